Source: an optimization exercise on an open RTL-to-GDS flow (aim: small area). Production flows keep margins and buffers that such runs may drop. At most, simulation tests tie the RTL to the original design; equivalence was not proved. Runs are listed by start time; runs that overlapped did not see each other's results, and the first one shown may already differ from the original design. Some runs may be left out. An edit can pass the tests and still lose a function that they never use. Function not checked in runs 6 and 12: the RTL went through the layout flow alone. No activity file was given, so power comes from the tool's default toggle rates.

[flow/config.mk]
export PLATFORM = sky130hd
export DESIGN_NAME = efpga_macc_pipe_regi
export DESIGN_NICKNAME = efpga_macc_pipe_regi
export VERILOG_FILES = /design/flow/design.v
export SDC_FILE = /design/flow/constraint.sdc
export NUM_CORES = 4
export LEC_CHECK = 0
export CAP_MARGIN = 20
export CORE_MARGIN = 2
export CORE_UTILIZATION = 40
export SLEW_MARGIN = 20
[flow/constraint.sdc]
create_clock -name core_clock -period 6.5 [get_ports {clk}]
set_input_delay 1.3000 -clock core_clock [delete_from_list [all_inputs] [get_ports {clk}]]
set_output_delay 1.3000 -clock core_clock [all_outputs]
set_load 0.01 [all_outputs]
[flow/design.v]
(* extract_order=0 *)
module efpga_macc_pipe_regi
  # (
     parameter INPUT_WIDTH = 18,
     parameter OUTPUT_WIDTH = 40
     )
   (
    input 			    clk,
    input 			    resetn,
    input [(INPUT_WIDTH-1):0] 	    a,
    input [(INPUT_WIDTH-1):0] 	    b,
    output reg [(OUTPUT_WIDTH-1):0] y
    );
   reg [(2*INPUT_WIDTH-1):0] 	    product;
   reg [(INPUT_WIDTH-1):0] 	    a_reg;
   reg [(INPUT_WIDTH-1):0] 	    b_reg;
   always @(posedge clk or negedge resetn) begin
      if (~resetn) begin
	 a_reg <= 'h0;
	 b_reg <= 'h0;
      end
      else begin
	 a_reg <= a;
	 b_reg <= b;
      end
   end  
   always @(posedge clk or negedge resetn) begin
      if (~resetn) begin
	 product <= 'h0;
      end
      else begin
	 product <= a_reg * b_reg;
      end
   end
   always @(posedge clk or negedge resetn) begin
      if (~resetn) begin
	 y <= 'h0;
      end
      else begin
	 /*verilator lint_off WIDTH*/
	 y <= y + product;
	 /*verilator lint_on WIDTH*/
      end
   end
endmodule  
[flow/run.sh]
#!/bin/bash
# synth_recipe.tcl (not shown) runs the flow's synth.tcl, then flattens the netlist and writes it again
# the make line also repeats each setting of config.mk as NAME=value (left out here)
make -C /OpenROAD-flow-scripts/flow DESIGN_CONFIG=/design/flow/config.mk WORK_HOME=/design/flow/orfs CLKGATE_MAP_FILE= SYNTH_SCRIPT=/design/flow/synth_recipe.tcl finish
==> results of run 1 <==
-- final cells by class --
class                   instances  area (um^2)
clock inverters                 4         36.3
flip-flops and latches        112         2810
clock buffers                  12          267
well taps                     511          639
multi-input cells            1105        11000
inverters                     329         1230
repair buffers                112         1030
fillers                      3688        20600
-- repair_timing --
| item | 4_1_cts | 5_1_grt |
|---|---|---|
| hold buffers | 0 | 0 |
| gates resized for setup | 0 | 9 |
| setup buffers | 0 | 0 |
| endpoints found under the setup margin | 0 | 5 |
-- per-layer routing --
| metal | wire length (um) | track usage (%) | vias up |
|---|---|---|---|
| met5 | 0 | 0 | - |
| li1 | - | - | 5031 |
| met1 | 14800 | 24.1 | 5557 |
| met3 | 1580 | 2.73 | 29 |
| met4 | 647 | 4.61 | 0 |
| met2 | 18500 | 34.4 | 249 |
-- placed cells by master, fill, tap and decap left out, types with 3 or more instances in the layout --
| master | instances |
|---|---|
| a211o_1 | 3 |
| a21o_1 | 40 |
| a21oi_1 | 62 |
| a21oi_2 | 6 |
| a311oi_1 | 3 |
| a31oi_1 | 6 |
| and2_1 | 145 |
| and3_1 | 6 |
| and4_1 | 3 |
| buf_4 | 36 |
| clkbuf_16 | 9 |
| clkbuf_8 | 3 |
| clkdlybuf4s50_1 | 76 |
| dfrtp_1 | 103 |
| dfrtp_2 | 9 |
| fa_1 | 257 |
| ha_1 | 146 |
| inv_1 | 329 |
| nand2_1 | 213 |
| nand2b_1 | 9 |
| nand3_1 | 9 |
| nand4_1 | 12 |
| nor2_1 | 30 |
| nor2b_1 | 5 |
| nor3_1 | 5 |
| o211ai_1 | 3 |
| o21a_1 | 4 |
| o21ai_0 | 16 |
| o21ai_1 | 3 |
| o21ai_2 | 3 |
| o21bai_1 | 13 |
| o221ai_1 | 3 |
| o31ai_1 | 3 |
| xnor2_1 | 46 |
| xor2_1 | 21 |
-- worst min-delay path by stage --
stage | from | endpoint | slack (ns) | cells after the start
2_1_floorplan | product[0] | y[0] | 0.44 | 1
6_report | product[0] | y[0] | 0.47 | 1
3_5_place_dp | product[0] | y[0] | 0.46 | 1
3_3_place_gp | product[0] | y[0] | 0.45 | 1
4_1_cts | y[39] | y[39] | 0.47 | 1
5_1_grt | y[39] | y[39] | 0.49 | 1
-- logic make-up (layout without fill, tap and decap cells) --
logic type                 count (synthesis)  after routing  share of synthesized area [%]
and+or+nand+nor                          449            449                           14.5
adders and majority gates                403            403                           45.6
buffers and inverters                    382            457                           9.39
AOI/OAI and AO/OA                        186            186                           8.31
DFF                                      112            112                           18.3
xor gates and xnor gates                  67             67                           3.84
-- synthesized netlist by cell type (9+ instances only) --
master,instances
inv_1,329
xor2_1,21
nor2_1,30
nand4_1,12
a21o_1,40
nand2_1,213
ha_1,146
a21oi_1,62
nand2b_1,9
and2_1,145
o21ai_0,16
fa_1,257
dfrtp_1,112
xnor2_1,46
clkbuf_1,53
o21bai_1,13
nand3_1,9
-- metrics by stage --
| stage | worst slack [ns] | area (um^2) |
|---|---|---|
| after global placement | 0.266 | 16700 |
| after floorplan | 0.561 | 15300 |
| after detailed placement | 0.181 | 16700 |
| after global routing | 0.00201 | 17100 |
| final | 0.225 | 17100 |
| after CTS | 0.152 | 17000 |
==> metrics.md, run 1 <==
| Metric | Value |
|---|---|
| Area contributors post-synth | `fa_1, dfrtp_1, ha_1` |
| # rows | `71` |
| R2R Path Start | `a_reg[7]` |
| CTS tree | `yes` |
| Clock slew at reported path FFs | `0.08 ns` |
| Die Span Y | `199 um` |
| Post-synth EDFFs | `0` |
| Diodes inserted | `0` |
| Post-DP HPWL | `29.5 mm` |
| CTS H-tree depth | `3` |
| CP peak stage delay | `0.66 ns` |
| Largest Register | `y` |
| Finished Layout Cells | `2185` |
| Type of destination of the critical path | `flop` |
| Min Tclk post-route | `6.27 ns` |
| Share of the synthesized area in the top cell type | `33.7%` |
| Antenna-violating nets left | `0` |
| Post-Syn Area | `15300 um^2` |
| Flop2flop setup slack | `0.23 ns` |
| Initial antenna violation count | `0` |
| Area Overhead vs Synth | `11.7%` |
| Setup crit start kind | `flop` |
| Setup TNS | `0 ns` |
| Via density | `4.97` |
| Endpoints failing setup | `0` |
| PortBufs | `77` |
| Max Clock Freq | `159 MHz` |
| Mapped Avg Cell Area | `9.55 um^2` |
| Global-route wire length before repair | `58.3 mm` |
| CP bufs+invs | `4` |
| Unique masters post-synth | `56` |
| FFs w/ async S/R, synth | `100%` |
| Sequential share of the synthesized area | `18.3%` |
| Worst clock skew | `0.00930 ns` |
| Avg WL per Cell | `16.3 um` |
| Max_cap viols | `0` |
| Critical Path Stages | `21` |
| Post-synth net total | `2040` |
| Top Registers | `y (40), product (36)` |
| Nets@finish | `2110` |
| Largest net degree at the start of global routing | `67` |
| Placed Cells | `2169` |
| Worst Tran Pin Value | `0.877 ns` |
| Via count | `10900` |
| Final design utilization | `45.3%` |
| Critical Path Start | `a_reg[7]` |
| Total core area | `37700 um^2` |
| Crit path DAT | `6.58 ns` |
| Die ar. | `39800 um^2` |
| IO Count | `78` |
| HP Class | `flop to flop` |
| DRT iter0 DRCs | `508` |
| Most used DFF post-synth | `dfrtp_1` |
| Status | `timing/DRC/antenna clean` |
| Clk root buf | `clkbuf_16` |
| Horiz. Die Dim | `199 um` |
| Total global-route track usage | `19.1%` |
| Yosys synthesis warning count | `1` |
| Later-pin clock latency in the skew report | `0.38 ns` |
| Yosys top cell by area | `fa_1` |
| TritonCTS buffer count | `9` |
| First-pass iteration count of the detailed router | `5` |
| Starting Density | `40.6%` |
| CP Cell Sequence | `buf_4 -> nand2_1 -> fa_1 -> inv_1 -> fa_1 -> fa_1 -> fa_1 -> fa_1 -> inv_1 -> fa_1 -> inv_1 -> ha_1 -> a21o_1 -> a211o_1 -> a31oi_1 -> nor2_1 -> and4_1 -> o31a_1 -> a311o_1 -> a21oi_2 -> xnor2_1` |
| Period Utilization, post-route | `96.5%` |
| Max_slew headroom | `41.5%` |
| Top cell by count, worst path | `fa_1` |
| Reg2reg end | `product[32]` |
| Number of global-route vias before repair | `11500` |
| Layout cell share with drive strength beyond 1 | `5.08%` |
| GPL Wtd Cong | `0.885` |
| Critical Path RT | `6.80 ns` |
| Reg2Reg Depth | `21` |
| # DRC | `0` |
| Worst hold margin | `0.474 ns` |
| Gate Count Post-Synth | `1599` |
| Max reg flops | `40` |
| Seq cells post-synth | `112` |
| Crit path to | `product[32]` |
| RSZ-0062 raised after global routing | `no` |
| Clock buffer depth | `2` |
| Worst path top cell family by delay | `adder cells` |
| Grt ovf | `0` |
| CTS sink count | `112` |
| Max Slew Vio Count | `0` |
| Final hold violation count | `0` |
| Cell at the slowest stage of the critical path | `dfrtp_1` |
| Final wirelength | `35.6 mm` |
| Kind of critical path | `flop to flop` |
| Worst-path maximum fanout | `9` |
Power of run 1 is not shown: the default activity estimate is doubtful for this run.
==> inputs of run 2 (changes only) <==
==> flow/design.v (replaced) <==
module efpga_macc_pipe_regi
  # (
     parameter INPUT_WIDTH = 18,
     parameter OUTPUT_WIDTH = 40
     )
   (
    input             clk,
    input             resetn,
    input [17:0]      a,
    input [17:0]      b,
    output reg [39:0] y
    );
   reg [17:0] a_r;       
   reg [19:1] t_r;       
   reg [26:0] sel_r;     
   reg [35:0] p_r;       
   wire t_s1, t_c1;
   macc_ha t_ha1 (.a(a[1]), .b(a[0]), .s(t_s1), .co(t_c1));
   wire t_s2, t_c2;
   macc_fa t_fa2 (.a(a[2]), .b(a[1]), .c(t_c1), .s(t_s2), .co(t_c2));
   wire t_s3, t_c3;
   macc_fa t_fa3 (.a(a[3]), .b(a[2]), .c(t_c2), .s(t_s3), .co(t_c3));
   wire t_s4, t_c4;
   macc_fa t_fa4 (.a(a[4]), .b(a[3]), .c(t_c3), .s(t_s4), .co(t_c4));
   wire t_s5, t_c5;
   macc_fa t_fa5 (.a(a[5]), .b(a[4]), .c(t_c4), .s(t_s5), .co(t_c5));
   wire t_s6, t_c6;
   macc_fa t_fa6 (.a(a[6]), .b(a[5]), .c(t_c5), .s(t_s6), .co(t_c6));
   wire t_s7, t_c7;
   macc_fa t_fa7 (.a(a[7]), .b(a[6]), .c(t_c6), .s(t_s7), .co(t_c7));
   wire t_s8, t_c8;
   macc_fa t_fa8 (.a(a[8]), .b(a[7]), .c(t_c7), .s(t_s8), .co(t_c8));
   wire t_s9, t_c9;
   macc_fa t_fa9 (.a(a[9]), .b(a[8]), .c(t_c8), .s(t_s9), .co(t_c9));
   wire t_s10, t_c10;
   macc_ha t_ha10 (.a(a[10]), .b(a[9]), .s(t_s10), .co(t_c10));
   wire t_s11, t_c11;
   macc_fa t_fa11 (.a(a[11]), .b(a[10]), .c(t_c10), .s(t_s11), .co(t_c11));
   wire t_s12, t_c12;
   macc_fa t_fa12 (.a(a[12]), .b(a[11]), .c(t_c11), .s(t_s12), .co(t_c12));
   wire t_s13, t_c13;
   macc_fa t_fa13 (.a(a[13]), .b(a[12]), .c(t_c12), .s(t_s13), .co(t_c13));
   wire t_s14, t_c14;
   macc_fa t_fa14 (.a(a[14]), .b(a[13]), .c(t_c13), .s(t_s14), .co(t_c14));
   wire t_s15, t_c15;
   macc_fa t_fa15 (.a(a[15]), .b(a[14]), .c(t_c14), .s(t_s15), .co(t_c15));
   wire t_s16, t_c16;
   macc_fa t_fa16 (.a(a[16]), .b(a[15]), .c(t_c15), .s(t_s16), .co(t_c16));
   wire t_s17, t_c17;
   macc_fa t_fa17 (.a(a[17]), .b(a[16]), .c(t_c16), .s(t_s17), .co(t_c17));
   wire t_r18 = t_s10 ^ t_c9;
   wire t_r19 = t_s11 ^ (t_c9 & t_s10);
   wire t_p20 = t_s10 & t_s11;
   wire t_r21 = t_s12 ^ (t_c9 & t_p20);
   wire t_p22 = t_p20 & t_s12;
   wire t_r23 = t_s13 ^ (t_c9 & t_p22);
   wire t_p24 = t_p22 & t_s13;
   wire t_r25 = t_s14 ^ (t_c9 & t_p24);
   wire t_p26 = t_p24 & t_s14;
   wire t_r27 = t_s15 ^ (t_c9 & t_p26);
   wire t_p28 = t_p26 & t_s15;
   wire t_r29 = t_s16 ^ (t_c9 & t_p28);
   wire t_p30 = t_p28 & t_s16;
   wire t_r31 = t_s17 ^ (t_c9 & t_p30);
   wire t_p32 = t_p30 & t_s17;
   wire t_k33 = t_c17 | (t_p32 & t_c9);
   wire t_r34 = a[17] ^ t_k33;
   wire t_r35 = 1'b0 ^ (t_k33 & a[17]);
   wire [19:1] t_in = {t_r35, t_r34, t_r31, t_r29, t_r27, t_r25, t_r23, t_r21, t_r19, t_r18, t_s9, t_s8, t_s7, t_s6, t_s5, t_s4, t_s3, t_s2, t_s1};
   wire [26:0] sel_in;
   genvar g;
   generate for (g = 0; g < 9; g = g + 1) begin : dsel
      assign sel_in[3*g]   =  b[2*g] & ~b[2*g+1];
      assign sel_in[3*g+1] = ~b[2*g] &  b[2*g+1];
      assign sel_in[3*g+2] =  b[2*g] &  b[2*g+1];
   end endgenerate
   wire m_q1 = ~((sel_r[0] | sel_r[2]) & a_r[0]);
   wire m_q2;
   wire m_w2;
   macc_ao22 m_ao2 (.s1(sel_r[0]), .s2(sel_r[1]), .x1(a_r[1]), .x2(a_r[0]), .w(m_w2));
   macc_pp m_pp2 (.s3(sel_r[2]), .x3(t_r[1]), .w(m_w2), .n(m_q2));
   wire m_q3;
   wire m_w3;
   macc_ao22 m_ao3 (.s1(sel_r[0]), .s2(sel_r[1]), .x1(a_r[2]), .x2(a_r[1]), .w(m_w3));
   macc_pp m_pp3 (.s3(sel_r[2]), .x3(t_r[2]), .w(m_w3), .n(m_q3));
   wire m_q4;
   wire m_w4;
   macc_ao22 m_ao4 (.s1(sel_r[0]), .s2(sel_r[1]), .x1(a_r[3]), .x2(a_r[2]), .w(m_w4));
   macc_pp m_pp4 (.s3(sel_r[2]), .x3(t_r[3]), .w(m_w4), .n(m_q4));
   wire m_q5;
   wire m_w5;
   macc_ao22 m_ao5 (.s1(sel_r[0]), .s2(sel_r[1]), .x1(a_r[4]), .x2(a_r[3]), .w(m_w5));
   macc_pp m_pp5 (.s3(sel_r[2]), .x3(t_r[4]), .w(m_w5), .n(m_q5));
   wire m_q6;
   wire m_w6;
   macc_ao22 m_ao6 (.s1(sel_r[0]), .s2(sel_r[1]), .x1(a_r[5]), .x2(a_r[4]), .w(m_w6));
   macc_pp m_pp6 (.s3(sel_r[2]), .x3(t_r[5]), .w(m_w6), .n(m_q6));
   wire m_q7;
   wire m_w7;
   macc_ao22 m_ao7 (.s1(sel_r[0]), .s2(sel_r[1]), .x1(a_r[6]), .x2(a_r[5]), .w(m_w7));
   macc_pp m_pp7 (.s3(sel_r[2]), .x3(t_r[6]), .w(m_w7), .n(m_q7));
   wire m_q8;
   wire m_w8;
   macc_ao22 m_ao8 (.s1(sel_r[0]), .s2(sel_r[1]), .x1(a_r[7]), .x2(a_r[6]), .w(m_w8));
   macc_pp m_pp8 (.s3(sel_r[2]), .x3(t_r[7]), .w(m_w8), .n(m_q8));
   wire m_q9;
   wire m_w9;
   macc_ao22 m_ao9 (.s1(sel_r[0]), .s2(sel_r[1]), .x1(a_r[8]), .x2(a_r[7]), .w(m_w9));
   macc_pp m_pp9 (.s3(sel_r[2]), .x3(t_r[8]), .w(m_w9), .n(m_q9));
   wire m_q10;
   wire m_w10;
   macc_ao22 m_ao10 (.s1(sel_r[0]), .s2(sel_r[1]), .x1(a_r[9]), .x2(a_r[8]), .w(m_w10));
   macc_pp m_pp10 (.s3(sel_r[2]), .x3(t_r[9]), .w(m_w10), .n(m_q10));
   wire m_q11;
   wire m_w11;
   macc_ao22 m_ao11 (.s1(sel_r[0]), .s2(sel_r[1]), .x1(a_r[10]), .x2(a_r[9]), .w(m_w11));
   macc_pp m_pp11 (.s3(sel_r[2]), .x3(t_r[10]), .w(m_w11), .n(m_q11));
   wire m_q12;
   wire m_w12;
   macc_ao22 m_ao12 (.s1(sel_r[0]), .s2(sel_r[1]), .x1(a_r[11]), .x2(a_r[10]), .w(m_w12));
   macc_pp m_pp12 (.s3(sel_r[2]), .x3(t_r[11]), .w(m_w12), .n(m_q12));
   wire m_q13;
   wire m_w13;
   macc_ao22 m_ao13 (.s1(sel_r[0]), .s2(sel_r[1]), .x1(a_r[12]), .x2(a_r[11]), .w(m_w13));
   macc_pp m_pp13 (.s3(sel_r[2]), .x3(t_r[12]), .w(m_w13), .n(m_q13));
   wire m_q14;
   wire m_w14;
   macc_ao22 m_ao14 (.s1(sel_r[0]), .s2(sel_r[1]), .x1(a_r[13]), .x2(a_r[12]), .w(m_w14));
   macc_pp m_pp14 (.s3(sel_r[2]), .x3(t_r[13]), .w(m_w14), .n(m_q14));
   wire m_q15;
   wire m_w15;
   macc_ao22 m_ao15 (.s1(sel_r[0]), .s2(sel_r[1]), .x1(a_r[14]), .x2(a_r[13]), .w(m_w15));
   macc_pp m_pp15 (.s3(sel_r[2]), .x3(t_r[14]), .w(m_w15), .n(m_q15));
   wire m_q16;
   wire m_w16;
   macc_ao22 m_ao16 (.s1(sel_r[0]), .s2(sel_r[1]), .x1(a_r[15]), .x2(a_r[14]), .w(m_w16));
   macc_pp m_pp16 (.s3(sel_r[2]), .x3(t_r[15]), .w(m_w16), .n(m_q16));
   wire m_q17;
   wire m_w17;
   macc_ao22 m_ao17 (.s1(sel_r[0]), .s2(sel_r[1]), .x1(a_r[16]), .x2(a_r[15]), .w(m_w17));
   macc_pp m_pp17 (.s3(sel_r[2]), .x3(t_r[16]), .w(m_w17), .n(m_q17));
   wire m_q18;
   wire m_w18;
   macc_ao22 m_ao18 (.s1(sel_r[0]), .s2(sel_r[1]), .x1(a_r[17]), .x2(a_r[16]), .w(m_w18));
   macc_pp m_pp18 (.s3(sel_r[2]), .x3(t_r[17]), .w(m_w18), .n(m_q18));
   wire m_q19 = ~((sel_r[1] & a_r[17]) | (sel_r[2] & t_r[18]));
   wire m_q20 = ~((sel_r[1] & 1'b0) | (sel_r[2] & t_r[19]));
   wire m_q21 = ~((sel_r[3] | sel_r[5]) & a_r[0]);
   wire m_q22;
   wire m_w22;
   macc_ao22 m_ao22 (.s1(sel_r[3]), .s2(sel_r[4]), .x1(a_r[1]), .x2(a_r[0]), .w(m_w22));
   macc_pp m_pp22 (.s3(sel_r[5]), .x3(t_r[1]), .w(m_w22), .n(m_q22));
   wire m_q23;
   wire m_w23;
   macc_ao22 m_ao23 (.s1(sel_r[3]), .s2(sel_r[4]), .x1(a_r[2]), .x2(a_r[1]), .w(m_w23));
   macc_pp m_pp23 (.s3(sel_r[5]), .x3(t_r[2]), .w(m_w23), .n(m_q23));
   wire m_q24;
   wire m_w24;
   macc_ao22 m_ao24 (.s1(sel_r[3]), .s2(sel_r[4]), .x1(a_r[3]), .x2(a_r[2]), .w(m_w24));
   macc_pp m_pp24 (.s3(sel_r[5]), .x3(t_r[3]), .w(m_w24), .n(m_q24));
   wire m_q25;
   wire m_w25;
   macc_ao22 m_ao25 (.s1(sel_r[3]), .s2(sel_r[4]), .x1(a_r[4]), .x2(a_r[3]), .w(m_w25));
   macc_pp m_pp25 (.s3(sel_r[5]), .x3(t_r[4]), .w(m_w25), .n(m_q25));
   wire m_q26;
   wire m_w26;
   macc_ao22 m_ao26 (.s1(sel_r[3]), .s2(sel_r[4]), .x1(a_r[5]), .x2(a_r[4]), .w(m_w26));
   macc_pp m_pp26 (.s3(sel_r[5]), .x3(t_r[5]), .w(m_w26), .n(m_q26));
   wire m_q27;
   wire m_w27;
   macc_ao22 m_ao27 (.s1(sel_r[3]), .s2(sel_r[4]), .x1(a_r[6]), .x2(a_r[5]), .w(m_w27));
   macc_pp m_pp27 (.s3(sel_r[5]), .x3(t_r[6]), .w(m_w27), .n(m_q27));
   wire m_q28;
   wire m_w28;
   macc_ao22 m_ao28 (.s1(sel_r[3]), .s2(sel_r[4]), .x1(a_r[7]), .x2(a_r[6]), .w(m_w28));
   macc_pp m_pp28 (.s3(sel_r[5]), .x3(t_r[7]), .w(m_w28), .n(m_q28));
   wire m_q29;
   wire m_w29;
   macc_ao22 m_ao29 (.s1(sel_r[3]), .s2(sel_r[4]), .x1(a_r[8]), .x2(a_r[7]), .w(m_w29));
   macc_pp m_pp29 (.s3(sel_r[5]), .x3(t_r[8]), .w(m_w29), .n(m_q29));
   wire m_q30;
   wire m_w30;
   macc_ao22 m_ao30 (.s1(sel_r[3]), .s2(sel_r[4]), .x1(a_r[9]), .x2(a_r[8]), .w(m_w30));
   macc_pp m_pp30 (.s3(sel_r[5]), .x3(t_r[9]), .w(m_w30), .n(m_q30));
   wire m_q31;
   wire m_w31;
   macc_ao22 m_ao31 (.s1(sel_r[3]), .s2(sel_r[4]), .x1(a_r[10]), .x2(a_r[9]), .w(m_w31));
   macc_pp m_pp31 (.s3(sel_r[5]), .x3(t_r[10]), .w(m_w31), .n(m_q31));
   wire m_q32;
   wire m_w32;
   macc_ao22 m_ao32 (.s1(sel_r[3]), .s2(sel_r[4]), .x1(a_r[11]), .x2(a_r[10]), .w(m_w32));
   macc_pp m_pp32 (.s3(sel_r[5]), .x3(t_r[11]), .w(m_w32), .n(m_q32));
   wire m_q33;
   wire m_w33;
   macc_ao22 m_ao33 (.s1(sel_r[3]), .s2(sel_r[4]), .x1(a_r[12]), .x2(a_r[11]), .w(m_w33));
   macc_pp m_pp33 (.s3(sel_r[5]), .x3(t_r[12]), .w(m_w33), .n(m_q33));
   wire m_q34;
   wire m_w34;
   macc_ao22 m_ao34 (.s1(sel_r[3]), .s2(sel_r[4]), .x1(a_r[13]), .x2(a_r[12]), .w(m_w34));
   macc_pp m_pp34 (.s3(sel_r[5]), .x3(t_r[13]), .w(m_w34), .n(m_q34));
   wire m_q35;
   wire m_w35;
   macc_ao22 m_ao35 (.s1(sel_r[3]), .s2(sel_r[4]), .x1(a_r[14]), .x2(a_r[13]), .w(m_w35));
   macc_pp m_pp35 (.s3(sel_r[5]), .x3(t_r[14]), .w(m_w35), .n(m_q35));
   wire m_q36;
   wire m_w36;
   macc_ao22 m_ao36 (.s1(sel_r[3]), .s2(sel_r[4]), .x1(a_r[15]), .x2(a_r[14]), .w(m_w36));
   macc_pp m_pp36 (.s3(sel_r[5]), .x3(t_r[15]), .w(m_w36), .n(m_q36));
   wire m_q37;
   wire m_w37;
   macc_ao22 m_ao37 (.s1(sel_r[3]), .s2(sel_r[4]), .x1(a_r[16]), .x2(a_r[15]), .w(m_w37));
   macc_pp m_pp37 (.s3(sel_r[5]), .x3(t_r[16]), .w(m_w37), .n(m_q37));
   wire m_q38;
   wire m_w38;
   macc_ao22 m_ao38 (.s1(sel_r[3]), .s2(sel_r[4]), .x1(a_r[17]), .x2(a_r[16]), .w(m_w38));
   macc_pp m_pp38 (.s3(sel_r[5]), .x3(t_r[17]), .w(m_w38), .n(m_q38));
   wire m_q39 = ~((sel_r[4] & a_r[17]) | (sel_r[5] & t_r[18]));
   wire m_q40 = ~((sel_r[4] & 1'b0) | (sel_r[5] & t_r[19]));
   wire m_q41 = ~((sel_r[6] | sel_r[8]) & a_r[0]);
   wire m_q42;
   wire m_w42;
   macc_ao22 m_ao42 (.s1(sel_r[6]), .s2(sel_r[7]), .x1(a_r[1]), .x2(a_r[0]), .w(m_w42));
   macc_pp m_pp42 (.s3(sel_r[8]), .x3(t_r[1]), .w(m_w42), .n(m_q42));
   wire m_q43;
   wire m_w43;
   macc_ao22 m_ao43 (.s1(sel_r[6]), .s2(sel_r[7]), .x1(a_r[2]), .x2(a_r[1]), .w(m_w43));
   macc_pp m_pp43 (.s3(sel_r[8]), .x3(t_r[2]), .w(m_w43), .n(m_q43));
   wire m_q44;
   wire m_w44;
   macc_ao22 m_ao44 (.s1(sel_r[6]), .s2(sel_r[7]), .x1(a_r[3]), .x2(a_r[2]), .w(m_w44));
   macc_pp m_pp44 (.s3(sel_r[8]), .x3(t_r[3]), .w(m_w44), .n(m_q44));
   wire m_q45;
   wire m_w45;
   macc_ao22 m_ao45 (.s1(sel_r[6]), .s2(sel_r[7]), .x1(a_r[4]), .x2(a_r[3]), .w(m_w45));
   macc_pp m_pp45 (.s3(sel_r[8]), .x3(t_r[4]), .w(m_w45), .n(m_q45));
   wire m_q46;
   wire m_w46;
   macc_ao22 m_ao46 (.s1(sel_r[6]), .s2(sel_r[7]), .x1(a_r[5]), .x2(a_r[4]), .w(m_w46));
   macc_pp m_pp46 (.s3(sel_r[8]), .x3(t_r[5]), .w(m_w46), .n(m_q46));
   wire m_q47;
   wire m_w47;
   macc_ao22 m_ao47 (.s1(sel_r[6]), .s2(sel_r[7]), .x1(a_r[6]), .x2(a_r[5]), .w(m_w47));
   macc_pp m_pp47 (.s3(sel_r[8]), .x3(t_r[6]), .w(m_w47), .n(m_q47));
   wire m_q48;
   wire m_w48;
   macc_ao22 m_ao48 (.s1(sel_r[6]), .s2(sel_r[7]), .x1(a_r[7]), .x2(a_r[6]), .w(m_w48));
   macc_pp m_pp48 (.s3(sel_r[8]), .x3(t_r[7]), .w(m_w48), .n(m_q48));
   wire m_q49;
   wire m_w49;
   macc_ao22 m_ao49 (.s1(sel_r[6]), .s2(sel_r[7]), .x1(a_r[8]), .x2(a_r[7]), .w(m_w49));
   macc_pp m_pp49 (.s3(sel_r[8]), .x3(t_r[8]), .w(m_w49), .n(m_q49));
   wire m_q50;
   wire m_w50;
   macc_ao22 m_ao50 (.s1(sel_r[6]), .s2(sel_r[7]), .x1(a_r[9]), .x2(a_r[8]), .w(m_w50));
   macc_pp m_pp50 (.s3(sel_r[8]), .x3(t_r[9]), .w(m_w50), .n(m_q50));
   wire m_q51;
   wire m_w51;
   macc_ao22 m_ao51 (.s1(sel_r[6]), .s2(sel_r[7]), .x1(a_r[10]), .x2(a_r[9]), .w(m_w51));
   macc_pp m_pp51 (.s3(sel_r[8]), .x3(t_r[10]), .w(m_w51), .n(m_q51));
   wire m_q52;
   wire m_w52;
   macc_ao22 m_ao52 (.s1(sel_r[6]), .s2(sel_r[7]), .x1(a_r[11]), .x2(a_r[10]), .w(m_w52));
   macc_pp m_pp52 (.s3(sel_r[8]), .x3(t_r[11]), .w(m_w52), .n(m_q52));
   wire m_q53;
   wire m_w53;
   macc_ao22 m_ao53 (.s1(sel_r[6]), .s2(sel_r[7]), .x1(a_r[12]), .x2(a_r[11]), .w(m_w53));
   macc_pp m_pp53 (.s3(sel_r[8]), .x3(t_r[12]), .w(m_w53), .n(m_q53));
   wire m_q54;
   wire m_w54;
   macc_ao22 m_ao54 (.s1(sel_r[6]), .s2(sel_r[7]), .x1(a_r[13]), .x2(a_r[12]), .w(m_w54));
   macc_pp m_pp54 (.s3(sel_r[8]), .x3(t_r[13]), .w(m_w54), .n(m_q54));
   wire m_q55;
   wire m_w55;
   macc_ao22 m_ao55 (.s1(sel_r[6]), .s2(sel_r[7]), .x1(a_r[14]), .x2(a_r[13]), .w(m_w55));
   macc_pp m_pp55 (.s3(sel_r[8]), .x3(t_r[14]), .w(m_w55), .n(m_q55));
   wire m_q56;
   wire m_w56;
   macc_ao22 m_ao56 (.s1(sel_r[6]), .s2(sel_r[7]), .x1(a_r[15]), .x2(a_r[14]), .w(m_w56));
   macc_pp m_pp56 (.s3(sel_r[8]), .x3(t_r[15]), .w(m_w56), .n(m_q56));
   wire m_q57;
   wire m_w57;
   macc_ao22 m_ao57 (.s1(sel_r[6]), .s2(sel_r[7]), .x1(a_r[16]), .x2(a_r[15]), .w(m_w57));
   macc_pp m_pp57 (.s3(sel_r[8]), .x3(t_r[16]), .w(m_w57), .n(m_q57));
   wire m_q58;
   wire m_w58;
   macc_ao22 m_ao58 (.s1(sel_r[6]), .s2(sel_r[7]), .x1(a_r[17]), .x2(a_r[16]), .w(m_w58));
   macc_pp m_pp58 (.s3(sel_r[8]), .x3(t_r[17]), .w(m_w58), .n(m_q58));
   wire m_q59 = ~((sel_r[7] & a_r[17]) | (sel_r[8] & t_r[18]));
   wire m_q60 = ~((sel_r[7] & 1'b0) | (sel_r[8] & t_r[19]));
   wire m_q61 = ~((sel_r[9] | sel_r[11]) & a_r[0]);
   wire m_q62;
   wire m_w62;
   macc_ao22 m_ao62 (.s1(sel_r[9]), .s2(sel_r[10]), .x1(a_r[1]), .x2(a_r[0]), .w(m_w62));
   macc_pp m_pp62 (.s3(sel_r[11]), .x3(t_r[1]), .w(m_w62), .n(m_q62));
   wire m_q63;
   wire m_w63;
   macc_ao22 m_ao63 (.s1(sel_r[9]), .s2(sel_r[10]), .x1(a_r[2]), .x2(a_r[1]), .w(m_w63));
   macc_pp m_pp63 (.s3(sel_r[11]), .x3(t_r[2]), .w(m_w63), .n(m_q63));
   wire m_q64;
   wire m_w64;
   macc_ao22 m_ao64 (.s1(sel_r[9]), .s2(sel_r[10]), .x1(a_r[3]), .x2(a_r[2]), .w(m_w64));
   macc_pp m_pp64 (.s3(sel_r[11]), .x3(t_r[3]), .w(m_w64), .n(m_q64));
   wire m_q65;
   wire m_w65;
   macc_ao22 m_ao65 (.s1(sel_r[9]), .s2(sel_r[10]), .x1(a_r[4]), .x2(a_r[3]), .w(m_w65));
   macc_pp m_pp65 (.s3(sel_r[11]), .x3(t_r[4]), .w(m_w65), .n(m_q65));
   wire m_q66;
   wire m_w66;
   macc_ao22 m_ao66 (.s1(sel_r[9]), .s2(sel_r[10]), .x1(a_r[5]), .x2(a_r[4]), .w(m_w66));
   macc_pp m_pp66 (.s3(sel_r[11]), .x3(t_r[5]), .w(m_w66), .n(m_q66));
   wire m_q67;
   wire m_w67;
   macc_ao22 m_ao67 (.s1(sel_r[9]), .s2(sel_r[10]), .x1(a_r[6]), .x2(a_r[5]), .w(m_w67));
   macc_pp m_pp67 (.s3(sel_r[11]), .x3(t_r[6]), .w(m_w67), .n(m_q67));
   wire m_q68;
   wire m_w68;
   macc_ao22 m_ao68 (.s1(sel_r[9]), .s2(sel_r[10]), .x1(a_r[7]), .x2(a_r[6]), .w(m_w68));
   macc_pp m_pp68 (.s3(sel_r[11]), .x3(t_r[7]), .w(m_w68), .n(m_q68));
   wire m_q69;
   wire m_w69;
   macc_ao22 m_ao69 (.s1(sel_r[9]), .s2(sel_r[10]), .x1(a_r[8]), .x2(a_r[7]), .w(m_w69));
   macc_pp m_pp69 (.s3(sel_r[11]), .x3(t_r[8]), .w(m_w69), .n(m_q69));
   wire m_q70;
   wire m_w70;
   macc_ao22 m_ao70 (.s1(sel_r[9]), .s2(sel_r[10]), .x1(a_r[9]), .x2(a_r[8]), .w(m_w70));
   macc_pp m_pp70 (.s3(sel_r[11]), .x3(t_r[9]), .w(m_w70), .n(m_q70));
   wire m_q71;
   wire m_w71;
   macc_ao22 m_ao71 (.s1(sel_r[9]), .s2(sel_r[10]), .x1(a_r[10]), .x2(a_r[9]), .w(m_w71));
   macc_pp m_pp71 (.s3(sel_r[11]), .x3(t_r[10]), .w(m_w71), .n(m_q71));
   wire m_q72;
   wire m_w72;
   macc_ao22 m_ao72 (.s1(sel_r[9]), .s2(sel_r[10]), .x1(a_r[11]), .x2(a_r[10]), .w(m_w72));
   macc_pp m_pp72 (.s3(sel_r[11]), .x3(t_r[11]), .w(m_w72), .n(m_q72));
   wire m_q73;
   wire m_w73;
   macc_ao22 m_ao73 (.s1(sel_r[9]), .s2(sel_r[10]), .x1(a_r[12]), .x2(a_r[11]), .w(m_w73));
   macc_pp m_pp73 (.s3(sel_r[11]), .x3(t_r[12]), .w(m_w73), .n(m_q73));
   wire m_q74;
   wire m_w74;
   macc_ao22 m_ao74 (.s1(sel_r[9]), .s2(sel_r[10]), .x1(a_r[13]), .x2(a_r[12]), .w(m_w74));
   macc_pp m_pp74 (.s3(sel_r[11]), .x3(t_r[13]), .w(m_w74), .n(m_q74));
   wire m_q75;
   wire m_w75;
   macc_ao22 m_ao75 (.s1(sel_r[9]), .s2(sel_r[10]), .x1(a_r[14]), .x2(a_r[13]), .w(m_w75));
   macc_pp m_pp75 (.s3(sel_r[11]), .x3(t_r[14]), .w(m_w75), .n(m_q75));
   wire m_q76;
   wire m_w76;
   macc_ao22 m_ao76 (.s1(sel_r[9]), .s2(sel_r[10]), .x1(a_r[15]), .x2(a_r[14]), .w(m_w76));
   macc_pp m_pp76 (.s3(sel_r[11]), .x3(t_r[15]), .w(m_w76), .n(m_q76));
   wire m_q77;
   wire m_w77;
   macc_ao22 m_ao77 (.s1(sel_r[9]), .s2(sel_r[10]), .x1(a_r[16]), .x2(a_r[15]), .w(m_w77));
   macc_pp m_pp77 (.s3(sel_r[11]), .x3(t_r[16]), .w(m_w77), .n(m_q77));
   wire m_q78;
   wire m_w78;
   macc_ao22 m_ao78 (.s1(sel_r[9]), .s2(sel_r[10]), .x1(a_r[17]), .x2(a_r[16]), .w(m_w78));
   macc_pp m_pp78 (.s3(sel_r[11]), .x3(t_r[17]), .w(m_w78), .n(m_q78));
   wire m_q79 = ~((sel_r[10] & a_r[17]) | (sel_r[11] & t_r[18]));
   wire m_q80 = ~((sel_r[10] & 1'b0) | (sel_r[11] & t_r[19]));
   wire m_q81 = ~((sel_r[12] | sel_r[14]) & a_r[0]);
   wire m_q82;
   wire m_w82;
   macc_ao22 m_ao82 (.s1(sel_r[12]), .s2(sel_r[13]), .x1(a_r[1]), .x2(a_r[0]), .w(m_w82));
   macc_pp m_pp82 (.s3(sel_r[14]), .x3(t_r[1]), .w(m_w82), .n(m_q82));
   wire m_q83;
   wire m_w83;
   macc_ao22 m_ao83 (.s1(sel_r[12]), .s2(sel_r[13]), .x1(a_r[2]), .x2(a_r[1]), .w(m_w83));
   macc_pp m_pp83 (.s3(sel_r[14]), .x3(t_r[2]), .w(m_w83), .n(m_q83));
   wire m_q84;
   wire m_w84;
   macc_ao22 m_ao84 (.s1(sel_r[12]), .s2(sel_r[13]), .x1(a_r[3]), .x2(a_r[2]), .w(m_w84));
   macc_pp m_pp84 (.s3(sel_r[14]), .x3(t_r[3]), .w(m_w84), .n(m_q84));
   wire m_q85;
   wire m_w85;
   macc_ao22 m_ao85 (.s1(sel_r[12]), .s2(sel_r[13]), .x1(a_r[4]), .x2(a_r[3]), .w(m_w85));
   macc_pp m_pp85 (.s3(sel_r[14]), .x3(t_r[4]), .w(m_w85), .n(m_q85));
   wire m_q86;
   wire m_w86;
   macc_ao22 m_ao86 (.s1(sel_r[12]), .s2(sel_r[13]), .x1(a_r[5]), .x2(a_r[4]), .w(m_w86));
   macc_pp m_pp86 (.s3(sel_r[14]), .x3(t_r[5]), .w(m_w86), .n(m_q86));
   wire m_q87;
   wire m_w87;
   macc_ao22 m_ao87 (.s1(sel_r[12]), .s2(sel_r[13]), .x1(a_r[6]), .x2(a_r[5]), .w(m_w87));
   macc_pp m_pp87 (.s3(sel_r[14]), .x3(t_r[6]), .w(m_w87), .n(m_q87));
   wire m_q88;
   wire m_w88;
   macc_ao22 m_ao88 (.s1(sel_r[12]), .s2(sel_r[13]), .x1(a_r[7]), .x2(a_r[6]), .w(m_w88));
   macc_pp m_pp88 (.s3(sel_r[14]), .x3(t_r[7]), .w(m_w88), .n(m_q88));
   wire m_q89;
   wire m_w89;
   macc_ao22 m_ao89 (.s1(sel_r[12]), .s2(sel_r[13]), .x1(a_r[8]), .x2(a_r[7]), .w(m_w89));
   macc_pp m_pp89 (.s3(sel_r[14]), .x3(t_r[8]), .w(m_w89), .n(m_q89));
   wire m_q90;
   wire m_w90;
   macc_ao22 m_ao90 (.s1(sel_r[12]), .s2(sel_r[13]), .x1(a_r[9]), .x2(a_r[8]), .w(m_w90));
   macc_pp m_pp90 (.s3(sel_r[14]), .x3(t_r[9]), .w(m_w90), .n(m_q90));
   wire m_q91;
   wire m_w91;
   macc_ao22 m_ao91 (.s1(sel_r[12]), .s2(sel_r[13]), .x1(a_r[10]), .x2(a_r[9]), .w(m_w91));
   macc_pp m_pp91 (.s3(sel_r[14]), .x3(t_r[10]), .w(m_w91), .n(m_q91));
   wire m_q92;
   wire m_w92;
   macc_ao22 m_ao92 (.s1(sel_r[12]), .s2(sel_r[13]), .x1(a_r[11]), .x2(a_r[10]), .w(m_w92));
   macc_pp m_pp92 (.s3(sel_r[14]), .x3(t_r[11]), .w(m_w92), .n(m_q92));
   wire m_q93;
   wire m_w93;
   macc_ao22 m_ao93 (.s1(sel_r[12]), .s2(sel_r[13]), .x1(a_r[12]), .x2(a_r[11]), .w(m_w93));
   macc_pp m_pp93 (.s3(sel_r[14]), .x3(t_r[12]), .w(m_w93), .n(m_q93));
   wire m_q94;
   wire m_w94;
   macc_ao22 m_ao94 (.s1(sel_r[12]), .s2(sel_r[13]), .x1(a_r[13]), .x2(a_r[12]), .w(m_w94));
   macc_pp m_pp94 (.s3(sel_r[14]), .x3(t_r[13]), .w(m_w94), .n(m_q94));
   wire m_q95;
   wire m_w95;
   macc_ao22 m_ao95 (.s1(sel_r[12]), .s2(sel_r[13]), .x1(a_r[14]), .x2(a_r[13]), .w(m_w95));
   macc_pp m_pp95 (.s3(sel_r[14]), .x3(t_r[14]), .w(m_w95), .n(m_q95));
   wire m_q96;
   wire m_w96;
   macc_ao22 m_ao96 (.s1(sel_r[12]), .s2(sel_r[13]), .x1(a_r[15]), .x2(a_r[14]), .w(m_w96));
   macc_pp m_pp96 (.s3(sel_r[14]), .x3(t_r[15]), .w(m_w96), .n(m_q96));
   wire m_q97;
   wire m_w97;
   macc_ao22 m_ao97 (.s1(sel_r[12]), .s2(sel_r[13]), .x1(a_r[16]), .x2(a_r[15]), .w(m_w97));
   macc_pp m_pp97 (.s3(sel_r[14]), .x3(t_r[16]), .w(m_w97), .n(m_q97));
   wire m_q98;
   wire m_w98;
   macc_ao22 m_ao98 (.s1(sel_r[12]), .s2(sel_r[13]), .x1(a_r[17]), .x2(a_r[16]), .w(m_w98));
   macc_pp m_pp98 (.s3(sel_r[14]), .x3(t_r[17]), .w(m_w98), .n(m_q98));
   wire m_q99 = ~((sel_r[13] & a_r[17]) | (sel_r[14] & t_r[18]));
   wire m_q100 = ~((sel_r[13] & 1'b0) | (sel_r[14] & t_r[19]));
   wire m_q101 = ~((sel_r[15] | sel_r[17]) & a_r[0]);
   wire m_q102;
   wire m_w102;
   macc_ao22 m_ao102 (.s1(sel_r[15]), .s2(sel_r[16]), .x1(a_r[1]), .x2(a_r[0]), .w(m_w102));
   macc_pp m_pp102 (.s3(sel_r[17]), .x3(t_r[1]), .w(m_w102), .n(m_q102));
   wire m_q103;
   wire m_w103;
   macc_ao22 m_ao103 (.s1(sel_r[15]), .s2(sel_r[16]), .x1(a_r[2]), .x2(a_r[1]), .w(m_w103));
   macc_pp m_pp103 (.s3(sel_r[17]), .x3(t_r[2]), .w(m_w103), .n(m_q103));
   wire m_q104;
   wire m_w104;
   macc_ao22 m_ao104 (.s1(sel_r[15]), .s2(sel_r[16]), .x1(a_r[3]), .x2(a_r[2]), .w(m_w104));
   macc_pp m_pp104 (.s3(sel_r[17]), .x3(t_r[3]), .w(m_w104), .n(m_q104));
   wire m_q105;
   wire m_w105;
   macc_ao22 m_ao105 (.s1(sel_r[15]), .s2(sel_r[16]), .x1(a_r[4]), .x2(a_r[3]), .w(m_w105));
   macc_pp m_pp105 (.s3(sel_r[17]), .x3(t_r[4]), .w(m_w105), .n(m_q105));
   wire m_q106;
   wire m_w106;
   macc_ao22 m_ao106 (.s1(sel_r[15]), .s2(sel_r[16]), .x1(a_r[5]), .x2(a_r[4]), .w(m_w106));
   macc_pp m_pp106 (.s3(sel_r[17]), .x3(t_r[5]), .w(m_w106), .n(m_q106));
   wire m_q107;
   wire m_w107;
   macc_ao22 m_ao107 (.s1(sel_r[15]), .s2(sel_r[16]), .x1(a_r[6]), .x2(a_r[5]), .w(m_w107));
   macc_pp m_pp107 (.s3(sel_r[17]), .x3(t_r[6]), .w(m_w107), .n(m_q107));
   wire m_q108;
   wire m_w108;
   macc_ao22 m_ao108 (.s1(sel_r[15]), .s2(sel_r[16]), .x1(a_r[7]), .x2(a_r[6]), .w(m_w108));
   macc_pp m_pp108 (.s3(sel_r[17]), .x3(t_r[7]), .w(m_w108), .n(m_q108));
   wire m_q109;
   wire m_w109;
   macc_ao22 m_ao109 (.s1(sel_r[15]), .s2(sel_r[16]), .x1(a_r[8]), .x2(a_r[7]), .w(m_w109));
   macc_pp m_pp109 (.s3(sel_r[17]), .x3(t_r[8]), .w(m_w109), .n(m_q109));
   wire m_q110;
   wire m_w110;
   macc_ao22 m_ao110 (.s1(sel_r[15]), .s2(sel_r[16]), .x1(a_r[9]), .x2(a_r[8]), .w(m_w110));
   macc_pp m_pp110 (.s3(sel_r[17]), .x3(t_r[9]), .w(m_w110), .n(m_q110));
   wire m_q111;
   wire m_w111;
   macc_ao22 m_ao111 (.s1(sel_r[15]), .s2(sel_r[16]), .x1(a_r[10]), .x2(a_r[9]), .w(m_w111));
   macc_pp m_pp111 (.s3(sel_r[17]), .x3(t_r[10]), .w(m_w111), .n(m_q111));
   wire m_q112;
   wire m_w112;
   macc_ao22 m_ao112 (.s1(sel_r[15]), .s2(sel_r[16]), .x1(a_r[11]), .x2(a_r[10]), .w(m_w112));
   macc_pp m_pp112 (.s3(sel_r[17]), .x3(t_r[11]), .w(m_w112), .n(m_q112));
   wire m_q113;
   wire m_w113;
   macc_ao22 m_ao113 (.s1(sel_r[15]), .s2(sel_r[16]), .x1(a_r[12]), .x2(a_r[11]), .w(m_w113));
   macc_pp m_pp113 (.s3(sel_r[17]), .x3(t_r[12]), .w(m_w113), .n(m_q113));
   wire m_q114;
   wire m_w114;
   macc_ao22 m_ao114 (.s1(sel_r[15]), .s2(sel_r[16]), .x1(a_r[13]), .x2(a_r[12]), .w(m_w114));
   macc_pp m_pp114 (.s3(sel_r[17]), .x3(t_r[13]), .w(m_w114), .n(m_q114));
   wire m_q115;
   wire m_w115;
   macc_ao22 m_ao115 (.s1(sel_r[15]), .s2(sel_r[16]), .x1(a_r[14]), .x2(a_r[13]), .w(m_w115));
   macc_pp m_pp115 (.s3(sel_r[17]), .x3(t_r[14]), .w(m_w115), .n(m_q115));
   wire m_q116;
   wire m_w116;
   macc_ao22 m_ao116 (.s1(sel_r[15]), .s2(sel_r[16]), .x1(a_r[15]), .x2(a_r[14]), .w(m_w116));
   macc_pp m_pp116 (.s3(sel_r[17]), .x3(t_r[15]), .w(m_w116), .n(m_q116));
   wire m_q117;
   wire m_w117;
   macc_ao22 m_ao117 (.s1(sel_r[15]), .s2(sel_r[16]), .x1(a_r[16]), .x2(a_r[15]), .w(m_w117));
   macc_pp m_pp117 (.s3(sel_r[17]), .x3(t_r[16]), .w(m_w117), .n(m_q117));
   wire m_q118;
   wire m_w118;
   macc_ao22 m_ao118 (.s1(sel_r[15]), .s2(sel_r[16]), .x1(a_r[17]), .x2(a_r[16]), .w(m_w118));
   macc_pp m_pp118 (.s3(sel_r[17]), .x3(t_r[17]), .w(m_w118), .n(m_q118));
   wire m_q119 = ~((sel_r[16] & a_r[17]) | (sel_r[17] & t_r[18]));
   wire m_q120 = ~((sel_r[16] & 1'b0) | (sel_r[17] & t_r[19]));
   wire m_q121 = ~((sel_r[18] | sel_r[20]) & a_r[0]);
   wire m_q122;
   wire m_w122;
   macc_ao22 m_ao122 (.s1(sel_r[18]), .s2(sel_r[19]), .x1(a_r[1]), .x2(a_r[0]), .w(m_w122));
   macc_pp m_pp122 (.s3(sel_r[20]), .x3(t_r[1]), .w(m_w122), .n(m_q122));
   wire m_q123;
   wire m_w123;
   macc_ao22 m_ao123 (.s1(sel_r[18]), .s2(sel_r[19]), .x1(a_r[2]), .x2(a_r[1]), .w(m_w123));
   macc_pp m_pp123 (.s3(sel_r[20]), .x3(t_r[2]), .w(m_w123), .n(m_q123));
   wire m_q124;
   wire m_w124;
   macc_ao22 m_ao124 (.s1(sel_r[18]), .s2(sel_r[19]), .x1(a_r[3]), .x2(a_r[2]), .w(m_w124));
   macc_pp m_pp124 (.s3(sel_r[20]), .x3(t_r[3]), .w(m_w124), .n(m_q124));
   wire m_q125;
   wire m_w125;
   macc_ao22 m_ao125 (.s1(sel_r[18]), .s2(sel_r[19]), .x1(a_r[4]), .x2(a_r[3]), .w(m_w125));
   macc_pp m_pp125 (.s3(sel_r[20]), .x3(t_r[4]), .w(m_w125), .n(m_q125));
   wire m_q126;
   wire m_w126;
   macc_ao22 m_ao126 (.s1(sel_r[18]), .s2(sel_r[19]), .x1(a_r[5]), .x2(a_r[4]), .w(m_w126));
   macc_pp m_pp126 (.s3(sel_r[20]), .x3(t_r[5]), .w(m_w126), .n(m_q126));
   wire m_q127;
   wire m_w127;
   macc_ao22 m_ao127 (.s1(sel_r[18]), .s2(sel_r[19]), .x1(a_r[6]), .x2(a_r[5]), .w(m_w127));
   macc_pp m_pp127 (.s3(sel_r[20]), .x3(t_r[6]), .w(m_w127), .n(m_q127));
   wire m_q128;
   wire m_w128;
   macc_ao22 m_ao128 (.s1(sel_r[18]), .s2(sel_r[19]), .x1(a_r[7]), .x2(a_r[6]), .w(m_w128));
   macc_pp m_pp128 (.s3(sel_r[20]), .x3(t_r[7]), .w(m_w128), .n(m_q128));
   wire m_q129;
   wire m_w129;
   macc_ao22 m_ao129 (.s1(sel_r[18]), .s2(sel_r[19]), .x1(a_r[8]), .x2(a_r[7]), .w(m_w129));
   macc_pp m_pp129 (.s3(sel_r[20]), .x3(t_r[8]), .w(m_w129), .n(m_q129));
   wire m_q130;
   wire m_w130;
   macc_ao22 m_ao130 (.s1(sel_r[18]), .s2(sel_r[19]), .x1(a_r[9]), .x2(a_r[8]), .w(m_w130));
   macc_pp m_pp130 (.s3(sel_r[20]), .x3(t_r[9]), .w(m_w130), .n(m_q130));
   wire m_q131;
   wire m_w131;
   macc_ao22 m_ao131 (.s1(sel_r[18]), .s2(sel_r[19]), .x1(a_r[10]), .x2(a_r[9]), .w(m_w131));
   macc_pp m_pp131 (.s3(sel_r[20]), .x3(t_r[10]), .w(m_w131), .n(m_q131));
   wire m_q132;
   wire m_w132;
   macc_ao22 m_ao132 (.s1(sel_r[18]), .s2(sel_r[19]), .x1(a_r[11]), .x2(a_r[10]), .w(m_w132));
   macc_pp m_pp132 (.s3(sel_r[20]), .x3(t_r[11]), .w(m_w132), .n(m_q132));
   wire m_q133;
   wire m_w133;
   macc_ao22 m_ao133 (.s1(sel_r[18]), .s2(sel_r[19]), .x1(a_r[12]), .x2(a_r[11]), .w(m_w133));
   macc_pp m_pp133 (.s3(sel_r[20]), .x3(t_r[12]), .w(m_w133), .n(m_q133));
   wire m_q134;
   wire m_w134;
   macc_ao22 m_ao134 (.s1(sel_r[18]), .s2(sel_r[19]), .x1(a_r[13]), .x2(a_r[12]), .w(m_w134));
   macc_pp m_pp134 (.s3(sel_r[20]), .x3(t_r[13]), .w(m_w134), .n(m_q134));
   wire m_q135;
   wire m_w135;
   macc_ao22 m_ao135 (.s1(sel_r[18]), .s2(sel_r[19]), .x1(a_r[14]), .x2(a_r[13]), .w(m_w135));
   macc_pp m_pp135 (.s3(sel_r[20]), .x3(t_r[14]), .w(m_w135), .n(m_q135));
   wire m_q136;
   wire m_w136;
   macc_ao22 m_ao136 (.s1(sel_r[18]), .s2(sel_r[19]), .x1(a_r[15]), .x2(a_r[14]), .w(m_w136));
   macc_pp m_pp136 (.s3(sel_r[20]), .x3(t_r[15]), .w(m_w136), .n(m_q136));
   wire m_q137;
   wire m_w137;
   macc_ao22 m_ao137 (.s1(sel_r[18]), .s2(sel_r[19]), .x1(a_r[16]), .x2(a_r[15]), .w(m_w137));
   macc_pp m_pp137 (.s3(sel_r[20]), .x3(t_r[16]), .w(m_w137), .n(m_q137));
   wire m_q138;
   wire m_w138;
   macc_ao22 m_ao138 (.s1(sel_r[18]), .s2(sel_r[19]), .x1(a_r[17]), .x2(a_r[16]), .w(m_w138));
   macc_pp m_pp138 (.s3(sel_r[20]), .x3(t_r[17]), .w(m_w138), .n(m_q138));
   wire m_q139 = ~((sel_r[19] & a_r[17]) | (sel_r[20] & t_r[18]));
   wire m_q140 = ~((sel_r[19] & 1'b0) | (sel_r[20] & t_r[19]));
   wire m_q141 = ~((sel_r[21] | sel_r[23]) & a_r[0]);
   wire m_q142;
   wire m_w142;
   macc_ao22 m_ao142 (.s1(sel_r[21]), .s2(sel_r[22]), .x1(a_r[1]), .x2(a_r[0]), .w(m_w142));
   macc_pp m_pp142 (.s3(sel_r[23]), .x3(t_r[1]), .w(m_w142), .n(m_q142));
   wire m_q143;
   wire m_w143;
   macc_ao22 m_ao143 (.s1(sel_r[21]), .s2(sel_r[22]), .x1(a_r[2]), .x2(a_r[1]), .w(m_w143));
   macc_pp m_pp143 (.s3(sel_r[23]), .x3(t_r[2]), .w(m_w143), .n(m_q143));
   wire m_q144;
   wire m_w144;
   macc_ao22 m_ao144 (.s1(sel_r[21]), .s2(sel_r[22]), .x1(a_r[3]), .x2(a_r[2]), .w(m_w144));
   macc_pp m_pp144 (.s3(sel_r[23]), .x3(t_r[3]), .w(m_w144), .n(m_q144));
   wire m_q145;
   wire m_w145;
   macc_ao22 m_ao145 (.s1(sel_r[21]), .s2(sel_r[22]), .x1(a_r[4]), .x2(a_r[3]), .w(m_w145));
   macc_pp m_pp145 (.s3(sel_r[23]), .x3(t_r[4]), .w(m_w145), .n(m_q145));
   wire m_q146;
   wire m_w146;
   macc_ao22 m_ao146 (.s1(sel_r[21]), .s2(sel_r[22]), .x1(a_r[5]), .x2(a_r[4]), .w(m_w146));
   macc_pp m_pp146 (.s3(sel_r[23]), .x3(t_r[5]), .w(m_w146), .n(m_q146));
   wire m_q147;
   wire m_w147;
   macc_ao22 m_ao147 (.s1(sel_r[21]), .s2(sel_r[22]), .x1(a_r[6]), .x2(a_r[5]), .w(m_w147));
   macc_pp m_pp147 (.s3(sel_r[23]), .x3(t_r[6]), .w(m_w147), .n(m_q147));
   wire m_q148;
   wire m_w148;
   macc_ao22 m_ao148 (.s1(sel_r[21]), .s2(sel_r[22]), .x1(a_r[7]), .x2(a_r[6]), .w(m_w148));
   macc_pp m_pp148 (.s3(sel_r[23]), .x3(t_r[7]), .w(m_w148), .n(m_q148));
   wire m_q149;
   wire m_w149;
   macc_ao22 m_ao149 (.s1(sel_r[21]), .s2(sel_r[22]), .x1(a_r[8]), .x2(a_r[7]), .w(m_w149));
   macc_pp m_pp149 (.s3(sel_r[23]), .x3(t_r[8]), .w(m_w149), .n(m_q149));
   wire m_q150;
   wire m_w150;
   macc_ao22 m_ao150 (.s1(sel_r[21]), .s2(sel_r[22]), .x1(a_r[9]), .x2(a_r[8]), .w(m_w150));
   macc_pp m_pp150 (.s3(sel_r[23]), .x3(t_r[9]), .w(m_w150), .n(m_q150));
   wire m_q151;
   wire m_w151;
   macc_ao22 m_ao151 (.s1(sel_r[21]), .s2(sel_r[22]), .x1(a_r[10]), .x2(a_r[9]), .w(m_w151));
   macc_pp m_pp151 (.s3(sel_r[23]), .x3(t_r[10]), .w(m_w151), .n(m_q151));
   wire m_q152;
   wire m_w152;
   macc_ao22 m_ao152 (.s1(sel_r[21]), .s2(sel_r[22]), .x1(a_r[11]), .x2(a_r[10]), .w(m_w152));
   macc_pp m_pp152 (.s3(sel_r[23]), .x3(t_r[11]), .w(m_w152), .n(m_q152));
   wire m_q153;
   wire m_w153;
   macc_ao22 m_ao153 (.s1(sel_r[21]), .s2(sel_r[22]), .x1(a_r[12]), .x2(a_r[11]), .w(m_w153));
   macc_pp m_pp153 (.s3(sel_r[23]), .x3(t_r[12]), .w(m_w153), .n(m_q153));
   wire m_q154;
   wire m_w154;
   macc_ao22 m_ao154 (.s1(sel_r[21]), .s2(sel_r[22]), .x1(a_r[13]), .x2(a_r[12]), .w(m_w154));
   macc_pp m_pp154 (.s3(sel_r[23]), .x3(t_r[13]), .w(m_w154), .n(m_q154));
   wire m_q155;
   wire m_w155;
   macc_ao22 m_ao155 (.s1(sel_r[21]), .s2(sel_r[22]), .x1(a_r[14]), .x2(a_r[13]), .w(m_w155));
   macc_pp m_pp155 (.s3(sel_r[23]), .x3(t_r[14]), .w(m_w155), .n(m_q155));
   wire m_q156;
   wire m_w156;
   macc_ao22 m_ao156 (.s1(sel_r[21]), .s2(sel_r[22]), .x1(a_r[15]), .x2(a_r[14]), .w(m_w156));
   macc_pp m_pp156 (.s3(sel_r[23]), .x3(t_r[15]), .w(m_w156), .n(m_q156));
   wire m_q157;
   wire m_w157;
   macc_ao22 m_ao157 (.s1(sel_r[21]), .s2(sel_r[22]), .x1(a_r[16]), .x2(a_r[15]), .w(m_w157));
   macc_pp m_pp157 (.s3(sel_r[23]), .x3(t_r[16]), .w(m_w157), .n(m_q157));
   wire m_q158;
   wire m_w158;
   macc_ao22 m_ao158 (.s1(sel_r[21]), .s2(sel_r[22]), .x1(a_r[17]), .x2(a_r[16]), .w(m_w158));
   macc_pp m_pp158 (.s3(sel_r[23]), .x3(t_r[17]), .w(m_w158), .n(m_q158));
   wire m_q159 = ~((sel_r[22] & a_r[17]) | (sel_r[23] & t_r[18]));
   wire m_q160 = ~((sel_r[22] & 1'b0) | (sel_r[23] & t_r[19]));
   wire m_q161 = ~((sel_r[24] | sel_r[26]) & a_r[0]);
   wire m_q162;
   wire m_w162;
   macc_ao22 m_ao162 (.s1(sel_r[24]), .s2(sel_r[25]), .x1(a_r[1]), .x2(a_r[0]), .w(m_w162));
   macc_pp m_pp162 (.s3(sel_r[26]), .x3(t_r[1]), .w(m_w162), .n(m_q162));
   wire m_q163;
   wire m_w163;
   macc_ao22 m_ao163 (.s1(sel_r[24]), .s2(sel_r[25]), .x1(a_r[2]), .x2(a_r[1]), .w(m_w163));
   macc_pp m_pp163 (.s3(sel_r[26]), .x3(t_r[2]), .w(m_w163), .n(m_q163));
   wire m_q164;
   wire m_w164;
   macc_ao22 m_ao164 (.s1(sel_r[24]), .s2(sel_r[25]), .x1(a_r[3]), .x2(a_r[2]), .w(m_w164));
   macc_pp m_pp164 (.s3(sel_r[26]), .x3(t_r[3]), .w(m_w164), .n(m_q164));
   wire m_q165;
   wire m_w165;
   macc_ao22 m_ao165 (.s1(sel_r[24]), .s2(sel_r[25]), .x1(a_r[4]), .x2(a_r[3]), .w(m_w165));
   macc_pp m_pp165 (.s3(sel_r[26]), .x3(t_r[4]), .w(m_w165), .n(m_q165));
   wire m_q166;
   wire m_w166;
   macc_ao22 m_ao166 (.s1(sel_r[24]), .s2(sel_r[25]), .x1(a_r[5]), .x2(a_r[4]), .w(m_w166));
   macc_pp m_pp166 (.s3(sel_r[26]), .x3(t_r[5]), .w(m_w166), .n(m_q166));
   wire m_q167;
   wire m_w167;
   macc_ao22 m_ao167 (.s1(sel_r[24]), .s2(sel_r[25]), .x1(a_r[6]), .x2(a_r[5]), .w(m_w167));
   macc_pp m_pp167 (.s3(sel_r[26]), .x3(t_r[6]), .w(m_w167), .n(m_q167));
   wire m_q168;
   wire m_w168;
   macc_ao22 m_ao168 (.s1(sel_r[24]), .s2(sel_r[25]), .x1(a_r[7]), .x2(a_r[6]), .w(m_w168));
   macc_pp m_pp168 (.s3(sel_r[26]), .x3(t_r[7]), .w(m_w168), .n(m_q168));
   wire m_q169;
   wire m_w169;
   macc_ao22 m_ao169 (.s1(sel_r[24]), .s2(sel_r[25]), .x1(a_r[8]), .x2(a_r[7]), .w(m_w169));
   macc_pp m_pp169 (.s3(sel_r[26]), .x3(t_r[8]), .w(m_w169), .n(m_q169));
   wire m_q170;
   wire m_w170;
   macc_ao22 m_ao170 (.s1(sel_r[24]), .s2(sel_r[25]), .x1(a_r[9]), .x2(a_r[8]), .w(m_w170));
   macc_pp m_pp170 (.s3(sel_r[26]), .x3(t_r[9]), .w(m_w170), .n(m_q170));
   wire m_q171;
   wire m_w171;
   macc_ao22 m_ao171 (.s1(sel_r[24]), .s2(sel_r[25]), .x1(a_r[10]), .x2(a_r[9]), .w(m_w171));
   macc_pp m_pp171 (.s3(sel_r[26]), .x3(t_r[10]), .w(m_w171), .n(m_q171));
   wire m_q172;
   wire m_w172;
   macc_ao22 m_ao172 (.s1(sel_r[24]), .s2(sel_r[25]), .x1(a_r[11]), .x2(a_r[10]), .w(m_w172));
   macc_pp m_pp172 (.s3(sel_r[26]), .x3(t_r[11]), .w(m_w172), .n(m_q172));
   wire m_q173;
   wire m_w173;
   macc_ao22 m_ao173 (.s1(sel_r[24]), .s2(sel_r[25]), .x1(a_r[12]), .x2(a_r[11]), .w(m_w173));
   macc_pp m_pp173 (.s3(sel_r[26]), .x3(t_r[12]), .w(m_w173), .n(m_q173));
   wire m_q174;
   wire m_w174;
   macc_ao22 m_ao174 (.s1(sel_r[24]), .s2(sel_r[25]), .x1(a_r[13]), .x2(a_r[12]), .w(m_w174));
   macc_pp m_pp174 (.s3(sel_r[26]), .x3(t_r[13]), .w(m_w174), .n(m_q174));
   wire m_q175;
   wire m_w175;
   macc_ao22 m_ao175 (.s1(sel_r[24]), .s2(sel_r[25]), .x1(a_r[14]), .x2(a_r[13]), .w(m_w175));
   macc_pp m_pp175 (.s3(sel_r[26]), .x3(t_r[14]), .w(m_w175), .n(m_q175));
   wire m_q176;
   wire m_w176;
   macc_ao22 m_ao176 (.s1(sel_r[24]), .s2(sel_r[25]), .x1(a_r[15]), .x2(a_r[14]), .w(m_w176));
   macc_pp m_pp176 (.s3(sel_r[26]), .x3(t_r[15]), .w(m_w176), .n(m_q176));
   wire m_q177;
   wire m_w177;
   macc_ao22 m_ao177 (.s1(sel_r[24]), .s2(sel_r[25]), .x1(a_r[16]), .x2(a_r[15]), .w(m_w177));
   macc_pp m_pp177 (.s3(sel_r[26]), .x3(t_r[16]), .w(m_w177), .n(m_q177));
   wire m_q178;
   wire m_w178;
   macc_ao22 m_ao178 (.s1(sel_r[24]), .s2(sel_r[25]), .x1(a_r[17]), .x2(a_r[16]), .w(m_w178));
   macc_pp m_pp178 (.s3(sel_r[26]), .x3(t_r[17]), .w(m_w178), .n(m_q178));
   wire m_q179 = ~((sel_r[25] & a_r[17]) | (sel_r[26] & t_r[18]));
   wire m_q180 = ~((sel_r[25] & 1'b0) | (sel_r[26] & t_r[19]));
   wire m_s181 = ~m_q17;
   wire m_s182, m_c182;
   macc_ha m_ha182 (.a(m_q18), .b(m_q36), .s(m_s182), .co(m_c182));
   wire m_s183, m_c183;
   macc_ha m_ha183 (.a(m_q19), .b(m_q37), .s(m_s183), .co(m_c183));
   wire m_s184, m_c184;
   macc_ha m_ha184 (.a(m_q20), .b(m_q38), .s(m_s184), .co(m_c184));
   wire m_s185 = ~m_q39;
   wire m_s186 = ~m_q40;
   wire m_s187 = ~m_q11;
   wire m_s188, m_c188;
   macc_ha m_ha188 (.a(m_q12), .b(m_q30), .s(m_s188), .co(m_c188));
   wire m_s189 = m_q13 ~^ m_q31;
   wire m_c190 = m_q13 | m_q31;
   wire m_s191, m_c191;
   macc_ha m_ha191 (.a(m_q49), .b(m_q67), .s(m_s191), .co(m_c191));
   wire m_s192, m_c192;
   macc_fa m_fa192 (.a(m_q14), .b(m_q32), .c(m_q50), .s(m_s192), .co(m_c192));
   wire m_s193, m_c193;
   macc_ha m_ha193 (.a(m_q68), .b(m_q86), .s(m_s193), .co(m_c193));
   wire m_s194 = m_q15 ~^ m_q33;
   wire m_c195 = m_q15 | m_q33;
   wire m_s196, m_c196;
   macc_fa m_fa196 (.a(m_q51), .b(m_q69), .c(m_q87), .s(m_s196), .co(m_c196));
   wire m_s197, m_c197;
   macc_ha m_ha197 (.a(m_q105), .b(m_q123), .s(m_s197), .co(m_c197));
   wire m_s198, m_c198;
   macc_fa m_fa198 (.a(m_q16), .b(m_q34), .c(m_q52), .s(m_s198), .co(m_c198));
   wire m_s199, m_c199;
   macc_fa m_fa199 (.a(m_q70), .b(m_q88), .c(m_q106), .s(m_s199), .co(m_c199));
   wire m_s200, m_c200;
   macc_ha m_ha200 (.a(m_q124), .b(m_q142), .s(m_s200), .co(m_c200));
   wire m_s201, m_c201;
   macc_fa m_fa201 (.a(m_q35), .b(m_q53), .c(m_q71), .s(m_s201), .co(m_c201));
   wire m_s202, m_c202;
   macc_fa m_fa202 (.a(m_q89), .b(m_q107), .c(m_q125), .s(m_s202), .co(m_c202));
   wire m_s203, m_c203;
   macc_fa m_fa203 (.a(m_q143), .b(m_q161), .c(m_s181), .s(m_s203), .co(m_c203));
   wire m_s204, m_c204;
   macc_fa m_fa204 (.a(m_q54), .b(m_q72), .c(m_q90), .s(m_s204), .co(m_c204));
   wire m_s205, m_c205;
   macc_fa m_fa205 (.a(m_q108), .b(m_q126), .c(m_q144), .s(m_s205), .co(m_c205));
   wire m_s206, m_c206;
   macc_fa m_fa206 (.a(m_q162), .b(m_q17), .c(m_s182), .s(m_s206), .co(m_c206));
   wire m_s207, m_c207;
   macc_fa m_fa207 (.a(m_q55), .b(m_q73), .c(m_q91), .s(m_s207), .co(m_c207));
   wire m_s208, m_c208;
   macc_fa m_fa208 (.a(m_q109), .b(m_q127), .c(m_q145), .s(m_s208), .co(m_c208));
   wire m_s209, m_c209;
   macc_fa m_fa209 (.a(m_q163), .b(m_s183), .c(m_c182), .s(m_s209), .co(m_c209));
   wire m_s210, m_c210;
   macc_fa m_fa210 (.a(m_q56), .b(m_q74), .c(m_q92), .s(m_s210), .co(m_c210));
   wire m_s211, m_c211;
   macc_fa m_fa211 (.a(m_q110), .b(m_q128), .c(m_q146), .s(m_s211), .co(m_c211));
   wire m_s212, m_c212;
   macc_fa m_fa212 (.a(m_q164), .b(m_s184), .c(m_c183), .s(m_s212), .co(m_c212));
   wire m_s213, m_c213;
   macc_fa m_fa213 (.a(m_q57), .b(m_q75), .c(m_q93), .s(m_s213), .co(m_c213));
   wire m_s214, m_c214;
   macc_fa m_fa214 (.a(m_q111), .b(m_q129), .c(m_q147), .s(m_s214), .co(m_c214));
   wire m_s215, m_c215;
   macc_fa m_fa215 (.a(m_q165), .b(m_s185), .c(m_c184), .s(m_s215), .co(m_c215));
   wire m_s216, m_c216;
   macc_fa m_fa216 (.a(m_q58), .b(m_q76), .c(m_q94), .s(m_s216), .co(m_c216));
   wire m_s217, m_c217;
   macc_fa m_fa217 (.a(m_q112), .b(m_q130), .c(m_q148), .s(m_s217), .co(m_c217));
   wire m_s218, m_c218;
   macc_fa m_fa218 (.a(m_q166), .b(m_q39), .c(m_s186), .s(m_s218), .co(m_c218));
   wire m_s219, m_c219;
   macc_fa m_fa219 (.a(m_q59), .b(m_q77), .c(m_q95), .s(m_s219), .co(m_c219));
   wire m_s220, m_c220;
   macc_fa m_fa220 (.a(m_q113), .b(m_q131), .c(m_q149), .s(m_s220), .co(m_c220));
   wire m_s221, m_c221;
   macc_ha m_ha221 (.a(m_q167), .b(m_q40), .s(m_s221), .co(m_c221));
   wire m_s222 = m_q60 ~^ m_q78;
   wire m_c223 = m_q60 | m_q78;
   wire m_s224, m_c224;
   macc_fa m_fa224 (.a(m_q96), .b(m_q114), .c(m_q132), .s(m_s224), .co(m_c224));
   wire m_s225, m_c225;
   macc_ha m_ha225 (.a(m_q150), .b(m_q168), .s(m_s225), .co(m_c225));
   wire m_s226, m_c226;
   macc_fa m_fa226 (.a(m_q79), .b(m_q97), .c(m_q115), .s(m_s226), .co(m_c226));
   wire m_s227, m_c227;
   macc_ha m_ha227 (.a(m_q133), .b(m_q151), .s(m_s227), .co(m_c227));
   wire m_s228 = m_q80 ~^ m_q98;
   wire m_c229 = m_q80 | m_q98;
   wire m_s230, m_c230;
   macc_ha m_ha230 (.a(m_q116), .b(m_q134), .s(m_s230), .co(m_c230));
   wire m_s231, m_c231;
   macc_ha m_ha231 (.a(m_q99), .b(m_q117), .s(m_s231), .co(m_c231));
   wire m_s232 = ~m_q100;
   wire m_s233 = ~m_q7;
   wire m_s234, m_c234;
   macc_ha m_ha234 (.a(m_q8), .b(m_q26), .s(m_s234), .co(m_c234));
   wire m_s235 = m_q9 ~^ m_q27;
   wire m_c236 = m_q9 | m_q27;
   wire m_s237, m_c237;
   macc_ha m_ha237 (.a(m_q45), .b(m_q63), .s(m_s237), .co(m_c237));
   wire m_s238, m_c238;
   macc_fa m_fa238 (.a(m_q10), .b(m_q28), .c(m_q46), .s(m_s238), .co(m_c238));
   wire m_s239, m_c239;
   macc_ha m_ha239 (.a(m_q64), .b(m_q82), .s(m_s239), .co(m_c239));
   wire m_s240, m_c240;
   macc_fa m_fa240 (.a(m_q29), .b(m_q47), .c(m_q65), .s(m_s240), .co(m_c240));
   wire m_s241, m_c241;
   macc_fa m_fa241 (.a(m_q83), .b(m_q101), .c(m_s187), .s(m_s241), .co(m_c241));
   wire m_s242, m_c242;
   macc_fa m_fa242 (.a(m_q48), .b(m_q66), .c(m_q84), .s(m_s242), .co(m_c242));
   wire m_s243, m_c243;
   macc_fa m_fa243 (.a(m_q102), .b(m_q11), .c(m_s188), .s(m_s243), .co(m_c243));
   wire m_s244, m_c244;
   macc_fa m_fa244 (.a(m_q85), .b(m_q103), .c(m_q121), .s(m_s244), .co(m_c244));
   wire m_s245, m_c245;
   macc_fa m_fa245 (.a(m_s189), .b(m_s191), .c(m_c188), .s(m_s245), .co(m_c245));
   wire m_s246, m_c246;
   macc_fa m_fa246 (.a(m_q104), .b(m_q122), .c(m_c190), .s(m_s246), .co(m_c246));
   wire m_s247, m_c247;
   macc_fa m_fa247 (.a(m_s193), .b(m_c191), .c(m_s192), .s(m_s247), .co(m_c247));
   wire m_s248, m_c248;
   macc_fa m_fa248 (.a(m_q141), .b(m_s194), .c(m_s197), .s(m_s248), .co(m_c248));
   wire m_s249, m_c249;
   macc_fa m_fa249 (.a(m_c193), .b(m_s196), .c(m_c192), .s(m_s249), .co(m_c249));
   wire m_s250, m_c250;
   macc_fa m_fa250 (.a(m_c195), .b(m_s200), .c(m_c197), .s(m_s250), .co(m_c250));
   wire m_s251, m_c251;
   macc_fa m_fa251 (.a(m_s198), .b(m_s199), .c(m_c196), .s(m_s251), .co(m_c251));
   wire m_s252, m_c252;
   macc_fa m_fa252 (.a(m_c200), .b(m_s201), .c(m_s202), .s(m_s252), .co(m_c252));
   wire m_s253, m_c253;
   macc_fa m_fa253 (.a(m_c198), .b(m_c199), .c(m_s203), .s(m_s253), .co(m_c253));
   wire m_s254, m_c254;
   macc_fa m_fa254 (.a(m_s204), .b(m_s205), .c(m_c201), .s(m_s254), .co(m_c254));
   wire m_s255, m_c255;
   macc_fa m_fa255 (.a(m_c202), .b(m_c203), .c(m_s206), .s(m_s255), .co(m_c255));
   wire m_s256, m_c256;
   macc_fa m_fa256 (.a(m_s207), .b(m_s208), .c(m_c204), .s(m_s256), .co(m_c256));
   wire m_s257, m_c257;
   macc_fa m_fa257 (.a(m_c205), .b(m_s209), .c(m_c206), .s(m_s257), .co(m_c257));
   wire m_s258, m_c258;
   macc_fa m_fa258 (.a(m_s210), .b(m_s211), .c(m_c207), .s(m_s258), .co(m_c258));
   wire m_s259, m_c259;
   macc_fa m_fa259 (.a(m_c208), .b(m_s212), .c(m_c209), .s(m_s259), .co(m_c259));
   wire m_s260, m_c260;
   macc_fa m_fa260 (.a(m_s213), .b(m_s214), .c(m_c210), .s(m_s260), .co(m_c260));
   wire m_s261, m_c261;
   macc_fa m_fa261 (.a(m_c211), .b(m_s215), .c(m_c212), .s(m_s261), .co(m_c261));
   wire m_s262, m_c262;
   macc_fa m_fa262 (.a(m_s216), .b(m_s217), .c(m_c213), .s(m_s262), .co(m_c262));
   wire m_s263, m_c263;
   macc_fa m_fa263 (.a(m_c214), .b(m_s218), .c(m_c215), .s(m_s263), .co(m_c263));
   wire m_s264, m_c264;
   macc_fa m_fa264 (.a(m_s221), .b(m_s219), .c(m_s220), .s(m_s264), .co(m_c264));
   wire m_s265, m_c265;
   macc_fa m_fa265 (.a(m_c216), .b(m_c217), .c(m_c218), .s(m_s265), .co(m_c265));
   wire m_s266, m_c266;
   macc_fa m_fa266 (.a(m_s222), .b(m_s225), .c(m_c221), .s(m_s266), .co(m_c266));
   wire m_s267, m_c267;
   macc_fa m_fa267 (.a(m_s224), .b(m_c219), .c(m_c220), .s(m_s267), .co(m_c267));
   wire m_s268, m_c268;
   macc_fa m_fa268 (.a(m_q169), .b(m_c223), .c(m_s227), .s(m_s268), .co(m_c268));
   wire m_s269, m_c269;
   macc_fa m_fa269 (.a(m_c225), .b(m_s226), .c(m_c224), .s(m_s269), .co(m_c269));
   wire m_s270, m_c270;
   macc_fa m_fa270 (.a(m_q152), .b(m_q170), .c(m_s228), .s(m_s270), .co(m_c270));
   wire m_s271, m_c271;
   macc_fa m_fa271 (.a(m_s230), .b(m_c227), .c(m_c226), .s(m_s271), .co(m_c271));
   wire m_s272, m_c272;
   macc_fa m_fa272 (.a(m_q135), .b(m_q153), .c(m_q171), .s(m_s272), .co(m_c272));
   wire m_s273, m_c273;
   macc_fa m_fa273 (.a(m_c229), .b(m_s231), .c(m_c230), .s(m_s273), .co(m_c273));
   wire m_s274, m_c274;
   macc_fa m_fa274 (.a(m_q118), .b(m_q136), .c(m_q154), .s(m_s274), .co(m_c274));
   wire m_s275, m_c275;
   macc_fa m_fa275 (.a(m_q172), .b(m_s232), .c(m_c231), .s(m_s275), .co(m_c275));
   wire m_s276, m_c276;
   macc_fa m_fa276 (.a(m_q119), .b(m_q137), .c(m_q155), .s(m_s276), .co(m_c276));
   wire m_s277, m_c277;
   macc_ha m_ha277 (.a(m_q173), .b(m_q100), .s(m_s277), .co(m_c277));
   wire m_s278 = m_q120 ~^ m_q138;
   wire m_c279 = m_q120 | m_q138;
   wire m_s280, m_c280;
   macc_ha m_ha280 (.a(m_q156), .b(m_q174), .s(m_s280), .co(m_c280));
   wire m_s281, m_c281;
   macc_ha m_ha281 (.a(m_q139), .b(m_q157), .s(m_s281), .co(m_c281));
   wire m_s282 = ~m_q140;
   wire m_s283 = ~m_q5;
   wire m_s284, m_c284;
   macc_ha m_ha284 (.a(m_q6), .b(m_q24), .s(m_s284), .co(m_c284));
   wire m_s285, m_c285;
   macc_fa m_fa285 (.a(m_q25), .b(m_q43), .c(m_q61), .s(m_s285), .co(m_c285));
   wire m_s286, m_c286;
   macc_fa m_fa286 (.a(m_q44), .b(m_q62), .c(m_q7), .s(m_s286), .co(m_c286));
   wire m_s287, m_c287;
   macc_fa m_fa287 (.a(m_q81), .b(m_s235), .c(m_s237), .s(m_s287), .co(m_c287));
   wire m_s288, m_c288;
   macc_fa m_fa288 (.a(m_c236), .b(m_s239), .c(m_c237), .s(m_s288), .co(m_c288));
   wire m_s289, m_c289;
   macc_fa m_fa289 (.a(m_c239), .b(m_s240), .c(m_c238), .s(m_s289), .co(m_c289));
   wire m_s290, m_c290;
   macc_fa m_fa290 (.a(m_s242), .b(m_c240), .c(m_c241), .s(m_s290), .co(m_c290));
   wire m_s291, m_c291;
   macc_fa m_fa291 (.a(m_s244), .b(m_c242), .c(m_s245), .s(m_s291), .co(m_c291));
   wire m_s292, m_c292;
   macc_fa m_fa292 (.a(m_c244), .b(m_s246), .c(m_c245), .s(m_s292), .co(m_c292));
   wire m_s293, m_c293;
   macc_fa m_fa293 (.a(m_c246), .b(m_s248), .c(m_s249), .s(m_s293), .co(m_c293));
   wire m_s294, m_c294;
   macc_fa m_fa294 (.a(m_s250), .b(m_c248), .c(m_s251), .s(m_s294), .co(m_c294));
   wire m_s295, m_c295;
   macc_fa m_fa295 (.a(m_c250), .b(m_s252), .c(m_c251), .s(m_s295), .co(m_c295));
   wire m_s296, m_c296;
   macc_fa m_fa296 (.a(m_s254), .b(m_c252), .c(m_c253), .s(m_s296), .co(m_c296));
   wire m_s297, m_c297;
   macc_fa m_fa297 (.a(m_s256), .b(m_c254), .c(m_s257), .s(m_s297), .co(m_c297));
   wire m_s298, m_c298;
   macc_fa m_fa298 (.a(m_s258), .b(m_c256), .c(m_s259), .s(m_s298), .co(m_c298));
   wire m_s299, m_c299;
   macc_fa m_fa299 (.a(m_s260), .b(m_c258), .c(m_s261), .s(m_s299), .co(m_c299));
   wire m_s300, m_c300;
   macc_fa m_fa300 (.a(m_s262), .b(m_c260), .c(m_s263), .s(m_s300), .co(m_c300));
   wire m_s301, m_c301;
   macc_fa m_fa301 (.a(m_s264), .b(m_c262), .c(m_s265), .s(m_s301), .co(m_c301));
   wire m_s302, m_c302;
   macc_fa m_fa302 (.a(m_s266), .b(m_s267), .c(m_c264), .s(m_s302), .co(m_c302));
   wire m_s303, m_c303;
   macc_fa m_fa303 (.a(m_s268), .b(m_c266), .c(m_s269), .s(m_s303), .co(m_c303));
   wire m_s304, m_c304;
   macc_fa m_fa304 (.a(m_s270), .b(m_c268), .c(m_s271), .s(m_s304), .co(m_c304));
   wire m_s305, m_c305;
   macc_fa m_fa305 (.a(m_s272), .b(m_c270), .c(m_s273), .s(m_s305), .co(m_c305));
   wire m_s306, m_c306;
   macc_fa m_fa306 (.a(m_s274), .b(m_c272), .c(m_s275), .s(m_s306), .co(m_c306));
   wire m_s307, m_c307;
   macc_fa m_fa307 (.a(m_s277), .b(m_s276), .c(m_c274), .s(m_s307), .co(m_c307));
   wire m_s308, m_c308;
   macc_fa m_fa308 (.a(m_s278), .b(m_s280), .c(m_c277), .s(m_s308), .co(m_c308));
   wire m_s309, m_c309;
   macc_fa m_fa309 (.a(m_q175), .b(m_c279), .c(m_s281), .s(m_s309), .co(m_c309));
   wire m_s310, m_c310;
   macc_fa m_fa310 (.a(m_q158), .b(m_q176), .c(m_s282), .s(m_s310), .co(m_c310));
   wire m_s311, m_c311;
   macc_ha m_ha311 (.a(m_q159), .b(m_q177), .s(m_s311), .co(m_c311));
   wire m_s312 = ~m_q160;
   wire m_s313 = ~m_q3;
   wire m_s314, m_c314;
   macc_ha m_ha314 (.a(m_q4), .b(m_q22), .s(m_s314), .co(m_c314));
   wire m_s315, m_c315;
   macc_fa m_fa315 (.a(m_q23), .b(m_q41), .c(m_s283), .s(m_s315), .co(m_c315));
   wire m_s316, m_c316;
   macc_fa m_fa316 (.a(m_q42), .b(m_q5), .c(m_s284), .s(m_s316), .co(m_c316));
   wire m_s317, m_c317;
   macc_fa m_fa317 (.a(m_s233), .b(m_c284), .c(m_s285), .s(m_s317), .co(m_c317));
   wire m_s318, m_c318;
   macc_fa m_fa318 (.a(m_s234), .b(m_s286), .c(m_c285), .s(m_s318), .co(m_c318));
   wire m_s319, m_c319;
   macc_fa m_fa319 (.a(m_c234), .b(m_c286), .c(m_s287), .s(m_s319), .co(m_c319));
   wire m_s320, m_c320;
   macc_fa m_fa320 (.a(m_s238), .b(m_s288), .c(m_c287), .s(m_s320), .co(m_c320));
   wire m_s321, m_c321;
   macc_fa m_fa321 (.a(m_s241), .b(m_c288), .c(m_s289), .s(m_s321), .co(m_c321));
   wire m_s322, m_c322;
   macc_fa m_fa322 (.a(m_s243), .b(m_c289), .c(m_s290), .s(m_s322), .co(m_c322));
   wire m_s323, m_c323;
   macc_fa m_fa323 (.a(m_c243), .b(m_c290), .c(m_s291), .s(m_s323), .co(m_c323));
   wire m_s324, m_c324;
   macc_fa m_fa324 (.a(m_s247), .b(m_s292), .c(m_c291), .s(m_s324), .co(m_c324));
   wire m_s325, m_c325;
   macc_fa m_fa325 (.a(m_c247), .b(m_c292), .c(m_s293), .s(m_s325), .co(m_c325));
   wire m_s326, m_c326;
   macc_fa m_fa326 (.a(m_c249), .b(m_s294), .c(m_c293), .s(m_s326), .co(m_c326));
   wire m_s327, m_c327;
   macc_fa m_fa327 (.a(m_s253), .b(m_s295), .c(m_c294), .s(m_s327), .co(m_c327));
   wire m_s328, m_c328;
   macc_fa m_fa328 (.a(m_s255), .b(m_c295), .c(m_s296), .s(m_s328), .co(m_c328));
   wire m_s329, m_c329;
   macc_fa m_fa329 (.a(m_c255), .b(m_c296), .c(m_s297), .s(m_s329), .co(m_c329));
   wire m_s330, m_c330;
   macc_fa m_fa330 (.a(m_c257), .b(m_s298), .c(m_c297), .s(m_s330), .co(m_c330));
   wire m_s331, m_c331;
   macc_fa m_fa331 (.a(m_c259), .b(m_s299), .c(m_c298), .s(m_s331), .co(m_c331));
   wire m_s332, m_c332;
   macc_fa m_fa332 (.a(m_c261), .b(m_s300), .c(m_c299), .s(m_s332), .co(m_c332));
   wire m_s333, m_c333;
   macc_fa m_fa333 (.a(m_c263), .b(m_s301), .c(m_c300), .s(m_s333), .co(m_c333));
   wire m_s334, m_c334;
   macc_fa m_fa334 (.a(m_c265), .b(m_s302), .c(m_c301), .s(m_s334), .co(m_c334));
   wire m_s335, m_c335;
   macc_fa m_fa335 (.a(m_c267), .b(m_s303), .c(m_c302), .s(m_s335), .co(m_c335));
   wire m_s336, m_c336;
   macc_fa m_fa336 (.a(m_c269), .b(m_s304), .c(m_c303), .s(m_s336), .co(m_c336));
   wire m_s337, m_c337;
   macc_fa m_fa337 (.a(m_c271), .b(m_s305), .c(m_c304), .s(m_s337), .co(m_c337));
   wire m_s338, m_c338;
   macc_fa m_fa338 (.a(m_c273), .b(m_s306), .c(m_c305), .s(m_s338), .co(m_c338));
   wire m_s339, m_c339;
   macc_fa m_fa339 (.a(m_c275), .b(m_s307), .c(m_c306), .s(m_s339), .co(m_c339));
   wire m_s340, m_c340;
   macc_fa m_fa340 (.a(m_c276), .b(m_s308), .c(m_c307), .s(m_s340), .co(m_c340));
   wire m_s341, m_c341;
   macc_fa m_fa341 (.a(m_c280), .b(m_s309), .c(m_c308), .s(m_s341), .co(m_c341));
   wire m_s342, m_c342;
   macc_fa m_fa342 (.a(m_c281), .b(m_s310), .c(m_c309), .s(m_s342), .co(m_c342));
   wire m_s343, m_c343;
   macc_fa m_fa343 (.a(m_q140), .b(m_s311), .c(m_c310), .s(m_s343), .co(m_c343));
   wire m_s344, m_c344;
   macc_fa m_fa344 (.a(m_q178), .b(m_s312), .c(m_c311), .s(m_s344), .co(m_c344));
   wire m_s345, m_c345;
   macc_ha m_ha345 (.a(m_q179), .b(m_q160), .s(m_s345), .co(m_c345));
   wire m_s346 = ~m_q180;
   wire m_s347, m_c347;
   macc_ha m_ha347 (.a(m_q21), .b(m_s313), .s(m_s347), .co(m_c347));
   wire m_s348, m_c348;
   macc_fa m_fa348 (.a(m_s314), .b(m_q3), .c(m_c347), .s(m_s348), .co(m_c348));
   wire m_s349, m_c349;
   macc_fa m_fa349 (.a(m_s315), .b(m_c314), .c(m_c348), .s(m_s349), .co(m_c349));
   wire m_s350, m_c350;
   macc_fa m_fa350 (.a(m_s316), .b(m_c315), .c(m_c349), .s(m_s350), .co(m_c350));
   wire m_s351, m_c351;
   macc_fa m_fa351 (.a(m_s317), .b(m_c316), .c(m_c350), .s(m_s351), .co(m_c351));
   wire m_s352, m_c352;
   macc_fa m_fa352 (.a(m_s318), .b(m_c317), .c(m_c351), .s(m_s352), .co(m_c352));
   wire m_s353, m_c353;
   macc_fa m_fa353 (.a(m_s319), .b(m_c318), .c(m_c352), .s(m_s353), .co(m_c353));
   wire m_s354, m_c354;
   macc_fa m_fa354 (.a(m_s320), .b(m_c319), .c(m_c353), .s(m_s354), .co(m_c354));
   wire m_i355 = ~m_q1;
   wire m_i356 = ~m_q2;
   wire m_i357 = ~m_s347;
   wire m_i358 = ~m_s348;
   wire m_i359 = ~m_s349;
   wire m_i360 = ~m_s350;
   wire m_i361 = ~m_s351;
   wire m_i362 = ~m_s352;
   wire m_i363 = ~m_s353;
   wire m_i364 = ~m_s354;
   wire m_s365, m_c365;
   macc_ha m_ha365 (.a(m_s321), .b(m_c320), .s(m_s365), .co(m_c365));
   wire m_s366, m_c366;
   macc_fa m_fa366 (.a(m_s322), .b(m_c321), .c(m_c365), .s(m_s366), .co(m_c366));
   wire m_s367, m_c367;
   macc_fa m_fa367 (.a(m_s323), .b(m_c322), .c(m_c366), .s(m_s367), .co(m_c367));
   wire m_s368, m_c368;
   macc_fa m_fa368 (.a(m_s324), .b(m_c323), .c(m_c367), .s(m_s368), .co(m_c368));
   wire m_r369 = m_s365 ~^ m_c354;
   wire m_r370 = m_s366 ~^ (m_c354 & m_s365);
   wire m_p371 = m_s365 & m_s366;
   wire m_r372 = m_s367 ~^ (m_c354 & m_p371);
   wire m_p373 = m_p371 & m_s367;
   wire m_r374 = m_s368 ~^ (m_c354 & m_p373);
   wire m_p375 = m_p373 & m_s368;
   wire m_k376 = m_c368 | (m_p375 & m_c354);
   wire m_s377, m_c377;
   macc_ha m_ha377 (.a(m_s325), .b(m_c324), .s(m_s377), .co(m_c377));
   wire m_s378, m_c378;
   macc_fa m_fa378 (.a(m_s326), .b(m_c325), .c(m_c377), .s(m_s378), .co(m_c378));
   wire m_s379, m_c379;
   macc_fa m_fa379 (.a(m_s327), .b(m_c326), .c(m_c378), .s(m_s379), .co(m_c379));
   wire m_s380, m_c380;
   macc_fa m_fa380 (.a(m_s328), .b(m_c327), .c(m_c379), .s(m_s380), .co(m_c380));
   wire m_r381 = m_s377 ~^ m_k376;
   wire m_r382 = m_s378 ~^ (m_k376 & m_s377);
   wire m_p383 = m_s377 & m_s378;
   wire m_r384 = m_s379 ~^ (m_k376 & m_p383);
   wire m_p385 = m_p383 & m_s379;
   wire m_r386 = m_s380 ~^ (m_k376 & m_p385);
   wire m_p387 = m_p385 & m_s380;
   wire m_k388 = m_c380 | (m_p387 & m_k376);
   wire m_s389, m_c389;
   macc_ha m_ha389 (.a(m_s329), .b(m_c328), .s(m_s389), .co(m_c389));
   wire m_s390, m_c390;
   macc_fa m_fa390 (.a(m_s330), .b(m_c329), .c(m_c389), .s(m_s390), .co(m_c390));
   wire m_s391, m_c391;
   macc_fa m_fa391 (.a(m_s331), .b(m_c330), .c(m_c390), .s(m_s391), .co(m_c391));
   wire m_s392, m_c392;
   macc_fa m_fa392 (.a(m_s332), .b(m_c331), .c(m_c391), .s(m_s392), .co(m_c392));
   wire m_r393 = m_s389 ~^ m_k388;
   wire m_r394 = m_s390 ~^ (m_k388 & m_s389);
   wire m_p395 = m_s389 & m_s390;
   wire m_r396 = m_s391 ~^ (m_k388 & m_p395);
   wire m_p397 = m_p395 & m_s391;
   wire m_r398 = m_s392 ~^ (m_k388 & m_p397);
   wire m_p399 = m_p397 & m_s392;
   wire m_k400 = m_c392 | (m_p399 & m_k388);
   wire m_s401, m_c401;
   macc_ha m_ha401 (.a(m_s333), .b(m_c332), .s(m_s401), .co(m_c401));
   wire m_s402, m_c402;
   macc_fa m_fa402 (.a(m_s334), .b(m_c333), .c(m_c401), .s(m_s402), .co(m_c402));
   wire m_s403, m_c403;
   macc_fa m_fa403 (.a(m_s335), .b(m_c334), .c(m_c402), .s(m_s403), .co(m_c403));
   wire m_s404, m_c404;
   macc_fa m_fa404 (.a(m_s336), .b(m_c335), .c(m_c403), .s(m_s404), .co(m_c404));
   wire m_r405 = m_s401 ~^ m_k400;
   wire m_r406 = m_s402 ~^ (m_k400 & m_s401);
   wire m_p407 = m_s401 & m_s402;
   wire m_r408 = m_s403 ~^ (m_k400 & m_p407);
   wire m_p409 = m_p407 & m_s403;
   wire m_r410 = m_s404 ~^ (m_k400 & m_p409);
   wire m_p411 = m_p409 & m_s404;
   wire m_k412 = m_c404 | (m_p411 & m_k400);
   wire m_s413, m_c413;
   macc_ha m_ha413 (.a(m_s337), .b(m_c336), .s(m_s413), .co(m_c413));
   wire m_s414, m_c414;
   macc_fa m_fa414 (.a(m_s338), .b(m_c337), .c(m_c413), .s(m_s414), .co(m_c414));
   wire m_s415, m_c415;
   macc_fa m_fa415 (.a(m_s339), .b(m_c338), .c(m_c414), .s(m_s415), .co(m_c415));
   wire m_s416, m_c416;
   macc_fa m_fa416 (.a(m_s340), .b(m_c339), .c(m_c415), .s(m_s416), .co(m_c416));
   wire m_s417, m_c417;
   macc_fa m_fa417 (.a(m_s341), .b(m_c340), .c(m_c416), .s(m_s417), .co(m_c417));
   wire m_r418 = m_s413 ~^ m_k412;
   wire m_r419 = m_s414 ~^ (m_k412 & m_s413);
   wire m_p420 = m_s413 & m_s414;
   wire m_r421 = m_s415 ~^ (m_k412 & m_p420);
   wire m_p422 = m_p420 & m_s415;
   wire m_r423 = m_s416 ~^ (m_k412 & m_p422);
   wire m_p424 = m_p422 & m_s416;
   wire m_r425 = m_s417 ~^ (m_k412 & m_p424);
   wire m_p426 = m_p424 & m_s417;
   wire m_k427 = m_c417 | (m_p426 & m_k412);
   wire m_s428, m_c428;
   macc_ha m_ha428 (.a(m_s342), .b(m_c341), .s(m_s428), .co(m_c428));
   wire m_s429, m_c429;
   macc_fa m_fa429 (.a(m_s343), .b(m_c342), .c(m_c428), .s(m_s429), .co(m_c429));
   wire m_s430, m_c430;
   macc_fa m_fa430 (.a(m_s344), .b(m_c343), .c(m_c429), .s(m_s430), .co(m_c430));
   wire m_s431, m_c431;
   macc_fa m_fa431 (.a(m_s345), .b(m_c344), .c(m_c430), .s(m_s431), .co(m_c431));
   wire m_r432 = m_s428 ~^ m_k427;
   wire m_r433 = m_s429 ~^ (m_k427 & m_s428);
   wire m_p434 = m_s428 & m_s429;
   wire m_r435 = m_s430 ~^ (m_k427 & m_p434);
   wire m_p436 = m_p434 & m_s430;
   wire m_r437 = m_s431 ~^ (m_k427 & m_p436);
   wire m_p438 = m_p436 & m_s431;
   wire m_k439 = m_c431 | (m_p438 & m_k427);
   wire m_s440, m_c440;
   macc_ha m_ha440 (.a(m_s346), .b(m_c345), .s(m_s440), .co(m_c440));
   wire m_r441 = m_s440 ~^ m_k439;
   wire [35:0] p_in = {m_r441, m_r437, m_r435, m_r433, m_r432, m_r425, m_r423, m_r421, m_r419, m_r418, m_r410, m_r408, m_r406, m_r405, m_r398, m_r396, m_r394, m_r393, m_r386, m_r384, m_r382, m_r381, m_r374, m_r372, m_r370, m_r369, m_i364, m_i363, m_i362, m_i361, m_i360, m_i359, m_i358, m_i357, m_i356, m_i355};
   wire y_s1, y_c1;
   macc_ha y_ha1 (.a(y[0]), .b(p_r[0]), .s(y_s1), .co(y_c1));
   wire y_s2, y_c2;
   macc_fa y_fa2 (.a(y[1]), .b(p_r[1]), .c(y_c1), .s(y_s2), .co(y_c2));
   wire y_s3, y_c3;
   macc_fa y_fa3 (.a(y[2]), .b(p_r[2]), .c(y_c2), .s(y_s3), .co(y_c3));
   wire y_s4, y_c4;
   macc_fa y_fa4 (.a(y[3]), .b(p_r[3]), .c(y_c3), .s(y_s4), .co(y_c4));
   wire y_s5, y_c5;
   macc_fa y_fa5 (.a(y[4]), .b(p_r[4]), .c(y_c4), .s(y_s5), .co(y_c5));
   wire y_s6, y_c6;
   macc_fa y_fa6 (.a(y[5]), .b(p_r[5]), .c(y_c5), .s(y_s6), .co(y_c6));
   wire y_s7, y_c7;
   macc_fa y_fa7 (.a(y[6]), .b(p_r[6]), .c(y_c6), .s(y_s7), .co(y_c7));
   wire y_s8, y_c8;
   macc_fa y_fa8 (.a(y[7]), .b(p_r[7]), .c(y_c7), .s(y_s8), .co(y_c8));
   wire y_s9, y_c9;
   macc_fa y_fa9 (.a(y[8]), .b(p_r[8]), .c(y_c8), .s(y_s9), .co(y_c9));
   wire y_s10, y_c10;
   macc_fa y_fa10 (.a(y[9]), .b(p_r[9]), .c(y_c9), .s(y_s10), .co(y_c10));
   wire y_s11, y_c11;
   macc_ha y_ha11 (.a(y[10]), .b(p_r[10]), .s(y_s11), .co(y_c11));
   wire y_s12, y_c12;
   macc_fa y_fa12 (.a(y[11]), .b(p_r[11]), .c(y_c11), .s(y_s12), .co(y_c12));
   wire y_s13, y_c13;
   macc_fa y_fa13 (.a(y[12]), .b(p_r[12]), .c(y_c12), .s(y_s13), .co(y_c13));
   wire y_s14, y_c14;
   macc_fa y_fa14 (.a(y[13]), .b(p_r[13]), .c(y_c13), .s(y_s14), .co(y_c14));
   wire y_s15, y_c15;
   macc_fa y_fa15 (.a(y[14]), .b(p_r[14]), .c(y_c14), .s(y_s15), .co(y_c15));
   wire y_s16, y_c16;
   macc_fa y_fa16 (.a(y[15]), .b(p_r[15]), .c(y_c15), .s(y_s16), .co(y_c16));
   wire y_s17, y_c17;
   macc_fa y_fa17 (.a(y[16]), .b(p_r[16]), .c(y_c16), .s(y_s17), .co(y_c17));
   wire y_s18, y_c18;
   macc_fa y_fa18 (.a(y[17]), .b(p_r[17]), .c(y_c17), .s(y_s18), .co(y_c18));
   wire y_s19, y_c19;
   macc_fa y_fa19 (.a(y[18]), .b(p_r[18]), .c(y_c18), .s(y_s19), .co(y_c19));
   wire y_r20 = y_s11 ^ y_c10;
   wire y_r21 = y_s12 ^ (y_c10 & y_s11);
   wire y_p22 = y_s11 & y_s12;
   wire y_r23 = y_s13 ^ (y_c10 & y_p22);
   wire y_p24 = y_p22 & y_s13;
   wire y_r25 = y_s14 ^ (y_c10 & y_p24);
   wire y_p26 = y_p24 & y_s14;
   wire y_r27 = y_s15 ^ (y_c10 & y_p26);
   wire y_p28 = y_p26 & y_s15;
   wire y_r29 = y_s16 ^ (y_c10 & y_p28);
   wire y_p30 = y_p28 & y_s16;
   wire y_r31 = y_s17 ^ (y_c10 & y_p30);
   wire y_p32 = y_p30 & y_s17;
   wire y_r33 = y_s18 ^ (y_c10 & y_p32);
   wire y_p34 = y_p32 & y_s18;
   wire y_r35 = y_s19 ^ (y_c10 & y_p34);
   wire y_p36 = y_p34 & y_s19;
   wire y_k37 = y_c19 | (y_p36 & y_c10);
   wire y_s38, y_c38;
   macc_ha y_ha38 (.a(y[19]), .b(p_r[19]), .s(y_s38), .co(y_c38));
   wire y_s39, y_c39;
   macc_fa y_fa39 (.a(y[20]), .b(p_r[20]), .c(y_c38), .s(y_s39), .co(y_c39));
   wire y_s40, y_c40;
   macc_fa y_fa40 (.a(y[21]), .b(p_r[21]), .c(y_c39), .s(y_s40), .co(y_c40));
   wire y_s41, y_c41;
   macc_fa y_fa41 (.a(y[22]), .b(p_r[22]), .c(y_c40), .s(y_s41), .co(y_c41));
   wire y_s42, y_c42;
   macc_fa y_fa42 (.a(y[23]), .b(p_r[23]), .c(y_c41), .s(y_s42), .co(y_c42));
   wire y_s43, y_c43;
   macc_fa y_fa43 (.a(y[24]), .b(p_r[24]), .c(y_c42), .s(y_s43), .co(y_c43));
   wire y_s44, y_c44;
   macc_fa y_fa44 (.a(y[25]), .b(p_r[25]), .c(y_c43), .s(y_s44), .co(y_c44));
   wire y_s45, y_c45;
   macc_fa y_fa45 (.a(y[26]), .b(p_r[26]), .c(y_c44), .s(y_s45), .co(y_c45));
   wire y_s46, y_c46;
   macc_fa y_fa46 (.a(y[27]), .b(p_r[27]), .c(y_c45), .s(y_s46), .co(y_c46));
   wire y_s47, y_c47;
   macc_fa y_fa47 (.a(y[28]), .b(p_r[28]), .c(y_c46), .s(y_s47), .co(y_c47));
   wire y_r48 = y_s38 ^ y_k37;
   wire y_r49 = y_s39 ^ (y_k37 & y_s38);
   wire y_p50 = y_s38 & y_s39;
   wire y_r51 = y_s40 ^ (y_k37 & y_p50);
   wire y_p52 = y_p50 & y_s40;
   wire y_r53 = y_s41 ^ (y_k37 & y_p52);
   wire y_p54 = y_p52 & y_s41;
   wire y_r55 = y_s42 ^ (y_k37 & y_p54);
   wire y_p56 = y_p54 & y_s42;
   wire y_r57 = y_s43 ^ (y_k37 & y_p56);
   wire y_p58 = y_p56 & y_s43;
   wire y_r59 = y_s44 ^ (y_k37 & y_p58);
   wire y_p60 = y_p58 & y_s44;
   wire y_r61 = y_s45 ^ (y_k37 & y_p60);
   wire y_p62 = y_p60 & y_s45;
   wire y_r63 = y_s46 ^ (y_k37 & y_p62);
   wire y_p64 = y_p62 & y_s46;
   wire y_r65 = y_s47 ^ (y_k37 & y_p64);
   wire y_p66 = y_p64 & y_s47;
   wire y_k67 = y_c47 | (y_p66 & y_k37);
   wire y_s68, y_c68;
   macc_ha y_ha68 (.a(y[29]), .b(p_r[29]), .s(y_s68), .co(y_c68));
   wire y_s69, y_c69;
   macc_fa y_fa69 (.a(y[30]), .b(p_r[30]), .c(y_c68), .s(y_s69), .co(y_c69));
   wire y_s70, y_c70;
   macc_fa y_fa70 (.a(y[31]), .b(p_r[31]), .c(y_c69), .s(y_s70), .co(y_c70));
   wire y_s71, y_c71;
   macc_fa y_fa71 (.a(y[32]), .b(p_r[32]), .c(y_c70), .s(y_s71), .co(y_c71));
   wire y_s72, y_c72;
   macc_fa y_fa72 (.a(y[33]), .b(p_r[33]), .c(y_c71), .s(y_s72), .co(y_c72));
   wire y_s73, y_c73;
   macc_fa y_fa73 (.a(y[34]), .b(p_r[34]), .c(y_c72), .s(y_s73), .co(y_c73));
   wire y_r74 = y_s68 ^ y_k67;
   wire y_r75 = y_s69 ^ (y_k67 & y_s68);
   wire y_p76 = y_s68 & y_s69;
   wire y_r77 = y_s70 ^ (y_k67 & y_p76);
   wire y_p78 = y_p76 & y_s70;
   wire y_r79 = y_s71 ^ (y_k67 & y_p78);
   wire y_p80 = y_p78 & y_s71;
   wire y_r81 = y_s72 ^ (y_k67 & y_p80);
   wire y_p82 = y_p80 & y_s72;
   wire y_r83 = y_s73 ^ (y_k67 & y_p82);
   wire y_p84 = y_p82 & y_s73;
   wire y_k85 = y_c73 | (y_p84 & y_k67);
   wire y_s86, y_c86;
   macc_ha y_ha86 (.a(y[35]), .b(p_r[35]), .s(y_s86), .co(y_c86));
   wire y_r87 = y_s86 ^ y_k85;
   wire y_k88 = y_c86 | (y_s86 & y_k85);
   wire y_r89 = y[36] ^ y_k88;
   wire y_r90 = y[37] ^ (y_k88 & y[36]);
   wire y_p91 = y[36] & y[37];
   wire y_r92 = y[38] ^ (y_k88 & y_p91);
   wire y_p93 = y_p91 & y[38];
   wire y_r94 = y[39] ^ (y_k88 & y_p93);
   wire [39:0] y_in = {y_r94, y_r92, y_r90, y_r89, y_r87, y_r83, y_r81, y_r79, y_r77, y_r75, y_r74, y_r65, y_r63, y_r61, y_r59, y_r57, y_r55, y_r53, y_r51, y_r49, y_r48, y_r35, y_r33, y_r31, y_r29, y_r27, y_r25, y_r23, y_r21, y_r20, y_s10, y_s9, y_s8, y_s7, y_s6, y_s5, y_s4, y_s3, y_s2, y_s1};
   always @(posedge clk) begin
      a_r <= a;
      t_r <= t_in;
   end
   always @(posedge clk or negedge resetn) begin
      if (~resetn) begin
         sel_r <= 27'h0;
         p_r <= 36'h0;
         y   <= 40'h0;
      end
      else begin
         sel_r <= sel_in;
         p_r <= p_in;
         y   <= y_in;
      end
   end
endmodule
module macc_fa (input a, input b, input c, output s, output co);
   assign s  = a ^ b ^ c;
   assign co = (a & b) | (a & c) | (b & c);
endmodule
module macc_ha (input a, input b, output s, output co);
   assign s  = a ^ b;
   assign co = a & b;
endmodule
module macc_ao22 (input s1, input s2, input x1, input x2, output w);
   assign w = (s1 & x1) | (s2 & x2);
endmodule
module macc_pp (input s3, input x3, input w, output n);
   assign n = ~((s3 & x3) | w);
endmodule
==> flow/flow/run.sh (new file) <==
#!/bin/bash
# Layout flow: the standard flow (standard.sh) with its synthesis unchanged,
# and these changes to how the layout is made:
#  - after synthesis, combinational cells that synthesis sized up are swapped
#    for the smallest cell of the same function (flow/downsize.tcl); the
#    flow's own timing repair sizes up again what needs it;
#  - the buffers that global placement puts on every input and output port
#    are sky130_fd_sc_hd__buf_1;
#  - clock tree synthesis inserts no dummy loads (CTS_EXTRA below).
# Each tool's output goes to a log of its own in this folder; ORFS also keeps
# each step's log under orfs/logs.
set -euo pipefail
cd "$(dirname "$0")/.."
CTS_EXTRA="${CTS_EXTRA:-}"
cat >> config.mk <<EOF
export BUFFER_PORTS_ARGS = -buffer_cell sky130_fd_sc_hd__buf_1
export CTS_ARGS = -sink_clustering_enable -repair_clock_nets -dont_use_dummy_load $CTS_EXTRA
EOF
bash standard.sh synth > synth.log 2>&1
DOWNSIZE_ODB=orfs/results/$FLOW_PLATFORM/efpga_macc_pipe_regi/base/1_synth.odb \
LIB=$FLOW_HOME/platforms/$FLOW_PLATFORM/lib/sky130_fd_sc_hd__tt_025C_1v80.lib \
  openroad -no_init -exit flow/downsize.tcl > downsize.log 2>&1
bash standard.sh > layout.log 2>&1
==> flow/flow/downsize.tcl (new file) <==
# Swap every combinational cell that synthesis sized up for the smallest cell
# of the same function (same name up to the drive-strength suffix). Registers
# are left alone. Timing repair later in the flow sizes up what needs it.
set odb $::env(DOWNSIZE_ODB)
read_liberty $::env(LIB)
read_db $odb
set block [ord::get_db_block]
set n 0
foreach inst [$block getInsts] {
  set m [[$inst getMaster] getName]
  if {![regexp {^(sky130_fd_sc_hd__([a-z0-9]+))_([0-9]+)$} $m -> base fn drive]} { continue }
  if {[regexp {^(df|sdf|edf|dl|sdl|clk|buf|conb|tap|fill|decap|lpflow|diode|probe|mux4|inv)} $fn]} { continue }
  if {$drive <= 1} { continue }
  foreach cand [list ${base}_1 ${base}_0] {
    set cm [[ord::get_db] findMaster $cand]
    if {$cm ne "NULL"} {
      $inst swapMaster $cm
      incr n
      break
    }
  }
}
puts "downsize: swapped $n instances"
write_db $odb
==> flow/standard.sh (new file) <==
#!/bin/bash
# synth_recipe.tcl (not shown) runs the flow's synth.tcl, then flattens the netlist and writes it again
# the make line also repeats each setting of config.mk as NAME=value (left out here)
make -C /OpenROAD-flow-scripts/flow DESIGN_CONFIG=/design/flow/config.mk WORK_HOME=/design/flow/orfs CLKGATE_MAP_FILE= SYNTH_SCRIPT=/design/flow/synth_recipe.tcl "${@:-finish}"
--- a/flow/config.mk
+++ b/flow/config.mk
@@ -11 +11,4 @@
 export SLEW_MARGIN = 20
+export SYNTH_HIERARCHICAL = 1
+export BUFFER_PORTS_ARGS = -buffer_cell sky130_fd_sc_hd__buf_1
+export CTS_ARGS = -sink_clustering_enable -repair_clock_nets -dont_use_dummy_load 
removed: flow/run.sh
==> run 2 against run 1 <==
  * Still clean
  * Worst setup slack gained 0.055 ns
  * Hold slack lost 0.0088 ns
  * Critical path depth is the same
  * Final cell count shrank 33%
  * Synthesized cell count shrank 42%
  * Register-to-register slack gained 0.06 ns
  * Critical path type unchanged
  * Critical endpoint is now y[37]
==> metrics.md, run 2 <==
| Metric | Value |
|---|---|
| FILL cells | `2602 (-29%)` |
| GPL Wtd Cong | `0.957 (+8.1%)` |
| Max Clock Freq | `161 MHz (+0.88%)` |
| Via density | `5.69 (+15%)` |
| Max reg flops | `40 (unchanged)` |
| Post-DP HPWL | `23.3 mm (-21%)` |
| Worst Tran Pin Value | `0.773 ns (-0.105 ns)` |
| Period Utilization, post-route | `95.7% (-0.85 points)` |
| # rows | `61 (-14%)` |
| Min Tclk post-route | `6.22 ns (-0.0550 ns)` |
| Commonest non-fill, non-tap cell in the layout | `fa_1` |
| Status | `timing/DRC/antenna clean` |
| Largest Register | `y` |
| Setup crit start kind | `flop` |
| Area Overhead vs Synth | `14.9%` |
| Worst-path maximum fanout | `6 (-3)` |
| Max_cap viols | `0 (unchanged)` |
| Max_slew headroom | `48.5% (+7.0 points)` |
| Kind of critical path | `flop to flop` |
| DRT iter0 DRCs | `844 (+66%)` |
| Grt ovf | `0 (unchanged)` |
| Setup TNS | `0 ns (unchanged)` |
| Worst clock skew | `0.0325 ns (+0.0232 ns)` |
| Largest net degree at the start of global routing | `63 (-6.0%)` |
| PortBufs | `77 (unchanged)` |
| Nets@finish | `1381 (-35%)` |
| Gate Count Post-Synth | `933 (-42%)` |
| RSZ-0062 raised after global routing | `no` |
| Dpl cell area | `12700 um^2 (-24%)` |
| CTS sink count | `140 (+25%)` |
| Die ar. | `29900 um^2 (-25%)` |
| Type of destination of the critical path | `flop` |
| Die Span Y | `173 um (-13%)` |
| CTS tree | `yes` |
| Clock slew at reported path FFs | `0.06 ns (-0.02 ns)` |
| Horiz. Die Dim | `173 um (-13%)` |
| Via count | `8371 (-23%)` |
| Final wirelength | `29.8 mm (-16%)` |
| Crit path DAT | `6.53 ns (-0.05 ns)` |
| CTS Hold Bufs | `0 (unchanged)` |
| Global-route wire length before repair | `47.6 mm (-18%)` |
| Starting Density | `40.8% (+0.28 points)` |
| Antenna-violating nets left | `0 (unchanged)` |
| # DRC | `0 (unchanged)` |
| Resized cells post-CTS | `0 (unchanged)` |
| Initial antenna violation count | `0 (unchanged)` |
| Diodes inserted | `0 (unchanged)` |
| CTS H-tree depth | `4 (+1)` |
| # Post-CTS Setup Buffers | `0 (unchanged)` |
| First-pass iteration count of the detailed router | `7 (+2)` |
| Total global-route track usage | `20.4% (+1.3 points)` |
| Avg WL per Cell | `20.3 um (+24%)` |
| TritonCTS buffer count | `17 (+8)` |
| IO Count | `78 (unchanged)` |
| Later-pin clock latency in the skew report | `0.43 ns (+0.05 ns)` |
| Register Area | `3320 um^2 (+18%)` |
| Number of global-route vias before repair | `8490 (-26%)` |
| Layout cell share with drive strength beyond 1 | `8.24% (+3.2 points)` |
| Mapped Avg Cell Area | `12.2 um^2 (+28%)` |
| Most frequent cells in the layout | `fa_1, a21oi_1, a22o_1, dfrtp_1, buf_1` |
| Footprint of the multi-input gates | `7880 um^2 (-29%)` |
| Clk root buf | `clkbuf_16` |
| Max Slew Vio Count | `0 (unchanged)` |
| Post-Syn Area | `11400 um^2 (-25%)` |
| HP Class | `flop to flop` |
| Top Registers | `y (40), p_r (36), sel_r (27)` |
| Total core area | `27900 um^2 (-26%)` |
| Yosys synthesis warning count | `7 (+6)` |
| Critical Path RT | `6.81 ns (about the same)` |
| Final hold violation count | `0 (unchanged)` |
| Post-route cell area | `13100 um^2 (-23%)` |
| Post-synth net total | `1220 (-40%)` |
| Endpoints failing setup | `0 (unchanged)` |
| Clock buffer depth | `2 (unchanged)` |
-- run 2: critical path, cell delays in order, from the launching register on --
cell     delay [ns]
dfrtp_1        0.38
ha_1           0.21
fa_1           0.39
fa_1           0.40
fa_1           0.39
fa_1           0.40
fa_1           0.39
fa_1           0.39
fa_1           0.39
fa_1           0.40
fa_2           0.38
and4_2         0.29
a41oi_2        0.20
buf_4          0.16
o41ai_1        0.14
nand4_1        0.15
nor2_1         0.08
a21o_1         0.18
ha_1           0.17
or2_1          0.26
ha_1           0.20
xor2_1         0.15
-- run 2: layer usage --
metal	track usage (%)	wire, um
met5	0	0
met4	6.14	645
met1	29.0	12600
met3	3.34	2350
met2	32.2	14100
-- run 2: final cells by class --
| cell class | count | area share (%) |
|---|---|---|
| flip-flops and latches | 140 | 25.3 |
| inverters | 52 | 1.49 |
| multi-input cells | 737 | 60.1 |
| clock buffers | 17 | 3.25 |
| repair buffers | 146 | 6.19 |
| well taps | 378 | 3.61 |
-- run 2: final timing paths --
path                            startpoint         to  slack (ns)  cells past startpoint
worst min register to register      p_r[0]       y[0]        0.47                      1
worst min-delay path                p_r[0]       y[0]        0.47                      1
worst max-delay path                  y[0]      y[37]        0.28                     21
worst max register to register        y[0]      y[37]        0.28                     21
min in group asynchronous           resetn   sel_r[2]        0.93                      1
max in group asynchronous           resetn  sel_r[11]        4.37                      2
-- run 2: through the flow --
stage / hold WS (ns) / worst slack [ns] / instances / util [%]
floorplan: 0.443 / 0.473 / 933 / -
global placement: 0.457 / 0.217 / 1453 / 45.3
detailed placement: 0.455 / 0.149 / 1453 / 45.3
CTS: 0.469 / 0.125 / 1470 / 46.9
global route: 0.472 / 0.00784 / 1470 / 46.9
finish: 0.465 / 0.280 / 1470 / 46.9
Power of run 2 is not shown: the default activity estimate is doubtful for this run.
==> inputs of run 3 (changes only) <==
--- a/flow/flow/run.sh
+++ b/flow/flow/run.sh
@@ -13,3 +13,3 @@
 cd "$(dirname "$0")/.."
-CTS_EXTRA="${CTS_EXTRA:-}"
+CTS_EXTRA="-buf_list sky130_fd_sc_hd__clkbuf_8"
 cat >> config.mk <<EOF
--- a/flow/config.mk
+++ b/flow/config.mk
@@ -7,8 +7,9 @@
 export LEC_CHECK = 0
-export CAP_MARGIN = 20
+export CAP_MARGIN = 0
 export CORE_MARGIN = 2
 export CORE_UTILIZATION = 40
-export SLEW_MARGIN = 20
+export GPL_TIMING_DRIVEN = 0
+export SLEW_MARGIN = 0
 export SYNTH_HIERARCHICAL = 1
 export BUFFER_PORTS_ARGS = -buffer_cell sky130_fd_sc_hd__buf_1
-export CTS_ARGS = -sink_clustering_enable -repair_clock_nets -dont_use_dummy_load 
+export CTS_ARGS = -sink_clustering_enable -repair_clock_nets -dont_use_dummy_load -buf_list sky130_fd_sc_hd__clkbuf_8
==> run 3 against run 2 <==
  * Final cell count fell by 4.1%
  * Die area did not move
  * Global-route usage rose by 0.31 points
  * Final area fell by 4.4%
  * Register-to-register slack got worse by 0.02 ns
  * Area after synthesis did not move
  * Critical path depth fell by 4
  * Clock skew rose by 0.011 ns
  * Via count fell by 2.8%
  * Synthesized cell count did not move
  * Critical path type unchanged
==> metrics.md, run 3 <==
| Metric | Value |
|---|---|
| Status | `timing/DRC/antenna clean` |
| Worst-path maximum fanout | `18 (+12)` |
| Die ar. | `29900 um^2 (unchanged)` |
| Total global-route track usage | `20.7% (+0.31 points)` |
| Starting Density | `40.8% (unchanged)` |
| TritonCTS buffer count | `17 (unchanged)` |
| Grt ovf | `0 (unchanged)` |
| Worst slack, placed | `-0.283 ns (-0.431 ns)` |
| Gate Count Post-Synth | `933 (unchanged)` |
| Nets@finish | `1320 (-4.4%)` |
| Period Utilization, post-route | `96.0% (+0.34 points)` |
| Via count | `8137 (-2.8%)` |
| Mapped Avg Cell Area | `12.2 um^2 (unchanged)` |
| Setup crit start kind | `flop` |
| Max_cap viols | `0 (unchanged)` |
| Max reg flops | `40 (unchanged)` |
| Final hold violation count | `0 (unchanged)` |
| Setup TNS | `0 ns (unchanged)` |
| Type of destination of the critical path | `flop` |
| # DRC | `0 (unchanged)` |
| Post-DP HPWL | `21.2 mm (-9.0%)` |
| Via density | `5.78 (+1.4%)` |
| Antenna-violating nets left | `0 (unchanged)` |
| Max Clock Freq | `160 MHz (-0.36%)` |
| PortBufs | `77 (unchanged)` |
| Crit path DAT | `6.58 ns (+0.05 ns)` |
| Clk root buf | `clkbuf_8` |
| Number of global-route vias before repair | `8477 (-0.15%)` |
| Post-synth net total | `1220 (unchanged)` |
| First-pass iteration count of the detailed router | `5 (-2)` |
| Die Span Y | `173 um (unchanged)` |
| Worst clock skew | `0.0435 ns (+0.0110 ns)` |
| Min Tclk post-route | `6.24 ns (+0.0224 ns)` |
| Layout cell share with drive strength beyond 1 | `3.88% (-4.4 points)` |
| Commonest non-fill, non-tap cell in the layout | `fa_1` |
| Global-route wire length before repair | `48.4 mm (+1.6%)` |
| Yosys synthesis warning count | `7 (unchanged)` |
| Dpl cell area | `12200 um^2 (-3.6%)` |
| GPL Wtd Cong | `0.888 (-7.3%)` |
| CTS H-tree depth | `4 (unchanged)` |
| Most frequent cells in the layout | `fa_1, a22o_1, a21oi_1, dfrtp_1, buf_1` |
| CTS Hold Bufs | `0 (unchanged)` |
| Clock buffer depth | `2 (unchanged)` |
| Max_slew headroom | `32.9% (-16 points)` |
| Worst Tran Pin Value | `1.01 ns (+0.235 ns)` |
| Largest net degree at the start of global routing | `42 (-33%)` |
| CTS sink count | `140 (unchanged)` |
| Finished Layout Cells | `1409 (-4.1%)` |
| Final wirelength | `29.7 mm (-0.27%)` |
| Diodes inserted | `0 (unchanged)` |
| Post-Syn Area | `11400 um^2 (unchanged)` |
| Avg WL per Cell | `21.1 um (+4.0%)` |
| Total core area | `27900 um^2 (unchanged)` |
| HP Class | `flop to flop` |
| Initial antenna violation count | `0 (unchanged)` |
| Area Overhead vs Synth | `9.87%` |
| Clock slew at reported path FFs | `0.07 ns (about the same)` |
| RSZ-0062 raised after global routing | `no` |
| Top Registers | `y (40), p_r (36), sel_r (27)` |
| Later-pin clock latency in the skew report | `0.47 ns (+0.04 ns)` |
| # rows | `61 (unchanged)` |
| Placed Cells | `1390 (-4.3%)` |
| Max Slew Vio Count | `0 (unchanged)` |
| Critical Path RT | `6.84 ns (+0.03 ns)` |
| Post-route cell area | `12500 um^2 (-4.4%)` |
| Horiz. Die Dim | `173 um (unchanged)` |
| DRT iter0 DRCs | `585 (-31%)` |
| IO Count | `78 (unchanged)` |
| Largest Register | `y` |
| Endpoints failing setup | `0 (unchanged)` |
| Kind of critical path | `flop to flop` |
| PnR worst setup slack | `0.258 ns (-0.0224 ns)` |
| CTS tree | `yes` |
run 3: per-layer routing:
metal | part of all wire, % | GRT usage [%]
met4 | 3.4 | 8.55
met5 | 0 | 0
met3 | 7.1 | 3.96
met1 | 43 | 28.8
met2 | 47 | 31.9
run 3: area by class of cell:
cell class	instances	area (um^2)
fillers	2672	15400
multi-input cells	737	7930
flip-flops and latches	140	3330
well taps	378	473
repair buffers	81	345
clock buffers	17	234
inverters	52	195
plain buffers	4	23.8
run 3: path summary, 6_finish.rpt:
path	end	slack, ns	startpoint	cells after the start
min reg2reg	y[0]	0.47	p_r[0]	1
max	p_r[32]	0.26	sel_r[9]	17
min in group asynchronous	y[16]	0.96	resetn	1
min	y[0]	0.47	p_r[0]	1
max in group asynchronous	sel_r[12]	4.81	resetn	2
max reg2reg	p_r[32]	0.26	sel_r[9]	17
run 3: what timing repair did:
item                                    in CTS  in global routing
pin swaps                                    0                  2
resized for setup                            3                 19
buffers inserted                             0                  2
hold endpoints to repair                     0                  0
endpoints found under the setup margin       9                  9
run 3: per-stage QoR:
step	utilization (%)	hold slack, ns
after floorplan	-	0.443
after global routing	44.9	0.499
after detailed placement	43.7	0.456
after CTS	44.6	0.470
final	44.9	0.467
after global placement	43.6	0.452
run 3: critical path, cell delays in order (launching register included):
cell and delay, ns:
dfrtp_1 0.84, a22o_1 0.25, a21oi_1 0.06, fa_1 0.57, fa_1 0.45, fa_1 0.51
fa_1 0.42, ha_1 0.22, fa_1 0.38, fa_1 0.39, fa_1 0.49, nand4_1 0.20
o21ai_1 0.18, o21ai_0 0.46, a21oi_2 0.16, or2_1 0.24, ha_1 0.19, xnor2_1 0.12
Power of run 3 is not shown: the default activity estimate is doubtful for this run.
==> inputs of run 4 (changes only) <==
--- a/flow/config.mk
+++ b/flow/config.mk
@@ -10,3 +10,2 @@
 export CORE_UTILIZATION = 40
-export GPL_TIMING_DRIVEN = 0
 export SLEW_MARGIN = 0
==> run 4 against run 3 <==
  * Sequential share of layout area down 0.89 points
  * Worst setup slack better by 0.089 ns
  * Non-clock buffer count grew 61
  * Largest cell class unchanged
==> metrics.md, run 4 <==
| Metric | Value |
|---|---|
| Grt ovf | `0 (unchanged)` |
| Worst clock skew | `0.0484 ns (+0.00488 ns)` |
| Nets@finish | `1381 (+4.6%)` |
| Setup TNS | `0 ns (unchanged)` |
| DRT iter0 DRCs | `808 (+38%)` |
| Top Registers | `y (40), p_r (36), sel_r (27)` |
| Dpl cell area | `12700 um^2 (+3.8%)` |
| Top layer in use | `met4` |
| IO Count | `78 (unchanged)` |
| Worst Tran Pin Value | `0.779 ns (-0.228 ns)` |
| CTS sink count | `140 (unchanged)` |
| Footprint of the multi-input gates | `7880 um^2 (-0.58%)` |
| PnR worst setup slack | `0.347 ns (+0.0887 ns)` |
| Via count | `8375 (+2.9%)` |
| CTS Hold Bufs | `0 (unchanged)` |
| WHS Path Cells | `1 (unchanged)` |
| Setup crit start kind | `flop` |
| Max reg flops | `40 (unchanged)` |
| CTS H-tree depth | `4 (unchanged)` |
| Antenna-violating nets left | `0 (unchanged)` |
| FILL cells | `2635 (-1.4%)` |
| Status | `timing/DRC/antenna clean` |
| Avg WL per Cell | `20.2 um (-3.9%)` |
| # Post-CTS Setup Buffers | `0 (unchanged)` |
| HP Class | `flop to flop` |
| Diodes inserted | `0 (unchanged)` |
| Metal-1 WL | `12.7 mm (about the same)` |
| Largest Register | `y` |
| GPL Wtd Cong | `0.957 (+7.8%)` |
| Endpoints failing setup | `0 (unchanged)` |
| Cell at the slowest stage of the critical path | `fa_1` |
| Via density | `5.70 (-1.3%)` |
| CTS tree | `yes` |
| Gate Count Post-Synth | `933 (unchanged)` |
| CP peak stage delay | `0.40 ns (-0.44 ns)` |
| Post-DP HPWL | `23.3 mm (+9.9%)` |
| Post-synth net total | `1220 (unchanged)` |
| Resized cells post-CTS | `0 (-3)` |
| Die ar. | `29900 um^2 (unchanged)` |
| Max_cap viols | `0 (unchanged)` |
| Clock buffer depth | `2 (unchanged)` |
| Post-route cell area | `12900 um^2 (+3.0%)` |
| Area Overhead vs Synth | `13.2%` |
| Mapped Avg Cell Area | `12.2 um^2 (unchanged)` |
| Global-route wire length before repair | `47.5 mm (-1.9%)` |
| Clock slew at reported path FFs | `0.09 ns (+0.02 ns)` |
| Layout cell share with drive strength beyond 1 | `8.24% (+4.4 points)` |
| Register Area | `3320 um^2 (-0.41%)` |
| Max Clock Freq | `163 MHz (+1.4%)` |
| Initial antenna violation count | `0 (unchanged)` |
| Later-pin clock latency in the skew report | `0.47 ns (about the same)` |
| Starting Density | `40.8% (unchanged)` |
| Post-Syn Area | `11400 um^2 (unchanged)` |
| Number of global-route vias before repair | `8457 (-0.24%)` |
| Kind of critical path | `flop to flop` |
| Most frequent cells in the layout | `fa_1, a21oi_1, a22o_1, dfrtp_1, buf_1` |
| Final wirelength | `29.8 mm (+0.23%)` |
| TritonCTS buffer count | `17 (unchanged)` |
| CP Cell Sequence | `ha_1 -> fa_1 -> fa_1 -> fa_1 -> fa_1 -> fa_1 -> fa_1 -> fa_1 -> fa_1 -> fa_2 -> and4_4 -> a41oi_2 -> buf_4 -> o41ai_1 -> nand4_1 -> nor2_1 -> a21o_1 -> ha_1 -> or2_1 -> ha_1 -> xor2_1` |
| Max_slew headroom | `48.1% (+15 points)` |
| Clk root buf | `clkbuf_8` |
| Total core area | `27900 um^2 (unchanged)` |
| Horiz. Die Dim | `173 um (unchanged)` |
| Top cell by count, worst path | `fa_1` |
| Worst-path maximum fanout | `6 (-12)` |
| # DRC | `0 (unchanged)` |
| Die Span Y | `173 um (unchanged)` |
| First-pass iteration count of the detailed router | `9 (+4)` |
| Worst slack, placed | `0.149 ns (+0.431 ns)` |
| Type of destination of the critical path | `flop` |
| Reg2Reg Depth | `21 (+4)` |
| Min Tclk post-route | `6.15 ns (-0.0887 ns)` |
| Crit path DAT | `6.49 ns (-0.09 ns)` |
| PortBufs | `77 (unchanged)` |
| Commonest non-fill, non-tap cell in the layout | `fa_1` |
| DR WL met2 | `14.0 mm (+0.99%)` |
| Max Slew Vio Count | `0 (unchanged)` |
| RSZ-0062 raised after global routing | `no` |
| Total global-route track usage | `20.3% (-0.41 points)` |
| Met3 routed WL | `2.32 mm (+9.4%)` |
| # rows | `61 (unchanged)` |
| Largest net degree at the start of global routing | `63 (+50%)` |
| Critical Path RT | `6.84 ns (about the same)` |
| Final hold violation count | `0 (unchanged)` |
| Yosys synthesis warning count | `7 (unchanged)` |
| Period Utilization, post-route | `94.7% (-1.4 points)` |
-- run 4: cell count changes in the layout (fill, tap and decap cells not counted), sizes merged --
cell    before  now
clkbuf      20   18
buf         82  145
-- run 4: area by class of cell --
| class | instances | share of cell area, % |
|---|---|---|
| inverter | 52 | 1.51 |
| timing repair buffer | 146 | 6.28 |
| tap | 378 | 3.66 |
| multi-input combinational | 737 | 61.0 |
| sequential | 140 | 25.7 |
| clock buffer | 17 | 1.81 |
-- run 4: final timing paths --
path | start | to | slack, ns
min | p_r[0] | y[0] | 0.47
max | y[0] | y[37] | 0.35
max reg2reg | y[0] | y[37] | 0.35
max in group asynchronous | resetn | sel_r[11] | 4.40
min reg2reg | p_r[0] | y[0] | 0.47
min in group asynchronous | resetn | sel_r[2] | 0.89
-- run 4: per-layer routing --
| metal | GRT usage [%] | up-vias |
|---|---|---|
| met5 | 0 | - |
| met4 | 5.61 | 0 |
| met3 | 3.36 | 64 |
| met2 | 32.2 | 398 |
| met1 | 28.9 | 4210 |
| li1 | - | 3703 |
-- run 4: worst max-delay path, delay by kind of cell, from the launching register on --
kind	cells	cell delay, ns
adders and majority gates	12	4.11
and+or+nand+nor	4	0.72
AOI/OAI and AO/OA	3	0.50
DFF	1	0.39
buffers and inverters	1	0.16
xor gates and xnor gates	1	0.15
-- run 4: per-stage QoR --
step                util [%]  hold WS, ns  cells
detailed placement      45.3        0.455   1453
floorplan                  -        0.443    933
finish                  46.2        0.474   1470
global route            46.2        0.479   1470
CTS                     46.2        0.476   1470
global placement        45.3        0.457   1453
Power of run 4 is not shown: the default activity estimate is doubtful for this run.
==> run 5: too many edits to list; what changed since run 4 <==
flow/design.v: 1316 -> 1109 lines; modules unchanged: 2
  efpga_macc_pipe_regi: edited, 1302 -> 1095 lines, shown in part
  macc_aoi22: new, 3 lines
  macc_pp: edited, 3 -> 3 lines
  removed: macc_ao22
==> module efpga_macc_pipe_regi, changes in run 5, first 45 of 1933 lines <==
@@ -13,4 +13,6 @@
    reg [17:0] a_r;       
-   reg [19:1] t_r;       
-   reg [26:0] sel_r;     
+   reg [19:1] nt_r;      
+   reg [8:0]  s1_r;      
+   reg [8:0]  s2_r;      
+   reg [8:0]  ns3_r;     
    reg [35:0] p_r;       
@@ -34,1122 +36,909 @@
    macc_fa t_fa9 (.a(a[9]), .b(a[8]), .c(t_c8), .s(t_s9), .co(t_c9));
-   wire t_s10, t_c10;
-   macc_ha t_ha10 (.a(a[10]), .b(a[9]), .s(t_s10), .co(t_c10));
-   wire t_s11, t_c11;
-   macc_fa t_fa11 (.a(a[11]), .b(a[10]), .c(t_c10), .s(t_s11), .co(t_c11));
-   wire t_s12, t_c12;
-   macc_fa t_fa12 (.a(a[12]), .b(a[11]), .c(t_c11), .s(t_s12), .co(t_c12));
-   wire t_s13, t_c13;
-   macc_fa t_fa13 (.a(a[13]), .b(a[12]), .c(t_c12), .s(t_s13), .co(t_c13));
-   wire t_s14, t_c14;
-   macc_fa t_fa14 (.a(a[14]), .b(a[13]), .c(t_c13), .s(t_s14), .co(t_c14));
-   wire t_s15, t_c15;
-   macc_fa t_fa15 (.a(a[15]), .b(a[14]), .c(t_c14), .s(t_s15), .co(t_c15));
-   wire t_s16, t_c16;
-   macc_fa t_fa16 (.a(a[16]), .b(a[15]), .c(t_c15), .s(t_s16), .co(t_c16));
-   wire t_s17, t_c17;
-   macc_fa t_fa17 (.a(a[17]), .b(a[16]), .c(t_c16), .s(t_s17), .co(t_c17));
-   wire t_r18 = t_s10 ^ t_c9;
-   wire t_r19 = t_s11 ^ (t_c9 & t_s10);
-   wire t_p20 = t_s10 & t_s11;
-   wire t_r21 = t_s12 ^ (t_c9 & t_p20);
-   wire t_p22 = t_p20 & t_s12;
-   wire t_r23 = t_s13 ^ (t_c9 & t_p22);
-   wire t_p24 = t_p22 & t_s13;
-   wire t_r25 = t_s14 ^ (t_c9 & t_p24);
-   wire t_p26 = t_p24 & t_s14;
-   wire t_r27 = t_s15 ^ (t_c9 & t_p26);
-   wire t_p28 = t_p26 & t_s15;
-   wire t_r29 = t_s16 ^ (t_c9 & t_p28);
-   wire t_p30 = t_p28 & t_s16;
-   wire t_r31 = t_s17 ^ (t_c9 & t_p30);
-   wire t_p32 = t_p30 & t_s17;
-   wire t_k33 = t_c17 | (t_p32 & t_c9);
-   wire t_r34 = a[17] ^ t_k33;
-   wire t_r35 = 1'b0 ^ (t_k33 & a[17]);
==> module macc_aoi22 as of run 5 <==
module macc_aoi22 (input s1, input x1, input s2, input x2, output nw);
   assign nw = ~((s1 & x1) | (s2 & x2));
endmodule
==> module macc_pp as of run 5 <==
module macc_pp (input ns3, input nx3, input nw, output p);
   assign p = ~((ns3 | nx3) & nw);
endmodule
--- a/flow/config.mk
+++ b/flow/config.mk
@@ -10,2 +10,3 @@
 export CORE_UTILIZATION = 40
+export GPL_TIMING_DRIVEN = 0
 export SLEW_MARGIN = 0
==> run 5 against run 4 <==
  * Still clean on timing, DRC and antenna
  * Sequential share of layout area increased by 2.5 points
  * Flip-flop and latch count is the same
  * Final area down 7.6%
  * Die area shrank 4.6%
  * Via count down 3.7%
  * Maximum frequency is 0.37% lower
  * Core utilization down 1.7 points
  * Clock skew is 0.010 ns lower
  * Final cell count decreased by 8.1%
  * Area after synthesis shrank 4.7%
  * First-iteration DRC count increased by 17%
==> metrics.md, run 5 <==
| Metric | Value |
|---|---|
| Status | `timing/DRC/antenna clean` |
| DR WL met2 | `13.4 mm (-4.2%)` |
| Worst Tran Pin Value | `0.744 ns (-0.0350 ns)` |
| Final wirelength | `27.7 mm (-7.0%)` |
| FILL cells | `2532 (-3.9%)` |
| Mapped Avg Cell Area | `11.9 um^2 (-2.7%)` |
| Horiz. Die Dim | `169 um (-2.3%)` |
| Kind of critical path | `flop to flop` |
| GPL Wtd Cong | `0.887 (-7.3%)` |
| Via count | `8063 (-3.7%)` |
| Grt ovf | `0 (unchanged)` |
| Metal-1 WL | `11.5 mm (-10%)` |
| Starting Density | `40.6% (-0.28 points)` |
| Clock slew at reported path FFs | `0.07 ns (-0.02 ns)` |
| Setup crit start kind | `flop` |
| Most frequent cells in the layout | `fa_1, o21ai_1, a22oi_1, dfrtp_1, buf_1` |
| Critical Path RT | `6.83 ns (about the same)` |
| Via density | `5.97 (+4.8%)` |
| Top Registers | `y (40), p_r (36), nt_r (19)` |
| # DRC | `0 (unchanged)` |
| Final hold violation count | `0 (unchanged)` |
| CTS sink count | `140 (unchanged)` |
| Layout cell share with drive strength beyond 1 | `6.24% (-2.0 points)` |
| First-pass iteration count of the detailed router | `6 (-3)` |
| IO Count | `78 (unchanged)` |
| Top cell by count, worst path | `fa_1` |
| CP Cell Sequence | `o21ai_1 -> fa_1 -> fa_1 -> fa_1 -> fa_1 -> ha_1 -> fa_1 -> fa_1 -> fa_1 -> fa_1 -> nand2_1 -> nor2_1 -> a221oi_2 -> o31ai_1 -> ha_1 -> xor2_1` |
| CTS Hold Bufs | `0 (unchanged)` |
| Worst-path maximum fanout | `20 (+14)` |
| Min Tclk post-route | `6.18 ns (+0.0231 ns)` |
| Met3 routed WL | `1.71 mm (-26%)` |
| Max_cap viols | `0 (unchanged)` |
| Worst path top cell family by delay | `adder cells` |
| Type of destination of the critical path | `flop` |
| Endpoints failing setup | `0 (unchanged)` |
| Cell at the slowest stage of the critical path | `dfstp_2` |
| RSZ-0062 raised after global routing | `no` |
| Dpl cell area | `11600 um^2 (-8.2%)` |
| Yosys synthesis warning count | `7 (unchanged)` |
| CP bufs+invs | `0 (-1)` |
| TritonCTS buffer count | `17 (unchanged)` |
| DRT iter0 DRCs | `946 (+17%)` |
| Later-pin clock latency in the skew report | `0.46 ns (about the same)` |
| Max reg flops | `40 (unchanged)` |
| Worst clock skew | `0.0381 ns (-0.0104 ns)` |
| Die Span Y | `169 um (-2.3%)` |
| PortBufs | `77 (unchanged)` |
| Worst hold margin | `0.470 ns (-0.00352 ns)` |
| CTS tree | `yes` |
| Number of global-route vias before repair | `8339 (-1.4%)` |
| Max Slew Vio Count | `0 (unchanged)` |
| Largest Register | `y` |
| Post-synth net total | `1177 (-3.5%)` |
| Post-DP HPWL | `20.5 mm (-12%)` |
| Commonest non-fill, non-tap cell in the layout | `fa_1` |
| Crit path DAT | `6.50 ns (about the same)` |
| HP Class | `flop to flop` |
| Post-Syn Area | `10900 um^2 (-4.7%)` |
| Max Clock Freq | `162 MHz (-0.37%)` |
| Max_slew headroom | `50.3% (+2.3 points)` |
| Total core area | `26800 um^2 (-4.1%)` |
| CP peak stage delay | `0.85 ns (+0.45 ns)` |
| Diodes inserted | `0 (unchanged)` |
| Largest net degree at the start of global routing | `40 (-37%)` |
| Initial antenna violation count | `0 (unchanged)` |
| Total global-route track usage | `20.2% (-0.11 points)` |
| Top layer in use | `met4` |
| CTS H-tree depth | `4 (unchanged)` |
| Clock buffer depth | `2 (unchanged)` |
| Global-route wire length before repair | `45.2 mm (-4.8%)` |
| Die ar. | `28500 um^2 (-4.6%)` |
| Period Utilization, post-route | `95.0% (+0.36 points)` |
| Post-route cell area | `11900 um^2 (-7.6%)` |
| Clk root buf | `clkbuf_8` |
| # rows | `60 (-1.6%)` |
| Nets@finish | `1275 (-7.7%)` |
| Footprint of the multi-input gates | `7440 um^2 (-5.7%)` |
| Antenna-violating nets left | `0 (unchanged)` |
| Register Area | `3370 um^2 (+1.4%)` |
| Gate Count Post-Synth | `914 (-2.0%)` |
| Avg WL per Cell | `20.5 um (+1.2%)` |
| Area Overhead vs Synth | `9.83%` |
-- run 5: cell type report --
| cell class | instances | share of cell area [%] |
|---|---|---|
| multi-input combinational | 738 | 62.3 |
| sequential | 140 | 28.2 |
| tap | 341 | 3.57 |
| timing repair buffer | 79 | 2.77 |
| clock buffer | 17 | 1.96 |
| inverter | 31 | 0.975 |
| buffer | 5 | 0.231 |
-- run 5: worst paths after layout --
| check | startpoint | end | slack, ns | cells after the start |
|---|---|---|---|---|
| max | ns3_r[6] | p_r[33] | 0.32 | 16 |
| min | p_r[0] | y[0] | 0.47 | 1 |
| max reg2reg | ns3_r[6] | p_r[33] | 0.32 | 16 |
| min reg2reg | p_r[0] | y[0] | 0.47 | 1 |
| max in group asynchronous | resetn | ns3_r[3] | 4.89 | 2 |
| min in group asynchronous | resetn | y[5] | 0.90 | 1 |
-- run 5: worst reg2reg max path, cell delays in order, from the launching register on --
cell      delay (ns)
dfstp_2         0.85
o21ai_1         0.17
fa_1            0.52
fa_1            0.61
fa_1            0.45
fa_1            0.47
ha_1            0.22
fa_1            0.38
fa_1            0.39
fa_1            0.38
fa_1            0.51
nand2_1         0.14
nor2_1          0.06
a221oi_2        0.41
o31ai_1         0.14
ha_1            0.21
xor2_1          0.16
-- run 5: repair_timing --
action / 4_1_cts / 5_1_grt
gates resized for setup: 2 / 34
setup buffers: 0 / 0
setup endpoints to repair: 5 / 10
pin swaps: 0 / 2
-- run 5: layer usage --
layer,up-vias,GRT usage (%)
li1,3538,-
met1,4092,27.6
met2,353,32.2
met3,80,2.95
met4,0,8.81
met5,-,0
-- run 5: stage by stage --
stage / setup TNS, ns / utilization [%] / worst slack [ns] / instances
3_3_place_gp: -33.51 / 43.2 / -0.374 / 1332
4_1_cts: 0 / 44.3 / 0.0149 / 1351
2_1_floorplan: 0 / - / 0.371 / 914
6_report: 0 / 44.5 / 0.323 / 1351
3_5_place_dp: -0.502 / 43.4 / -0.221 / 1334
5_1_grt: 0 / 44.5 / 0.0576 / 1351
Power of run 5 is not shown: the default activity estimate is doubtful for this run.
==> run 6: too many edits to list; what changed since run 5 <==
flow/design.v: 1109 -> 1129 lines; modules unchanged: 4
  efpga_macc_pipe_regi: edited, 1095 -> 1115 lines, shown in part
==> module efpga_macc_pipe_regi, changes in run 6, first 36 of 1541 lines <==
@@ -14,5 +14,3 @@
    reg [19:1] nt_r;      
-   reg [8:0]  s1_r;      
-   reg [8:0]  s2_r;      
-   reg [8:0]  ns3_r;     
+   reg [17:0] b_r;       
    reg [35:0] p_r;       
@@ -80,865 +78,891 @@
    wire [19:1] nt_in = {t_r44, t_r43, t_r40, t_r38, t_r36, t_r34, t_r32, t_r30, t_r28, t_r27, t_i18, t_i17, t_i16, t_i15, t_i14, t_i13, t_i12, t_i11, t_i10};
-   wire [8:0] s1_in, s2_in, ns3_in;
-   genvar g;
-   generate for (g = 0; g < 9; g = g + 1) begin : digit
-      assign s1_in[g]  =   b[2*g] & ~b[2*g+1];
-      assign s2_in[g]  =  ~b[2*g] &  b[2*g+1];
-      assign ns3_in[g] = ~(b[2*g] &  b[2*g+1]);
-   end endgenerate
-   wire m_q1 = (s1_r[0] | ~ns3_r[0]) & a_r[0];
-   wire m_q2, m_w2;
-   macc_aoi22 m_ao2 (.s1(s1_r[0]), .x1(a_r[1]), .s2(s2_r[0]), .x2(a_r[0]), .nw(m_w2));
-   macc_pp m_pp2 (.ns3(ns3_r[0]), .nx3(nt_r[1]), .nw(m_w2), .p(m_q2));
-   wire m_q3, m_w3;
-   macc_aoi22 m_ao3 (.s1(s1_r[0]), .x1(a_r[2]), .s2(s2_r[0]), .x2(a_r[1]), .nw(m_w3));
-   macc_pp m_pp3 (.ns3(ns3_r[0]), .nx3(nt_r[2]), .nw(m_w3), .p(m_q3));
-   wire m_q4, m_w4;
-   macc_aoi22 m_ao4 (.s1(s1_r[0]), .x1(a_r[3]), .s2(s2_r[0]), .x2(a_r[2]), .nw(m_w4));
-   macc_pp m_pp4 (.ns3(ns3_r[0]), .nx3(nt_r[3]), .nw(m_w4), .p(m_q4));
+   wire m_sa1 = b_r[0] & ~b_r[1];
+   wire m_sb2 = ~b_r[0] & b_r[1];
+   wire m_sc3 = ~(b_r[0] & b_r[1]);
+   wire m_q4 = (m_sa1 | ~m_sc3) & a_r[0];
    wire m_q5, m_w5;
-   macc_aoi22 m_ao5 (.s1(s1_r[0]), .x1(a_r[4]), .s2(s2_r[0]), .x2(a_r[3]), .nw(m_w5));
-   macc_pp m_pp5 (.ns3(ns3_r[0]), .nx3(nt_r[4]), .nw(m_w5), .p(m_q5));
+   macc_aoi22 m_ao5 (.s1(m_sa1), .x1(a_r[1]), .s2(m_sb2), .x2(a_r[0]), .nw(m_w5));
+   macc_pp m_pp5 (.ns3(m_sc3), .nx3(nt_r[1]), .nw(m_w5), .p(m_q5));
    wire m_q6, m_w6;
==> run 6 against run 5 <==
  * Hold slack improved by 0.0011 ns
  * Highest routed layer unchanged
  * Routed wire length increased by 3.3%
  * Clock-buffer cell count did not move
  * Non-clock buffer count up 50
  * Flip-flop and latch count is 9 lower
  * Worst setup slack worse by 0.16 ns
  * Via count is 1.0% higher
  * Die area fell by 2.7%
  * Maximum frequency shrank 2.5%
  * First-iteration DRC count increased by 11%
  * Global-route usage is 0.53 points higher
==> metrics.md, run 6 <==
| Metric | Value |
|---|---|
| Max Slew Vio Count | `0 (unchanged)` |
| Mapped Avg Cell Area | `12.0 um^2 (+0.70%)` |
| Worst slack, placed | `-0.838 ns (-0.617 ns)` |
| CP Cell Sequence | `ha_1 -> fa_2 -> fa_2 -> fa_2 -> fa_2 -> fa_1 -> fa_1 -> fa_1 -> fa_1 -> fa_2 -> and4_1 -> clkbuf_2 -> a41o_4 -> a31o_1 -> and4_2 -> a41o_1 -> ha_1 -> or2_1 -> ha_1 -> xor2_1` |
| Post-DP HPWL | `20.5 mm (+0.12%)` |
| Worst clock skew | `0.0501 ns (+0.0121 ns)` |
| Total global-route track usage | `20.7% (+0.53 points)` |
| Critical Path RT | `6.84 ns (about the same)` |
| Antenna-violating nets left | `0 (unchanged)` |
| Global-route wire length before repair | `45.1 mm (-0.12%)` |
| Largest net degree at the start of global routing | `41 (+2.5%)` |
| Nets@finish | `1299 (+1.9%)` |
| Reg2reg end | `y[37]` |
| CTS sink count | `131 (-6.4%)` |
| DRT iter0 DRCs | `1047 (+11%)` |
| Avg WL per Cell | `21.0 um (+2.3%)` |
| Top cell by count, worst path | `fa_2` |
| Post-route cell area | `12200 um^2 (+2.1%)` |
| IO Count | `78 (unchanged)` |
| R2R Path Start | `y[0]` |
| # rows | `59 (-1.7%)` |
| Post-Syn Area | `10600 um^2 (-2.7%)` |
| Max reg flops | `40 (unchanged)` |
| Finished Layout Cells | `1364 (+0.96%)` |
| Dpl cell area | `11300 um^2 (-2.6%)` |
| Worst hold margin | `0.471 ns (+0.00109 ns)` |
| Worst-path maximum fanout | `6 (-70%)` |
| Maximum vdd drop | `0.000330 V` |
| PnR worst setup slack | `0.167 ns (-0.157 ns)` |
| Setup crit start kind | `flop` |
| CP bufs+invs | `1 (+1)` |
| Cell at the slowest stage of the critical path | `fa_1` |
| GPL Wtd Cong | `0.939 (+5.8%)` |
| CTS tree | `yes` |
| Period Utilization, post-route | `97.4% (+2.4 points)` |
| # DRC | `0 (unchanged)` |
| CP peak stage delay | `0.40 ns (-0.45 ns)` |
| Status | `timing/DRC/antenna clean` |
| Diodes inserted | `0 (unchanged)` |
| Layout cell share with drive strength beyond 1 | `11.5% (+5.2 points)` |
| Horiz. Die Dim | `167 um (-1.3%)` |
| Max_slew headroom | `46.0% (-4.4 points)` |
| Worst Tran Pin Value | `0.806 ns (+0.0619 ns)` |
| Endpoints failing setup | `0 (unchanged)` |
| Clock slew at reported path FFs | `0.07 ns (about the same)` |
| Max_cap viols | `0 (unchanged)` |
| Worst path top cell family by delay | `adder cells` |
| Most frequent cells in the layout | `fa_1, o21ai_1, a22oi_1, dfrtp_1, buf_1` |
| Max Clock Freq | `158 MHz (-2.5%)` |
| Flop2flop setup slack | `0.17 ns (-0.16 ns)` |
| Commonest non-fill, non-tap cell in the layout | `fa_1` |
| HP Class | `flop to flop` |
| Later-pin clock latency in the skew report | `0.46 ns (about the same)` |
| Kind of critical path | `flop to flop` |
| Crit path to | `y[37]` |
| CTS Hold Bufs | `0 (unchanged)` |
| Min Tclk post-route | `6.33 ns (+0.157 ns)` |
| Die ar. | `27700 um^2 (-2.7%)` |
| TritonCTS buffer count | `17 (unchanged)` |
| Leak pwr | `5.09 nW` |
| Placed Cells | `1297 (-2.8%)` |
| Die Span Y | `167 um (-1.3%)` |
| Critical Path Start | `y[0]` |
| Crit path DAT | `6.67 ns (+0.17 ns)` |
| Starting Density | `40.7% (+0.14 points)` |
| Grt ovf | `0 (unchanged)` |
| Initial antenna violation count | `0 (unchanged)` |
| Via density | `5.97 (about the same)` |
| Post-synth net total | `1151 (-2.2%)` |
| Yosys synthesis warning count | `7 (unchanged)` |
| Power Dens Cells | `547 nW/um^2` |
| Number of global-route vias before repair | `8121 (-2.6%)` |
| Type of destination of the critical path | `flop` |
| Critical Path Stages | `20 (+4)` |
| FILL cells | `2436 (-3.8%)` |
| PortBufs | `77 (unchanged)` |
| Total power | `0.00667 W` |
| CTS H-tree depth | `4 (unchanged)` |
| First-pass iteration count of the detailed router | `8 (+2)` |
| Gate Count Post-Synth | `883 (-3.4%)` |
| Clock buffer depth | `2 (unchanged)` |
| Clk root buf | `clkbuf_8` |
| Reg2Reg Depth | `20 (+4)` |
| Final hold violation count | `0 (unchanged)` |
| Top Registers | `y (40), p_r (36), nt_r (19)` |
| RSZ-0062 raised after global routing | `no` |
| Via count | `8147 (+1.0%)` |
| Total core area | `26000 um^2 (-3.0%)` |
| Largest Register | `y` |
| Area Overhead vs Synth | `15.3%` |
| Final wirelength | `28.6 mm (+3.3%)` |
[run 6: area by class of cell]
| type | count | area, um^2 | area share, % |
|---|---|---|---|
| Buffer | 5 | 22.5 | 0.185 |
| Sequential cell | 131 | 3100 | 25.5 |
| Inverter | 17 | 63.8 | 0.523 |
| Clock buffer | 17 | 234 | 1.92 |
| Multi-Input combinational cell | 730 | 7600 | 62.4 |
| Timing Repair Buffer | 129 | 743 | 6.10 |
| Tap cell | 335 | 419 | 3.44 |
[run 6: what timing repair did]
action / 4_1_cts / 5_1_grt
gates resized for setup: 45 / 24
buffers inserted: 5 / 45
cloned: 0 / 0
endpoints found under the setup margin: 16 / 6
pin swaps: 0 / 1
[run 6: worst min path at each step]
stage,from,end,cells after the start
3_5_place_dp,p_r[0],y[0],1
5_1_grt,p_r[0],y[0],1
4_1_cts,p_r[0],y[0],1
3_3_place_gp,p_r[0],y[0],1
6_report,p_r[0],y[0],1
2_1_floorplan,p_r[0],y[0],1
[run 6: worst reg2reg max path, stage by stage (launching register included)]
cell and delay, ns:
dfrtp_1 0.38, ha_1 0.23, fa_2 0.36, fa_2 0.36, fa_2 0.37, fa_2 0.36
fa_1 0.39, fa_1 0.40, fa_1 0.39, fa_1 0.40, fa_2 0.38, and4_1 0.21
clkbuf_2 0.16, a41o_4 0.31, a31o_1 0.22, and4_2 0.28, a41o_1 0.25, ha_1 0.17
or2_1 0.26, ha_1 0.20, xor2_1 0.15
[run 6: routing by layer]
| layer | up-vias | global-route usage, % | share of wire (%) |
|---|---|---|---|
| li1 | 3554 | - | - |
| met5 | - | 0 | 0 |
| met1 | 4123 | 28.2 | 42 |
| met3 | 68 | 4.49 | 7.6 |
| met4 | 0 | 8.06 | 3.0 |
| met2 | 402 | 32.4 | 48 |
[run 6: through the flow]
stage                     util, %  TNS [ns]
final                        46.9         0
after global routing         46.9         0
after CTS                    45.2  -0.00335
after detailed placement     43.6     -4.89
after global placement       43.4     -5.48
after floorplan                 -         0
[run 6: report_power, final]
part	internal [W]	switching [W]	leakage, nW
logic	0.00219	0.00244	3.56
registers	0.00121	0.000307	1.41
clock network	0.000230	0.000288	0.122
total	0.00363	0.00304	5.09
==> inputs of run 7 (changes only) <==
==> flow/design.v: back to that of run 5 <==
--- a/flow/flow/run.sh
+++ b/flow/flow/run.sh
@@ -13,3 +13,3 @@
 cd "$(dirname "$0")/.."
-CTS_EXTRA="-buf_list sky130_fd_sc_hd__clkbuf_8"
+CTS_EXTRA="-buf_list sky130_fd_sc_hd__clkbuf_8 -sink_clustering_size 30 -sink_clustering_max_diameter 100"
 cat >> config.mk <<EOF
--- a/flow/config.mk
+++ b/flow/config.mk
@@ -14,2 +14,2 @@
 export BUFFER_PORTS_ARGS = -buffer_cell sky130_fd_sc_hd__buf_1
-export CTS_ARGS = -sink_clustering_enable -repair_clock_nets -dont_use_dummy_load -buf_list sky130_fd_sc_hd__clkbuf_8
+export CTS_ARGS = -sink_clustering_enable -repair_clock_nets -dont_use_dummy_load -buf_list sky130_fd_sc_hd__clkbuf_8 -sink_clustering_size 30 -sink_clustering_max_diameter 100
==> run 7 against run 6 <==
  * Critical path depth shrank 4
  * Clock skew is 0.012 ns lower
  * First-iteration DRC count is 9.6% lower
  * Largest cell class unchanged
  * Synthesized cell count rose by 3.5%
==> metrics.md, run 7 <==
| Metric | Value |
|---|---|
| First-pass iteration count of the detailed router | `6 (-2)` |
| CP peak stage delay | `0.85 ns (+0.45 ns)` |
| Gate Count Post-Synth | `914 (+3.5%)` |
| Global-route wire length before repair | `45.2 mm (+0.12%)` |
| Status | `timing/DRC/antenna clean` |
| Layout cell share with drive strength beyond 1 | `6.24% (-5.2 points)` |
| Worst hold margin | `0.470 ns (-0.00109 ns)` |
| Post-DP HPWL | `20.5 mm (-0.12%)` |
| HP Class | `flop to flop` |
| TritonCTS buffer count | `17 (unchanged)` |
| Yosys synthesis warning count | `7 (unchanged)` |
| CTS H-tree depth | `4 (unchanged)` |
| Critical Path RT | `6.83 ns (about the same)` |
| Worst Tran Pin Value | `0.744 ns (-0.0619 ns)` |
| Min Tclk post-route | `6.18 ns (-0.157 ns)` |
| Flop2flop setup slack | `0.32 ns (+0.16 ns)` |
| Commonest non-fill, non-tap cell in the layout | `fa_1` |
| Mapped Avg Cell Area | `11.9 um^2 (-0.69%)` |
| Nets@finish | `1275 (-1.8%)` |
| Post-Syn Area | `10900 um^2 (+2.8%)` |
| Antenna-violating nets left | `0 (unchanged)` |
| CP Cell Sequence | `o21ai_1 -> fa_1 -> fa_1 -> fa_1 -> fa_1 -> ha_1 -> fa_1 -> fa_1 -> fa_1 -> fa_1 -> nand2_1 -> nor2_1 -> a221oi_2 -> o31ai_1 -> ha_1 -> xor2_1` |
| Worst-path maximum fanout | `20 (+14)` |
| CTS sink count | `140 (+6.9%)` |
| Max Clock Freq | `162 MHz (+2.5%)` |
| Endpoints failing setup | `0 (unchanged)` |
| Initial antenna violation count | `0 (unchanged)` |
| # DRC | `0 (unchanged)` |
| Total global-route track usage | `20.2% (-0.53 points)` |
| Final design utilization | `44.5% (-2.4 points)` |
| Max reg flops | `40 (unchanged)` |
| Via density | `5.97 (about the same)` |
| Most frequent cells in the layout | `fa_1, o21ai_1, a22oi_1, dfrtp_1, buf_1` |
| Number of global-route vias before repair | `8339 (+2.7%)` |
| Later-pin clock latency in the skew report | `0.46 ns (about the same)` |
| Period Utilization, post-route | `95.0% (-2.4 points)` |
| PortBufs | `77 (unchanged)` |
| Horiz. Die Dim | `169 um (+1.4%)` |
| Total core area | `26800 um^2 (+3.1%)` |
| Max Slew Vio Count | `0 (unchanged)` |
| Setup crit start kind | `flop` |
| Die Span Y | `169 um (+1.4%)` |
| # Post-CTS Setup Buffers | `0 (-5)` |
| Top cell by count, worst path | `fa_1` |
| Avg WL per Cell | `20.5 um (-2.3%)` |
| DRT iter0 DRCs | `946 (-9.6%)` |
| Die ar. | `28500 um^2 (+2.7%)` |
| Clk root buf | `clkbuf_8` |
| Setup TNS | `0 ns (unchanged)` |
| Cell at the slowest stage of the critical path | `dfstp_2` |
| Clock buffer depth | `2 (unchanged)` |
| Crit path DAT | `6.50 ns (-0.17 ns)` |
| Final hold violation count | `0 (unchanged)` |
| FILL cells | `2532 (+3.9%)` |
| Via count | `8063 (-1.0%)` |
| Diodes inserted | `0 (unchanged)` |
| Footprint of the multi-input gates | `7440 um^2 (-2.2%)` |
| RSZ-0062 raised after global routing | `no` |
| Largest net degree at the start of global routing | `40 (-2.4%)` |
| Top Registers | `y (40), p_r (36), nt_r (19)` |
| Max_cap viols | `0 (unchanged)` |
| Final wirelength | `27.7 mm (-3.2%)` |
| Area Overhead vs Synth | `9.83%` |
| Grt ovf | `0 (unchanged)` |
| IO Count | `78 (unchanged)` |
| Largest Register | `y` |
| Type of destination of the critical path | `flop` |
| Kind of critical path | `flop to flop` |
| # rows | `60 (+1.7%)` |
| Clock slew at reported path FFs | `0.07 ns (about the same)` |
| CTS Hold Bufs | `0 (unchanged)` |
| Register Area | `3370 um^2 (+8.4%)` |
| Starting Density | `40.6% (-0.14 points)` |
| GPL Wtd Cong | `0.887 (-5.5%)` |
| Worst clock skew | `0.0381 ns (-0.0121 ns)` |
| Max_slew headroom | `50.3% (+4.4 points)` |
| CTS tree | `yes` |
| Post-synth net total | `1177 (+2.3%)` |
==> run 7: cell types whose count changed in the layout (fill, tap and decap cells not counted), moves of 9 or more <==
cell / before / now
buf_4: 47 / 2
nor2b_4: 18 / 0
nor2b_1: 1 / 18
inv_1: 17 / 31
and2_1: 12 / 1
ha_1: 52 / 42
nand2_1: 25 / 35
a21boi_0: 0 / 9
o211a_1: 9 / 0
o21ai_0: 1 / 10
==> run 7: what timing repair did <==
action / 4_1_cts / 5_1_grt
gates cloned: 0 / 0
pin swaps: 0 / 2
resized for setup: 2 / 34
setup endpoints to repair: 5 / 10
==> run 7: layer usage <==
| metal | part of all wire, % | GRT usage [%] | up-vias |
|---|---|---|---|
| met5 | 0 | 0 | - |
| met4 | 4.0 | 8.81 | 0 |
| met3 | 6.2 | 2.95 | 80 |
| met2 | 48 | 32.2 | 353 |
| met1 | 41 | 27.6 | 4092 |
| li1 | - | - | 3538 |
==> run 7: cell type report <==
type	instances	share of cell area, %
Multi-Input combinational cell	738	62.3
Buffer	5	0.231
Inverter	31	0.975
Timing Repair Buffer	79	2.77
Tap cell	341	3.57
Sequential cell	140	28.2
Clock buffer	17	1.96
==> run 7: final timing paths <==
path	to	cells after the start	startpoint
setup / recovery	p_r[33]	16	ns3_r[6]
hold / removal	y[0]	1	p_r[0]
setup reg to reg	p_r[33]	16	ns3_r[6]
hold reg to reg	y[0]	1	p_r[0]
max in group asynchronous	ns3_r[3]	2	resetn
min in group asynchronous	y[5]	1	resetn
==> run 7: metrics by stage <==
step	cell area (um^2)	cells	setup WS [ns]
after floorplan	10900	914	0.371
after global placement	11600	1332	-0.374
after detailed placement	11600	1334	-0.221
after CTS	11900	1351	0.0149
after global routing	11900	1351	0.0576
final	11900	1351	0.323
==> run 7: worst max-delay path: cells and delay by family (launching register included) <==
| family | cells | cell delay [ns] |
|---|---|---|
| AND/OR/NAND/NOR | 2 | 0.20 |
| flip-flops | 1 | 0.85 |
| AO/OA/AOI/OAI | 3 | 0.71 |
| XOR/XNOR | 1 | 0.16 |
| adder cells (fa/ha/maj) | 10 | 4.13 |
Power of run 7 is not shown: the default activity estimate is doubtful for this run.
==> inputs of run 8 (changes only) <==
--- a/flow/flow/run.sh
+++ b/flow/flow/run.sh
@@ -13,3 +13,3 @@
 cd "$(dirname "$0")/.."
-CTS_EXTRA="-buf_list sky130_fd_sc_hd__clkbuf_8 -sink_clustering_size 30 -sink_clustering_max_diameter 100"
+CTS_EXTRA="-buf_list {sky130_fd_sc_hd__clkbuf_4 sky130_fd_sc_hd__clkbuf_8}"
 cat >> config.mk <<EOF
--- a/flow/config.mk
+++ b/flow/config.mk
@@ -14,2 +14,2 @@
 export BUFFER_PORTS_ARGS = -buffer_cell sky130_fd_sc_hd__buf_1
-export CTS_ARGS = -sink_clustering_enable -repair_clock_nets -dont_use_dummy_load -buf_list sky130_fd_sc_hd__clkbuf_8 -sink_clustering_size 30 -sink_clustering_max_diameter 100
+export CTS_ARGS = -sink_clustering_enable -repair_clock_nets -dont_use_dummy_load -buf_list {sky130_fd_sc_hd__clkbuf_4 sky130_fd_sc_hd__clkbuf_8}
==> run 8 against run 7 <==
  * Still clean
  * First-iteration DRC count stayed put
  * Core utilization unchanged
  * Flip-flop and latch count stayed put
  * Die area is the same
  * Final area is the same
  * Largest cell class unchanged
==> metrics.md, run 8 <==
| Metric | Value |
|---|---|
| Status | `timing/DRC/antenna clean` |
| Die ar. | `28500 um^2 (unchanged)` |
| Max Clock Freq | `162 MHz (unchanged)` |
| Starting Density | `40.6% (unchanged)` |
| Final hold violation count | `0 (unchanged)` |
| Via count | `8063 (unchanged)` |
| Largest Register | `y` |
| Yosys synthesis warning count | `7 (unchanged)` |
| Clock buffer depth | `2 (unchanged)` |
| Max_cap viols | `0 (unchanged)` |
| TritonCTS buffer count | `17 (unchanged)` |
| First-pass iteration count of the detailed router | `6 (unchanged)` |
| Max reg flops | `40 (unchanged)` |
| Avg WL per Cell | `20.5 um (unchanged)` |
| Nets@finish | `1275 (unchanged)` |
| Horiz. Die Dim | `169 um (unchanged)` |
| CTS tree | `yes` |
| Max Slew Vio Count | `0 (unchanged)` |
| Most frequent cells in the layout | `fa_1, o21ai_1, a22oi_1, dfrtp_1, buf_1` |
| Worst Tran Pin Value | `0.744 ns (unchanged)` |
| Worst-path maximum fanout | `20 (unchanged)` |
| Final wirelength | `27.7 mm (unchanged)` |
| CTS Hold Bufs | `0 (unchanged)` |
| DRT iter0 DRCs | `946 (unchanged)` |
| Die Span Y | `169 um (unchanged)` |
| Number of global-route vias before repair | `8339 (unchanged)` |
| Mapped Avg Cell Area | `11.9 um^2 (unchanged)` |
| # rows | `60 (unchanged)` |
| CTS sink count | `140 (unchanged)` |
| Post-Syn Area | `10900 um^2 (unchanged)` |
| Total global-route track usage | `20.2% (unchanged)` |
| Diodes inserted | `0 (unchanged)` |
| Grt ovf | `0 (unchanged)` |
| Layout cell share with drive strength beyond 1 | `6.24% (unchanged)` |
| Grt peak-use layer | `met2` |
| Worst hold margin | `0.470 ns (unchanged)` |
| Commonest non-fill, non-tap cell in the layout | `fa_1` |
| Met2 usage | `32.2% (unchanged)` |
| Largest net degree at the start of global routing | `40 (unchanged)` |
| Type of destination of the critical path | `flop` |
| Antenna-violating nets left | `0 (unchanged)` |
| HP Class | `flop to flop` |
| Final design utilization | `44.5% (unchanged)` |
| Setup crit start kind | `flop` |
| Post-DP HPWL | `20.5 mm (unchanged)` |
| Clock slew at reported path FFs | `0.07 ns (about the same)` |
| FILL cells | `2532 (unchanged)` |
| Top Registers | `y (40), p_r (36), nt_r (19)` |
| PortBufs | `77 (unchanged)` |
| Later-pin clock latency in the skew report | `0.46 ns (about the same)` |
| Area Overhead vs Synth | `9.83% (unchanged)` |
| GPL Wtd Cong | `0.887 (unchanged)` |
| Worst clock skew | `0.0381 ns (unchanged)` |
| Total core area | `26800 um^2 (unchanged)` |
| Period Utilization, post-route | `95.0% (unchanged)` |
| Endpoints failing setup | `0 (unchanged)` |
| Critical Path RT | `6.83 ns (about the same)` |
| Global-route wire length before repair | `45.2 mm (unchanged)` |
| # DRC | `0 (unchanged)` |
| Clk root buf | `clkbuf_8` |
| Gate Count Post-Synth | `914 (unchanged)` |
| Kind of critical path | `flop to flop` |
| CTS H-tree depth | `4 (unchanged)` |
| Via density | `5.97 (unchanged)` |
| Initial antenna violation count | `0 (unchanged)` |
| IO Count | `78 (unchanged)` |
| Met3 usage | `2.95% (unchanged)` |
| Min Tclk post-route | `6.18 ns (unchanged)` |
| Max_slew headroom | `50.3% (unchanged)` |
| Met1 Use GR | `27.6% (unchanged)` |
| Crit path DAT | `6.50 ns (about the same)` |
| Post-synth net total | `1177 (unchanged)` |
| RSZ-0062 raised after global routing | `no` |
run 8: worst paths after layout:
check / startpoint / end / slack (ns) / cells after the start
setup reg to reg: ns3_r[6] / p_r[33] / 0.32 / 16
hold / removal: p_r[0] / y[0] / 0.47 / 1
setup / recovery: ns3_r[6] / p_r[33] / 0.32 / 16
min in group asynchronous: resetn / y[5] / 0.90 / 1
hold reg to reg: p_r[0] / y[0] / 0.47 / 1
max in group asynchronous: resetn / ns3_r[3] / 4.89 / 2
run 8: layout make-up:
cell class / count / area, um^2 / area share, %
clock buffer: 17 / 234 / 1.96
multi-input combinational: 738 / 7440 / 62.3
timing repair buffer: 79 / 330 / 2.77
sequential: 140 / 3370 / 28.2
inverter: 31 / 116 / 0.975
buffer: 5 / 27.5 / 0.231
tap: 341 / 427 / 3.57
run 8: repair_timing:
| action | in CTS | in global routing |
|---|---|---|
| gates resized for setup | 2 | 34 |
| pin swaps | 0 | 2 |
| gates cloned | 0 | 0 |
| setup endpoints to repair | 5 | 10 |
| buffers inserted | 0 | 0 |
run 8: metrics by stage:
| stage | TNS [ns] | area [um^2] | worst slack (ns) | instances |
|---|---|---|---|---|
| floorplan | 0 | 10900 | 0.371 | 914 |
| global placement | -33.51 | 11600 | -0.374 | 1332 |
| detailed placement | -0.502 | 11600 | -0.221 | 1334 |
| CTS | 0 | 11900 | 0.0149 | 1351 |
| global route | 0 | 11900 | 0.0576 | 1351 |
| finish | 0 | 11900 | 0.323 | 1351 |
run 8: layer usage:
metal  vias to the layer above  share of wire, %
met3                        80               6.2
li1                       3538                 -
met2                       353                48
met5                         -                 0
met1                      4092                41
met4                         0               4.0
run 8: worst max-delay path, cell delays in order, from the launching register on:
cell and delay, ns:
dfstp_2 0.85, o21ai_1 0.16, fa_1 0.52, fa_1 0.60, fa_1 0.45, fa_1 0.47
ha_1 0.22, fa_1 0.38, fa_1 0.39, fa_1 0.38, fa_1 0.51, nand2_1 0.14
nor2_1 0.06, a221oi_2 0.41, o31ai_1 0.14, ha_1 0.21, xor2_1 0.16
Power of run 8 is not shown: the default activity estimate is doubtful for this run.
==> inputs of run 9 (changes only) <==
--- a/flow/flow/run.sh
+++ b/flow/flow/run.sh
@@ -13,3 +13,3 @@
 cd "$(dirname "$0")/.."
-CTS_EXTRA="-buf_list {sky130_fd_sc_hd__clkbuf_4 sky130_fd_sc_hd__clkbuf_8}"
+CTS_EXTRA="-buf_list sky130_fd_sc_hd__clkbuf_8 -distance_between_buffers 200 -branching_point_buffers_distance 200"
 cat >> config.mk <<EOF
--- a/flow/config.mk
+++ b/flow/config.mk
@@ -14,2 +14,2 @@
 export BUFFER_PORTS_ARGS = -buffer_cell sky130_fd_sc_hd__buf_1
-export CTS_ARGS = -sink_clustering_enable -repair_clock_nets -dont_use_dummy_load -buf_list {sky130_fd_sc_hd__clkbuf_4 sky130_fd_sc_hd__clkbuf_8}
+export CTS_ARGS = -sink_clustering_enable -repair_clock_nets -dont_use_dummy_load -buf_list sky130_fd_sc_hd__clkbuf_8 -distance_between_buffers 200 -branching_point_buffers_distance 200
==> run 9 against run 8 <==
  * Clock skew increased by 0.00091 ns
  * Highest routed layer unchanged
  * Synthesized cell count unchanged
  * Clock-buffer cell count unchanged
  * Core utilization about the same
  * Worst setup slack got worse by 0.015 ns
==> metrics.md, run 9 <==
| Metric | Value |
|---|---|
| Min Tclk post-route | `6.19 ns (+0.0148 ns)` |
| Layout cell share with drive strength beyond 1 | `5.84% (-0.40 points)` |
| Later-pin clock latency in the skew report | `0.47 ns (about the same)` |
| DRT iter0 DRCs | `866 (-8.5%)` |
| # DRC | `0 (unchanged)` |
| Initial antenna violation count | `0 (unchanged)` |
| Number of global-route vias before repair | `8366 (+0.32%)` |
| Worst hold margin | `0.470 ns (-0.000528 ns)` |
| Setup crit start kind | `flop` |
| TritonCTS buffer count | `17 (unchanged)` |
| Period Utilization, post-route | `95.3% (+0.23 points)` |
| Nets@finish | `1275 (unchanged)` |
| First-pass iteration count of the detailed router | `7 (+1)` |
| Die Span Y | `169 um (unchanged)` |
| Clk root buf | `clkbuf_8` |
| Worst-path maximum fanout | `20 (unchanged)` |
| Yosys synthesis warning count | `7 (unchanged)` |
| Max Slew Vio Count | `0 (unchanged)` |
| Most frequent cells in the layout | `fa_1, o21ai_1, a22oi_1, dfrtp_1, buf_1` |
| CTS tree | `yes` |
| # rows | `60 (unchanged)` |
| Post-DP HPWL | `20.5 mm (unchanged)` |
| Final wirelength | `27.5 mm (-0.50%)` |
| Worst Tran Pin Value | `0.734 ns (-0.00973 ns)` |
| Grt ovf | `0 (unchanged)` |
| Diodes inserted | `0 (unchanged)` |
| Critical Path RT | `6.88 ns (+0.05 ns)` |
| Largest net degree at the start of global routing | `40 (unchanged)` |
| Max_slew headroom | `51.0% (+0.65 points)` |
| Die ar. | `28500 um^2 (unchanged)` |
| Max Clock Freq | `162 MHz (-0.24%)` |
| Status | `timing/DRC/antenna clean` |
| Global-route wire length before repair | `44.9 mm (-0.75%)` |
| CTS sink count | `140 (unchanged)` |
| Largest Register | `y` |
| Endpoints failing setup | `0 (unchanged)` |
| Clock slew at reported path FFs | `0.07 ns (about the same)` |
| Antenna-violating nets left | `0 (unchanged)` |
| Via density | `6.00 (+0.53%)` |
| Avg WL per Cell | `20.4 um (-0.50%)` |
| Final hold violation count | `0 (unchanged)` |
| Max_cap viols | `0 (unchanged)` |
| Post-synth net total | `1177 (unchanged)` |
| Type of destination of the critical path | `flop` |
| RSZ-0062 raised after global routing | `no` |
| Worst clock skew | `0.0390 ns (+0.000907 ns)` |
| IO Count | `78 (unchanged)` |
| Crit path DAT | `6.58 ns (+0.08 ns)` |
| Area Overhead vs Synth | `9.74% (about the same)` |
| Via count | `8106 (+0.53%)` |
| Total core area | `26800 um^2 (unchanged)` |
| CTS H-tree depth | `4 (unchanged)` |
| Gate Count Post-Synth | `914 (unchanged)` |
| Horiz. Die Dim | `169 um (unchanged)` |
| Starting Density | `40.6% (unchanged)` |
| Kind of critical path | `flop to flop` |
| Commonest non-fill, non-tap cell in the layout | `fa_1` |
| CTS Hold Bufs | `0 (unchanged)` |
| Max reg flops | `40 (unchanged)` |
| GPL Wtd Cong | `0.887 (unchanged)` |
| Mapped Avg Cell Area | `11.9 um^2 (unchanged)` |
| Total global-route track usage | `20.2% (about the same)` |
| HP Class | `flop to flop` |
| Top Registers | `y (40), p_r (36), nt_r (19)` |
| Clock buffer depth | `2 (unchanged)` |
| Post-Syn Area | `10900 um^2 (unchanged)` |
| PortBufs | `77 (unchanged)` |
==> run 9: path summary, 6_finish.rpt <==
path	startpoint	end	slack, ns	cells past startpoint
worst min register to register	p_r[0]	y[0]	0.47	1
max in group asynchronous	resetn	ns3_r[3]	4.90	2
min in group asynchronous	resetn	y[5]	0.88	1
worst max register to register	ns3_r[6]	p_r[33]	0.31	16
worst max-delay path	ns3_r[6]	p_r[33]	0.31	16
worst min-delay path	p_r[0]	y[0]	0.47	1
==> run 9: final cells by class <==
class,instances,area [um^2]
inverters,31,116
multi-input cells,738,7430
plain buffers,5,27.5
clock buffers,17,234
fillers,2518,14900
flip-flops and latches,140,3360
repair buffers,79,330
well taps,341,427
==> run 9: metrics by stage <==
step | cells | instance area [um^2] | worst slack (ns) | util, % | setup TNS, ns
5_1_grt | 1351 | 11900 | 0.00965 | 44.5 | 0
6_report | 1351 | 11900 | 0.309 | 44.5 | 0
3_3_place_gp | 1332 | 11600 | -0.374 | 43.2 | -33.51
3_5_place_dp | 1334 | 11600 | -0.221 | 43.4 | -0.502
4_1_cts | 1351 | 11900 | 0.0173 | 44.3 | 0
2_1_floorplan | 914 | 10900 | 0.371 | - | 0
==> run 9: what timing repair did <==
item,4_1_cts,5_1_grt
setup buffers,0,0
pin swaps,0,2
resized for setup,2,30
setup endpoints to repair,5,9
==> run 9: critical path, cell delays in order, from the launching register on <==
cell and delay (ns):
dfstp_2 0.86, o21ai_1 0.15, fa_1 0.52, fa_1 0.62, fa_1 0.45, fa_1 0.47
ha_1 0.22, fa_1 0.38, fa_1 0.39, fa_1 0.38, fa_1 0.57, nand2_1 0.09
nor4_1 0.23, a221oi_2 0.15, o31ai_1 0.28, ha_1 0.20, xor2_1 0.15
==> run 9: per-layer routing <==
layer | vias to the layer above | routed length (um) | GRT usage, %
li1 | 3533 | - | -
met1 | 4117 | 11300 | 27.3
met2 | 374 | 13300 | 31.6
met3 | 82 | 1730 | 3.65
met4 | 0 | 1110 | 9.48
met5 | - | 0 | 0
Power of run 9 is not shown: the default activity estimate is doubtful for this run.
==> inputs of run 10 (changes only) <==
--- a/flow/flow/run.sh
+++ b/flow/flow/run.sh
@@ -13,3 +13,3 @@
 cd "$(dirname "$0")/.."
-CTS_EXTRA="-buf_list sky130_fd_sc_hd__clkbuf_8 -distance_between_buffers 200 -branching_point_buffers_distance 200"
+CTS_EXTRA="-buf_list sky130_fd_sc_hd__clkbuf_16 -sink_clustering_size 40 -sink_clustering_max_diameter 300 -sink_clustering_levels 1"
 cat >> config.mk <<EOF
--- a/flow/config.mk
+++ b/flow/config.mk
@@ -14,2 +14,2 @@
 export BUFFER_PORTS_ARGS = -buffer_cell sky130_fd_sc_hd__buf_1
-export CTS_ARGS = -sink_clustering_enable -repair_clock_nets -dont_use_dummy_load -buf_list sky130_fd_sc_hd__clkbuf_8 -distance_between_buffers 200 -branching_point_buffers_distance 200
+export CTS_ARGS = -sink_clustering_enable -repair_clock_nets -dont_use_dummy_load -buf_list sky130_fd_sc_hd__clkbuf_16 -sink_clustering_size 40 -sink_clustering_max_diameter 300 -sink_clustering_levels 1
==> run 10 against run 9 <==
  * Still clean on timing, DRC and antenna
  * Worst setup slack improved by 0.021 ns
  * Core utilization grew 0.78 points
  * Sequential share of layout area fell by 0.39 points
  * Final area grew 1.8%
  * Clock-buffer cell count did not move
  * Clock skew is 0.0058 ns lower
  * Area after synthesis stayed put
  * Highest routed layer unchanged
==> metrics.md, run 10 <==
| Metric | Value |
|---|---|
| CTS Hold Bufs | `0 (unchanged)` |
| Horiz. Die Dim | `169 um (unchanged)` |
| Most frequent cells in the layout | `fa_1, o21ai_1, a22oi_1, dfrtp_1, buf_1` |
| Top layer in use | `met4` |
| Post-synth net total | `1177 (unchanged)` |
| Critical Path RT | `6.81 ns (-0.07 ns)` |
| Yosys synthesis warning count | `7 (unchanged)` |
| Initial antenna violation count | `0 (unchanged)` |
| PortBufs | `77 (unchanged)` |
| # DRC | `0 (unchanged)` |
| Gate Count Post-Synth | `914 (unchanged)` |
| Global-route wire length before repair | `45.0 mm (+0.39%)` |
| HP Class | `flop to flop` |
| Status | `timing/DRC/antenna clean` |
| Die ar. | `28500 um^2 (unchanged)` |
| Worst path top cell family by delay | `adder cells` |
| Max_cap viols | `0 (unchanged)` |
| CTS H-tree depth | `4 (unchanged)` |
| Endpoints failing setup | `0 (unchanged)` |
| Type of destination of the critical path | `flop` |
| CP peak stage delay | `0.40 ns (-0.46 ns)` |
| DRT iter0 DRCs | `906 (+4.6%)` |
| Final wirelength | `27.5 mm (-0.19%)` |
| RSZ-0062 raised after global routing | `no` |
| Max reg flops | `40 (unchanged)` |
| Largest net degree at the start of global routing | `40 (unchanged)` |
| Avg WL per Cell | `20.3 um (-0.19%)` |
| Metal-1 WL | `11.2 mm (-1.3%)` |
| # Post-CTS Setup Buffers | `0 (unchanged)` |
| Total core area | `26800 um^2 (unchanged)` |
| Max_slew headroom | `50.8% (-0.20 points)` |
| Clk root buf | `clkbuf_16` |
| Clock slew at reported path FFs | `0.06 ns (about the same)` |
| Commonest non-fill, non-tap cell in the layout | `fa_1` |
| Post-Syn Area | `10900 um^2 (unchanged)` |
| Starting Density | `40.6% (unchanged)` |
| Dpl cell area | `11600 um^2 (unchanged)` |
| Period Utilization, post-route | `94.9% (-0.32 points)` |
| Via count | `8054 (-0.64%)` |
| Diodes inserted | `0 (unchanged)` |
| Final hold violation count | `0 (unchanged)` |
| FILL cells | `2499 (-0.75%)` |
| CTS sink count | `140 (unchanged)` |
| # rows | `60 (unchanged)` |
| DR WL met2 | `13.2 mm (-1.3%)` |
| Area Overhead vs Synth | `11.7%` |
| Worst Tran Pin Value | `0.737 ns (+0.00302 ns)` |
| Met3 routed WL | `1.98 mm (+15%)` |
| First-pass iteration count of the detailed router | `7 (unchanged)` |
| CTS tree | `yes` |
| Min Tclk post-route | `6.17 ns (-0.0208 ns)` |
| Antenna-violating nets left | `0 (unchanged)` |
| Largest Register | `y` |
| Later-pin clock latency in the skew report | `0.43 ns (-0.04 ns)` |
| Setup crit start kind | `flop` |
| TritonCTS buffer count | `17 (unchanged)` |
| CP Cell Sequence | `ha_1 -> fa_1 -> fa_2 -> fa_1 -> fa_2 -> fa_1 -> fa_1 -> fa_2 -> fa_1 -> fa_2 -> and4_1 -> buf_4 -> and3_1 -> a211oi_4 -> nor3b_2 -> a21o_1 -> ha_1 -> or2_1 -> ha_1 -> xor2_1` |
| Worst hold margin | `0.466 ns (-0.00367 ns)` |
| Worst clock skew | `0.0331 ns (-0.00583 ns)` |
| Post-DP HPWL | `20.5 mm (unchanged)` |
| GPL Wtd Cong | `0.887 (unchanged)` |
| Cell at the slowest stage of the critical path | `fa_1` |
| Clock buffer depth | `2 (unchanged)` |
| Grt ovf | `0 (unchanged)` |
| Worst-path maximum fanout | `6 (-70%)` |
| Top Registers | `y (40), p_r (36), nt_r (19)` |
| Top cell by count, worst path | `fa_1` |
| Via density | `5.96 (-0.64%)` |
| Layout cell share with drive strength beyond 1 | `6.24% (+0.40 points)` |
| Max Clock Freq | `162 MHz (+0.34%)` |
| Nets@finish | `1275 (unchanged)` |
| Max Slew Vio Count | `0 (unchanged)` |
| Post-route cell area | `12100 um^2 (+1.8%)` |
| IO Count | `78 (unchanged)` |
| Number of global-route vias before repair | `8351 (-0.18%)` |
| Kind of critical path | `flop to flop` |
| Die Span Y | `169 um (unchanged)` |
| Total global-route track usage | `20.2% (about the same)` |
| Mapped Avg Cell Area | `11.9 um^2 (unchanged)` |
| CP bufs+invs | `1 (+1)` |
| Crit path DAT | `6.48 ns (-0.10 ns)` |
run 10: cell count changes in the layout (fill, tap and decap cells not counted):
cell,before,now
dfrtp_2,9,12
dfstp_4,2,4
dfrtp_1,85,82
clkbuf_8,17,0
nor4_1,3,2
clkbuf_16,0,17
nor4_2,0,1
dfstp_2,7,5
run 10: layout make-up:
type | instances | area (um^2) | area share [%]
Clock buffer | 17 | 425 | 3.51
Inverter | 31 | 116 | 0.959
Buffer | 5 | 27.5 | 0.227
Sequential cell | 140 | 3370 | 27.8
Timing Repair Buffer | 79 | 330 | 2.72
Multi-Input combinational cell | 738 | 7440 | 61.3
Tap cell | 341 | 427 | 3.52
run 10: worst reg2reg max path, cell delays in order (launching register included):
cell and delay [ns]:
dfrtp_1 0.37, ha_1 0.21, fa_1 0.40, fa_2 0.37
fa_1 0.40, fa_2 0.36, fa_1 0.38, fa_1 0.40
fa_2 0.36, fa_1 0.39, fa_2 0.38, and4_1 0.21
buf_4 0.16, and3_1 0.21, a211oi_4 0.38, nor3b_2 0.11
a21o_1 0.20, ha_1 0.16, or2_1 0.26, ha_1 0.20
xor2_1 0.15
run 10: path summary, 6_finish.rpt:
| path | end | slack (ns) | startpoint | cells past startpoint |
|---|---|---|---|---|
| max | y[37] | 0.33 | y[0] | 20 |
| max reg2reg | y[37] | 0.33 | y[0] | 20 |
| min in group asynchronous | y[5] | 0.93 | resetn | 1 |
| min | y[0] | 0.47 | p_r[0] | 1 |
| max in group asynchronous | ns3_r[3] | 4.87 | resetn | 2 |
| min reg2reg | y[0] | 0.47 | p_r[0] | 1 |
run 10: layer usage:
metal	vias to the layer above	global-route usage (%)
met4	0	9.52
met1	4056	27.2
met5	-	0
met3	79	3.48
li1	3537	-
met2	382	31.9
run 10: through the flow:
| step | utilization [%] | std cells | setup slack (ns) | TNS (ns) |
|---|---|---|---|---|
| CTS | 45.0 | 1351 | 0.0102 | 0 |
| floorplan | - | 914 | 0.371 | 0 |
| finish | 45.3 | 1351 | 0.330 | 0 |
| global placement | 43.2 | 1332 | -0.374 | -33.51 |
| global route | 45.3 | 1351 | 0.0528 | 0 |
| detailed placement | 43.4 | 1334 | -0.221 | -0.502 |
run 10: repair_timing:
item	CTS	global route
pin swaps	0	2
resized for setup	2	36
setup endpoints to repair	5	10
Power of run 10 is not shown: the default activity estimate is doubtful for this run.
==> inputs of run 11 (changes only) <==
--- a/flow/design.v
+++ b/flow/design.v
@@ -34,48 +34,51 @@
    macc_fa t_fa8 (.a(a[8]), .b(a[7]), .c(t_c7), .s(t_s8), .co(t_c8));
-   wire t_s9, t_c9;
-   macc_fa t_fa9 (.a(a[9]), .b(a[8]), .c(t_c8), .s(t_s9), .co(t_c9));
-   wire t_i10 = ~t_s1;
-   wire t_i11 = ~t_s2;
-   wire t_i12 = ~t_s3;
-   wire t_i13 = ~t_s4;
-   wire t_i14 = ~t_s5;
-   wire t_i15 = ~t_s6;
-   wire t_i16 = ~t_s7;
-   wire t_i17 = ~t_s8;
-   wire t_i18 = ~t_s9;
+   wire t_i9 = ~t_s1;
+   wire t_i10 = ~t_s2;
+   wire t_i11 = ~t_s3;
+   wire t_i12 = ~t_s4;
+   wire t_i13 = ~t_s5;
+   wire t_i14 = ~t_s6;
+   wire t_i15 = ~t_s7;
+   wire t_i16 = ~t_s8;
+   wire t_s17, t_c17;
+   macc_ha t_ha17 (.a(a[9]), .b(a[8]), .s(t_s17), .co(t_c17));
+   wire t_s18, t_c18;
+   macc_fa t_fa18 (.a(a[10]), .b(a[9]), .c(t_c17), .s(t_s18), .co(t_c18));
    wire t_s19, t_c19;
-   macc_ha t_ha19 (.a(a[10]), .b(a[9]), .s(t_s19), .co(t_c19));
+   macc_fa t_fa19 (.a(a[11]), .b(a[10]), .c(t_c18), .s(t_s19), .co(t_c19));
    wire t_s20, t_c20;
-   macc_fa t_fa20 (.a(a[11]), .b(a[10]), .c(t_c19), .s(t_s20), .co(t_c20));
+   macc_fa t_fa20 (.a(a[12]), .b(a[11]), .c(t_c19), .s(t_s20), .co(t_c20));
    wire t_s21, t_c21;
-   macc_fa t_fa21 (.a(a[12]), .b(a[11]), .c(t_c20), .s(t_s21), .co(t_c21));
+   macc_fa t_fa21 (.a(a[13]), .b(a[12]), .c(t_c20), .s(t_s21), .co(t_c21));
    wire t_s22, t_c22;
-   macc_fa t_fa22 (.a(a[13]), .b(a[12]), .c(t_c21), .s(t_s22), .co(t_c22));
-   wire t_s23, t_c23;
-   macc_fa t_fa23 (.a(a[14]), .b(a[13]), .c(t_c22), .s(t_s23), .co(t_c23));
-   wire t_s24, t_c24;
-   macc_fa t_fa24 (.a(a[15]), .b(a[14]), .c(t_c23), .s(t_s24), .co(t_c24));
-   wire t_s25, t_c25;
-   macc_fa t_fa25 (.a(a[16]), .b(a[15]), .c(t_c24), .s(t_s25), .co(t_c25));
-   wire t_s26, t_c26;
-   macc_fa t_fa26 (.a(a[17]), .b(a[16]), .c(t_c25), .s(t_s26), .co(t_c26));
-   wire t_r27 = t_s19 ~^ t_c9;
-   wire t_r28 = t_s20 ~^ (t_c9 & t_s19);
-   wire t_p29 = t_s19 & t_s20;
-   wire t_r30 = t_s21 ~^ (t_c9 & t_p29);
+   macc_fa t_fa22 (.a(a[14]), .b(a[13]), .c(t_c21), .s(t_s22), .co(t_c22));
+   wire t_r23 = t_s17 ~^ t_c8;
+   wire t_r24 = t_s18 ~^ (t_c8 & t_s17);
+   wire t_p25 = t_s17 & t_s18;
+   wire t_r26 = t_s19 ~^ (t_c8 & t_p25);
+   wire t_p27 = t_p25 & t_s19;
+   wire t_r28 = t_s20 ~^ (t_c8 & t_p27);
+   wire t_p29 = t_p27 & t_s20;
+   wire t_r30 = t_s21 ~^ (t_c8 & t_p29);
    wire t_p31 = t_p29 & t_s21;
-   wire t_r32 = t_s22 ~^ (t_c9 & t_p31);
+   wire t_r32 = t_s22 ~^ (t_c8 & t_p31);
    wire t_p33 = t_p31 & t_s22;
-   wire t_r34 = t_s23 ~^ (t_c9 & t_p33);
-   wire t_p35 = t_p33 & t_s23;
-   wire t_r36 = t_s24 ~^ (t_c9 & t_p35);
-   wire t_p37 = t_p35 & t_s24;
-   wire t_r38 = t_s25 ~^ (t_c9 & t_p37);
-   wire t_p39 = t_p37 & t_s25;
-   wire t_r40 = t_s26 ~^ (t_c9 & t_p39);
-   wire t_p41 = t_p39 & t_s26;
-   wire t_k42 = t_c26 | (t_p41 & t_c9);
-   wire t_r43 = a[17] ~^ t_k42;
-   wire t_r44 = 1'b0 ~^ (t_k42 & a[17]);
-   wire [19:1] nt_in = {t_r44, t_r43, t_r40, t_r38, t_r36, t_r34, t_r32, t_r30, t_r28, t_r27, t_i18, t_i17, t_i16, t_i15, t_i14, t_i13, t_i12, t_i11, t_i10};
+   wire t_k34 = t_c22 | (t_p33 & t_c8);
+   wire t_s35, t_c35;
+   macc_ha t_ha35 (.a(a[15]), .b(a[14]), .s(t_s35), .co(t_c35));
+   wire t_r36 = t_s35 ~^ t_k34;
+   wire t_k37 = t_c35 | (t_s35 & t_k34);
+   wire t_s38, t_c38;
+   macc_ha t_ha38 (.a(a[16]), .b(a[15]), .s(t_s38), .co(t_c38));
+   wire t_r39 = t_s38 ~^ t_k37;
+   wire t_k40 = t_c38 | (t_s38 & t_k37);
+   wire t_s41, t_c41;
+   macc_ha t_ha41 (.a(a[17]), .b(a[16]), .s(t_s41), .co(t_c41));
+   wire t_r42 = t_s41 ~^ t_k40;
+   wire t_k43 = t_c41 | (t_s41 & t_k40);
+   wire t_s44, t_c44;
+   macc_ha t_ha44 (.a(a[17]), .b(t_k43), .s(t_s44), .co(t_c44));
+   wire t_i45 = ~t_s44;
+   wire t_i46 = ~t_c44;
+   wire [19:1] nt_in = {t_i46, t_i45, t_r42, t_r39, t_r36, t_r32, t_r30, t_r28, t_r26, t_r24, t_r23, t_i16, t_i15, t_i14, t_i13, t_i12, t_i11, t_i10, t_i9};
    wire [8:0] s1_in, s2_in, ns3_in;
@@ -574,253 +577,253 @@
    wire m_s181, m_c181;
-   macc_ha m_ha181 (.a(m_q13), .b(m_q31), .s(m_s181), .co(m_c181));
+   macc_fa m_fa181 (.a(m_q5), .b(m_q23), .c(m_q41), .s(m_s181), .co(m_c181));
    wire m_s182, m_c182;
-   macc_fa m_fa182 (.a(m_q14), .b(m_q32), .c(m_q50), .s(m_s182), .co(m_c182));
+   macc_fa m_fa182 (.a(m_q6), .b(m_q24), .c(m_q42), .s(m_s182), .co(m_c182));
    wire m_s183, m_c183;
-   macc_fa m_fa183 (.a(m_q15), .b(m_q33), .c(m_q51), .s(m_s183), .co(m_c183));
+   macc_fa m_fa183 (.a(m_q7), .b(m_q25), .c(m_q43), .s(m_s183), .co(m_c183));
    wire m_s184, m_c184;
-   macc_ha m_ha184 (.a(m_q69), .b(m_q87), .s(m_s184), .co(m_c184));
+   macc_fa m_fa184 (.a(m_q8), .b(m_q26), .c(m_q44), .s(m_s184), .co(m_c184));
    wire m_s185, m_c185;
-   macc_fa m_fa185 (.a(m_q16), .b(m_q34), .c(m_q52), .s(m_s185), .co(m_c185));
+   macc_fa m_fa185 (.a(m_q9), .b(m_q27), .c(m_q45), .s(m_s185), .co(m_c185));
    wire m_s186, m_c186;
-   macc_fa m_fa186 (.a(m_q70), .b(m_q88), .c(m_q106), .s(m_s186), .co(m_c186));
+   macc_fa m_fa186 (.a(m_q10), .b(m_q28), .c(m_q46), .s(m_s186), .co(m_c186));
    wire m_s187, m_c187;
-   macc_fa m_fa187 (.a(m_q17), .b(m_q35), .c(m_q53), .s(m_s187), .co(m_c187));
+   macc_fa m_fa187 (.a(m_q11), .b(m_q29), .c(m_q47), .s(m_s187), .co(m_c187));
    wire m_s188, m_c188;
-   macc_fa m_fa188 (.a(m_q71), .b(m_q89), .c(m_q107), .s(m_s188), .co(m_c188));
+   macc_fa m_fa188 (.a(m_q65), .b(m_q83), .c(m_q101), .s(m_s188), .co(m_c188));
    wire m_s189, m_c189;
-   macc_ha m_ha189 (.a(m_q125), .b(m_q143), .s(m_s189), .co(m_c189));
+   macc_fa m_fa189 (.a(m_q12), .b(m_q30), .c(m_q48), .s(m_s189), .co(m_c189));
    wire m_s190, m_c190;
-   macc_fa m_fa190 (.a(m_q18), .b(m_q36), .c(m_q54), .s(m_s190), .co(m_c190));
+   macc_fa m_fa190 (.a(m_q66), .b(m_q84), .c(m_q102), .s(m_s190), .co(m_c190));
    wire m_s191, m_c191;
-   macc_fa m_fa191 (.a(m_q72), .b(m_q90), .c(m_q108), .s(m_s191), .co(m_c191));
+   macc_fa m_fa191 (.a(m_q13), .b(m_q31), .c(m_q49), .s(m_s191), .co(m_c191));
    wire m_s192, m_c192;
-   macc_fa m_fa192 (.a(m_q126), .b(m_q144), .c(m_q162), .s(m_s192), .co(m_c192));
+   macc_fa m_fa192 (.a(m_q67), .b(m_q85), .c(m_q103), .s(m_s192), .co(m_c192));
    wire m_s193, m_c193;
-   macc_fa m_fa193 (.a(m_q19), .b(m_q37), .c(m_q55), .s(m_s193), .co(m_c193));
+   macc_fa m_fa193 (.a(m_q14), .b(m_q32), .c(m_q50), .s(m_s193), .co(m_c193));
    wire m_s194, m_c194;
-   macc_fa m_fa194 (.a(m_q73), .b(m_q91), .c(m_q109), .s(m_s194), .co(m_c194));
+   macc_fa m_fa194 (.a(m_q68), .b(m_q86), .c(m_q104), .s(m_s194), .co(m_c194));
    wire m_s195, m_c195;
-   macc_fa m_fa195 (.a(m_q127), .b(m_q145), .c(m_q163), .s(m_s195), .co(m_c195));
+   macc_fa m_fa195 (.a(m_q15), .b(m_q33), .c(m_q51), .s(m_s195), .co(m_c195));
    wire m_s196, m_c196;
-   macc_fa m_fa196 (.a(m_q20), .b(m_q38), .c(m_q56), .s(m_s196), .co(m_c196));
+   macc_fa m_fa196 (.a(m_q69), .b(m_q87), .c(m_q105), .s(m_s196), .co(m_c196));
    wire m_s197, m_c197;
-   macc_fa m_fa197 (.a(m_q74), .b(m_q92), .c(m_q110), .s(m_s197), .co(m_c197));
+   macc_fa m_fa197 (.a(m_q16), .b(m_q34), .c(m_q52), .s(m_s197), .co(m_c197));
    wire m_s198, m_c198;
-   macc_fa m_fa198 (.a(m_q128), .b(m_q146), .c(m_q164), .s(m_s198), .co(m_c198));
+   macc_fa m_fa198 (.a(m_q70), .b(m_q88), .c(m_q106), .s(m_s198), .co(m_c198));
    wire m_s199, m_c199;
-   macc_fa m_fa199 (.a(m_q39), .b(m_q57), .c(m_q75), .s(m_s199), .co(m_c199));
+   macc_fa m_fa199 (.a(m_q17), .b(m_q35), .c(m_q53), .s(m_s199), .co(m_c199));
    wire m_s200, m_c200;
-   macc_fa m_fa200 (.a(m_q93), .b(m_q111), .c(m_q129), .s(m_s200), .co(m_c200));
+   macc_fa m_fa200 (.a(m_q71), .b(m_q89), .c(m_q107), .s(m_s200), .co(m_c200));
    wire m_s201, m_c201;
-   macc_ha m_ha201 (.a(m_q147), .b(m_q165), .s(m_s201), .co(m_c201));
+   macc_fa m_fa201 (.a(m_q125), .b(m_q143), .c(m_q161), .s(m_s201), .co(m_c201));
    wire m_s202, m_c202;
-   macc_fa m_fa202 (.a(m_q40), .b(m_q58), .c(m_q76), .s(m_s202), .co(m_c202));
+   macc_fa m_fa202 (.a(m_q18), .b(m_q36), .c(m_q54), .s(m_s202), .co(m_c202));
    wire m_s203, m_c203;
-   macc_fa m_fa203 (.a(m_q94), .b(m_q112), .c(m_q130), .s(m_s203), .co(m_c203));
+   macc_fa m_fa203 (.a(m_q72), .b(m_q90), .c(m_q108), .s(m_s203), .co(m_c203));
    wire m_s204, m_c204;
-   macc_ha m_ha204 (.a(m_q148), .b(m_q166), .s(m_s204), .co(m_c204));
+   macc_fa m_fa204 (.a(m_q126), .b(m_q144), .c(m_q162), .s(m_s204), .co(m_c204));
    wire m_s205, m_c205;
-   macc_fa m_fa205 (.a(m_q59), .b(m_q77), .c(m_q95), .s(m_s205), .co(m_c205));
+   macc_fa m_fa205 (.a(m_q19), .b(m_q37), .c(m_q55), .s(m_s205), .co(m_c205));
    wire m_s206, m_c206;
-   macc_fa m_fa206 (.a(m_q113), .b(m_q131), .c(m_q149), .s(m_s206), .co(m_c206));
+   macc_fa m_fa206 (.a(m_q73), .b(m_q91), .c(m_q109), .s(m_s206), .co(m_c206));
    wire m_s207, m_c207;
-   macc_fa m_fa207 (.a(m_q60), .b(m_q78), .c(m_q96), .s(m_s207), .co(m_c207));
+   macc_fa m_fa207 (.a(m_q127), .b(m_q145), .c(m_q163), .s(m_s207), .co(m_c207));
    wire m_s208, m_c208;
-   macc_ha m_ha208 (.a(m_q114), .b(m_q132), .s(m_s208), .co(m_c208));
+   macc_fa m_fa208 (.a(m_q20), .b(m_q38), .c(m_q56), .s(m_s208), .co(m_c208));
    wire m_s209, m_c209;
-   macc_fa m_fa209 (.a(m_q79), .b(m_q97), .c(m_q115), .s(m_s209), .co(m_c209));
+   macc_fa m_fa209 (.a(m_q74), .b(m_q92), .c(m_q110), .s(m_s209), .co(m_c209));
    wire m_s210, m_c210;
-   macc_ha m_ha210 (.a(m_q80), .b(m_q98), .s(m_s210), .co(m_c210));
+   macc_fa m_fa210 (.a(m_q128), .b(m_q146), .c(m_q164), .s(m_s210), .co(m_c210));
    wire m_s211, m_c211;
-   macc_ha m_ha211 (.a(m_q9), .b(m_q27), .s(m_s211), .co(m_c211));
+   macc_fa m_fa211 (.a(m_q39), .b(m_q57), .c(m_q75), .s(m_s211), .co(m_c211));
    wire m_s212, m_c212;
-   macc_fa m_fa212 (.a(m_q10), .b(m_q28), .c(m_q46), .s(m_s212), .co(m_c212));
+   macc_fa m_fa212 (.a(m_q93), .b(m_q111), .c(m_q129), .s(m_s212), .co(m_c212));
    wire m_s213, m_c213;
-   macc_fa m_fa213 (.a(m_q11), .b(m_q29), .c(m_q47), .s(m_s213), .co(m_c213));
+   macc_fa m_fa213 (.a(m_q40), .b(m_q58), .c(m_q76), .s(m_s213), .co(m_c213));
    wire m_s214, m_c214;
-   macc_ha m_ha214 (.a(m_q65), .b(m_q83), .s(m_s214), .co(m_c214));
+   macc_fa m_fa214 (.a(m_q94), .b(m_q112), .c(m_q130), .s(m_s214), .co(m_c214));
    wire m_s215, m_c215;
-   macc_fa m_fa215 (.a(m_q12), .b(m_q30), .c(m_q48), .s(m_s215), .co(m_c215));
+   macc_fa m_fa215 (.a(m_q59), .b(m_q77), .c(m_q95), .s(m_s215), .co(m_c215));
    wire m_s216, m_c216;
-   macc_fa m_fa216 (.a(m_q66), .b(m_q84), .c(m_q102), .s(m_s216), .co(m_c216));
+   macc_fa m_fa216 (.a(m_q113), .b(m_q131), .c(m_q149), .s(m_s216), .co(m_c216));
    wire m_s217, m_c217;
-   macc_fa m_fa217 (.a(m_q49), .b(m_q67), .c(m_q85), .s(m_s217), .co(m_c217));
+   macc_fa m_fa217 (.a(m_q60), .b(m_q78), .c(m_q96), .s(m_s217), .co(m_c217));
    wire m_s218, m_c218;
-   macc_fa m_fa218 (.a(m_q103), .b(m_q121), .c(m_s181), .s(m_s218), .co(m_c218));
+   macc_fa m_fa218 (.a(m_q114), .b(m_q132), .c(m_q150), .s(m_s218), .co(m_c218));
    wire m_s219, m_c219;
-   macc_fa m_fa219 (.a(m_q68), .b(m_q86), .c(m_q104), .s(m_s219), .co(m_c219));
+   macc_fa m_fa219 (.a(m_q79), .b(m_q97), .c(m_q115), .s(m_s219), .co(m_c219));
    wire m_s220, m_c220;
-   macc_fa m_fa220 (.a(m_q122), .b(m_c181), .c(m_s182), .s(m_s220), .co(m_c220));
+   macc_fa m_fa220 (.a(m_q133), .b(m_q151), .c(m_q169), .s(m_s220), .co(m_c220));
    wire m_s221, m_c221;
-   macc_fa m_fa221 (.a(m_q105), .b(m_q123), .c(m_q141), .s(m_s221), .co(m_c221));
+   macc_fa m_fa221 (.a(m_q80), .b(m_q98), .c(m_q116), .s(m_s221), .co(m_c221));
    wire m_s222, m_c222;
-   macc_fa m_fa222 (.a(m_s184), .b(m_s183), .c(m_c182), .s(m_s222), .co(m_c222));
+   macc_fa m_fa222 (.a(m_q134), .b(m_q152), .c(m_q170), .s(m_s222), .co(m_c222));
    wire m_s223, m_c223;
-   macc_fa m_fa223 (.a(m_q124), .b(m_q142), .c(m_c184), .s(m_s223), .co(m_c223));
+   macc_fa m_fa223 (.a(m_q99), .b(m_q117), .c(m_q135), .s(m_s223), .co(m_c223));
    wire m_s224, m_c224;
-   macc_fa m_fa224 (.a(m_s185), .b(m_s186), .c(m_c183), .s(m_s224), .co(m_c224));
+   macc_fa m_fa224 (.a(m_q100), .b(m_q118), .c(m_q136), .s(m_s224), .co(m_c224));
    wire m_s225, m_c225;
-   macc_fa m_fa225 (.a(m_q161), .b(m_s189), .c(m_s187), .s(m_s225), .co(m_c225));
+   macc_fa m_fa225 (.a(m_q119), .b(m_q137), .c(m_q155), .s(m_s225), .co(m_c225));
    wire m_s226, m_c226;
-   macc_fa m_fa226 (.a(m_s188), .b(m_c185), .c(m_c186), .s(m_s226), .co(m_c226));
+   macc_fa m_fa226 (.a(m_q120), .b(m_q138), .c(m_q156), .s(m_s226), .co(m_c226));
    wire m_s227, m_c227;
-   macc_fa m_fa227 (.a(m_c189), .b(m_s190), .c(m_s191), .s(m_s227), .co(m_c227));
+   macc_fa m_fa227 (.a(m_q139), .b(m_q157), .c(m_q175), .s(m_s227), .co(m_c227));
    wire m_s228, m_c228;
-   macc_fa m_fa228 (.a(m_s192), .b(m_c187), .c(m_c188), .s(m_s228), .co(m_c228));
+   macc_fa m_fa228 (.a(m_q140), .b(m_q158), .c(m_q176), .s(m_s228), .co(m_c228));
    wire m_s229, m_c229;
-   macc_fa m_fa229 (.a(m_s193), .b(m_s194), .c(m_s195), .s(m_s229), .co(m_c229));
+   macc_fa m_fa229 (.a(m_q61), .b(m_c182), .c(m_s183), .s(m_s229), .co(m_c229));
    wire m_s230, m_c230;
-   macc_fa m_fa230 (.a(m_c190), .b(m_c191), .c(m_c192), .s(m_s230), .co(m_c230));
+   macc_fa m_fa230 (.a(m_q62), .b(m_c183), .c(m_s184), .s(m_s230), .co(m_c230));
    wire m_s231, m_c231;
-   macc_fa m_fa231 (.a(m_s196), .b(m_s197), .c(m_s198), .s(m_s231), .co(m_c231));
+   macc_fa m_fa231 (.a(m_q63), .b(m_q81), .c(m_c184), .s(m_s231), .co(m_c231));
    wire m_s232, m_c232;
-   macc_fa m_fa232 (.a(m_c193), .b(m_c194), .c(m_c195), .s(m_s232), .co(m_c232));
+   macc_fa m_fa232 (.a(m_q64), .b(m_q82), .c(m_c185), .s(m_s232), .co(m_c232));
    wire m_s233, m_c233;
-   macc_fa m_fa233 (.a(m_s201), .b(m_s199), .c(m_s200), .s(m_s233), .co(m_c233));
+   macc_fa m_fa233 (.a(m_c186), .b(m_s187), .c(m_s188), .s(m_s233), .co(m_c233));
    wire m_s234, m_c234;
-   macc_fa m_fa234 (.a(m_c196), .b(m_c197), .c(m_c198), .s(m_s234), .co(m_c234));
+   macc_fa m_fa234 (.a(m_c187), .b(m_c188), .c(m_s189), .s(m_s234), .co(m_c234));
    wire m_s235, m_c235;
-   macc_fa m_fa235 (.a(m_s204), .b(m_c201), .c(m_s202), .s(m_s235), .co(m_c235));
+   macc_fa m_fa235 (.a(m_q121), .b(m_c189), .c(m_c190), .s(m_s235), .co(m_c235));
    wire m_s236, m_c236;
-   macc_fa m_fa236 (.a(m_s203), .b(m_c199), .c(m_c200), .s(m_s236), .co(m_c236));
+   macc_fa m_fa236 (.a(m_q122), .b(m_c191), .c(m_c192), .s(m_s236), .co(m_c236));
    wire m_s237, m_c237;
-   macc_fa m_fa237 (.a(m_q167), .b(m_c204), .c(m_s205), .s(m_s237), .co(m_c237));
+   macc_fa m_fa237 (.a(m_q123), .b(m_q141), .c(m_c193), .s(m_s237), .co(m_c237));
    wire m_s238, m_c238;
-   macc_fa m_fa238 (.a(m_s206), .b(m_c202), .c(m_c203), .s(m_s238), .co(m_c238));
+   macc_fa m_fa238 (.a(m_c194), .b(m_s195), .c(m_s196), .s(m_s238), .co(m_c238));
    wire m_s239, m_c239;
-   macc_fa m_fa239 (.a(m_q150), .b(m_q168), .c(m_s208), .s(m_s239), .co(m_c239));
+   macc_fa m_fa239 (.a(m_q124), .b(m_q142), .c(m_c195), .s(m_s239), .co(m_c239));
    wire m_s240, m_c240;
-   macc_fa m_fa240 (.a(m_s207), .b(m_c205), .c(m_c206), .s(m_s240), .co(m_c240));
+   macc_fa m_fa240 (.a(m_c196), .b(m_s197), .c(m_s198), .s(m_s240), .co(m_c240));
    wire m_s241, m_c241;
-   macc_fa m_fa241 (.a(m_q133), .b(m_q151), .c(m_q169), .s(m_s241), .co(m_c241));
+   macc_fa m_fa241 (.a(m_c197), .b(m_c198), .c(m_s199), .s(m_s241), .co(m_c241));
    wire m_s242, m_c242;
-   macc_fa m_fa242 (.a(m_c208), .b(m_s209), .c(m_c207), .s(m_s242), .co(m_c242));
+   macc_fa m_fa242 (.a(m_c199), .b(m_c200), .c(m_c201), .s(m_s242), .co(m_c242));
    wire m_s243, m_c243;
-   macc_fa m_fa243 (.a(m_q116), .b(m_q134), .c(m_q152), .s(m_s243), .co(m_c243));
+   macc_fa m_fa243 (.a(m_s202), .b(m_s203), .c(m_s204), .s(m_s243), .co(m_c243));
    wire m_s244, m_c244;
-   macc_fa m_fa244 (.a(m_q170), .b(m_s210), .c(m_c209), .s(m_s244), .co(m_c244));
+   macc_fa m_fa244 (.a(m_c202), .b(m_c203), .c(m_c204), .s(m_s244), .co(m_c244));
    wire m_s245, m_c245;
-   macc_fa m_fa245 (.a(m_q99), .b(m_q117), .c(m_q135), .s(m_s245), .co(m_c245));
+   macc_fa m_fa245 (.a(m_s205), .b(m_s206), .c(m_s207), .s(m_s245), .co(m_c245));
    wire m_s246, m_c246;
-   macc_fa m_fa246 (.a(m_q153), .b(m_q171), .c(m_c210), .s(m_s246), .co(m_c246));
+   macc_fa m_fa246 (.a(m_c205), .b(m_c206), .c(m_c207), .s(m_s246), .co(m_c246));
    wire m_s247, m_c247;
-   macc_fa m_fa247 (.a(m_q100), .b(m_q118), .c(m_q136), .s(m_s247), .co(m_c247));
+   macc_fa m_fa247 (.a(m_s208), .b(m_s209), .c(m_s210), .s(m_s247), .co(m_c247));
    wire m_s248, m_c248;
-   macc_ha m_ha248 (.a(m_q154), .b(m_q172), .s(m_s248), .co(m_c248));
+   macc_fa m_fa248 (.a(m_q147), .b(m_q165), .c(m_c208), .s(m_s248), .co(m_c248));
    wire m_s249, m_c249;
-   macc_fa m_fa249 (.a(m_q119), .b(m_q137), .c(m_q155), .s(m_s249), .co(m_c249));
+   macc_fa m_fa249 (.a(m_c209), .b(m_c210), .c(m_s211), .s(m_s249), .co(m_c249));
    wire m_s250, m_c250;
-   macc_ha m_ha250 (.a(m_q120), .b(m_q138), .s(m_s250), .co(m_c250));
+   macc_fa m_fa250 (.a(m_q148), .b(m_q166), .c(m_c211), .s(m_s250), .co(m_c250));
    wire m_s251, m_c251;
-   macc_ha m_ha251 (.a(m_q7), .b(m_q25), .s(m_s251), .co(m_c251));
+   macc_fa m_fa251 (.a(m_c212), .b(m_s213), .c(m_s214), .s(m_s251), .co(m_c251));
    wire m_s252, m_c252;
-   macc_fa m_fa252 (.a(m_q8), .b(m_q26), .c(m_q44), .s(m_s252), .co(m_c252));
+   macc_fa m_fa252 (.a(m_q167), .b(m_c213), .c(m_c214), .s(m_s252), .co(m_c252));
    wire m_s253, m_c253;
-   macc_fa m_fa253 (.a(m_q45), .b(m_q63), .c(m_q81), .s(m_s253), .co(m_c253));
+   macc_fa m_fa253 (.a(m_q168), .b(m_c215), .c(m_c216), .s(m_s253), .co(m_c253));
    wire m_s254, m_c254;
-   macc_fa m_fa254 (.a(m_q64), .b(m_q82), .c(m_c211), .s(m_s254), .co(m_c254));
+   macc_fa m_fa254 (.a(m_c217), .b(m_c218), .c(m_s219), .s(m_s254), .co(m_c254));
    wire m_s255, m_c255;
-   macc_fa m_fa255 (.a(m_q101), .b(m_s214), .c(m_s213), .s(m_s255), .co(m_c255));
+   macc_fa m_fa255 (.a(m_c219), .b(m_c220), .c(m_s221), .s(m_s255), .co(m_c255));
    wire m_s256, m_c256;
-   macc_fa m_fa256 (.a(m_c214), .b(m_s215), .c(m_s216), .s(m_s256), .co(m_c256));
+   macc_fa m_fa256 (.a(m_q153), .b(m_q171), .c(m_c221), .s(m_s256), .co(m_c256));
    wire m_s257, m_c257;
-   macc_fa m_fa257 (.a(m_s217), .b(m_c215), .c(m_c216), .s(m_s257), .co(m_c257));
+   macc_fa m_fa257 (.a(m_q154), .b(m_q172), .c(m_c223), .s(m_s257), .co(m_c257));
    wire m_s258, m_c258;
-   macc_fa m_fa258 (.a(m_s219), .b(m_c217), .c(m_c218), .s(m_s258), .co(m_c258));
+   macc_fa m_fa258 (.a(m_q173), .b(m_c224), .c(m_s225), .s(m_s258), .co(m_c258));
    wire m_s259, m_c259;
-   macc_fa m_fa259 (.a(m_s221), .b(m_c219), .c(m_s222), .s(m_s259), .co(m_c259));
+   macc_fa m_fa259 (.a(m_q174), .b(m_c225), .c(m_s226), .s(m_s259), .co(m_c259));
    wire m_s260, m_c260;
-   macc_fa m_fa260 (.a(m_c221), .b(m_s223), .c(m_s224), .s(m_s260), .co(m_c260));
+   macc_fa m_fa260 (.a(m_q159), .b(m_q177), .c(m_c228), .s(m_s260), .co(m_c260));
    wire m_s261, m_c261;
-   macc_fa m_fa261 (.a(m_c223), .b(m_s225), .c(m_s226), .s(m_s261), .co(m_c261));
+   macc_fa m_fa261 (.a(m_s185), .b(m_c230), .c(m_s231), .s(m_s261), .co(m_c261));
    wire m_s262, m_c262;
-   macc_fa m_fa262 (.a(m_s227), .b(m_s228), .c(m_c225), .s(m_s262), .co(m_c262));
+   macc_fa m_fa262 (.a(m_s186), .b(m_c231), .c(m_s232), .s(m_s262), .co(m_c262));
    wire m_s263, m_c263;
-   macc_fa m_fa263 (.a(m_s229), .b(m_s230), .c(m_c227), .s(m_s263), .co(m_c263));
+   macc_fa m_fa263 (.a(m_s190), .b(m_c233), .c(m_s234), .s(m_s263), .co(m_c263));
    wire m_s264, m_c264;
-   macc_fa m_fa264 (.a(m_s231), .b(m_s232), .c(m_c229), .s(m_s264), .co(m_c264));
+   macc_fa m_fa264 (.a(m_s191), .b(m_s192), .c(m_c234), .s(m_s264), .co(m_c264));
    wire m_s265, m_c265;
-   macc_fa m_fa265 (.a(m_s233), .b(m_s234), .c(m_c231), .s(m_s265), .co(m_c265));
+   macc_fa m_fa265 (.a(m_s193), .b(m_s194), .c(m_c235), .s(m_s265), .co(m_c265));
    wire m_s266, m_c266;
-   macc_fa m_fa266 (.a(m_s235), .b(m_s236), .c(m_c233), .s(m_s266), .co(m_c266));
+   macc_fa m_fa266 (.a(m_c236), .b(m_s237), .c(m_s238), .s(m_s266), .co(m_c266));
    wire m_s267, m_c267;
-   macc_fa m_fa267 (.a(m_s237), .b(m_s238), .c(m_c235), .s(m_s267), .co(m_c267));
+   macc_fa m_fa267 (.a(m_c237), .b(m_c238), .c(m_s239), .s(m_s267), .co(m_c267));
    wire m_s268, m_c268;
-   macc_fa m_fa268 (.a(m_s239), .b(m_s240), .c(m_c237), .s(m_s268), .co(m_c268));
+   macc_fa m_fa268 (.a(m_s200), .b(m_s201), .c(m_c239), .s(m_s268), .co(m_c268));
    wire m_s269, m_c269;
-   macc_fa m_fa269 (.a(m_s241), .b(m_c239), .c(m_s242), .s(m_s269), .co(m_c269));
+   macc_fa m_fa269 (.a(m_c241), .b(m_s242), .c(m_s243), .s(m_s269), .co(m_c269));
    wire m_s270, m_c270;
-   macc_fa m_fa270 (.a(m_s243), .b(m_c241), .c(m_s244), .s(m_s270), .co(m_c270));
+   macc_fa m_fa270 (.a(m_c242), .b(m_c243), .c(m_s244), .s(m_s270), .co(m_c270));
    wire m_s271, m_c271;
-   macc_fa m_fa271 (.a(m_s245), .b(m_c243), .c(m_s246), .s(m_s271), .co(m_c271));
+   macc_fa m_fa271 (.a(m_c244), .b(m_c245), .c(m_s246), .s(m_s271), .co(m_c271));
    wire m_s272, m_c272;
-   macc_fa m_fa272 (.a(m_s248), .b(m_s247), .c(m_c245), .s(m_s272), .co(m_c272));
+   macc_fa m_fa272 (.a(m_s212), .b(m_c246), .c(m_c247), .s(m_s272), .co(m_c272));
    wire m_s273, m_c273;
-   macc_fa m_fa273 (.a(m_q173), .b(m_c248), .c(m_s249), .s(m_s273), .co(m_c273));
+   macc_fa m_fa273 (.a(m_c248), .b(m_c249), .c(m_s250), .s(m_s273), .co(m_c273));
    wire m_s274, m_c274;
-   macc_fa m_fa274 (.a(m_q156), .b(m_q174), .c(m_s250), .s(m_s274), .co(m_c274));
+   macc_fa m_fa274 (.a(m_s215), .b(m_s216), .c(m_c250), .s(m_s274), .co(m_c274));
    wire m_s275, m_c275;
-   macc_fa m_fa275 (.a(m_q139), .b(m_q157), .c(m_q175), .s(m_s275), .co(m_c275));
+   macc_fa m_fa275 (.a(m_s217), .b(m_s218), .c(m_c252), .s(m_s275), .co(m_c275));
    wire m_s276, m_c276;
-   macc_ha m_ha276 (.a(m_q140), .b(m_q158), .s(m_s276), .co(m_c276));
+   macc_fa m_fa276 (.a(m_s220), .b(m_c253), .c(m_s254), .s(m_s276), .co(m_c276));
    wire m_s277, m_c277;
-   macc_ha m_ha277 (.a(m_q5), .b(m_q23), .s(m_s277), .co(m_c277));
+   macc_fa m_fa277 (.a(m_s222), .b(m_c254), .c(m_s255), .s(m_s277), .co(m_c277));
    wire m_s278, m_c278;
-   macc_fa m_fa278 (.a(m_q6), .b(m_q24), .c(m_q42), .s(m_s278), .co(m_c278));
+   macc_fa m_fa278 (.a(m_c222), .b(m_s223), .c(m_c255), .s(m_s278), .co(m_c278));
    wire m_s279, m_c279;
-   macc_fa m_fa279 (.a(m_q43), .b(m_q61), .c(m_s251), .s(m_s279), .co(m_c279));
+   macc_fa m_fa279 (.a(m_s224), .b(m_c256), .c(m_s257), .s(m_s279), .co(m_c279));
    wire m_s280, m_c280;
-   macc_fa m_fa280 (.a(m_q62), .b(m_c251), .c(m_s252), .s(m_s280), .co(m_c280));
+   macc_fa m_fa280 (.a(m_c226), .b(m_s227), .c(m_c259), .s(m_s280), .co(m_c280));
    wire m_s281, m_c281;
-   macc_fa m_fa281 (.a(m_s211), .b(m_s253), .c(m_c252), .s(m_s281), .co(m_c281));
+   macc_fa m_fa281 (.a(m_q160), .b(m_q178), .c(m_c260), .s(m_s281), .co(m_c281));
    wire m_s282, m_c282;
-   macc_fa m_fa282 (.a(m_s212), .b(m_c253), .c(m_s254), .s(m_s282), .co(m_c282));
+   macc_fa m_fa282 (.a(m_c232), .b(m_s233), .c(m_c262), .s(m_s282), .co(m_c282));
    wire m_s283, m_c283;
-   macc_fa m_fa283 (.a(m_c212), .b(m_c254), .c(m_s255), .s(m_s283), .co(m_c283));
+   macc_fa m_fa283 (.a(m_s235), .b(m_c263), .c(m_s264), .s(m_s283), .co(m_c283));
    wire m_s284, m_c284;
-   macc_fa m_fa284 (.a(m_c213), .b(m_s256), .c(m_c255), .s(m_s284), .co(m_c284));
+   macc_fa m_fa284 (.a(m_s236), .b(m_c264), .c(m_s265), .s(m_s284), .co(m_c284));
    wire m_s285, m_c285;
-   macc_fa m_fa285 (.a(m_s218), .b(m_s257), .c(m_c256), .s(m_s285), .co(m_c285));
+   macc_fa m_fa285 (.a(m_s240), .b(m_c266), .c(m_s267), .s(m_s285), .co(m_c285));
    wire m_s286, m_c286;
-   macc_fa m_fa286 (.a(m_s220), .b(m_c257), .c(m_s258), .s(m_s286), .co(m_c286));
+   macc_fa m_fa286 (.a(m_c240), .b(m_s241), .c(m_c267), .s(m_s286), .co(m_c286));
    wire m_s287, m_c287;
-   macc_fa m_fa287 (.a(m_c220), .b(m_c258), .c(m_s259), .s(m_s287), .co(m_c287));
+   macc_fa m_fa287 (.a(m_s245), .b(m_c269), .c(m_s270), .s(m_s287), .co(m_c287));
    wire m_s288, m_c288;
-   macc_fa m_fa288 (.a(m_c222), .b(m_s260), .c(m_c259), .s(m_s288), .co(m_c288));
+   macc_fa m_fa288 (.a(m_s247), .b(m_c270), .c(m_s271), .s(m_s288), .co(m_c288));
    wire m_s289, m_c289;
-   macc_fa m_fa289 (.a(m_c224), .b(m_s261), .c(m_c260), .s(m_s289), .co(m_c289));
+   macc_fa m_fa289 (.a(m_s248), .b(m_s249), .c(m_c271), .s(m_s289), .co(m_c289));
    wire m_s290, m_c290;
-   macc_fa m_fa290 (.a(m_c226), .b(m_s262), .c(m_c261), .s(m_s290), .co(m_c290));
+   macc_fa m_fa290 (.a(m_s251), .b(m_c272), .c(m_s273), .s(m_s290), .co(m_c290));
    wire m_s291, m_c291;
-   macc_fa m_fa291 (.a(m_c228), .b(m_s263), .c(m_c262), .s(m_s291), .co(m_c291));
+   macc_fa m_fa291 (.a(m_c251), .b(m_s252), .c(m_c273), .s(m_s291), .co(m_c291));
    wire m_s292, m_c292;
-   macc_fa m_fa292 (.a(m_c230), .b(m_s264), .c(m_c263), .s(m_s292), .co(m_c292));
+   macc_fa m_fa292 (.a(m_s253), .b(m_c274), .c(m_s275), .s(m_s292), .co(m_c292));
    wire m_s293, m_c293;
-   macc_fa m_fa293 (.a(m_c232), .b(m_s265), .c(m_c264), .s(m_s293), .co(m_c293));
+   macc_fa m_fa293 (.a(m_s256), .b(m_c277), .c(m_s278), .s(m_s293), .co(m_c293));
    wire m_s294, m_c294;
-   macc_fa m_fa294 (.a(m_c234), .b(m_s266), .c(m_c265), .s(m_s294), .co(m_c294));
+   macc_fa m_fa294 (.a(m_c257), .b(m_s258), .c(m_c279), .s(m_s294), .co(m_c294));
    wire m_s295, m_c295;
-   macc_fa m_fa295 (.a(m_c236), .b(m_s267), .c(m_c266), .s(m_s295), .co(m_c295));
+   macc_fa m_fa295 (.a(m_c227), .b(m_s228), .c(m_c280), .s(m_s295), .co(m_c295));
    wire m_s296, m_c296;
-   macc_fa m_fa296 (.a(m_c238), .b(m_s268), .c(m_c267), .s(m_s296), .co(m_c296));
+   macc_fa m_fa296 (.a(m_c265), .b(m_s266), .c(m_c284), .s(m_s296), .co(m_c296));
    wire m_s297, m_c297;
-   macc_fa m_fa297 (.a(m_c240), .b(m_s269), .c(m_c268), .s(m_s297), .co(m_c297));
+   macc_fa m_fa297 (.a(m_s268), .b(m_c285), .c(m_s286), .s(m_s297), .co(m_c297));
    wire m_s298, m_c298;
-   macc_fa m_fa298 (.a(m_c242), .b(m_s270), .c(m_c269), .s(m_s298), .co(m_c298));
+   macc_fa m_fa298 (.a(m_c268), .b(m_s269), .c(m_c286), .s(m_s298), .co(m_c298));
    wire m_s299, m_c299;
-   macc_fa m_fa299 (.a(m_c244), .b(m_s271), .c(m_c270), .s(m_s299), .co(m_c299));
+   macc_fa m_fa299 (.a(m_s272), .b(m_c288), .c(m_s289), .s(m_s299), .co(m_c299));
    wire m_s300, m_c300;
-   macc_fa m_fa300 (.a(m_c246), .b(m_s272), .c(m_c271), .s(m_s300), .co(m_c300));
+   macc_fa m_fa300 (.a(m_s274), .b(m_c290), .c(m_s291), .s(m_s300), .co(m_c300));
    wire m_s301, m_c301;
-   macc_fa m_fa301 (.a(m_c247), .b(m_s273), .c(m_c272), .s(m_s301), .co(m_c301));
+   macc_fa m_fa301 (.a(m_c275), .b(m_s276), .c(m_c292), .s(m_s301), .co(m_c301));
    wire m_s302, m_c302;
-   macc_fa m_fa302 (.a(m_c249), .b(m_s274), .c(m_c273), .s(m_s302), .co(m_c302));
+   macc_fa m_fa302 (.a(m_c278), .b(m_s279), .c(m_c293), .s(m_s302), .co(m_c302));
    wire m_s303, m_c303;
-   macc_fa m_fa303 (.a(m_c250), .b(m_s275), .c(m_c274), .s(m_s303), .co(m_c303));
+   macc_fa m_fa303 (.a(m_c258), .b(m_s259), .c(m_c294), .s(m_s303), .co(m_c303));
    wire m_s304, m_c304;
-   macc_fa m_fa304 (.a(m_q176), .b(m_s276), .c(m_c275), .s(m_s304), .co(m_c304));
+   macc_fa m_fa304 (.a(m_c289), .b(m_s290), .c(m_c299), .s(m_s304), .co(m_c304));
    wire m_s305, m_c305;
-   macc_fa m_fa305 (.a(m_q159), .b(m_q177), .c(m_c276), .s(m_s305), .co(m_c305));
+   macc_fa m_fa305 (.a(m_c291), .b(m_s292), .c(m_c300), .s(m_s305), .co(m_c305));
    wire m_s306, m_c306;
-   macc_ha m_ha306 (.a(m_q160), .b(m_q178), .s(m_s306), .co(m_c306));
+   macc_fa m_fa306 (.a(m_c276), .b(m_s277), .c(m_c301), .s(m_s306), .co(m_c306));
    wire m_s307, m_c307;
@@ -830,115 +833,95 @@
    wire m_s309, m_c309;
-   macc_fa m_fa309 (.a(m_q41), .b(m_s277), .c(m_c308), .s(m_s309), .co(m_c309));
+   macc_ha m_ha309 (.a(m_s181), .b(m_c308), .s(m_s309), .co(m_c309));
    wire m_s310, m_c310;
-   macc_fa m_fa310 (.a(m_s278), .b(m_c277), .c(m_c309), .s(m_s310), .co(m_c310));
+   macc_fa m_fa310 (.a(m_c181), .b(m_s182), .c(m_c309), .s(m_s310), .co(m_c310));
    wire m_s311, m_c311;
-   macc_fa m_fa311 (.a(m_s279), .b(m_c278), .c(m_c310), .s(m_s311), .co(m_c311));
+   macc_ha m_ha311 (.a(m_s229), .b(m_c310), .s(m_s311), .co(m_c311));
    wire m_s312, m_c312;
-   macc_fa m_fa312 (.a(m_s280), .b(m_c279), .c(m_c311), .s(m_s312), .co(m_c312));
+   macc_fa m_fa312 (.a(m_c229), .b(m_s230), .c(m_c311), .s(m_s312), .co(m_c312));
    wire m_s313, m_c313;
-   macc_fa m_fa313 (.a(m_s281), .b(m_c280), .c(m_c312), .s(m_s313), .co(m_c313));
-   wire m_s314, m_c314;
-   macc_fa m_fa314 (.a(m_s282), .b(m_c281), .c(m_c313), .s(m_s314), .co(m_c314));
-   wire m_s315, m_c315;
-   macc_ha m_ha315 (.a(m_s283), .b(m_c282), .s(m_s315), .co(m_c315));
-   wire m_s316, m_c316;
-   macc_fa m_fa316 (.a(m_s284), .b(m_c283), .c(m_c315), .s(m_s316), .co(m_c316));
-   wire m_s317, m_c317;
-   macc_fa m_fa317 (.a(m_s285), .b(m_c284), .c(m_c316), .s(m_s317), .co(m_c317));
+   macc_ha m_ha313 (.a(m_c261), .b(m_s262), .s(m_s313), .co(m_c313));
+   wire m_r314 = m_s261 ^ m_c312;
+   wire m_r315 = m_s313 ^ (m_c312 & m_s261);
+   wire m_p316 = m_s261 & m_s313;
+   wire m_k317 = m_c313 | (m_p316 & m_c312);
    wire m_s318, m_c318;
-   macc_fa m_fa318 (.a(m_s286), .b(m_c285), .c(m_c317), .s(m_s318), .co(m_c318));
-   wire m_r319 = m_s315 ^ m_c314;
-   wire m_r320 = m_s316 ^ (m_c314 & m_s315);
-   wire m_p321 = m_s315 & m_s316;
-   wire m_r322 = m_s317 ^ (m_c314 & m_p321);
-   wire m_p323 = m_p321 & m_s317;
-   wire m_r324 = m_s318 ^ (m_c314 & m_p323);
-   wire m_p325 = m_p323 & m_s318;
-   wire m_k326 = m_c318 | (m_p325 & m_c314);
-   wire m_s327, m_c327;
-   macc_ha m_ha327 (.a(m_s287), .b(m_c286), .s(m_s327), .co(m_c327));
+   macc_ha m_ha318 (.a(m_s263), .b(m_c282), .s(m_s318), .co(m_c318));
+   wire m_r319 = m_s282 ^ m_k317;
+   wire m_r320 = m_s318 ^ (m_k317 & m_s282);
+   wire m_p321 = m_s282 & m_s318;
+   wire m_k322 = m_c318 | (m_p321 & m_k317);
+   wire m_s323, m_c323;
+   macc_ha m_ha323 (.a(m_c283), .b(m_s284), .s(m_s323), .co(m_c323));
+   wire m_r324 = m_s283 ^ m_k322;
+   wire m_r325 = m_s323 ^ (m_k322 & m_s283);
+   wire m_p326 = m_s283 & m_s323;
+   wire m_k327 = m_c323 | (m_p326 & m_k322);
    wire m_s328, m_c328;
-   macc_fa m_fa328 (.a(m_s288), .b(m_c287), .c(m_c327), .s(m_s328), .co(m_c328));
-   wire m_s329, m_c329;
-   macc_fa m_fa329 (.a(m_s289), .b(m_c288), .c(m_c328), .s(m_s329), .co(m_c329));
-   wire m_s330, m_c330;
-   macc_fa m_fa330 (.a(m_s290), .b(m_c289), .c(m_c329), .s(m_s330), .co(m_c330));
-   wire m_r331 = m_s327 ^ m_k326;
-   wire m_r332 = m_s328 ^ (m_k326 & m_s327);
-   wire m_p333 = m_s327 & m_s328;
-   wire m_r334 = m_s329 ^ (m_k326 & m_p333);
-   wire m_p335 = m_p333 & m_s329;
-   wire m_r336 = m_s330 ^ (m_k326 & m_p335);
-   wire m_p337 = m_p335 & m_s330;
-   wire m_k338 = m_c330 | (m_p337 & m_k326);
+   macc_ha m_ha328 (.a(m_s285), .b(m_c296), .s(m_s328), .co(m_c328));
+   wire m_r329 = m_s296 ^ m_k327;
+   wire m_r330 = m_s328 ^ (m_k327 & m_s296);
+   wire m_p331 = m_s296 & m_s328;
+   wire m_k332 = m_c328 | (m_p331 & m_k327);
+   wire m_s333, m_c333;
+   macc_ha m_ha333 (.a(m_c297), .b(m_s298), .s(m_s333), .co(m_c333));
+   wire m_r334 = m_s297 ^ m_k332;
+   wire m_r335 = m_s333 ^ (m_k332 & m_s297);
+   wire m_p336 = m_s297 & m_s333;
+   wire m_k337 = m_c333 | (m_p336 & m_k332);
+   wire m_s338, m_c338;
+   macc_ha m_ha338 (.a(m_s287), .b(m_c298), .s(m_s338), .co(m_c338));
    wire m_s339, m_c339;
-   macc_ha m_ha339 (.a(m_s291), .b(m_c290), .s(m_s339), .co(m_c339));
-   wire m_s340, m_c340;
-   macc_fa m_fa340 (.a(m_s292), .b(m_c291), .c(m_c339), .s(m_s340), .co(m_c340));
-   wire m_s341, m_c341;
-   macc_fa m_fa341 (.a(m_s293), .b(m_c292), .c(m_c340), .s(m_s341), .co(m_c341));
-   wire m_s342, m_c342;
-   macc_fa m_fa342 (.a(m_s294), .b(m_c293), .c(m_c341), .s(m_s342), .co(m_c342));
-   wire m_r343 = m_s339 ^ m_k338;
-   wire m_r344 = m_s340 ^ (m_k338 & m_s339);
-   wire m_p345 = m_s339 & m_s340;
-   wire m_r346 = m_s341 ^ (m_k338 & m_p345);
-   wire m_p347 = m_p345 & m_s341;
-   wire m_r348 = m_s342 ^ (m_k338 & m_p347);
-   wire m_p349 = m_p347 & m_s342;
-   wire m_k350 = m_c342 | (m_p349 & m_k338);
+   macc_fa m_fa339 (.a(m_c287), .b(m_s288), .c(m_c338), .s(m_s339), .co(m_c339));
+   wire m_r340 = m_s338 ^ m_k337;
+   wire m_r341 = m_s339 ^ (m_k337 & m_s338);
+   wire m_p342 = m_s338 & m_s339;
+   wire m_k343 = m_c339 | (m_p342 & m_k337);
+   wire m_s344, m_c344;
+   macc_ha m_ha344 (.a(m_c304), .b(m_s300), .s(m_s344), .co(m_c344));
+   wire m_r345 = m_s299 ^ m_k343;
+   wire m_r346 = m_s304 ^ (m_k343 & m_s299);
+   wire m_p347 = m_s299 & m_s304;
+   wire m_r348 = m_s344 ^ (m_k343 & m_p347);
+   wire m_p349 = m_p347 & m_s344;
+   wire m_k350 = m_c344 | (m_p349 & m_k343);
    wire m_s351, m_c351;
-   macc_ha m_ha351 (.a(m_s295), .b(m_c294), .s(m_s351), .co(m_c351));
-   wire m_s352, m_c352;
-   macc_fa m_fa352 (.a(m_s296), .b(m_c295), .c(m_c351), .s(m_s352), .co(m_c352));
-   wire m_s353, m_c353;
-   macc_fa m_fa353 (.a(m_s297), .b(m_c296), .c(m_c352), .s(m_s353), .co(m_c353));
-   wire m_s354, m_c354;
-   macc_fa m_fa354 (.a(m_s298), .b(m_c297), .c(m_c353), .s(m_s354), .co(m_c354));
-   wire m_s355, m_c355;
-   macc_fa m_fa355 (.a(m_s299), .b(m_c298), .c(m_c354), .s(m_s355), .co(m_c355));
-   wire m_r356 = m_s351 ^ m_k350;
-   wire m_r357 = m_s352 ^ (m_k350 & m_s351);
-   wire m_p358 = m_s351 & m_s352;
-   wire m_r359 = m_s353 ^ (m_k350 & m_p358);
-   wire m_p360 = m_p358 & m_s353;
-   wire m_r361 = m_s354 ^ (m_k350 & m_p360);
-   wire m_p362 = m_p360 & m_s354;
-   wire m_r363 = m_s355 ^ (m_k350 & m_p362);
-   wire m_p364 = m_p362 & m_s355;
-   wire m_k365 = m_c355 | (m_p364 & m_k350);
-   wire m_s366, m_c366;
-   macc_ha m_ha366 (.a(m_s300), .b(m_c299), .s(m_s366), .co(m_c366));
-   wire m_s367, m_c367;
-   macc_fa m_fa367 (.a(m_s301), .b(m_c300), .c(m_c366), .s(m_s367), .co(m_c367));
-   wire m_s368, m_c368;
-   macc_fa m_fa368 (.a(m_s302), .b(m_c301), .c(m_c367), .s(m_s368), .co(m_c368));
-   wire m_s369, m_c369;
-   macc_fa m_fa369 (.a(m_s303), .b(m_c302), .c(m_c368), .s(m_s369), .co(m_c369));
-   wire m_s370, m_c370;
-   macc_fa m_fa370 (.a(m_s304), .b(m_c303), .c(m_c369), .s(m_s370), .co(m_c370));
-   wire m_r371 = m_s366 ^ m_k365;
-   wire m_r372 = m_s367 ^ (m_k365 & m_s366);
-   wire m_p373 = m_s366 & m_s367;
-   wire m_r374 = m_s368 ^ (m_k365 & m_p373);
-   wire m_p375 = m_p373 & m_s368;
-   wire m_r376 = m_s369 ^ (m_k365 & m_p375);
-   wire m_p377 = m_p375 & m_s369;
-   wire m_r378 = m_s370 ^ (m_k365 & m_p377);
-   wire m_p379 = m_p377 & m_s370;
-   wire m_k380 = m_c370 | (m_p379 & m_k365);
-   wire m_s381, m_c381;
-   macc_ha m_ha381 (.a(m_s305), .b(m_c304), .s(m_s381), .co(m_c381));
-   wire m_s382, m_c382;
-   macc_fa m_fa382 (.a(m_s306), .b(m_c305), .c(m_c381), .s(m_s382), .co(m_c382));
-   wire m_s383, m_c383;
-   macc_fa m_fa383 (.a(m_q179), .b(m_c306), .c(m_c382), .s(m_s383), .co(m_c383));
-   wire m_r384 = m_s381 ^ m_k380;
-   wire m_r385 = m_s382 ^ (m_k380 & m_s381);
-   wire m_p386 = m_s381 & m_s382;
-   wire m_r387 = m_s383 ^ (m_k380 & m_p386);
-   wire m_p388 = m_p386 & m_s383;
-   wire m_k389 = m_c383 | (m_p388 & m_k380);
-   wire m_r390 = m_q180 ^ m_k389;
-   wire [35:0] p_in = {m_r390, m_r387, m_r385, m_r384, m_r378, m_r376, m_r374, m_r372, m_r371, m_r363, m_r361, m_r359, m_r357, m_r356, m_r348, m_r346, m_r344, m_r343, m_r336, m_r334, m_r332, m_r331, m_r324, m_r322, m_r320, m_r319, m_s314, m_s313, m_s312, m_s311, m_s310, m_s309, m_s308, m_s307, m_q2, m_q1};
+   macc_ha m_ha351 (.a(m_c305), .b(m_s301), .s(m_s351), .co(m_c351));
+   wire m_r352 = m_s305 ^ m_k350;
+   wire m_r353 = m_s351 ^ (m_k350 & m_s305);
+   wire m_p354 = m_s305 & m_s351;
+   wire m_k355 = m_c351 | (m_p354 & m_k350);
+   wire m_s356, m_c356;
+   macc_ha m_ha356 (.a(m_c306), .b(m_s293), .s(m_s356), .co(m_c356));
+   wire m_r357 = m_s306 ^ m_k355;
+   wire m_r358 = m_s356 ^ (m_k355 & m_s306);
+   wire m_p359 = m_s306 & m_s356;
+   wire m_k360 = m_c356 | (m_p359 & m_k355);
+   wire m_s361, m_c361;
+   macc_ha m_ha361 (.a(m_s294), .b(m_c302), .s(m_s361), .co(m_c361));
+   wire m_s362, m_c362;
+   macc_ha m_ha362 (.a(m_s303), .b(m_c361), .s(m_s362), .co(m_c362));
+   wire m_s363, m_c363;
+   macc_fa m_fa363 (.a(m_s280), .b(m_c303), .c(m_c362), .s(m_s363), .co(m_c363));
+   wire m_r364 = m_s302 ^ m_k360;
+   wire m_r365 = m_s361 ^ (m_k360 & m_s302);
+   wire m_p366 = m_s302 & m_s361;
+   wire m_r367 = m_s362 ^ (m_k360 & m_p366);
+   wire m_p368 = m_p366 & m_s362;
+   wire m_r369 = m_s363 ^ (m_k360 & m_p368);
+   wire m_p370 = m_p368 & m_s363;
+   wire m_k371 = m_c363 | (m_p370 & m_k360);
+   wire m_s372, m_c372;
+   macc_ha m_ha372 (.a(m_s260), .b(m_c295), .s(m_s372), .co(m_c372));
+   wire m_r373 = m_s295 ^ m_k371;
+   wire m_r374 = m_s372 ^ (m_k371 & m_s295);
+   wire m_p375 = m_s295 & m_s372;
+   wire m_k376 = m_c372 | (m_p375 & m_k371);
+   wire m_s377, m_c377;
+   macc_ha m_ha377 (.a(m_q179), .b(m_c281), .s(m_s377), .co(m_c377));
+   wire m_r378 = m_s281 ^ m_k376;
+   wire m_r379 = m_s377 ^ (m_k376 & m_s281);
+   wire m_p380 = m_s281 & m_s377;
+   wire m_k381 = m_c377 | (m_p380 & m_k376);
+   wire m_r382 = m_q180 ^ m_k381;
+   wire [35:0] p_in = {m_r382, m_r379, m_r378, m_r374, m_r373, m_r369, m_r367, m_r365, m_r364, m_r358, m_r357, m_r353, m_r352, m_r348, m_r346, m_r345, m_r341, m_r340, m_r335, m_r334, m_r330, m_r329, m_r325, m_r324, m_r320, m_r319, m_r315, m_r314, m_s312, m_s311, m_s310, m_s309, m_s308, m_s307, m_q2, m_q1};
    wire y_s1, y_c1;
--- a/flow/flow/run.sh
+++ b/flow/flow/run.sh
@@ -13,3 +13,3 @@
 cd "$(dirname "$0")/.."
-CTS_EXTRA="-buf_list sky130_fd_sc_hd__clkbuf_16 -sink_clustering_size 40 -sink_clustering_max_diameter 300 -sink_clustering_levels 1"
+CTS_EXTRA="-buf_list sky130_fd_sc_hd__clkbuf_8"
 cat >> config.mk <<EOF
--- a/flow/config.mk
+++ b/flow/config.mk
@@ -14,2 +14,2 @@
 export BUFFER_PORTS_ARGS = -buffer_cell sky130_fd_sc_hd__buf_1
-export CTS_ARGS = -sink_clustering_enable -repair_clock_nets -dont_use_dummy_load -buf_list sky130_fd_sc_hd__clkbuf_16 -sink_clustering_size 40 -sink_clustering_max_diameter 300 -sink_clustering_levels 1
+export CTS_ARGS = -sink_clustering_enable -repair_clock_nets -dont_use_dummy_load -buf_list sky130_fd_sc_hd__clkbuf_8
==> run 11 against run 10 <==
  * Worst setup slack worse by 0.0035 ns
  * Core utilization is 0.57 points lower
  * Sequential share of layout area is 0.78 points higher
  * Maximum frequency hardly changed
  * Clock-buffer cell count stayed put
  * Final cell count is 2.7% lower
  * Non-clock buffer count is 2 lower
  * Critical path depth stayed put
  * Final area is 4.0% lower
  * Flip-flop and latch count stayed put
  * Area after synthesis is 2.2% lower
  * Critical path type unchanged
  * Critical endpoint unchanged
==> metrics.md, run 11 <==
| Metric | Value |
|---|---|
| Total global-route track usage | `20.4% (+0.22 points)` |
| Period Utilization, post-route | `95.0% (about the same)` |
| Final wirelength | `27.4 mm (-0.39%)` |
| DRT iter0 DRCs | `848 (-6.4%)` |
| Total core area | `26100 um^2 (-2.8%)` |
| Worst slack, placed | `-0.0913 ns (+0.129 ns)` |
| Type of destination of the critical path | `flop` |
| CP peak stage delay | `0.41 ns (about the same)` |
| Number of global-route vias before repair | `8296 (-0.66%)` |
| FILL cells | `2472 (-1.1%)` |
| Setup TNS | `0 ns (unchanged)` |
| Flop2flop setup slack | `0.33 ns (about the same)` |
| Kind of critical path | `flop to flop` |
| CTS sink count | `140 (unchanged)` |
| Leak pwr | `4.72 nW` |
| Grt ovf | `0 (unchanged)` |
| Largest net degree at the start of global routing | `40 (unchanged)` |
| Final hold violation count | `0 (unchanged)` |
| Antenna-violating nets left | `0 (unchanged)` |
| Combinational share of power | `66.0%` |
| # DRC | `0 (unchanged)` |
| CP bufs+invs | `0 (-1)` |
| P_int | `0.00342 W` |
| Power Dens Cells | `540 nW/um^2` |
| Critical Path RT | `6.85 ns (+0.04 ns)` |
| Clk root buf | `clkbuf_8` |
| Yosys synthesis warning count | `7 (unchanged)` |
| PnR worst setup slack | `0.326 ns (-0.00352 ns)` |
| Maximum vdd drop | `0.000274 V` |
| RSZ-0062 raised after global routing | `no` |
| Clock buffer depth | `2 (unchanged)` |
| Max_slew headroom | `41.2% (-9.6 points)` |
| First-pass iteration count of the detailed router | `6 (-1)` |
| Top cell by count, worst path | `fa_1` |
| Cell at the slowest stage of the critical path | `fa_1` |
| CTS H-tree depth | `4 (unchanged)` |
| Die ar. | `27900 um^2 (-2.2%)` |
| Via count | `7917 (-1.7%)` |
| TritonCTS buffer count | `17 (unchanged)` |
| Die Span Y | `167 um (-1.1%)` |
| Footprint of the multi-input gates | `7220 um^2 (-2.9%)` |
| Register Area | `3330 um^2 (-1.3%)` |
| Commonest non-fill, non-tap cell in the layout | `fa_1` |
| Post-Syn Area | `10600 um^2 (-2.2%)` |
| Setup crit start kind | `flop` |
| Worst clock skew | `0.0320 ns (-0.00115 ns)` |
| Total power | `0.00629 W` |
| Endpoints failing setup | `0 (unchanged)` |
| Via density | `6.02 (+0.99%)` |
| HP Class | `flop to flop` |
| Top Registers | `y (40), p_r (36), nt_r (19)` |
| Min Tclk post-route | `6.17 ns (+0.00352 ns)` |
| Crit path DAT | `6.52 ns (+0.04 ns)` |
| Post-synth net total | `1143 (-2.9%)` |
| Max Clock Freq | `162 MHz (about the same)` |
| Most frequent cells in the layout | `fa_1, a22oi_1, o21ai_1, dfrtp_1, buf_1` |
| Max reg flops | `40 (unchanged)` |
| Largest Register | `y` |
| # rows | `59 (-1.7%)` |
| Worst path top cell family by delay | `adder cells` |
| Gate Count Post-Synth | `883 (-3.4%)` |
| Global-route wire length before repair | `44.9 mm (-0.18%)` |
| Flop pwr share | `25.6%` |
| PortBufs | `77 (unchanged)` |
| Clock slew at reported path FFs | `0.09 ns (+0.03 ns)` |
| Area Overhead vs Synth | `9.66%` |
| CTS tree | `yes` |
| Later-pin clock latency in the skew report | `0.46 ns (+0.03 ns)` |
| Avg WL per Cell | `20.8 um (+2.3%)` |
| Final design utilization | `44.7% (-0.57 points)` |
| Initial antenna violation count | `0 (unchanged)` |
| Worst Tran Pin Value | `0.882 ns (+0.145 ns)` |
| Nets@finish | `1242 (-2.6%)` |
| Worst-path maximum fanout | `7 (+1)` |
| Max Slew Vio Count | `0 (unchanged)` |
| Sw Pwr | `0.00287 W` |
| Worst hold margin | `0.454 ns (-0.0121 ns)` |
| IO Count | `78 (unchanged)` |
| Clock Power Share | `8.4%` |
| Diodes inserted | `0 (unchanged)` |
| GPL Wtd Cong | `0.910 (+2.6%)` |
| CP Cell Sequence | `ha_1 -> fa_1 -> fa_1 -> fa_2 -> fa_1 -> fa_1 -> fa_1 -> fa_1 -> fa_1 -> fa_2 -> and4_2 -> nand4_1 -> o21ai_4 -> a21oi_4 -> nor3b_1 -> a31o_1 -> ha_1 -> or2_1 -> ha_1 -> xor2_1` |
| Starting Density | `40.8% (+0.22 points)` |
| Layout cell share with drive strength beyond 1 | `3.67% (-2.6 points)` |
| Horiz. Die Dim | `167 um (-1.1%)` |
| Mapped Avg Cell Area | `12.0 um^2 (+1.2%)` |
| Post-DP HPWL | `19.6 mm (-4.5%)` |
| Max_cap viols | `0 (unchanged)` |
| Status | `timing/DRC/antenna clean` |
| Sw Share | `45.6%` |
## run 11: per-stage QoR
step,cells,instance area (um^2)
after floorplan,883,10600
after global placement,1295,11300
after detailed placement,1297,11400
after CTS,1314,11600
after global routing,1315,11700
final,1315,11700
## run 11: timing repair
| item | CTS | global route |
|---|---|---|
| resized for setup | 2 | 6 |
| buffers inserted | 0 | 1 |
| pin swaps | 0 | 2 |
| hold buffers | 0 | 0 |
| endpoints found under the setup margin | 2 | 5 |
## run 11: power groups by stage
stage	Clock [W]	Combinational, W	Sequential (W)
global placement	0	0.00403	0.00162
finish	0.000529	0.00415	0.00161
floorplan	0	0.00312	0.00158
CTS	0.000555	0.00421	0.00161
detailed placement	0	0.00417	0.00162
global route	0.000592	0.00481	0.00166
## run 11: metal layers
| layer | part of all wire (%) | wire length, um | GRT usage, % | vias up |
|---|---|---|---|---|
| met1 | 41 | 11200 | 27.7 | 3982 |
| met5 | 0 | 0 | 0 | - |
| met2 | 47 | 12900 | 31.8 | 423 |
| met3 | 9.0 | 2460 | 4.85 | 73 |
| met4 | 3.0 | 808 | 7.83 | 0 |
| li1 | - | - | - | 3439 |
## run 11: cell type report
class | instances | share of cell area [%]
flip-flops and latches | 140 | 28.6
well taps | 335 | 3.60
clock buffers | 17 | 2.01
multi-input cells | 713 | 62.0
repair buffers | 80 | 2.90
inverters | 28 | 0.902
plain buffers | 2 | 0.0644
## run 11: final timing paths
check,from,endpoint,depth (start not counted)
setup / recovery,y[0],y[37],20
hold / removal,p_r[0],y[0],1
setup reg to reg,y[0],y[37],20
hold reg to reg,p_r[0],y[0],1
max in group asynchronous,resetn,p_r[15],2
min in group asynchronous,resetn,s1_r[5],1
==> inputs of run 12 (changes only) <==
--- a/flow/design.v
+++ b/flow/design.v
@@ -34,51 +34,48 @@
    macc_fa t_fa8 (.a(a[8]), .b(a[7]), .c(t_c7), .s(t_s8), .co(t_c8));
-   wire t_i9 = ~t_s1;
-   wire t_i10 = ~t_s2;
-   wire t_i11 = ~t_s3;
-   wire t_i12 = ~t_s4;
-   wire t_i13 = ~t_s5;
-   wire t_i14 = ~t_s6;
-   wire t_i15 = ~t_s7;
-   wire t_i16 = ~t_s8;
-   wire t_s17, t_c17;
-   macc_ha t_ha17 (.a(a[9]), .b(a[8]), .s(t_s17), .co(t_c17));
-   wire t_s18, t_c18;
-   macc_fa t_fa18 (.a(a[10]), .b(a[9]), .c(t_c17), .s(t_s18), .co(t_c18));
-   wire t_s19, t_c19;
-   macc_fa t_fa19 (.a(a[11]), .b(a[10]), .c(t_c18), .s(t_s19), .co(t_c19));
-   wire t_s20, t_c20;
-   macc_fa t_fa20 (.a(a[12]), .b(a[11]), .c(t_c19), .s(t_s20), .co(t_c20));
+   wire t_s9, t_c9;
+   macc_fa t_fa9 (.a(a[9]), .b(a[8]), .c(t_c8), .s(t_s9), .co(t_c9));
+   wire t_s10, t_c10;
+   macc_fa t_fa10 (.a(a[10]), .b(a[9]), .c(t_c9), .s(t_s10), .co(t_c10));
+   wire t_i11 = ~t_s1;
+   wire t_i12 = ~t_s2;
+   wire t_i13 = ~t_s3;
+   wire t_i14 = ~t_s4;
+   wire t_i15 = ~t_s5;
+   wire t_i16 = ~t_s6;
+   wire t_i17 = ~t_s7;
+   wire t_i18 = ~t_s8;
+   wire t_i19 = ~t_s9;
+   wire t_i20 = ~t_s10;
    wire t_s21, t_c21;
-   macc_fa t_fa21 (.a(a[13]), .b(a[12]), .c(t_c20), .s(t_s21), .co(t_c21));
+   macc_ha t_ha21 (.a(a[11]), .b(a[10]), .s(t_s21), .co(t_c21));
    wire t_s22, t_c22;
-   macc_fa t_fa22 (.a(a[14]), .b(a[13]), .c(t_c21), .s(t_s22), .co(t_c22));
-   wire t_r23 = t_s17 ~^ t_c8;
-   wire t_r24 = t_s18 ~^ (t_c8 & t_s17);
-   wire t_p25 = t_s17 & t_s18;
-   wire t_r26 = t_s19 ~^ (t_c8 & t_p25);
-   wire t_p27 = t_p25 & t_s19;
-   wire t_r28 = t_s20 ~^ (t_c8 & t_p27);
-   wire t_p29 = t_p27 & t_s20;
-   wire t_r30 = t_s21 ~^ (t_c8 & t_p29);
-   wire t_p31 = t_p29 & t_s21;
-   wire t_r32 = t_s22 ~^ (t_c8 & t_p31);
-   wire t_p33 = t_p31 & t_s22;
-   wire t_k34 = t_c22 | (t_p33 & t_c8);
-   wire t_s35, t_c35;
-   macc_ha t_ha35 (.a(a[15]), .b(a[14]), .s(t_s35), .co(t_c35));
-   wire t_r36 = t_s35 ~^ t_k34;
-   wire t_k37 = t_c35 | (t_s35 & t_k34);
-   wire t_s38, t_c38;
-   macc_ha t_ha38 (.a(a[16]), .b(a[15]), .s(t_s38), .co(t_c38));
-   wire t_r39 = t_s38 ~^ t_k37;
-   wire t_k40 = t_c38 | (t_s38 & t_k37);
-   wire t_s41, t_c41;
-   macc_ha t_ha41 (.a(a[17]), .b(a[16]), .s(t_s41), .co(t_c41));
-   wire t_r42 = t_s41 ~^ t_k40;
-   wire t_k43 = t_c41 | (t_s41 & t_k40);
-   wire t_s44, t_c44;
-   macc_ha t_ha44 (.a(a[17]), .b(t_k43), .s(t_s44), .co(t_c44));
-   wire t_i45 = ~t_s44;
-   wire t_i46 = ~t_c44;
-   wire [19:1] nt_in = {t_i46, t_i45, t_r42, t_r39, t_r36, t_r32, t_r30, t_r28, t_r26, t_r24, t_r23, t_i16, t_i15, t_i14, t_i13, t_i12, t_i11, t_i10, t_i9};
+   macc_fa t_fa22 (.a(a[12]), .b(a[11]), .c(t_c21), .s(t_s22), .co(t_c22));
+   wire t_s23, t_c23;
+   macc_fa t_fa23 (.a(a[13]), .b(a[12]), .c(t_c22), .s(t_s23), .co(t_c23));
+   wire t_s24, t_c24;
+   macc_fa t_fa24 (.a(a[14]), .b(a[13]), .c(t_c23), .s(t_s24), .co(t_c24));
+   wire t_s25, t_c25;
+   macc_fa t_fa25 (.a(a[15]), .b(a[14]), .c(t_c24), .s(t_s25), .co(t_c25));
+   wire t_s26, t_c26;
+   macc_fa t_fa26 (.a(a[16]), .b(a[15]), .c(t_c25), .s(t_s26), .co(t_c26));
+   wire t_s27, t_c27;
+   macc_fa t_fa27 (.a(a[17]), .b(a[16]), .c(t_c26), .s(t_s27), .co(t_c27));
+   wire t_r28 = t_s21 ~^ t_c10;
+   wire t_r29 = t_s22 ~^ (t_c10 & t_s21);
+   wire t_p30 = t_s21 & t_s22;
+   wire t_r31 = t_s23 ~^ (t_c10 & t_p30);
+   wire t_p32 = t_p30 & t_s23;
+   wire t_r33 = t_s24 ~^ (t_c10 & t_p32);
+   wire t_p34 = t_p32 & t_s24;
+   wire t_r35 = t_s25 ~^ (t_c10 & t_p34);
+   wire t_p36 = t_p34 & t_s25;
+   wire t_r37 = t_s26 ~^ (t_c10 & t_p36);
+   wire t_p38 = t_p36 & t_s26;
+   wire t_r39 = t_s27 ~^ (t_c10 & t_p38);
+   wire t_p40 = t_p38 & t_s27;
+   wire t_k41 = t_c27 | (t_p40 & t_c10);
+   wire t_r42 = a[17] ~^ t_k41;
+   wire t_k43 = 1'b0 | (a[17] & t_k41);
+   wire t_i44 = ~t_k43;
+   wire [19:1] nt_in = {t_i44, t_r42, t_r39, t_r37, t_r35, t_r33, t_r31, t_r29, t_r28, t_i20, t_i19, t_i18, t_i17, t_i16, t_i15, t_i14, t_i13, t_i12, t_i11};
    wire [8:0] s1_in, s2_in, ns3_in;
@@ -866,14 +863,14 @@
    macc_ha m_ha333 (.a(m_c297), .b(m_s298), .s(m_s333), .co(m_c333));
-   wire m_r334 = m_s297 ^ m_k332;
-   wire m_r335 = m_s333 ^ (m_k332 & m_s297);
-   wire m_p336 = m_s297 & m_s333;
-   wire m_k337 = m_c333 | (m_p336 & m_k332);
-   wire m_s338, m_c338;
-   macc_ha m_ha338 (.a(m_s287), .b(m_c298), .s(m_s338), .co(m_c338));
-   wire m_s339, m_c339;
-   macc_fa m_fa339 (.a(m_c287), .b(m_s288), .c(m_c338), .s(m_s339), .co(m_c339));
-   wire m_r340 = m_s338 ^ m_k337;
-   wire m_r341 = m_s339 ^ (m_k337 & m_s338);
-   wire m_p342 = m_s338 & m_s339;
-   wire m_k343 = m_c339 | (m_p342 & m_k337);
+   wire m_s334, m_c334;
+   macc_fa m_fa334 (.a(m_s287), .b(m_c298), .c(m_c333), .s(m_s334), .co(m_c334));
+   wire m_r335 = m_s297 ^ m_k332;
+   wire m_r336 = m_s333 ^ (m_k332 & m_s297);
+   wire m_p337 = m_s297 & m_s333;
+   wire m_r338 = m_s334 ^ (m_k332 & m_p337);
+   wire m_p339 = m_p337 & m_s334;
+   wire m_k340 = m_c334 | (m_p339 & m_k332);
+   wire m_s341, m_c341;
+   macc_ha m_ha341 (.a(m_c287), .b(m_s288), .s(m_s341), .co(m_c341));
+   wire m_r342 = m_s341 ^ m_k340;
+   wire m_k343 = m_c341 | (m_s341 & m_k340);
    wire m_s344, m_c344;
@@ -900,28 +897,26 @@
    macc_ha m_ha361 (.a(m_s294), .b(m_c302), .s(m_s361), .co(m_c361));
-   wire m_s362, m_c362;
-   macc_ha m_ha362 (.a(m_s303), .b(m_c361), .s(m_s362), .co(m_c362));
-   wire m_s363, m_c363;
-   macc_fa m_fa363 (.a(m_s280), .b(m_c303), .c(m_c362), .s(m_s363), .co(m_c363));
-   wire m_r364 = m_s302 ^ m_k360;
-   wire m_r365 = m_s361 ^ (m_k360 & m_s302);
-   wire m_p366 = m_s302 & m_s361;
-   wire m_r367 = m_s362 ^ (m_k360 & m_p366);
-   wire m_p368 = m_p366 & m_s362;
-   wire m_r369 = m_s363 ^ (m_k360 & m_p368);
-   wire m_p370 = m_p368 & m_s363;
-   wire m_k371 = m_c363 | (m_p370 & m_k360);
-   wire m_s372, m_c372;
-   macc_ha m_ha372 (.a(m_s260), .b(m_c295), .s(m_s372), .co(m_c372));
-   wire m_r373 = m_s295 ^ m_k371;
-   wire m_r374 = m_s372 ^ (m_k371 & m_s295);
-   wire m_p375 = m_s295 & m_s372;
-   wire m_k376 = m_c372 | (m_p375 & m_k371);
-   wire m_s377, m_c377;
-   macc_ha m_ha377 (.a(m_q179), .b(m_c281), .s(m_s377), .co(m_c377));
-   wire m_r378 = m_s281 ^ m_k376;
-   wire m_r379 = m_s377 ^ (m_k376 & m_s281);
-   wire m_p380 = m_s281 & m_s377;
-   wire m_k381 = m_c377 | (m_p380 & m_k376);
-   wire m_r382 = m_q180 ^ m_k381;
-   wire [35:0] p_in = {m_r382, m_r379, m_r378, m_r374, m_r373, m_r369, m_r367, m_r365, m_r364, m_r358, m_r357, m_r353, m_r352, m_r348, m_r346, m_r345, m_r341, m_r340, m_r335, m_r334, m_r330, m_r329, m_r325, m_r324, m_r320, m_r319, m_r315, m_r314, m_s312, m_s311, m_s310, m_s309, m_s308, m_s307, m_q2, m_q1};
+   wire m_r362 = m_s302 ^ m_k360;
+   wire m_r363 = m_s361 ^ (m_k360 & m_s302);
+   wire m_p364 = m_s302 & m_s361;
+   wire m_k365 = m_c361 | (m_p364 & m_k360);
+   wire m_s366, m_c366;
+   macc_ha m_ha366 (.a(m_s280), .b(m_c303), .s(m_s366), .co(m_c366));
+   wire m_r367 = m_s303 ^ m_k365;
+   wire m_r368 = m_s366 ^ (m_k365 & m_s303);
+   wire m_p369 = m_s303 & m_s366;
+   wire m_k370 = m_c366 | (m_p369 & m_k365);
+   wire m_s371, m_c371;
+   macc_ha m_ha371 (.a(m_s260), .b(m_c295), .s(m_s371), .co(m_c371));
+   wire m_r372 = m_s295 ^ m_k370;
+   wire m_r373 = m_s371 ^ (m_k370 & m_s295);
+   wire m_p374 = m_s295 & m_s371;
+   wire m_k375 = m_c371 | (m_p374 & m_k370);
+   wire m_s376, m_c376;
+   macc_ha m_ha376 (.a(m_q179), .b(m_c281), .s(m_s376), .co(m_c376));
+   wire m_r377 = m_s281 ^ m_k375;
+   wire m_r378 = m_s376 ^ (m_k375 & m_s281);
+   wire m_p379 = m_s281 & m_s376;
+   wire m_k380 = m_c376 | (m_p379 & m_k375);
+   wire m_r381 = m_q180 ^ m_k380;
+   wire [35:0] p_in = {m_r381, m_r378, m_r377, m_r373, m_r372, m_r368, m_r367, m_r363, m_r362, m_r358, m_r357, m_r353, m_r352, m_r348, m_r346, m_r345, m_r342, m_r338, m_r336, m_r335, m_r330, m_r329, m_r325, m_r324, m_r320, m_r319, m_r315, m_r314, m_s312, m_s311, m_s310, m_s309, m_s308, m_s307, m_q2, m_q1};
    wire y_s1, y_c1;
@@ -947,5 +942,5 @@
    wire y_s11, y_c11;
-   macc_ha y_ha11 (.a(y[10]), .b(p_r[10]), .s(y_s11), .co(y_c11));
+   macc_fa y_fa11 (.a(y[10]), .b(p_r[10]), .c(y_c10), .s(y_s11), .co(y_c11));
    wire y_s12, y_c12;
-   macc_fa y_fa12 (.a(y[11]), .b(p_r[11]), .c(y_c11), .s(y_s12), .co(y_c12));
+   macc_ha y_ha12 (.a(y[11]), .b(p_r[11]), .s(y_s12), .co(y_c12));
    wire y_s13, y_c13;
@@ -964,95 +959,93 @@
    macc_fa y_fa19 (.a(y[18]), .b(p_r[18]), .c(y_c18), .s(y_s19), .co(y_c19));
-   wire y_r20 = y_s11 ^ y_c10;
-   wire y_r21 = y_s12 ^ (y_c10 & y_s11);
-   wire y_p22 = y_s11 & y_s12;
-   wire y_r23 = y_s13 ^ (y_c10 & y_p22);
-   wire y_p24 = y_p22 & y_s13;
-   wire y_r25 = y_s14 ^ (y_c10 & y_p24);
+   wire y_s20, y_c20;
+   macc_fa y_fa20 (.a(y[19]), .b(p_r[19]), .c(y_c19), .s(y_s20), .co(y_c20));
+   wire y_s21, y_c21;
+   macc_fa y_fa21 (.a(y[20]), .b(p_r[20]), .c(y_c20), .s(y_s21), .co(y_c21));
+   wire y_r22 = y_s12 ^ y_c11;
+   wire y_r23 = y_s13 ^ (y_c11 & y_s12);
+   wire y_p24 = y_s12 & y_s13;
+   wire y_r25 = y_s14 ^ (y_c11 & y_p24);
    wire y_p26 = y_p24 & y_s14;
-   wire y_r27 = y_s15 ^ (y_c10 & y_p26);
+   wire y_r27 = y_s15 ^ (y_c11 & y_p26);
    wire y_p28 = y_p26 & y_s15;
-   wire y_r29 = y_s16 ^ (y_c10 & y_p28);
+   wire y_r29 = y_s16 ^ (y_c11 & y_p28);
    wire y_p30 = y_p28 & y_s16;
-   wire y_r31 = y_s17 ^ (y_c10 & y_p30);
+   wire y_r31 = y_s17 ^ (y_c11 & y_p30);
    wire y_p32 = y_p30 & y_s17;
-   wire y_r33 = y_s18 ^ (y_c10 & y_p32);
+   wire y_r33 = y_s18 ^ (y_c11 & y_p32);
    wire y_p34 = y_p32 & y_s18;
-   wire y_r35 = y_s19 ^ (y_c10 & y_p34);
+   wire y_r35 = y_s19 ^ (y_c11 & y_p34);
    wire y_p36 = y_p34 & y_s19;
-   wire y_k37 = y_c19 | (y_p36 & y_c10);
-   wire y_s38, y_c38;
-   macc_ha y_ha38 (.a(y[19]), .b(p_r[19]), .s(y_s38), .co(y_c38));
-   wire y_s39, y_c39;
-   macc_fa y_fa39 (.a(y[20]), .b(p_r[20]), .c(y_c38), .s(y_s39), .co(y_c39));
-   wire y_s40, y_c40;
-   macc_fa y_fa40 (.a(y[21]), .b(p_r[21]), .c(y_c39), .s(y_s40), .co(y_c40));
-   wire y_s41, y_c41;
-   macc_fa y_fa41 (.a(y[22]), .b(p_r[22]), .c(y_c40), .s(y_s41), .co(y_c41));
+   wire y_r37 = y_s20 ^ (y_c11 & y_p36);
+   wire y_p38 = y_p36 & y_s20;
+   wire y_r39 = y_s21 ^ (y_c11 & y_p38);
+   wire y_p40 = y_p38 & y_s21;
+   wire y_k41 = y_c21 | (y_p40 & y_c11);
    wire y_s42, y_c42;
-   macc_fa y_fa42 (.a(y[23]), .b(p_r[23]), .c(y_c41), .s(y_s42), .co(y_c42));
+   macc_ha y_ha42 (.a(y[21]), .b(p_r[21]), .s(y_s42), .co(y_c42));
    wire y_s43, y_c43;
-   macc_fa y_fa43 (.a(y[24]), .b(p_r[24]), .c(y_c42), .s(y_s43), .co(y_c43));
+   macc_fa y_fa43 (.a(y[22]), .b(p_r[22]), .c(y_c42), .s(y_s43), .co(y_c43));
    wire y_s44, y_c44;
-   macc_fa y_fa44 (.a(y[25]), .b(p_r[25]), .c(y_c43), .s(y_s44), .co(y_c44));
+   macc_fa y_fa44 (.a(y[23]), .b(p_r[23]), .c(y_c43), .s(y_s44), .co(y_c44));
    wire y_s45, y_c45;
-   macc_fa y_fa45 (.a(y[26]), .b(p_r[26]), .c(y_c44), .s(y_s45), .co(y_c45));
+   macc_fa y_fa45 (.a(y[24]), .b(p_r[24]), .c(y_c44), .s(y_s45), .co(y_c45));
    wire y_s46, y_c46;
-   macc_fa y_fa46 (.a(y[27]), .b(p_r[27]), .c(y_c45), .s(y_s46), .co(y_c46));
+   macc_fa y_fa46 (.a(y[25]), .b(p_r[25]), .c(y_c45), .s(y_s46), .co(y_c46));
    wire y_s47, y_c47;
-   macc_fa y_fa47 (.a(y[28]), .b(p_r[28]), .c(y_c46), .s(y_s47), .co(y_c47));
-   wire y_r48 = y_s38 ^ y_k37;
-   wire y_r49 = y_s39 ^ (y_k37 & y_s38);
-   wire y_p50 = y_s38 & y_s39;
-   wire y_r51 = y_s40 ^ (y_k37 & y_p50);
-   wire y_p52 = y_p50 & y_s40;
-   wire y_r53 = y_s41 ^ (y_k37 & y_p52);
-   wire y_p54 = y_p52 & y_s41;
-   wire y_r55 = y_s42 ^ (y_k37 & y_p54);
-   wire y_p56 = y_p54 & y_s42;
-   wire y_r57 = y_s43 ^ (y_k37 & y_p56);
-   wire y_p58 = y_p56 & y_s43;
-   wire y_r59 = y_s44 ^ (y_k37 & y_p58);
-   wire y_p60 = y_p58 & y_s44;
-   wire y_r61 = y_s45 ^ (y_k37 & y_p60);
-   wire y_p62 = y_p60 & y_s45;
-   wire y_r63 = y_s46 ^ (y_k37 & y_p62);
-   wire y_p64 = y_p62 & y_s46;
-   wire y_r65 = y_s47 ^ (y_k37 & y_p64);
-   wire y_p66 = y_p64 & y_s47;
-   wire y_k67 = y_c47 | (y_p66 & y_k37);
-   wire y_s68, y_c68;
-   macc_ha y_ha68 (.a(y[29]), .b(p_r[29]), .s(y_s68), .co(y_c68));
-   wire y_s69, y_c69;
-   macc_fa y_fa69 (.a(y[30]), .b(p_r[30]), .c(y_c68), .s(y_s69), .co(y_c69));
-   wire y_s70, y_c70;
-   macc_fa y_fa70 (.a(y[31]), .b(p_r[31]), .c(y_c69), .s(y_s70), .co(y_c70));
-   wire y_s71, y_c71;
-   macc_fa y_fa71 (.a(y[32]), .b(p_r[32]), .c(y_c70), .s(y_s71), .co(y_c71));
-   wire y_s72, y_c72;
-   macc_fa y_fa72 (.a(y[33]), .b(p_r[33]), .c(y_c71), .s(y_s72), .co(y_c72));
-   wire y_s73, y_c73;
-   macc_fa y_fa73 (.a(y[34]), .b(p_r[34]), .c(y_c72), .s(y_s73), .co(y_c73));
-   wire y_r74 = y_s68 ^ y_k67;
-   wire y_r75 = y_s69 ^ (y_k67 & y_s68);
-   wire y_p76 = y_s68 & y_s69;
-   wire y_r77 = y_s70 ^ (y_k67 & y_p76);
-   wire y_p78 = y_p76 & y_s70;
-   wire y_r79 = y_s71 ^ (y_k67 & y_p78);
-   wire y_p80 = y_p78 & y_s71;
-   wire y_r81 = y_s72 ^ (y_k67 & y_p80);
-   wire y_p82 = y_p80 & y_s72;
-   wire y_r83 = y_s73 ^ (y_k67 & y_p82);
-   wire y_p84 = y_p82 & y_s73;
-   wire y_k85 = y_c73 | (y_p84 & y_k67);
-   wire y_s86, y_c86;
-   macc_ha y_ha86 (.a(y[35]), .b(p_r[35]), .s(y_s86), .co(y_c86));
-   wire y_r87 = y_s86 ^ y_k85;
-   wire y_k88 = y_c86 | (y_s86 & y_k85);
-   wire y_r89 = y[36] ^ y_k88;
-   wire y_r90 = y[37] ^ (y_k88 & y[36]);
-   wire y_p91 = y[36] & y[37];
-   wire y_r92 = y[38] ^ (y_k88 & y_p91);
-   wire y_p93 = y_p91 & y[38];
-   wire y_r94 = y[39] ^ (y_k88 & y_p93);
-   wire [39:0] y_in = {y_r94, y_r92, y_r90, y_r89, y_r87, y_r83, y_r81, y_r79, y_r77, y_r75, y_r74, y_r65, y_r63, y_r61, y_r59, y_r57, y_r55, y_r53, y_r51, y_r49, y_r48, y_r35, y_r33, y_r31, y_r29, y_r27, y_r25, y_r23, y_r21, y_r20, y_s10, y_s9, y_s8, y_s7, y_s6, y_s5, y_s4, y_s3, y_s2, y_s1};
+   macc_fa y_fa47 (.a(y[26]), .b(p_r[26]), .c(y_c46), .s(y_s47), .co(y_c47));
+   wire y_s48, y_c48;
+   macc_fa y_fa48 (.a(y[27]), .b(p_r[27]), .c(y_c47), .s(y_s48), .co(y_c48));
+   wire y_s49, y_c49;
+   macc_fa y_fa49 (.a(y[28]), .b(p_r[28]), .c(y_c48), .s(y_s49), .co(y_c49));
+   wire y_s50, y_c50;
+   macc_fa y_fa50 (.a(y[29]), .b(p_r[29]), .c(y_c49), .s(y_s50), .co(y_c50));
+   wire y_s51, y_c51;
+   macc_fa y_fa51 (.a(y[30]), .b(p_r[30]), .c(y_c50), .s(y_s51), .co(y_c51));
+   wire y_s52, y_c52;
+   macc_fa y_fa52 (.a(y[31]), .b(p_r[31]), .c(y_c51), .s(y_s52), .co(y_c52));
+   wire y_r53 = y_s42 ^ y_k41;
+   wire y_r54 = y_s43 ^ (y_k41 & y_s42);
+   wire y_p55 = y_s42 & y_s43;
+   wire y_r56 = y_s44 ^ (y_k41 & y_p55);
+   wire y_p57 = y_p55 & y_s44;
+   wire y_r58 = y_s45 ^ (y_k41 & y_p57);
+   wire y_p59 = y_p57 & y_s45;
+   wire y_r60 = y_s46 ^ (y_k41 & y_p59);
+   wire y_p61 = y_p59 & y_s46;
+   wire y_r62 = y_s47 ^ (y_k41 & y_p61);
+   wire y_p63 = y_p61 & y_s47;
+   wire y_r64 = y_s48 ^ (y_k41 & y_p63);
+   wire y_p65 = y_p63 & y_s48;
+   wire y_r66 = y_s49 ^ (y_k41 & y_p65);
+   wire y_p67 = y_p65 & y_s49;
+   wire y_r68 = y_s50 ^ (y_k41 & y_p67);
+   wire y_p69 = y_p67 & y_s50;
+   wire y_r70 = y_s51 ^ (y_k41 & y_p69);
+   wire y_p71 = y_p69 & y_s51;
+   wire y_r72 = y_s52 ^ (y_k41 & y_p71);
+   wire y_p73 = y_p71 & y_s52;
+   wire y_k74 = y_c52 | (y_p73 & y_k41);
+   wire y_s75, y_c75;
+   macc_ha y_ha75 (.a(y[32]), .b(p_r[32]), .s(y_s75), .co(y_c75));
+   wire y_s76, y_c76;
+   macc_fa y_fa76 (.a(y[33]), .b(p_r[33]), .c(y_c75), .s(y_s76), .co(y_c76));
+   wire y_s77, y_c77;
+   macc_fa y_fa77 (.a(y[34]), .b(p_r[34]), .c(y_c76), .s(y_s77), .co(y_c77));
+   wire y_s78, y_c78;
+   macc_fa y_fa78 (.a(y[35]), .b(p_r[35]), .c(y_c77), .s(y_s78), .co(y_c78));
+   wire y_r79 = y_s75 ^ y_k74;
+   wire y_r80 = y_s76 ^ (y_k74 & y_s75);
+   wire y_p81 = y_s75 & y_s76;
+   wire y_r82 = y_s77 ^ (y_k74 & y_p81);
+   wire y_p83 = y_p81 & y_s77;
+   wire y_r84 = y_s78 ^ (y_k74 & y_p83);
+   wire y_p85 = y_p83 & y_s78;
+   wire y_k86 = y_c78 | (y_p85 & y_k74);
+   wire y_r87 = y[36] ^ y_k86;
+   wire y_r88 = y[37] ^ (y_k86 & y[36]);
+   wire y_p89 = y[36] & y[37];
+   wire y_r90 = y[38] ^ (y_k86 & y_p89);
+   wire y_p91 = y_p89 & y[38];
+   wire y_r92 = y[39] ^ (y_k86 & y_p91);
+   wire [39:0] y_in = {y_r92, y_r90, y_r88, y_r87, y_r84, y_r82, y_r80, y_r79, y_r72, y_r70, y_r68, y_r66, y_r64, y_r62, y_r60, y_r58, y_r56, y_r54, y_r53, y_r39, y_r37, y_r35, y_r33, y_r31, y_r29, y_r27, y_r25, y_r23, y_r22, y_s11, y_s10, y_s9, y_s8, y_s7, y_s6, y_s5, y_s4, y_s3, y_s2, y_s1};
    always @(posedge clk) begin
==> run 12 against run 11 <==
  * Clock-buffer cell count unchanged
  * Synthesized cell count decreased by 0.11%
  * First-iteration DRC count is 18% lower
  * Clock skew rose by 0.0072 ns
  * Final area up 0.42%
  * Hold slack gained 0.023 ns
==> metrics.md, run 12 <==
| Metric | Value |
|---|---|
| Worst-path maximum fanout | `6 (-1)` |
| Max_cap viols | `0 (unchanged)` |
| HP Class | `flop to flop` |
| Critical Path RT | `6.82 ns (-0.03 ns)` |
| Horiz. Die Dim | `167 um (-0.11%)` |
| Most frequent cells in the layout | `fa_1, a22oi_1, o21ai_1, dfrtp_1, buf_1` |
| Gate Count Post-Synth | `882 (-0.11%)` |
| Post-route cell area | `11700 um^2 (+0.42%)` |
| Placed Cells | `1296 (-0.077%)` |
| Max Slew Vio Count | `0 (unchanged)` |
| Worst hold start | `p_r[0]` |
| Nets@finish | `1241 (-0.081%)` |
| Worst clock skew | `0.0392 ns (+0.00719 ns)` |
| Clk root buf | `clkbuf_8` |
| Status | `timing/DRC/antenna clean` |
| Max_slew headroom | `48.8% (+7.6 points)` |
| Mapped Avg Cell Area | `12.0 um^2 (-0.12%)` |
| Clock buffer depth | `2 (unchanged)` |
| Max reg flops | `40 (unchanged)` |
| Yosys synthesis warning count | `7 (unchanged)` |
| TritonCTS buffer count | `17 (unchanged)` |
| Type of destination of the critical path | `flop` |
| Crit path DAT | `6.55 ns (+0.03 ns)` |
| Top cell by count, worst path | `fa_1` |
| Layout cell share with drive strength beyond 1 | `6.31% (+2.6 points)` |
| CP Cell Sequence | `ha_1 -> fa_1 -> fa_1 -> fa_1 -> fa_1 -> fa_1 -> fa_1 -> fa_1 -> fa_1 -> fa_1 -> fa_1 -> and4_1 -> buf_4 -> a41oi_4 -> o31a_1 -> nor2_1 -> a21o_1 -> ha_1 -> xor2_1` |
| Via density | `5.94 (-1.3%)` |
| PortBufs | `77 (unchanged)` |
| Die Span Y | `167 um (-0.11%)` |
| Endpoints failing setup | `0 (unchanged)` |
| CTS tree | `yes` |
| Final design utilization | `44.9% (+0.19 points)` |
| Clock slew at reported path FFs | `0.08 ns (about the same)` |
| Min Tclk post-route | `6.23 ns (+0.0545 ns)` |
| Avg WL per Cell | `20.3 um (-2.7%)` |
| Die ar. | `27800 um^2 (-0.23%)` |
| Post-synth net total | `1138 (-0.44%)` |
| Period Utilization, post-route | `95.8% (+0.84 points)` |
| FILL cells | `2464 (-0.32%)` |
| Footprint of the multi-input gates | `7180 um^2 (-0.54%)` |
| Kind of critical path | `flop to flop` |
| Global-route wire length before repair | `43.8 mm (-2.5%)` |
| CTS sink count | `140 (unchanged)` |
| CP peak stage delay | `0.42 ns (about the same)` |
| Total core area | `26100 um^2 (unchanged)` |
| Reg2Reg Depth | `19 (-5.0%)` |
| Commonest non-fill, non-tap cell in the layout | `fa_1` |
| Total global-route track usage | `19.8% (-0.59 points)` |
| Total power | `0.00635 W (+0.89%)` |
| DRT iter0 DRCs | `692 (-18%)` |
| WHS Path Cells | `1 (unchanged)` |
| # DRC | `0 (unchanged)` |
| Worst hold margin | `0.477 ns (+0.0231 ns)` |
| Diodes inserted | `0 (unchanged)` |
| Maximum vdd drop | `0.000299 V (+9.2%)` |
| Largest net degree at the start of global routing | `40 (unchanged)` |
| Hold endpoint | `y[0]` |
| Power Dens Cells | `543 nW/um^2 (+0.47%)` |
| IO Count | `78 (unchanged)` |
| # rows | `59 (unchanged)` |
| Number of global-route vias before repair | `7890 (-4.9%)` |
| Finished Layout Cells | `1318 (+0.23%)` |
| Post-Syn Area | `10600 um^2 (-0.24%)` |
| Register Area | `3380 um^2 (+1.6%)` |
| Leak pwr | `4.68 nW (-0.94%)` |
| Dpl cell area | `11300 um^2 (-0.22%)` |
| Largest Register | `y` |
| Max Clock Freq | `161 MHz (-0.88%)` |
| Area Overhead vs Synth | `10.4%` |
| Worst Tran Pin Value | `0.757 ns (-0.125 ns)` |
| First-pass iteration count of the detailed router | `5 (-1)` |
| Initial antenna violation count | `0 (unchanged)` |
| R2R Path Start | `y[0]` |
| Reg2reg end | `y[37]` |
| Via count | `7832 (-1.1%)` |
| Setup crit start kind | `flop` |
| Post-DP HPWL | `19.5 mm (-0.50%)` |
| Antenna-violating nets left | `0 (unchanged)` |
| CTS H-tree depth | `4 (unchanged)` |
| Final hold violation count | `0 (unchanged)` |
| Later-pin clock latency in the skew report | `0.45 ns (about the same)` |
| Grt ovf | `0 (unchanged)` |
| Starting Density | `40.7% (-0.096 points)` |
| Cell at the slowest stage of the critical path | `fa_1` |
| Flop2flop setup slack | `0.27 ns (-0.05 ns)` |
| Top Registers | `y (40), p_r (36), nt_r (19)` |
| Final wirelength | `26.7 mm (-2.5%)` |
| GPL Wtd Cong | `0.884 (-2.8%)` |
| RSZ-0062 raised after global routing | `no` |
## run 12: cell count changes in the layout (fill, tap and decap cells not counted), sizes merged, moves of 3 or more
cell | before | now
ha | 48 | 41
a41o | 0 | 3
a31o | 8 | 5
or2 | 4 | 1
buf | 80 | 85
nand2 | 32 | 37
fa | 174 | 177
nor2 | 13 | 16
## run 12: through the flow
stage	setup WS [ns]	TNS [ns]
6_report	0.271	0
5_1_grt	0.0294	0
4_1_cts	0.0638	0
3_5_place_dp	-0.171	-0.266
3_3_place_gp	-0.397	-36.05
2_1_floorplan	0.469	0
## run 12: what timing repair did
item	in CTS	in global routing
setup endpoints to repair	3	5
setup buffers	0	5
resized for setup	1	34
hold buffers	0	0
pin swaps	0	2
## run 12: critical path: cells and delay by family, from the launching register on
kind	cells	cell delay, ns
DFF	1	0.38
buffers and inverters	1	0.16
adders and majority gates	12	4.37
and+or+nand+nor	2	0.32
AOI/OAI and AO/OA	3	0.72
xor gates and xnor gates	1	0.16
## run 12: worst max path at each step
| stage | slack [ns] | endpoint | startpoint |
|---|---|---|---|
| 3_5_place_dp | -0.17 | y[37] | y[0] |
| 5_1_grt | 0.03 | y[37] | y[0] |
| 6_report | 0.27 | y[37] | y[0] |
| 3_3_place_gp | -0.40 | s1_r[5] | resetn |
| 4_1_cts | 0.06 | y[37] | y[0] |
| 2_1_floorplan | 0.47 | y[37] | y[0] |
## run 12: layout make-up
type,instances,area share [%]
clock buffer,17,2.00
inverter,27,0.866
timing repair buffer,84,3.14
sequential,140,28.9
multi-input combinational,712,61.4
tap,335,3.58
buffer,3,0.128
## run 12: report_power, final
group | internal [W] | switching (W)
Combinational | 0.00199 | 0.00224
Clock | 0.000230 | 0.000292
Sequential | 0.00126 | 0.000340
Total | 0.00348 | 0.00287
## run 12: per-layer routing
layer	wire length [um]	GRT usage [%]	vias up
met5	0	0	-
met3	2060	4.04	43
li1	-	-	3441
met1	11400	28.3	3973
met2	12600	30.5	375
met4	574	6.37	0
==> inputs of run 13 (changes only) <==
--- a/flow/design.v
+++ b/flow/design.v
@@ -863,14 +863,14 @@
    macc_ha m_ha333 (.a(m_c297), .b(m_s298), .s(m_s333), .co(m_c333));
-   wire m_s334, m_c334;
-   macc_fa m_fa334 (.a(m_s287), .b(m_c298), .c(m_c333), .s(m_s334), .co(m_c334));
-   wire m_r335 = m_s297 ^ m_k332;
-   wire m_r336 = m_s333 ^ (m_k332 & m_s297);
-   wire m_p337 = m_s297 & m_s333;
-   wire m_r338 = m_s334 ^ (m_k332 & m_p337);
-   wire m_p339 = m_p337 & m_s334;
-   wire m_k340 = m_c334 | (m_p339 & m_k332);
-   wire m_s341, m_c341;
-   macc_ha m_ha341 (.a(m_c287), .b(m_s288), .s(m_s341), .co(m_c341));
-   wire m_r342 = m_s341 ^ m_k340;
-   wire m_k343 = m_c341 | (m_s341 & m_k340);
+   wire m_r334 = m_s297 ^ m_k332;
+   wire m_r335 = m_s333 ^ (m_k332 & m_s297);
+   wire m_p336 = m_s297 & m_s333;
+   wire m_k337 = m_c333 | (m_p336 & m_k332);
+   wire m_s338, m_c338;
+   macc_ha m_ha338 (.a(m_s287), .b(m_c298), .s(m_s338), .co(m_c338));
+   wire m_s339, m_c339;
+   macc_fa m_fa339 (.a(m_c287), .b(m_s288), .c(m_c338), .s(m_s339), .co(m_c339));
+   wire m_r340 = m_s338 ^ m_k337;
+   wire m_r341 = m_s339 ^ (m_k337 & m_s338);
+   wire m_p342 = m_s338 & m_s339;
+   wire m_k343 = m_c339 | (m_p342 & m_k337);
    wire m_s344, m_c344;
@@ -920,3 +920,3 @@
    wire m_r381 = m_q180 ^ m_k380;
-   wire [35:0] p_in = {m_r381, m_r378, m_r377, m_r373, m_r372, m_r368, m_r367, m_r363, m_r362, m_r358, m_r357, m_r353, m_r352, m_r348, m_r346, m_r345, m_r342, m_r338, m_r336, m_r335, m_r330, m_r329, m_r325, m_r324, m_r320, m_r319, m_r315, m_r314, m_s312, m_s311, m_s310, m_s309, m_s308, m_s307, m_q2, m_q1};
+   wire [35:0] p_in = {m_r381, m_r378, m_r377, m_r373, m_r372, m_r368, m_r367, m_r363, m_r362, m_r358, m_r357, m_r353, m_r352, m_r348, m_r346, m_r345, m_r341, m_r340, m_r335, m_r334, m_r330, m_r329, m_r325, m_r324, m_r320, m_r319, m_r315, m_r314, m_s312, m_s311, m_s310, m_s309, m_s308, m_s307, m_q2, m_q1};
    wire y_s1, y_c1;
==> run 13 against run 12 <==
  * Synthesized cell count did not move
  * Flip-flop and latch count unchanged
  * Final area is 0.90% lower
  * Non-clock buffer count down 5
  * Critical endpoint unchanged
  * Highest routed layer unchanged
==> metrics.md, run 13 <==
| Metric | Value |
|---|---|
| Nets@finish | `1236 (-0.40%)` |
| Layout cell share with drive strength beyond 1 | `3.07% (-3.2 points)` |
| Max reg flops | `40 (unchanged)` |
| Commonest non-fill, non-tap cell in the layout | `fa_1` |
| Critical Path RT | `6.86 ns (+0.04 ns)` |
| Leak pwr | `4.70 nW (+0.41%)` |
| Footprint of the multi-input gates | `7170 um^2 (-0.16%)` |
| Kind of critical path | `flop to flop` |
| Type of destination of the critical path | `flop` |
| CTS Hold Bufs | `0 (unchanged)` |
| Post-Syn Area | `10600 um^2 (+0.11%)` |
| GPL Wtd Cong | `0.913 (+3.3%)` |
| Setup TNS | `0 ns (unchanged)` |
| Min Tclk post-route | `6.24 ns (+0.00773 ns)` |
| RSZ-0062 raised after global routing | `no` |
| DRT iter0 DRCs | `998 (+44%)` |
| PortBufs | `77 (unchanged)` |
| Gate Count Post-Synth | `882 (unchanged)` |
| Period Utilization, post-route | `95.9% (+0.12 points)` |
| Grt ovf | `0 (unchanged)` |
| Register Area | `3330 um^2 (-1.6%)` |
| Die ar. | `27800 um^2 (+0.10%)` |
| Horiz. Die Dim | `167 um (about the same)` |
| Final hold violation count | `0 (unchanged)` |
| Power Dens Cells | `541 nW/um^2 (-0.21%)` |
| Dpl cell area | `11400 um^2 (about the same)` |
| HP Class | `flop to flop` |
| FILL cells | `2501 (+1.5%)` |
| Initial antenna violation count | `0 (unchanged)` |
| IO Count | `78 (unchanged)` |
| Maximum vdd drop | `0.000296 V (-0.90%)` |
| Endpoints failing setup | `0 (unchanged)` |
| Status | `timing/DRC/antenna clean` |
| Most frequent cells in the layout | `fa_1, a22oi_1, o21ai_1, dfrtp_1, buf_1` |
| Worst clock skew | `0.0399 ns (+0.000762 ns)` |
| Worst Tran Pin Value | `0.872 ns (+0.115 ns)` |
| Clock buffer depth | `2 (unchanged)` |
| Max Clock Freq | `160 MHz (-0.12%)` |
| Antenna-violating nets left | `0 (unchanged)` |
| # rows | `59 (unchanged)` |
| Crit path DAT | `6.59 ns (+0.04 ns)` |
| Largest Register | `y` |
| Clock slew at reported path FFs | `0.09 ns (about the same)` |
| Total core area | `26100 um^2 (unchanged)` |
| Worst-path maximum fanout | `4 (-2)` |
| Clk root buf | `clkbuf_8` |
| Global-route wire length before repair | `45.7 mm (+4.3%)` |
| Post-DP HPWL | `19.9 mm (+2.5%)` |
| Setup crit start kind | `flop` |
| Mapped Avg Cell Area | `12.0 um^2 (+0.11%)` |
| CTS sink count | `140 (unchanged)` |
| Area Overhead vs Synth | `9.27%` |
| CTS H-tree depth | `4 (unchanged)` |
| # Post-CTS Setup Buffers | `0 (unchanged)` |
| Die Span Y | `167 um (about the same)` |
| # DRC | `0 (unchanged)` |
| Yosys synthesis warning count | `7 (unchanged)` |
| Largest net degree at the start of global routing | `41 (+2.5%)` |
| First-pass iteration count of the detailed router | `6 (+1)` |
| TritonCTS buffer count | `17 (unchanged)` |
| Top Registers | `y (40), p_r (36), nt_r (19)` |
| CTS tree | `yes` |
| Post-route cell area | `11600 um^2 (-0.90%)` |
| Resized cells post-CTS | `0 (-1)` |
| Final wirelength | `27.9 mm (+4.3%)` |
| Total global-route track usage | `20.7% (+0.87 points)` |
| Number of global-route vias before repair | `8277 (+4.9%)` |
| Max Slew Vio Count | `0 (unchanged)` |
| Starting Density | `40.7% (+0.043 points)` |
| Max_cap viols | `0 (unchanged)` |
| Avg WL per Cell | `21.2 um (+4.7%)` |
| Later-pin clock latency in the skew report | `0.47 ns (+0.02 ns)` |
| Diodes inserted | `0 (unchanged)` |
| Via density | `5.98 (+0.69%)` |
| Max_slew headroom | `41.9% (-6.9 points)` |
| Via count | `7856 (+0.31%)` |
| Post-synth net total | `1138 (unchanged)` |
[run 13: path summary, 6_finish.rpt]
path / cells past startpoint / from / end / slack [ns]
setup reg to reg: 18 / y[0] / y[37] / 0.26
setup / recovery: 18 / y[0] / y[37] / 0.26
min in group asynchronous: 1 / resetn / y[3] / 0.91
hold / removal: 1 / p_r[0] / y[0] / 0.47
max in group asynchronous: 2 / resetn / ns3_r[6] / 4.83
hold reg to reg: 1 / p_r[0] / y[0] / 0.47
[run 13: layout make-up]
class,instances,share of cell area [%]
well taps,335,3.61
multi-input cells,712,61.8
flip-flops and latches,140,28.7
plain buffers,3,0.108
inverters,27,0.874
clock buffers,17,2.02
repair buffers,79,2.85
[run 13: critical path: stages, from the launching register on]
cell and delay (ns):
dfrtp_1 0.38, ha_1 0.22, fa_1 0.40, fa_1 0.41, fa_1 0.40, fa_1 0.40
fa_1 0.40, fa_1 0.40, fa_1 0.39, fa_1 0.39, fa_1 0.39, fa_1 0.43
and4_1 0.29, nand4_1 0.23, a2111oi_1 0.20, o211a_1 0.27, or2_1 0.22, ha_1 0.19
xor2_1 0.16
[run 13: routing by layer]
layer | vias to the layer above | wire length, um | GRT usage, %
li1 | 3423 | - | -
met1 | 3966 | 11700 | 28.7
met2 | 410 | 13000 | 32.0
met3 | 57 | 2480 | 5.49
met4 | 0 | 642 | 6.41
met5 | - | 0 | 0
[run 13: through the flow]
stage / hold WS [ns] / instances / total power (W) / setup WS [ns] / util (%)
6_report: 0.469 / 1313 / 0.00628 / 0.264 / 44.5
5_1_grt: 0.489 / 1313 / 0.00702 / 0.0335 / 44.5
4_1_cts: 0.475 / 1313 / 0.00639 / 0.241 / 44.5
3_5_place_dp: 0.460 / 1296 / 0.00581 / 0.233 / 43.6
3_3_place_gp: 0.450 / 1294 / 0.00566 / -0.309 / 43.4
2_1_floorplan: 0.443 / 882 / 0.00466 / 0.730 / -
[run 13: power by group]
part	leakage, nW	switching [W]	internal [W]
logic	3.04	0.00220	0.00193
clock network	0.122	0.000295	0.000230
registers	1.53	0.000357	0.00126
total	4.70	0.00285	0.00342

==> port drivers added, routing unchanged <==
The flow's constraints put no driver on any port. The routed layouts listed below were extracted and timed again, unchanged, in two steps. Step 1, drivers: a clkbuf_16 drives clk and a buf_2 each remaining input, both assumed. Step 2 moves the port delays by t, midway between the first and last clock arrival at a register: inputs arrive t later, outputs are due t later. That takes back most of the time a late clock gives input paths. a / b / c = no drivers / after step 1 / after step 2; a / b = the first two.
| run | shift t [ns] | setup WS [ns] | latest minus earliest clock arrival (ns) |
|---|---|---|---|
| run 1 | 0.431 | 0.225 / 0.225 / 0.225 | 0.010 / 0.010 |
| run 2 | 0.468 | 0.280 / 0.280 / 0.280 | 0.032 / 0.032 |
| run 3 | 0.493 | 0.258 / 0.258 / 0.258 | 0.043 / 0.044 |
| run 4 | 0.490 | 0.347 / 0.347 / 0.347 | 0.048 / 0.048 |
| run 5 | 0.484 | 0.323 / 0.323 / 0.323 | 0.038 / 0.038 |
| run 6 | 0.483 | 0.167 / 0.167 / 0.167 | 0.050 / 0.050 |
| run 7 | 0.484 | 0.323 / 0.323 / 0.323 | 0.038 / 0.038 |
| run 8 | 0.484 | 0.323 / 0.323 / 0.323 | 0.038 / 0.038 |
| run 9 | 0.498 | 0.309 / 0.309 / 0.309 | 0.038 / 0.039 |
| run 10 | 0.468 | 0.330 / 0.330 / 0.330 | 0.033 / 0.033 |
| run 11 | 0.483 | 0.326 / 0.326 / 0.055 | 0.032 / 0.032 |
| run 12 | 0.474 | 0.271 / 0.271 / 0.271 | 0.039 / 0.039 |
| run 13 | 0.490 | 0.264 / 0.264 / 0.264 | 0.040 / 0.040 |
After both steps setup and hold are still met in every run listed. The setup slack of run 11, which loses most, moves by 0.000 ns with the drivers and by -0.271 ns with both steps.
